What follows belongs to an exercise in optimizing a design on an open flow for small area and a short achievable clock period; a production flow would make more cautious choices. At most, simulation tests tie the RTL to the original design; equivalence was not proved. The runs stand in the order in which they began. Some may have run side by side, so a run need not build on the results above it, and the first need not be the original design. The series may have gaps, and a smaller design here may also do less where the tests do not look. Function not checked in runs 2 to 9, 13 to 18, 24, 25 and 27: the RTL went through the layout flow alone.

$ cat design/flow/design.v
module mas_ripple_carry_adder_4b (
  input  [3:0] in1,
  input  [3:0] in2,
  input        cin,
  output       cout,
  output [3:0] res
);
wire  [3:0] c  ;
wire  [3:0] tmp;
assign c[0]   = ( in1[0] & in2[0] ) | ( in1[0] ^ in2[0] ) & cin;
assign res[0] = ( in1[0] ^ in2[0] ) ^ cin;
assign c[1]   = ( in1[1] & in2[1] ) | ( in1[1] ^ in2[1] ) & c[0];
assign res[1] = ( in1[1] ^ in2[1] ) ^ c[0];
assign c[2]   = ( in1[2] & in2[2] ) | ( in1[2] ^ in2[2] ) & c[1];
assign res[2] = ( in1[2] ^ in2[2] ) ^ c[1];
assign cout   = ( in1[3] & in2[3] ) | ( in1[3] ^ in2[3] ) & c[2];
assign res[3] = ( in1[3] ^ in2[3] ) ^ c[2];
endmodule
module mas_ripple_carry_adder_8b (
  input  [7:0] in1,
  input  [7:0] in2,
  input        cin,
  output       cout,
  output [7:0] res
);
wire        c  ;
mas_ripple_carry_adder_4b 
rca0 
(
.in1(in1[3:0]), 
.in2(in2[3:0]), 
.cin(cin), 
.cout(c), 
.res(res[3:0])
);
mas_ripple_carry_adder_4b 
rca1 
(
.in1(in1[7:4]), 
.in2(in2[7:4]), 
.cin(c), 
.cout(cout), 
.res(res[7:4])
);
endmodule
module mas_ripple_carry_adder_16b (
  input  [15:0] in1,
  input  [15:0] in2,
  input        cin,
  output       cout,
  output [15:0] res
);
wire        c  ;
mas_ripple_carry_adder_8b 
rca0 
(
.in1(in1[7:0]), 
.in2(in2[7:0]), 
.cin(cin), 
.cout(c), 
.res(res[7:0])
);
mas_ripple_carry_adder_8b 
rca1 
(
.in1(in1[15:8]), 
.in2(in2[15:8]), 
.cin(c), 
.cout(cout), 
.res(res[15:8])
);
endmodule
module mas_ripple_carry_adder_32b (
  input  [31:0] in1,
  input  [31:0] in2,
  input        cin,
  output       cout,
  output [31:0] res
);
wire        c  ;
mas_ripple_carry_adder_16b 
rca0 
(
.in1(in1[15:0]), 
.in2(in2[15:0]), 
.cin(cin), 
.cout(c), 
.res(res[15:0])
);
mas_ripple_carry_adder_16b 
rca1 
(
.in1(in1[31:16]), 
.in2(in2[31:16]), 
.cin(c), 
.cout(cout), 
.res(res[31:16])
);
endmodule
module mas_mul_vedic_2x2 (
  input  [1:0] in1,
  input  [1:0] in2,
  output [3:0] res
);
assign res[0] =  in1[0] & in2[0];
assign res[1] = (in1[1] & in2[0]) ^ ( in1[0] & in2[1] );
assign res[2] = (in1[0] & in2[1]) & ( in1[1] & in2[0] ) ^ ( in1[1] & in2[1] );
assign res[3] = (in1[0] & in2[1]) & ( in1[1] & in2[0] ) & ( in1[1] & in2[1] );
endmodule
module mas_mul_vedic_4x4 (
  input  [3:0] in1,
  input  [3:0] in2,
  output [7:0] res
);
wire  [3:0] mulv_out0;
wire  [3:0] mulv_out1;
wire  [3:0] mulv_out2;
wire  [3:0] mulv_out3;
wire  [1:0] rca_cout ;
wire  [3:0] rca_out0 ;
wire  [3:0] rca_out1 ;
mas_mul_vedic_2x2 mulv_2b_0 (.in1(in1[1:0]),.in2(in2[1:0]),.res(mulv_out0));
mas_mul_vedic_2x2 mulv_2b_1 (.in1(in1[1:0]),.in2(in2[3:2]),.res(mulv_out1));
mas_mul_vedic_2x2 mulv_2b_2 (.in1(in1[3:2]),.in2(in2[1:0]),.res(mulv_out2));
mas_mul_vedic_2x2 mulv_2b_3 (.in1(in1[3:2]),.in2(in2[3:2]),.res(mulv_out3));
mas_ripple_carry_adder_4b 
add_4b_0 
(
.in1(mulv_out1),
.in2(mulv_out2),
.cin(1'b0),
.cout(rca_cout[0]),
.res(rca_out0)
);
mas_ripple_carry_adder_4b 
add_4b_1 
(
.in1({2'b0,mulv_out0[3:2]}),
.in2(rca_out0),
.cin(1'b0),
.cout(rca_cout[1]),
.res(rca_out1)
);
mas_ripple_carry_adder_4b 
add_4b_2 
(
.in1({1'b0,(rca_cout[0]|rca_cout[1]),rca_out1[3:2]}),
.in2(mulv_out3),
.cin(1'b0),
.cout(),
.res(res[7:4])
);
assign res[1:0] = mulv_out0[1:0];
assign res[3:2] = rca_out1[1:0] ;
endmodule
module mas_mul_vedic_8x8 (
  input  [7:0] in1,
  input  [7:0] in2,
  output [15:0] res
);
wire  [7:0] mulv_out0;
wire  [7:0] mulv_out1;
wire  [7:0] mulv_out2;
wire  [7:0] mulv_out3;
wire  [1:0] rca_cout ;
wire  [7:0] rca_out0 ;
wire  [7:0] rca_out1 ;
mas_mul_vedic_4x4 mulv_4b_0 (.in1(in1[3:0]),.in2(in2[3:0]),.res(mulv_out0));
mas_mul_vedic_4x4 mulv_4b_1 (.in1(in1[3:0]),.in2(in2[7:4]),.res(mulv_out1));
mas_mul_vedic_4x4 mulv_4b_2 (.in1(in1[7:4]),.in2(in2[3:0]),.res(mulv_out2));
mas_mul_vedic_4x4 mulv_4b_3 (.in1(in1[7:4]),.in2(in2[7:4]),.res(mulv_out3));
mas_ripple_carry_adder_8b 
add_8b_0 
(
.in1(mulv_out1),
.in2(mulv_out2),
.cin(1'b0),
.cout(rca_cout[0]),
.res(rca_out0)
);
mas_ripple_carry_adder_8b 
add_8b_1 
(
.in1({4'b0,mulv_out0[7:4]}),
.in2(rca_out0),
.cin(1'b0),
.cout(rca_cout[1]),
.res(rca_out1)
);
mas_ripple_carry_adder_8b 
add_8b_2 
(
.in1({3'b0,(rca_cout[0]|rca_cout[1]),rca_out1[7:4]}),
.in2(mulv_out3),
.cin(1'b0),
.cout(),
.res(res[15:8])
);
assign res[3:0] = mulv_out0[3:0];
assign res[7:4] = rca_out1[3:0] ;
endmodule
module mas_mul_vedic_16x16 (
  input  [15:0] in1,
  input  [15:0] in2,
  output [31:0] res
);
wire  [15:0] mulv_out0;
wire  [15:0] mulv_out1;
wire  [15:0] mulv_out2;
wire  [15:0] mulv_out3;
wire  [1:0] rca_cout ;
wire  [15:0] rca_out0 ;
wire  [15:0] rca_out1 ;
mas_mul_vedic_8x8 mulv_8b_0 (.in1(in1[7:0]),.in2(in2[7:0]),.res(mulv_out0));
mas_mul_vedic_8x8 mulv_8b_1 (.in1(in1[7:0]),.in2(in2[15:8]),.res(mulv_out1));
mas_mul_vedic_8x8 mulv_8b_2 (.in1(in1[15:8]),.in2(in2[7:0]),.res(mulv_out2));
mas_mul_vedic_8x8 mulv_8b_3 (.in1(in1[15:8]),.in2(in2[15:8]),.res(mulv_out3));
mas_ripple_carry_adder_16b 
add_16b_0 
(
.in1(mulv_out1),
.in2(mulv_out2),
.cin(1'b0),
.cout(rca_cout[0]),
.res(rca_out0)
);
mas_ripple_carry_adder_16b 
add_16b_1 
(
.in1({8'b0,mulv_out0[15:8]}),
.in2(rca_out0),
.cin(1'b0),
.cout(rca_cout[1]),
.res(rca_out1)
);
mas_ripple_carry_adder_16b 
add_16b_2 
(
.in1({7'b0,(rca_cout[0]|rca_cout[1]),rca_out1[15:8]}),
.in2(mulv_out3),
.cin(1'b0),
.cout(),
.res(res[31:16])
);
assign res[7:0] = mulv_out0[7:0];
assign res[15:8] = rca_out1[7:0] ;
endmodule
module mas_mul_vedic_32x32 (
  input               clk,
  input               rstn,
  input        [31:0] in1,
  input        [31:0] in2,
  output logic [63:0] res
);
logic [31:0] in1_r;
logic [31:0] in2_r;
wire  [31:0] mulv_out0;
wire  [31:0] mulv_out1;
wire  [31:0] mulv_out2;
wire  [31:0] mulv_out3;
wire  [1:0]  rca_cout ;
wire  [31:0] rca_out0 ;
wire  [31:0] rca_out1 ;
wire  [63:0] res_w    ;
mas_mul_vedic_16x16 mulv_16b_0 (.in1(in1_r[15:0]), .in2(in2_r[15:0]), .res(mulv_out0));
mas_mul_vedic_16x16 mulv_16b_1 (.in1(in1_r[15:0]), .in2(in2_r[31:16]),.res(mulv_out1));
mas_mul_vedic_16x16 mulv_16b_2 (.in1(in1_r[31:16]),.in2(in2_r[15:0]), .res(mulv_out2));
mas_mul_vedic_16x16 mulv_16b_3 (.in1(in1_r[31:16]),.in2(in2_r[31:16]),.res(mulv_out3));
mas_ripple_carry_adder_32b 
add_32b_0 
(
.in1(mulv_out1),
.in2(mulv_out2),
.cin(1'b0),
.cout(rca_cout[0]),
.res(rca_out0)
);
mas_ripple_carry_adder_32b 
add_32b_1 
(
.in1({16'b0,mulv_out0[31:16]}),
.in2(rca_out0),
.cin(1'b0),
.cout(rca_cout[1]),
.res(rca_out1)
);
mas_ripple_carry_adder_32b 
add_32b_2 
(
.in1({15'b0,(rca_cout[0]|rca_cout[1]),rca_out1[31:16]}),
.in2(mulv_out3),
.cin(1'b0),
.cout(),
.res(res_w[63:32])
);
assign res_w[15:0] = mulv_out0[15:0];
assign res_w[31:16] = rca_out1[15:0] ;
always_ff@(posedge clk, negedge rstn)
begin
  if(!rstn)
  begin
    in1_r <= '0;
    in2_r <= '0;
    res   <= '0;
  end
  else 
  begin
    in1_r <= in1;
    in2_r <= in2;
    res   <= res_w;
  end
end
endmodule
$ cat design/flow/config.mk
export PLATFORM = sky130hd
export DESIGN_NAME = mas_mul_vedic_32x32
export DESIGN_NICKNAME = mas_mul_vedic_32x32
export VERILOG_FILES = /design/flow/design.v
export SDC_FILE = /design/flow/constraint.sdc
export NUM_CORES = 4
export LEC_CHECK = 0
export CAP_MARGIN = 20
export CORE_MARGIN = 2
export CORE_UTILIZATION = 40
export SLEW_MARGIN = 20
$ cat design/flow/run.sh
#!/bin/bash
# synth_recipe.tcl (not shown) runs the flow's synth.tcl, then flattens the netlist and writes it again
# the make line also repeats each setting of config.mk as NAME=value (left out here)
make -C /OpenROAD-flow-scripts/flow DESIGN_CONFIG=/design/flow/config.mk WORK_HOME=/design/flow/orfs CLKGATE_MAP_FILE= SYNTH_SCRIPT=/design/flow/synth_recipe.tcl finish
$ cat design/flow/constraint.sdc
create_clock -name core_clock -period 25.0 [get_ports {clk}]
set_input_delay 5.0000 -clock core_clock [delete_from_list [all_inputs] [get_ports {clk}]]
set_output_delay 5.0000 -clock core_clock [all_outputs]
set_load 0.01 [all_outputs]
==> reports/metrics.cfg, run 1 <==
[run_status]
outcome=timing/DRC/antenna clean

[yosys]
yosys.area.top_type_share=0.343
synth_area_sq_um=46200
synth.largest_area_cell=fa_1
ys_seq_area_frac=0.0694
synthCells=4779
yosys_register_bits=128
yosysUniqueCellTypes=11
ys_warn_count=1
avgSynthCellArea_sq_um=9.66
synthTopCellsByArea=fa_1 (34%), ha_1 (29%), and2_1 (14%)

[cts]
root_buffer=clkbuf_16
clockBufferDepth=2
cts_tree=done
clock_latency_ns=0.55
clock_sinks=128
clk_pin_slew_worst_paths_ns=0.06
cts_inserted_buffers=17
htreeDepth=4

[worst_setup_path]
critPathLaunchType=flip-flop
worstPathMaxFanout=2
end_kind=flip-flop
crit_required_ns=25.41
r2r_slack_ns=0.84
worstSetupPathType=flip-flop to flip-flop
critPathMaxStageDelay_ns=0.53
cpMaxStageDelayCell=fa_2
crit_arrival_ns=24.58
crit_top_cell=fa_1

[sta]
hold_viol_final=0
fin_crit_sh=0.967
finalSetupViolations=0
relSlewSlack=0.387
fin_skew_ns=0.0266
fin_crit_ns=24.16
drv_slew=0
worst_pin_slew_ns=0.920
fmax_mhz=41.4

[global_routing]
overflow=0
antenna_found_initial=14
grt_pass1_wl_mm=176
grt_pass1_vias=32000
track_usage=0.195
grt_max_degree=58

[drt]
viasPerCell=4.55
ant_nets=0
route.vias.total=28900
wire_per_inst_um=16.7
firstDrtPassIters=5
dr.first_iter.drc_count=923
drc=0
drt-total-wl_mm=106

[finish]
area_delta_synth_final_pct=8.03
final_nets=6740
drive_gt1_frac=0.0274
final_area_sq_um=49900
final_util=0.436
instances_no_fill=6338

[die]
rows=124
die_area_sq_um=118000
ios=130
die_w_um=344
core_area_sq_um=114000
die_h_um=344
initial_core_util=0.404

[place]
dpl-instance-area_sq_um=49200
dpl.hpwl_mm=84.6
gp_congestion=0.843
port-buffer-count=129
dp.cells=6300

[flow_run]
drv_cap=0

[worst_hold_path]
min_path_type=flip-flop to flip-flop

==> final cells by class <==
| cell class | count | area, sq um |
|---|---|---|
| Timing Repair Buffer | 201 | 1830 |
| Inverter | 1399 | 5250 |
| Tap cell | 1512 | 1890 |
| Clock buffer | 21 | 460 |
| Antenna cell | 6 | 15.0 |
| Fill cell | 11100 | 64500 |
| Sequential cell | 128 | 3200 |
| Multi-Input combinational cell | 3060 | 37000 |
| Clock inverter | 11 | 154 |
==> cells in the final DEF, fill, tap and decap left out <==
cell type,instances
clkdlybuf4s50_1,128
nand2b_1,2
buf_4,72
dfrtp_1,127
clkbuf_16,17
ha_2,1
inv_6,3
clkinv_4,2
xor2_1,51
clkbuf_8,2
buf_6,1
diode_2,6
fa_1,763
clkbuf_1,2
fa_2,27
ha_1,1076
nor2b_1,83
inv_1,1399
clkinv_2,1
xnor2_1,32
xnor3_1,1
and2_1,1024
clkinvlp_4,2
dfrtp_2,1
bufinv_16,3
==> repair_timing <==
| item | in CTS | in global routing |
|---|---|---|
| buffers inserted | 0 | 0 |
| resized for setup | 7 | 21 |
| hold buffers | 0 | 0 |
| endpoints found under the setup margin | 3 | 5 |
| pin swaps | 2 | 4 |
==> layer usage <==
metal	GRT usage	share of wire	up-vias	wire length (um)
met3	0.0212	0.035	52	3660
met5	0	0	-	0
met4	0.0321	0.010	0	1060
met1	0.266	0.47	14600	49300
met2	0.339	0.49	302	51700
li1	-	-	13900	-
==> flip-flops by register name, summed over array words and instances, names as in the netlist <==
register,flops
in1_r,32
in2_r,32
res,64
==> stage by stage <==
stage	hold WS (ns)	TNS (ns)	setup WS [ns]
finish	0.719	0	0.837
detailed placement	0.710	-0.388	-0.291
CTS	0.725	0	0.00825
global placement	0.714	-0.119	-0.119
global route	0.768	-0.0286	-0.0286
floorplan	0.716	0	0.932
==> critical path, delay by kind of cell (launching register included) <==
kind                     cells  cell delay (ns)
XOR/XNOR                     2             0.29
adder cells (fa/ha/maj)     69            22.83
buffers and inverters        6             0.37
flip-flops                   1             0.37
AND/OR/NAND/NOR              1             0.16
==> path summary, 6_finish.rpt <==
check | start | endpoint | cells past startpoint
max in group asynchronous | rstn | res[12]$_DFF_PN0_ | 2
worst min-delay path | in2_r[0]$_DFF_PN0_ | res[1]$_DFF_PN0_ | 3
worst min register to register | in2_r[0]$_DFF_PN0_ | res[1]$_DFF_PN0_ | 3
worst max register to register | in1_r[0]$_DFF_PN0_ | res[63]$_DFF_PN0_ | 78
worst max-delay path | in1_r[0]$_DFF_PN0_ | res[63]$_DFF_PN0_ | 78
min in group asynchronous | rstn | res[56]$_DFF_PN0_ | 1
==> synthesized netlist by cell type, drive strengths merged <==
master	n
dfrtp	128
xor2	51
nor2b	83
nand2b	2
ha	1077
xnor3	1
xnor2	32
inv	1399
fa	790
and2	1024
clkbuf	192
==> cell families (layout without fill, tap and decap cells) <==
kind of cell               Yosys count  count (layout)  share of synthesized area
adders and majority gates         1867            1867                      0.635
buffers and inverters             1591            1632                      0.129
and+or+nand+nor                   1109            1109                      0.150
DFF                                128             128                     0.0694
xor gates and xnor gates            84              84                     0.0162
other                                0               6                          0
Power of run 1 is not shown: default switching activity piles up to over one toggle a cycle in this logic, so the estimate is an artifact.
--- run 2: outline of the changes from run 1 ---
design/flow/design.v: 313 -> 1945 lines; modules unchanged: 8
  mas_mul_vedic_32x32: edited, 66 -> 1698 lines, shown in part
==> module mas_mul_vedic_32x32, changes in run 2, first 77 of 1750 lines <==
@@ -6,61 +6,1693 @@
   output logic [63:0] res
 );
-logic [31:0] in1_r;
-logic [31:0] in2_r;
-wire  [31:0] mulv_out0;
-wire  [31:0] mulv_out1;
-wire  [31:0] mulv_out2;
-wire  [31:0] mulv_out3;
-wire  [1:0]  rca_cout ;
-wire  [31:0] rca_out0 ;
-wire  [31:0] rca_out1 ;
-wire  [63:0] res_w    ;
-mas_mul_vedic_16x16 mulv_16b_0 (.in1(in1_r[15:0]), .in2(in2_r[15:0]), .res(mulv_out0));
-mas_mul_vedic_16x16 mulv_16b_1 (.in1(in1_r[15:0]), .in2(in2_r[31:16]),.res(mulv_out1));
-mas_mul_vedic_16x16 mulv_16b_2 (.in1(in1_r[31:16]),.in2(in2_r[15:0]), .res(mulv_out2));
-mas_mul_vedic_16x16 mulv_16b_3 (.in1(in1_r[31:16]),.in2(in2_r[31:16]),.res(mulv_out3));
-mas_ripple_carry_adder_32b 
-add_32b_0 
-(
-.in1(mulv_out1),
-.in2(mulv_out2),
-.cin(1'b0),
-.cout(rca_cout[0]),
-.res(rca_out0)
-);
-mas_ripple_carry_adder_32b 
-add_32b_1 
-(
-.in1({16'b0,mulv_out0[31:16]}),
-.in2(rca_out0),
-.cin(1'b0),
-.cout(rca_cout[1]),
-.res(rca_out1)
-);
-mas_ripple_carry_adder_32b 
-add_32b_2 
-(
-.in1({15'b0,(rca_cout[0]|rca_cout[1]),rca_out1[31:16]}),
-.in2(mulv_out3),
-.cin(1'b0),
-.cout(),
-.res(res_w[63:32])
-);
-assign res_w[15:0] = mulv_out0[15:0];
-assign res_w[31:16] = rca_out1[15:0] ;
-always_ff@(posedge clk, negedge rstn)
-begin
-  if(!rstn)
-  begin
-    in1_r <= '0;
-    in2_r <= '0;
-    res   <= '0;
-  end
-  else 
-  begin
-    in1_r <= in1;
-    in2_r <= in2;
-    res   <= res_w;
+logic [31:0] a;
+logic [31:0] b;
+wire  [63:0] p;
+always_ff @(posedge clk, negedge rstn) begin
+  if (!rstn) begin
+    a   <= '0;
+    res <= '0;
+  end else begin
+    a   <= in1;
+    res <= p;
   end
 end
+always_ff @(posedge clk) begin
+  b <= in2;
+end
+wire one_0 = b[0] ^ 1'b0;
+wire two_0 = (b[1] & ~b[0] & ~1'b0) | (~b[1] & b[0] & 1'b0);
+wire neg_0 = b[1];
==> reports/metrics.cfg, run 2 <==
[run_status]
outcome=timing/DRC/antenna clean

[global_routing]
grt_max_degree=90
grt_pass1_wl_mm=233
overflow=0
grt_pass1_vias=35200
track_usage=0.317
antenna_found_initial=2

[sta]
relSlewSlack=0.278
fmax_mhz=117
fin_skew_ns=0.0156
finalSetupViolations=0
drv_slew=0
setup_tns_ns=0
fin_crit_ns=8.53
rsz0062_at_grt=no
fin_crit_sh=0.341
hold_viol_final=0
worst_pin_slew_ns=1.08
whs_ns=0.767

[yosys]
synthSimpleGateAreaFrac=0.143
synthCells=5207
ys_warn_count=1
synthTopCellsByArea=fa_1 (25%), nand2_1 (7.1%), a21oi_1 (6.9%)
synth_edf_count=0
synth_ff_type=dfrtp_1
synth_top_family_by_area=adder cells
yosys_register_bits=128
synth.largest_area_cell=fa_1
synthAdderAreaFrac=0.334
ys_async_sr_fraction=0.750
synth_xor_area_frac=0.0214
synth_mux_area_frac=0.00828
avgSynthCellArea_sq_um=7.23
synthTopCellsByCount=nand2_1 (715), clkbuf_1 (546), inv_1 (531)
synth_area_sq_um=37600
ys_seq_area_frac=0.0808
synth_compound_area_frac=0.292
yosysUniqueCellTypes=70
yosys.area.top_type_share=0.249
yosysMostFrequentCell=nand2_1

[drt]
drt-total-wl_mm=156
ant_nets=0
viasPerCell=6.32
wire_per_inst_um=25.6
route.vias.total=38400
drc=0
firstDrtPassIters=7
dr.first_iter.drc_count=5490

[cts]
clockBufferDepth=2
clock_sinks=128
root_buffer=clkbuf_16
cts_inserted_buffers=17
postCtsHoldBufs=0
htreeDepth=4
clk_pin_slew_worst_paths_ns=0.07
cts_resized=0
cts_setup_buffers=0
cts_tree=done
clock_latency_ns=0.54

[place]
dp.cells=6041
dpl.hpwl_mm=108
port-buffer-count=129
gp_congestion=0.944

[finish]
mostFrequentLayoutCells=nand2_1 (715), inv_1 (531), a21oi_1 (522), fa_1 (468), nor2_1 (338)
diodes=0
final_nets=5455
fillers=9688
largest_reg_flops=64
area_delta_synth_final_pct=5.30
largestRegisters=res x64, a x32, b x32
multi_input_area_sq_um=30100
final_util=0.425
largest_register=res
final_common_cell=nand2_1
regArea_sq_um=3130
drive_gt1_frac=0.0500
instances_no_fill=6073

[worst_setup_path]
crit_arrival_ns=8.94
end_kind=flip-flop
crit_required_ns=25.41
worstPathMaxFanout=36
worstSetupPathType=flip-flop to flip-flop
critPathLaunchType=flip-flop

[die]
die_w_um=311
ios=130
die_area_sq_um=96600
initial_core_util=0.403
core_area_sq_um=93300
die_h_um=311
rows=112

[flow_run]
drv_cap=0

[worst_hold_path]
min_path_type=flip-flop to flip-flop

run 2: cell types whose count changed after synthesis, sizes merged, moves of 347 or more:
cell / change
and2: -984
nand2: +715
nor2: +347
a21oi: +525
inv: -867
ha: -962
clkbuf: +354
run 2: cell families (layout without fill, tap and decap cells):
| logic type | Yosys count | in the layout |
|---|---|---|
| buf+inv | 1210 | 822 |
| simple gates | 1290 | 1290 |
| fa+ha+maj | 758 | 758 |
| compound gates | 1698 | 1698 |
| mux | 31 | 31 |
| flops | 128 | 128 |
| xor+xnor | 92 | 92 |
run 2: per-layer routing:
metal,part of all wire,global-route usage,vias to the layer above
met2,0.44,0.492,2327
met5,0.000084,0,-
met4,0.064,0.176,2
met1,0.39,0.422,18700
met3,0.099,0.0497,421
li1,-,-,16900
run 2: per-stage QoR:
| stage | setup WS [ns] | area, sq um |
|---|---|---|
| 6_report | 16.47 | 39600 |
| 5_1_grt | 16.21 | 39600 |
| 4_1_cts | 16.69 | 39600 |
| 3_5_place_dp | 16.73 | 39000 |
| 3_3_place_gp | 16.83 | 39000 |
| 2_1_floorplan | 18.02 | 37600 |
run 2: layout make-up:
class                   count  share of cell area
clock buffers              19              0.0114
clock inverters            13             0.00379
inverters                 538              0.0509
multi-input cells        3869               0.760
flip-flops and latches    128              0.0789
well taps                1254              0.0396
repair buffers            252              0.0558
run 2: path summary, 6_finish.rpt:
check                               from                 to  slack [ns]  cells past startpoint
setup / recovery           b[10]$_DFF_P_  res[58]$_DFF_PN0_       16.47                     27
setup reg to reg           b[10]$_DFF_P_  res[58]$_DFF_PN0_       16.47                     27
hold reg to reg             b[1]$_DFF_P_   res[0]$_DFF_PN0_        0.77                      1
max in group asynchronous           rstn  res[48]$_DFF_PN0_       19.22                      2
hold / removal              b[1]$_DFF_P_   res[0]$_DFF_PN0_        0.77                      1
min in group asynchronous           rstn   res[3]$_DFF_PN0_        4.46                      1
run 2: critical path, cell delays in order (launching register included):
cell	delay [ns]
dfxtp_1	0.31
buf_4	0.39
inv_1	0.08
buf_4	0.24
nor2_1	0.73
nand2_1	0.13
a21oi_1	0.16
nor2_1	0.06
a221oi_1	0.83
ha_1	0.38
inv_1	0.10
fa_1	0.45
fa_1	0.51
inv_1	0.05
fa_1	0.50
inv_1	0.05
ha_1	0.42
nand2_1	0.17
nor4_1	0.06
o311ai_0	0.11
o211ai_1	0.22
a211oi_2	0.85
o221ai_2	0.39
a31oi_1	0.49
o21bai_1	0.19
a21oi_1	0.26
o21ai_1	0.11
xnor2_1	0.14
Power of run 2 is left out for the same reason.
## Run 3: large edit since run 2, in outline
design/flow/design.v: 1945 -> 3158 lines; modules unchanged: 8
  mas_mul_vedic_32x32: edited, 1698 -> 2911 lines, shown in part
==> module mas_mul_vedic_32x32 as of run 3, first 66 of 2911 lines <==
module mas_mul_vedic_32x32 (
  input               clk,
  input               rstn,
  input        [31:0] in1,
  input        [31:0] in2,
  output logic [63:0] res
);
logic [31:0] a;
logic [31:0] b;
wire  [63:0] p;
always_ff @(posedge clk, negedge rstn) begin
  if (!rstn) begin
    a   <= '0;
    res <= '0;
  end else begin
    a   <= in1;
    res <= p;
  end
end
always_ff @(posedge clk) begin
  b <= in2;
end
wire pp_0_0 = ~(a[0] & b[0]);
wire pp_0_1 = ~(a[1] & b[0]);
wire pp_0_2 = ~(a[2] & b[0]);
wire pp_0_3 = ~(a[3] & b[0]);
wire pp_0_4 = ~(a[4] & b[0]);
wire pp_0_5 = ~(a[5] & b[0]);
wire pp_0_6 = ~(a[6] & b[0]);
wire pp_0_7 = ~(a[7] & b[0]);
wire pp_0_8 = ~(a[8] & b[0]);
wire pp_0_9 = ~(a[9] & b[0]);
wire pp_0_10 = ~(a[10] & b[0]);
wire pp_0_11 = ~(a[11] & b[0]);
wire pp_0_12 = ~(a[12] & b[0]);
wire pp_0_13 = ~(a[13] & b[0]);
wire pp_0_14 = ~(a[14] & b[0]);
wire pp_0_15 = ~(a[15] & b[0]);
wire pp_0_16 = ~(a[16] & b[0]);
wire pp_0_17 = ~(a[17] & b[0]);
wire pp_0_18 = ~(a[18] & b[0]);
wire pp_0_19 = ~(a[19] & b[0]);
wire pp_0_20 = ~(a[20] & b[0]);
wire pp_0_21 = ~(a[21] & b[0]);
wire pp_0_22 = ~(a[22] & b[0]);
wire pp_0_23 = ~(a[23] & b[0]);
wire pp_0_24 = ~(a[24] & b[0]);
wire pp_0_25 = ~(a[25] & b[0]);
wire pp_0_26 = ~(a[26] & b[0]);
wire pp_0_27 = ~(a[27] & b[0]);
wire pp_0_28 = ~(a[28] & b[0]);
wire pp_0_29 = ~(a[29] & b[0]);
wire pp_0_30 = ~(a[30] & b[0]);
wire pp_0_31 = ~(a[31] & b[0]);
wire pp_1_0 = ~(a[0] & b[1]);
wire pp_1_1 = ~(a[1] & b[1]);
wire pp_1_2 = ~(a[2] & b[1]);
wire pp_1_3 = ~(a[3] & b[1]);
wire pp_1_4 = ~(a[4] & b[1]);
wire pp_1_5 = ~(a[5] & b[1]);
wire pp_1_6 = ~(a[6] & b[1]);
wire pp_1_7 = ~(a[7] & b[1]);
wire pp_1_8 = ~(a[8] & b[1]);
wire pp_1_9 = ~(a[9] & b[1]);
wire pp_1_10 = ~(a[10] & b[1]);
wire pp_1_11 = ~(a[11] & b[1]);
==> reports/metrics.cfg, run 3 <==
[place]
dpl.hpwl_mm=76.4
port-buffer-count=129
gp_congestion=0.896
dp.cells=4753
place_ws_ns=17.37

[global_routing]
grt_max_degree=54
track_usage=0.263
overflow=0
grt_pass1_wl_mm=172
grt_pass1_vias=27800
antenna_found_initial=6

[cts]
root_buffer=clkbuf_16
cts_resized=0
clk_pin_slew_worst_paths_ns=0.07
cts_setup_buffers=0
clockBufferDepth=2
cts_tree=done
postCtsHoldBufs=0
clock_latency_ns=0.52
htreeDepth=4
cts_inserted_buffers=17
clock_sinks=128

[worst_hold_path]
min_path_type=flip-flop to flip-flop

[die]
ios=130
core_area_sq_um=86300
die_w_um=299
die_h_um=299
initial_core_util=0.402
rows=108
die_area_sq_um=89100

[sta]
finalSetupViolations=0
setup_tns_ns=0
relSlewSlack=0.327
worst_pin_slew_ns=1.01
fin_crit_ns=7.71
whs_ns=0.765
setup_slack_ns=17.29
drv_slew=0
fin_crit_sh=0.308
rsz0062_at_grt=no
fmax_mhz=130
fin_skew_ns=0.0107
hold_viol_final=0

[worst_setup_path]
crit_arrival_ns=8.16
critPathMaxStageDelay_ns=0.65
cp_cell_sequence=buf_4 > and2_1 > fa_1 > fa_1 > inv_1 > fa_1 > fa_1 > fa_1 > inv_1 > fa_1 > inv_1 > fa_1 > fa_1 > ha_1 > nand2_1 > nor2_1 > and2_1 > a31oi_1 > o21ai_0 > a311oi_1 > o21ba_2 > o311ai_1 > a41oi_2 > xor2_1
cpMaxStageDelayCell=a311oi_1
worstPathMaxFanout=32
crit_required_ns=25.45
crit_top_cell=fa_1
cp_top_family=adder cells
worst-path-buf-inv=4
critPathLaunchType=flip-flop
end_kind=flip-flop
worstSetupPathType=flip-flop to flip-flop

[finish]
largest_reg_flops=64
mostFrequentLayoutCells=fa_1 (900), inv_1 (864), and2_1 (817), nand2_1 (257), clkdlybuf4s50_1 (128)
instances_no_fill=4789
largestRegisters=res x64, a x32, b x32
area_delta_synth_final_pct=8.58
largest_register=res
fillers=8396
final_common_cell=fa_1
final_nets=4676
drive_gt1_frac=0.0339

[yosys]
synthCells=3617
yosysMostFrequentCell=fa_1
synth_edf_count=0
ys_async_sr_fraction=0.750
yosys.area.top_type_share=0.519
avgSynthCellArea_sq_um=9.59
yosys_register_bits=128
ys_seq_area_frac=0.0877
synth.largest_area_cell=fa_1
synth_area_sq_um=34700
yosysUniqueCellTypes=57
ys_warn_count=1
synth_ff_type=dfrtp_1
synthTopCellsByArea=fa_1 (52%), and2_1 (15%), inv_1 (9.3%)
synthTopCellsByCount=fa_1 (900), inv_1 (864), and2_1 (817)

[drt]
wire_per_inst_um=23.2
route.vias.total=24700
drc=0
viasPerCell=5.16
dr.first_iter.drc_count=1659
ant_nets=0
firstDrtPassIters=5
drt-total-wl_mm=111

[run_status]
outcome=timing/DRC/antenna clean

[flow_run]
drv_cap=0

run 3: path summary, 6_finish.rpt:
check	start	end	slack [ns]	depth (start not counted)
setup reg to reg	a[28]$_DFF_PN0_	res[60]$_DFF_PN0_	17.29	24
min in group asynchronous	rstn	a[26]$_DFF_PN0_	4.58	1
setup / recovery	a[28]$_DFF_PN0_	res[60]$_DFF_PN0_	17.29	24
hold / removal	b[0]$_DFF_P_	res[0]$_DFF_PN0_	0.76	2
max in group asynchronous	rstn	a[14]$_DFF_PN0_	19.21	2
hold reg to reg	b[0]$_DFF_P_	res[0]$_DFF_PN0_	0.76	2
run 3: worst register-to-register path: stages, from the launching register on:
cell,delay [ns]
dfrtp_1,0.36
buf_4,0.28
and2_1,0.25
fa_1,0.46
fa_1,0.55
inv_1,0.05
fa_1,0.42
fa_1,0.54
fa_1,0.56
inv_1,0.09
fa_1,0.42
inv_1,0.08
fa_1,0.44
fa_1,0.50
ha_1,0.39
nand2_1,0.19
nor2_1,0.08
and2_1,0.19
a31oi_1,0.16
o21ai_0,0.21
a311oi_1,0.65
o21ba_2,0.21
o311ai_1,0.15
a41oi_2,0.24
xor2_1,0.16
run 3: cell type report:
type                    instances  area (sq um)  area share
multi-input cells            2425         27700       0.734
inverters                     864          3240      0.0861
flip-flops and latches        128          3070      0.0816
repair buffers                181          1680      0.0446
well taps                    1155          1450      0.0384
clock buffers                  22           454      0.0121
clock inverters                10           114     0.00302
diodes                          4          10.0    0.000266
run 3: per-stage QoR:
step | instance area, sq um | util
finish | 37700 | 0.436
global route | 37700 | 0.436
CTS | 37700 | 0.436
detailed placement | 37100 | 0.430
global placement | 37100 | 0.430
floorplan | 34700 | -
run 3: cell families (layout without fill, tap and decap cells):
kind of cell | count (synthesis) | after routing | synth area share
and+or+nand+nor | 1169 | 1169 | 0.190
buffers and inverters | 1064 | 1077 | 0.115
adders and majority gates | 993 | 993 | 0.553
AOI/OAI and AO/OA | 203 | 203 | 0.0393
DFF | 128 | 128 | 0.0877
xor gates and xnor gates | 58 | 58 | 0.0146
muxes | 2 | 2 | 0.000613
other | 0 | 4 | 0
run 3: routing by layer:
layer | GRT usage | share of wire | vias up | wire (um)
met5 | 0 | 0 | - | 0
met4 | 0.122 | 0.050 | 0 | 5530
met3 | 0.0472 | 0.073 | 269 | 8070
met2 | 0.446 | 0.49 | 1043 | 54900
met1 | 0.326 | 0.38 | 13100 | 42700
li1 | - | - | 10300 | -
Power of run 3 is left out for the same reason.
--- run 4: outline of the changes from run 3 ---
design/flow/design.v: 3158 -> 2490 lines; modules unchanged: 8
  mas_mul_vedic_32x32: edited, 2911 -> 2225 lines, shown in part
  mas_mul_fa: new, 4 lines
  mas_mul_ha: new, 4 lines
  mas_mul_bsel: new, 3 lines
  mas_mul_bseli: new, 3 lines
  mas_mul_hai: new, 4 lines
==> module mas_mul_vedic_32x32 as of run 4, first 48 of 2225 lines <==
module mas_mul_vedic_32x32 (
  input               clk,
  input               rstn,
  input        [31:0] in1,
  input        [31:0] in2,
  output logic [63:0] res
);
logic [31:0] a;
logic [31:0] b;
wire  [63:0] p;
always_ff @(posedge clk, negedge rstn) begin
  if (!rstn) begin
    a   <= '0;
    res <= '0;
  end else begin
    a   <= in1;
    res <= p;
  end
end
always_ff @(posedge clk) begin
  b <= in2;
end
wire one_0 = b[0] ^ 1'b0;
wire two_0 = (b[1] & ~b[0] & ~1'b0) | (~b[1] & b[0] & 1'b0);
wire neg_0 = b[1];
wire pp_0_0;
mas_mul_bsel u_pp_0_0 (.one(one_0), .two(two_0), .neg(neg_0), .x1(a[0]), .x0(1'b0), .pp(pp_0_0));
wire pp_0_1;
mas_mul_bsel u_pp_0_1 (.one(one_0), .two(two_0), .neg(neg_0), .x1(a[1]), .x0(a[0]), .pp(pp_0_1));
wire pp_0_2;
mas_mul_bsel u_pp_0_2 (.one(one_0), .two(two_0), .neg(neg_0), .x1(a[2]), .x0(a[1]), .pp(pp_0_2));
wire pp_0_3;
mas_mul_bsel u_pp_0_3 (.one(one_0), .two(two_0), .neg(neg_0), .x1(a[3]), .x0(a[2]), .pp(pp_0_3));
wire pp_0_4;
mas_mul_bsel u_pp_0_4 (.one(one_0), .two(two_0), .neg(neg_0), .x1(a[4]), .x0(a[3]), .pp(pp_0_4));
wire pp_0_5;
mas_mul_bsel u_pp_0_5 (.one(one_0), .two(two_0), .neg(neg_0), .x1(a[5]), .x0(a[4]), .pp(pp_0_5));
wire pp_0_6;
mas_mul_bsel u_pp_0_6 (.one(one_0), .two(two_0), .neg(neg_0), .x1(a[6]), .x0(a[5]), .pp(pp_0_6));
wire pp_0_7;
mas_mul_bsel u_pp_0_7 (.one(one_0), .two(two_0), .neg(neg_0), .x1(a[7]), .x0(a[6]), .pp(pp_0_7));
wire pp_0_8;
mas_mul_bsel u_pp_0_8 (.one(one_0), .two(two_0), .neg(neg_0), .x1(a[8]), .x0(a[7]), .pp(pp_0_8));
wire pp_0_9;
mas_mul_bsel u_pp_0_9 (.one(one_0), .two(two_0), .neg(neg_0), .x1(a[9]), .x0(a[8]), .pp(pp_0_9));
wire pp_0_10;
mas_mul_bsel u_pp_0_10 (.one(one_0), .two(two_0), .neg(neg_0), .x1(a[10]), .x0(a[9]), .pp(pp_0_10));
wire pp_0_11;
==> module mas_mul_fa as of run 4 <==
module mas_mul_fa (input a, input b, input c, output s, output co);
assign s  = a ^ b ^ c;
assign co = (a & b) | (a & c) | (b & c);
endmodule
==> module mas_mul_ha as of run 4 <==
module mas_mul_ha (input a, input b, output s, output co);
assign s  = a ^ b;
assign co = a & b;
endmodule
==> module mas_mul_bsel as of run 4 <==
module mas_mul_bsel (input one, input two, input neg, input x1, input x0, output pp);
assign pp = ((one & x1) | (two & x0)) ^ neg;
endmodule
==> module mas_mul_bseli as of run 4 <==
module mas_mul_bseli (input one, input two, input neg, input x1, input x0, output pp);
assign pp = ~(((one & x1) | (two & x0)) ^ neg);
endmodule
==> module mas_mul_hai as of run 4 <==
module mas_mul_hai (input a, input b, output s, output co);
assign s  = ~(a ^ b);
assign co = a | b;
endmodule
--- a/design/flow/config.mk
+++ b/design/flow/config.mk
@@ -10,2 +10,3 @@
 export CORE_UTILIZATION = 40
 export SLEW_MARGIN = 20
+export SYNTH_HIERARCHICAL = 1
==> reports/metrics.cfg, run 4 <==
[sta]
setup_slack_ns=17.06
fin_skew_ns=0.0184
relSlewSlack=0.394
rsz0062_at_grt=no
hold_viol_final=0
fin_crit_ns=7.94
drv_slew=0
fmax_mhz=126
worst_pin_slew_ns=0.909
setup_tns_ns=0
finalSetupViolations=0
fin_crit_sh=0.318

[worst_setup_path]
cpMaxStageDelayCell=buf_4
worst-path-buf-inv=3
crit_arrival_ns=8.33
worstPathMaxFanout=39
critPathMaxStageDelay_ns=0.62
cp_cell_sequence=buf_4 > inv_1 > or3_1 > o21ai_4 > buf_4 > a22oi_2 > xnor2_1 > fa_1 > fa_1 > fa_1 > fa_1 > fa_1 > fa_1 > ha_1 > nand4_1 > nand2b_1 > or2_2 > a311oi_2 > nor3_2 > a211oi_1 > nor4b_1 > a311oi_1
worstSetupPathType=flip-flop to flip-flop
crit_top_cell=fa_1
crit_required_ns=25.39
end_kind=flip-flop
critPathLaunchType=flip-flop
cp_top_family=adder cells

[cts]
clk_pin_slew_worst_paths_ns=0.07
clock_latency_ns=0.50
cts_tree=done
clockBufferDepth=2
htreeDepth=4
clock_sinks=128
postCtsHoldBufs=0
cts_setup_buffers=0
cts_resized=0
cts_inserted_buffers=17
root_buffer=clkbuf_16

[die]
die_w_um=274
initial_core_util=0.406
rows=98
die_h_um=274
core_area_sq_um=71700
die_area_sq_um=74900
ios=130

[yosys]
synth_edf_count=0
ys_warn_count=7
synth_ff_type=dfrtp_1
yosys_register_bits=128
ys_seq_area_frac=0.105
yosys.area.top_type_share=0.323
ys_async_sr_fraction=0.750
yosysUniqueCellTypes=70
synthTopCellsByArea=fa_1 (32%), a22oi_2 (23%), xnor2_1 (17%)
synth.largest_area_cell=fa_1
synthTopCellsByCount=xnor2_1 (561), a22oi_2 (528), fa_1 (469)
synth_area_sq_um=29100
synthCells=2459
yosysMostFrequentCell=xnor2_1
avgSynthCellArea_sq_um=11.8

[global_routing]
grt_pass1_wl_mm=165
overflow=0
grt_max_degree=62
antenna_found_initial=1
track_usage=0.296
grt_pass1_vias=26000

[drt]
drc=0
ant_nets=0
dr.first_iter.drc_count=1870
route.vias.total=23000
viasPerCell=6.28
wire_per_inst_um=29.5
firstDrtPassIters=5
drt-total-wl_mm=108

[place]
gp_congestion=0.933
place_ws_ns=17.18
dpl.hpwl_mm=72.1
port-buffer-count=129

[worst_hold_path]
min_path_type=flip-flop to flip-flop

[finish]
largest_reg_flops=64
final_nets=3343
area_delta_synth_final_pct=14.7
final_common_cell=xnor2_1
diodes=0
drive_gt1_frac=0.274
largest_register=res
largestRegisters=res x64, a x32, b x32
final_util=0.465
mostFrequentLayoutCells=xnor2_1 (561), a22oi_2 (528), fa_1 (469), clkdlybuf4s50_1 (128), ha_1 (115)

[flow_run]
drv_cap=0

[run_status]
outcome=timing/DRC/antenna clean

run 4: changes by cell type in the layout (fill, tap and decap cells not counted), sizes merged, moves of 11 or more:
| cell | delta |
|---|---|
| and2 | -786 |
| inv | -777 |
| a22oi | +531 |
| xnor2 | +528 |
| fa | -431 |
| nand2 | -187 |
| conb | +32 |
| buf | +31 |
| o21ai | +26 |
| ha | +22 |
| a21oi | +14 |
| nand3 | +14 |
| xor2 | +14 |
| nor2 | +11 |
run 4: cell families (layout without fill, tap and decap cells):
logic type               Yosys count  after routing  synth area share
AO/OA/AOI/OAI                    779            779             0.283
adder cells (fa/ha/maj)          584            584             0.372
flip-flops                       128            128             0.105
XOR/XNOR                         600            600             0.181
other                              1             32          0.000129
AND/OR/NAND/NOR                  252            252            0.0443
multiplexers                       1              1          0.000344
buffers and inverters            114            330            0.0150
run 4: layout make-up:
class / count / area (sq um)
Timing Repair Buffer: 212 / 1920
Tap cell: 950 / 1190
Clock buffer: 20 / 457
Fill cell: 6581 / 38400
Multi-Input combinational cell: 2248 / 26200
Inverter: 86 / 323
Clock inverter: 12 / 181
Sequential cell: 128 / 3100
run 4: Yosys stat by module, one instance, submodules excluded:
module	cells	area, sq um
mas_mul_ha	1	12.5
mas_mul_bsel	2	21.3
mas_mul_vedic_32x32	838	7660
mas_mul_hai	5	27.5
mas_mul_fa	1	20.0
run 4: worst paths after layout:
check	from	end	slack, ns	cells after the start
max	b[21]$_DFF_P_	res[60]$_DFF_PN0_	17.06	22
min	b[1]$_DFF_P_	res[0]$_DFF_PN0_	1.11	2
max reg2reg	b[21]$_DFF_P_	res[60]$_DFF_PN0_	17.06	22
min reg2reg	b[1]$_DFF_P_	res[0]$_DFF_PN0_	1.11	2
max in group asynchronous	rstn	res[55]$_DFF_PN0_	19.21	2
min in group asynchronous	rstn	a[5]$_DFF_PN0_	4.53	1
run 4: worst register-to-register path, cell delays in order (launching register included):
cell and delay (ns):
dfxtp_2 0.31, buf_4 0.62, inv_1 0.21, or3_1 0.46
o21ai_4 0.07, buf_4 0.53, a22oi_2 0.15, xnor2_1 0.19
fa_1 0.43, fa_1 0.54, fa_1 0.43, fa_1 0.43
fa_1 0.52, fa_1 0.45, ha_1 0.46, nand4_1 0.21
nand2b_1 0.28, or2_2 0.35, a311oi_2 0.40, nor3_2 0.17
a211oi_1 0.29, nor4b_1 0.09, a311oi_1 0.27
run 4: per-stage QoR:
stage | std cells | instance area, sq um | hold slack [ns]
final | 3656 | 33400 | 1.11
after global routing | 3656 | 33400 | 1.13
after CTS | 3656 | 33400 | 1.11
after detailed placement | 3624 | 32700 | 1.08
after global placement | 3623 | 32700 | 1.09
after floorplan | 2490 | 29200 | 1.31
run 4: layer usage:
metal  share of wire  global-route usage
met1            0.38               0.357
met2            0.47               0.479
met3           0.076              0.0619
met4           0.072               0.192
met5         0.00012                   0
Power of run 4 is left out for the same reason.
## Run 5: large edit since run 4, in outline
design/flow/design.v: 2490 -> 1957 lines; modules unchanged: 11
  mas_mul_vedic_32x32: edited, 2225 -> 1698 lines, shown in part
  removed: mas_mul_bsel, mas_mul_bseli
==> module mas_mul_vedic_32x32 as of run 5, first 45 of 1698 lines <==
module mas_mul_vedic_32x32 (
  input               clk,
  input               rstn,
  input        [31:0] in1,
  input        [31:0] in2,
  output logic [63:0] res
);
logic [31:0] a;
logic [31:0] b;
wire  [63:0] p;
always_ff @(posedge clk, negedge rstn) begin
  if (!rstn) begin
    a   <= '0;
    res <= '0;
  end else begin
    a   <= in1;
    res <= p;
  end
end
always_ff @(posedge clk) begin
  b <= in2;
end
wire one_0 = b[0] ^ 1'b0;
wire two_0 = (b[1] & ~b[0] & ~1'b0) | (~b[1] & b[0] & 1'b0);
wire neg_0 = b[1];
wire pp_0_0 = ~(((one_0 & a[0]) | (two_0 & 1'b0)) ^ neg_0);
wire pp_0_1 = ~(((one_0 & a[1]) | (two_0 & a[0])) ^ neg_0);
wire pp_0_2 = ~(((one_0 & a[2]) | (two_0 & a[1])) ^ neg_0);
wire pp_0_3 = ~(((one_0 & a[3]) | (two_0 & a[2])) ^ neg_0);
wire pp_0_4 = ~(((one_0 & a[4]) | (two_0 & a[3])) ^ neg_0);
wire pp_0_5 = ~(((one_0 & a[5]) | (two_0 & a[4])) ^ neg_0);
wire pp_0_6 = ~(((one_0 & a[6]) | (two_0 & a[5])) ^ neg_0);
wire pp_0_7 = ~(((one_0 & a[7]) | (two_0 & a[6])) ^ neg_0);
wire pp_0_8 = ~(((one_0 & a[8]) | (two_0 & a[7])) ^ neg_0);
wire pp_0_9 = ~(((one_0 & a[9]) | (two_0 & a[8])) ^ neg_0);
wire pp_0_10 = ~(((one_0 & a[10]) | (two_0 & a[9])) ^ neg_0);
wire pp_0_11 = ~(((one_0 & a[11]) | (two_0 & a[10])) ^ neg_0);
wire pp_0_12 = ~(((one_0 & a[12]) | (two_0 & a[11])) ^ neg_0);
wire pp_0_13 = ~(((one_0 & a[13]) | (two_0 & a[12])) ^ neg_0);
wire pp_0_14 = ~(((one_0 & a[14]) | (two_0 & a[13])) ^ neg_0);
wire pp_0_15 = ~(((one_0 & a[15]) | (two_0 & a[14])) ^ neg_0);
wire pp_0_16 = ~(((one_0 & a[16]) | (two_0 & a[15])) ^ neg_0);
wire pp_0_17 = ~(((one_0 & a[17]) | (two_0 & a[16])) ^ neg_0);
wire pp_0_18 = ~(((one_0 & a[18]) | (two_0 & a[17])) ^ neg_0);
wire pp_0_19 = ~(((one_0 & a[19]) | (two_0 & a[18])) ^ neg_0);
--- a/design/flow/config.mk
+++ b/design/flow/config.mk
@@ -6,4 +6,5 @@
 export NUM_CORES = 4
 export LEC_CHECK = 0
+export ABC_AREA = 1
 export CAP_MARGIN = 20
 export CORE_MARGIN = 2
==> reports/metrics.cfg, run 5 <==
[run_status]
outcome=timing/DRC/antenna clean

[finish]
mostFrequentLayoutCells=xor2_1 (521), o22ai_1 (495), fa_1 (469), inv_1 (336), nand2_1 (283)
largest_register=res
largest_reg_flops=64
area_delta_synth_final_pct=9.13
largestRegisters=res x64, a x32, b x32
fillers=6916
drive_gt1_frac=0.0617
final_nets=3829
instances_no_fill=4134
final_common_cell=xor2_1

[global_routing]
grt_max_degree=59
antenna_found_initial=2
grt_pass1_vias=25300
grt_pass1_wl_mm=159
track_usage=0.299
overflow=0

[drt]
dr.first_iter.drc_count=2853
route.vias.total=24800
drt-total-wl_mm=106
drc=0
ant_nets=0
viasPerCell=5.99
wire_per_inst_um=25.7
firstDrtPassIters=6

[worst_setup_path]
critPathLaunchType=flip-flop
cpMaxStageDelayCell=dfxtp_1
worstSetupPathType=flip-flop to flip-flop
worstPathMaxFanout=21
crit_required_ns=25.39
critPathMaxStageDelay_ns=0.58
end_kind=flip-flop
crit_top_cell=fa_1
crit_arrival_ns=7.14
cp_cell_sequence=nor2_1 > a21oi_2 > buf_4 > o22ai_1 > xor2_1 > fa_1 > fa_1 > fa_1 > fa_1 > fa_1 > fa_1 > ha_1 > a21oi_1 > o21ai_0 > a21oi_1 > o21bai_1 > a21oi_1 > nand2_1 > nand2_1 > nand2_1

[yosys]
synth_edf_count=0
ys_async_sr_fraction=0.750
synthTopCellsByCount=xor2_1 (521), o22ai_1 (495), fa_1 (469)
yosys.area.top_type_share=0.335
synthCells=3225
yosys_register_bits=128
synth.largest_area_cell=fa_1
synth_area_sq_um=28000
ys_seq_area_frac=0.109
avgSynthCellArea_sq_um=8.69
ys_warn_count=7
synth_ff_type=dfrtp_1
yosysUniqueCellTypes=38
synthTopCellsByArea=fa_1 (33%), xor2_1 (16%), o22ai_1 (11%)
yosysMostFrequentCell=xor2_1

[die]
ios=130
initial_core_util=0.402
die_w_um=269
die_h_um=269
rows=97
core_area_sq_um=69700
die_area_sq_um=72200

[sta]
relSlewSlack=0.224
setup_tns_ns=0
fin_crit_sh=0.270
drv_slew=0
fin_crit_ns=6.75
setup_slack_ns=18.25
worst_pin_slew_ns=1.16
rsz0062_at_grt=no
fmax_mhz=148
hold_viol_final=0
finalSetupViolations=0
fin_skew_ns=0.0200

[place]
dpl.hpwl_mm=75.5
gp_congestion=0.956
dp.cells=4100
port-buffer-count=129
place_ws_ns=18.39

[cts]
postCtsHoldBufs=0
htreeDepth=4
cts_inserted_buffers=17
clock_latency_ns=0.50
cts_tree=done
clockBufferDepth=2
clk_pin_slew_worst_paths_ns=0.07
cts_setup_buffers=0
root_buffer=clkbuf_16
clock_sinks=128
cts_resized=0

[flow_run]
drv_cap=0

[worst_hold_path]
min_path_type=flip-flop to flip-flop

run 5: per-module statistics from Yosys (local to each module, per instance):
module	copies in the design	area, sq um
mas_mul_vedic_32x32	1	17400
mas_mul_hai	41	27.5
mas_mul_fa	469	20.0
mas_mul_ha	11	12.5
run 5: layout make-up:
class | count | area [sq um] | share of cell area
multi-input cells | 2451 | 22500 | 0.737
diodes | 2 | 5.00 | 0.000164
inverters | 386 | 1450 | 0.0473
well taps | 940 | 1180 | 0.0384
clock inverters | 12 | 156 | 0.00511
clock buffers | 20 | 447 | 0.0146
flip-flops and latches | 128 | 3040 | 0.0994
repair buffers | 195 | 1780 | 0.0583
run 5: final timing paths:
kind | from | end | slack, ns | cells after the start
setup / recovery | b[23]$_DFF_P_ | res[62]$_DFF_PN0_ | 18.25 | 20
hold / removal | b[1]$_DFF_P_ | res[0]$_DFF_PN0_ | 0.68 | 1
setup reg to reg | b[23]$_DFF_P_ | res[62]$_DFF_PN0_ | 18.25 | 20
hold reg to reg | b[1]$_DFF_P_ | res[0]$_DFF_PN0_ | 0.68 | 1
max in group asynchronous | rstn | res[15]$_DFF_PN0_ | 19.27 | 2
min in group asynchronous | rstn | a[18]$_DFF_PN0_ | 4.51 | 1
run 5: worst max-delay path, delay by kind of cell (launching register included):
kind,cells,cell delay [ns]
AND/OR/NAND/NOR,4,0.32
buffers and inverters,1,0.43
XOR/XNOR,1,0.18
adder cells (fa/ha/maj),7,3.32
AO/OA/AOI/OAI,7,1.81
flip-flops,1,0.58
run 5: per-layer routing:
layer / global-route usage / vias up / wire (um)
met2: 0.457 / 1666 / 46900
met3: 0.0738 / 376 / 11100
met1: 0.386 / 12300 / 41700
li1: - / 10500 / -
met5: 0 / - / 32
met4: 0.175 / 2 / 6780
run 5: cell families after synthesis:
| kind of cell | count (synthesis) | share of synthesized area |
|---|---|---|
| AOI/OAI and AO/OA | 728 | 0.156 |
| buffers and inverters | 646 | 0.0899 |
| and+or+nand+nor | 585 | 0.0861 |
| adders and majority gates | 584 | 0.386 |
| xor gates and xnor gates | 554 | 0.173 |
| DFF | 128 | 0.109 |
run 5: per-stage QoR:
stage	area [sq um]	hold slack (ns)	utilization
3_5_place_dp	30000	0.675	0.431
3_3_place_gp	30000	0.656	0.431
2_1_floorplan	28000	0.574	-
5_1_grt	30600	0.714	0.439
6_report	30600	0.677	0.439
4_1_cts	30600	0.685	0.439
Power of run 5 is left out for the same reason.
==> run 6: too many edits to list; what changed since run 5 <==
design/flow/design.v: 1957 -> 2542 lines; modules unchanged: 11
  mas_mul_vedic_32x32: edited, 1698 -> 2277 lines, shown in part
  mas_mul_bsel: new, 3 lines
  mas_mul_bseli: new, 3 lines
==> module mas_mul_vedic_32x32, changes in run 6, first 41 of 1827 lines <==
@@ -7,6 +7,7 @@
 );
 logic [31:0] a;
-logic [31:0] b;
 wire  [63:0] p;
+wire  [15:0] eone, etwo, eneg;
+logic [15:0] bone, btwo, bneg;
 always_ff @(posedge clk, negedge rstn) begin
   if (!rstn) begin
@@ -19,630 +20,1208 @@
 end
 always_ff @(posedge clk) begin
-  b <= in2;
+  bone <= eone;
+  btwo <= etwo;
+  bneg <= eneg;
 end
-wire one_0 = b[0] ^ 1'b0;
-wire two_0 = (b[1] & ~b[0] & ~1'b0) | (~b[1] & b[0] & 1'b0);
-wire neg_0 = b[1];
-wire pp_0_0 = ~(((one_0 & a[0]) | (two_0 & 1'b0)) ^ neg_0);
-wire pp_0_1 = ~(((one_0 & a[1]) | (two_0 & a[0])) ^ neg_0);
-wire pp_0_2 = ~(((one_0 & a[2]) | (two_0 & a[1])) ^ neg_0);
-wire pp_0_3 = ~(((one_0 & a[3]) | (two_0 & a[2])) ^ neg_0);
-wire pp_0_4 = ~(((one_0 & a[4]) | (two_0 & a[3])) ^ neg_0);
-wire pp_0_5 = ~(((one_0 & a[5]) | (two_0 & a[4])) ^ neg_0);
-wire pp_0_6 = ~(((one_0 & a[6]) | (two_0 & a[5])) ^ neg_0);
-wire pp_0_7 = ~(((one_0 & a[7]) | (two_0 & a[6])) ^ neg_0);
-wire pp_0_8 = ~(((one_0 & a[8]) | (two_0 & a[7])) ^ neg_0);
-wire pp_0_9 = ~(((one_0 & a[9]) | (two_0 & a[8])) ^ neg_0);
-wire pp_0_10 = ~(((one_0 & a[10]) | (two_0 & a[9])) ^ neg_0);
-wire pp_0_11 = ~(((one_0 & a[11]) | (two_0 & a[10])) ^ neg_0);
-wire pp_0_12 = ~(((one_0 & a[12]) | (two_0 & a[11])) ^ neg_0);
-wire pp_0_13 = ~(((one_0 & a[13]) | (two_0 & a[12])) ^ neg_0);
-wire pp_0_14 = ~(((one_0 & a[14]) | (two_0 & a[13])) ^ neg_0);
-wire pp_0_15 = ~(((one_0 & a[15]) | (two_0 & a[14])) ^ neg_0);
-wire pp_0_16 = ~(((one_0 & a[16]) | (two_0 & a[15])) ^ neg_0);
-wire pp_0_17 = ~(((one_0 & a[17]) | (two_0 & a[16])) ^ neg_0);
-wire pp_0_18 = ~(((one_0 & a[18]) | (two_0 & a[17])) ^ neg_0);
-wire pp_0_19 = ~(((one_0 & a[19]) | (two_0 & a[18])) ^ neg_0);
-wire pp_0_20 = ~(((one_0 & a[20]) | (two_0 & a[19])) ^ neg_0);
==> module mas_mul_bsel as of run 6 <==
module mas_mul_bsel (input one, input two, input neg, input x1, input x0, output pp);
assign pp = ((one & x1) | (two & x0)) ^ neg;
endmodule
==> module mas_mul_bseli as of run 6 <==
module mas_mul_bseli (input one, input two, input neg, input x1, input x0, output pp);
assign pp = ~(((one & x1) | (two & x0)) ^ neg);
endmodule
==> reports/metrics.cfg, run 6 <==
[run_status]
outcome=timing/DRC/antenna clean

[worst_setup_path]
cp_cell_sequence=clkdlybuf4s50_1
crit_required_ns=20.00
worstPathMaxFanout=1
critPathMaxStageDelay_ns=0.57
worstSetupPathType=flip-flop to primary output
cpMaxStageDelayCell=clkdlybuf4s50_1
cp_top_family=buffers and inverters
r2r_slack_ns=18.85
critPathLaunchType=flip-flop
end_kind=primary output
worst-path-buf-inv=1
crit_arrival_ns=1.52

[drt]
wire_per_inst_um=19.0
drc=0
route.vias.total=37600
drt-total-wl_mm=139
viasPerCell=5.11
ant_nets=0
dr.first_iter.drc_count=3347
firstDrtPassIters=7

[yosys]
ys_warn_count=7
yosysMostFrequentCell=nand2_1
yosys.area.top_type_share=0.353
synth_edf_count=0
synthTopCellsByArea=nand2_1 (35%), fa_1 (27%), inv_1 (11%)
ys_async_sr_fraction=0.667
synth.largest_area_cell=nand2_1
synth_ff_type=dfrtp_1
synth_top_family_by_area=simple AND/OR/NAND/NOR gates
yosysUniqueCellTypes=29
synth_mux_area_frac=0.00483
synthSimpleGateAreaFrac=0.462
synth_area_sq_um=35000
synthCells=5932
yosys_register_bits=144
synth_compound_area_frac=0.00736
avgSynthCellArea_sq_um=5.90
ys_seq_area_frac=0.0961
synthAdderAreaFrac=0.309
synthTopCellsByCount=nand2_1 (3296), inv_1 (1036), nand3_1 (567)
synth_xor_area_frac=0.00801

[global_routing]
grt_max_degree=74
grtUsageMet2=0.520
grt_pass1_wl_mm=214
busiest_layer=met2
grt_use_met3=0.0439
met1_usage=0.408
overflow=0
track_usage=0.315
antenna_found_initial=0
grt_pass1_vias=36100

[finish]
regArea_sq_um=3390
fillers=9087
largest_register=res
area_delta_synth_final_pct=11.6
largestRegisters=res x64, a x32
mostFrequentLayoutCells=nand2_1 (3296), inv_1 (1036), nand3_1 (567), fa_1 (469), clkdlybuf4s50_1 (128)
final_common_cell=nand2_1
final_area_sq_um=39100
diodes=0
largest_reg_flops=64
multi_input_area_sq_um=27800
drive_gt1_frac=0.0298
final_nets=6838

[cts]
htreeDepth=4
cts_resized=0
postCtsHoldBufs=0
cts_inserted_buffers=17
clock_sinks=144
clk_pin_slew_worst_paths_ns=0.10
clock_latency_ns=0.53
cts_setup_buffers=0
clockBufferDepth=2
cts_tree=done
root_buffer=clkbuf_16

[die]
initial_core_util=0.403
core_area_sq_um=86800
ios=130
die_h_um=300
rows=108
die_area_sq_um=89900
die_w_um=300

[place]
gp_congestion=0.946
place_ws_ns=18.59
dpl-instance-area_sq_um=38500
dpl.hpwl_mm=91.7
port-buffer-count=129

[sta]
setup_tns_ns=0
hold_viol_final=0
fin_skew_ns=0.0287
rsz0062_at_grt=no
drv_slew=0
fmax_mhz=153
finalSetupViolations=0
setup_slack_ns=18.48
fin_crit_ns=6.52
relSlewSlack=0.327
worst_pin_slew_ns=1.01
fin_crit_sh=0.261

[flow_run]
drv_cap=0

[worst_hold_path]
min_path_type=flip-flop to flip-flop

-- run 6: cell count changes after synthesis, moves of 24 or more --
cell      previous run  this run
nand2_1            283      3296
inv_1              344      1036
nand3_1             44       567
xor2_1             521         2
o22ai_1            495         0
clkbuf_1           129         4
a21oi_1            130        44
buf_2               69         1
nor2_1             192       127
buf_1               59         0
o21ai_0             46         3
inv_2               41         7
nand2_2             33         9
-- run 6: path summary, 6_finish.rpt --
| path | start | end | cells after the start |
|---|---|---|---|
| max in group asynchronous | rstn | res[36]$_DFF_PN0_ | 2 |
| min in group asynchronous | rstn | a[0]$_DFF_PN0_ | 1 |
| min reg2reg | bneg[15]$_DFF_P_ | res[63]$_DFF_PN0_ | 5 |
| min | bneg[15]$_DFF_P_ | res[63]$_DFF_PN0_ | 5 |
| max | res[52]$_DFF_PN0_ | res[52] | 1 |
| max reg2reg | bneg[1]$_DFF_P_ | res[45]$_DFF_PN0_ | 20 |
-- run 6: layout make-up --
type                    count  area share
multi-input cells        4770       0.712
inverters                1044       0.100
flip-flops and latches    144      0.0866
repair buffers            211      0.0487
well taps                1155      0.0370
clock buffers              17      0.0109
clock inverters            15     0.00471
-- run 6: stage by stage --
stage / utilization / cells / hold WS, ns
2_1_floorplan: - / 5963 / 1.02
3_3_place_gp: 0.443 / 7324 / 1.06
3_5_place_dp: 0.443 / 7324 / 1.09
4_1_cts: 0.451 / 7356 / 1.13
5_1_grt: 0.451 / 7356 / 1.21
6_report: 0.451 / 7356 / 1.12
-- run 6: metal layers --
layer,vias to the layer above,wire [um],share of wire
met5,-,0,0
met4,0,6700,0.048
met3,360,11400,0.081
met2,1610,63500,0.46
met1,17400,57900,0.42
li1,18200,-,-
-- run 6: kinds of logic after synthesis --
group	after synthesis
compound gates	50
xor+xnor	32
fa+ha+maj	584
buf+inv	1049
flops	144
mux	15
other cells	1
simple gates	4057
-- run 6: tightest hold or removal path: stages, from the launching register on --
cell and delay (ns):
dfxtp_4 0.53, nand2_1 0.14, fa_1 0.18, xor2_1 0.09
nand2_1 0.07, nand2_1 0.04
-- run 6: per-module statistics from Yosys, one instance, submodules excluded --
module / copies in the design / cell area (sq um) / cells
mas_mul_bseli: 528 / 27.5 / 7
mas_mul_fa: 469 / 20.0 / 1
mas_mul_ha: 11 / 12.5 / 1
mas_mul_hai: 41 / 27.5 / 5
mas_mul_vedic_32x32: 1 / 9820 / 1551
Power of run 6 is left out for the same reason.
==> run 7: too many edits to list; what changed since run 6 <==
design/flow/design.v: 2542 -> 2014 lines; modules unchanged: 13
  mas_mul_vedic_32x32: edited, 2277 -> 1749 lines, shown in part
==> module mas_mul_vedic_32x32 as of run 7, first 53 of 1749 lines <==
module mas_mul_vedic_32x32 (
  input               clk,
  input               rstn,
  input        [31:0] in1,
  input        [31:0] in2,
  output logic [63:0] res
);
logic [31:0] a;
wire  [63:0] p;
wire  [15:0] eone, etwo, eneg;
logic [15:0] bone, btwo, bneg;
always_ff @(posedge clk, negedge rstn) begin
  if (!rstn) begin
    a   <= '0;
    res <= '0;
  end else begin
    a   <= in1;
    res <= p;
  end
end
always_ff @(posedge clk) begin
  bone <= eone;
  btwo <= etwo;
  bneg <= eneg;
end
assign eone[0] = in2[0] ^ 1'b0;
assign etwo[0] = (in2[1] & ~in2[0] & ~1'b0) | (~in2[1] & in2[0] & 1'b0);
assign eneg[0] = in2[1];
assign eone[1] = in2[2] ^ in2[1];
assign etwo[1] = (in2[3] & ~in2[2] & ~in2[1]) | (~in2[3] & in2[2] & in2[1]);
assign eneg[1] = in2[3];
assign eone[2] = in2[4] ^ in2[3];
assign etwo[2] = (in2[5] & ~in2[4] & ~in2[3]) | (~in2[5] & in2[4] & in2[3]);
assign eneg[2] = in2[5];
assign eone[3] = in2[6] ^ in2[5];
assign etwo[3] = (in2[7] & ~in2[6] & ~in2[5]) | (~in2[7] & in2[6] & in2[5]);
assign eneg[3] = in2[7];
assign eone[4] = in2[8] ^ in2[7];
assign etwo[4] = (in2[9] & ~in2[8] & ~in2[7]) | (~in2[9] & in2[8] & in2[7]);
assign eneg[4] = in2[9];
assign eone[5] = in2[10] ^ in2[9];
assign etwo[5] = (in2[11] & ~in2[10] & ~in2[9]) | (~in2[11] & in2[10] & in2[9]);
assign eneg[5] = in2[11];
assign eone[6] = in2[12] ^ in2[11];
assign etwo[6] = (in2[13] & ~in2[12] & ~in2[11]) | (~in2[13] & in2[12] & in2[11]);
assign eneg[6] = in2[13];
assign eone[7] = in2[14] ^ in2[13];
assign etwo[7] = (in2[15] & ~in2[14] & ~in2[13]) | (~in2[15] & in2[14] & in2[13]);
assign eneg[7] = in2[15];
assign eone[8] = in2[16] ^ in2[15];
assign etwo[8] = (in2[17] & ~in2[16] & ~in2[15]) | (~in2[17] & in2[16] & in2[15]);
assign eneg[8] = in2[17];
assign eone[9] = in2[18] ^ in2[17];
removed: design/flow/run.sh
==> design/flow/flow/run.sh (new file) <==
#!/bin/bash
# The standard layout, with plain buffers (not delay cells) on the ports.
export BUFFER_PORTS_ARGS="-buffer_cell sky130_fd_sc_hd__buf_2"
bash standard.sh > standard.log 2>&1
==> design/flow/standard.sh (new file) <==
#!/bin/bash
# synth_recipe.tcl (not shown) runs the flow's synth.tcl, then flattens the netlist and writes it again
# the make line also repeats each setting of config.mk as NAME=value (left out here)
make -C /OpenROAD-flow-scripts/flow DESIGN_CONFIG=/design/flow/config.mk WORK_HOME=/design/flow/orfs CLKGATE_MAP_FILE= SYNTH_SCRIPT=/design/flow/synth_recipe.tcl "${@:-finish}"
--- a/design/flow/config.mk
+++ b/design/flow/config.mk
@@ -6,5 +6,4 @@
 export NUM_CORES = 4
 export LEC_CHECK = 0
-export ABC_AREA = 1
 export CAP_MARGIN = 20
 export CORE_MARGIN = 2
==> reports/metrics.cfg, run 7 <==
[cts]
clock_latency_ns=0.52
postCtsHoldBufs=0
cts_tree=done
clk_pin_slew_worst_paths_ns=0.09
cts_inserted_buffers=17
cts_resized=0
root_buffer=clkbuf_16
clock_sinks=144
clockBufferDepth=2
htreeDepth=4
cts_setup_buffers=0

[yosys]
synth_area_sq_um=27700
synth.largest_area_cell=fa_1
avgSynthCellArea_sq_um=9.90
synthCells=2801
synthTopCellsByArea=fa_1 (34%), xnor2_1 (17%), a22oi_1 (13%)
synthTopCellsByCount=xnor2_1 (532), a22oi_1 (498), fa_1 (469)
ys_warn_count=7
ys_async_sr_fraction=0.667
synth_ff_type=dfrtp_1
synth_edf_count=0
yosysMostFrequentCell=xnor2_1
yosys_register_bits=144
yosys.area.top_type_share=0.339
ys_seq_area_frac=0.121
yosysUniqueCellTypes=56

[die]
rows=96
die_h_um=267
core_area_sq_um=68600
die_area_sq_um=71400
ios=130
die_w_um=267
initial_core_util=0.404

[worst_hold_path]
min_path_type=flip-flop to flip-flop
hold_path.startpoint=bone[0]$_DFF_P_
worstHoldPathCells=2
min_to=res[0]$_DFF_PN0_

[global_routing]
busiest_layer=met2
antenna_found_initial=1
track_usage=0.279
grtUsageMet2=0.442
grt_use_met3=0.0626
overflow=0
grt_pass1_wl_mm=148
grt_max_degree=51
grt_pass1_vias=24300
met1_usage=0.349

[worst_setup_path]
crit_required_ns=25.44
worstPathMaxFanout=34
end_kind=flip-flop
crit_arrival_ns=7.84
regToRegEndpoint=res[60]$_DFF_PN0_
worstSetupPathType=flip-flop to flip-flop
r2r_slack_ns=17.60
critPathLaunchType=flip-flop
r2r_start=bneg[2]$_DFF_P_
ff2ff_path_depth=19

[finish]
regArea_sq_um=3380
diodes=0
final_common_cell=xnor2_1
area_delta_synth_final_pct=6.71
largest_register=res
drive_gt1_frac=0.105
multi_input_area_sq_um=22500
mostFrequentLayoutCells=xnor2_1 (532), a22oi_1 (498), fa_1 (469), inv_1 (188), buf_2 (128)
instances_no_fill=3669
largestRegisters=res x64, a x32
largest_reg_flops=64
fillers=6583
final_nets=3374

[sta]
finalSetupViolations=0
fin_crit_ns=7.40
fin_skew_ns=0.0229
fmax_mhz=135
drv_slew=0
rsz0062_at_grt=no
hold_viol_final=0
setup_tns_ns=0
fin_crit_sh=0.296
worst_pin_slew_ns=1.10
relSlewSlack=0.270

[drt]
wire_per_inst_um=26.8
drt-total-wl_mm=98.3
route.vias.total=22600
firstDrtPassIters=6
dr.first_iter.drc_count=2909
drc=0
viasPerCell=6.17
ant_nets=0

[place]
dp.cells=3637
port-buffer-count=129
gp_congestion=1.00
dpl.hpwl_mm=64.2

[flow_run]
drv_cap=0

[run_status]
outcome=timing/DRC/antenna clean

-- run 7: changes by cell type after synthesis, moves of 47 or more --
cell	before	now
o21ai_0	3	50
xor2_1	2	73
nand3_1	567	14
buf_1	0	47
inv_1	1036	188
a22oi_1	0	498
nand2_1	3296	112
nor2_1	127	35
xnor2_1	30	532
clkbuf_1	4	248
-- run 7: layout make-up --
type	count	area share
clock buffers	17	0.0144
clock inverters	15	0.00558
inverters	203	0.0258
multi-input cells	2154	0.759
flip-flops and latches	144	0.114
well taps	931	0.0394
repair buffers	205	0.0412
-- run 7: layer usage --
metal | wire, um | vias to the layer above
li1 | - | 9238
met4 | 6040 | 0
met3 | 9800 | 354
met1 | 36800 | 11500
met5 | 0 | -
met2 | 45600 | 1524
-- run 7: logic make-up (layout without fill, tap and decap cells) --
group,Yosys count,in the layout,share of synthesized area
buf+inv,503,440,0.0683
flops,144,144,0.121
simple gates,240,240,0.0408
fa+ha+maj,583,583,0.390
compound gates,726,726,0.188
xor+xnor,605,605,0.191
-- run 7: how the worst max path moves through the flow --
| stage | startpoint | endpoint | depth (start not counted) |
|---|---|---|---|
| global placement | a[28]$_DFF_PN0_ | res[59]$_DFF_PN0_ | 18 |
| global route | a[28]$_DFF_PN0_ | res[59]$_DFF_PN0_ | 18 |
| detailed placement | a[28]$_DFF_PN0_ | res[59]$_DFF_PN0_ | 18 |
| CTS | a[28]$_DFF_PN0_ | res[59]$_DFF_PN0_ | 18 |
| floorplan | bneg[0]$_DFF_P_ | res[60]$_DFF_PN0_ | 22 |
| finish | bneg[2]$_DFF_P_ | res[60]$_DFF_PN0_ | 19 |
-- run 7: worst max-delay path: stages, from the launching register on --
cell,delay (ns)
dfxtp_1,0.34
inv_2,0.77
xnor2_1,0.23
fa_1,0.61
fa_1,0.43
fa_1,0.40
fa_1,0.52
fa_1,0.42
ha_1,0.39
nand4_1,0.16
a2111oi_2,0.34
o2111ai_1,0.23
a211oi_2,0.55
nor2_1,0.20
a211oi_2,0.56
a41oi_2,0.29
o211ai_1,0.32
a31oi_1,0.19
o21ai_2,0.17
xnor2_1,0.13
-- run 7: through the flow --
stage	hold WS [ns]	instance area, sq um	worst slack (ns)	util
2_1_floorplan	0.590	27700	18.79	-
3_3_place_gp	0.841	29000	17.79	0.423
3_5_place_dp	0.854	29000	17.77	0.423
4_1_cts	0.872	29600	17.71	0.431
5_1_grt	0.897	29600	17.37	0.431
6_report	0.862	29600	17.60	0.431
-- run 7: Yosys stat by module, one instance, submodules excluded --
module | cell area (sq um) | flip-flops and latches
mas_mul_ha | 12.5 | 0
mas_mul_vedic_32x32 | 17100 | 144
mas_mul_hai | 27.5 | 0
mas_mul_fa | 20.0 | 0
Power of run 7 is left out for the same reason.
==> inputs of run 8 (changes only) <==
==> design/flow/run.sh (new file) <==
#!/bin/bash
# synth_recipe.tcl (not shown) runs the flow's synth.tcl, then flattens the netlist and writes it again
# the make line also repeats each setting of config.mk as NAME=value (left out here)
make -C /OpenROAD-flow-scripts/flow DESIGN_CONFIG=/design/flow/config.mk WORK_HOME=/design/flow/orfs CLKGATE_MAP_FILE= SYNTH_SCRIPT=/design/flow/synth_recipe.tcl finish
removed: design/flow/flow/run.sh
removed: design/flow/standard.sh
==> reports/metrics.cfg, run 8 <==
[yosys]
synthTopCellsByArea=fa_1 (34%), xnor2_1 (17%), a22oi_1 (13%)
avgSynthCellArea_sq_um=9.90
synthTopCellsByCount=xnor2_1 (532), a22oi_1 (498), fa_1 (469)
yosysUniqueCellTypes=56
synth_xor_area_frac=0.191
synth_ff_type=dfrtp_1
synthCells=2801
yosys_register_bits=144
synth_mux_area_frac=0
ys_seq_area_frac=0.121
synthSimpleGateAreaFrac=0.0408
synth_area_sq_um=27700
synthAdderAreaFrac=0.390
yosysMostFrequentCell=xnor2_1
synth_top_family_by_area=adder cells
synth_compound_area_frac=0.188
yosys.area.top_type_share=0.339
synth.largest_area_cell=fa_1
ys_async_sr_fraction=0.667
synth_edf_count=0
ys_warn_count=7

[worst_setup_path]
crit_arrival_ns=7.96
worstSetupPathType=flip-flop to flip-flop
end_kind=flip-flop
critPathMaxStageDelay_ns=0.99
crit_required_ns=25.38
worstPathMaxFanout=33
critPathLaunchType=flip-flop
crit_top_cell=fa_1
cpMaxStageDelayCell=dfrtp_2
cp_cell_sequence=a22oi_1 > xnor2_1 > fa_1 > fa_1 > fa_1 > fa_1 > fa_1 > fa_1 > ha_1 > nand2_1 > nor4_1 > nand2_1 > o311ai_2 > o31ai_2 > o211a_1 > o21ai_1 > a21oi_1 > xor2_1

[die]
die_area_sq_um=71400
core_area_sq_um=68600
rows=96
die_w_um=267
ios=130
initial_core_util=0.404
die_h_um=267

[drt]
firstDrtPassIters=7
ant_nets=0
dr.first_iter.drc_count=2756
drc=0
route.vias.total=22600
wire_per_inst_um=26.6
drt-total-wl_mm=97.8
viasPerCell=6.15

[cts]
postCtsHoldBufs=0
cts_setup_buffers=0
clock_sinks=144
clockBufferDepth=2
cts_resized=0
htreeDepth=4
clk_pin_slew_worst_paths_ns=0.08
cts_tree=done
clock_latency_ns=0.51
cts_inserted_buffers=17
root_buffer=clkbuf_16

[sta]
fin_skew_ns=0.0234
drv_slew=0
worst_pin_slew_ns=1.05
fin_crit_sh=0.303
rsz0062_at_grt=no
hold_viol_final=0
relSlewSlack=0.298
finalSetupViolations=0
fin_crit_ns=7.58
setup_tns_ns=0
fmax_mhz=132

[finish]
largest_reg_flops=64
area_delta_synth_final_pct=9.19
largestRegisters=res x64, a x32
multi_input_area_sq_um=22500
final_util=0.441
regArea_sq_um=3380
final_nets=3377
final_common_cell=xnor2_1
largest_register=res
drive_gt1_frac=0.0595
mostFrequentLayoutCells=xnor2_1 (532), a22oi_1 (498), fa_1 (469), inv_1 (188), clkdlybuf4s50_1 (128)
fillers=6577

[place]
port-buffer-count=129
dpl.hpwl_mm=64.3
gp_congestion=1.03

[global_routing]
grt_pass1_wl_mm=148
grt_max_degree=51
antenna_found_initial=1
grt_pass1_vias=23800
overflow=0
track_usage=0.278

[worst_hold_path]
min_path_type=flip-flop to flip-flop

[flow_run]
drv_cap=0

[run_status]
outcome=timing/DRC/antenna clean

-- run 8: area by class of cell --
cell class,count,area share
multi-input combinational,2154,0.742
antenna,1,0.0000827
tap,931,0.0385
timing repair buffer,208,0.0622
clock buffer,17,0.0141
sequential,144,0.112
clock inverter,15,0.00616
inverter,203,0.0252
-- run 8: cells by family after synthesis --
kind of cell | Yosys count
XOR/XNOR | 605
AO/OA/AOI/OAI | 726
AND/OR/NAND/NOR | 240
flip-flops | 144
adder cells (fa/ha/maj) | 583
buffers and inverters | 503
-- run 8: worst paths after layout --
kind	startpoint	endpoint	slack (ns)	depth (start not counted)
worst max register to register	a[28]$_DFF_PN0_	res[59]$_DFF_PN0_	17.42	18
min in group asynchronous	rstn	a[16]$_DFF_PN0_	4.58	1
worst max-delay path	a[28]$_DFF_PN0_	res[59]$_DFF_PN0_	17.42	18
max in group asynchronous	rstn	a[28]$_DFF_PN0_	19.20	2
worst min-delay path	bone[0]$_DFF_P_	res[0]$_DFF_PN0_	0.87	2
worst min register to register	bone[0]$_DFF_P_	res[0]$_DFF_PN0_	0.87	2
-- run 8: Yosys stat by module (local to each module, per instance) --
| module | cells | copies in the design |
|---|---|---|
| mas_mul_fa | 1 | 469 |
| mas_mul_hai | 5 | 41 |
| mas_mul_ha | 1 | 11 |
| mas_mul_vedic_32x32 | 2116 | 1 |
-- run 8: routing by layer --
layer  vias up  global-route usage  routed length [um]
met1     11500               0.356               36700
met3       315              0.0603                9960
met4         0               0.157                5770
met5         -                   0                   0
met2      1553               0.436               45300
li1       9245                   -                   -
-- run 8: critical path, delay by kind of cell, from the launching register on --
kind / cells / cell delay [ns]
DFF: 1 / 0.99
xor gates and xnor gates: 2 / 0.38
AOI/OAI and AO/OA: 6 / 1.83
adders and majority gates: 7 / 3.38
and+or+nand+nor: 3 / 0.84
-- run 8: metrics by stage --
step	area, sq um	setup WS, ns	std cells	hold slack, ns
after global placement	29700	17.54	3640	0.835
after global routing	30300	17.10	3672	0.872
after CTS	30300	17.48	3672	0.846
after detailed placement	29700	17.52	3640	0.835
after floorplan	27700	18.79	2801	0.590
final	30300	17.42	3673	0.872
Power of run 8 is left out for the same reason.
==> inputs of run 9 (changes only) <==
--- a/design/flow/design.v
+++ b/design/flow/design.v
@@ -1992,6 +1992,249 @@
 wire [63:0] nx = {c1045, c1043, c1041, c1039, c1037, c1035, c1033, c1031, c1029, c1027, c1025, c1023, c1021, c1019, c1017, c1015, c1013, c1011, c1009, c1007, c1005, c1003, c1001, c999, c997, c995, c993, c991, c989, c987, c985, c983, c981, c979, c977, c975, c973, c971, c969, c967, c965, c963, c961, c959, c957, c955, c953, c951, c949, c947, c945, c943, c941, c939, c937, c935, c933, c931, c929, c927, c925, s924, pp_0_1, nneg_0};
 wire [63:0] ny = {s1046, s1044, s1042, s1040, s1038, s1036, s1034, s1032, s1030, s1028, s1026, s1024, s1022, s1020, s1018, s1016, s1014, s1012, s1010, s1008, s1006, s1004, s1002, s1000, s998, s996, s994, s992, s990, s988, s986, s984, s982, s980, s978, s976, s974, s972, s970, s968, s966, s964, s962, s960, s958, s956, s954, s952, s950, s948, s946, s944, s942, s940, s938, s936, s934, s932, s930, s928, s926, pp_1_0, 1'b1, pp_0_0};
-wire [64:0] sm = {nx, 1'b1} + {ny, 1'b1};
-assign p = ~sm[64:1];
+wire [63:0] g0 = nx & ny;
+wire [63:0] p0 = nx ^ ny;
+wire gg0 = g0[0] | p0[0];
+wire bg1048 = g0[1] | (p0[1] & gg0);
+wire bp1049 = p0[1] & p0[0];
+wire bg1050 = g0[3] | (p0[3] & g0[2]);
+wire bp1051 = p0[3] & p0[2];
+wire bg1052 = g0[5] | (p0[5] & g0[4]);
+wire bp1053 = p0[5] & p0[4];
+wire bg1054 = g0[7] | (p0[7] & g0[6]);
+wire bp1055 = p0[7] & p0[6];
+wire bg1056 = g0[9] | (p0[9] & g0[8]);
+wire bp1057 = p0[9] & p0[8];
+wire bg1058 = g0[11] | (p0[11] & g0[10]);
+wire bp1059 = p0[11] & p0[10];
+wire bg1060 = g0[13] | (p0[13] & g0[12]);
+wire bp1061 = p0[13] & p0[12];
+wire bg1062 = g0[15] | (p0[15] & g0[14]);
+wire bp1063 = p0[15] & p0[14];
+wire bg1064 = g0[17] | (p0[17] & g0[16]);
+wire bp1065 = p0[17] & p0[16];
+wire bg1066 = g0[19] | (p0[19] & g0[18]);
+wire bp1067 = p0[19] & p0[18];
+wire bg1068 = g0[21] | (p0[21] & g0[20]);
+wire bp1069 = p0[21] & p0[20];
+wire bg1070 = g0[23] | (p0[23] & g0[22]);
+wire bp1071 = p0[23] & p0[22];
+wire bg1072 = g0[25] | (p0[25] & g0[24]);
+wire bp1073 = p0[25] & p0[24];
+wire bg1074 = g0[27] | (p0[27] & g0[26]);
+wire bp1075 = p0[27] & p0[26];
+wire bg1076 = g0[29] | (p0[29] & g0[28]);
+wire bp1077 = p0[29] & p0[28];
+wire bg1078 = g0[31] | (p0[31] & g0[30]);
+wire bp1079 = p0[31] & p0[30];
+wire bg1080 = g0[33] | (p0[33] & g0[32]);
+wire bp1081 = p0[33] & p0[32];
+wire bg1082 = g0[35] | (p0[35] & g0[34]);
+wire bp1083 = p0[35] & p0[34];
+wire bg1084 = g0[37] | (p0[37] & g0[36]);
+wire bp1085 = p0[37] & p0[36];
+wire bg1086 = g0[39] | (p0[39] & g0[38]);
+wire bp1087 = p0[39] & p0[38];
+wire bg1088 = g0[41] | (p0[41] & g0[40]);
+wire bp1089 = p0[41] & p0[40];
+wire bg1090 = g0[43] | (p0[43] & g0[42]);
+wire bp1091 = p0[43] & p0[42];
+wire bg1092 = g0[45] | (p0[45] & g0[44]);
+wire bp1093 = p0[45] & p0[44];
+wire bg1094 = g0[47] | (p0[47] & g0[46]);
+wire bp1095 = p0[47] & p0[46];
+wire bg1096 = g0[49] | (p0[49] & g0[48]);
+wire bp1097 = p0[49] & p0[48];
+wire bg1098 = g0[51] | (p0[51] & g0[50]);
+wire bp1099 = p0[51] & p0[50];
+wire bg1100 = g0[53] | (p0[53] & g0[52]);
+wire bp1101 = p0[53] & p0[52];
+wire bg1102 = g0[55] | (p0[55] & g0[54]);
+wire bp1103 = p0[55] & p0[54];
+wire bg1104 = g0[57] | (p0[57] & g0[56]);
+wire bp1105 = p0[57] & p0[56];
+wire bg1106 = g0[59] | (p0[59] & g0[58]);
+wire bp1107 = p0[59] & p0[58];
+wire bg1108 = g0[61] | (p0[61] & g0[60]);
+wire bp1109 = p0[61] & p0[60];
+wire bg1110 = g0[63] | (p0[63] & g0[62]);
+wire bp1111 = p0[63] & p0[62];
+wire bg1112 = bg1050 | (bp1051 & bg1048);
+wire bp1113 = bp1051 & bp1049;
+wire bg1114 = bg1054 | (bp1055 & bg1052);
+wire bp1115 = bp1055 & bp1053;
+wire bg1116 = bg1058 | (bp1059 & bg1056);
+wire bp1117 = bp1059 & bp1057;
+wire bg1118 = bg1062 | (bp1063 & bg1060);
+wire bp1119 = bp1063 & bp1061;
+wire bg1120 = bg1066 | (bp1067 & bg1064);
+wire bp1121 = bp1067 & bp1065;
+wire bg1122 = bg1070 | (bp1071 & bg1068);
+wire bp1123 = bp1071 & bp1069;
+wire bg1124 = bg1074 | (bp1075 & bg1072);
+wire bp1125 = bp1075 & bp1073;
+wire bg1126 = bg1078 | (bp1079 & bg1076);
+wire bp1127 = bp1079 & bp1077;
+wire bg1128 = bg1082 | (bp1083 & bg1080);
+wire bp1129 = bp1083 & bp1081;
+wire bg1130 = bg1086 | (bp1087 & bg1084);
+wire bp1131 = bp1087 & bp1085;
+wire bg1132 = bg1090 | (bp1091 & bg1088);
+wire bp1133 = bp1091 & bp1089;
+wire bg1134 = bg1094 | (bp1095 & bg1092);
+wire bp1135 = bp1095 & bp1093;
+wire bg1136 = bg1098 | (bp1099 & bg1096);
+wire bp1137 = bp1099 & bp1097;
+wire bg1138 = bg1102 | (bp1103 & bg1100);
+wire bp1139 = bp1103 & bp1101;
+wire bg1140 = bg1106 | (bp1107 & bg1104);
+wire bp1141 = bp1107 & bp1105;
+wire bg1142 = bg1110 | (bp1111 & bg1108);
+wire bp1143 = bp1111 & bp1109;
+wire bg1144 = bg1114 | (bp1115 & bg1112);
+wire bp1145 = bp1115 & bp1113;
+wire bg1146 = bg1118 | (bp1119 & bg1116);
+wire bp1147 = bp1119 & bp1117;
+wire bg1148 = bg1122 | (bp1123 & bg1120);
+wire bp1149 = bp1123 & bp1121;
+wire bg1150 = bg1126 | (bp1127 & bg1124);
+wire bp1151 = bp1127 & bp1125;
+wire bg1152 = bg1130 | (bp1131 & bg1128);
+wire bp1153 = bp1131 & bp1129;
+wire bg1154 = bg1134 | (bp1135 & bg1132);
+wire bp1155 = bp1135 & bp1133;
+wire bg1156 = bg1138 | (bp1139 & bg1136);
+wire bp1157 = bp1139 & bp1137;
+wire bg1158 = bg1142 | (bp1143 & bg1140);
+wire bp1159 = bp1143 & bp1141;
+wire bg1160 = bg1146 | (bp1147 & bg1144);
+wire bp1161 = bp1147 & bp1145;
+wire bg1162 = bg1150 | (bp1151 & bg1148);
+wire bp1163 = bp1151 & bp1149;
+wire bg1164 = bg1154 | (bp1155 & bg1152);
+wire bp1165 = bp1155 & bp1153;
+wire bg1166 = bg1158 | (bp1159 & bg1156);
+wire bp1167 = bp1159 & bp1157;
+wire bg1168 = bg1162 | (bp1163 & bg1160);
+wire bp1169 = bp1163 & bp1161;
+wire bg1170 = bg1166 | (bp1167 & bg1164);
+wire bp1171 = bp1167 & bp1165;
+wire bg1172 = bg1170 | (bp1171 & bg1168);
+wire bp1173 = bp1171 & bp1169;
+wire bg1174 = bg1164 | (bp1165 & bg1168);
+wire bp1175 = bp1165 & bp1169;
+wire bg1176 = bg1148 | (bp1149 & bg1160);
+wire bp1177 = bp1149 & bp1161;
+wire bg1178 = bg1152 | (bp1153 & bg1168);
+wire bp1179 = bp1153 & bp1169;
+wire bg1180 = bg1156 | (bp1157 & bg1174);
+wire bp1181 = bp1157 & bp1175;
+wire bg1182 = bg1116 | (bp1117 & bg1144);
+wire bp1183 = bp1117 & bp1145;
+wire bg1184 = bg1120 | (bp1121 & bg1160);
+wire bp1185 = bp1121 & bp1161;
+wire bg1186 = bg1124 | (bp1125 & bg1176);
+wire bp1187 = bp1125 & bp1177;
+wire bg1188 = bg1128 | (bp1129 & bg1168);
+wire bp1189 = bp1129 & bp1169;
+wire bg1190 = bg1132 | (bp1133 & bg1178);
+wire bp1191 = bp1133 & bp1179;
+wire bg1192 = bg1136 | (bp1137 & bg1174);
+wire bp1193 = bp1137 & bp1175;
+wire bg1194 = bg1140 | (bp1141 & bg1180);
+wire bp1195 = bp1141 & bp1181;
+wire bg1196 = bg1052 | (bp1053 & bg1112);
+wire bp1197 = bp1053 & bp1113;
+wire bg1198 = bg1056 | (bp1057 & bg1144);
+wire bp1199 = bp1057 & bp1145;
+wire bg1200 = bg1060 | (bp1061 & bg1182);
+wire bp1201 = bp1061 & bp1183;
+wire bg1202 = bg1064 | (bp1065 & bg1160);
+wire bp1203 = bp1065 & bp1161;
+wire bg1204 = bg1068 | (bp1069 & bg1184);
+wire bp1205 = bp1069 & bp1185;
+wire bg1206 = bg1072 | (bp1073 & bg1176);
+wire bp1207 = bp1073 & bp1177;
+wire bg1208 = bg1076 | (bp1077 & bg1186);
+wire bp1209 = bp1077 & bp1187;
+wire bg1210 = bg1080 | (bp1081 & bg1168);
+wire bp1211 = bp1081 & bp1169;
+wire bg1212 = bg1084 | (bp1085 & bg1188);
+wire bp1213 = bp1085 & bp1189;
+wire bg1214 = bg1088 | (bp1089 & bg1178);
+wire bp1215 = bp1089 & bp1179;
+wire bg1216 = bg1092 | (bp1093 & bg1190);
+wire bp1217 = bp1093 & bp1191;
+wire bg1218 = bg1096 | (bp1097 & bg1174);
+wire bp1219 = bp1097 & bp1175;
+wire bg1220 = bg1100 | (bp1101 & bg1192);
+wire bp1221 = bp1101 & bp1193;
+wire bg1222 = bg1104 | (bp1105 & bg1180);
+wire bp1223 = bp1105 & bp1181;
+wire bg1224 = bg1108 | (bp1109 & bg1194);
+wire bp1225 = bp1109 & bp1195;
+wire bg1226 = g0[2] | (p0[2] & bg1048);
+wire bp1227 = p0[2] & bp1049;
+wire bg1228 = g0[4] | (p0[4] & bg1112);
+wire bp1229 = p0[4] & bp1113;
+wire bg1230 = g0[6] | (p0[6] & bg1196);
+wire bp1231 = p0[6] & bp1197;
+wire bg1232 = g0[8] | (p0[8] & bg1144);
+wire bp1233 = p0[8] & bp1145;
+wire bg1234 = g0[10] | (p0[10] & bg1198);
+wire bp1235 = p0[10] & bp1199;
+wire bg1236 = g0[12] | (p0[12] & bg1182);
+wire bp1237 = p0[12] & bp1183;
+wire bg1238 = g0[14] | (p0[14] & bg1200);
+wire bp1239 = p0[14] & bp1201;
+wire bg1240 = g0[16] | (p0[16] & bg1160);
+wire bp1241 = p0[16] & bp1161;
+wire bg1242 = g0[18] | (p0[18] & bg1202);
+wire bp1243 = p0[18] & bp1203;
+wire bg1244 = g0[20] | (p0[20] & bg1184);
+wire bp1245 = p0[20] & bp1185;
+wire bg1246 = g0[22] | (p0[22] & bg1204);
+wire bp1247 = p0[22] & bp1205;
+wire bg1248 = g0[24] | (p0[24] & bg1176);
+wire bp1249 = p0[24] & bp1177;
+wire bg1250 = g0[26] | (p0[26] & bg1206);
+wire bp1251 = p0[26] & bp1207;
+wire bg1252 = g0[28] | (p0[28] & bg1186);
+wire bp1253 = p0[28] & bp1187;
+wire bg1254 = g0[30] | (p0[30] & bg1208);
+wire bp1255 = p0[30] & bp1209;
+wire bg1256 = g0[32] | (p0[32] & bg1168);
+wire bp1257 = p0[32] & bp1169;
+wire bg1258 = g0[34] | (p0[34] & bg1210);
+wire bp1259 = p0[34] & bp1211;
+wire bg1260 = g0[36] | (p0[36] & bg1188);
+wire bp1261 = p0[36] & bp1189;
+wire bg1262 = g0[38] | (p0[38] & bg1212);
+wire bp1263 = p0[38] & bp1213;
+wire bg1264 = g0[40] | (p0[40] & bg1178);
+wire bp1265 = p0[40] & bp1179;
+wire bg1266 = g0[42] | (p0[42] & bg1214);
+wire bp1267 = p0[42] & bp1215;
+wire bg1268 = g0[44] | (p0[44] & bg1190);
+wire bp1269 = p0[44] & bp1191;
+wire bg1270 = g0[46] | (p0[46] & bg1216);
+wire bp1271 = p0[46] & bp1217;
+wire bg1272 = g0[48] | (p0[48] & bg1174);
+wire bp1273 = p0[48] & bp1175;
+wire bg1274 = g0[50] | (p0[50] & bg1218);
+wire bp1275 = p0[50] & bp1219;
+wire bg1276 = g0[52] | (p0[52] & bg1192);
+wire bp1277 = p0[52] & bp1193;
+wire bg1278 = g0[54] | (p0[54] & bg1220);
+wire bp1279 = p0[54] & bp1221;
+wire bg1280 = g0[56] | (p0[56] & bg1180);
+wire bp1281 = p0[56] & bp1181;
+wire bg1282 = g0[58] | (p0[58] & bg1222);
+wire bp1283 = p0[58] & bp1223;
+wire bg1284 = g0[60] | (p0[60] & bg1194);
+wire bp1285 = p0[60] & bp1195;
+wire bg1286 = g0[62] | (p0[62] & bg1224);
+wire bp1287 = p0[62] & bp1225;
+wire [63:0] cc = {bg1286, bg1224, bg1284, bg1194, bg1282, bg1222, bg1280, bg1180, bg1278, bg1220, bg1276, bg1192, bg1274, bg1218, bg1272, bg1174, bg1270, bg1216, bg1268, bg1190, bg1266, bg1214, bg1264, bg1178, bg1262, bg1212, bg1260, bg1188, bg1258, bg1210, bg1256, bg1168, bg1254, bg1208, bg1252, bg1186, bg1250, bg1206, bg1248, bg1176, bg1246, bg1204, bg1244, bg1184, bg1242, bg1202, bg1240, bg1160, bg1238, bg1200, bg1236, bg1182, bg1234, bg1198, bg1232, bg1144, bg1230, bg1196, bg1228, bg1112, bg1226, bg1048, gg0, 1'b1};
+assign p = ~(p0 ^ cc);
 endmodule
 module mas_mul_fa (input a, input b, input c, output s, output co);
==> design/flow/flow/run.sh (new file) <==
#!/bin/bash
# The standard layout, with plain buffers (not delay cells) on the ports.
export BUFFER_PORTS_ARGS="-buffer_cell sky130_fd_sc_hd__buf_2"
bash standard.sh > standard.log 2>&1
==> design/flow/standard.sh (new file) <==
#!/bin/bash
# synth_recipe.tcl (not shown) runs the flow's synth.tcl, then flattens the netlist and writes it again
# the make line also repeats each setting of config.mk as NAME=value (left out here)
make -C /OpenROAD-flow-scripts/flow DESIGN_CONFIG=/design/flow/config.mk WORK_HOME=/design/flow/orfs CLKGATE_MAP_FILE= SYNTH_SCRIPT=/design/flow/synth_recipe.tcl "${@:-finish}"
--- a/design/flow/config.mk
+++ b/design/flow/config.mk
@@ -6,4 +6,5 @@
 export NUM_CORES = 4
 export LEC_CHECK = 0
+export ABC_AREA = 1
 export CAP_MARGIN = 20
 export CORE_MARGIN = 2
removed: design/flow/run.sh
==> reports/metrics.cfg, run 9 <==
[worst_setup_path]
end_kind=flip-flop
crit_required_ns=25.38
critPathLaunchType=flip-flop
worstSetupPathType=flip-flop to flip-flop
crit_arrival_ns=7.48
worstPathMaxFanout=17

[sta]
setup_tns_ns=0
hold_viol_final=0
fin_crit_ns=7.09
drv_slew=0
rsz0062_at_grt=no
relSlewSlack=0.268
fin_crit_sh=0.284
worst_pin_slew_ns=1.10
fin_skew_ns=0.0176
finalSetupViolations=0
fmax_mhz=141

[yosys]
synthTopCellsByArea=fa_1 (38%), xor2_1 (18%), o22ai_1 (12%)
ys_warn_count=7
ys_seq_area_frac=0.127
synthCells=2685
synthTopCellsByCount=xor2_1 (545), fa_1 (500), o22ai_1 (496)
yosysUniqueCellTypes=37
yosys.area.top_type_share=0.377
synth_ff_type=dfrtp_1
yosys_register_bits=144
synth_edf_count=0
ys_async_sr_fraction=0.667
yosysMostFrequentCell=xor2_1
avgSynthCellArea_sq_um=9.89
synth.largest_area_cell=fa_1
synth_area_sq_um=26600

[cts]
htreeDepth=4
cts_tree=done
cts_inserted_buffers=17
clockBufferDepth=2
cts_resized=0
postCtsHoldBufs=0
root_buffer=clkbuf_16
clock_sinks=144
clk_pin_slew_worst_paths_ns=0.07
cts_setup_buffers=0
clock_latency_ns=0.50

[global_routing]
grt_pass1_vias=23900
grt_pass1_wl_mm=144
grtUsageMet2=0.448
met1_usage=0.333
grt_use_met3=0.0958
grt_max_degree=59
busiest_layer=met2
antenna_found_initial=1
overflow=0
track_usage=0.283

[drt]
route.vias.total=21600
drc=0
viasPerCell=6.09
dr.first_iter.drc_count=2652
ant_nets=0
wire_per_inst_um=26.8
drt-total-wl_mm=94.9
firstDrtPassIters=7

[place]
gp_congestion=0.945
port-buffer-count=129
dpl.hpwl_mm=62.9
dp.cells=3512

[finish]
instances_no_fill=3545
area_delta_synth_final_pct=7.39
final_common_cell=xor2_1
final_nets=3346
largestRegisters=res x64, a x32
mostFrequentLayoutCells=xor2_1 (545), fa_1 (500), o22ai_1 (496), inv_1 (325), buf_2 (128)
largest_reg_flops=64
largest_register=res
drive_gt1_frac=0.116

[die]
die_w_um=262
ios=130
die_area_sq_um=68500
initial_core_util=0.404
die_h_um=262
rows=94
core_area_sq_um=65700

[run_status]
outcome=timing/DRC/antenna clean

[worst_hold_path]
min_path_type=flip-flop to flip-flop

[flow_run]
drv_cap=0

-- run 9: cell types whose count changed after synthesis, sizes merged, moves of 22 or more --
cell and change:
clkbuf -57, o22ai +496, nand2 +34, a22oi -498
a21oi -64, xnor2 -520, inv +144, xor2 +472
o21ai -56, nand2b -22, fa +31
-- run 9: Yosys stat by module (local to each module, per instance) --
module               times used  cell area [sq um]  cells inside  flip-flops and latches
mas_mul_fa                  469               20.0             1                       0
mas_mul_vedic_32x32           1              15900          2000                     144
mas_mul_ha                   11               12.5             1                       0
mas_mul_hai                  41               27.5             5                       0
-- run 9: path summary, 6_finish.rpt --
check / start / endpoint / slack [ns] / depth (start not counted)
min in group asynchronous: rstn / res[19]$_DFF_PN0_ / 4.52 / 1
max reg2reg: a[31]$_DFF_PN0_ / res[61]$_DFF_PN0_ / 17.91 / 23
min: bone[0]$_DFF_P_ / res[0]$_DFF_PN0_ / 0.47 / 2
max: a[31]$_DFF_PN0_ / res[61]$_DFF_PN0_ / 17.91 / 23
min reg2reg: bone[0]$_DFF_P_ / res[0]$_DFF_PN0_ / 0.47 / 2
max in group asynchronous: rstn / res[53]$_DFF_PN0_ / 19.26 / 2
-- run 9: kinds of logic after synthesis --
kind of cell / synth area share
simple gates: 0.0360
mux: 0.00636
flops: 0.127
buf+inv: 0.0864
fa+ha+maj: 0.430
compound gates: 0.131
xor+xnor: 0.184
-- run 9: layout make-up --
class	count	area [sq um]
fill	6328	37200
multi-input combinational	1947	20900
sequential	144	3360
inverter	350	1320
timing repair buffer	207	1230
tap	864	1080
clock buffer	17	425
clock inverter	15	196
antenna	1	2.50
-- run 9: metrics by stage --
stage | instance area [sq um] | hold WS (ns) | setup WS (ns) | util
floorplan | 26600 | 0.423 | 19.26 | -
global placement | 27900 | 0.454 | 18.05 | 0.424
detailed placement | 27900 | 0.468 | 17.95 | 0.424
CTS | 28500 | 0.475 | 17.92 | 0.434
global route | 28500 | 0.505 | 17.60 | 0.434
finish | 28500 | 0.471 | 17.91 | 0.434
-- run 9: critical path, cell delays in order (launching register included) --
cell,delay (ns)
dfrtp_1,0.74
clkinv_1,0.77
o22ai_1,0.44
xor2_1,0.24
fa_1,0.45
fa_1,0.53
fa_1,0.44
fa_1,0.39
fa_1,0.51
fa_1,0.47
ha_1,0.34
nand4_1,0.18
nor2_1,0.14
inv_1,0.11
nor3_4,0.16
nand2_4,0.07
nand2_4,0.13
nand2_4,0.06
nand2_4,0.08
nand2_2,0.05
nand2_2,0.08
inv_1,0.06
fa_1,0.38
xor2_1,0.15
-- run 9: layer usage --
layer / share of wire / vias to the layer above / wire, um
li1: - / 8707 / -
met1: 0.35 / 10800 / 33700
met2: 0.46 / 1610 / 43800
met3: 0.12 / 445 / 11100
met4: 0.067 / 2 / 6320
met5: 0.000095 / - / 9
Power of run 9 is left out for the same reason.
==> inputs of run 10 (changes only) <==
--- a/design/flow/design.v
+++ b/design/flow/design.v
@@ -1995,245 +1995,389 @@
 wire [63:0] p0 = nx ^ ny;
 wire gg0 = g0[0] | p0[0];
-wire bg1048 = g0[1] | (p0[1] & gg0);
-wire bp1049 = p0[1] & p0[0];
-wire bg1050 = g0[3] | (p0[3] & g0[2]);
-wire bp1051 = p0[3] & p0[2];
-wire bg1052 = g0[5] | (p0[5] & g0[4]);
-wire bp1053 = p0[5] & p0[4];
-wire bg1054 = g0[7] | (p0[7] & g0[6]);
-wire bp1055 = p0[7] & p0[6];
-wire bg1056 = g0[9] | (p0[9] & g0[8]);
-wire bp1057 = p0[9] & p0[8];
-wire bg1058 = g0[11] | (p0[11] & g0[10]);
-wire bp1059 = p0[11] & p0[10];
-wire bg1060 = g0[13] | (p0[13] & g0[12]);
-wire bp1061 = p0[13] & p0[12];
-wire bg1062 = g0[15] | (p0[15] & g0[14]);
-wire bp1063 = p0[15] & p0[14];
-wire bg1064 = g0[17] | (p0[17] & g0[16]);
-wire bp1065 = p0[17] & p0[16];
-wire bg1066 = g0[19] | (p0[19] & g0[18]);
-wire bp1067 = p0[19] & p0[18];
-wire bg1068 = g0[21] | (p0[21] & g0[20]);
-wire bp1069 = p0[21] & p0[20];
-wire bg1070 = g0[23] | (p0[23] & g0[22]);
-wire bp1071 = p0[23] & p0[22];
-wire bg1072 = g0[25] | (p0[25] & g0[24]);
-wire bp1073 = p0[25] & p0[24];
-wire bg1074 = g0[27] | (p0[27] & g0[26]);
-wire bp1075 = p0[27] & p0[26];
-wire bg1076 = g0[29] | (p0[29] & g0[28]);
-wire bp1077 = p0[29] & p0[28];
-wire bg1078 = g0[31] | (p0[31] & g0[30]);
-wire bp1079 = p0[31] & p0[30];
-wire bg1080 = g0[33] | (p0[33] & g0[32]);
-wire bp1081 = p0[33] & p0[32];
-wire bg1082 = g0[35] | (p0[35] & g0[34]);
-wire bp1083 = p0[35] & p0[34];
-wire bg1084 = g0[37] | (p0[37] & g0[36]);
-wire bp1085 = p0[37] & p0[36];
-wire bg1086 = g0[39] | (p0[39] & g0[38]);
-wire bp1087 = p0[39] & p0[38];
-wire bg1088 = g0[41] | (p0[41] & g0[40]);
-wire bp1089 = p0[41] & p0[40];
-wire bg1090 = g0[43] | (p0[43] & g0[42]);
-wire bp1091 = p0[43] & p0[42];
-wire bg1092 = g0[45] | (p0[45] & g0[44]);
-wire bp1093 = p0[45] & p0[44];
-wire bg1094 = g0[47] | (p0[47] & g0[46]);
-wire bp1095 = p0[47] & p0[46];
-wire bg1096 = g0[49] | (p0[49] & g0[48]);
-wire bp1097 = p0[49] & p0[48];
-wire bg1098 = g0[51] | (p0[51] & g0[50]);
-wire bp1099 = p0[51] & p0[50];
-wire bg1100 = g0[53] | (p0[53] & g0[52]);
-wire bp1101 = p0[53] & p0[52];
-wire bg1102 = g0[55] | (p0[55] & g0[54]);
-wire bp1103 = p0[55] & p0[54];
-wire bg1104 = g0[57] | (p0[57] & g0[56]);
-wire bp1105 = p0[57] & p0[56];
-wire bg1106 = g0[59] | (p0[59] & g0[58]);
-wire bp1107 = p0[59] & p0[58];
-wire bg1108 = g0[61] | (p0[61] & g0[60]);
-wire bp1109 = p0[61] & p0[60];
-wire bg1110 = g0[63] | (p0[63] & g0[62]);
-wire bp1111 = p0[63] & p0[62];
-wire bg1112 = bg1050 | (bp1051 & bg1048);
-wire bp1113 = bp1051 & bp1049;
-wire bg1114 = bg1054 | (bp1055 & bg1052);
-wire bp1115 = bp1055 & bp1053;
-wire bg1116 = bg1058 | (bp1059 & bg1056);
-wire bp1117 = bp1059 & bp1057;
-wire bg1118 = bg1062 | (bp1063 & bg1060);
-wire bp1119 = bp1063 & bp1061;
-wire bg1120 = bg1066 | (bp1067 & bg1064);
-wire bp1121 = bp1067 & bp1065;
-wire bg1122 = bg1070 | (bp1071 & bg1068);
-wire bp1123 = bp1071 & bp1069;
-wire bg1124 = bg1074 | (bp1075 & bg1072);
-wire bp1125 = bp1075 & bp1073;
-wire bg1126 = bg1078 | (bp1079 & bg1076);
-wire bp1127 = bp1079 & bp1077;
-wire bg1128 = bg1082 | (bp1083 & bg1080);
-wire bp1129 = bp1083 & bp1081;
-wire bg1130 = bg1086 | (bp1087 & bg1084);
-wire bp1131 = bp1087 & bp1085;
-wire bg1132 = bg1090 | (bp1091 & bg1088);
-wire bp1133 = bp1091 & bp1089;
-wire bg1134 = bg1094 | (bp1095 & bg1092);
-wire bp1135 = bp1095 & bp1093;
-wire bg1136 = bg1098 | (bp1099 & bg1096);
-wire bp1137 = bp1099 & bp1097;
-wire bg1138 = bg1102 | (bp1103 & bg1100);
-wire bp1139 = bp1103 & bp1101;
-wire bg1140 = bg1106 | (bp1107 & bg1104);
-wire bp1141 = bp1107 & bp1105;
-wire bg1142 = bg1110 | (bp1111 & bg1108);
-wire bp1143 = bp1111 & bp1109;
-wire bg1144 = bg1114 | (bp1115 & bg1112);
-wire bp1145 = bp1115 & bp1113;
-wire bg1146 = bg1118 | (bp1119 & bg1116);
-wire bp1147 = bp1119 & bp1117;
-wire bg1148 = bg1122 | (bp1123 & bg1120);
-wire bp1149 = bp1123 & bp1121;
-wire bg1150 = bg1126 | (bp1127 & bg1124);
-wire bp1151 = bp1127 & bp1125;
-wire bg1152 = bg1130 | (bp1131 & bg1128);
-wire bp1153 = bp1131 & bp1129;
-wire bg1154 = bg1134 | (bp1135 & bg1132);
-wire bp1155 = bp1135 & bp1133;
-wire bg1156 = bg1138 | (bp1139 & bg1136);
-wire bp1157 = bp1139 & bp1137;
-wire bg1158 = bg1142 | (bp1143 & bg1140);
-wire bp1159 = bp1143 & bp1141;
-wire bg1160 = bg1146 | (bp1147 & bg1144);
-wire bp1161 = bp1147 & bp1145;
-wire bg1162 = bg1150 | (bp1151 & bg1148);
-wire bp1163 = bp1151 & bp1149;
-wire bg1164 = bg1154 | (bp1155 & bg1152);
-wire bp1165 = bp1155 & bp1153;
-wire bg1166 = bg1158 | (bp1159 & bg1156);
-wire bp1167 = bp1159 & bp1157;
-wire bg1168 = bg1162 | (bp1163 & bg1160);
-wire bp1169 = bp1163 & bp1161;
-wire bg1170 = bg1166 | (bp1167 & bg1164);
-wire bp1171 = bp1167 & bp1165;
-wire bg1172 = bg1170 | (bp1171 & bg1168);
-wire bp1173 = bp1171 & bp1169;
-wire bg1174 = bg1164 | (bp1165 & bg1168);
-wire bp1175 = bp1165 & bp1169;
-wire bg1176 = bg1148 | (bp1149 & bg1160);
-wire bp1177 = bp1149 & bp1161;
-wire bg1178 = bg1152 | (bp1153 & bg1168);
-wire bp1179 = bp1153 & bp1169;
-wire bg1180 = bg1156 | (bp1157 & bg1174);
-wire bp1181 = bp1157 & bp1175;
-wire bg1182 = bg1116 | (bp1117 & bg1144);
-wire bp1183 = bp1117 & bp1145;
-wire bg1184 = bg1120 | (bp1121 & bg1160);
-wire bp1185 = bp1121 & bp1161;
-wire bg1186 = bg1124 | (bp1125 & bg1176);
-wire bp1187 = bp1125 & bp1177;
-wire bg1188 = bg1128 | (bp1129 & bg1168);
-wire bp1189 = bp1129 & bp1169;
-wire bg1190 = bg1132 | (bp1133 & bg1178);
-wire bp1191 = bp1133 & bp1179;
-wire bg1192 = bg1136 | (bp1137 & bg1174);
-wire bp1193 = bp1137 & bp1175;
-wire bg1194 = bg1140 | (bp1141 & bg1180);
-wire bp1195 = bp1141 & bp1181;
-wire bg1196 = bg1052 | (bp1053 & bg1112);
-wire bp1197 = bp1053 & bp1113;
-wire bg1198 = bg1056 | (bp1057 & bg1144);
-wire bp1199 = bp1057 & bp1145;
-wire bg1200 = bg1060 | (bp1061 & bg1182);
-wire bp1201 = bp1061 & bp1183;
-wire bg1202 = bg1064 | (bp1065 & bg1160);
-wire bp1203 = bp1065 & bp1161;
-wire bg1204 = bg1068 | (bp1069 & bg1184);
-wire bp1205 = bp1069 & bp1185;
-wire bg1206 = bg1072 | (bp1073 & bg1176);
-wire bp1207 = bp1073 & bp1177;
-wire bg1208 = bg1076 | (bp1077 & bg1186);
-wire bp1209 = bp1077 & bp1187;
-wire bg1210 = bg1080 | (bp1081 & bg1168);
-wire bp1211 = bp1081 & bp1169;
-wire bg1212 = bg1084 | (bp1085 & bg1188);
-wire bp1213 = bp1085 & bp1189;
-wire bg1214 = bg1088 | (bp1089 & bg1178);
-wire bp1215 = bp1089 & bp1179;
-wire bg1216 = bg1092 | (bp1093 & bg1190);
-wire bp1217 = bp1093 & bp1191;
-wire bg1218 = bg1096 | (bp1097 & bg1174);
-wire bp1219 = bp1097 & bp1175;
-wire bg1220 = bg1100 | (bp1101 & bg1192);
-wire bp1221 = bp1101 & bp1193;
-wire bg1222 = bg1104 | (bp1105 & bg1180);
-wire bp1223 = bp1105 & bp1181;
-wire bg1224 = bg1108 | (bp1109 & bg1194);
-wire bp1225 = bp1109 & bp1195;
-wire bg1226 = g0[2] | (p0[2] & bg1048);
-wire bp1227 = p0[2] & bp1049;
-wire bg1228 = g0[4] | (p0[4] & bg1112);
-wire bp1229 = p0[4] & bp1113;
-wire bg1230 = g0[6] | (p0[6] & bg1196);
-wire bp1231 = p0[6] & bp1197;
-wire bg1232 = g0[8] | (p0[8] & bg1144);
-wire bp1233 = p0[8] & bp1145;
-wire bg1234 = g0[10] | (p0[10] & bg1198);
-wire bp1235 = p0[10] & bp1199;
-wire bg1236 = g0[12] | (p0[12] & bg1182);
-wire bp1237 = p0[12] & bp1183;
-wire bg1238 = g0[14] | (p0[14] & bg1200);
-wire bp1239 = p0[14] & bp1201;
-wire bg1240 = g0[16] | (p0[16] & bg1160);
-wire bp1241 = p0[16] & bp1161;
-wire bg1242 = g0[18] | (p0[18] & bg1202);
-wire bp1243 = p0[18] & bp1203;
-wire bg1244 = g0[20] | (p0[20] & bg1184);
-wire bp1245 = p0[20] & bp1185;
-wire bg1246 = g0[22] | (p0[22] & bg1204);
-wire bp1247 = p0[22] & bp1205;
-wire bg1248 = g0[24] | (p0[24] & bg1176);
-wire bp1249 = p0[24] & bp1177;
-wire bg1250 = g0[26] | (p0[26] & bg1206);
-wire bp1251 = p0[26] & bp1207;
-wire bg1252 = g0[28] | (p0[28] & bg1186);
-wire bp1253 = p0[28] & bp1187;
-wire bg1254 = g0[30] | (p0[30] & bg1208);
-wire bp1255 = p0[30] & bp1209;
-wire bg1256 = g0[32] | (p0[32] & bg1168);
-wire bp1257 = p0[32] & bp1169;
-wire bg1258 = g0[34] | (p0[34] & bg1210);
-wire bp1259 = p0[34] & bp1211;
-wire bg1260 = g0[36] | (p0[36] & bg1188);
-wire bp1261 = p0[36] & bp1189;
-wire bg1262 = g0[38] | (p0[38] & bg1212);
-wire bp1263 = p0[38] & bp1213;
-wire bg1264 = g0[40] | (p0[40] & bg1178);
-wire bp1265 = p0[40] & bp1179;
-wire bg1266 = g0[42] | (p0[42] & bg1214);
-wire bp1267 = p0[42] & bp1215;
-wire bg1268 = g0[44] | (p0[44] & bg1190);
-wire bp1269 = p0[44] & bp1191;
-wire bg1270 = g0[46] | (p0[46] & bg1216);
-wire bp1271 = p0[46] & bp1217;
-wire bg1272 = g0[48] | (p0[48] & bg1174);
-wire bp1273 = p0[48] & bp1175;
-wire bg1274 = g0[50] | (p0[50] & bg1218);
-wire bp1275 = p0[50] & bp1219;
-wire bg1276 = g0[52] | (p0[52] & bg1192);
-wire bp1277 = p0[52] & bp1193;
-wire bg1278 = g0[54] | (p0[54] & bg1220);
-wire bp1279 = p0[54] & bp1221;
-wire bg1280 = g0[56] | (p0[56] & bg1180);
-wire bp1281 = p0[56] & bp1181;
-wire bg1282 = g0[58] | (p0[58] & bg1222);
-wire bp1283 = p0[58] & bp1223;
-wire bg1284 = g0[60] | (p0[60] & bg1194);
-wire bp1285 = p0[60] & bp1195;
-wire bg1286 = g0[62] | (p0[62] & bg1224);
-wire bp1287 = p0[62] & bp1225;
-wire [63:0] cc = {bg1286, bg1224, bg1284, bg1194, bg1282, bg1222, bg1280, bg1180, bg1278, bg1220, bg1276, bg1192, bg1274, bg1218, bg1272, bg1174, bg1270, bg1216, bg1268, bg1190, bg1266, bg1214, bg1264, bg1178, bg1262, bg1212, bg1260, bg1188, bg1258, bg1210, bg1256, bg1168, bg1254, bg1208, bg1252, bg1186, bg1250, bg1206, bg1248, bg1176, bg1246, bg1204, bg1244, bg1184, bg1242, bg1202, bg1240, bg1160, bg1238, bg1200, bg1236, bg1182, bg1234, bg1198, bg1232, bg1144, bg1230, bg1196, bg1228, bg1112, bg1226, bg1048, gg0, 1'b1};
+wire sg1048 = g0[1] | (p0[1] & gg0);
+wire sp1049 = p0[1] & p0[0];
+wire sg1050 = g0[3] | (p0[3] & g0[2]);
+wire sp1051 = p0[3] & p0[2];
+wire sg1052 = g0[5] | (p0[5] & g0[4]);
+wire sp1053 = p0[5] & p0[4];
+wire sg1054 = g0[7] | (p0[7] & g0[6]);
+wire sp1055 = p0[7] & p0[6];
+wire sg1056 = g0[9] | (p0[9] & g0[8]);
+wire sp1057 = p0[9] & p0[8];
+wire sg1058 = g0[11] | (p0[11] & g0[10]);
+wire sp1059 = p0[11] & p0[10];
+wire sg1060 = g0[13] | (p0[13] & g0[12]);
+wire sp1061 = p0[13] & p0[12];
+wire sg1062 = g0[15] | (p0[15] & g0[14]);
+wire sp1063 = p0[15] & p0[14];
+wire sg1064 = g0[17] | (p0[17] & g0[16]);
+wire sp1065 = p0[17] & p0[16];
+wire sg1066 = g0[19] | (p0[19] & g0[18]);
+wire sp1067 = p0[19] & p0[18];
+wire sg1068 = g0[21] | (p0[21] & g0[20]);
+wire sp1069 = p0[21] & p0[20];
+wire sg1070 = g0[23] | (p0[23] & g0[22]);
+wire sp1071 = p0[23] & p0[22];
+wire sg1072 = g0[25] | (p0[25] & g0[24]);
+wire sp1073 = p0[25] & p0[24];
+wire sg1074 = g0[27] | (p0[27] & g0[26]);
+wire sp1075 = p0[27] & p0[26];
+wire sg1076 = g0[29] | (p0[29] & g0[28]);
+wire sp1077 = p0[29] & p0[28];
+wire sg1078 = g0[31] | (p0[31] & g0[30]);
+wire sp1079 = p0[31] & p0[30];
+wire sg1080 = g0[33] | (p0[33] & g0[32]);
+wire sp1081 = p0[33] & p0[32];
+wire sg1082 = g0[35] | (p0[35] & g0[34]);
+wire sp1083 = p0[35] & p0[34];
+wire sg1084 = g0[37] | (p0[37] & g0[36]);
+wire sp1085 = p0[37] & p0[36];
+wire sg1086 = g0[39] | (p0[39] & g0[38]);
+wire sp1087 = p0[39] & p0[38];
+wire sg1088 = g0[41] | (p0[41] & g0[40]);
+wire sp1089 = p0[41] & p0[40];
+wire sg1090 = g0[43] | (p0[43] & g0[42]);
+wire sp1091 = p0[43] & p0[42];
+wire sg1092 = g0[45] | (p0[45] & g0[44]);
+wire sp1093 = p0[45] & p0[44];
+wire sg1094 = g0[47] | (p0[47] & g0[46]);
+wire sp1095 = p0[47] & p0[46];
+wire sg1096 = g0[49] | (p0[49] & g0[48]);
+wire sp1097 = p0[49] & p0[48];
+wire sg1098 = g0[51] | (p0[51] & g0[50]);
+wire sp1099 = p0[51] & p0[50];
+wire sg1100 = g0[53] | (p0[53] & g0[52]);
+wire sp1101 = p0[53] & p0[52];
+wire sg1102 = g0[55] | (p0[55] & g0[54]);
+wire sp1103 = p0[55] & p0[54];
+wire sg1104 = g0[57] | (p0[57] & g0[56]);
+wire sp1105 = p0[57] & p0[56];
+wire sg1106 = g0[59] | (p0[59] & g0[58]);
+wire sp1107 = p0[59] & p0[58];
+wire sg1108 = g0[61] | (p0[61] & g0[60]);
+wire sp1109 = p0[61] & p0[60];
+wire sg1110 = g0[63] | (p0[63] & g0[62]);
+wire sp1111 = p0[63] & p0[62];
+wire sg1112 = g0[2] | (p0[2] & sg1048);
+wire sp1113 = p0[2] & sp1049;
+wire sg1114 = sg1050 | (sp1051 & sg1048);
+wire sp1115 = sp1051 & sp1049;
+wire sg1116 = g0[6] | (p0[6] & sg1052);
+wire sp1117 = p0[6] & sp1053;
+wire sg1118 = sg1054 | (sp1055 & sg1052);
+wire sp1119 = sp1055 & sp1053;
+wire sg1120 = g0[10] | (p0[10] & sg1056);
+wire sp1121 = p0[10] & sp1057;
+wire sg1122 = sg1058 | (sp1059 & sg1056);
+wire sp1123 = sp1059 & sp1057;
+wire sg1124 = g0[14] | (p0[14] & sg1060);
+wire sp1125 = p0[14] & sp1061;
+wire sg1126 = sg1062 | (sp1063 & sg1060);
+wire sp1127 = sp1063 & sp1061;
+wire sg1128 = g0[18] | (p0[18] & sg1064);
+wire sp1129 = p0[18] & sp1065;
+wire sg1130 = sg1066 | (sp1067 & sg1064);
+wire sp1131 = sp1067 & sp1065;
+wire sg1132 = g0[22] | (p0[22] & sg1068);
+wire sp1133 = p0[22] & sp1069;
+wire sg1134 = sg1070 | (sp1071 & sg1068);
+wire sp1135 = sp1071 & sp1069;
+wire sg1136 = g0[26] | (p0[26] & sg1072);
+wire sp1137 = p0[26] & sp1073;
+wire sg1138 = sg1074 | (sp1075 & sg1072);
+wire sp1139 = sp1075 & sp1073;
+wire sg1140 = g0[30] | (p0[30] & sg1076);
+wire sp1141 = p0[30] & sp1077;
+wire sg1142 = sg1078 | (sp1079 & sg1076);
+wire sp1143 = sp1079 & sp1077;
+wire sg1144 = g0[34] | (p0[34] & sg1080);
+wire sp1145 = p0[34] & sp1081;
+wire sg1146 = sg1082 | (sp1083 & sg1080);
+wire sp1147 = sp1083 & sp1081;
+wire sg1148 = g0[38] | (p0[38] & sg1084);
+wire sp1149 = p0[38] & sp1085;
+wire sg1150 = sg1086 | (sp1087 & sg1084);
+wire sp1151 = sp1087 & sp1085;
+wire sg1152 = g0[42] | (p0[42] & sg1088);
+wire sp1153 = p0[42] & sp1089;
+wire sg1154 = sg1090 | (sp1091 & sg1088);
+wire sp1155 = sp1091 & sp1089;
+wire sg1156 = g0[46] | (p0[46] & sg1092);
+wire sp1157 = p0[46] & sp1093;
+wire sg1158 = sg1094 | (sp1095 & sg1092);
+wire sp1159 = sp1095 & sp1093;
+wire sg1160 = g0[50] | (p0[50] & sg1096);
+wire sp1161 = p0[50] & sp1097;
+wire sg1162 = sg1098 | (sp1099 & sg1096);
+wire sp1163 = sp1099 & sp1097;
+wire sg1164 = g0[54] | (p0[54] & sg1100);
+wire sp1165 = p0[54] & sp1101;
+wire sg1166 = sg1102 | (sp1103 & sg1100);
+wire sp1167 = sp1103 & sp1101;
+wire sg1168 = g0[58] | (p0[58] & sg1104);
+wire sp1169 = p0[58] & sp1105;
+wire sg1170 = sg1106 | (sp1107 & sg1104);
+wire sp1171 = sp1107 & sp1105;
+wire sg1172 = g0[62] | (p0[62] & sg1108);
+wire sp1173 = p0[62] & sp1109;
+wire sg1174 = sg1110 | (sp1111 & sg1108);
+wire sp1175 = sp1111 & sp1109;
+wire sg1176 = g0[4] | (p0[4] & sg1114);
+wire sp1177 = p0[4] & sp1115;
+wire sg1178 = sg1052 | (sp1053 & sg1114);
+wire sp1179 = sp1053 & sp1115;
+wire sg1180 = sg1116 | (sp1117 & sg1114);
+wire sp1181 = sp1117 & sp1115;
+wire sg1182 = sg1118 | (sp1119 & sg1114);
+wire sp1183 = sp1119 & sp1115;
+wire sg1184 = g0[12] | (p0[12] & sg1122);
+wire sp1185 = p0[12] & sp1123;
+wire sg1186 = sg1060 | (sp1061 & sg1122);
+wire sp1187 = sp1061 & sp1123;
+wire sg1188 = sg1124 | (sp1125 & sg1122);
+wire sp1189 = sp1125 & sp1123;
+wire sg1190 = sg1126 | (sp1127 & sg1122);
+wire sp1191 = sp1127 & sp1123;
+wire sg1192 = g0[20] | (p0[20] & sg1130);
+wire sp1193 = p0[20] & sp1131;
+wire sg1194 = sg1068 | (sp1069 & sg1130);
+wire sp1195 = sp1069 & sp1131;
+wire sg1196 = sg1132 | (sp1133 & sg1130);
+wire sp1197 = sp1133 & sp1131;
+wire sg1198 = sg1134 | (sp1135 & sg1130);
+wire sp1199 = sp1135 & sp1131;
+wire sg1200 = g0[28] | (p0[28] & sg1138);
+wire sp1201 = p0[28] & sp1139;
+wire sg1202 = sg1076 | (sp1077 & sg1138);
+wire sp1203 = sp1077 & sp1139;
+wire sg1204 = sg1140 | (sp1141 & sg1138);
+wire sp1205 = sp1141 & sp1139;
+wire sg1206 = sg1142 | (sp1143 & sg1138);
+wire sp1207 = sp1143 & sp1139;
+wire sg1208 = g0[36] | (p0[36] & sg1146);
+wire sp1209 = p0[36] & sp1147;
+wire sg1210 = sg1084 | (sp1085 & sg1146);
+wire sp1211 = sp1085 & sp1147;
+wire sg1212 = sg1148 | (sp1149 & sg1146);
+wire sp1213 = sp1149 & sp1147;
+wire sg1214 = sg1150 | (sp1151 & sg1146);
+wire sp1215 = sp1151 & sp1147;
+wire sg1216 = g0[44] | (p0[44] & sg1154);
+wire sp1217 = p0[44] & sp1155;
+wire sg1218 = sg1092 | (sp1093 & sg1154);
+wire sp1219 = sp1093 & sp1155;
+wire sg1220 = sg1156 | (sp1157 & sg1154);
+wire sp1221 = sp1157 & sp1155;
+wire sg1222 = sg1158 | (sp1159 & sg1154);
+wire sp1223 = sp1159 & sp1155;
+wire sg1224 = g0[52] | (p0[52] & sg1162);
+wire sp1225 = p0[52] & sp1163;
+wire sg1226 = sg1100 | (sp1101 & sg1162);
+wire sp1227 = sp1101 & sp1163;
+wire sg1228 = sg1164 | (sp1165 & sg1162);
+wire sp1229 = sp1165 & sp1163;
+wire sg1230 = sg1166 | (sp1167 & sg1162);
+wire sp1231 = sp1167 & sp1163;
+wire sg1232 = g0[60] | (p0[60] & sg1170);
+wire sp1233 = p0[60] & sp1171;
+wire sg1234 = sg1108 | (sp1109 & sg1170);
+wire sp1235 = sp1109 & sp1171;
+wire sg1236 = sg1172 | (sp1173 & sg1170);
+wire sp1237 = sp1173 & sp1171;
+wire sg1238 = sg1174 | (sp1175 & sg1170);
+wire sp1239 = sp1175 & sp1171;
+wire sg1240 = g0[8] | (p0[8] & sg1182);
+wire sp1241 = p0[8] & sp1183;
+wire sg1242 = sg1056 | (sp1057 & sg1182);
+wire sp1243 = sp1057 & sp1183;
+wire sg1244 = sg1120 | (sp1121 & sg1182);
+wire sp1245 = sp1121 & sp1183;
+wire sg1246 = sg1122 | (sp1123 & sg1182);
+wire sp1247 = sp1123 & sp1183;
+wire sg1248 = sg1184 | (sp1185 & sg1182);
+wire sp1249 = sp1185 & sp1183;
+wire sg1250 = sg1186 | (sp1187 & sg1182);
+wire sp1251 = sp1187 & sp1183;
+wire sg1252 = sg1188 | (sp1189 & sg1182);
+wire sp1253 = sp1189 & sp1183;
+wire sg1254 = sg1190 | (sp1191 & sg1182);
+wire sp1255 = sp1191 & sp1183;
+wire sg1256 = g0[24] | (p0[24] & sg1198);
+wire sp1257 = p0[24] & sp1199;
+wire sg1258 = sg1072 | (sp1073 & sg1198);
+wire sp1259 = sp1073 & sp1199;
+wire sg1260 = sg1136 | (sp1137 & sg1198);
+wire sp1261 = sp1137 & sp1199;
+wire sg1262 = sg1138 | (sp1139 & sg1198);
+wire sp1263 = sp1139 & sp1199;
+wire sg1264 = sg1200 | (sp1201 & sg1198);
+wire sp1265 = sp1201 & sp1199;
+wire sg1266 = sg1202 | (sp1203 & sg1198);
+wire sp1267 = sp1203 & sp1199;
+wire sg1268 = sg1204 | (sp1205 & sg1198);
+wire sp1269 = sp1205 & sp1199;
+wire sg1270 = sg1206 | (sp1207 & sg1198);
+wire sp1271 = sp1207 & sp1199;
+wire sg1272 = g0[40] | (p0[40] & sg1214);
+wire sp1273 = p0[40] & sp1215;
+wire sg1274 = sg1088 | (sp1089 & sg1214);
+wire sp1275 = sp1089 & sp1215;
+wire sg1276 = sg1152 | (sp1153 & sg1214);
+wire sp1277 = sp1153 & sp1215;
+wire sg1278 = sg1154 | (sp1155 & sg1214);
+wire sp1279 = sp1155 & sp1215;
+wire sg1280 = sg1216 | (sp1217 & sg1214);
+wire sp1281 = sp1217 & sp1215;
+wire sg1282 = sg1218 | (sp1219 & sg1214);
+wire sp1283 = sp1219 & sp1215;
+wire sg1284 = sg1220 | (sp1221 & sg1214);
+wire sp1285 = sp1221 & sp1215;
+wire sg1286 = sg1222 | (sp1223 & sg1214);
+wire sp1287 = sp1223 & sp1215;
+wire sg1288 = g0[56] | (p0[56] & sg1230);
+wire sp1289 = p0[56] & sp1231;
+wire sg1290 = sg1104 | (sp1105 & sg1230);
+wire sp1291 = sp1105 & sp1231;
+wire sg1292 = sg1168 | (sp1169 & sg1230);
+wire sp1293 = sp1169 & sp1231;
+wire sg1294 = sg1170 | (sp1171 & sg1230);
+wire sp1295 = sp1171 & sp1231;
+wire sg1296 = sg1232 | (sp1233 & sg1230);
+wire sp1297 = sp1233 & sp1231;
+wire sg1298 = sg1234 | (sp1235 & sg1230);
+wire sp1299 = sp1235 & sp1231;
+wire sg1300 = sg1236 | (sp1237 & sg1230);
+wire sp1301 = sp1237 & sp1231;
+wire sg1302 = sg1238 | (sp1239 & sg1230);
+wire sp1303 = sp1239 & sp1231;
+wire sg1304 = g0[16] | (p0[16] & sg1254);
+wire sp1305 = p0[16] & sp1255;
+wire sg1306 = sg1064 | (sp1065 & sg1254);
+wire sp1307 = sp1065 & sp1255;
+wire sg1308 = sg1128 | (sp1129 & sg1254);
+wire sp1309 = sp1129 & sp1255;
+wire sg1310 = sg1130 | (sp1131 & sg1254);
+wire sp1311 = sp1131 & sp1255;
+wire sg1312 = sg1192 | (sp1193 & sg1254);
+wire sp1313 = sp1193 & sp1255;
+wire sg1314 = sg1194 | (sp1195 & sg1254);
+wire sp1315 = sp1195 & sp1255;
+wire sg1316 = sg1196 | (sp1197 & sg1254);
+wire sp1317 = sp1197 & sp1255;
+wire sg1318 = sg1198 | (sp1199 & sg1254);
+wire sp1319 = sp1199 & sp1255;
+wire sg1320 = sg1256 | (sp1257 & sg1254);
+wire sp1321 = sp1257 & sp1255;
+wire sg1322 = sg1258 | (sp1259 & sg1254);
+wire sp1323 = sp1259 & sp1255;
+wire sg1324 = sg1260 | (sp1261 & sg1254);
+wire sp1325 = sp1261 & sp1255;
+wire sg1326 = sg1262 | (sp1263 & sg1254);
+wire sp1327 = sp1263 & sp1255;
+wire sg1328 = sg1264 | (sp1265 & sg1254);
+wire sp1329 = sp1265 & sp1255;
+wire sg1330 = sg1266 | (sp1267 & sg1254);
+wire sp1331 = sp1267 & sp1255;
+wire sg1332 = sg1268 | (sp1269 & sg1254);
+wire sp1333 = sp1269 & sp1255;
+wire sg1334 = sg1270 | (sp1271 & sg1254);
+wire sp1335 = sp1271 & sp1255;
+wire sg1336 = g0[48] | (p0[48] & sg1286);
+wire sp1337 = p0[48] & sp1287;
+wire sg1338 = sg1096 | (sp1097 & sg1286);
+wire sp1339 = sp1097 & sp1287;
+wire sg1340 = sg1160 | (sp1161 & sg1286);
+wire sp1341 = sp1161 & sp1287;
+wire sg1342 = sg1162 | (sp1163 & sg1286);
+wire sp1343 = sp1163 & sp1287;
+wire sg1344 = sg1224 | (sp1225 & sg1286);
+wire sp1345 = sp1225 & sp1287;
+wire sg1346 = sg1226 | (sp1227 & sg1286);
+wire sp1347 = sp1227 & sp1287;
+wire sg1348 = sg1228 | (sp1229 & sg1286);
+wire sp1349 = sp1229 & sp1287;
+wire sg1350 = sg1230 | (sp1231 & sg1286);
+wire sp1351 = sp1231 & sp1287;
+wire sg1352 = sg1288 | (sp1289 & sg1286);
+wire sp1353 = sp1289 & sp1287;
+wire sg1354 = sg1290 | (sp1291 & sg1286);
+wire sp1355 = sp1291 & sp1287;
+wire sg1356 = sg1292 | (sp1293 & sg1286);
+wire sp1357 = sp1293 & sp1287;
+wire sg1358 = sg1294 | (sp1295 & sg1286);
+wire sp1359 = sp1295 & sp1287;
+wire sg1360 = sg1296 | (sp1297 & sg1286);
+wire sp1361 = sp1297 & sp1287;
+wire sg1362 = sg1298 | (sp1299 & sg1286);
+wire sp1363 = sp1299 & sp1287;
+wire sg1364 = sg1300 | (sp1301 & sg1286);
+wire sp1365 = sp1301 & sp1287;
+wire sg1366 = sg1302 | (sp1303 & sg1286);
+wire sp1367 = sp1303 & sp1287;
+wire sg1368 = g0[32] | (p0[32] & sg1334);
+wire sp1369 = p0[32] & sp1335;
+wire sg1370 = sg1080 | (sp1081 & sg1334);
+wire sp1371 = sp1081 & sp1335;
+wire sg1372 = sg1144 | (sp1145 & sg1334);
+wire sp1373 = sp1145 & sp1335;
+wire sg1374 = sg1146 | (sp1147 & sg1334);
+wire sp1375 = sp1147 & sp1335;
+wire sg1376 = sg1208 | (sp1209 & sg1334);
+wire sp1377 = sp1209 & sp1335;
+wire sg1378 = sg1210 | (sp1211 & sg1334);
+wire sp1379 = sp1211 & sp1335;
+wire sg1380 = sg1212 | (sp1213 & sg1334);
+wire sp1381 = sp1213 & sp1335;
+wire sg1382 = sg1214 | (sp1215 & sg1334);
+wire sp1383 = sp1215 & sp1335;
+wire sg1384 = sg1272 | (sp1273 & sg1334);
+wire sp1385 = sp1273 & sp1335;
+wire sg1386 = sg1274 | (sp1275 & sg1334);
+wire sp1387 = sp1275 & sp1335;
+wire sg1388 = sg1276 | (sp1277 & sg1334);
+wire sp1389 = sp1277 & sp1335;
+wire sg1390 = sg1278 | (sp1279 & sg1334);
+wire sp1391 = sp1279 & sp1335;
+wire sg1392 = sg1280 | (sp1281 & sg1334);
+wire sp1393 = sp1281 & sp1335;
+wire sg1394 = sg1282 | (sp1283 & sg1334);
+wire sp1395 = sp1283 & sp1335;
+wire sg1396 = sg1284 | (sp1285 & sg1334);
+wire sp1397 = sp1285 & sp1335;
+wire sg1398 = sg1286 | (sp1287 & sg1334);
+wire sp1399 = sp1287 & sp1335;
+wire sg1400 = sg1336 | (sp1337 & sg1334);
+wire sp1401 = sp1337 & sp1335;
+wire sg1402 = sg1338 | (sp1339 & sg1334);
+wire sp1403 = sp1339 & sp1335;
+wire sg1404 = sg1340 | (sp1341 & sg1334);
+wire sp1405 = sp1341 & sp1335;
+wire sg1406 = sg1342 | (sp1343 & sg1334);
+wire sp1407 = sp1343 & sp1335;
+wire sg1408 = sg1344 | (sp1345 & sg1334);
+wire sp1409 = sp1345 & sp1335;
+wire sg1410 = sg1346 | (sp1347 & sg1334);
+wire sp1411 = sp1347 & sp1335;
+wire sg1412 = sg1348 | (sp1349 & sg1334);
+wire sp1413 = sp1349 & sp1335;
+wire sg1414 = sg1350 | (sp1351 & sg1334);
+wire sp1415 = sp1351 & sp1335;
+wire sg1416 = sg1352 | (sp1353 & sg1334);
+wire sp1417 = sp1353 & sp1335;
+wire sg1418 = sg1354 | (sp1355 & sg1334);
+wire sp1419 = sp1355 & sp1335;
+wire sg1420 = sg1356 | (sp1357 & sg1334);
+wire sp1421 = sp1357 & sp1335;
+wire sg1422 = sg1358 | (sp1359 & sg1334);
+wire sp1423 = sp1359 & sp1335;
+wire sg1424 = sg1360 | (sp1361 & sg1334);
+wire sp1425 = sp1361 & sp1335;
+wire sg1426 = sg1362 | (sp1363 & sg1334);
+wire sp1427 = sp1363 & sp1335;
+wire sg1428 = sg1364 | (sp1365 & sg1334);
+wire sp1429 = sp1365 & sp1335;
+wire sg1430 = sg1366 | (sp1367 & sg1334);
+wire sp1431 = sp1367 & sp1335;
+wire [63:0] cc = {sg1428, sg1426, sg1424, sg1422, sg1420, sg1418, sg1416, sg1414, sg1412, sg1410, sg1408, sg1406, sg1404, sg1402, sg1400, sg1398, sg1396, sg1394, sg1392, sg1390, sg1388, sg1386, sg1384, sg1382, sg1380, sg1378, sg1376, sg1374, sg1372, sg1370, sg1368, sg1334, sg1332, sg1330, sg1328, sg1326, sg1324, sg1322, sg1320, sg1318, sg1316, sg1314, sg1312, sg1310, sg1308, sg1306, sg1304, sg1254, sg1252, sg1250, sg1248, sg1246, sg1244, sg1242, sg1240, sg1182, sg1180, sg1178, sg1176, sg1114, sg1112, sg1048, gg0, 1'b1};
 assign p = ~(p0 ^ cc);
 endmodule
==> reports/metrics.cfg, run 10 <==
[global_routing]
antenna_found_initial=0
met1_usage=0.337
busiest_layer=met2
grt_pass1_wl_mm=144
overflow=0
grt_pass1_vias=23500
track_usage=0.271
grtUsageMet2=0.417
grt_max_degree=50
grt_use_met3=0.0812

[finish]
final_area_sq_um=29300
final_nets=3646
fillers=6631
instances_no_fill=3878
largestRegisters=res x64, a x32
final_common_cell=xor2_1
drive_gt1_frac=0.106
diodes=0
largest_register=res
mostFrequentLayoutCells=xor2_1 (536), o22ai_1 (496), fa_1 (474), inv_1 (344), nand2_1 (342)
largest_reg_flops=64
area_delta_synth_final_pct=6.93

[worst_setup_path]
ff2ff_path_depth=22
worstSetupPathType=flip-flop to flip-flop
crit_arrival_ns=7.11
end_kind=flip-flop
crit_top_cell=nand2_1
critPathLaunchType=flip-flop
cpMaxStageDelayCell=clkinv_1
worstPathMaxFanout=17
crit_required_ns=25.38
cp_cell_sequence=clkinv_1 > o22ai_1 > xor2_1 > fa_1 > fa_1 > fa_1 > fa_1 > fa_1 > fa_1 > ha_1 > nand2_1 > nand2_1 > nand2_1 > nand2_2 > nand2_1 > nand2_2 > nand2_2 > nand2_4 > a21oi_1 > nand2_1 > nand2_1 > nand2_1
critPathMaxStageDelay_ns=0.88

[cts]
cts_inserted_buffers=17
clk_pin_slew_worst_paths_ns=0.08
clockBufferDepth=2
htreeDepth=4
postCtsHoldBufs=0
cts_setup_buffers=0
root_buffer=clkbuf_16
cts_resized=0
clock_latency_ns=0.50
clock_sinks=144
cts_tree=done

[yosys]
ys_async_sr_fraction=0.667
yosys_register_bits=144
synthTopCellsByArea=fa_1 (35%), xor2_1 (17%), o22ai_1 (11%)
ys_seq_area_frac=0.123
synth_edf_count=0
yosysMostFrequentCell=xor2_1
yosys.area.top_type_share=0.346
synth_ff_type=dfrtp_1
synth.largest_area_cell=fa_1
synth_area_sq_um=27400
ys_warn_count=7
avgSynthCellArea_sq_um=9.10
synthTopCellsByCount=xor2_1 (536), o22ai_1 (496), fa_1 (474)
yosysUniqueCellTypes=39
synthCells=3014

[sta]
relSlewSlack=0.285
setup_tns_ns=0
rsz0062_at_grt=no
fin_crit_sh=0.269
hold_viol_final=0
finalSetupViolations=0
drv_slew=0
fin_skew_ns=0.0232
fin_crit_ns=6.73
setup_slack_ns=18.27
fmax_mhz=149
worst_pin_slew_ns=1.07

[die]
initial_core_util=0.406
die_area_sq_um=70600
rows=95
die_h_um=266
die_w_um=266
core_area_sq_um=67500
ios=130

[drt]
dr.first_iter.drc_count=2638
drt-total-wl_mm=93.9
firstDrtPassIters=8
drc=0
wire_per_inst_um=24.2
ant_nets=0
viasPerCell=5.88
route.vias.total=22800

[run_status]
outcome=timing/DRC/antenna clean

[place]
port-buffer-count=129
place_ws_ns=18.38
dpl.hpwl_mm=62.9
gp_congestion=0.898
dpl-instance-area_sq_um=28700
dp.cells=3846

[worst_hold_path]
worstHoldPathCells=2
min_path_type=flip-flop to flip-flop

[flow_run]
drv_cap=0

==> run 10: modules after synthesis (local to each module, per instance) <==
module,times used,area (sq um)
mas_mul_fa,469,20.0
mas_mul_ha,11,12.5
mas_mul_hai,41,27.5
mas_mul_vedic_32x32,1,16800
==> run 10: area by class of cell <==
type                    instances  area, sq um  share of cell area
flip-flops and latches        144         3360               0.115
clock buffers                  18          439              0.0150
inverters                     383         1440              0.0490
clock inverters                14          160             0.00546
repair buffers                208         1240              0.0423
well taps                     873         1090              0.0373
multi-input cells            2238        21600               0.736
==> run 10: stage by stage <==
stage                     hold slack (ns)  utilization
after floorplan                     0.423            -
after global placement              0.446        0.425
after detailed placement            0.446        0.425
after CTS                           0.456        0.434
after global routing                0.485        0.434
final                               0.457        0.434
==> run 10: metal layers <==
layer  up-vias  wire length [um]
met5         -                 0
met4         0              5890
met2      1583             42400
li1       9723                 -
met3       351             11400
met1     11100             34300
==> run 10: path summary, 6_finish.rpt <==
kind,to,slack (ns),from
max,res[52]$_DFF_PN0_,18.27,a[31]$_DFF_PN0_
max reg2reg,res[52]$_DFF_PN0_,18.27,a[31]$_DFF_PN0_
max in group asynchronous,a[14]$_DFF_PN0_,19.30,rstn
min reg2reg,res[0]$_DFF_PN0_,0.46,bone[0]$_DFF_P_
min in group asynchronous,res[23]$_DFF_PN0_,4.54,rstn
min,res[0]$_DFF_PN0_,0.46,bone[0]$_DFF_P_
==> run 10: critical path, delay by kind of cell, from the launching register on <==
| family | cells | cell delay, ns |
|---|---|---|
| AOI/OAI and AO/OA | 2 | 0.71 |
| xor gates and xnor gates | 1 | 0.28 |
| adders and majority gates | 7 | 3.06 |
| buffers and inverters | 1 | 0.88 |
| DFF | 1 | 0.73 |
| and+or+nand+nor | 11 | 0.93 |
==> run 10: kinds of logic after synthesis <==
| kind of cell | share of synthesized area |
|---|---|
| buffers and inverters | 0.0901 |
| flip-flops | 0.123 |
| AO/OA/AOI/OAI | 0.129 |
| AND/OR/NAND/NOR | 0.0788 |
| XOR/XNOR | 0.175 |
| multiplexers | 0.00616 |
| adder cells (fa/ha/maj) | 0.398 |
Power of run 10 is left out for the same reason.
==> inputs of run 11 (changes only) <==
--- a/design/flow/config.mk
+++ b/design/flow/config.mk
@@ -10,4 +10,4 @@
 export CORE_MARGIN = 2
 export CORE_UTILIZATION = 40
-export SLEW_MARGIN = 20
+export SLEW_MARGIN = 80
 export SYNTH_HIERARCHICAL = 1
==> reports/metrics.cfg, run 11 <==
[drt]
ant_nets=0
drc=0
wire_per_inst_um=24.1
viasPerCell=5.88
drt-total-wl_mm=94.7
dr.first_iter.drc_count=2892
firstDrtPassIters=6
route.vias.total=23100

[global_routing]
overflow=0
grt_pass1_wl_mm=144
antenna_found_initial=0
grt_pass1_vias=23800
track_usage=0.271
grt_max_degree=35

[yosys]
yosysMostFrequentCell=xor2_1
yosysUniqueCellTypes=39
ys_seq_area_frac=0.123
synthTopCellsByArea=fa_1 (35%), xor2_1 (17%), o22ai_1 (11%)
synth_edf_count=0
synth_area_sq_um=27400
synth_ff_type=dfrtp_1
ys_async_sr_fraction=0.667
avgSynthCellArea_sq_um=9.10
yosys_register_bits=144
ys_warn_count=7
synthTopCellsByCount=xor2_1 (536), o22ai_1 (496), fa_1 (474)
synth.largest_area_cell=fa_1
synthCells=3014
yosys.area.top_type_share=0.346

[sta]
worst_pin_slew_ns=0.322
fin_crit_ns=6.05
fmax_mhz=165
rsz0062_at_grt=no
setup_tns_ns=0
finalSetupViolations=0
fin_skew_ns=0.0138
fin_crit_sh=0.242
drv_slew=0
hold_viol_final=0
relSlewSlack=0.785

[cts]
htreeDepth=4
cts_inserted_buffers=17
clock_latency_ns=0.50
cts_resized=0
clk_pin_slew_worst_paths_ns=0.07
root_buffer=clkbuf_16
cts_setup_buffers=0
clock_sinks=144
postCtsHoldBufs=0
clockBufferDepth=2
cts_tree=done

[worst_setup_path]
worstSetupPathType=flip-flop to primary output
critPathLaunchType=flip-flop
cpMaxStageDelayCell=dfrtp_1
critPathMaxStageDelay_ns=0.41
r2r_slack_ns=19.11
crit_arrival_ns=1.05
cp_top_family=flip-flops
crit_required_ns=20.00
worst-path-buf-inv=1
cp_cell_sequence=buf_2
worstPathMaxFanout=1
end_kind=primary output

[place]
gp_congestion=0.898
port-buffer-count=129
dpl.hpwl_mm=66.9

[finish]
diodes=0
drive_gt1_frac=0.139
fillers=6310
largestRegisters=res x64, a x32
area_delta_synth_final_pct=14.4
final_common_cell=xor2_1
largest_reg_flops=64
mostFrequentLayoutCells=xor2_1 (520), o22ai_1 (495), fa_1 (473), nand2_1 (341), inv_1 (333)
final_nets=3697
largest_register=res

[die]
ios=130
rows=95
initial_core_util=0.406
die_w_um=266
die_h_um=266
core_area_sq_um=67500
die_area_sq_um=70600

[flow_run]
drv_cap=0

[run_status]
outcome=timing/DRC/antenna clean

[worst_hold_path]
min_path_type=flip-flop to flip-flop

run 11: layout make-up:
| type | count | area [sq um] | share of cell area |
|---|---|---|---|
| Inverter | 383 | 1490 | 0.0475 |
| Tap cell | 873 | 1090 | 0.0348 |
| Multi-Input combinational cell | 2238 | 21800 | 0.696 |
| Clock inverter | 11 | 110 | 0.00351 |
| Sequential cell | 144 | 3390 | 0.108 |
| Timing Repair Buffer | 259 | 2950 | 0.0941 |
| Clock buffer | 21 | 493 | 0.0157 |
run 11: layer usage:
layer,GRT usage,share of wire,vias up
met5,0,0,-
met4,0.154,0.059,0
met3,0.0787,0.11,352
met2,0.417,0.46,1564
met1,0.342,0.38,11400
li1,-,-,9812
run 11: path summary, 6_finish.rpt:
| kind | start | endpoint | depth (start not counted) |
|---|---|---|---|
| worst max-delay path | res[50]$_DFF_PN0_ | res[50] | 1 |
| worst min-delay path | bone[0]$_DFF_P_ | res[0]$_DFF_PN0_ | 2 |
| worst max register to register | btwo[0]$_DFF_P_ | res[33]$_DFF_PN0_ | 19 |
| worst min register to register | bone[0]$_DFF_P_ | res[0]$_DFF_PN0_ | 2 |
| max in group asynchronous | rstn | a[20]$_DFF_PN0_ | 4 |
| min in group asynchronous | rstn | res[24]$_DFF_PN0_ | 1 |
run 11: per-module statistics from Yosys (local to each module, per instance):
module / copies in the design / flops+latches / area [sq um] / cells inside
mas_mul_vedic_32x32: 1 / 144 / 16800 / 2329
mas_mul_hai: 41 / 0 / 27.5 / 5
mas_mul_fa: 469 / 0 / 20.0 / 1
mas_mul_ha: 11 / 0 / 12.5 / 1
run 11: per-stage QoR:
| stage | hold slack [ns] | setup WS (ns) | std cells | instance area (sq um) | utilization |
|---|---|---|---|---|---|
| 6_report | 0.451 | 18.95 | 3929 | 31400 | 0.464 |
| 5_1_grt | 0.474 | 18.85 | 3929 | 31400 | 0.464 |
| 4_1_cts | 0.449 | 18.89 | 3910 | 30900 | 0.457 |
| 3_5_place_dp | 0.447 | 19.15 | 3878 | 30300 | 0.448 |
| 3_3_place_gp | 0.446 | 18.50 | 3846 | 28700 | 0.425 |
| 2_1_floorplan | 0.423 | 19.56 | 3014 | 27400 | - |
run 11: cell families after synthesis:
kind of cell / synth area share
buffers and inverters: 0.0901
flip-flops: 0.123
multiplexers: 0.00616
AO/OA/AOI/OAI: 0.129
AND/OR/NAND/NOR: 0.0788
XOR/XNOR: 0.175
adder cells (fa/ha/maj): 0.398
run 11: tightest hold or removal path: cells and delay by family (launching register included):
family,cells,cell delay (ns)
buf+inv,1,0.05
flops,1,0.31
simple gates,1,0.06
Power of run 11 is left out for the same reason.
==> inputs of run 12 (changes only) <==
--- a/design/flow/config.mk
+++ b/design/flow/config.mk
@@ -7,7 +7,7 @@
 export LEC_CHECK = 0
 export ABC_AREA = 1
-export CAP_MARGIN = 20
+export CAP_MARGIN = 60
 export CORE_MARGIN = 2
 export CORE_UTILIZATION = 40
-export SLEW_MARGIN = 80
+export SLEW_MARGIN = 60
 export SYNTH_HIERARCHICAL = 1
==> reports/metrics.cfg, run 12 <==
[run_status]
outcome=timing/DRC/antenna clean

[place]
port-buffer-count=129
gp_congestion=0.898
dpl-instance-area_sq_um=28800
dpl.hpwl_mm=62.9
dp.cells=3846

[yosys]
ys_seq_area_frac=0.123
synth_mux_area_frac=0.00616
yosysUniqueCellTypes=39
synth_xor_area_frac=0.175
synth.largest_area_cell=fa_1
synthCells=3014
synthTopCellsByCount=xor2_1 (536), o22ai_1 (496), fa_1 (474)
synth_area_sq_um=27400
avgSynthCellArea_sq_um=9.10
synthTopCellsByArea=fa_1 (35%), xor2_1 (17%), o22ai_1 (11%)
synthSimpleGateAreaFrac=0.0788
yosys.area.top_type_share=0.346
synthAdderAreaFrac=0.398
yosysMostFrequentCell=xor2_1
ys_warn_count=7
yosys_register_bits=144
ys_async_sr_fraction=0.667
synth_top_family_by_area=adder cells
synth_compound_area_frac=0.129
synth_ff_type=dfrtp_1
synth_edf_count=0

[sta]
drv_slew=0
finalSetupViolations=0
relSlewSlack=0.526
rsz0062_at_grt=no
fin_crit_sh=0.246
fin_crit_ns=6.16
worst_pin_slew_ns=0.709
fin_skew_ns=0.0193
fmax_mhz=162
hold_viol_final=0
setup_tns_ns=0

[die]
core_area_sq_um=67500
die_w_um=266
rows=95
initial_core_util=0.406
die_area_sq_um=70600
die_h_um=266
ios=130

[finish]
area_delta_synth_final_pct=7.39
final_area_sq_um=29400
instances_no_fill=3879
largest_register=res
largest_reg_flops=64
final_nets=3647
mostFrequentLayoutCells=xor2_1 (530), o22ai_1 (496), fa_1 (474), nand2_1 (342), inv_1 (341)
fillers=6636
diodes=0
final_common_cell=xor2_1
largestRegisters=res x64, a x32
drive_gt1_frac=0.111

[drt]
drc=0
firstDrtPassIters=6
drt-total-wl_mm=94.3
viasPerCell=5.86
dr.first_iter.drc_count=2489
ant_nets=0
wire_per_inst_um=24.3
route.vias.total=22700

[cts]
root_buffer=clkbuf_16
clock_latency_ns=0.49
clock_sinks=144
cts_setup_buffers=0
clk_pin_slew_worst_paths_ns=0.08
cts_resized=0
cts_tree=done
cts_inserted_buffers=17
htreeDepth=4
postCtsHoldBufs=0
clockBufferDepth=2

[worst_setup_path]
worstPathMaxFanout=32
critPathLaunchType=flip-flop
end_kind=flip-flop
crit_arrival_ns=6.59
worstSetupPathType=flip-flop to flip-flop
critPathMaxStageDelay_ns=0.67
cp_cell_sequence=inv_2 > buf_4 > xor2_1 > fa_1 > fa_1 > fa_1 > fa_1 > fa_1 > fa_1 > ha_1 > nand2_1 > nor2_1 > nand2_1 > nor2_1 > nand2_2 > nand2_4 > fa_1 > inv_1
cpMaxStageDelayCell=dfxtp_1
crit_top_cell=fa_1
crit_required_ns=25.43

[global_routing]
antenna_found_initial=1
grt_pass1_wl_mm=144
grt_pass1_vias=23500
overflow=0
grt_max_degree=50
track_usage=0.271

[worst_hold_path]
min_path_type=flip-flop to flip-flop

[flow_run]
drv_cap=0

run 12: cell type report:
cell class	instances	area [sq um]	area share
clock buffer	21	493	0.0167
timing repair buffer	209	1300	0.0441
clock inverter	11	111	0.00378
inverter	383	1460	0.0495
multi-input combinational	2238	21600	0.735
tap	873	1090	0.0371
sequential	144	3360	0.114
run 12: cells by family (layout without fill, tap and decap cells):
| group | after synthesis | in the layout |
|---|---|---|
| buf+inv | 632 | 624 |
| fa+ha+maj | 588 | 588 |
| compound gates | 570 | 570 |
| xor+xnor | 547 | 547 |
| simple gates | 518 | 518 |
| flops | 144 | 144 |
| mux | 15 | 15 |
run 12: through the flow:
stage                     utilization  setup WS (ns)  hold WS (ns)
after floorplan                     -          19.56         0.423
after global placement          0.425          18.50         0.446
after detailed placement        0.427          18.78         0.445
after CTS                       0.436          18.78         0.449
after global routing            0.436          18.57         0.485
final                           0.436          18.84         0.450
run 12: Yosys stat by module, one instance, submodules excluded:
module	flip-flops and latches	area (sq um)	times used	cells inside
mas_mul_fa	0	20.0	469	1
mas_mul_ha	0	12.5	11	1
mas_mul_hai	0	27.5	41	5
mas_mul_vedic_32x32	144	16800	1	2329
run 12: worst paths after layout:
check	from	end	slack, ns	depth (start not counted)
worst max-delay path	bneg[1]$_DFF_P_	res[32]$_DFF_PN0_	18.84	18
worst min-delay path	bone[0]$_DFF_P_	res[0]$_DFF_PN0_	0.45	2
worst max register to register	bneg[1]$_DFF_P_	res[32]$_DFF_PN0_	18.84	18
worst min register to register	bone[0]$_DFF_P_	res[0]$_DFF_PN0_	0.45	2
max in group asynchronous	rstn	a[20]$_DFF_PN0_	19.69	2
min in group asynchronous	rstn	res[24]$_DFF_PN0_	4.47	1
run 12: critical path, delay by kind of cell, from the launching register on:
kind	cells	cell delay (ns)
xor gates and xnor gates	1	0.25
buffers and inverters	3	0.58
DFF	1	0.67
and+or+nand+nor	6	0.90
adders and majority gates	8	3.66
run 12: routing by layer:
metal,vias up,wire (um),GRT usage
met1,11100,35300,0.338
li1,9714,-,-
met4,0,5980,0.156
met2,1495,42500,0.419
met5,-,0,0
met3,376,10500,0.0787
Power of run 12 is left out for the same reason.
--- run 13: outline of the changes from run 12 ---
design/flow/design.v: 2401 -> 2420 lines; modules unchanged: 13
  mas_mul_vedic_32x32: edited, 2136 -> 2155 lines, shown in part
==> module mas_mul_vedic_32x32, changes in run 13, first 42 of 1313 lines <==
@@ -6,694 +6,713 @@
   output logic [63:0] res
 );
-logic [31:0] a;
 wire  [63:0] p;
 wire  [15:0] eone, etwo, eneg;
-logic [15:0] bone, btwo, bneg;
+logic [7:0]  bone_e, btwo_e, bneg_e;    
+logic [7:0]  bone_o, btwo_o, bneg_o;    
+wire  [15:0] bone = {bone_o[7], bone_e[7], bone_o[6], bone_e[6], bone_o[5], bone_e[5], bone_o[4], bone_e[4], bone_o[3], bone_e[3], bone_o[2], bone_e[2], bone_o[1], bone_e[1], bone_o[0], bone_e[0]};
+wire  [15:0] btwo = {btwo_o[7], btwo_e[7], btwo_o[6], btwo_e[6], btwo_o[5], btwo_e[5], btwo_o[4], btwo_e[4], btwo_o[3], btwo_e[3], btwo_o[2], btwo_e[2], btwo_o[1], btwo_e[1], btwo_o[0], btwo_e[0]};
+wire  [15:0] bneg = {bneg_o[7], bneg_e[7], bneg_o[6], bneg_e[6], bneg_o[5], bneg_e[5], bneg_o[4], bneg_e[4], bneg_o[3], bneg_e[3], bneg_o[2], bneg_e[2], bneg_o[1], bneg_e[1], bneg_o[0], bneg_e[0]};
+logic [31:0] na;                  
+logic [31:0] nb;                  
 always_ff @(posedge clk, negedge rstn) begin
   if (!rstn) begin
-    a   <= '0;
+    na  <= '1;
     res <= '0;
   end else begin
-    a   <= in1;
+    na  <= ~in1;
     res <= p;
   end
 end
 always_ff @(posedge clk) begin
-  bone <= eone;
-  btwo <= etwo;
-  bneg <= eneg;
+  bone_e <= {eone[14], eone[12], eone[10], eone[8], eone[6], eone[4], eone[2], eone[0]};
+  btwo_e <= {etwo[14], etwo[12], etwo[10], etwo[8], etwo[6], etwo[4], etwo[2], etwo[0]};
+  bneg_e <= {eneg[14], eneg[12], eneg[10], eneg[8], eneg[6], eneg[4], eneg[2], eneg[0]};
 end
-assign eone[0] = in2[0] ^ 1'b0;
-assign etwo[0] = (in2[1] & ~in2[0] & ~1'b0) | (~in2[1] & in2[0] & 1'b0);
+always_ff @(posedge clk, negedge rstn) begin
+  if (!rstn) begin
+    bone_o <= '1;
+    btwo_o <= '1;
+    bneg_o <= '0;
+  end else begin
+    bone_o <= {eone[15], eone[13], eone[11], eone[9], eone[7], eone[5], eone[3], eone[1]};
==> reports/metrics.cfg, run 13 <==
[run_status]
outcome=timing/DRC/antenna clean

[worst_setup_path]
worstPathMaxFanout=32
crit_required_ns=25.39
crit_arrival_ns=6.58
worstSetupPathType=flip-flop to flip-flop
end_kind=flip-flop
critPathLaunchType=flip-flop

[yosys]
synthTopCellsByCount=xor2_1 (537), o22ai_1 (496), fa_1 (474)
yosys_register_bits=176
synth.largest_area_cell=fa_1
yosysMostFrequentCell=xor2_1
synth_ff_type=dfrtp_1
synth_edf_count=0
synthCells=3048
yosys.area.top_type_share=0.336
synthTopCellsByArea=fa_1 (34%), xor2_1 (17%), o22ai_1 (11%)
yosysUniqueCellTypes=38
ys_seq_area_frac=0.148
synth_area_sq_um=28300
ys_warn_count=7
avgSynthCellArea_sq_um=9.28
ys_async_sr_fraction=0.682

[sta]
fin_skew_ns=0.0221
fin_crit_ns=6.19
fin_crit_sh=0.248
relSlewSlack=0.573
hold_viol_final=0
setup_tns_ns=0
finalSetupViolations=0
fmax_mhz=162
rsz0062_at_grt=no
worst_pin_slew_ns=0.641
drv_slew=0

[global_routing]
overflow=0
grt_pass1_wl_mm=148
grt_pass1_vias=23900
grt_max_degree=59
antenna_found_initial=1
track_usage=0.270

[drt]
route.vias.total=23000
ant_nets=0
drc=0
viasPerCell=5.83
firstDrtPassIters=6
dr.first_iter.drc_count=2917
drt-total-wl_mm=97.0
wire_per_inst_um=24.6

[cts]
clk_pin_slew_worst_paths_ns=0.07
htreeDepth=4
clock_latency_ns=0.51
cts_inserted_buffers=17
clock_sinks=176
cts_resized=0
cts_tree=done
postCtsHoldBufs=0
cts_setup_buffers=0
root_buffer=clkbuf_16
clockBufferDepth=2

[die]
die_w_um=270
die_area_sq_um=72800
initial_core_util=0.404
core_area_sq_um=70000
die_h_um=270
ios=130
rows=97

[worst_hold_path]
min_path_type=flip-flop to flip-flop

[finish]
final_util=0.431
largest_reg_flops=64
largestRegisters=res x64, na x32, nb x32
largest_register=res
mostFrequentLayoutCells=xor2_1 (537), o22ai_1 (496), fa_1 (474), inv_1 (314), nand2_1 (286)
diodes=0
final_common_cell=xor2_1
drive_gt1_frac=0.123
final_nets=3642
area_delta_synth_final_pct=6.77

[place]
dpl.hpwl_mm=66.1
gp_congestion=0.927
port-buffer-count=129

[flow_run]
drv_cap=0

## run 13: changes by cell type after synthesis, moves of 6 or more
cell,delta
nor2_1,+38
dfxtp_1,+8
dfrtp_1,-24
dfstp_2,+48
inv_1,-40
nand2_1,-56
buf_2,-10
xnor2_1,+16
a21oi_1,+14
mux2_2,-15
or2_2,+28
inv_2,-6
clkbuf_1,+41
## run 13: through the flow
stage,hold WS [ns],area [sq um],setup WS (ns),std cells
after detailed placement,0.557,29600,18.82,3908
final,0.568,30200,18.81,3940
after global routing,0.594,30200,18.48,3940
after CTS,0.570,30200,18.81,3940
after floorplan,0.512,28300,19.38,3048
after global placement,0.547,29500,18.63,3907
## run 13: worst max-delay path, stage by stage (launching register included)
cell	delay, ns
dfxtp_1	0.44
clkinv_1	0.44
buf_4	0.43
xor2_1	0.22
fa_1	0.49
fa_1	0.54
fa_1	0.43
fa_1	0.41
fa_1	0.51
fa_1	0.43
ha_1	0.35
a21o_1	0.18
nor2_1	0.10
nand2_1	0.06
a21oi_2	0.15
nand2_4	0.24
fa_1	0.47
xnor2_1	0.14
## run 13: cells by family after synthesis
logic type	Yosys count	synth area share
buffers and inverters	615	0.0845
adder cells (fa/ha/maj)	589	0.386
AO/OA/AOI/OAI	579	0.127
XOR/XNOR	564	0.175
AND/OR/NAND/NOR	525	0.0798
flip-flops	176	0.148
## run 13: cell type report
| cell class | instances | area, sq um |
|---|---|---|
| Fill cell | 6823 | 39800 |
| Multi-Input combinational cell | 2257 | 21700 |
| Sequential cell | 176 | 4240 |
| Inverter | 334 | 1270 |
| Timing Repair Buffer | 201 | 1260 |
| Tap cell | 940 | 1180 |
| Clock buffer | 21 | 450 |
| Clock inverter | 11 | 95.1 |
## run 13: per-module statistics from Yosys (local to each module, per instance)
module               area [sq um]  times used
mas_mul_vedic_32x32         17600           1
mas_mul_hai                  27.5          41
mas_mul_fa                   20.0         469
mas_mul_ha                   12.5          11
## run 13: per-layer routing
| metal | share of wire | track usage |
|---|---|---|
| met1 | 0.36 | 0.330 |
| met2 | 0.45 | 0.422 |
| met3 | 0.11 | 0.0652 |
| met4 | 0.077 | 0.182 |
| met5 | 0 | 0 |
## run 13: final timing paths
path	start	slack, ns	end	cells past startpoint
worst max-delay path	bneg_e[0]$_DFF_P_	18.81	res[33]$_DFF_PN0_	17
worst min-delay path	bneg_e[0]$_DFF_P_	0.57	res[0]$_DFF_PN0_	1
worst max register to register	bneg_e[0]$_DFF_P_	18.81	res[33]$_DFF_PN0_	17
worst min register to register	bneg_e[0]$_DFF_P_	0.57	res[0]$_DFF_PN0_	1
max in group asynchronous	rstn	19.91	na[20]$_DFF_PN1_	2
min in group asynchronous	rstn	4.35	bneg_o[0]$_DFF_PN0_	1
Power of run 13 is left out for the same reason.
## Run 14: large edit since run 13, in outline
design/flow/design.v: 2420 -> 2396 lines; modules unchanged: 12
  mas_mul_vedic_32x32: edited, 2155 -> 2135 lines, shown in part
  removed: mas_mul_hai
==> module mas_mul_vedic_32x32, changes in run 14, first 37 of 1590 lines <==
@@ -8,11 +8,6 @@
 wire  [63:0] p;
 wire  [15:0] eone, etwo, eneg;
-logic [7:0]  bone_e, btwo_e, bneg_e;    
-logic [7:0]  bone_o, btwo_o, bneg_o;    
-wire  [15:0] bone = {bone_o[7], bone_e[7], bone_o[6], bone_e[6], bone_o[5], bone_e[5], bone_o[4], bone_e[4], bone_o[3], bone_e[3], bone_o[2], bone_e[2], bone_o[1], bone_e[1], bone_o[0], bone_e[0]};
-wire  [15:0] btwo = {btwo_o[7], btwo_e[7], btwo_o[6], btwo_e[6], btwo_o[5], btwo_e[5], btwo_o[4], btwo_e[4], btwo_o[3], btwo_e[3], btwo_o[2], btwo_e[2], btwo_o[1], btwo_e[1], btwo_o[0], btwo_e[0]};
-wire  [15:0] bneg = {bneg_o[7], bneg_e[7], bneg_o[6], bneg_e[6], bneg_o[5], bneg_e[5], bneg_o[4], bneg_e[4], bneg_o[3], bneg_e[3], bneg_o[2], bneg_e[2], bneg_o[1], bneg_e[1], bneg_o[0], bneg_e[0]};
+logic [15:0] bone, btwo, bneg;    
 logic [31:0] na;                  
-logic [31:0] nb;                  
 always_ff @(posedge clk, negedge rstn) begin
   if (!rstn) begin
@@ -25,21 +20,7 @@
 end
 always_ff @(posedge clk) begin
-  bone_e <= {eone[14], eone[12], eone[10], eone[8], eone[6], eone[4], eone[2], eone[0]};
-  btwo_e <= {etwo[14], etwo[12], etwo[10], etwo[8], etwo[6], etwo[4], etwo[2], etwo[0]};
-  bneg_e <= {eneg[14], eneg[12], eneg[10], eneg[8], eneg[6], eneg[4], eneg[2], eneg[0]};
-end
-always_ff @(posedge clk, negedge rstn) begin
-  if (!rstn) begin
-    bone_o <= '1;
-    btwo_o <= '1;
-    bneg_o <= '0;
-  end else begin
-    bone_o <= {eone[15], eone[13], eone[11], eone[9], eone[7], eone[5], eone[3], eone[1]};
-    btwo_o <= {etwo[15], etwo[13], etwo[11], etwo[9], etwo[7], etwo[5], etwo[3], etwo[1]};
-    bneg_o <= {eneg[15], eneg[13], eneg[11], eneg[9], eneg[7], eneg[5], eneg[3], eneg[1]};
-  end
-end
-always_ff @(posedge clk) begin
-  nb <= ~in1;
+  bone <= eone;
+  btwo <= etwo;
+  bneg <= eneg;
 end
==> reports/metrics.cfg, run 14 <==
[global_routing]
grt_pass1_wl_mm=143
grt_pass1_vias=24900
track_usage=0.269
antenna_found_initial=0
grt_max_degree=54
overflow=0

[drt]
drt-total-wl_mm=92.0
dr.first_iter.drc_count=2544
viasPerCell=6.15
drc=0
firstDrtPassIters=6
route.vias.total=22600
wire_per_inst_um=25.0
ant_nets=0

[finish]
drive_gt1_frac=0.116
largest_register=res
final_common_cell=xor2_1
final_util=0.430
area_delta_synth_final_pct=6.96
instances_no_fill=3676
mostFrequentLayoutCells=xor2_1 (546), o22ai_1 (496), fa_1 (485), nand2_1 (283), inv_1 (160)
diodes=0
largestRegisters=res x64, na x32
largest_reg_flops=64
final_nets=3445

[yosys]
synth_ff_type=dfrtp_1
ys_async_sr_fraction=0.667
yosysMostFrequentCell=xor2_1
synthCells=2862
synthTopCellsByArea=fa_1 (36%), xor2_1 (18%), o22ai_1 (12%)
yosys_register_bits=144
synthTopCellsByCount=xor2_1 (546), o22ai_1 (496), fa_1 (485)
yosys.area.top_type_share=0.361
yosysUniqueCellTypes=38
ys_seq_area_frac=0.126
synth.largest_area_cell=fa_1
synth_area_sq_um=26900
synth_edf_count=0
ys_warn_count=7
avgSynthCellArea_sq_um=9.41

[cts]
postCtsHoldBufs=0
cts_tree=done
clock_latency_ns=0.50
cts_inserted_buffers=17
clk_pin_slew_worst_paths_ns=0.09
clock_sinks=144
clockBufferDepth=2
root_buffer=clkbuf_16
cts_setup_buffers=0
htreeDepth=4
cts_resized=0

[sta]
hold_viol_final=0
fin_skew_ns=0.0254
rsz0062_at_grt=no
finalSetupViolations=0
setup_tns_ns=0
fmax_mhz=160
fin_crit_sh=0.250
drv_slew=0
relSlewSlack=0.582
fin_crit_ns=6.26
worst_pin_slew_ns=0.627
whs_ns=0.829

[worst_setup_path]
critPathCapture=res[52]$_DFF_PN0_
worstPathMaxFanout=35
end_kind=flip-flop
cp_top_family=adder cells
cp_cell_sequence=buf_6 > inv_1 > buf_4 > nor2_1 > fa_1 > fa_1 > fa_1 > fa_1 > fa_1 > fa_1 > ha_1 > nand2_1 > nor2_1 > nand2_2 > nor3_2 > nand2_1 > nor2_1 > nand2_1 > nand2_1 > nand2_1 > nand2_1
crit_arrival_ns=6.69
ff2ff_path_depth=21
critPathMaxStageDelay_ns=0.59
worstSetupPathType=flip-flop to flip-flop
r2r_start=bneg[15]$_DFF_P_
worst-path-buf-inv=3
r2r_slack_ns=18.74
cpMaxStageDelayCell=fa_1
crit_required_ns=25.43
crit_path_start=bneg[15]$_DFF_P_
regToRegEndpoint=res[52]$_DFF_PN0_
critPathLaunchType=flip-flop
cp.depth=21

[place]
port-buffer-count=129
dpl.hpwl_mm=58.3
dp.cells=3644
gp_congestion=0.911

[die]
die_h_um=263
die_area_sq_um=69400
core_area_sq_um=66900
rows=95
ios=130
initial_core_util=0.402
die_w_um=263

[run_status]
outcome=timing/DRC/antenna clean

[flow_run]
drv_cap=0

[worst_hold_path]
min_path_type=flip-flop to flip-flop
hold_path.startpoint=bneg[0]$_DFF_P_

==> run 14: cell count changes after synthesis, sizes merged, moves of 8 or more <==
| cell | previous run | this run |
|---|---|---|
| inv | 333 | 162 |
| nor2 | 128 | 153 |
| or2 | 28 | 3 |
| dfstp | 48 | 32 |
| clkbuf | 227 | 240 |
| fa | 474 | 485 |
| ha | 115 | 104 |
| xor2 | 537 | 546 |
| dfrtp | 72 | 64 |
| dfxtp | 56 | 48 |
| xnor2 | 27 | 19 |
==> run 14: logic make-up (layout without fill, tap and decap cells) <==
kind of cell | Yosys count | count (layout) | synth area share
adder cells (fa/ha/maj) | 589 | 589 | 0.409
AO/OA/AOI/OAI | 585 | 585 | 0.135
XOR/XNOR | 565 | 565 | 0.184
AND/OR/NAND/NOR | 520 | 520 | 0.0784
buffers and inverters | 458 | 389 | 0.0672
flip-flops | 144 | 144 | 0.126
other | 1 | 11 | 0.000139
==> run 14: worst min path at each step <==
| stage | depth (start not counted) | to |
|---|---|---|
| global placement | 2 | res[0]$_DFF_PN0_ |
| global route | 2 | res[0]$_DFF_PN0_ |
| CTS | 2 | res[0]$_DFF_PN0_ |
| floorplan | 2 | res[0]$_DFF_PN0_ |
| detailed placement | 2 | res[0]$_DFF_PN0_ |
| finish | 2 | res[0]$_DFF_PN0_ |
==> run 14: final cells by class <==
type | count | area, sq um
tap | 873 | 1090
multi-input combinational | 2270 | 21800
inverter | 162 | 608
clock buffer | 18 | 429
timing repair buffer | 195 | 1210
sequential | 144 | 3510
clock inverter | 14 | 199
fill | 6418 | 38100
==> run 14: per-stage QoR <==
step / worst slack [ns] / area [sq um]
4_1_cts: 18.84 / 28800
6_report: 18.74 / 28800
2_1_floorplan: 19.43 / 27000
3_3_place_gp: 18.64 / 28000
3_5_place_dp: 18.84 / 28200
5_1_grt: 18.47 / 28800
==> run 14: modules after synthesis (local to each module, per instance) <==
module	area, sq um	cells inside	times used	flops+latches
mas_mul_vedic_32x32	16800	2341	1	144
mas_mul_fa	20.0	1	480	0
mas_mul_ha	12.5	1	41	0
==> run 14: per-layer routing <==
metal / global-route usage / part of all wire / up-vias
met2: 0.430 / 0.46 / 1638
met5: 0 / 0 / -
met4: 0.149 / 0.057 / 0
met3: 0.0774 / 0.11 / 368
li1: - / - / 9314
met1: 0.328 / 0.37 / 11300
==> run 14: worst register-to-register path, stage by stage, from the launching register on <==
cell and delay (ns):
dfxtp_2 0.32, buf_6 0.42, inv_1 0.09, buf_4 0.30, nor2_1 0.22, fa_1 0.48
fa_1 0.59, fa_1 0.45, fa_1 0.50, fa_1 0.53, fa_1 0.41, ha_1 0.33
nand2_1 0.11, nor2_1 0.30, nand2_2 0.22, nor3_2 0.32, nand2_1 0.18, nor2_1 0.13
nand2_1 0.08, nand2_1 0.09, nand2_1 0.06, nand2_1 0.07
Power of run 14 is left out for the same reason.
==> inputs of run 15 (changes only) <==
--- a/design/flow/config.mk
+++ b/design/flow/config.mk
@@ -9,5 +9,5 @@
 export CAP_MARGIN = 60
 export CORE_MARGIN = 2
-export CORE_UTILIZATION = 40
+export CORE_UTILIZATION = 55
 export SLEW_MARGIN = 60
 export SYNTH_HIERARCHICAL = 1
==> reports/metrics.cfg, run 15 <==
[cts]
postCtsHoldBufs=0
cts_inserted_buffers=17
cts_resized=0
clock_sinks=144
clockBufferDepth=2
clock_latency_ns=0.51
cts_setup_buffers=0
cts_tree=done
htreeDepth=4
root_buffer=clkbuf_16
clk_pin_slew_worst_paths_ns=0.07

[worst_setup_path]
regToRegEndpoint=res[53]$_DFF_PN0_
crit_required_ns=25.39
critPathMaxStageDelay_ns=0.61
crit_top_cell=fa_1
r2r_slack_ns=18.77
cpMaxStageDelayCell=fa_1
crit_arrival_ns=6.62
critPathCapture=res[53]$_DFF_PN0_
worstSetupPathType=flip-flop to flip-flop
r2r_start=bneg[15]$_DFF_P_
cp_cell_sequence=buf_6 > inv_2 > nor2_1 > fa_1 > fa_1 > fa_1 > fa_1 > fa_1 > fa_1 > ha_1 > nand2_1 > nor2_1 > nand2_2 > inv_1 > nand2_1 > nor3_1 > nand2_1 > nand3_1 > nand2_1
worstPathMaxFanout=35
crit_path_start=bneg[15]$_DFF_P_
end_kind=flip-flop
critPathLaunchType=flip-flop
ff2ff_path_depth=19

[sta]
finalSetupViolations=0
relSlewSlack=0.599
drv_slew=0
setup_tns_ns=0
worst_pin_slew_ns=0.602
rsz0062_at_grt=no
fin_crit_sh=0.249
hold_viol_final=0
fin_skew_ns=0.0255
fin_crit_ns=6.23
fmax_mhz=161

[drt]
firstDrtPassIters=6
route.vias.total=22400
dr.first_iter.drc_count=2905
drc=0
wire_per_inst_um=25.9
ant_nets=0
drt-total-wl_mm=88.6
viasPerCell=6.53

[yosys]
yosysUniqueCellTypes=38
yosysMostFrequentCell=xor2_1
synth.largest_area_cell=fa_1
synthCells=2862
ys_async_sr_fraction=0.667
ys_seq_area_frac=0.126
ys_warn_count=7
yosys.area.top_type_share=0.361
synthTopCellsByArea=fa_1 (36%), xor2_1 (18%), o22ai_1 (12%)
avgSynthCellArea_sq_um=9.41
synth_edf_count=0
yosys_register_bits=144
synth_ff_type=dfrtp_1
synth_area_sq_um=26900
synthTopCellsByCount=xor2_1 (546), o22ai_1 (496), fa_1 (485)

[finish]
final_nets=3446
diodes=0
fillers=4200
drive_gt1_frac=0.117
mostFrequentLayoutCells=xor2_1 (546), o22ai_1 (496), fa_1 (485), nand2_1 (284), inv_1 (159)
largest_register=res
multi_input_area_sq_um=21800
largest_reg_flops=64
regArea_sq_um=3510
largestRegisters=res x64, na x32
final_common_cell=xor2_1
area_delta_synth_final_pct=5.67

[die]
rows=81
die_w_um=225
ios=130
die_area_sq_um=50700
core_area_sq_um=48600
die_h_um=225
initial_core_util=0.553

[global_routing]
track_usage=0.361
overflow=0
grt_pass1_vias=23300
antenna_found_initial=1
grt_pass1_wl_mm=138
grt_max_degree=59

[run_status]
outcome=timing/DRC/antenna clean

[place]
dpl.hpwl_mm=58.4
gp_congestion=0.881
port-buffer-count=129

[worst_hold_path]
min_path_type=flip-flop to flip-flop

[flow_run]
drv_cap=0

==> run 15: cell types whose count changed in the layout (fill, tap and decap cells not counted), sizes merged <==
cell / previous run / this run
buf: 194 / 196
bufinv: 3 / 0
clkbuf: 19 / 18
inv: 170 / 173
==> run 15: Yosys stat by module, one instance, submodules excluded <==
module | flops+latches | copies in the design | cells | cell area (sq um)
mas_mul_fa | 0 | 480 | 1 | 20.0
mas_mul_ha | 0 | 41 | 1 | 12.5
mas_mul_vedic_32x32 | 144 | 1 | 2341 | 16800
==> run 15: kinds of logic after synthesis <==
group | count (synthesis) | synth area share
adder cells (fa/ha/maj) | 589 | 0.409
AO/OA/AOI/OAI | 585 | 0.135
XOR/XNOR | 565 | 0.184
AND/OR/NAND/NOR | 520 | 0.0784
buffers and inverters | 458 | 0.0672
flip-flops | 144 | 0.126
other | 1 | 0.000139
==> run 15: routing by layer <==
metal	vias up	GRT usage	wire (um)
li1	9334	-	-
met1	11100	0.489	35500
met2	1615	0.548	39400
met3	299	0.0913	9790
met4	2	0.159	3950
met5	-	0.000978	13
==> run 15: critical path: cells and delay by family (launching register included) <==
kind | cells | cell delay [ns]
buffers and inverters | 3 | 0.89
AND/OR/NAND/NOR | 9 | 1.54
adder cells (fa/ha/maj) | 7 | 3.32
flip-flops | 1 | 0.33
==> run 15: worst min-delay path by stage <==
| stage | start | endpoint | slack [ns] | cells past startpoint |
|---|---|---|---|---|
| finish | bneg[0]$_DFF_P_ | res[0]$_DFF_PN0_ | 0.76 | 2 |
| global route | bneg[0]$_DFF_P_ | res[0]$_DFF_PN0_ | 0.80 | 2 |
| CTS | bneg[0]$_DFF_P_ | res[0]$_DFF_PN0_ | 0.77 | 2 |
| detailed placement | bneg[0]$_DFF_P_ | res[0]$_DFF_PN0_ | 0.75 | 2 |
| global placement | bneg[0]$_DFF_P_ | res[0]$_DFF_PN0_ | 0.87 | 2 |
| floorplan | bneg[0]$_DFF_P_ | res[0]$_DFF_PN0_ | 0.54 | 2 |
==> run 15: final cells by class <==
cell class / instances / share of cell area
clock inverter: 14 / 0.00466
sequential: 144 / 0.123
timing repair buffer: 196 / 0.0429
tap: 622 / 0.0274
clock buffer: 18 / 0.0158
inverter: 162 / 0.0214
multi-input combinational: 2270 / 0.765
==> run 15: stage by stage <==
stage | area (sq um) | utilization | instances | setup slack (ns) | hold WS [ns]
2_1_floorplan | 27000 | - | 2872 | 19.43 | 0.543
3_3_place_gp | 27700 | 0.570 | 3393 | 18.55 | 0.867
3_5_place_dp | 27900 | 0.573 | 3394 | 18.72 | 0.752
4_1_cts | 28400 | 0.585 | 3426 | 18.64 | 0.775
5_1_grt | 28500 | 0.585 | 3426 | 18.50 | 0.805
6_report | 28500 | 0.585 | 3426 | 18.77 | 0.764
Power of run 15 is left out for the same reason.
==> inputs of run 16 (changes only) <==
--- a/design/flow/design.v
+++ b/design/flow/design.v
@@ -256,4 +256,5 @@
 wire  [15:0] eone, etwo, eneg;
 logic [15:0] bone, btwo, bneg;    
+logic        nb31;                
 logic [31:0] na;                  
 always_ff @(posedge clk, negedge rstn) begin
@@ -271,4 +272,7 @@
   bneg <= eneg;
 end
+always_ff @(posedge clk) begin
+  nb31 <= ~in2[31];
+end
 assign eone[0] = ~(in2[0] ^ 1'b0);
 assign etwo[0] = ~((in2[1] & ~in2[0] & ~1'b0) | (~in2[1] & in2[0] & 1'b0));
@@ -911,36 +915,36 @@
 wire pp_15_32 = (~((one_15 | 1'b1) & (two_15 | na[31]))) ^ neg_15;
 wire nneg_15 = ~neg_15;
-wire pp_16_0 = ~na[0] & bneg[15];
-wire pp_16_1 = ~na[1] & bneg[15];
-wire pp_16_2 = ~na[2] & bneg[15];
-wire pp_16_3 = ~na[3] & bneg[15];
-wire pp_16_4 = ~na[4] & bneg[15];
-wire pp_16_5 = ~na[5] & bneg[15];
-wire pp_16_6 = ~na[6] & bneg[15];
-wire pp_16_7 = ~na[7] & bneg[15];
-wire pp_16_8 = ~na[8] & bneg[15];
-wire pp_16_9 = ~na[9] & bneg[15];
-wire pp_16_10 = ~na[10] & bneg[15];
-wire pp_16_11 = ~na[11] & bneg[15];
-wire pp_16_12 = ~na[12] & bneg[15];
-wire pp_16_13 = ~na[13] & bneg[15];
-wire pp_16_14 = ~na[14] & bneg[15];
-wire pp_16_15 = ~na[15] & bneg[15];
-wire pp_16_16 = ~na[16] & bneg[15];
-wire pp_16_17 = ~na[17] & bneg[15];
-wire pp_16_18 = ~na[18] & bneg[15];
-wire pp_16_19 = ~na[19] & bneg[15];
-wire pp_16_20 = ~na[20] & bneg[15];
-wire pp_16_21 = ~na[21] & bneg[15];
-wire pp_16_22 = ~na[22] & bneg[15];
-wire pp_16_23 = ~na[23] & bneg[15];
-wire pp_16_24 = ~na[24] & bneg[15];
-wire pp_16_25 = ~na[25] & bneg[15];
-wire pp_16_26 = ~na[26] & bneg[15];
-wire pp_16_27 = ~na[27] & bneg[15];
-wire pp_16_28 = ~na[28] & bneg[15];
-wire pp_16_29 = ~na[29] & bneg[15];
-wire pp_16_30 = ~na[30] & bneg[15];
-wire pp_16_31 = ~na[31] & bneg[15];
+wire pp_16_0 = ~(na[0] | nb31);
+wire pp_16_1 = ~(na[1] | nb31);
+wire pp_16_2 = ~(na[2] | nb31);
+wire pp_16_3 = ~(na[3] | nb31);
+wire pp_16_4 = ~(na[4] | nb31);
+wire pp_16_5 = ~(na[5] | nb31);
+wire pp_16_6 = ~(na[6] | nb31);
+wire pp_16_7 = ~(na[7] | nb31);
+wire pp_16_8 = ~(na[8] | nb31);
+wire pp_16_9 = ~(na[9] | nb31);
+wire pp_16_10 = ~(na[10] | nb31);
+wire pp_16_11 = ~(na[11] | nb31);
+wire pp_16_12 = ~(na[12] | nb31);
+wire pp_16_13 = ~(na[13] | nb31);
+wire pp_16_14 = ~(na[14] | nb31);
+wire pp_16_15 = ~(na[15] | nb31);
+wire pp_16_16 = ~(na[16] | nb31);
+wire pp_16_17 = ~(na[17] | nb31);
+wire pp_16_18 = ~(na[18] | nb31);
+wire pp_16_19 = ~(na[19] | nb31);
+wire pp_16_20 = ~(na[20] | nb31);
+wire pp_16_21 = ~(na[21] | nb31);
+wire pp_16_22 = ~(na[22] | nb31);
+wire pp_16_23 = ~(na[23] | nb31);
+wire pp_16_24 = ~(na[24] | nb31);
+wire pp_16_25 = ~(na[25] | nb31);
+wire pp_16_26 = ~(na[26] | nb31);
+wire pp_16_27 = ~(na[27] | nb31);
+wire pp_16_28 = ~(na[28] | nb31);
+wire pp_16_29 = ~(na[29] | nb31);
+wire pp_16_30 = ~(na[30] | nb31);
+wire pp_16_31 = ~(na[31] | nb31);
 wire s1, c2;
 mas_mul_ha u_s1 (.a(neg_12), .b(pp_0_24), .s(s1), .co(c2));
==> reports/metrics.cfg, run 16 <==
[sta]
drv_slew=0
fin_crit_ns=6.09
fmax_mhz=164
setup_tns_ns=0
hold_viol_final=0
finalSetupViolations=0
fin_skew_ns=0.0217
worst_pin_slew_ns=0.594
relSlewSlack=0.604
rsz0062_at_grt=no
fin_crit_sh=0.244

[yosys]
yosysMostFrequentCell=xor2_1
synthTopCellsByArea=fa_1 (36%), xor2_1 (18%), o22ai_1 (11%)
synthSimpleGateAreaFrac=0.0806
synth_compound_area_frac=0.134
ys_seq_area_frac=0.127
synth.largest_area_cell=fa_1
synth_xor_area_frac=0.183
synthTopCellsByCount=xor2_1 (546), o22ai_1 (496), fa_1 (485)
ys_warn_count=7
yosys_register_bits=145
synth_mux_area_frac=0
ys_async_sr_fraction=0.662
synth_top_family_by_area=adder cells
synthCells=2863
avgSynthCellArea_sq_um=9.44
synth_area_sq_um=27000
yosysUniqueCellTypes=37
synthAdderAreaFrac=0.407
synth_edf_count=0
synth_ff_type=dfrtp_1
yosys.area.top_type_share=0.359

[global_routing]
grt_max_degree=59
overflow=0
grt_pass1_wl_mm=138
track_usage=0.362
grt_pass1_vias=23700
antenna_found_initial=1

[cts]
htreeDepth=4
clk_pin_slew_worst_paths_ns=0.08
clock_latency_ns=0.52
root_buffer=clkbuf_16
cts_resized=0
cts_inserted_buffers=17
cts_tree=done
cts_setup_buffers=0
clockBufferDepth=2
clock_sinks=145
postCtsHoldBufs=0

[finish]
largest_reg_flops=64
multi_input_area_sq_um=21800
instances_no_fill=3453
diodes=0
largestRegisters=res x64, na x32
mostFrequentLayoutCells=xor2_1 (546), o22ai_1 (496), fa_1 (485), nand2_1 (264), inv_1 (157)
fillers=4190
final_nets=3431
regArea_sq_um=3570
area_delta_synth_final_pct=5.73
final_util=0.586
drive_gt1_frac=0.121
final_area_sq_um=28600
final_common_cell=xor2_1
largest_register=res

[drt]
route.vias.total=22300
wire_per_inst_um=25.6
firstDrtPassIters=6
drc=0
drt-total-wl_mm=88.4
ant_nets=0
viasPerCell=6.46
dr.first_iter.drc_count=2350

[die]
initial_core_util=0.554
rows=81
ios=130
die_h_um=226
die_w_um=226
core_area_sq_um=48700
die_area_sq_um=50900

[place]
dpl.hpwl_mm=57.4
dpl-instance-area_sq_um=27900
dp.cells=3420
port-buffer-count=129
gp_congestion=0.892

[worst_setup_path]
critPathLaunchType=flip-flop
worstPathMaxFanout=33
worstSetupPathType=flip-flop to flip-flop
end_kind=flip-flop
crit_required_ns=25.40
crit_arrival_ns=6.49

[run_status]
outcome=timing/DRC/antenna clean

[flow_run]
drv_cap=0

[worst_hold_path]
min_path_type=flip-flop to flip-flop

[run 16: cell families after synthesis]
family / count (synthesis)
adders and majority gates: 589
AOI/OAI and AO/OA: 585
xor gates and xnor gates: 565
and+or+nand+nor: 518
buffers and inverters: 460
DFF: 145
other: 1
[run 16: final timing paths]
kind                                  startpoint           endpoint  slack (ns)  cells past startpoint
worst min register to register   bneg[0]$_DFF_P_   res[0]$_DFF_PN0_        0.78                      2
max in group asynchronous                   rstn   na[16]$_DFF_PN1_       19.64                      3
worst min-delay path             bneg[0]$_DFF_P_   res[0]$_DFF_PN0_        0.78                      2
worst max-delay path            na[27]$_DFF_PN1_  res[33]$_DFF_PN0_       18.91                     20
min in group asynchronous                   rstn  res[32]$_DFF_PN0_        4.42                      1
worst max register to register  na[27]$_DFF_PN1_  res[33]$_DFF_PN0_       18.91                     20
[run 16: layout make-up]
| class | count | share of cell area |
|---|---|---|
| well taps | 664 | 0.0291 |
| repair buffers | 181 | 0.0391 |
| flip-flops and latches | 145 | 0.125 |
| clock buffers | 17 | 0.0149 |
| inverters | 163 | 0.0214 |
| multi-input cells | 2268 | 0.763 |
| clock inverters | 15 | 0.00727 |
[run 16: per-layer routing]
layer | global-route usage | vias up | routed length (um)
met5 | 0 | - | 7
met4 | 0.170 | 2 | 3640
met3 | 0.101 | 293 | 9680
met2 | 0.562 | 1497 | 40300
met1 | 0.472 | 11200 | 34800
li1 | - | 9277 | -
[run 16: Yosys stat by module, one instance, submodules excluded]
module / cells / flip-flops and latches
mas_mul_ha: 1 / 0
mas_mul_vedic_32x32: 2342 / 145
mas_mul_fa: 1 / 0
[run 16: critical path, cell delays in order (launching register included)]
cell and delay, ns:
dfstp_2 0.52, buf_4 0.40, o22ai_1 0.15, xor2_1 0.18, fa_1 0.51, fa_1 0.56, fa_1 0.45, fa_1 0.41
fa_1 0.51, fa_1 0.42, ha_1 0.34, nand2_1 0.08, nand2_1 0.05, inv_1 0.07, nor2_1 0.04, nor2_1 0.08
nand2_1 0.07, a21oi_2 0.15, nand2_4 0.28, fa_1 0.50, xor2_1 0.15
[run 16: per-stage QoR]
stage / hold slack [ns] / worst slack, ns
2_1_floorplan: 0.543 / 19.45
3_3_place_gp: 0.893 / 18.70
3_5_place_dp: 0.792 / 19.00
4_1_cts: 0.811 / 18.92
5_1_grt: 0.824 / 18.64
6_report: 0.782 / 18.91
Power of run 16 is left out for the same reason.
==> inputs of run 17 (changes only) <==
--- a/design/flow/design.v
+++ b/design/flow/design.v
@@ -1167,7 +1167,7 @@
 mas_mul_fa u_s218 (.a(s41), .b(s43), .c(s45), .s(s218), .co(c219));
 wire s220, c221;
-mas_mul_fa u_s220 (.a(s49), .b(pp_12_9), .c(pp_13_7), .s(s220), .co(c221));
+mas_mul_fa u_s220 (.a(pp_12_9), .b(pp_13_7), .c(pp_14_5), .s(s220), .co(c221));
 wire s222, c223;
-mas_mul_fa u_s222 (.a(pp_14_5), .b(pp_15_3), .c(s57), .s(s222), .co(c223));
+mas_mul_fa u_s222 (.a(pp_15_3), .b(s49), .c(s57), .s(s222), .co(c223));
 wire s224, c225;
 mas_mul_fa u_s224 (.a(c42), .b(c44), .c(c46), .s(s224), .co(c225));
@@ -1175,7 +1175,7 @@
 mas_mul_fa u_s226 (.a(c48), .b(s51), .c(s53), .s(s226), .co(c227));
 wire s228, c229;
-mas_mul_fa u_s228 (.a(c50), .b(pp_13_8), .c(pp_14_6), .s(s228), .co(c229));
+mas_mul_fa u_s228 (.a(pp_13_8), .b(pp_14_6), .c(pp_15_4), .s(s228), .co(c229));
 wire s230, c231;
-mas_mul_fa u_s230 (.a(pp_15_4), .b(c58), .c(s59), .s(s230), .co(c231));
+mas_mul_fa u_s230 (.a(c50), .b(c58), .c(s59), .s(s230), .co(c231));
 wire s232, c233;
 mas_mul_fa u_s232 (.a(s67), .b(c52), .c(c54), .s(s232), .co(c233));
@@ -1193,7 +1193,7 @@
 mas_mul_fa u_s244 (.a(pp_11_14), .b(pp_12_12), .c(pp_13_10), .s(s244), .co(c245));
 wire s246, c247;
-mas_mul_fa u_s246 (.a(pp_14_8), .b(pp_15_6), .c(c70), .s(s246), .co(c247));
+mas_mul_fa u_s246 (.a(pp_14_8), .b(pp_15_6), .c(s77), .s(s246), .co(c247));
 wire s248, c249;
-mas_mul_fa u_s248 (.a(s77), .b(s83), .c(c72), .s(s248), .co(c249));
+mas_mul_fa u_s248 (.a(s83), .b(c70), .c(c72), .s(s248), .co(c249));
 wire s250, c251;
 mas_mul_fa u_s250 (.a(c74), .b(c76), .c(s79), .s(s250), .co(c251));
@@ -1211,7 +1211,7 @@
 mas_mul_fa u_s262 (.a(pp_12_14), .b(pp_13_12), .c(pp_14_10), .s(s262), .co(c263));
 wire s264, c265;
-mas_mul_fa u_s264 (.a(pp_15_8), .b(c86), .c(s91), .s(s264), .co(c265));
+mas_mul_fa u_s264 (.a(pp_15_8), .b(s91), .c(s95), .s(s264), .co(c265));
 wire s266, c267;
-mas_mul_fa u_s266 (.a(s95), .b(c88), .c(c90), .s(s266), .co(c267));
+mas_mul_fa u_s266 (.a(c86), .b(c88), .c(c90), .s(s266), .co(c267));
 wire s268, c269;
 mas_mul_fa u_s268 (.a(pp_8_23), .b(pp_9_21), .c(pp_10_19), .s(s268), .co(c269));
@@ -1229,5 +1229,5 @@
 mas_mul_fa u_s280 (.a(pp_13_14), .b(pp_14_12), .c(pp_15_10), .s(s280), .co(c281));
 wire s282, c283;
-mas_mul_fa u_s282 (.a(c98), .b(s101), .c(s103), .s(s282), .co(c283));
+mas_mul_fa u_s282 (.a(s101), .b(s103), .c(c98), .s(s282), .co(c283));
 wire s284, c285;
 mas_mul_fa u_s284 (.a(pp_6_29), .b(pp_7_27), .c(pp_8_25), .s(s284), .co(c285));
@@ -1247,5 +1247,5 @@
 mas_mul_fa u_s298 (.a(pp_13_16), .b(pp_14_14), .c(pp_15_12), .s(s298), .co(c299));
 wire s300, c301;
-mas_mul_fa u_s300 (.a(nneg_5), .b(pp_16_10), .c(pp_16_11), .s(s300), .co(c301));
+mas_mul_fa u_s300 (.a(pp_16_10), .b(nneg_5), .c(pp_16_11), .s(s300), .co(c301));
 wire s302, c303;
 mas_mul_fa u_s302 (.a(pp_6_31), .b(pp_7_29), .c(pp_8_27), .s(s302), .co(c303));
@@ -1432,5 +1432,5 @@
 mas_mul_fa u_s483 (.a(c237), .b(s244), .c(s81), .s(s483), .co(c484));
 wire s485, c486;
-mas_mul_fa u_s485 (.a(s246), .b(c239), .c(s248), .s(s485), .co(c486));
+mas_mul_fa u_s485 (.a(c239), .b(s246), .c(s248), .s(s485), .co(c486));
 wire s487, c488;
 mas_mul_fa u_s487 (.a(c241), .b(c243), .c(s250), .s(s487), .co(c488));
@@ -1452,5 +1452,5 @@
 mas_mul_fa u_s503 (.a(s270), .b(s99), .c(s272), .s(s503), .co(c504));
 wire s505, c506;
-mas_mul_fa u_s505 (.a(c265), .b(s274), .c(c267), .s(s505), .co(c506));
+mas_mul_fa u_s505 (.a(c265), .b(c267), .c(s274), .s(s505), .co(c506));
 wire s507, c508;
 mas_mul_fa u_s507 (.a(c269), .b(c271), .c(c100), .s(s507), .co(c508));
@@ -1458,5 +1458,5 @@
 mas_mul_fa u_s509 (.a(s276), .b(s278), .c(s280), .s(s509), .co(c510));
 wire s511, c512;
-mas_mul_fa u_s511 (.a(c273), .b(c275), .c(s282), .s(s511), .co(c512));
+mas_mul_fa u_s511 (.a(c273), .b(s282), .c(c275), .s(s511), .co(c512));
 wire s513, c514;
 mas_mul_fa u_s513 (.a(s105), .b(c277), .c(c279), .s(s513), .co(c514));
@@ -1478,5 +1478,5 @@
 mas_mul_fa u_s529 (.a(s302), .b(s304), .c(s306), .s(s529), .co(c530));
 wire s531, c532;
-mas_mul_fa u_s531 (.a(c301), .b(pp_15_14), .c(s308), .s(s531), .co(c532));
+mas_mul_fa u_s531 (.a(pp_15_14), .b(c301), .c(s308), .s(s531), .co(c532));
 wire s533, c534;
 mas_mul_fa u_s533 (.a(s314), .b(c303), .c(c305), .s(s533), .co(c534));
@@ -1492,5 +1492,5 @@
 mas_mul_fa u_s543 (.a(pp_13_20), .b(pp_14_18), .c(pp_15_16), .s(s543), .co(c544));
 wire s545, c546;
-mas_mul_fa u_s545 (.a(c317), .b(s322), .c(s326), .s(s545), .co(c546));
+mas_mul_fa u_s545 (.a(s322), .b(s326), .c(c317), .s(s545), .co(c546));
 wire s547, c548;
 mas_mul_fa u_s547 (.a(c319), .b(c321), .c(s324), .s(s547), .co(c548));
@@ -1504,7 +1504,7 @@
 mas_mul_fa u_s555 (.a(pp_11_26), .b(pp_12_24), .c(pp_13_22), .s(s555), .co(c556));
 wire s557, c558;
-mas_mul_fa u_s557 (.a(pp_14_20), .b(pp_15_18), .c(c329), .s(s557), .co(c558));
+mas_mul_fa u_s557 (.a(pp_14_20), .b(pp_15_18), .c(s332), .s(s557), .co(c558));
 wire s559, c560;
-mas_mul_fa u_s559 (.a(s332), .b(s334), .c(c331), .s(s559), .co(c560));
+mas_mul_fa u_s559 (.a(s334), .b(c329), .c(c331), .s(s559), .co(c560));
 wire s561, c562;
 mas_mul_fa u_s561 (.a(pp_10_29), .b(pp_11_27), .c(pp_12_25), .s(s561), .co(c562));
@@ -1520,5 +1520,5 @@
 mas_mul_fa u_s571 (.a(pp_14_22), .b(pp_15_20), .c(c337), .s(s571), .co(c572));
 wire s573, c574;
-mas_mul_fa u_s573 (.a(nneg_9), .b(pp_16_18), .c(pp_16_19), .s(s573), .co(c574));
+mas_mul_fa u_s573 (.a(pp_16_18), .b(nneg_9), .c(pp_16_19), .s(s573), .co(c574));
 wire s575, c576;
 mas_mul_fa u_s575 (.a(pp_10_31), .b(pp_11_29), .c(pp_12_27), .s(s575), .co(c576));
@@ -1681,5 +1681,5 @@
 mas_mul_fa u_s732 (.a(c508), .b(c510), .c(s513), .s(s732), .co(c733));
 wire s734, c735;
-mas_mul_fa u_s734 (.a(s515), .b(c512), .c(s517), .s(s734), .co(c735));
+mas_mul_fa u_s734 (.a(s515), .b(s517), .c(c512), .s(s734), .co(c735));
 wire s736, c737;
 mas_mul_fa u_s736 (.a(c514), .b(c516), .c(s519), .s(s736), .co(c737));
@@ -1695,11 +1695,11 @@
 mas_mul_fa u_s746 (.a(c530), .b(s533), .c(s535), .s(s746), .co(c747));
 wire s748, c749;
-mas_mul_fa u_s748 (.a(c532), .b(s537), .c(s539), .s(s748), .co(c749));
+mas_mul_fa u_s748 (.a(s537), .b(c532), .c(c534), .s(s748), .co(c749));
 wire s750, c751;
-mas_mul_fa u_s750 (.a(c534), .b(c536), .c(s541), .s(s750), .co(c751));
+mas_mul_fa u_s750 (.a(s539), .b(c536), .c(s541), .s(s750), .co(c751));
 wire s752, c753;
-mas_mul_fa u_s752 (.a(s543), .b(c538), .c(c540), .s(s752), .co(c753));
+mas_mul_fa u_s752 (.a(s543), .b(c538), .c(s545), .s(s752), .co(c753));
 wire s754, c755;
-mas_mul_fa u_s754 (.a(s545), .b(c542), .c(s547), .s(s754), .co(c755));
+mas_mul_fa u_s754 (.a(c540), .b(c542), .c(s547), .s(s754), .co(c755));
 wire s756, c757;
 mas_mul_fa u_s756 (.a(c544), .b(s549), .c(c546), .s(s756), .co(c757));
@@ -1707,7 +1707,7 @@
 mas_mul_fa u_s758 (.a(s551), .b(c548), .c(s553), .s(s758), .co(c759));
 wire s760, c761;
-mas_mul_fa u_s760 (.a(c550), .b(s555), .c(s557), .s(s760), .co(c761));
+mas_mul_fa u_s760 (.a(c550), .b(s555), .c(c552), .s(s760), .co(c761));
 wire s762, c763;
-mas_mul_fa u_s762 (.a(c552), .b(s559), .c(c554), .s(s762), .co(c763));
+mas_mul_fa u_s762 (.a(s557), .b(s559), .c(c554), .s(s762), .co(c763));
 wire s764, c765;
 mas_mul_fa u_s764 (.a(c556), .b(s561), .c(s563), .s(s764), .co(c765));
@@ -1717,5 +1717,5 @@
 mas_mul_fa u_s768 (.a(c562), .b(c564), .c(s567), .s(s768), .co(c769));
 wire s770, c771;
-mas_mul_fa u_s770 (.a(s569), .b(s571), .c(c566), .s(s770), .co(c771));
+mas_mul_fa u_s770 (.a(s569), .b(c566), .c(s571), .s(s770), .co(c771));
 wire s772, c773;
 mas_mul_fa u_s772 (.a(s573), .b(c568), .c(c570), .s(s772), .co(c773));
@@ -1731,7 +1731,7 @@
 mas_mul_fa u_s782 (.a(s585), .b(c582), .c(s587), .s(s782), .co(c783));
 wire s784, c785;
-mas_mul_fa u_s784 (.a(pp_14_26), .b(pp_15_24), .c(c586), .s(s784), .co(c785));
+mas_mul_fa u_s784 (.a(pp_14_26), .b(pp_15_24), .c(s589), .s(s784), .co(c785));
 wire s786, c787;
-mas_mul_fa u_s786 (.a(s589), .b(s591), .c(c588), .s(s786), .co(c787));
+mas_mul_fa u_s786 (.a(s591), .b(c586), .c(c588), .s(s786), .co(c787));
 wire s788, c789;
 mas_mul_fa u_s788 (.a(pp_13_29), .b(pp_14_27), .c(pp_15_25), .s(s788), .co(c789));
@@ -1743,5 +1743,5 @@
 mas_mul_fa u_s794 (.a(pp_14_28), .b(pp_15_26), .c(c594), .s(s794), .co(c795));
 wire s796, c797;
-mas_mul_fa u_s796 (.a(nneg_12), .b(pp_16_24), .c(pp_16_25), .s(s796), .co(c797));
+mas_mul_fa u_s796 (.a(pp_16_24), .b(nneg_12), .c(pp_16_25), .s(s796), .co(c797));
 wire s798, c799;
 mas_mul_fa u_s798 (.a(pp_13_31), .b(pp_14_29), .c(pp_15_27), .s(s798), .co(c799));
@@ -1796,7 +1796,7 @@
 mas_mul_fa u_s847 (.a(c661), .b(s664), .c(c663), .s(s847), .co(c848));
 wire s849, c850;
-mas_mul_fa u_s849 (.a(c665), .b(s668), .c(c667), .s(s849), .co(c850));
+mas_mul_fa u_s849 (.a(c665), .b(c667), .c(s668), .s(s849), .co(c850));
 wire s851, c852;
-mas_mul_fa u_s851 (.a(c669), .b(s672), .c(c671), .s(s851), .co(c852));
+mas_mul_fa u_s851 (.a(c669), .b(c671), .c(s672), .s(s851), .co(c852));
 wire s853, c854;
 mas_mul_fa u_s853 (.a(c673), .b(s676), .c(c675), .s(s853), .co(c854));
@@ -1820,13 +1820,13 @@
 mas_mul_fa u_s871 (.a(c709), .b(s712), .c(c711), .s(s871), .co(c872));
 wire s873, c874;
-mas_mul_fa u_s873 (.a(c713), .b(s716), .c(c715), .s(s873), .co(c874));
+mas_mul_fa u_s873 (.a(s716), .b(c713), .c(c715), .s(s873), .co(c874));
 wire s875, c876;
-mas_mul_fa u_s875 (.a(c717), .b(s720), .c(c719), .s(s875), .co(c876));
+mas_mul_fa u_s875 (.a(c717), .b(s720), .c(s722), .s(s875), .co(c876));
 wire s877, c878;
-mas_mul_fa u_s877 (.a(c721), .b(s724), .c(c723), .s(s877), .co(c878));
+mas_mul_fa u_s877 (.a(s724), .b(c721), .c(c723), .s(s877), .co(c878));
 wire s879, c880;
 mas_mul_fa u_s879 (.a(c725), .b(s728), .c(c727), .s(s879), .co(c880));
 wire s881, c882;
-mas_mul_fa u_s881 (.a(c729), .b(s732), .c(c731), .s(s881), .co(c882));
+mas_mul_fa u_s881 (.a(c729), .b(s732), .c(s734), .s(s881), .co(c882));
 wire s883, c884;
 mas_mul_fa u_s883 (.a(c733), .b(s736), .c(s738), .s(s883), .co(c884));
@@ -1840,5 +1840,5 @@
 mas_mul_fa u_s891 (.a(s752), .b(c749), .c(c751), .s(s891), .co(c892));
 wire s893, c894;
-mas_mul_fa u_s893 (.a(c753), .b(s756), .c(c755), .s(s893), .co(c894));
+mas_mul_fa u_s893 (.a(s756), .b(c753), .c(c755), .s(s893), .co(c894));
 wire s895, c896;
 mas_mul_fa u_s895 (.a(c757), .b(s760), .c(c759), .s(s895), .co(c896));
@@ -1854,9 +1854,9 @@
 mas_mul_fa u_s905 (.a(c777), .b(s780), .c(c779), .s(s905), .co(c906));
 wire s907, c908;
-mas_mul_fa u_s907 (.a(s784), .b(c781), .c(s786), .s(s907), .co(c908));
+mas_mul_fa u_s907 (.a(c781), .b(s784), .c(s786), .s(s907), .co(c908));
 wire s909, c910;
 mas_mul_fa u_s909 (.a(s788), .b(c785), .c(c787), .s(s909), .co(c910));
 wire s911, c912;
-mas_mul_fa u_s911 (.a(c789), .b(s792), .c(s794), .s(s911), .co(c912));
+mas_mul_fa u_s911 (.a(c789), .b(s792), .c(c791), .s(s911), .co(c912));
 wire s913, c914;
 mas_mul_fa u_s913 (.a(s796), .b(c793), .c(s798), .s(s913), .co(c914));
@@ -1868,5 +1868,5 @@
 mas_mul_fa u_s919 (.a(s806), .b(pp_14_32), .c(pp_15_30), .s(s919), .co(c920));
 wire s921, c922;
-mas_mul_fa u_s921 (.a(nneg_14), .b(pp_16_28), .c(pp_16_29), .s(s921), .co(c922));
+mas_mul_fa u_s921 (.a(pp_16_28), .b(nneg_14), .c(pp_16_29), .s(s921), .co(c922));
 wire s923 = ~pp_16_30;
 wire s924, c925;
@@ -1943,5 +1943,5 @@
 mas_mul_fa u_s994 (.a(s718), .b(c872), .c(s873), .s(s994), .co(c995));
 wire s996, c997;
-mas_mul_fa u_s996 (.a(s722), .b(c874), .c(s875), .s(s996), .co(c997));
+mas_mul_fa u_s996 (.a(c719), .b(c874), .c(s875), .s(s996), .co(c997));
 wire s998, c999;
 mas_mul_fa u_s998 (.a(s726), .b(c876), .c(s877), .s(s998), .co(c999));
@@ -1949,5 +1949,5 @@
 mas_mul_fa u_s1000 (.a(s730), .b(c878), .c(s879), .s(s1000), .co(c1001));
 wire s1002, c1003;
-mas_mul_fa u_s1002 (.a(s734), .b(c880), .c(s881), .s(s1002), .co(c1003));
+mas_mul_fa u_s1002 (.a(c731), .b(s881), .c(c880), .s(s1002), .co(c1003));
 wire s1004, c1005;
 mas_mul_fa u_s1004 (.a(c735), .b(s883), .c(c882), .s(s1004), .co(c1005));
@@ -1955,5 +1955,5 @@
 mas_mul_fa u_s1006 (.a(c739), .b(s885), .c(c884), .s(s1006), .co(c1007));
 wire s1008, c1009;
-mas_mul_fa u_s1008 (.a(s746), .b(c886), .c(s887), .s(s1008), .co(c1009));
+mas_mul_fa u_s1008 (.a(s746), .b(s887), .c(c886), .s(s1008), .co(c1009));
 wire s1010, c1011;
 mas_mul_fa u_s1010 (.a(s750), .b(c888), .c(s889), .s(s1010), .co(c1011));
@@ -1963,7 +1963,7 @@
 mas_mul_fa u_s1014 (.a(s758), .b(c892), .c(s893), .s(s1014), .co(c1015));
 wire s1016, c1017;
-mas_mul_fa u_s1016 (.a(s762), .b(c894), .c(s895), .s(s1016), .co(c1017));
+mas_mul_fa u_s1016 (.a(s762), .b(s895), .c(c894), .s(s1016), .co(c1017));
 wire s1018, c1019;
-mas_mul_fa u_s1018 (.a(c763), .b(c896), .c(s897), .s(s1018), .co(c1019));
+mas_mul_fa u_s1018 (.a(c763), .b(s897), .c(c896), .s(s1018), .co(c1019));
 wire s1020, c1021;
 mas_mul_fa u_s1020 (.a(s770), .b(c898), .c(s899), .s(s1020), .co(c1021));
@@ -1979,5 +1979,5 @@
 mas_mul_fa u_s1030 (.a(s790), .b(s909), .c(c908), .s(s1030), .co(c1031));
 wire s1032, c1033;
-mas_mul_fa u_s1032 (.a(c791), .b(c910), .c(s911), .s(s1032), .co(c1033));
+mas_mul_fa u_s1032 (.a(s794), .b(c910), .c(s911), .s(s1032), .co(c1033));
 wire s1034, c1035;
 mas_mul_fa u_s1034 (.a(c795), .b(s913), .c(c912), .s(s1034), .co(c1035));
@@ -1991,7 +1991,7 @@
 mas_mul_fa u_s1042 (.a(pp_15_31), .b(s921), .c(c920), .s(s1042), .co(c1043));
 wire s1044, c1045;
-mas_mul_fa u_s1044 (.a(s923), .b(c922), .c(pp_15_32), .s(s1044), .co(c1045));
+mas_mul_fa u_s1044 (.a(s923), .b(pp_15_32), .c(c922), .s(s1044), .co(c1045));
 wire s1046, c1047;
-mas_mul_fa u_s1046 (.a(nneg_15), .b(pp_16_30), .c(pp_16_31), .s(s1046), .co(c1047));
+mas_mul_fa u_s1046 (.a(pp_16_30), .b(nneg_15), .c(pp_16_31), .s(s1046), .co(c1047));
 wire [63:0] nx = {c1045, c1043, c1041, c1039, c1037, c1035, c1033, c1031, c1029, c1027, c1025, c1023, c1021, c1019, c1017, c1015, c1013, c1011, c1009, c1007, c1005, c1003, c1001, c999, c997, c995, c993, c991, c989, c987, c985, c983, c981, c979, c977, c975, c973, c971, c969, c967, c965, c963, c961, c959, c957, c955, c953, c951, c949, c947, c945, c943, c941, c939, c937, c935, c933, c931, c929, c927, c925, s924, pp_0_1, neg_0};
 wire [63:0] ny = {s1046, s1044, s1042, s1040, s1038, s1036, s1034, s1032, s1030, s1028, s1026, s1024, s1022, s1020, s1018, s1016, s1014, s1012, s1010, s1008, s1006, s1004, s1002, s1000, s998, s996, s994, s992, s990, s988, s986, s984, s982, s980, s978, s976, s974, s972, s970, s968, s966, s964, s962, s960, s958, s956, s954, s952, s950, s948, s946, s944, s942, s940, s938, s936, s934, s932, s930, s928, s926, pp_1_0, 1'b0, pp_0_0};
==> reports/metrics.cfg, run 17 <==
[die]
die_h_um=226
die_area_sq_um=50900
initial_core_util=0.554
core_area_sq_um=48700
die_w_um=226
rows=81
ios=130

[worst_setup_path]
critPathLaunchType=flip-flop
worstPathMaxFanout=33
worstSetupPathType=flip-flop to flip-flop
crit_required_ns=25.37
r2r_slack_ns=18.88
crit_arrival_ns=6.49
end_kind=flip-flop

[yosys]
ys_warn_count=7
yosys_register_bits=145
synthTopCellsByArea=fa_1 (36%), xor2_1 (18%), o22ai_1 (11%)
synthTopCellsByCount=xor2_1 (546), o22ai_1 (496), fa_1 (485)
synthSimpleGateAreaFrac=0.0806
ys_seq_area_frac=0.127
synth_compound_area_frac=0.134
synth_area_sq_um=27000
synth.largest_area_cell=fa_1
synth_xor_area_frac=0.183
synthCells=2863
synth_top_family_by_area=adder cells
avgSynthCellArea_sq_um=9.44
yosys.area.top_type_share=0.359
synth_mux_area_frac=0
synthAdderAreaFrac=0.407
yosysUniqueCellTypes=37
ys_async_sr_fraction=0.662
synth_ff_type=dfrtp_1
yosysMostFrequentCell=xor2_1
synth_edf_count=0

[sta]
worst_pin_slew_ns=0.621
relSlewSlack=0.586
drv_slew=0
fin_crit_ns=6.12
fin_crit_sh=0.245
finalSetupViolations=0
hold_viol_final=0
setup_tns_ns=0
fmax_mhz=163
fin_skew_ns=0.0136
setup_slack_ns=18.88
rsz0062_at_grt=no

[finish]
area_delta_synth_final_pct=5.69
final_common_cell=xor2_1
final_nets=3427
fillers=4205
final_util=0.586
largestRegisters=res x64, na x32
diodes=0
drive_gt1_frac=0.123
mostFrequentLayoutCells=xor2_1 (546), o22ai_1 (496), fa_1 (485), nand2_1 (264), inv_1 (157)
largest_register=res
largest_reg_flops=64

[global_routing]
grt_pass1_wl_mm=137
grt_max_degree=57
track_usage=0.356
antenna_found_initial=2
overflow=0
grt_pass1_vias=23400

[cts]
cts_setup_buffers=0
cts_resized=0
cts_tree=done
cts_inserted_buffers=17
clock_latency_ns=0.51
clockBufferDepth=2
postCtsHoldBufs=0
clock_sinks=145
htreeDepth=4
root_buffer=clkbuf_16
clk_pin_slew_worst_paths_ns=0.07

[drt]
drt-total-wl_mm=87.3
wire_per_inst_um=25.3
dr.first_iter.drc_count=2314
viasPerCell=6.36
route.vias.total=21900
ant_nets=0
firstDrtPassIters=6
drc=0

[worst_hold_path]
min_path_type=flip-flop to flip-flop

[place]
gp_congestion=0.892
port-buffer-count=129
place_ws_ns=18.96
dpl.hpwl_mm=58.5

[run_status]
outcome=timing/DRC/antenna clean

[flow_run]
drv_cap=0

[run 17: cell counts after synthesis]
Identical to the previous run, type by type.
[run 17: per-layer routing]
metal	wire [um]	global-route usage	up-vias
met5	27	0	-
met4	3560	0.151	4
met3	8900	0.0891	262
met2	39100	0.547	1422
met1	35800	0.481	11000
li1	-	-	9282
[run 17: path summary, 6_finish.rpt]
path                                   from                end  cells after the start
max in group asynchronous              rstn   na[18]$_DFF_PN1_                      2
min reg2reg                 bneg[0]$_DFF_P_   res[0]$_DFF_PN0_                      2
min                         bneg[0]$_DFF_P_   res[0]$_DFF_PN0_                      2
min in group asynchronous              rstn  res[30]$_DFF_PN0_                      1
max                        na[24]$_DFF_PN1_  res[32]$_DFF_PN0_                     16
max reg2reg                na[24]$_DFF_PN1_  res[32]$_DFF_PN0_                     16
[run 17: Yosys stat by module, one instance, submodules excluded]
| module | area (sq um) | times used |
|---|---|---|
| mas_mul_vedic_32x32 | 16900 | 1 |
| mas_mul_fa | 20.0 | 480 |
| mas_mul_ha | 12.5 | 41 |
[run 17: critical path, cell delays in order (launching register included)]
cell and delay (ns):
dfstp_4 0.87, o22ai_1 0.17, xor2_1 0.21, fa_1 0.49
fa_1 0.62, fa_1 0.47, fa_1 0.41, fa_1 0.52
fa_1 0.41, ha_1 0.36, nand2_1 0.10, nor2_1 0.14
nand2_1 0.06, nor2_1 0.12, nand2_2 0.08, nand2_4 0.38
fa_1 0.51
[run 17: stage by stage]
stage                     cell area, sq um  instances  hold WS [ns]
after floorplan                      27100       2873         0.543
after global placement               27700       3416         0.859
after detailed placement             27900       3417         0.855
after CTS                            28600       3449         0.879
after global routing                 28600       3449         0.808
final                                28600       3449         0.781
[run 17: kinds of logic (layout without fill, tap and decap cells)]
logic type,Yosys count,in the layout
flops,145,145
buf+inv,460,372
xor+xnor,565,565
compound gates,585,585
simple gates,518,518
other cells,1,11
fa+ha+maj,589,589
[run 17: area by class of cell]
cell class                      count  area [sq um]  area share
Timing Repair Buffer              177          1090      0.0382
Clock inverter                     14           191     0.00670
Multi-Input combinational cell   2268         21800       0.764
Clock buffer                       18           429      0.0150
Inverter                          163           612      0.0214
Tap cell                          664           831      0.0291
Sequential cell                   145          3590       0.126
Power of run 17 is left out for the same reason.
==> inputs of run 18 (changes only) <==
==> design/flow/design.v: back to that of run 16 <==
--- a/design/flow/config.mk
+++ b/design/flow/config.mk
@@ -10,4 +10,5 @@
 export CORE_MARGIN = 2
 export CORE_UTILIZATION = 55
+export CTS_BUF_LIST = sky130_fd_sc_hd__clkbuf_8
 export SLEW_MARGIN = 60
 export SYNTH_HIERARCHICAL = 1
==> reports/metrics.cfg, run 18 <==
[global_routing]
antenna_found_initial=1
grtUsageMet2=0.563
grt_pass1_vias=23700
grt_max_degree=59
met1_usage=0.472
busiest_layer=met2
grt_pass1_wl_mm=138
track_usage=0.362
grt_use_met3=0.103
overflow=0

[sta]
setup_slack_ns=18.85
finalSetupViolations=0
fin_crit_sh=0.246
hold_viol_final=0
worst_pin_slew_ns=0.586
fmax_mhz=163
relSlewSlack=0.610
drv_slew=0
rsz0062_at_grt=no
fin_crit_ns=6.15
whs_ns=0.784
fin_skew_ns=0.0217
setup_tns_ns=0

[finish]
final_common_cell=xor2_1
largest_register=res
final_nets=3431
largestRegisters=res x64, na x32
largest_reg_flops=64
mostFrequentLayoutCells=xor2_1 (546), o22ai_1 (496), fa_1 (485), nand2_1 (264), inv_1 (157)
diodes=0
drive_gt1_frac=0.121
area_delta_synth_final_pct=5.02

[die]
initial_core_util=0.554
die_w_um=226
ios=130
core_area_sq_um=48700
die_h_um=226
rows=81
die_area_sq_um=50900

[cts]
cts_tree=done
clock_latency_ns=0.58
postCtsHoldBufs=0
htreeDepth=4
cts_inserted_buffers=17
cts_setup_buffers=0
clockBufferDepth=2
cts_resized=0
clock_sinks=145
clk_pin_slew_worst_paths_ns=0.11
root_buffer=clkbuf_8

[worst_setup_path]
regToRegEndpoint=res[33]$_DFF_PN0_
crit_arrival_ns=6.62
critPathCapture=res[33]$_DFF_PN0_
critPathLaunchType=flip-flop
r2r_slack_ns=18.85
crit_path_start=na[27]$_DFF_PN1_
crit_required_ns=25.47
r2r_start=na[27]$_DFF_PN1_
worstPathMaxFanout=33
ff2ff_path_depth=20
end_kind=flip-flop
worstSetupPathType=flip-flop to flip-flop

[place]
gp_congestion=0.892
place_ws_ns=19.00
port-buffer-count=129
dpl.hpwl_mm=57.4

[yosys]
yosysMostFrequentCell=xor2_1
synth.largest_area_cell=fa_1
synthTopCellsByArea=fa_1 (36%), xor2_1 (18%), o22ai_1 (11%)
ys_warn_count=7
yosysUniqueCellTypes=37
synthTopCellsByCount=xor2_1 (546), o22ai_1 (496), fa_1 (485)
yosys.area.top_type_share=0.359
ys_seq_area_frac=0.127
avgSynthCellArea_sq_um=9.44
yosys_register_bits=145
synth_edf_count=0
synth_area_sq_um=27000
ys_async_sr_fraction=0.662
synthCells=2863
synth_ff_type=dfrtp_1

[drt]
wire_per_inst_um=25.6
firstDrtPassIters=6
dr.first_iter.drc_count=2295
viasPerCell=6.44
ant_nets=0
drc=0
drt-total-wl_mm=88.4
route.vias.total=22300

[run_status]
outcome=timing/DRC/antenna clean

[flow_run]
drv_cap=0

[worst_hold_path]
worstHoldPathCells=2
min_path_type=flip-flop to flip-flop

## run 18: area by class of cell
type                    count  area (sq um)
clock buffers              17           234
clock inverters            15           208
fillers                  4210         20400
inverters                 163           612
multi-input cells        2268         21800
flip-flops and latches    145          3570
well taps                 664           831
repair buffers            181          1120
## run 18: worst max-delay path, cell delays in order, from the launching register on
cell and delay, ns:
dfstp_2 0.53, buf_4 0.40, o22ai_1 0.16, xor2_1 0.19
fa_1 0.52, fa_1 0.56, fa_1 0.45, fa_1 0.41
fa_1 0.52, fa_1 0.42, ha_1 0.34, nand2_1 0.08
nand2_1 0.05, inv_1 0.08, nor2_1 0.04, nor2_1 0.11
nand2_1 0.08, a21oi_2 0.15, nand2_4 0.28, fa_1 0.50
xor2_1 0.15
## run 18: how the worst min path moves through the flow
stage | start | slack [ns] | end
6_report | bneg[0]$_DFF_P_ | 0.78 | res[0]$_DFF_PN0_
5_1_grt | bneg[0]$_DFF_P_ | 0.83 | res[0]$_DFF_PN0_
4_1_cts | bneg[0]$_DFF_P_ | 0.81 | res[0]$_DFF_PN0_
3_5_place_dp | bneg[0]$_DFF_P_ | 0.79 | res[0]$_DFF_PN0_
3_3_place_gp | bneg[0]$_DFF_P_ | 0.89 | res[0]$_DFF_PN0_
2_1_floorplan | bneg[0]$_DFF_P_ | 0.54 | res[0]$_DFF_PN0_
## run 18: logic make-up (layout without fill, tap and decap cells)
logic type	Yosys count	count (layout)	synth area share
compound gates	585	585	0.134
fa+ha+maj	589	589	0.407
flops	145	145	0.127
buf+inv	460	376	0.0675
simple gates	518	518	0.0806
other cells	1	11	0.000139
xor+xnor	565	565	0.183
## run 18: per-stage QoR
stage / utilization / instances / area, sq um
floorplan: - / 2873 / 27100
global placement: 0.569 / 3420 / 27700
detailed placement: 0.573 / 3420 / 27900
CTS: 0.582 / 3452 / 28400
global route: 0.582 / 3453 / 28400
finish: 0.582 / 3453 / 28400
## run 18: routing by layer
metal / wire length [um] / vias to the layer above
li1: - / 9277
met2: 40500 / 1495
met3: 9870 / 312
met5: 10 / -
met4: 3540 / 2
met1: 34500 / 11200
## run 18: modules after synthesis (local to each module, per instance)
module               flops+latches  copies in the design  area (sq um)  cells inside
mas_mul_fa                       0                   480          20.0             1
mas_mul_ha                       0                    41          12.5             1
mas_mul_vedic_32x32            145                     1         16900          2342
Power of run 18 is left out for the same reason.
==> inputs of run 19 (changes only) <==
--- a/design/flow/design.v
+++ b/design/flow/design.v
@@ -259,11 +259,9 @@
 logic [31:0] na;                  
 always_ff @(posedge clk, negedge rstn) begin
-  if (!rstn) begin
-    na  <= '1;
-    res <= '0;
-  end else begin
-    na  <= ~in1;
-    res <= p;
-  end
+  if (!rstn) res <= '0;
+  else       res <= p;
+end
+always_ff @(posedge clk) begin
+  na <= ~(in1 & {32{rstn}});
 end
 always_ff @(posedge clk) begin
--- a/design/flow/config.mk
+++ b/design/flow/config.mk
@@ -10,5 +10,4 @@
 export CORE_MARGIN = 2
 export CORE_UTILIZATION = 55
-export CTS_BUF_LIST = sky130_fd_sc_hd__clkbuf_8
 export SLEW_MARGIN = 60
 export SYNTH_HIERARCHICAL = 1
==> reports/metrics.cfg, run 19 <==
[finish]
final_common_cell=xor2_1
final_nets=3443
area_delta_synth_final_pct=5.65
largest_register=res
instances_no_fill=3419
largest_reg_flops=64
drive_gt1_frac=0.121
final_area_sq_um=28400
largestRegisters=res x64, na x32
mostFrequentLayoutCells=xor2_1 (546), o22ai_1 (496), fa_1 (485), nand2_1 (295), nor2_1 (142)

[sta]
fin_skew_ns=0.0250
fin_crit_ns=6.06
drv_slew=0
rsz0062_at_grt=no
setup_slack_ns=18.94
fmax_mhz=165
finalSetupViolations=0
fin_crit_sh=0.242
setup_tns_ns=0
worst_pin_slew_ns=0.615
hold_viol_final=0
relSlewSlack=0.590

[worst_setup_path]
cp_cell_sequence=buf_4 > o22ai_1 > xor2_1 > fa_1 > fa_1 > fa_1 > fa_1 > fa_1 > fa_1 > ha_1 > nand2_1 > nor2_1 > nand2_1 > nor2_1 > nand2_2 > nand2_4 > fa_1
worstPathMaxFanout=33
end_kind=flip-flop
critPathLaunchType=flip-flop
crit_arrival_ns=6.42
worstSetupPathType=flip-flop to flip-flop
crit_required_ns=25.37
crit_top_cell=fa_1
critPathMaxStageDelay_ns=0.65
cpMaxStageDelayCell=fa_1

[place]
dp.cells=3384
dpl-instance-area_sq_um=27700
dpl.hpwl_mm=56.6
gp_congestion=0.870
port-buffer-count=129
place_ws_ns=18.97

[yosys]
ys_seq_area_frac=0.120
synth_ff_type=dfxtp_1
yosys.area.top_type_share=0.362
synthCells=2866
yosysMostFrequentCell=xor2_1
synth_edf_count=0
yosys_register_bits=145
synthTopCellsByArea=fa_1 (36%), xor2_1 (18%), o22ai_1 (12%)
ys_async_sr_fraction=0.441
yosysUniqueCellTypes=36
synthTopCellsByCount=xor2_1 (546), o22ai_1 (496), fa_1 (485)
avgSynthCellArea_sq_um=9.36
ys_warn_count=7
synth_area_sq_um=26800
synth.largest_area_cell=fa_1

[global_routing]
overflow=0
busiest_layer=met2
grt_use_met3=0.0956
met1_usage=0.471
grt_pass1_wl_mm=134
track_usage=0.351
antenna_found_initial=5
grtUsageMet2=0.530
grt_max_degree=47
grt_pass1_vias=23000

[cts]
cts_inserted_buffers=17
cts_resized=0
clk_pin_slew_worst_paths_ns=0.07
cts_setup_buffers=0
clockBufferDepth=2
htreeDepth=4
clock_latency_ns=0.52
postCtsHoldBufs=0
root_buffer=clkbuf_16
clock_sinks=145
cts_tree=done

[die]
initial_core_util=0.560
die_w_um=225
die_area_sq_um=50600
rows=80
ios=130
die_h_um=225
core_area_sq_um=47900

[drt]
firstDrtPassIters=6
viasPerCell=6.46
wire_per_inst_um=25.3
dr.first_iter.drc_count=2335
drt-total-wl_mm=86.6
route.vias.total=22100
drc=0
ant_nets=0

[worst_hold_path]
min_path_type=flip-flop to flip-flop

[flow_run]
drv_cap=0

[run_status]
outcome=timing/DRC/antenna clean

[run 19: cell types whose count changed after synthesis, sizes merged]
cell,before,now
dfstp,32,0
dfxtp,49,81
inv,163,131
nand2,298,330
clkbuf,243,246
[run 19: metrics by stage]
step,utilization,hold slack [ns]
after floorplan,-,0.543
after global placement,0.576,0.887
after detailed placement,0.578,0.884
after CTS,0.591,0.906
after global routing,0.591,0.834
final,0.591,0.806
[run 19: logic make-up (layout without fill, tap and decap cells)]
family | after synthesis | in the layout | share of synthesized area
and+or+nand+nor | 550 | 550 | 0.0857
DFF | 145 | 145 | 0.120
buffers and inverters | 431 | 356 | 0.0640
xor gates and xnor gates | 565 | 565 | 0.184
adders and majority gates | 589 | 589 | 0.410
other | 1 | 14 | 0.000140
AOI/OAI and AO/OA | 585 | 585 | 0.135
[run 19: area by class of cell]
type                    instances  area [sq um]
diodes                          3          7.51
repair buffers                193          1190
fillers                      4113         19600
flip-flops and latches        145          3330
clock inverters                13           154
clock buffers                  19           475
well taps                     615           769
inverters                     131           492
multi-input cells            2300         21900
[run 19: final timing paths]
path	startpoint	end	slack [ns]	cells after the start
max	na[20]$_DFF_P_	res[32]$_DFF_PN0_	18.94	17
min reg2reg	bneg[0]$_DFF_P_	res[0]$_DFF_PN0_	0.81	2
max in group asynchronous	rstn	res[55]$_DFF_PN0_	20.00	2
max reg2reg	na[20]$_DFF_P_	res[32]$_DFF_PN0_	18.94	17
min in group asynchronous	rstn	res[29]$_DFF_PN0_	4.33	1
min	bneg[0]$_DFF_P_	res[0]$_DFF_PN0_	0.81	2
[run 19: layer usage]
layer,up-vias,routed length (um)
li1,9355,-
met1,11000,34200
met2,1429,39100
met3,280,9490
met4,2,3810
met5,-,13
[run 19: per-module statistics from Yosys (local to each module, per instance)]
module / cells inside / cell area, sq um / times used
mas_mul_fa: 1 / 20.0 / 480
mas_mul_ha: 1 / 12.5 / 41
mas_mul_vedic_32x32: 2345 / 16700 / 1
[run 19: critical path: cells and delay by family, from the launching register on]
family	cells	cell delay (ns)
xor+xnor	1	0.20
simple gates	6	0.89
flops	1	0.31
fa+ha+maj	8	3.83
compound gates	1	0.20
buf+inv	1	0.43
Power of run 19 is left out for the same reason.
==> inputs of run 20 (changes only) <==
--- a/design/flow/config.mk
+++ b/design/flow/config.mk
@@ -7,7 +7,7 @@
 export LEC_CHECK = 0
 export ABC_AREA = 1
-export CAP_MARGIN = 60
+export CAP_MARGIN = 50
 export CORE_MARGIN = 2
 export CORE_UTILIZATION = 55
-export SLEW_MARGIN = 60
+export SLEW_MARGIN = 50
 export SYNTH_HIERARCHICAL = 1
==> reports/metrics.cfg, run 20 <==
[cts]
postCtsHoldBufs=0
clock_latency_ns=0.52
root_buffer=clkbuf_16
cts_inserted_buffers=17
clk_pin_slew_worst_paths_ns=0.07
clockBufferDepth=2
cts_resized=0
cts_setup_buffers=0
clock_sinks=145
cts_tree=done
htreeDepth=4

[drt]
firstDrtPassIters=6
drt-total-wl_mm=86.3
viasPerCell=6.42
ant_nets=0
wire_per_inst_um=25.2
dr.first_iter.drc_count=2228
route.vias.total=22000
drc=0

[flow_run]
drv_cap=0

[sta]
worst_pin_slew_ns=0.750
fin_crit_sh=0.243
drv_slew=0
fmax_mhz=165
hold_viol_final=0
rsz0062_at_grt=no
setup_tns_ns=0
finalSetupViolations=0
fin_skew_ns=0.0261
relSlewSlack=0.500
fin_crit_ns=6.07

[place]
dpl.hpwl_mm=56.8
gp_congestion=0.870
port-buffer-count=129

[global_routing]
grt_pass1_wl_mm=134
grt_pass1_vias=22900
track_usage=0.352
overflow=0
grt_max_degree=47
antenna_found_initial=4

[worst_setup_path]
worstSetupPathType=flip-flop to flip-flop
critPathLaunchType=flip-flop
crit_required_ns=25.37
end_kind=flip-flop
crit_arrival_ns=6.44
worstPathMaxFanout=35

[finish]
area_delta_synth_final_pct=5.62
final_common_cell=xor2_1
largestRegisters=res x64, na x32
drive_gt1_frac=0.122
mostFrequentLayoutCells=xor2_1 (546), o22ai_1 (496), fa_1 (485), nand2_1 (295), nor2_1 (142)
largest_reg_flops=64
largest_register=res
final_nets=3445
fillers=4213

[die]
ios=130
initial_core_util=0.560
die_area_sq_um=50600
die_h_um=225
die_w_um=225
core_area_sq_um=47900
rows=80

[yosys]
yosys_register_bits=145
ys_seq_area_frac=0.120
ys_async_sr_fraction=0.441
synth.largest_area_cell=fa_1
avgSynthCellArea_sq_um=9.36
yosysUniqueCellTypes=36
synth_edf_count=0
synth_ff_type=dfxtp_1
synth_area_sq_um=26800
ys_warn_count=7
synthCells=2866
yosys.area.top_type_share=0.362
synthTopCellsByArea=fa_1 (36%), xor2_1 (18%), o22ai_1 (12%)
synthTopCellsByCount=xor2_1 (546), o22ai_1 (496), fa_1 (485)
yosysMostFrequentCell=xor2_1

[worst_hold_path]
min_path_type=flip-flop to flip-flop

[run_status]
outcome=timing/DRC/antenna clean

run 20: cell types whose count changed in the layout (fill, tap and decap cells not counted), sizes merged:
cell and change:
inv -1, buf +2, clkinvlp +1
run 20: final cells by class:
class                      count  area (sq um)  share of cell area
clock buffer                  19           464              0.0164
timing repair buffer         195          1190              0.0420
sequential                   145          3330               0.117
antenna                        3          7.51            0.000265
multi-input combinational   2300         21900               0.774
tap                          615           769              0.0271
inverter                     131           492              0.0173
clock inverter                13           159             0.00561
run 20: metrics by stage:
step	worst slack, ns	util	hold WS [ns]	instances	instance area [sq um]
6_report	18.93	0.591	0.915	3421	28300
5_1_grt	18.67	0.591	0.945	3419	28300
4_1_cts	18.93	0.589	0.906	3416	28300
3_5_place_dp	18.94	0.576	0.884	3384	27600
3_3_place_gp	18.99	0.576	0.887	3384	27600
2_1_floorplan	19.57	-	0.543	2876	26900
run 20: Yosys stat by module (local to each module, per instance):
module,flip-flops and latches,times used,cells inside,cell area [sq um]
mas_mul_vedic_32x32,145,1,2345,16700
mas_mul_ha,0,41,1,12.5
mas_mul_fa,0,480,1,20.0
run 20: worst max-delay path, stage by stage, from the launching register on:
cell and delay (ns):
dfxtp_2 0.31, buf_4 0.55, xor2_1 0.28, fa_1 0.47, fa_1 0.61, fa_1 0.49
fa_1 0.41, fa_1 0.51, fa_1 0.46, ha_1 0.34, nand2_1 0.09, nor2_1 0.14
nand2_1 0.06, nor2_1 0.12, nand2_2 0.09, nand2_4 0.40, fa_1 0.52
run 20: cell families (layout without fill, tap and decap cells):
logic type                 Yosys count  in the layout  synth area share
buffers and inverters              431            358            0.0640
AOI/OAI and AO/OA                  585            585             0.135
DFF                                145            145             0.120
xor gates and xnor gates           565            565             0.184
other                                1             14          0.000140
adders and majority gates          589            589             0.410
and+or+nand+nor                    550            550            0.0857
run 20: final timing paths:
| kind | start | to | slack [ns] | cells after the start |
|---|---|---|---|---|
| setup / recovery | bneg[3]$_DFF_P_ | res[32]$_DFF_PN0_ | 18.93 | 16 |
| hold / removal | bneg[0]$_DFF_P_ | res[0]$_DFF_PN0_ | 0.91 | 2 |
| setup reg to reg | bneg[3]$_DFF_P_ | res[32]$_DFF_PN0_ | 18.93 | 16 |
| hold reg to reg | bneg[0]$_DFF_P_ | res[0]$_DFF_PN0_ | 0.91 | 2 |
| max in group asynchronous | rstn | res[0]$_DFF_PN0_ | 19.90 | 2 |
| min in group asynchronous | rstn | res[30]$_DFF_PN0_ | 4.32 | 1 |
run 20: routing by layer:
metal,up-vias,GRT usage,wire length [um]
li1,9348,-,-
met1,10900,0.473,34500
met2,1409,0.540,39400
met3,274,0.0941,9010
met4,2,0.147,3420
met5,-,0,12
Power of run 20 is left out for the same reason.
==> inputs of run 21 (changes only) <==
==> design/flow/flow/run.sh (replaced) <==
#!/bin/bash
# The standard layout, with plain buffers (not delay cells) on the ports.
export BUFFER_PORTS_ARGS="-buffer_cell sky130_fd_sc_hd__buf_1"
bash standard.sh > standard.log 2>&1
--- a/design/flow/config.mk
+++ b/design/flow/config.mk
@@ -7,7 +7,7 @@
 export LEC_CHECK = 0
 export ABC_AREA = 1
-export CAP_MARGIN = 50
+export CAP_MARGIN = 60
 export CORE_MARGIN = 2
 export CORE_UTILIZATION = 55
-export SLEW_MARGIN = 50
+export SLEW_MARGIN = 60
 export SYNTH_HIERARCHICAL = 1
==> reports/metrics.cfg, run 21 <==
[die]
rows=80
initial_core_util=0.560
die_h_um=225
core_area_sq_um=47900
die_area_sq_um=50600
ios=130
die_w_um=225

[sta]
drv_slew=0
worst_pin_slew_ns=0.617
finalSetupViolations=0
fin_crit_sh=0.244
whs_ns=0.812
fmax_mhz=164
fin_crit_ns=6.10
fin_skew_ns=0.0154
relSlewSlack=0.588
hold_viol_final=0
setup_tns_ns=0
rsz0062_at_grt=no

[yosys]
yosys.area.top_type_share=0.362
avgSynthCellArea_sq_um=9.36
ys_warn_count=7
synth.largest_area_cell=fa_1
synthTopCellsByCount=xor2_1 (546), o22ai_1 (496), fa_1 (485)
yosysUniqueCellTypes=36
synth_ff_type=dfxtp_1
synth_area_sq_um=26800
ys_seq_area_frac=0.120
yosysMostFrequentCell=xor2_1
ys_async_sr_fraction=0.441
synthCells=2866
synth_edf_count=0
synthTopCellsByArea=fa_1 (36%), xor2_1 (18%), o22ai_1 (12%)
yosys_register_bits=145

[worst_hold_path]
min_path_type=flip-flop to flip-flop
hold_path.startpoint=bneg[0]$_DFF_P_
min_to=res[0]$_DFF_PN0_
worstHoldPathCells=2

[worst_setup_path]
ff2ff_path_depth=19
r2r_slack_ns=18.90
cp_cell_sequence=buf_4 > o22ai_1 > xor2_1 > fa_1 > fa_1 > fa_1 > fa_1 > fa_1 > fa_1 > ha_1 > nand2_1 > nor2_2 > nand2_2 > nor3_2 > nand2_1 > nor2_1 > nand2_2 > nand3_1 > nand2_1
crit_required_ns=25.38
regToRegEndpoint=res[60]$_DFF_PN0_
worstSetupPathType=flip-flop to flip-flop
critPathMaxStageDelay_ns=0.66
worstPathMaxFanout=18
cpMaxStageDelayCell=dfxtp_2
crit_top_cell=fa_1
r2r_start=btwo[10]$_DFF_P_
critPathLaunchType=flip-flop
crit_arrival_ns=6.48
end_kind=flip-flop

[cts]
clockBufferDepth=2
clock_sinks=145
clk_pin_slew_worst_paths_ns=0.07
root_buffer=clkbuf_16
htreeDepth=4
cts_setup_buffers=0
postCtsHoldBufs=0
cts_resized=0
cts_inserted_buffers=17
clock_latency_ns=0.49
cts_tree=done

[global_routing]
track_usage=0.354
grt_use_met3=0.0930
overflow=0
busiest_layer=met2
grt_max_degree=58
met1_usage=0.481
grtUsageMet2=0.533
grt_pass1_vias=23500
antenna_found_initial=4
grt_pass1_wl_mm=135

[run_status]
outcome=timing/DRC/antenna clean

[drt]
ant_nets=0
dr.first_iter.drc_count=2265
wire_per_inst_um=25.5
drc=0
drt-total-wl_mm=87.0
viasPerCell=6.54
firstDrtPassIters=6
route.vias.total=22400

[finish]
largest_reg_flops=64
final_common_cell=xor2_1
largest_register=res
area_delta_synth_final_pct=5.01
multi_input_area_sq_um=21900
fillers=4202
largestRegisters=res x64, na x32
drive_gt1_frac=0.0756
regArea_sq_um=3330
final_nets=3445
mostFrequentLayoutCells=xor2_1 (546), o22ai_1 (496), fa_1 (485), nand2_1 (295), nor2_1 (142)

[place]
port-buffer-count=129
dpl.hpwl_mm=55.8
gp_congestion=0.855

[flow_run]
drv_cap=0

run 21: cell counts after synthesis:
No cell type changed its count.
run 21: worst max path at each step:
stage | startpoint | end | slack, ns
after CTS | res[21]$_DFF_PN0_ | res[21] | 18.90
after floorplan | rstn | na[0]$_DFF_P_ | 19.57
after global routing | btwo[10]$_DFF_P_ | res[61]$_DFF_PN0_ | 18.74
after global placement | rstn | na[27]$_DFF_P_ | 18.53
after detailed placement | rstn | na[23]$_DFF_P_ | 18.75
final | btwo[10]$_DFF_P_ | res[60]$_DFF_PN0_ | 18.90
run 21: worst max-delay path: cells and delay by family (launching register included):
family / cells / cell delay [ns]
flip-flops: 1 / 0.66
buffers and inverters: 1 / 0.40
AO/OA/AOI/OAI: 1 / 0.14
adder cells (fa/ha/maj): 7 / 3.16
AND/OR/NAND/NOR: 9 / 1.40
XOR/XNOR: 1 / 0.20
run 21: per-module statistics from Yosys, one instance, submodules excluded:
module               cells inside  flops+latches  times used  area (sq um)
mas_mul_fa                      1              0         480          20.0
mas_mul_ha                      1              0          41          12.5
mas_mul_vedic_32x32          2345            145           1         16700
run 21: area by class of cell:
type                            instances  share of cell area
Sequential cell                       145               0.118
Clock inverter                         15             0.00573
Antenna cell                            2            0.000178
Inverter                              131              0.0174
Tap cell                              615              0.0273
Timing Repair Buffer                  195              0.0379
Multi-Input combinational cell       2300               0.778
Clock buffer                           17              0.0151
run 21: kinds of logic after synthesis:
group                    Yosys count  share of synthesized area
adder cells (fa/ha/maj)          589                      0.410
AO/OA/AOI/OAI                    585                      0.135
XOR/XNOR                         565                      0.184
AND/OR/NAND/NOR                  550                     0.0857
buffers and inverters            431                     0.0640
flip-flops                       145                      0.120
other                              1                   0.000140
run 21: per-stage QoR:
step                      setup slack, ns  std cells   util  cell area, sq um
after detailed placement            18.75       3385  0.575             27600
after global routing                18.74       3418  0.588             28200
final                               18.90       3420  0.588             28200
after CTS                           18.90       3417  0.587             28200
after floorplan                     19.57       2876      -             26900
after global placement              18.53       3384  0.572             27400
run 21: per-layer routing:
layer | share of wire | vias up
li1 | - | 9355
met1 | 0.40 | 11200
met2 | 0.45 | 1493
met3 | 0.11 | 311
met4 | 0.044 | 4
met5 | 0.00030 | -
Power of run 21 is left out for the same reason.
==> inputs of run 22 (changes only) <==
==> design/flow/flow/run.sh (replaced) <==
#!/bin/bash
# The standard layout, with plain buffers (not delay cells) on the ports.
export BUFFER_PORTS_ARGS="-buffer_cell sky130_fd_sc_hd__buf_2"
bash standard.sh > standard.log 2>&1
--- a/design/flow/config.mk
+++ b/design/flow/config.mk
@@ -9,5 +9,5 @@
 export CAP_MARGIN = 60
 export CORE_MARGIN = 2
-export CORE_UTILIZATION = 55
+export CORE_UTILIZATION = 68
 export SLEW_MARGIN = 60
 export SYNTH_HIERARCHICAL = 1
==> reports/metrics.cfg, run 22 <==
[run_status]
outcome=timing/DRC/antenna clean

[yosys]
yosysUniqueCellTypes=36
synthTopCellsByCount=xor2_1 (546), o22ai_1 (496), fa_1 (485)
yosys_register_bits=145
synth_ff_type=dfxtp_1
ys_seq_area_frac=0.120
synth.largest_area_cell=fa_1
yosys.area.top_type_share=0.362
ys_async_sr_fraction=0.441
ys_warn_count=7
synth_area_sq_um=26800
synth_edf_count=0
synthCells=2866
avgSynthCellArea_sq_um=9.36
yosysMostFrequentCell=xor2_1
synthTopCellsByArea=fa_1 (36%), xor2_1 (18%), o22ai_1 (12%)

[sta]
fmax_mhz=164
hold_viol_final=0
whs_ns=0.831
fin_skew_ns=0.0175
relSlewSlack=0.607
setup_tns_ns=0
fin_crit_ns=6.11
rsz0062_at_grt=no
drv_slew=0
worst_pin_slew_ns=0.590
finalSetupViolations=0
setup_slack_ns=18.89
fin_crit_sh=0.245

[worst_setup_path]
cp_top_family=adder cells
ff2ff_path_depth=18
worst-path-buf-inv=1
worstPathMaxFanout=31
critPathLaunchType=flip-flop
cp_cell_sequence=buf_4 > o22ai_1 > xor2_1 > fa_1 > fa_1 > fa_1 > fa_1 > fa_1 > fa_1 > ha_1 > nand2_1 > nor2_1 > nor2_1 > nand2_1 > a21oi_2 > nand2_4 > fa_1 > xor2_1
crit_arrival_ns=6.50
worstSetupPathType=flip-flop to flip-flop
crit_required_ns=25.38
cpMaxStageDelayCell=fa_1
crit_top_cell=fa_1
cp.depth=18
critPathMaxStageDelay_ns=0.61
end_kind=flip-flop

[place]
dpl.hpwl_mm=54.9
port-buffer-count=129
place_ws_ns=18.69
gp_congestion=0.876

[finish]
area_delta_synth_final_pct=4.92
drive_gt1_frac=0.119
final_common_cell=xor2_1
largest_register=res
mostFrequentLayoutCells=xor2_1 (546), o22ai_1 (496), fa_1 (485), nand2_1 (295), nor2_1 (142)
fillers=2943
largest_reg_flops=64
largestRegisters=res x64, na x32
final_nets=3441

[drt]
drc=0
drt-total-wl_mm=85.1
firstDrtPassIters=7
viasPerCell=6.87
dr.first_iter.drc_count=2957
route.vias.total=22800
ant_nets=0
wire_per_inst_um=25.6

[global_routing]
grt_max_degree=52
antenna_found_initial=7
grt_pass1_wl_mm=134
track_usage=0.427
grt_pass1_vias=24700
overflow=0

[cts]
cts_setup_buffers=0
postCtsHoldBufs=0
clock_latency_ns=0.51
htreeDepth=4
clock_sinks=145
clk_pin_slew_worst_paths_ns=0.07
cts_inserted_buffers=17
clockBufferDepth=2
root_buffer=clkbuf_16
cts_tree=done
cts_resized=0

[die]
rows=72
core_area_sq_um=38800
initial_core_util=0.691
die_w_um=203
die_h_um=203
ios=130
die_area_sq_um=41100

[worst_hold_path]
worstHoldPathCells=2
min_path_type=flip-flop to flip-flop

[flow_run]
drv_cap=0

## run 22: worst register-to-register path, cell delays in order (launching register included)
cell	delay (ns)
dfxtp_1	0.41
buf_4	0.43
o22ai_1	0.18
xor2_1	0.18
fa_1	0.50
fa_1	0.61
fa_1	0.48
fa_1	0.41
fa_1	0.51
fa_1	0.45
ha_1	0.33
nand2_1	0.13
nor2_1	0.06
nor2_1	0.11
nand2_1	0.07
a21oi_2	0.16
nand2_4	0.29
fa_1	0.54
xor2_1	0.15
## run 22: final cells by class
cell class,count,area (sq um),area share
antenna,6,15.0,0.000533
inverter,131,492,0.0175
clock buffer,18,439,0.0156
clock inverter,14,121,0.00431
tap,518,648,0.0230
timing repair buffer,191,1180,0.0419
sequential,145,3330,0.118
multi-input combinational,2300,21900,0.779
## run 22: worst paths after layout
| path | slack (ns) | end | startpoint |
|---|---|---|---|
| min in group asynchronous | 4.42 | res[26]$_DFF_PN0_ | rstn |
| worst max-delay path | 18.89 | res[33]$_DFF_PN0_ | na[29]$_DFF_P_ |
| worst min register to register | 0.83 | res[0]$_DFF_PN0_ | bneg[0]$_DFF_P_ |
| worst min-delay path | 0.83 | res[0]$_DFF_PN0_ | bneg[0]$_DFF_P_ |
| worst max register to register | 18.89 | res[33]$_DFF_PN0_ | na[29]$_DFF_P_ |
| max in group asynchronous | 19.78 | res[58]$_DFF_PN0_ | rstn |
## run 22: cells by family (layout without fill, tap and decap cells)
group | count (synthesis) | in the layout | synth area share
adder cells (fa/ha/maj) | 589 | 589 | 0.410
AO/OA/AOI/OAI | 585 | 585 | 0.135
XOR/XNOR | 565 | 565 | 0.184
AND/OR/NAND/NOR | 550 | 550 | 0.0857
buffers and inverters | 431 | 354 | 0.0640
flip-flops | 145 | 145 | 0.120
other | 1 | 17 | 0.000140
## run 22: Yosys stat by module, one instance, submodules excluded
module | flops+latches | times used | cells
mas_mul_ha | 0 | 41 | 1
mas_mul_fa | 0 | 480 | 1
mas_mul_vedic_32x32 | 145 | 1 | 2345
## run 22: per-stage QoR
stage	cells	cell area [sq um]	utilization
floorplan	2876	26900	-
global placement	3285	27500	0.707
detailed placement	3285	27600	0.710
CTS	3317	28100	0.725
global route	3320	28200	0.725
finish	3323	28200	0.725
## run 22: routing by layer
metal | vias to the layer above | global-route usage | share of wire
li1 | 9348 | - | -
met1 | 11100 | 0.536 | 0.36
met2 | 1850 | 0.650 | 0.44
met3 | 476 | 0.146 | 0.14
met4 | 8 | 0.240 | 0.058
met5 | - | 0.00952 | 0.0011
Power of run 22 is left out for the same reason.
==> inputs of run 23 (changes only) <==
--- a/design/flow/config.mk
+++ b/design/flow/config.mk
@@ -9,5 +9,7 @@
 export CAP_MARGIN = 60
 export CORE_MARGIN = 2
-export CORE_UTILIZATION = 68
+export CORE_UTILIZATION = 55
+export CTS_CLUSTER_DIAMETER = 150
+export CTS_CLUSTER_SIZE = 36
 export SLEW_MARGIN = 60
 export SYNTH_HIERARCHICAL = 1
==> reports/metrics.cfg, run 23 <==
[cts]
clk_pin_slew_worst_paths_ns=0.07
cts_resized=0
cts_inserted_buffers=17
cts_tree=done
clock_latency_ns=0.52
root_buffer=clkbuf_16
clockBufferDepth=2
cts_setup_buffers=0
postCtsHoldBufs=0
htreeDepth=4
clock_sinks=145

[finish]
final_common_cell=xor2_1
final_area_sq_um=28400
drive_gt1_frac=0.121
mostFrequentLayoutCells=xor2_1 (546), o22ai_1 (496), fa_1 (485), nand2_1 (295), nor2_1 (142)
final_nets=3443
largestRegisters=res x64, na x32
area_delta_synth_final_pct=5.65
largest_register=res
largest_reg_flops=64

[global_routing]
grt_max_degree=47
grt_pass1_vias=23000
track_usage=0.351
grt_pass1_wl_mm=134
overflow=0
antenna_found_initial=5

[die]
die_area_sq_um=50600
die_w_um=225
ios=130
initial_core_util=0.560
core_area_sq_um=47900
die_h_um=225
rows=80

[yosys]
yosys.area.top_type_share=0.362
ys_async_sr_fraction=0.441
yosysMostFrequentCell=xor2_1
ys_warn_count=7
synth_ff_type=dfxtp_1
yosys_register_bits=145
synthTopCellsByCount=xor2_1 (546), o22ai_1 (496), fa_1 (485)
avgSynthCellArea_sq_um=9.36
synthCells=2866
yosysUniqueCellTypes=36
ys_seq_area_frac=0.120
synthTopCellsByArea=fa_1 (36%), xor2_1 (18%), o22ai_1 (12%)
synth.largest_area_cell=fa_1
synth_area_sq_um=26800
synth_edf_count=0

[run_status]
outcome=timing/DRC/antenna clean

[drt]
viasPerCell=6.46
ant_nets=0
route.vias.total=22100
firstDrtPassIters=6
drc=0
wire_per_inst_um=25.3
dr.first_iter.drc_count=2335
drt-total-wl_mm=86.6

[worst_setup_path]
cp.depth=17
crit_top_cell=fa_1
worst-path-buf-inv=1
ff2ff_path_depth=17
end_kind=flip-flop
cpMaxStageDelayCell=fa_1
crit_arrival_ns=6.42
cp_top_family=adder cells
worstSetupPathType=flip-flop to flip-flop
cp_cell_sequence=buf_4 > o22ai_1 > xor2_1 > fa_1 > fa_1 > fa_1 > fa_1 > fa_1 > fa_1 > ha_1 > nand2_1 > nor2_1 > nand2_1 > nor2_1 > nand2_2 > nand2_4 > fa_1
crit_required_ns=25.37
critPathMaxStageDelay_ns=0.65
critPathLaunchType=flip-flop
worstPathMaxFanout=33

[sta]
setup_tns_ns=0
whs_ns=0.806
fmax_mhz=165
worst_pin_slew_ns=0.615
finalSetupViolations=0
drv_slew=0
fin_crit_ns=6.06
fin_skew_ns=0.0250
fin_crit_sh=0.242
relSlewSlack=0.590
rsz0062_at_grt=no
hold_viol_final=0

[place]
port-buffer-count=129
gp_congestion=0.870
dpl-instance-area_sq_um=27700
dpl.hpwl_mm=56.6

[worst_hold_path]
worstHoldPathCells=2
min_path_type=flip-flop to flip-flop

[flow_run]
drv_cap=0

-- run 23: cell counts after synthesis --
Identical to the previous run, type by type.
-- run 23: worst reg2reg max path, delay by kind of cell (launching register included) --
kind / cells / cell delay, ns
adder cells (fa/ha/maj): 8 / 3.86
XOR/XNOR: 1 / 0.20
AND/OR/NAND/NOR: 6 / 0.89
AO/OA/AOI/OAI: 1 / 0.23
flip-flops: 1 / 0.31
buffers and inverters: 1 / 0.43
-- run 23: layout make-up --
type | instances | area (sq um)
clock buffer | 19 | 475
clock inverter | 13 | 154
sequential | 145 | 3330
antenna | 3 | 7.51
multi-input combinational | 2300 | 21900
tap | 615 | 769
fill | 4113 | 19600
timing repair buffer | 193 | 1190
inverter | 131 | 492
-- run 23: final timing paths --
kind / startpoint / to / slack, ns
setup / recovery: na[20]$_DFF_P_ / res[32]$_DFF_PN0_ / 18.94
hold / removal: bneg[0]$_DFF_P_ / res[0]$_DFF_PN0_ / 0.81
setup reg to reg: na[20]$_DFF_P_ / res[32]$_DFF_PN0_ / 18.94
hold reg to reg: bneg[0]$_DFF_P_ / res[0]$_DFF_PN0_ / 0.81
max in group asynchronous: rstn / res[55]$_DFF_PN0_ / 20.00
min in group asynchronous: rstn / res[29]$_DFF_PN0_ / 4.33
-- run 23: per-module statistics from Yosys (local to each module, per instance) --
| module | flip-flops and latches | copies in the design | cells inside |
|---|---|---|---|
| mas_mul_ha | 0 | 41 | 1 |
| mas_mul_vedic_32x32 | 145 | 1 | 2345 |
| mas_mul_fa | 0 | 480 | 1 |
-- run 23: metal layers --
metal	vias to the layer above	global-route usage	share of wire
li1	9355	-	-
met1	11000	0.471	0.39
met2	1429	0.530	0.45
met3	280	0.0956	0.11
met4	2	0.167	0.044
met5	-	0	0.00015
-- run 23: through the flow --
step | worst slack (ns) | cells | util
finish | 18.94 | 3419 | 0.591
global route | 18.73 | 3417 | 0.591
CTS | 18.93 | 3416 | 0.591
detailed placement | 18.97 | 3384 | 0.578
global placement | 18.99 | 3384 | 0.576
floorplan | 19.57 | 2876 | -
-- run 23: cells by family after synthesis --
logic type	Yosys count	synth area share
xor gates and xnor gates	565	0.184
AOI/OAI and AO/OA	585	0.135
DFF	145	0.120
other	1	0.000140
adders and majority gates	589	0.410
buffers and inverters	431	0.0640
and+or+nand+nor	550	0.0857
Power of run 23 is left out for the same reason.
==> inputs of run 24 (changes only) <==
--- a/design/flow/design.v
+++ b/design/flow/design.v
@@ -2380,6 +2380,10 @@
 wire sg1430 = sg1366 | (sp1367 & sg1334);
 wire sp1431 = sp1367 & sp1335;
-wire [63:0] cc = {sg1428, sg1426, sg1424, sg1422, sg1420, sg1418, sg1416, sg1414, sg1412, sg1410, sg1408, sg1406, sg1404, sg1402, sg1400, sg1398, sg1396, sg1394, sg1392, sg1390, sg1388, sg1386, sg1384, sg1382, sg1380, sg1378, sg1376, sg1374, sg1372, sg1370, sg1368, sg1334, sg1332, sg1330, sg1328, sg1326, sg1324, sg1322, sg1320, sg1318, sg1316, sg1314, sg1312, sg1310, sg1308, sg1306, sg1304, sg1254, sg1252, sg1250, sg1248, sg1246, sg1244, sg1242, sg1240, sg1182, sg1180, sg1178, sg1176, sg1114, sg1112, sg1048, g0[0], 1'b0};
-assign p = p0 ^ cc;
+wire sel33_0 = p0[33] ^ g0[32];
+wire sel33_1 = p0[33] ^ (g0[32] | p0[32]);
+wire sel33 = sg1334 ? sel33_1 : sel33_0;
+wire [63:0] cc = {sg1428, sg1426, sg1424, sg1422, sg1420, sg1418, sg1416, sg1414, sg1412, sg1410, sg1408, sg1406, sg1404, sg1402, sg1400, sg1398, sg1396, sg1394, sg1392, sg1390, sg1388, sg1386, sg1384, sg1382, sg1380, sg1378, sg1376, sg1374, sg1372, sg1370, 1'b0, sg1334, sg1332, sg1330, sg1328, sg1326, sg1324, sg1322, sg1320, sg1318, sg1316, sg1314, sg1312, sg1310, sg1308, sg1306, sg1304, sg1254, sg1252, sg1250, sg1248, sg1246, sg1244, sg1242, sg1240, sg1182, sg1180, sg1178, sg1176, sg1114, sg1112, sg1048, g0[0], 1'b0};
+wire [63:0] q = p0 ^ cc;
+assign p = {q[63:34], sel33, q[32:0]};
 endmodule
 module mas_mul_fa (input a, input b, input c, output s, output co);
--- a/design/flow/config.mk
+++ b/design/flow/config.mk
@@ -10,6 +10,4 @@
 export CORE_MARGIN = 2
 export CORE_UTILIZATION = 55
-export CTS_CLUSTER_DIAMETER = 150
-export CTS_CLUSTER_SIZE = 36
 export SLEW_MARGIN = 60
 export SYNTH_HIERARCHICAL = 1
==> reports/metrics.cfg, run 24 <==
[die]
die_w_um=225
die_h_um=225
die_area_sq_um=50500
core_area_sq_um=47900
ios=130
initial_core_util=0.559
rows=80

[sta]
drv_slew=0
fmax_mhz=164
fin_crit_sh=0.244
rsz0062_at_grt=no
relSlewSlack=0.595
fin_crit_ns=6.10
setup_tns_ns=0
fin_skew_ns=0.0145
worst_pin_slew_ns=0.607
whs_ns=0.733
hold_viol_final=0
finalSetupViolations=0

[finish]
final_util=0.592
largest_register=res
final_common_cell=xor2_1
drive_gt1_frac=0.116
area_delta_synth_final_pct=5.83
largest_reg_flops=64
final_area_sq_um=28400
final_nets=3458
largestRegisters=res x64, na x32
mostFrequentLayoutCells=xor2_1 (546), o22ai_1 (496), fa_1 (484), nand2_1 (313), nor2_1 (146)

[worst_setup_path]
critPathCapture=res[50]$_DFF_PN0_
crit_required_ns=25.39
r2r_slack_ns=18.90
r2r_start=btwo[9]$_DFF_P_
worstPathMaxFanout=21
ff2ff_path_depth=19
critPathLaunchType=flip-flop
worstSetupPathType=flip-flop to flip-flop
regToRegEndpoint=res[50]$_DFF_PN0_
end_kind=flip-flop
crit_path_start=btwo[9]$_DFF_P_
crit_arrival_ns=6.49

[place]
dpl-instance-area_sq_um=27700
port-buffer-count=129
dpl.hpwl_mm=55.7
gp_congestion=0.855

[global_routing]
grt_pass1_vias=23800
overflow=0
track_usage=0.357
grt_pass1_wl_mm=137
antenna_found_initial=8
grt_max_degree=50

[cts]
clock_sinks=145
cts_resized=0
root_buffer=clkbuf_16
clk_pin_slew_worst_paths_ns=0.08
cts_setup_buffers=0
postCtsHoldBufs=0
clock_latency_ns=0.50
clockBufferDepth=2
cts_inserted_buffers=17
htreeDepth=4
cts_tree=done

[yosys]
synth_area_sq_um=26800
synthTopCellsByCount=xor2_1 (546), o22ai_1 (496), fa_1 (484)
yosysUniqueCellTypes=37
synthCells=2877
synth_edf_count=0
avgSynthCellArea_sq_um=9.32
synth_ff_type=dfxtp_1
synthTopCellsByArea=fa_1 (36%), xor2_1 (18%), o22ai_1 (12%)
synth.largest_area_cell=fa_1
yosysMostFrequentCell=xor2_1
ys_warn_count=7
yosys_register_bits=145
ys_seq_area_frac=0.120
yosys.area.top_type_share=0.361
ys_async_sr_fraction=0.441

[drt]
ant_nets=0
drc=0
dr.first_iter.drc_count=2518
route.vias.total=22500
firstDrtPassIters=6
wire_per_inst_um=25.6
viasPerCell=6.56
drt-total-wl_mm=87.8

[run_status]
outcome=timing/DRC/antenna clean

[flow_run]
drv_cap=0

[worst_hold_path]
min_path_type=flip-flop to flip-flop

==> run 24: cell types whose count changed after synthesis, sizes merged, moves of 2 or more <==
cell and delta:
nor3 +3, inv +8, nand2 +3, and3 -2, nor4 -2
==> run 24: cells by family (layout without fill, tap and decap cells) <==
group,after synthesis,in the layout,synth area share
fa+ha+maj,589,589,0.410
flops,145,145,0.120
buf+inv,438,367,0.0648
xor+xnor,565,565,0.185
compound gates,585,585,0.135
simple gates,554,554,0.0844
other cells,1,13,0.000140
==> run 24: cell type report <==
| cell class | instances | area, sq um |
|---|---|---|
| inverter | 139 | 522 |
| antenna | 2 | 5.00 |
| timing repair buffer | 196 | 1250 |
| fill | 4184 | 19600 |
| sequential | 145 | 3340 |
| clock buffer | 19 | 464 |
| tap | 615 | 769 |
| multi-input combinational | 2304 | 21900 |
| clock inverter | 13 | 143 |
==> run 24: per-stage QoR <==
| step | worst slack, ns | instances |
|---|---|---|
| 3_5_place_dp | 18.81 | 3398 |
| 6_report | 18.90 | 3433 |
| 2_1_floorplan | 19.57 | 2887 |
| 3_3_place_gp | 18.53 | 3397 |
| 4_1_cts | 18.94 | 3430 |
| 5_1_grt | 18.71 | 3431 |
==> run 24: worst min path at each step <==
stage,startpoint,to,slack [ns],cells after the start
detailed placement,bneg[0]$_DFF_P_,res[0]$_DFF_PN0_,0.71,2
finish,bneg[0]$_DFF_P_,res[0]$_DFF_PN0_,0.73,2
global placement,bneg[0]$_DFF_P_,res[0]$_DFF_PN0_,0.88,2
floorplan,bneg[0]$_DFF_P_,res[0]$_DFF_PN0_,0.54,2
CTS,bneg[0]$_DFF_P_,res[0]$_DFF_PN0_,0.74,2
global route,bneg[0]$_DFF_P_,res[0]$_DFF_PN0_,0.77,2
==> run 24: layer usage <==
| layer | up-vias | global-route usage | part of all wire |
|---|---|---|---|
| met5 | - | 0 | 0.00073 |
| met4 | 10 | 0.156 | 0.042 |
| met3 | 313 | 0.0976 | 0.11 |
| met2 | 1537 | 0.547 | 0.45 |
| met1 | 11300 | 0.477 | 0.40 |
| li1 | 9371 | - | - |
==> run 24: critical path: stages (launching register included) <==
cell and delay, ns:
dfxtp_2 0.60, buf_4 0.39, o22ai_1 0.16, xor2_1 0.20, fa_1 0.44, fa_1 0.57
fa_1 0.45, fa_1 0.43, fa_1 0.51, fa_1 0.41, ha_1 0.35, nand2_1 0.10
nor2_2 0.23, nand2_2 0.20, inv_1 0.23, nand4_2 0.25, nor3_1 0.20, nand2_1 0.09
nand3_1 0.10, nand2_1 0.06
==> run 24: modules after synthesis (local to each module, per instance) <==
module,cells,flops+latches,cell area (sq um),times used
mas_mul_ha,1,0,12.5,41
mas_mul_vedic_32x32,2356,145,16700,1
mas_mul_fa,1,0,20.0,480
Power of run 24 is left out for the same reason.
==> inputs of run 25 (changes only) <==
--- a/design/flow/design.v
+++ b/design/flow/design.v
@@ -1165,7 +1165,7 @@
 mas_mul_fa u_s218 (.a(s41), .b(s43), .c(s45), .s(s218), .co(c219));
 wire s220, c221;
-mas_mul_fa u_s220 (.a(s49), .b(pp_12_9), .c(pp_13_7), .s(s220), .co(c221));
+mas_mul_fa u_s220 (.a(pp_12_9), .b(pp_13_7), .c(pp_14_5), .s(s220), .co(c221));
 wire s222, c223;
-mas_mul_fa u_s222 (.a(pp_14_5), .b(pp_15_3), .c(s57), .s(s222), .co(c223));
+mas_mul_fa u_s222 (.a(pp_15_3), .b(s49), .c(s57), .s(s222), .co(c223));
 wire s224, c225;
 mas_mul_fa u_s224 (.a(c42), .b(c44), .c(c46), .s(s224), .co(c225));
@@ -1173,7 +1173,7 @@
 mas_mul_fa u_s226 (.a(c48), .b(s51), .c(s53), .s(s226), .co(c227));
 wire s228, c229;
-mas_mul_fa u_s228 (.a(c50), .b(pp_13_8), .c(pp_14_6), .s(s228), .co(c229));
+mas_mul_fa u_s228 (.a(pp_13_8), .b(pp_14_6), .c(pp_15_4), .s(s228), .co(c229));
 wire s230, c231;
-mas_mul_fa u_s230 (.a(pp_15_4), .b(c58), .c(s59), .s(s230), .co(c231));
+mas_mul_fa u_s230 (.a(c50), .b(c58), .c(s59), .s(s230), .co(c231));
 wire s232, c233;
 mas_mul_fa u_s232 (.a(s67), .b(c52), .c(c54), .s(s232), .co(c233));
@@ -1191,7 +1191,7 @@
 mas_mul_fa u_s244 (.a(pp_11_14), .b(pp_12_12), .c(pp_13_10), .s(s244), .co(c245));
 wire s246, c247;
-mas_mul_fa u_s246 (.a(pp_14_8), .b(pp_15_6), .c(c70), .s(s246), .co(c247));
+mas_mul_fa u_s246 (.a(pp_14_8), .b(pp_15_6), .c(s77), .s(s246), .co(c247));
 wire s248, c249;
-mas_mul_fa u_s248 (.a(s77), .b(s83), .c(c72), .s(s248), .co(c249));
+mas_mul_fa u_s248 (.a(s83), .b(c70), .c(c72), .s(s248), .co(c249));
 wire s250, c251;
 mas_mul_fa u_s250 (.a(c74), .b(c76), .c(s79), .s(s250), .co(c251));
@@ -1209,7 +1209,7 @@
 mas_mul_fa u_s262 (.a(pp_12_14), .b(pp_13_12), .c(pp_14_10), .s(s262), .co(c263));
 wire s264, c265;
-mas_mul_fa u_s264 (.a(pp_15_8), .b(c86), .c(s91), .s(s264), .co(c265));
+mas_mul_fa u_s264 (.a(pp_15_8), .b(s91), .c(s95), .s(s264), .co(c265));
 wire s266, c267;
-mas_mul_fa u_s266 (.a(s95), .b(c88), .c(c90), .s(s266), .co(c267));
+mas_mul_fa u_s266 (.a(c86), .b(c88), .c(c90), .s(s266), .co(c267));
 wire s268, c269;
 mas_mul_fa u_s268 (.a(pp_8_23), .b(pp_9_21), .c(pp_10_19), .s(s268), .co(c269));
@@ -1227,5 +1227,5 @@
 mas_mul_fa u_s280 (.a(pp_13_14), .b(pp_14_12), .c(pp_15_10), .s(s280), .co(c281));
 wire s282, c283;
-mas_mul_fa u_s282 (.a(c98), .b(s101), .c(s103), .s(s282), .co(c283));
+mas_mul_fa u_s282 (.a(s101), .b(s103), .c(c98), .s(s282), .co(c283));
 wire s284, c285;
 mas_mul_fa u_s284 (.a(pp_6_29), .b(pp_7_27), .c(pp_8_25), .s(s284), .co(c285));
@@ -1245,5 +1245,5 @@
 mas_mul_fa u_s298 (.a(pp_13_16), .b(pp_14_14), .c(pp_15_12), .s(s298), .co(c299));
 wire s300, c301;
-mas_mul_fa u_s300 (.a(nneg_5), .b(pp_16_10), .c(pp_16_11), .s(s300), .co(c301));
+mas_mul_fa u_s300 (.a(pp_16_10), .b(nneg_5), .c(pp_16_11), .s(s300), .co(c301));
 wire s302, c303;
 mas_mul_fa u_s302 (.a(pp_6_31), .b(pp_7_29), .c(pp_8_27), .s(s302), .co(c303));
@@ -1430,5 +1430,5 @@
 mas_mul_fa u_s483 (.a(c237), .b(s244), .c(s81), .s(s483), .co(c484));
 wire s485, c486;
-mas_mul_fa u_s485 (.a(s246), .b(c239), .c(s248), .s(s485), .co(c486));
+mas_mul_fa u_s485 (.a(c239), .b(s246), .c(s248), .s(s485), .co(c486));
 wire s487, c488;
 mas_mul_fa u_s487 (.a(c241), .b(c243), .c(s250), .s(s487), .co(c488));
@@ -1450,5 +1450,5 @@
 mas_mul_fa u_s503 (.a(s270), .b(s99), .c(s272), .s(s503), .co(c504));
 wire s505, c506;
-mas_mul_fa u_s505 (.a(c265), .b(s274), .c(c267), .s(s505), .co(c506));
+mas_mul_fa u_s505 (.a(c265), .b(c267), .c(s274), .s(s505), .co(c506));
 wire s507, c508;
 mas_mul_fa u_s507 (.a(c269), .b(c271), .c(c100), .s(s507), .co(c508));
@@ -1456,5 +1456,5 @@
 mas_mul_fa u_s509 (.a(s276), .b(s278), .c(s280), .s(s509), .co(c510));
 wire s511, c512;
-mas_mul_fa u_s511 (.a(c273), .b(c275), .c(s282), .s(s511), .co(c512));
+mas_mul_fa u_s511 (.a(c273), .b(s282), .c(c275), .s(s511), .co(c512));
 wire s513, c514;
 mas_mul_fa u_s513 (.a(s105), .b(c277), .c(c279), .s(s513), .co(c514));
@@ -1476,5 +1476,5 @@
 mas_mul_fa u_s529 (.a(s302), .b(s304), .c(s306), .s(s529), .co(c530));
 wire s531, c532;
-mas_mul_fa u_s531 (.a(c301), .b(pp_15_14), .c(s308), .s(s531), .co(c532));
+mas_mul_fa u_s531 (.a(pp_15_14), .b(c301), .c(s308), .s(s531), .co(c532));
 wire s533, c534;
 mas_mul_fa u_s533 (.a(s314), .b(c303), .c(c305), .s(s533), .co(c534));
@@ -1490,5 +1490,5 @@
 mas_mul_fa u_s543 (.a(pp_13_20), .b(pp_14_18), .c(pp_15_16), .s(s543), .co(c544));
 wire s545, c546;
-mas_mul_fa u_s545 (.a(c317), .b(s322), .c(s326), .s(s545), .co(c546));
+mas_mul_fa u_s545 (.a(s322), .b(s326), .c(c317), .s(s545), .co(c546));
 wire s547, c548;
 mas_mul_fa u_s547 (.a(c319), .b(c321), .c(s324), .s(s547), .co(c548));
@@ -1502,7 +1502,7 @@
 mas_mul_fa u_s555 (.a(pp_11_26), .b(pp_12_24), .c(pp_13_22), .s(s555), .co(c556));
 wire s557, c558;
-mas_mul_fa u_s557 (.a(pp_14_20), .b(pp_15_18), .c(c329), .s(s557), .co(c558));
+mas_mul_fa u_s557 (.a(pp_14_20), .b(pp_15_18), .c(s332), .s(s557), .co(c558));
 wire s559, c560;
-mas_mul_fa u_s559 (.a(s332), .b(s334), .c(c331), .s(s559), .co(c560));
+mas_mul_fa u_s559 (.a(s334), .b(c329), .c(c331), .s(s559), .co(c560));
 wire s561, c562;
 mas_mul_fa u_s561 (.a(pp_10_29), .b(pp_11_27), .c(pp_12_25), .s(s561), .co(c562));
@@ -1518,5 +1518,5 @@
 mas_mul_fa u_s571 (.a(pp_14_22), .b(pp_15_20), .c(c337), .s(s571), .co(c572));
 wire s573, c574;
-mas_mul_fa u_s573 (.a(nneg_9), .b(pp_16_18), .c(pp_16_19), .s(s573), .co(c574));
+mas_mul_fa u_s573 (.a(pp_16_18), .b(nneg_9), .c(pp_16_19), .s(s573), .co(c574));
 wire s575, c576;
 mas_mul_fa u_s575 (.a(pp_10_31), .b(pp_11_29), .c(pp_12_27), .s(s575), .co(c576));
@@ -1679,5 +1679,5 @@
 mas_mul_fa u_s732 (.a(c508), .b(c510), .c(s513), .s(s732), .co(c733));
 wire s734, c735;
-mas_mul_fa u_s734 (.a(s515), .b(c512), .c(s517), .s(s734), .co(c735));
+mas_mul_fa u_s734 (.a(s515), .b(s517), .c(c512), .s(s734), .co(c735));
 wire s736, c737;
 mas_mul_fa u_s736 (.a(c514), .b(c516), .c(s519), .s(s736), .co(c737));
@@ -1693,11 +1693,11 @@
 mas_mul_fa u_s746 (.a(c530), .b(s533), .c(s535), .s(s746), .co(c747));
 wire s748, c749;
-mas_mul_fa u_s748 (.a(c532), .b(s537), .c(s539), .s(s748), .co(c749));
+mas_mul_fa u_s748 (.a(s537), .b(c532), .c(c534), .s(s748), .co(c749));
 wire s750, c751;
-mas_mul_fa u_s750 (.a(c534), .b(c536), .c(s541), .s(s750), .co(c751));
+mas_mul_fa u_s750 (.a(s539), .b(c536), .c(s541), .s(s750), .co(c751));
 wire s752, c753;
-mas_mul_fa u_s752 (.a(s543), .b(c538), .c(c540), .s(s752), .co(c753));
+mas_mul_fa u_s752 (.a(s543), .b(c538), .c(s545), .s(s752), .co(c753));
 wire s754, c755;
-mas_mul_fa u_s754 (.a(s545), .b(c542), .c(s547), .s(s754), .co(c755));
+mas_mul_fa u_s754 (.a(c540), .b(c542), .c(s547), .s(s754), .co(c755));
 wire s756, c757;
 mas_mul_fa u_s756 (.a(c544), .b(s549), .c(c546), .s(s756), .co(c757));
@@ -1705,7 +1705,7 @@
 mas_mul_fa u_s758 (.a(s551), .b(c548), .c(s553), .s(s758), .co(c759));
 wire s760, c761;
-mas_mul_fa u_s760 (.a(c550), .b(s555), .c(s557), .s(s760), .co(c761));
+mas_mul_fa u_s760 (.a(c550), .b(s555), .c(c552), .s(s760), .co(c761));
 wire s762, c763;
-mas_mul_fa u_s762 (.a(c552), .b(s559), .c(c554), .s(s762), .co(c763));
+mas_mul_fa u_s762 (.a(s557), .b(s559), .c(c554), .s(s762), .co(c763));
 wire s764, c765;
 mas_mul_fa u_s764 (.a(c556), .b(s561), .c(s563), .s(s764), .co(c765));
@@ -1715,5 +1715,5 @@
 mas_mul_fa u_s768 (.a(c562), .b(c564), .c(s567), .s(s768), .co(c769));
 wire s770, c771;
-mas_mul_fa u_s770 (.a(s569), .b(s571), .c(c566), .s(s770), .co(c771));
+mas_mul_fa u_s770 (.a(s569), .b(c566), .c(s571), .s(s770), .co(c771));
 wire s772, c773;
 mas_mul_fa u_s772 (.a(s573), .b(c568), .c(c570), .s(s772), .co(c773));
@@ -1729,7 +1729,7 @@
 mas_mul_fa u_s782 (.a(s585), .b(c582), .c(s587), .s(s782), .co(c783));
 wire s784, c785;
-mas_mul_fa u_s784 (.a(pp_14_26), .b(pp_15_24), .c(c586), .s(s784), .co(c785));
+mas_mul_fa u_s784 (.a(pp_14_26), .b(pp_15_24), .c(s589), .s(s784), .co(c785));
 wire s786, c787;
-mas_mul_fa u_s786 (.a(s589), .b(s591), .c(c588), .s(s786), .co(c787));
+mas_mul_fa u_s786 (.a(s591), .b(c586), .c(c588), .s(s786), .co(c787));
 wire s788, c789;
 mas_mul_fa u_s788 (.a(pp_13_29), .b(pp_14_27), .c(pp_15_25), .s(s788), .co(c789));
@@ -1741,5 +1741,5 @@
 mas_mul_fa u_s794 (.a(pp_14_28), .b(pp_15_26), .c(c594), .s(s794), .co(c795));
 wire s796, c797;
-mas_mul_fa u_s796 (.a(nneg_12), .b(pp_16_24), .c(pp_16_25), .s(s796), .co(c797));
+mas_mul_fa u_s796 (.a(pp_16_24), .b(nneg_12), .c(pp_16_25), .s(s796), .co(c797));
 wire s798, c799;
 mas_mul_fa u_s798 (.a(pp_13_31), .b(pp_14_29), .c(pp_15_27), .s(s798), .co(c799));
@@ -1794,7 +1794,7 @@
 mas_mul_fa u_s847 (.a(c661), .b(s664), .c(c663), .s(s847), .co(c848));
 wire s849, c850;
-mas_mul_fa u_s849 (.a(c665), .b(s668), .c(c667), .s(s849), .co(c850));
+mas_mul_fa u_s849 (.a(c665), .b(c667), .c(s668), .s(s849), .co(c850));
 wire s851, c852;
-mas_mul_fa u_s851 (.a(c669), .b(s672), .c(c671), .s(s851), .co(c852));
+mas_mul_fa u_s851 (.a(c669), .b(c671), .c(s672), .s(s851), .co(c852));
 wire s853, c854;
 mas_mul_fa u_s853 (.a(c673), .b(s676), .c(c675), .s(s853), .co(c854));
@@ -1818,13 +1818,13 @@
 mas_mul_fa u_s871 (.a(c709), .b(s712), .c(c711), .s(s871), .co(c872));
 wire s873, c874;
-mas_mul_fa u_s873 (.a(c713), .b(s716), .c(c715), .s(s873), .co(c874));
+mas_mul_fa u_s873 (.a(s716), .b(c713), .c(c715), .s(s873), .co(c874));
 wire s875, c876;
-mas_mul_fa u_s875 (.a(c717), .b(s720), .c(c719), .s(s875), .co(c876));
+mas_mul_fa u_s875 (.a(c717), .b(s720), .c(s722), .s(s875), .co(c876));
 wire s877, c878;
-mas_mul_fa u_s877 (.a(c721), .b(s724), .c(c723), .s(s877), .co(c878));
+mas_mul_fa u_s877 (.a(s724), .b(c721), .c(c723), .s(s877), .co(c878));
 wire s879, c880;
 mas_mul_fa u_s879 (.a(c725), .b(s728), .c(c727), .s(s879), .co(c880));
 wire s881, c882;
-mas_mul_fa u_s881 (.a(c729), .b(s732), .c(c731), .s(s881), .co(c882));
+mas_mul_fa u_s881 (.a(c729), .b(s732), .c(s734), .s(s881), .co(c882));
 wire s883, c884;
 mas_mul_fa u_s883 (.a(c733), .b(s736), .c(s738), .s(s883), .co(c884));
@@ -1838,5 +1838,5 @@
 mas_mul_fa u_s891 (.a(s752), .b(c749), .c(c751), .s(s891), .co(c892));
 wire s893, c894;
-mas_mul_fa u_s893 (.a(c753), .b(s756), .c(c755), .s(s893), .co(c894));
+mas_mul_fa u_s893 (.a(s756), .b(c753), .c(c755), .s(s893), .co(c894));
 wire s895, c896;
 mas_mul_fa u_s895 (.a(c757), .b(s760), .c(c759), .s(s895), .co(c896));
@@ -1852,9 +1852,9 @@
 mas_mul_fa u_s905 (.a(c777), .b(s780), .c(c779), .s(s905), .co(c906));
 wire s907, c908;
-mas_mul_fa u_s907 (.a(s784), .b(c781), .c(s786), .s(s907), .co(c908));
+mas_mul_fa u_s907 (.a(c781), .b(s784), .c(s786), .s(s907), .co(c908));
 wire s909, c910;
 mas_mul_fa u_s909 (.a(s788), .b(c785), .c(c787), .s(s909), .co(c910));
 wire s911, c912;
-mas_mul_fa u_s911 (.a(c789), .b(s792), .c(s794), .s(s911), .co(c912));
+mas_mul_fa u_s911 (.a(c789), .b(s792), .c(c791), .s(s911), .co(c912));
 wire s913, c914;
 mas_mul_fa u_s913 (.a(s796), .b(c793), .c(s798), .s(s913), .co(c914));
@@ -1866,5 +1866,5 @@
 mas_mul_fa u_s919 (.a(s806), .b(pp_14_32), .c(pp_15_30), .s(s919), .co(c920));
 wire s921, c922;
-mas_mul_fa u_s921 (.a(nneg_14), .b(pp_16_28), .c(pp_16_29), .s(s921), .co(c922));
+mas_mul_fa u_s921 (.a(pp_16_28), .b(nneg_14), .c(pp_16_29), .s(s921), .co(c922));
 wire s923 = ~pp_16_30;
 wire s924, c925;
@@ -1941,5 +1941,5 @@
 mas_mul_fa u_s994 (.a(s718), .b(c872), .c(s873), .s(s994), .co(c995));
 wire s996, c997;
-mas_mul_fa u_s996 (.a(s722), .b(c874), .c(s875), .s(s996), .co(c997));
+mas_mul_fa u_s996 (.a(c719), .b(c874), .c(s875), .s(s996), .co(c997));
 wire s998, c999;
 mas_mul_fa u_s998 (.a(s726), .b(c876), .c(s877), .s(s998), .co(c999));
@@ -1947,5 +1947,5 @@
 mas_mul_fa u_s1000 (.a(s730), .b(c878), .c(s879), .s(s1000), .co(c1001));
 wire s1002, c1003;
-mas_mul_fa u_s1002 (.a(s734), .b(c880), .c(s881), .s(s1002), .co(c1003));
+mas_mul_fa u_s1002 (.a(c731), .b(s881), .c(c880), .s(s1002), .co(c1003));
 wire s1004, c1005;
 mas_mul_fa u_s1004 (.a(c735), .b(s883), .c(c882), .s(s1004), .co(c1005));
@@ -1953,5 +1953,5 @@
 mas_mul_fa u_s1006 (.a(c739), .b(s885), .c(c884), .s(s1006), .co(c1007));
 wire s1008, c1009;
-mas_mul_fa u_s1008 (.a(s746), .b(c886), .c(s887), .s(s1008), .co(c1009));
+mas_mul_fa u_s1008 (.a(s746), .b(s887), .c(c886), .s(s1008), .co(c1009));
 wire s1010, c1011;
 mas_mul_fa u_s1010 (.a(s750), .b(c888), .c(s889), .s(s1010), .co(c1011));
@@ -1961,7 +1961,7 @@
 mas_mul_fa u_s1014 (.a(s758), .b(c892), .c(s893), .s(s1014), .co(c1015));
 wire s1016, c1017;
-mas_mul_fa u_s1016 (.a(s762), .b(c894), .c(s895), .s(s1016), .co(c1017));
+mas_mul_fa u_s1016 (.a(s762), .b(s895), .c(c894), .s(s1016), .co(c1017));
 wire s1018, c1019;
-mas_mul_fa u_s1018 (.a(c763), .b(c896), .c(s897), .s(s1018), .co(c1019));
+mas_mul_fa u_s1018 (.a(c763), .b(s897), .c(c896), .s(s1018), .co(c1019));
 wire s1020, c1021;
 mas_mul_fa u_s1020 (.a(s770), .b(c898), .c(s899), .s(s1020), .co(c1021));
@@ -1977,5 +1977,5 @@
 mas_mul_fa u_s1030 (.a(s790), .b(s909), .c(c908), .s(s1030), .co(c1031));
 wire s1032, c1033;
-mas_mul_fa u_s1032 (.a(c791), .b(c910), .c(s911), .s(s1032), .co(c1033));
+mas_mul_fa u_s1032 (.a(s794), .b(c910), .c(s911), .s(s1032), .co(c1033));
 wire s1034, c1035;
 mas_mul_fa u_s1034 (.a(c795), .b(s913), .c(c912), .s(s1034), .co(c1035));
@@ -1989,7 +1989,7 @@
 mas_mul_fa u_s1042 (.a(pp_15_31), .b(s921), .c(c920), .s(s1042), .co(c1043));
 wire s1044, c1045;
-mas_mul_fa u_s1044 (.a(s923), .b(c922), .c(pp_15_32), .s(s1044), .co(c1045));
+mas_mul_fa u_s1044 (.a(s923), .b(pp_15_32), .c(c922), .s(s1044), .co(c1045));
 wire s1046, c1047;
-mas_mul_fa u_s1046 (.a(nneg_15), .b(pp_16_30), .c(pp_16_31), .s(s1046), .co(c1047));
+mas_mul_fa u_s1046 (.a(pp_16_30), .b(nneg_15), .c(pp_16_31), .s(s1046), .co(c1047));
 wire [63:0] nx = {c1045, c1043, c1041, c1039, c1037, c1035, c1033, c1031, c1029, c1027, c1025, c1023, c1021, c1019, c1017, c1015, c1013, c1011, c1009, c1007, c1005, c1003, c1001, c999, c997, c995, c993, c991, c989, c987, c985, c983, c981, c979, c977, c975, c973, c971, c969, c967, c965, c963, c961, c959, c957, c955, c953, c951, c949, c947, c945, c943, c941, c939, c937, c935, c933, c931, c929, c927, c925, s924, pp_0_1, neg_0};
 wire [63:0] ny = {s1046, s1044, s1042, s1040, s1038, s1036, s1034, s1032, s1030, s1028, s1026, s1024, s1022, s1020, s1018, s1016, s1014, s1012, s1010, s1008, s1006, s1004, s1002, s1000, s998, s996, s994, s992, s990, s988, s986, s984, s982, s980, s978, s976, s974, s972, s970, s968, s966, s964, s962, s960, s958, s956, s954, s952, s950, s948, s946, s944, s942, s940, s938, s936, s934, s932, s930, s928, s926, pp_1_0, 1'b0, pp_0_0};
@@ -2380,10 +2380,6 @@
 wire sg1430 = sg1366 | (sp1367 & sg1334);
 wire sp1431 = sp1367 & sp1335;
-wire sel33_0 = p0[33] ^ g0[32];
-wire sel33_1 = p0[33] ^ (g0[32] | p0[32]);
-wire sel33 = sg1334 ? sel33_1 : sel33_0;
-wire [63:0] cc = {sg1428, sg1426, sg1424, sg1422, sg1420, sg1418, sg1416, sg1414, sg1412, sg1410, sg1408, sg1406, sg1404, sg1402, sg1400, sg1398, sg1396, sg1394, sg1392, sg1390, sg1388, sg1386, sg1384, sg1382, sg1380, sg1378, sg1376, sg1374, sg1372, sg1370, 1'b0, sg1334, sg1332, sg1330, sg1328, sg1326, sg1324, sg1322, sg1320, sg1318, sg1316, sg1314, sg1312, sg1310, sg1308, sg1306, sg1304, sg1254, sg1252, sg1250, sg1248, sg1246, sg1244, sg1242, sg1240, sg1182, sg1180, sg1178, sg1176, sg1114, sg1112, sg1048, g0[0], 1'b0};
-wire [63:0] q = p0 ^ cc;
-assign p = {q[63:34], sel33, q[32:0]};
+wire [63:0] cc = {sg1428, sg1426, sg1424, sg1422, sg1420, sg1418, sg1416, sg1414, sg1412, sg1410, sg1408, sg1406, sg1404, sg1402, sg1400, sg1398, sg1396, sg1394, sg1392, sg1390, sg1388, sg1386, sg1384, sg1382, sg1380, sg1378, sg1376, sg1374, sg1372, sg1370, sg1368, sg1334, sg1332, sg1330, sg1328, sg1326, sg1324, sg1322, sg1320, sg1318, sg1316, sg1314, sg1312, sg1310, sg1308, sg1306, sg1304, sg1254, sg1252, sg1250, sg1248, sg1246, sg1244, sg1242, sg1240, sg1182, sg1180, sg1178, sg1176, sg1114, sg1112, sg1048, g0[0], 1'b0};
+assign p = p0 ^ cc;
 endmodule
 module mas_mul_fa (input a, input b, input c, output s, output co);
==> reports/metrics.cfg, run 25 <==
[run_status]
outcome=timing/DRC/antenna clean

[sta]
drv_slew=0
fin_crit_sh=0.245
fmax_mhz=163
finalSetupViolations=0
rsz0062_at_grt=no
worst_pin_slew_ns=0.617
whs_ns=0.802
hold_viol_final=0
fin_crit_ns=6.14
setup_tns_ns=0
relSlewSlack=0.589
fin_skew_ns=0.0219

[cts]
cts_tree=done
clk_pin_slew_worst_paths_ns=0.07
cts_resized=0
clock_latency_ns=0.51
root_buffer=clkbuf_16
cts_inserted_buffers=17
htreeDepth=4
clock_sinks=145
clockBufferDepth=2
cts_setup_buffers=0
postCtsHoldBufs=0

[global_routing]
overflow=0
track_usage=0.358
grtUsageMet2=0.546
grt_use_met3=0.101
busiest_layer=met2
grt_pass1_vias=23700
met1_usage=0.479
antenna_found_initial=6
grt_pass1_wl_mm=137
grt_max_degree=52

[finish]
drive_gt1_frac=0.123
fillers=4165
final_nets=3444
mostFrequentLayoutCells=xor2_1 (546), o22ai_1 (496), fa_1 (485), nand2_1 (295), nor2_1 (142)
largestRegisters=res x64, na x32
final_common_cell=xor2_1
area_delta_synth_final_pct=5.56
final_area_sq_um=28300
largest_register=res
largest_reg_flops=64

[place]
gp_congestion=0.841
dpl-instance-area_sq_um=27700
dpl.hpwl_mm=55.8
port-buffer-count=129

[drt]
drt-total-wl_mm=88.2
route.vias.total=22600
wire_per_inst_um=25.8
viasPerCell=6.60
drc=0
firstDrtPassIters=6
ant_nets=0
dr.first_iter.drc_count=2543

[yosys]
ys_async_sr_fraction=0.441
synthTopCellsByArea=fa_1 (36%), xor2_1 (18%), o22ai_1 (12%)
ys_warn_count=7
avgSynthCellArea_sq_um=9.36
synth_area_sq_um=26800
synth_edf_count=0
synthCells=2866
synth_ff_type=dfxtp_1
synthTopCellsByCount=xor2_1 (546), o22ai_1 (496), fa_1 (485)
yosysUniqueCellTypes=36
synth.largest_area_cell=fa_1
ys_seq_area_frac=0.120
yosys_register_bits=145
yosysMostFrequentCell=xor2_1
yosys.area.top_type_share=0.362

[die]
die_w_um=225
ios=130
core_area_sq_um=47900
initial_core_util=0.560
die_h_um=225
rows=80
die_area_sq_um=50600

[worst_setup_path]
crit_required_ns=25.39
crit_top_cell=fa_1
worst-path-buf-inv=2
critPathLaunchType=flip-flop
cp_cell_sequence=buf_4 > xor2_1 > fa_1 > fa_1 > fa_1 > fa_1 > fa_1 > fa_1 > ha_1 > nand2_1 > nor2_2 > nand2_2 > inv_1 > nand2_1 > nor4_1 > nand2_1 > nand3_1 > nand2_1
crit_arrival_ns=6.53
end_kind=flip-flop
r2r_slack_ns=18.86
critPathMaxStageDelay_ns=0.61
worstSetupPathType=flip-flop to flip-flop
r2r_start=bneg[7]$_DFF_P_
crit_path_start=bneg[7]$_DFF_P_
worstPathMaxFanout=23
cpMaxStageDelayCell=dfxtp_2
cp_top_family=adder cells

[worst_hold_path]
hold_path.startpoint=bneg[0]$_DFF_P_
min_path_type=flip-flop to flip-flop

[flow_run]
drv_cap=0

-- run 25: cell count changes after synthesis, sizes merged --
cell / before / now
and3: 0 / 2
buf: 53 / 54
fa: 484 / 485
ha: 105 / 104
inv: 139 / 131
nand2: 333 / 330
nand3: 52 / 51
nand4: 1 / 0
nor3: 13 / 10
nor4: 0 / 2
-- run 25: worst paths after layout --
kind | end | cells past startpoint
setup / recovery | res[62]$_DFF_PN0_ | 18
hold / removal | res[0]$_DFF_PN0_ | 2
setup reg to reg | res[62]$_DFF_PN0_ | 18
hold reg to reg | res[0]$_DFF_PN0_ | 2
max in group asynchronous | res[0]$_DFF_PN0_ | 2
min in group asynchronous | res[29]$_DFF_PN0_ | 1
-- run 25: modules after synthesis, one instance, submodules excluded --
module / cells inside / times used / area (sq um)
mas_mul_ha: 1 / 41 / 12.5
mas_mul_fa: 1 / 480 / 20.0
mas_mul_vedic_32x32: 2345 / 1 / 16700
-- run 25: kinds of logic (layout without fill, tap and decap cells) --
family                   Yosys count  in the layout  share of synthesized area
AO/OA/AOI/OAI                    585            585                      0.135
adder cells (fa/ha/maj)          589            589                      0.410
XOR/XNOR                         565            565                      0.184
flip-flops                       145            145                      0.120
AND/OR/NAND/NOR                  550            550                     0.0857
other                              1             14                   0.000140
buffers and inverters            431            357                     0.0640
-- run 25: layout make-up --
cell class	count	area (sq um)	share of cell area
sequential	145	3330	0.118
clock buffer	18	429	0.0151
tap	615	769	0.0272
inverter	131	492	0.0174
clock inverter	14	163	0.00574
antenna	3	7.51	0.000265
timing repair buffer	194	1200	0.0425
multi-input combinational	2300	21900	0.774
-- run 25: per-stage QoR --
step | util | setup slack [ns] | instances
after detailed placement | 0.578 | 18.81 | 3385
after global placement | 0.576 | 18.54 | 3385
final | 0.591 | 18.86 | 3420
after global routing | 0.591 | 18.67 | 3417
after CTS | 0.591 | 18.93 | 3417
after floorplan | - | 19.57 | 2876
-- run 25: worst register-to-register path, cell delays in order, from the launching register on --
cell	delay, ns
dfxtp_2	0.61
buf_4	0.52
xor2_1	0.25
fa_1	0.47
fa_1	0.54
fa_1	0.47
fa_1	0.43
fa_1	0.51
fa_1	0.44
ha_1	0.35
nand2_1	0.11
nor2_2	0.21
nand2_2	0.21
inv_1	0.17
nand2_1	0.23
nor4_1	0.23
nand2_1	0.11
nand3_1	0.11
nand2_1	0.06
-- run 25: per-layer routing --
layer | part of all wire | wire, um
met1 | 0.39 | 34500
met2 | 0.45 | 39500
met3 | 0.12 | 10200
met4 | 0.044 | 3910
met5 | 0.00062 | 55
Power of run 25 is left out for the same reason.
==> inputs of run 26 (changes only) <==
==> design/flow/design.v: back to that of run 19 <==
--- a/design/flow/config.mk
+++ b/design/flow/config.mk
@@ -9,5 +9,5 @@
 export CAP_MARGIN = 60
 export CORE_MARGIN = 2
-export CORE_UTILIZATION = 55
+export CORE_UTILIZATION = 45
 export SLEW_MARGIN = 60
 export SYNTH_HIERARCHICAL = 1
==> reports/metrics.cfg, run 26 <==
[yosys]
synth_area_sq_um=26800
synth_edf_count=0
synth_compound_area_frac=0.135
ys_async_sr_fraction=0.441
synthSimpleGateAreaFrac=0.0857
synth_ff_type=dfxtp_1
synthTopCellsByArea=fa_1 (36%), xor2_1 (18%), o22ai_1 (12%)
synthCells=2866
synth_mux_area_frac=0
ys_seq_area_frac=0.120
yosysMostFrequentCell=xor2_1
avgSynthCellArea_sq_um=9.36
synthAdderAreaFrac=0.410
synthTopCellsByCount=xor2_1 (546), o22ai_1 (496), fa_1 (485)
synth_top_family_by_area=adder cells
synth.largest_area_cell=fa_1
ys_warn_count=7
synth_xor_area_frac=0.184
yosysUniqueCellTypes=36
yosys_register_bits=145
yosys.area.top_type_share=0.362

[die]
core_area_sq_um=59000
die_w_um=248
ios=130
rows=89
die_area_sq_um=61600
die_h_um=248
initial_core_util=0.455

[drt]
route.vias.total=22600
dr.first_iter.drc_count=2282
firstDrtPassIters=8
drc=0
wire_per_inst_um=25.0
drt-total-wl_mm=89.6
ant_nets=0
viasPerCell=6.31

[global_routing]
track_usage=0.297
grt_pass1_vias=24000
antenna_found_initial=1
grt_max_degree=53
overflow=0
grt_pass1_wl_mm=139

[finish]
diodes=0
largest_reg_flops=64
final_util=0.484
fillers=5521
largestRegisters=res x64, na x32
final_nets=3448
area_delta_synth_final_pct=6.49
instances_no_fill=3579
mostFrequentLayoutCells=xor2_1 (546), o22ai_1 (496), fa_1 (485), nand2_1 (295), nor2_1 (142)
largest_register=res
drive_gt1_frac=0.126
final_common_cell=xor2_1

[place]
dpl.hpwl_mm=56.8
port-buffer-count=129
gp_congestion=0.872
dp.cells=3545

[worst_setup_path]
critPathMaxStageDelay_ns=0.39
worst-path-buf-inv=1
cp_top_family=flip-flops
crit_arrival_ns=1.03
end_kind=primary output
worstPathMaxFanout=1
cp_cell_sequence=buf_2
critPathLaunchType=flip-flop
crit_required_ns=20.00
cpMaxStageDelayCell=dfrtp_1
worstSetupPathType=flip-flop to primary output

[flow_run]
drv_cap=0

[sta]
fin_skew_ns=0.0275
setup_tns_ns=0
finalSetupViolations=0
worst_pin_slew_ns=0.613
fin_crit_sh=0.241
rsz0062_at_grt=no
relSlewSlack=0.592
fin_crit_ns=6.03
fmax_mhz=166
hold_viol_final=0
drv_slew=0

[cts]
htreeDepth=4
root_buffer=clkbuf_16
postCtsHoldBufs=0
cts_tree=done
clock_sinks=145
cts_resized=0
clk_pin_slew_worst_paths_ns=0.08
cts_setup_buffers=0
clock_latency_ns=0.51
cts_inserted_buffers=17
clockBufferDepth=2

[run_status]
outcome=timing/DRC/antenna clean

[worst_hold_path]
min_path_type=flip-flop to flip-flop

run 26: logic make-up (layout without fill, tap and decap cells):
kind of cell | after synthesis | after routing
xor+xnor | 565 | 565
flops | 145 | 145
fa+ha+maj | 589 | 589
buf+inv | 431 | 361
compound gates | 585 | 585
simple gates | 550 | 550
other cells | 1 | 11
run 26: area by class of cell:
cell class / instances / area, sq um / share of cell area
Multi-Input combinational cell: 2300 / 21900 / 0.767
Sequential cell: 145 / 3330 / 0.117
Timing Repair Buffer: 198 / 1260 / 0.0440
Clock inverter: 14 / 166 / 0.00582
Clock buffer: 18 / 429 / 0.0150
Tap cell: 773 / 967 / 0.0338
Inverter: 131 / 492 / 0.0172
run 26: metrics by stage:
step	setup WS, ns	hold slack (ns)	cell area, sq um
floorplan	19.57	0.543	26900
global placement	18.52	0.925	27800
detailed placement	18.81	0.814	27900
CTS	18.90	0.840	28500
global route	18.70	0.862	28600
finish	18.97	0.830	28600
run 26: per-layer routing:
layer | vias to the layer above | share of wire | GRT usage
li1 | 9342 | - | -
met1 | 11400 | 0.39 | 0.383
met2 | 1606 | 0.46 | 0.464
met3 | 296 | 0.12 | 0.0863
met4 | 2 | 0.041 | 0.133
met5 | - | 0.00015 | 0
run 26: worst paths after layout:
| path | startpoint | end | slack (ns) | cells after the start |
|---|---|---|---|---|
| worst min register to register | bneg[0]$_DFF_P_ | res[0]$_DFF_PN0_ | 0.83 | 2 |
| max in group asynchronous | rstn | res[20]$_DFF_PN0_ | 19.75 | 2 |
| min in group asynchronous | rstn | res[27]$_DFF_PN0_ | 4.43 | 1 |
| worst max-delay path | res[48]$_DFF_PN0_ | res[48] | 18.97 | 1 |
| worst max register to register | na[13]$_DFF_P_ | res[61]$_DFF_PN0_ | 19.07 | 19 |
| worst min-delay path | bneg[0]$_DFF_P_ | res[0]$_DFF_PN0_ | 0.83 | 2 |
run 26: modules after synthesis, one instance, submodules excluded:
| module | flops+latches | cell area (sq um) | copies in the design |
|---|---|---|---|
| mas_mul_vedic_32x32 | 145 | 16700 | 1 |
| mas_mul_ha | 0 | 12.5 | 41 |
| mas_mul_fa | 0 | 20.0 | 480 |
Power of run 26 is left out for the same reason.
==> inputs of run 27 (changes only) <==
--- a/design/flow/design.v
+++ b/design/flow/design.v
@@ -258,7 +258,6 @@
 logic        nb31;                
 logic [31:0] na;                  
-always_ff @(posedge clk, negedge rstn) begin
-  if (!rstn) res <= '0;
-  else       res <= p;
+always_ff @(posedge clk) begin
+  res <= p & {64{rstn}};
 end
 always_ff @(posedge clk) begin
==> reports/metrics.cfg, run 27 <==
[cts]
cts_setup_buffers=0
cts_inserted_buffers=17
htreeDepth=4
clock_sinks=145
clock_latency_ns=0.50
clk_pin_slew_worst_paths_ns=0.07
root_buffer=clkbuf_16
cts_tree=done
clockBufferDepth=2
cts_resized=0
postCtsHoldBufs=0

[drt]
ant_nets=0
drt-total-wl_mm=91.9
wire_per_inst_um=25.5
route.vias.total=22700
dr.first_iter.drc_count=2332
drc=0
firstDrtPassIters=8
viasPerCell=6.29

[finish]
diodes=0
mostFrequentLayoutCells=xor2_1 (531), o22ai_1 (496), fa_1 (485), nand2_1 (228), nor2_1 (188)
area_delta_synth_final_pct=6.19
largestRegisters=res x64, na x32
final_common_cell=xor2_1
largest_register=res
largest_reg_flops=64
drive_gt1_frac=0.121
final_nets=3479

[yosys]
yosys_register_bits=145
synth_edf_count=0
synth_compound_area_frac=0.147
synthTopCellsByCount=xor2_1 (531), o22ai_1 (496), fa_1 (485)
yosys.area.top_type_share=0.362
synthTopCellsByArea=fa_1 (36%), xor2_1 (17%), o22ai_1 (12%)
synth_area_sq_um=26800
synth.largest_area_cell=fa_1
ys_warn_count=7
yosysMostFrequentCell=xor2_1
avgSynthCellArea_sq_um=9.23
ys_async_sr_fraction=0
ys_seq_area_frac=0.108
synthCells=2904
synthAdderAreaFrac=0.411
synthSimpleGateAreaFrac=0.0893
synth_ff_type=dfxtp_1
synth_top_family_by_area=adder cells
synth_mux_area_frac=0
synth_xor_area_frac=0.179
yosysUniqueCellTypes=41

[worst_setup_path]
worst-path-buf-inv=1
end_kind=flip-flop
critPathMaxStageDelay_ns=0.55
cp_top_family=adder cells
crit_arrival_ns=6.47
r2r_slack_ns=18.91
r2r_start=na[26]$_DFF_P_
cp_cell_sequence=buf_4 > o22ai_1 > xor2_1 > fa_1 > fa_1 > fa_1 > fa_1 > fa_1 > fa_1 > ha_1 > nand2_1 > nor2_1 > nor2_1 > nand2_1 > a21oi_2 > nand2_8 > fa_1 > o21ai_0 > a21oi_1
cpMaxStageDelayCell=fa_1
critPathLaunchType=flip-flop
ff2ff_path_depth=19
worstPathMaxFanout=33
crit_top_cell=fa_1
regToRegEndpoint=res[33]$_DFF_P_
crit_required_ns=25.38
worstSetupPathType=flip-flop to flip-flop

[sta]
rsz0062_at_grt=no
fin_crit_ns=6.09
drv_slew=0
whs_ns=0.846
worst_pin_slew_ns=0.645
fin_crit_sh=0.243
setup_tns_ns=0
finalSetupViolations=0
fmax_mhz=164
hold_viol_final=0
fin_skew_ns=0.0151
relSlewSlack=0.570

[place]
dpl.hpwl_mm=56.5
port-buffer-count=129
gp_congestion=0.876

[worst_hold_path]
hold_path.startpoint=bneg[0]$_DFF_P_
min_to=res[0]$_DFF_P_
min_path_type=flip-flop to flip-flop
worstHoldPathCells=3

[die]
die_area_sq_um=61500
die_w_um=248
ios=130
rows=89
initial_core_util=0.455
die_h_um=248
core_area_sq_um=58900

[global_routing]
antenna_found_initial=0
overflow=0
grt_pass1_vias=24500
grt_pass1_wl_mm=140
grt_max_degree=76
track_usage=0.304

[flow_run]
drv_cap=0

[run_status]
outcome=timing/DRC/antenna clean

==> run 27: cell count changes after synthesis, sizes merged, moves of 4 or more <==
cell | before | now
nor2 | 151 | 199
dfxtp | 81 | 145
xor2 | 546 | 531
nand3 | 51 | 47
o21ai | 1 | 12
nand2 | 330 | 263
nor3 | 10 | 17
inv | 131 | 135
a21oi | 75 | 118
dfrtp | 64 | 0
==> run 27: metal layers <==
metal / wire [um] / part of all wire / up-vias / GRT usage
met4: 5170 / 0.056 / 0 / 0.177
li1: - / - / 9505 / -
met3: 9320 / 0.10 / 393 / 0.0766
met2: 44200 / 0.48 / 1510 / 0.501
met1: 33200 / 0.36 / 11300 / 0.360
met5: 0 / 0 / - / 0
==> run 27: per-module statistics from Yosys, one instance, submodules excluded <==
module,times used,cells,flip-flops and latches,cell area [sq um]
mas_mul_ha,41,1,0,12.5
mas_mul_fa,480,1,0,20.0
mas_mul_vedic_32x32,1,2383,145,16700
==> run 27: worst max-delay path by stage <==
stage                         start              end  slack, ns  cells after the start
finish               na[26]$_DFF_P_  res[33]$_DFF_P_      18.91                     19
global route         na[26]$_DFF_P_  res[33]$_DFF_P_      18.68                     19
CTS                 res[45]$_DFF_P_          res[45]      18.87                      1
detailed placement             rstn  res[30]$_DFF_P_      18.87                      5
global placement               rstn  res[30]$_DFF_P_      18.29                      5
floorplan                      rstn  res[19]$_DFF_P_      19.15                      4
==> run 27: cell type report <==
class | instances | area, sq um
repair buffers | 196 | 1260
clock buffers | 21 | 460
multi-input cells | 2328 | 22200
well taps | 773 | 967
flip-flops and latches | 145 | 3000
fillers | 5505 | 30400
clock inverters | 11 | 80.1
inverters | 136 | 512
==> run 27: cell families after synthesis <==
| logic type | Yosys count |
|---|---|
| buffers and inverters | 441 |
| AND/OR/NAND/NOR | 535 |
| XOR/XNOR | 548 |
| adder cells (fa/ha/maj) | 589 |
| AO/OA/AOI/OAI | 645 |
| other | 1 |
| flip-flops | 145 |
==> run 27: tightest hold or removal path: stages, from the launching register on <==
cell	delay [ns]
dfxtp_2	0.32
buf_6	0.22
xor2_1	0.21
nor2_1	0.05
==> run 27: per-stage QoR <==
step           cells  worst slack [ns]  area (sq um)  utilization
2_1_floorplan   2914             19.15         26800            -
3_3_place_gp    3576             18.29         27700        0.471
3_5_place_dp    3576             18.87         27900        0.473
4_1_cts         3608             18.87         28400        0.482
5_1_grt         3610             18.68         28500        0.483
6_report        3610             18.91         28500        0.483
Power of run 27 is left out for the same reason.
==> inputs of run 28 (changes only) <==
--- a/design/flow/design.v
+++ b/design/flow/design.v
@@ -258,6 +258,7 @@
 logic        nb31;                
 logic [31:0] na;                  
-always_ff @(posedge clk) begin
-  res <= p & {64{rstn}};
+always_ff @(posedge clk, negedge rstn) begin
+  if (!rstn) res <= '0;
+  else       res <= p;
 end
 always_ff @(posedge clk) begin
--- a/design/flow/config.mk
+++ b/design/flow/config.mk
@@ -9,5 +9,5 @@
 export CAP_MARGIN = 60
 export CORE_MARGIN = 2
-export CORE_UTILIZATION = 45
+export CORE_UTILIZATION = 40
 export SLEW_MARGIN = 60
 export SYNTH_HIERARCHICAL = 1
==> reports/metrics.cfg, run 28 <==
[run_status]
outcome=timing/DRC/antenna clean

[cts]
clock_sinks=145
cts_tree=done
postCtsHoldBufs=0
cts_inserted_buffers=17
clock_latency_ns=0.50
root_buffer=clkbuf_16
clockBufferDepth=2
cts_resized=0
htreeDepth=4
cts_setup_buffers=0
clk_pin_slew_worst_paths_ns=0.07

[yosys]
synthTopCellsByArea=fa_1 (36%), xor2_1 (18%), o22ai_1 (12%)
synthCells=2866
ys_seq_area_frac=0.120
synth.largest_area_cell=fa_1
ys_warn_count=7
synthTopCellsByCount=xor2_1 (546), o22ai_1 (496), fa_1 (485)
yosys.area.top_type_share=0.362
yosysMostFrequentCell=xor2_1
avgSynthCellArea_sq_um=9.36
yosys_register_bits=145
synth_ff_type=dfxtp_1
synth_area_sq_um=26800
yosysUniqueCellTypes=36
ys_async_sr_fraction=0.441
synth_edf_count=0

[drt]
drt-total-wl_mm=92.6
wire_per_inst_um=25.2
drc=0
route.vias.total=22800
ant_nets=0
firstDrtPassIters=6
dr.first_iter.drc_count=2700
viasPerCell=6.21

[sta]
finalSetupViolations=0
hold_viol_final=0
fin_crit_ns=6.03
relSlewSlack=0.577
fin_crit_sh=0.241
rsz0062_at_grt=no
fmax_mhz=166
drv_slew=0
fin_skew_ns=0.0243
worst_pin_slew_ns=0.634
setup_tns_ns=0
whs_ns=0.775

[worst_setup_path]
cpMaxStageDelayCell=dfrtp_1
critPathMaxStageDelay_ns=0.38
end_kind=primary output
crit_required_ns=20.00
crit_arrival_ns=1.03
worstSetupPathType=flip-flop to primary output
worst-path-buf-inv=1
cp_top_family=flip-flops
worstPathMaxFanout=1
cp_cell_sequence=buf_2
critPathLaunchType=flip-flop

[die]
initial_core_util=0.406
die_h_um=263
core_area_sq_um=66100
ios=130
die_area_sq_um=69200
die_w_um=263
rows=94

[finish]
final_nets=3451
largest_reg_flops=64
area_delta_synth_final_pct=7.12
fillers=6331
mostFrequentLayoutCells=xor2_1 (546), o22ai_1 (496), fa_1 (485), nand2_1 (295), nor2_1 (142)
largestRegisters=res x64, na x32
largest_register=res
diodes=0
drive_gt1_frac=0.127
final_area_sq_um=28700
final_util=0.435
final_common_cell=xor2_1

[place]
dpl-instance-area_sq_um=28100
port-buffer-count=129
gp_congestion=0.861
dpl.hpwl_mm=57.6

[worst_hold_path]
min_path_type=flip-flop to flip-flop

[global_routing]
grt_pass1_wl_mm=142
overflow=0
grt_pass1_vias=24500
antenna_found_initial=0
track_usage=0.266
grt_max_degree=51

[flow_run]
drv_cap=0

[run 28: cell type report]
cell class                      count  area [sq um]  area share
Multi-Input combinational cell   2300         21900       0.763
Sequential cell                   145          3330       0.116
Timing Repair Buffer              201          1320      0.0457
Tap cell                          864          1080      0.0376
Inverter                          131           492      0.0171
Clock buffer                       19           454      0.0158
Clock inverter                     13           145     0.00505
[run 28: cell families after synthesis]
family          synth area share
xor+xnor                   0.184
other cells             0.000140
flops                      0.120
simple gates              0.0857
buf+inv                   0.0640
compound gates             0.135
fa+ha+maj                  0.410
[run 28: stage by stage]
step,cells,setup WS [ns]
detailed placement,3638,18.57
CTS,3670,18.91
floorplan,2876,19.57
global route,3673,18.77
finish,3673,18.97
global placement,3638,18.49
[run 28: worst reg2reg max path, cell delays in order (launching register included)]
cell	delay [ns]
dfxtp_1	0.32
buf_4	0.43
o22ai_1	0.23
xor2_1	0.19
fa_1	0.49
fa_1	0.60
fa_1	0.46
fa_1	0.44
fa_1	0.52
fa_1	0.42
ha_1	0.34
nand2_1	0.10
nor2_1	0.14
nand2_1	0.06
nor2_1	0.12
nand2_2	0.08
nand2_4	0.37
fa_1	0.53
[run 28: path summary, 6_finish.rpt]
check,start,to,slack (ns),cells after the start
setup reg to reg,na[22]$_DFF_P_,res[32]$_DFF_PN0_,19.02,17
hold reg to reg,bneg[0]$_DFF_P_,res[0]$_DFF_PN0_,0.78,2
hold / removal,bneg[0]$_DFF_P_,res[0]$_DFF_PN0_,0.78,2
min in group asynchronous,rstn,res[24]$_DFF_PN0_,4.41,1
max in group asynchronous,rstn,res[19]$_DFF_PN0_,19.71,2
setup / recovery,res[25]$_DFF_PN0_,res[25],18.97,1
[run 28: per-layer routing]
layer	global-route usage	vias to the layer above	part of all wire	routed length, um
li1	-	9351	-	-
met1	0.328	11300	0.38	34900
met2	0.423	1761	0.46	42500
met3	0.0879	360	0.12	11300
met4	0.122	0	0.043	3950
met5	0	-	0	0
[run 28: modules after synthesis (local to each module, per instance)]
module | copies in the design | flops+latches | cell area, sq um | cells inside
mas_mul_fa | 480 | 0 | 20.0 | 1
mas_mul_ha | 41 | 0 | 12.5 | 1
mas_mul_vedic_32x32 | 1 | 145 | 16700 | 2345
Power of run 28 is left out for the same reason.

==> re-timing with driven ports <==
No port has a modelled driver above. Below, the same layouts with a new extraction and two added sets of constraints. Step 1 (the two cells are an assumption about what drives the block):
set clk [get_ports {clk}]
set_driving_cell -lib_cell sky130_fd_sc_hd__clkbuf_16 $clk
set_driving_cell -lib_cell sky130_fd_sc_hd__buf_2 [delete_from_list [all_inputs] $clk]
Step 2, shift: input delay + t, output delay - t, t = (earliest + latest rising clock arrival at the registers) / 2. This alone moves slack from input paths to output paths. Slacks: no drivers / after step 1 / after step 2; pairs: no drivers / after step 1.
run	t (ns)	slack for setup (ns)	worst data-port slew with drivers (ns)
run 1	0.603	0.837 / 0.837 / 0.837	0.14
run 2	0.602	16.472 / 16.472 / 16.472	0.07
run 3	0.587	17.290 / 17.290 / 17.290	0.09
run 4	0.556	17.057 / 17.057 / 17.057	0.07
run 5	0.559	18.248 / 18.248 / 18.248	0.05
run 6	0.589	18.478 / 18.406 / 18.700	0.07
run 7	0.574	17.600 / 17.600 / 17.600	0.07
run 8	0.565	17.421 / 17.421 / 17.421	0.05
run 9	0.554	17.908 / 17.908 / 17.908	0.05
run 10	0.551	18.274 / 18.274 / 18.274	0.06
run 11	0.550	18.948 / 18.888 / 19.105	0.06
run 12	0.548	18.841 / 18.841 / 18.841	0.06
run 13	0.571	18.810 / 18.810 / 18.810	0.05
run 14	0.554	18.740 / 18.740 / 18.740	0.05
run 15	0.564	18.773 / 18.773 / 18.773	0.07
run 16	0.575	18.912 / 18.899 / 18.912	0.06
run 17	0.558	18.877 / 18.877 / 18.877	0.06
run 18	0.631	18.853 / 18.833 / 18.853	0.07
run 19	0.562	18.944 / 18.909 / 18.944	0.07
run 20	0.561	18.929 / 18.919 / 18.929	0.07
run 21	0.544	18.902 / 18.860 / 18.790	0.09
run 22	0.559	18.885 / 18.885 / 18.885	0.07
run 23	0.562	18.944 / 18.909 / 18.944	0.07
run 24	0.554	18.903 / 18.903 / 18.903	0.09
run 25	0.561	18.863 / 18.863 / 18.858	0.08
run 26	0.557	18.966 / 18.905 / 18.826	0.06
run 27	0.554	18.914 / 18.868 / 18.914	0.05
run 28	0.551	18.972 / 18.912 / 18.830	0.05
After both steps setup and hold are still met in every run listed. For run 28, which loses most, drivers alone change the setup slack by -0.060 ns; drivers and shift together by -0.142 ns. The worst setup slack also covers recovery checks on asynchronous resets.
